What follows belongs to an exercise in optimizing a design on an open flow for small area and a short achievable clock period; a production flow would make more cautious choices. RTL that was checked went through simulation tests only; none was proved equivalent to the original. The runs stand in the order in which they began. Some may have run side by side, so a run need not build on the results above it, and the first need not be the original design. The series may have gaps, and a smaller design here may also do less where the tests do not look. The RTL of runs 3 to 8, 13, 14 and 20 was laid out without a check of its function. The clock port is modelled as an ideal driver; clocking choices that lean on that would not hold on a real chip. Power and IR drop assume default switching activity.

File: config.mk
export PLATFORM = sky130hd
export DESIGN_NAME = c6288
export DESIGN_NICKNAME = c6288
export VERILOG_FILES = /design/flow/design.v
export SDC_FILE = /design/flow/constraint.sdc
export NUM_CORES = 4
export LEC_CHECK = 0
export CAP_MARGIN = 20
export CORE_MARGIN = 2
export CORE_UTILIZATION = 40
export SLEW_MARGIN = 20
File: constraint.sdc
create_clock -name core_clock -period 14.0 [get_ports {clk}]
set_input_delay 2.8000 -clock core_clock [delete_from_list [all_inputs] [get_ports {clk}]]
set_output_delay 2.8000 -clock core_clock [all_outputs]
set_load 0.01 [all_outputs]
File: design.v
module c6288 (clk, reset, N1_wire,N18_wire,N35_wire,N52_wire,N69_wire,N86_wire,N103_wire,N120_wire,N137_wire,N154_wire,
      N171_wire,N188_wire,N205_wire,N222_wire,N239_wire,N256_wire,N273_wire,N290_wire,N307_wire,N324_wire,
      N341_wire,N358_wire,N375_wire,N392_wire,N409_wire,N426_wire,N443_wire,N460_wire,N477_wire,N494_wire,
      N511_wire,N528_wire,N545,N1581,N1901,N2223,N2548,N2877,N3211,N3552,N3895,N4241,
       N4591,N4946,N5308,N5672,N5971,N6123,N6150,N6160,N6170,N6180, N6190,N6200,N6210,N6220,N6230,N6240,N6250,N6260,N6270,N6280, N6287,N6288);
reg N1,N18,N35,N52,N69,N86,N103,N120,N137,N154,
      N171,N188,N205,N222,N239,N256,N273,N290,N307,N324,
      N341,N358,N375,N392,N409,N426,N443,N460,N477,N494,
      N511,N528;
output reg N545,N1581,N1901,N2223,N2548,N2877,N3211,N3552,N3895,N4241,
       N4591,N4946,N5308,N5672,N5971,N6123,N6150,N6160,N6170,N6180,
       N6190,N6200,N6210,N6220,N6230,N6240,N6250,N6260,N6270,N6280,
       N6287,N6288;
wire N545_wire,N1581_wire,N1901_wire,N2223_wire,N2548_wire,N2877_wire,N3211_wire,N3552_wire,N3895_wire,N4241_wire,
       N4591_wire,N4946_wire,N5308_wire,N5672_wire,N5971_wire,N6123_wire,N6150_wire,N6160_wire,N6170_wire,N6180_wire,
       N6190_wire,N6200_wire,N6210_wire,N6220_wire,N6230_wire,N6240_wire,N6250_wire,N6260_wire,N6270_wire,N6280_wire,
       N6287_wire,N6288_wire;	
input wire clk, reset, N1_wire,N18_wire,N35_wire,N52_wire,N69_wire,N86_wire,N103_wire,N120_wire,N137_wire,N154_wire,
      N171_wire,N188_wire,N205_wire,N222_wire,N239_wire,N256_wire,N273_wire,N290_wire,N307_wire,N324_wire,
      N341_wire,N358_wire,N375_wire,N392_wire,N409_wire,N426_wire,N443_wire,N460_wire,N477_wire,N494_wire,
      N511_wire,N528_wire;
wire N546,N549,N552,N555,N558,N561,N564,N567,N570,N573,
     N576,N579,N582,N585,N588,N591,N594,N597,N600,N603,
     N606,N609,N612,N615,N618,N621,N624,N627,N630,N633,
     N636,N639,N642,N645,N648,N651,N654,N657,N660,N663,
     N666,N669,N672,N675,N678,N681,N684,N687,N690,N693,
     N696,N699,N702,N705,N708,N711,N714,N717,N720,N723,
     N726,N729,N732,N735,N738,N741,N744,N747,N750,N753,
     N756,N759,N762,N765,N768,N771,N774,N777,N780,N783,
     N786,N789,N792,N795,N798,N801,N804,N807,N810,N813,
     N816,N819,N822,N825,N828,N831,N834,N837,N840,N843,
     N846,N849,N852,N855,N858,N861,N864,N867,N870,N873,
     N876,N879,N882,N885,N888,N891,N894,N897,N900,N903,
     N906,N909,N912,N915,N918,N921,N924,N927,N930,N933,
     N936,N939,N942,N945,N948,N951,N954,N957,N960,N963,
     N966,N969,N972,N975,N978,N981,N984,N987,N990,N993,
     N996,N999,N1002,N1005,N1008,N1011,N1014,N1017,N1020,N1023,
     N1026,N1029,N1032,N1035,N1038,N1041,N1044,N1047,N1050,N1053,
     N1056,N1059,N1062,N1065,N1068,N1071,N1074,N1077,N1080,N1083,
     N1086,N1089,N1092,N1095,N1098,N1101,N1104,N1107,N1110,N1113,
     N1116,N1119,N1122,N1125,N1128,N1131,N1134,N1137,N1140,N1143,
     N1146,N1149,N1152,N1155,N1158,N1161,N1164,N1167,N1170,N1173,
     N1176,N1179,N1182,N1185,N1188,N1191,N1194,N1197,N1200,N1203,
     N1206,N1209,N1212,N1215,N1218,N1221,N1224,N1227,N1230,N1233,
     N1236,N1239,N1242,N1245,N1248,N1251,N1254,N1257,N1260,N1263,
     N1266,N1269,N1272,N1275,N1278,N1281,N1284,N1287,N1290,N1293,
     N1296,N1299,N1302,N1305,N1308,N1311,N1315,N1319,N1323,N1327,
     N1331,N1335,N1339,N1343,N1347,N1351,N1355,N1359,N1363,N1367,
     N1371,N1372,N1373,N1374,N1375,N1376,N1377,N1378,N1379,N1380,
     N1381,N1382,N1383,N1384,N1385,N1386,N1387,N1388,N1389,N1390,
     N1391,N1392,N1393,N1394,N1395,N1396,N1397,N1398,N1399,N1400,
     N1401,N1404,N1407,N1410,N1413,N1416,N1419,N1422,N1425,N1428,
     N1431,N1434,N1437,N1440,N1443,N1446,N1450,N1454,N1458,N1462,
     N1466,N1470,N1474,N1478,N1482,N1486,N1490,N1494,N1498,N1502,
     N1506,N1507,N1508,N1511,N1512,N1513,N1516,N1517,N1518,N1521,
     N1522,N1523,N1526,N1527,N1528,N1531,N1532,N1533,N1536,N1537,
     N1538,N1541,N1542,N1543,N1546,N1547,N1548,N1551,N1552,N1553,
     N1556,N1557,N1558,N1561,N1562,N1563,N1566,N1567,N1568,N1571,
     N1572,N1573,N1576,N1577,N1578,N1582,N1585,N1588,N1591,N1594,
     N1597,N1600,N1603,N1606,N1609,N1612,N1615,N1618,N1621,N1624,
     N1628,N1632,N1636,N1640,N1644,N1648,N1652,N1656,N1660,N1664,
     N1668,N1672,N1676,N1680,N1684,N1685,N1686,N1687,N1688,N1689,
     N1690,N1691,N1692,N1693,N1694,N1695,N1696,N1697,N1698,N1699,
     N1700,N1701,N1702,N1703,N1704,N1705,N1706,N1707,N1708,N1709,
     N1710,N1711,N1712,N1713,N1714,N1717,N1720,N1723,N1726,N1729,
     N1732,N1735,N1738,N1741,N1744,N1747,N1750,N1753,N1756,N1759,
     N1763,N1767,N1771,N1775,N1779,N1783,N1787,N1791,N1795,N1799,
     N1803,N1807,N1811,N1815,N1819,N1820,N1821,N1824,N1825,N1826,
     N1829,N1830,N1831,N1834,N1835,N1836,N1839,N1840,N1841,N1844,
     N1845,N1846,N1849,N1850,N1851,N1854,N1855,N1856,N1859,N1860,
     N1861,N1864,N1865,N1866,N1869,N1870,N1871,N1874,N1875,N1876,
     N1879,N1880,N1881,N1884,N1885,N1886,N1889,N1890,N1891,N1894,
     N1897,N1902,N1905,N1908,N1911,N1914,N1917,N1920,N1923,N1926,
     N1929,N1932,N1935,N1938,N1941,N1945,N1946,N1947,N1951,N1955,
     N1959,N1963,N1967,N1971,N1975,N1979,N1983,N1987,N1991,N1995,
     N1999,N2000,N2001,N2004,N2005,N2006,N2007,N2008,N2009,N2010,
     N2011,N2012,N2013,N2014,N2015,N2016,N2017,N2018,N2019,N2020,
     N2021,N2022,N2023,N2024,N2025,N2026,N2027,N2028,N2029,N2030,
     N2033,N2037,N2040,N2043,N2046,N2049,N2052,N2055,N2058,N2061,
     N2064,N2067,N2070,N2073,N2076,N2080,N2081,N2082,N2085,N2089,
     N2093,N2097,N2101,N2105,N2109,N2113,N2117,N2121,N2125,N2129,
     N2133,N2137,N2138,N2139,N2142,N2145,N2149,N2150,N2151,N2154,
     N2155,N2156,N2159,N2160,N2161,N2164,N2165,N2166,N2169,N2170,
     N2171,N2174,N2175,N2176,N2179,N2180,N2181,N2184,N2185,N2186,
     N2189,N2190,N2191,N2194,N2195,N2196,N2199,N2200,N2201,N2204,
     N2205,N2206,N2209,N2210,N2211,N2214,N2217,N2221,N2222,N2224,
     N2227,N2230,N2233,N2236,N2239,N2242,N2245,N2248,N2251,N2254,
     N2257,N2260,N2264,N2265,N2266,N2269,N2273,N2277,N2281,N2285,
     N2289,N2293,N2297,N2301,N2305,N2309,N2313,N2317,N2318,N2319,
     N2322,N2326,N2327,N2328,N2329,N2330,N2331,N2332,N2333,N2334,
     N2335,N2336,N2337,N2338,N2339,N2340,N2341,N2342,N2343,N2344,
     N2345,N2346,N2347,N2348,N2349,N2350,N2353,N2357,N2358,N2359,
     N2362,N2365,N2368,N2371,N2374,N2377,N2380,N2383,N2386,N2389,
     N2392,N2395,N2398,N2402,N2403,N2404,N2407,N2410,N2414,N2418,
     N2422,N2426,N2430,N2434,N2438,N2442,N2446,N2450,N2454,N2458,
     N2462,N2463,N2464,N2467,N2470,N2474,N2475,N2476,N2477,N2478,
     N2481,N2482,N2483,N2486,N2487,N2488,N2491,N2492,N2493,N2496,
     N2497,N2498,N2501,N2502,N2503,N2506,N2507,N2508,N2511,N2512,
     N2513,N2516,N2517,N2518,N2521,N2522,N2523,N2526,N2527,N2528,
     N2531,N2532,N2533,N2536,N2539,N2543,N2544,N2545,N2549,N2552,
     N2555,N2558,N2561,N2564,N2567,N2570,N2573,N2576,N2579,N2582,
     N2586,N2587,N2588,N2591,N2595,N2599,N2603,N2607,N2611,N2615,
     N2619,N2623,N2627,N2631,N2635,N2639,N2640,N2641,N2644,N2648,
     N2649,N2650,N2653,N2654,N2655,N2656,N2657,N2658,N2659,N2660,
     N2661,N2662,N2663,N2664,N2665,N2666,N2667,N2668,N2669,N2670,
     N2671,N2672,N2673,N2674,N2675,N2678,N2682,N2683,N2684,N2687,
     N2690,N2694,N2697,N2700,N2703,N2706,N2709,N2712,N2715,N2718,
     N2721,N2724,N2727,N2731,N2732,N2733,N2736,N2739,N2743,N2744,
     N2745,N2749,N2753,N2757,N2761,N2765,N2769,N2773,N2777,N2781,
     N2785,N2789,N2790,N2791,N2794,N2797,N2801,N2802,N2803,N2806,
     N2807,N2808,N2811,N2812,N2813,N2816,N2817,N2818,N2821,N2822,
     N2823,N2826,N2827,N2828,N2831,N2832,N2833,N2836,N2837,N2838,
     N2841,N2842,N2843,N2846,N2847,N2848,N2851,N2852,N2853,N2856,
     N2857,N2858,N2861,N2864,N2868,N2869,N2870,N2873,N2878,N2881,
     N2884,N2887,N2890,N2893,N2896,N2899,N2902,N2905,N2908,N2912,
     N2913,N2914,N2917,N2921,N2922,N2923,N2926,N2930,N2934,N2938,
     N2942,N2946,N2950,N2954,N2958,N2962,N2966,N2967,N2968,N2971,
     N2975,N2976,N2977,N2980,N2983,N2987,N2988,N2989,N2990,N2991,
     N2992,N2993,N2994,N2995,N2996,N2997,N2998,N2999,N3000,N3001,
     N3002,N3003,N3004,N3005,N3006,N3007,N3010,N3014,N3015,N3016,
     N3019,N3022,N3026,N3027,N3028,N3031,N3034,N3037,N3040,N3043,
     N3046,N3049,N3052,N3055,N3058,N3062,N3063,N3064,N3067,N3070,
     N3074,N3075,N3076,N3079,N3083,N3087,N3091,N3095,N3099,N3103,
     N3107,N3111,N3115,N3119,N3120,N3121,N3124,N3127,N3131,N3132,
     N3133,N3136,N3140,N3141,N3142,N3145,N3146,N3147,N3150,N3151,
     N3152,N3155,N3156,N3157,N3160,N3161,N3162,N3165,N3166,N3167,
     N3170,N3171,N3172,N3175,N3176,N3177,N3180,N3181,N3182,N3185,
     N3186,N3187,N3190,N3193,N3197,N3198,N3199,N3202,N3206,N3207,
     N3208,N3212,N3215,N3218,N3221,N3224,N3227,N3230,N3233,N3236,
     N3239,N3243,N3244,N3245,N3248,N3252,N3253,N3254,N3257,N3260,
     N3264,N3268,N3272,N3276,N3280,N3284,N3288,N3292,N3296,N3300,
     N3301,N3302,N3305,N3309,N3310,N3311,N3314,N3317,N3321,N3322,
     N3323,N3324,N3325,N3326,N3327,N3328,N3329,N3330,N3331,N3332,
     N3333,N3334,N3335,N3336,N3337,N3338,N3339,N3340,N3341,N3344,
     N3348,N3349,N3350,N3353,N3356,N3360,N3361,N3362,N3365,N3368,
     N3371,N3374,N3377,N3380,N3383,N3386,N3389,N3392,N3396,N3397,
     N3398,N3401,N3404,N3408,N3409,N3410,N3413,N3417,N3421,N3425,
     N3429,N3433,N3437,N3441,N3445,N3449,N3453,N3454,N3455,N3458,
     N3461,N3465,N3466,N3467,N3470,N3474,N3475,N3476,N3479,N3480,
     N3481,N3484,N3485,N3486,N3489,N3490,N3491,N3494,N3495,N3496,
     N3499,N3500,N3501,N3504,N3505,N3506,N3509,N3510,N3511,N3514,
     N3515,N3516,N3519,N3520,N3521,N3524,N3527,N3531,N3532,N3533,
     N3536,N3540,N3541,N3542,N3545,N3548,N3553,N3556,N3559,N3562,
     N3565,N3568,N3571,N3574,N3577,N3581,N3582,N3583,N3586,N3590,
     N3591,N3592,N3595,N3598,N3602,N3603,N3604,N3608,N3612,N3616,
     N3620,N3624,N3628,N3632,N3636,N3637,N3638,N3641,N3645,N3646,
     N3647,N3650,N3653,N3657,N3658,N3659,N3662,N3663,N3664,N3665,
     N3666,N3667,N3668,N3669,N3670,N3671,N3672,N3673,N3674,N3675,
     N3676,N3677,N3678,N3681,N3685,N3686,N3687,N3690,N3693,N3697,
     N3698,N3699,N3702,N3706,N3709,N3712,N3715,N3718,N3721,N3724,
     N3727,N3730,N3734,N3735,N3736,N3739,N3742,N3746,N3747,N3748,
     N3751,N3755,N3756,N3757,N3760,N3764,N3768,N3772,N3776,N3780,
     N3784,N3788,N3792,N3793,N3794,N3797,N3800,N3804,N3805,N3806,
     N3809,N3813,N3814,N3815,N3818,N3821,N3825,N3826,N3827,N3830,
     N3831,N3832,N3835,N3836,N3837,N3840,N3841,N3842,N3845,N3846,
     N3847,N3850,N3851,N3852,N3855,N3856,N3857,N3860,N3861,N3862,
     N3865,N3868,N3872,N3873,N3874,N3877,N3881,N3882,N3883,N3886,
     N3889,N3893,N3894,N3896,N3899,N3902,N3905,N3908,N3911,N3914,
     N3917,N3921,N3922,N3923,N3926,N3930,N3931,N3932,N3935,N3938,
     N3942,N3943,N3944,N3947,N3951,N3955,N3959,N3963,N3967,N3971,
     N3975,N3976,N3977,N3980,N3984,N3985,N3986,N3989,N3992,N3996,
     N3997,N3998,N4001,N4005,N4006,N4007,N4008,N4009,N4010,N4011,
     N4012,N4013,N4014,N4015,N4016,N4017,N4018,N4019,N4022,N4026,
     N4027,N4028,N4031,N4034,N4038,N4039,N4040,N4043,N4047,N4048,
     N4049,N4052,N4055,N4058,N4061,N4064,N4067,N4070,N4073,N4077,
     N4078,N4079,N4082,N4085,N4089,N4090,N4091,N4094,N4098,N4099,
     N4100,N4103,N4106,N4110,N4114,N4118,N4122,N4126,N4130,N4134,
     N4138,N4139,N4140,N4143,N4146,N4150,N4151,N4152,N4155,N4159,
     N4160,N4161,N4164,N4167,N4171,N4172,N4173,N4174,N4175,N4178,
     N4179,N4180,N4183,N4184,N4185,N4188,N4189,N4190,N4193,N4194,
     N4195,N4198,N4199,N4200,N4203,N4204,N4205,N4208,N4211,N4215,
     N4216,N4217,N4220,N4224,N4225,N4226,N4229,N4232,N4236,N4237,
     N4238,N4242,N4245,N4248,N4251,N4254,N4257,N4260,N4264,N4265,
     N4266,N4269,N4273,N4274,N4275,N4278,N4281,N4285,N4286,N4287,
     N4290,N4294,N4298,N4302,N4306,N4310,N4314,N4318,N4319,N4320,
     N4323,N4327,N4328,N4329,N4332,N4335,N4339,N4340,N4341,N4344,
     N4348,N4349,N4350,N4353,N4354,N4355,N4356,N4357,N4358,N4359,
     N4360,N4361,N4362,N4363,N4364,N4365,N4368,N4372,N4373,N4374,
     N4377,N4380,N4384,N4385,N4386,N4389,N4393,N4394,N4395,N4398,
     N4401,N4405,N4408,N4411,N4414,N4417,N4420,N4423,N4427,N4428,
     N4429,N4432,N4435,N4439,N4440,N4441,N4444,N4448,N4449,N4450,
     N4453,N4456,N4460,N4461,N4462,N4466,N4470,N4474,N4478,N4482,
     N4486,N4487,N4488,N4491,N4494,N4498,N4499,N4500,N4503,N4507,
     N4508,N4509,N4512,N4515,N4519,N4520,N4521,N4524,N4525,N4526,
     N4529,N4530,N4531,N4534,N4535,N4536,N4539,N4540,N4541,N4544,
     N4545,N4546,N4549,N4550,N4551,N4554,N4557,N4561,N4562,N4563,
     N4566,N4570,N4571,N4572,N4575,N4578,N4582,N4583,N4584,N4587,
     N4592,N4595,N4598,N4601,N4604,N4607,N4611,N4612,N4613,N4616,
     N4620,N4621,N4622,N4625,N4628,N4632,N4633,N4634,N4637,N4641,
     N4642,N4643,N4646,N4650,N4654,N4658,N4662,N4666,N4667,N4668,
     N4671,N4675,N4676,N4677,N4680,N4683,N4687,N4688,N4689,N4692,
     N4696,N4697,N4698,N4701,N4704,N4708,N4709,N4710,N4711,N4712,
     N4713,N4714,N4715,N4716,N4717,N4718,N4721,N4725,N4726,N4727,
     N4730,N4733,N4737,N4738,N4739,N4742,N4746,N4747,N4748,N4751,
     N4754,N4758,N4759,N4760,N4763,N4766,N4769,N4772,N4775,N4779,
     N4780,N4781,N4784,N4787,N4791,N4792,N4793,N4796,N4800,N4801,
     N4802,N4805,N4808,N4812,N4813,N4814,N4817,N4821,N4825,N4829,
     N4833,N4837,N4838,N4839,N4842,N4845,N4849,N4850,N4851,N4854,
     N4858,N4859,N4860,N4863,N4866,N4870,N4871,N4872,N4875,N4879,
     N4880,N4881,N4884,N4885,N4886,N4889,N4890,N4891,N4894,N4895,
     N4896,N4899,N4900,N4901,N4904,N4907,N4911,N4912,N4913,N4916,
     N4920,N4921,N4922,N4925,N4928,N4932,N4933,N4934,N4937,N4941,
     N4942,N4943,N4947,N4950,N4953,N4956,N4959,N4963,N4964,N4965,
     N4968,N4972,N4973,N4974,N4977,N4980,N4984,N4985,N4986,N4989,
     N4993,N4994,N4995,N4998,N5001,N5005,N5009,N5013,N5017,N5021,
     N5022,N5023,N5026,N5030,N5031,N5032,N5035,N5038,N5042,N5043,
     N5044,N5047,N5051,N5052,N5053,N5056,N5059,N5063,N5064,N5065,
     N5066,N5067,N5068,N5069,N5070,N5071,N5072,N5073,N5076,N5080,
     N5081,N5082,N5085,N5088,N5092,N5093,N5094,N5097,N5101,N5102,
     N5103,N5106,N5109,N5113,N5114,N5115,N5118,N5121,N5124,N5127,
     N5130,N5134,N5135,N5136,N5139,N5142,N5146,N5147,N5148,N5151,
     N5155,N5156,N5157,N5160,N5163,N5167,N5168,N5169,N5172,N5176,
     N5180,N5184,N5188,N5192,N5193,N5194,N5197,N5200,N5204,N5205,
     N5206,N5209,N5213,N5214,N5215,N5218,N5221,N5225,N5226,N5227,
     N5230,N5234,N5235,N5236,N5239,N5240,N5241,N5244,N5245,N5246,
     N5249,N5250,N5251,N5254,N5255,N5256,N5259,N5262,N5266,N5267,
     N5268,N5271,N5275,N5276,N5277,N5280,N5283,N5287,N5288,N5289,
     N5292,N5296,N5297,N5298,N5301,N5304,N5309,N5312,N5315,N5318,
     N5322,N5323,N5324,N5327,N5331,N5332,N5333,N5336,N5339,N5343,
     N5344,N5345,N5348,N5352,N5353,N5354,N5357,N5360,N5364,N5365,
     N5366,N5370,N5374,N5378,N5379,N5380,N5383,N5387,N5388,N5389,
     N5392,N5395,N5399,N5400,N5401,N5404,N5408,N5409,N5410,N5413,
     N5416,N5420,N5421,N5422,N5425,N5426,N5427,N5428,N5429,N5430,
     N5431,N5434,N5438,N5439,N5440,N5443,N5446,N5450,N5451,N5452,
     N5455,N5459,N5460,N5461,N5464,N5467,N5471,N5472,N5473,N5476,
     N5480,N5483,N5486,N5489,N5493,N5494,N5495,N5498,N5501,N5505,
     N5506,N5507,N5510,N5514,N5515,N5516,N5519,N5522,N5526,N5527,
     N5528,N5531,N5535,N5536,N5537,N5540,N5544,N5548,N5552,N5553,
     N5554,N5557,N5560,N5564,N5565,N5566,N5569,N5573,N5574,N5575,
     N5578,N5581,N5585,N5586,N5587,N5590,N5594,N5595,N5596,N5599,
     N5602,N5606,N5607,N5608,N5611,N5612,N5613,N5616,N5617,N5618,
     N5621,N5624,N5628,N5629,N5630,N5633,N5637,N5638,N5639,N5642,
     N5645,N5649,N5650,N5651,N5654,N5658,N5659,N5660,N5663,N5666,
     N5670,N5671,N5673,N5676,N5679,N5683,N5684,N5685,N5688,N5692,
     N5693,N5694,N5697,N5700,N5704,N5705,N5706,N5709,N5713,N5714,
     N5715,N5718,N5721,N5725,N5726,N5727,N5730,N5734,N5738,N5739,
     N5740,N5743,N5747,N5748,N5749,N5752,N5755,N5759,N5760,N5761,
     N5764,N5768,N5769,N5770,N5773,N5776,N5780,N5781,N5782,N5785,
     N5786,N5787,N5788,N5789,N5792,N5796,N5797,N5798,N5801,N5804,
     N5808,N5809,N5810,N5813,N5817,N5818,N5819,N5822,N5825,N5829,
     N5830,N5831,N5834,N5837,N5840,N5844,N5845,N5846,N5849,N5852,
     N5856,N5857,N5858,N5861,N5865,N5866,N5867,N5870,N5873,N5877,
     N5878,N5879,N5882,N5886,N5890,N5891,N5892,N5895,N5898,N5902,
     N5903,N5904,N5907,N5911,N5912,N5913,N5916,N5919,N5923,N5924,
     N5925,N5928,N5929,N5930,N5933,N5934,N5935,N5938,N5941,N5945,
     N5946,N5947,N5950,N5954,N5955,N5956,N5959,N5962,N5966,N5967,
     N5968,N5972,N5975,N5979,N5980,N5981,N5984,N5988,N5989,N5990,
     N5993,N5996,N6000,N6001,N6002,N6005,N6009,N6010,N6011,N6014,
     N6018,N6019,N6020,N6023,N6026,N6030,N6031,N6032,N6035,N6036,
     N6037,N6040,N6044,N6045,N6046,N6049,N6052,N6056,N6057,N6058,
     N6061,N6064,N6068,N6069,N6070,N6073,N6076,N6080,N6081,N6082,
     N6085,N6089,N6090,N6091,N6094,N6097,N6101,N6102,N6103,N6106,
     N6107,N6108,N6111,N6114,N6118,N6119,N6120,N6124,N6128,N6129,
     N6130,N6133,N6134,N6135,N6138,N6141,N6145,N6146,N6147,N6151,
     N6155,N6156,N6157,N6161,N6165,N6166,N6167,N6171,N6175,N6176,
     N6177,N6181,N6185,N6186,N6187,N6191,N6195,N6196,N6197,N6201,
     N6205,N6206,N6207,N6211,N6215,N6216,N6217,N6221,N6225,N6226,
     N6227,N6231,N6235,N6236,N6237,N6241,N6245,N6246,N6247,N6251,
     N6255,N6256,N6257,N6261,N6265,N6266,N6267,N6271,N6275,N6276,
     N6277,N6281,N6285,N6286;
	always @ (posedge clk or posedge reset) begin
		if (reset) begin
			N1<= 1'b0;
N18<= 1'b0;
N35<= 1'b0;
N52<= 1'b0;
N69<= 1'b0;
N86<= 1'b0;
N103<= 1'b0;
N120<= 1'b0;
N137<= 1'b0;
N154<= 1'b0;
N171<= 1'b0;
N188<= 1'b0;
N205<= 1'b0;
N222<= 1'b0;
N239<= 1'b0;
N256<= 1'b0;
N273<= 1'b0;
N290<= 1'b0;
N307<= 1'b0;
N324<= 1'b0;
N341<= 1'b0;
N358<= 1'b0;
N375<= 1'b0;
N392<= 1'b0;
N409<= 1'b0;
N426<= 1'b0;
N443<= 1'b0;
N460<= 1'b0;
N477<= 1'b0;
N494<= 1'b0;
N511<= 1'b0;
N528<= 1'b0;
N545<= 1'b0;
N1581<= 1'b0;
N1901<= 1'b0;
N2223<= 1'b0;
N2548<= 1'b0;
N2877<= 1'b0;
N3211<= 1'b0;
N3552<= 1'b0;
N3895<= 1'b0;
N4241<= 1'b0;
N4591<= 1'b0;
N4946<= 1'b0;
N5308<= 1'b0;
N5672<= 1'b0;
N5971<= 1'b0;
N6123<= 1'b0;
N6150<= 1'b0;
N6160<= 1'b0;
N6170<= 1'b0;
N6180<= 1'b0;
N6190<= 1'b0;
N6200<= 1'b0;
N6210<= 1'b0;
N6220<= 1'b0;
N6230<= 1'b0;
N6240<= 1'b0;
N6250<= 1'b0;
N6260<= 1'b0;
N6270<= 1'b0;
N6280<= 1'b0;
N6287<= 1'b0;
N6288<= 1'b0;
		end else begin 
		N1<= N1_wire;
N18<= N18_wire;
N35<= N35_wire;
N52<= N52_wire;
N69<= N69_wire;
N86<= N86_wire;
N103<= N103_wire;
N120<= N120_wire;
N137<= N137_wire;
N154<= N154_wire;
N171<= N171_wire;
N188<= N188_wire;
N205<= N205_wire;
N222<= N222_wire;
N239<= N239_wire;
N256<= N256_wire;
N273<= N273_wire;
N290<= N290_wire;
N307<= N307_wire;
N324<= N324_wire;
N341<= N341_wire;
N358<= N358_wire;
N375<= N375_wire;
N392<= N392_wire;
N409<= N409_wire;
N426<= N426_wire;
N443<= N443_wire;
N460<= N460_wire;
N477<= N477_wire;
N494<= N494_wire;
N511<= N511_wire;
N528<= N528_wire;
N545<= N545_wire;
N1581<= N1581_wire;
N1901<= N1901_wire;
N2223<= N2223_wire;
N2548<= N2548_wire;
N2877<= N2877_wire;
N3211<= N3211_wire;
N3552<= N3552_wire;
N3895<= N3895_wire;
N4241<= N4241_wire;
N4591<= N4591_wire;
N4946<= N4946_wire;
N5308<= N5308_wire;
N5672<= N5672_wire;
N5971<= N5971_wire;
N6123<= N6123_wire;
N6150<= N6150_wire;
N6160<= N6160_wire;
N6170<= N6170_wire;
N6180<= N6180_wire;
N6190<= N6190_wire;
N6200<= N6200_wire;
N6210<= N6210_wire;
N6220<= N6220_wire;
N6230<= N6230_wire;
N6240<= N6240_wire;
N6250<= N6250_wire;
N6260<= N6260_wire;
N6270<= N6270_wire;
N6280<= N6280_wire;
N6287<= N6287_wire;
N6288<= N6288_wire;
		end
	end
	and AND2_1 (N545_wire, N1, N273);
and AND2_2 (N546, N1, N290);
and AND2_3 (N549, N1, N307);
and AND2_4 (N552, N1, N324);
and AND2_5 (N555, N1, N341);
and AND2_6 (N558, N1, N358);
and AND2_7 (N561, N1, N375);
and AND2_8 (N564, N1, N392);
and AND2_9 (N567, N1, N409);
and AND2_10 (N570, N1, N426);
and AND2_11 (N573, N1, N443);
and AND2_12 (N576, N1, N460);
and AND2_13 (N579, N1, N477);
and AND2_14 (N582, N1, N494);
and AND2_15 (N585, N1, N511);
and AND2_16 (N588, N1, N528);
and AND2_17 (N591, N18, N273);
and AND2_18 (N594, N18, N290);
and AND2_19 (N597, N18, N307);
and AND2_20 (N600, N18, N324);
and AND2_21 (N603, N18, N341);
and AND2_22 (N606, N18, N358);
and AND2_23 (N609, N18, N375);
and AND2_24 (N612, N18, N392);
and AND2_25 (N615, N18, N409);
and AND2_26 (N618, N18, N426);
and AND2_27 (N621, N18, N443);
and AND2_28 (N624, N18, N460);
and AND2_29 (N627, N18, N477);
and AND2_30 (N630, N18, N494);
and AND2_31 (N633, N18, N511);
and AND2_32 (N636, N18, N528);
and AND2_33 (N639, N35, N273);
and AND2_34 (N642, N35, N290);
and AND2_35 (N645, N35, N307);
and AND2_36 (N648, N35, N324);
and AND2_37 (N651, N35, N341);
and AND2_38 (N654, N35, N358);
and AND2_39 (N657, N35, N375);
and AND2_40 (N660, N35, N392);
and AND2_41 (N663, N35, N409);
and AND2_42 (N666, N35, N426);
and AND2_43 (N669, N35, N443);
and AND2_44 (N672, N35, N460);
and AND2_45 (N675, N35, N477);
and AND2_46 (N678, N35, N494);
and AND2_47 (N681, N35, N511);
and AND2_48 (N684, N35, N528);
and AND2_49 (N687, N52, N273);
and AND2_50 (N690, N52, N290);
and AND2_51 (N693, N52, N307);
and AND2_52 (N696, N52, N324);
and AND2_53 (N699, N52, N341);
and AND2_54 (N702, N52, N358);
and AND2_55 (N705, N52, N375);
and AND2_56 (N708, N52, N392);
and AND2_57 (N711, N52, N409);
and AND2_58 (N714, N52, N426);
and AND2_59 (N717, N52, N443);
and AND2_60 (N720, N52, N460);
and AND2_61 (N723, N52, N477);
and AND2_62 (N726, N52, N494);
and AND2_63 (N729, N52, N511);
and AND2_64 (N732, N52, N528);
and AND2_65 (N735, N69, N273);
and AND2_66 (N738, N69, N290);
and AND2_67 (N741, N69, N307);
and AND2_68 (N744, N69, N324);
and AND2_69 (N747, N69, N341);
and AND2_70 (N750, N69, N358);
and AND2_71 (N753, N69, N375);
and AND2_72 (N756, N69, N392);
and AND2_73 (N759, N69, N409);
and AND2_74 (N762, N69, N426);
and AND2_75 (N765, N69, N443);
and AND2_76 (N768, N69, N460);
and AND2_77 (N771, N69, N477);
and AND2_78 (N774, N69, N494);
and AND2_79 (N777, N69, N511);
and AND2_80 (N780, N69, N528);
and AND2_81 (N783, N86, N273);
and AND2_82 (N786, N86, N290);
and AND2_83 (N789, N86, N307);
and AND2_84 (N792, N86, N324);
and AND2_85 (N795, N86, N341);
and AND2_86 (N798, N86, N358);
and AND2_87 (N801, N86, N375);
and AND2_88 (N804, N86, N392);
and AND2_89 (N807, N86, N409);
and AND2_90 (N810, N86, N426);
and AND2_91 (N813, N86, N443);
and AND2_92 (N816, N86, N460);
and AND2_93 (N819, N86, N477);
and AND2_94 (N822, N86, N494);
and AND2_95 (N825, N86, N511);
and AND2_96 (N828, N86, N528);
and AND2_97 (N831, N103, N273);
and AND2_98 (N834, N103, N290);
and AND2_99 (N837, N103, N307);
and AND2_100 (N840, N103, N324);
and AND2_101 (N843, N103, N341);
and AND2_102 (N846, N103, N358);
and AND2_103 (N849, N103, N375);
and AND2_104 (N852, N103, N392);
and AND2_105 (N855, N103, N409);
and AND2_106 (N858, N103, N426);
and AND2_107 (N861, N103, N443);
and AND2_108 (N864, N103, N460);
and AND2_109 (N867, N103, N477);
and AND2_110 (N870, N103, N494);
and AND2_111 (N873, N103, N511);
and AND2_112 (N876, N103, N528);
and AND2_113 (N879, N120, N273);
and AND2_114 (N882, N120, N290);
and AND2_115 (N885, N120, N307);
and AND2_116 (N888, N120, N324);
and AND2_117 (N891, N120, N341);
and AND2_118 (N894, N120, N358);
and AND2_119 (N897, N120, N375);
and AND2_120 (N900, N120, N392);
and AND2_121 (N903, N120, N409);
and AND2_122 (N906, N120, N426);
and AND2_123 (N909, N120, N443);
and AND2_124 (N912, N120, N460);
and AND2_125 (N915, N120, N477);
and AND2_126 (N918, N120, N494);
and AND2_127 (N921, N120, N511);
and AND2_128 (N924, N120, N528);
and AND2_129 (N927, N137, N273);
and AND2_130 (N930, N137, N290);
and AND2_131 (N933, N137, N307);
and AND2_132 (N936, N137, N324);
and AND2_133 (N939, N137, N341);
and AND2_134 (N942, N137, N358);
and AND2_135 (N945, N137, N375);
and AND2_136 (N948, N137, N392);
and AND2_137 (N951, N137, N409);
and AND2_138 (N954, N137, N426);
and AND2_139 (N957, N137, N443);
and AND2_140 (N960, N137, N460);
and AND2_141 (N963, N137, N477);
and AND2_142 (N966, N137, N494);
and AND2_143 (N969, N137, N511);
and AND2_144 (N972, N137, N528);
and AND2_145 (N975, N154, N273);
and AND2_146 (N978, N154, N290);
and AND2_147 (N981, N154, N307);
and AND2_148 (N984, N154, N324);
and AND2_149 (N987, N154, N341);
and AND2_150 (N990, N154, N358);
and AND2_151 (N993, N154, N375);
and AND2_152 (N996, N154, N392);
and AND2_153 (N999, N154, N409);
and AND2_154 (N1002, N154, N426);
and AND2_155 (N1005, N154, N443);
and AND2_156 (N1008, N154, N460);
and AND2_157 (N1011, N154, N477);
and AND2_158 (N1014, N154, N494);
and AND2_159 (N1017, N154, N511);
and AND2_160 (N1020, N154, N528);
and AND2_161 (N1023, N171, N273);
and AND2_162 (N1026, N171, N290);
and AND2_163 (N1029, N171, N307);
and AND2_164 (N1032, N171, N324);
and AND2_165 (N1035, N171, N341);
and AND2_166 (N1038, N171, N358);
and AND2_167 (N1041, N171, N375);
and AND2_168 (N1044, N171, N392);
and AND2_169 (N1047, N171, N409);
and AND2_170 (N1050, N171, N426);
and AND2_171 (N1053, N171, N443);
and AND2_172 (N1056, N171, N460);
and AND2_173 (N1059, N171, N477);
and AND2_174 (N1062, N171, N494);
and AND2_175 (N1065, N171, N511);
and AND2_176 (N1068, N171, N528);
and AND2_177 (N1071, N188, N273);
and AND2_178 (N1074, N188, N290);
and AND2_179 (N1077, N188, N307);
and AND2_180 (N1080, N188, N324);
and AND2_181 (N1083, N188, N341);
and AND2_182 (N1086, N188, N358);
and AND2_183 (N1089, N188, N375);
and AND2_184 (N1092, N188, N392);
and AND2_185 (N1095, N188, N409);
and AND2_186 (N1098, N188, N426);
and AND2_187 (N1101, N188, N443);
and AND2_188 (N1104, N188, N460);
and AND2_189 (N1107, N188, N477);
and AND2_190 (N1110, N188, N494);
and AND2_191 (N1113, N188, N511);
and AND2_192 (N1116, N188, N528);
and AND2_193 (N1119, N205, N273);
and AND2_194 (N1122, N205, N290);
and AND2_195 (N1125, N205, N307);
and AND2_196 (N1128, N205, N324);
and AND2_197 (N1131, N205, N341);
and AND2_198 (N1134, N205, N358);
and AND2_199 (N1137, N205, N375);
and AND2_200 (N1140, N205, N392);
and AND2_201 (N1143, N205, N409);
and AND2_202 (N1146, N205, N426);
and AND2_203 (N1149, N205, N443);
and AND2_204 (N1152, N205, N460);
and AND2_205 (N1155, N205, N477);
and AND2_206 (N1158, N205, N494);
and AND2_207 (N1161, N205, N511);
and AND2_208 (N1164, N205, N528);
and AND2_209 (N1167, N222, N273);
and AND2_210 (N1170, N222, N290);
and AND2_211 (N1173, N222, N307);
and AND2_212 (N1176, N222, N324);
and AND2_213 (N1179, N222, N341);
and AND2_214 (N1182, N222, N358);
and AND2_215 (N1185, N222, N375);
and AND2_216 (N1188, N222, N392);
and AND2_217 (N1191, N222, N409);
and AND2_218 (N1194, N222, N426);
and AND2_219 (N1197, N222, N443);
and AND2_220 (N1200, N222, N460);
and AND2_221 (N1203, N222, N477);
and AND2_222 (N1206, N222, N494);
and AND2_223 (N1209, N222, N511);
and AND2_224 (N1212, N222, N528);
and AND2_225 (N1215, N239, N273);
and AND2_226 (N1218, N239, N290);
and AND2_227 (N1221, N239, N307);
and AND2_228 (N1224, N239, N324);
and AND2_229 (N1227, N239, N341);
and AND2_230 (N1230, N239, N358);
and AND2_231 (N1233, N239, N375);
and AND2_232 (N1236, N239, N392);
and AND2_233 (N1239, N239, N409);
and AND2_234 (N1242, N239, N426);
and AND2_235 (N1245, N239, N443);
and AND2_236 (N1248, N239, N460);
and AND2_237 (N1251, N239, N477);
and AND2_238 (N1254, N239, N494);
and AND2_239 (N1257, N239, N511);
and AND2_240 (N1260, N239, N528);
and AND2_241 (N1263, N256, N273);
and AND2_242 (N1266, N256, N290);
and AND2_243 (N1269, N256, N307);
and AND2_244 (N1272, N256, N324);
and AND2_245 (N1275, N256, N341);
and AND2_246 (N1278, N256, N358);
and AND2_247 (N1281, N256, N375);
and AND2_248 (N1284, N256, N392);
and AND2_249 (N1287, N256, N409);
and AND2_250 (N1290, N256, N426);
and AND2_251 (N1293, N256, N443);
and AND2_252 (N1296, N256, N460);
and AND2_253 (N1299, N256, N477);
and AND2_254 (N1302, N256, N494);
and AND2_255 (N1305, N256, N511);
and AND2_256 (N1308, N256, N528);
not NOT1_257 (N1311, N591);
not NOT1_258 (N1315, N639);
not NOT1_259 (N1319, N687);
not NOT1_260 (N1323, N735);
not NOT1_261 (N1327, N783);
not NOT1_262 (N1331, N831);
not NOT1_263 (N1335, N879);
not NOT1_264 (N1339, N927);
not NOT1_265 (N1343, N975);
not NOT1_266 (N1347, N1023);
not NOT1_267 (N1351, N1071);
not NOT1_268 (N1355, N1119);
not NOT1_269 (N1359, N1167);
not NOT1_270 (N1363, N1215);
not NOT1_271 (N1367, N1263);
nor NOR2_272 (N1371, N591, N1311);
not NOT1_273 (N1372, N1311);
nor NOR2_274 (N1373, N639, N1315);
not NOT1_275 (N1374, N1315);
nor NOR2_276 (N1375, N687, N1319);
not NOT1_277 (N1376, N1319);
nor NOR2_278 (N1377, N735, N1323);
not NOT1_279 (N1378, N1323);
nor NOR2_280 (N1379, N783, N1327);
not NOT1_281 (N1380, N1327);
nor NOR2_282 (N1381, N831, N1331);
not NOT1_283 (N1382, N1331);
nor NOR2_284 (N1383, N879, N1335);
not NOT1_285 (N1384, N1335);
nor NOR2_286 (N1385, N927, N1339);
not NOT1_287 (N1386, N1339);
nor NOR2_288 (N1387, N975, N1343);
not NOT1_289 (N1388, N1343);
nor NOR2_290 (N1389, N1023, N1347);
not NOT1_291 (N1390, N1347);
nor NOR2_292 (N1391, N1071, N1351);
not NOT1_293 (N1392, N1351);
nor NOR2_294 (N1393, N1119, N1355);
not NOT1_295 (N1394, N1355);
nor NOR2_296 (N1395, N1167, N1359);
not NOT1_297 (N1396, N1359);
nor NOR2_298 (N1397, N1215, N1363);
not NOT1_299 (N1398, N1363);
nor NOR2_300 (N1399, N1263, N1367);
not NOT1_301 (N1400, N1367);
nor NOR2_302 (N1401, N1371, N1372);
nor NOR2_303 (N1404, N1373, N1374);
nor NOR2_304 (N1407, N1375, N1376);
nor NOR2_305 (N1410, N1377, N1378);
nor NOR2_306 (N1413, N1379, N1380);
nor NOR2_307 (N1416, N1381, N1382);
nor NOR2_308 (N1419, N1383, N1384);
nor NOR2_309 (N1422, N1385, N1386);
nor NOR2_310 (N1425, N1387, N1388);
nor NOR2_311 (N1428, N1389, N1390);
nor NOR2_312 (N1431, N1391, N1392);
nor NOR2_313 (N1434, N1393, N1394);
nor NOR2_314 (N1437, N1395, N1396);
nor NOR2_315 (N1440, N1397, N1398);
nor NOR2_316 (N1443, N1399, N1400);
nor NOR2_317 (N1446, N1401, N546);
nor NOR2_318 (N1450, N1404, N594);
nor NOR2_319 (N1454, N1407, N642);
nor NOR2_320 (N1458, N1410, N690);
nor NOR2_321 (N1462, N1413, N738);
nor NOR2_322 (N1466, N1416, N786);
nor NOR2_323 (N1470, N1419, N834);
nor NOR2_324 (N1474, N1422, N882);
nor NOR2_325 (N1478, N1425, N930);
nor NOR2_326 (N1482, N1428, N978);
nor NOR2_327 (N1486, N1431, N1026);
nor NOR2_328 (N1490, N1434, N1074);
nor NOR2_329 (N1494, N1437, N1122);
nor NOR2_330 (N1498, N1440, N1170);
nor NOR2_331 (N1502, N1443, N1218);
nor NOR2_332 (N1506, N1401, N1446);
nor NOR2_333 (N1507, N1446, N546);
nor NOR2_334 (N1508, N1311, N1446);
nor NOR2_335 (N1511, N1404, N1450);
nor NOR2_336 (N1512, N1450, N594);
nor NOR2_337 (N1513, N1315, N1450);
nor NOR2_338 (N1516, N1407, N1454);
nor NOR2_339 (N1517, N1454, N642);
nor NOR2_340 (N1518, N1319, N1454);
nor NOR2_341 (N1521, N1410, N1458);
nor NOR2_342 (N1522, N1458, N690);
nor NOR2_343 (N1523, N1323, N1458);
nor NOR2_344 (N1526, N1413, N1462);
nor NOR2_345 (N1527, N1462, N738);
nor NOR2_346 (N1528, N1327, N1462);
nor NOR2_347 (N1531, N1416, N1466);
nor NOR2_348 (N1532, N1466, N786);
nor NOR2_349 (N1533, N1331, N1466);
nor NOR2_350 (N1536, N1419, N1470);
nor NOR2_351 (N1537, N1470, N834);
nor NOR2_352 (N1538, N1335, N1470);
nor NOR2_353 (N1541, N1422, N1474);
nor NOR2_354 (N1542, N1474, N882);
nor NOR2_355 (N1543, N1339, N1474);
nor NOR2_356 (N1546, N1425, N1478);
nor NOR2_357 (N1547, N1478, N930);
nor NOR2_358 (N1548, N1343, N1478);
nor NOR2_359 (N1551, N1428, N1482);
nor NOR2_360 (N1552, N1482, N978);
nor NOR2_361 (N1553, N1347, N1482);
nor NOR2_362 (N1556, N1431, N1486);
nor NOR2_363 (N1557, N1486, N1026);
nor NOR2_364 (N1558, N1351, N1486);
nor NOR2_365 (N1561, N1434, N1490);
nor NOR2_366 (N1562, N1490, N1074);
nor NOR2_367 (N1563, N1355, N1490);
nor NOR2_368 (N1566, N1437, N1494);
nor NOR2_369 (N1567, N1494, N1122);
nor NOR2_370 (N1568, N1359, N1494);
nor NOR2_371 (N1571, N1440, N1498);
nor NOR2_372 (N1572, N1498, N1170);
nor NOR2_373 (N1573, N1363, N1498);
nor NOR2_374 (N1576, N1443, N1502);
nor NOR2_375 (N1577, N1502, N1218);
nor NOR2_376 (N1578, N1367, N1502);
nor NOR2_377 (N1581_wire, N1506, N1507);
nor NOR2_378 (N1582, N1511, N1512);
nor NOR2_379 (N1585, N1516, N1517);
nor NOR2_380 (N1588, N1521, N1522);
nor NOR2_381 (N1591, N1526, N1527);
nor NOR2_382 (N1594, N1531, N1532);
nor NOR2_383 (N1597, N1536, N1537);
nor NOR2_384 (N1600, N1541, N1542);
nor NOR2_385 (N1603, N1546, N1547);
nor NOR2_386 (N1606, N1551, N1552);
nor NOR2_387 (N1609, N1556, N1557);
nor NOR2_388 (N1612, N1561, N1562);
nor NOR2_389 (N1615, N1566, N1567);
nor NOR2_390 (N1618, N1571, N1572);
nor NOR2_391 (N1621, N1576, N1577);
nor NOR2_392 (N1624, N1266, N1578);
nor NOR2_393 (N1628, N1582, N1508);
nor NOR2_394 (N1632, N1585, N1513);
nor NOR2_395 (N1636, N1588, N1518);
nor NOR2_396 (N1640, N1591, N1523);
nor NOR2_397 (N1644, N1594, N1528);
nor NOR2_398 (N1648, N1597, N1533);
nor NOR2_399 (N1652, N1600, N1538);
nor NOR2_400 (N1656, N1603, N1543);
nor NOR2_401 (N1660, N1606, N1548);
nor NOR2_402 (N1664, N1609, N1553);
nor NOR2_403 (N1668, N1612, N1558);
nor NOR2_404 (N1672, N1615, N1563);
nor NOR2_405 (N1676, N1618, N1568);
nor NOR2_406 (N1680, N1621, N1573);
nor NOR2_407 (N1684, N1266, N1624);
nor NOR2_408 (N1685, N1624, N1578);
nor NOR2_409 (N1686, N1582, N1628);
nor NOR2_410 (N1687, N1628, N1508);
nor NOR2_411 (N1688, N1585, N1632);
nor NOR2_412 (N1689, N1632, N1513);
nor NOR2_413 (N1690, N1588, N1636);
nor NOR2_414 (N1691, N1636, N1518);
nor NOR2_415 (N1692, N1591, N1640);
nor NOR2_416 (N1693, N1640, N1523);
nor NOR2_417 (N1694, N1594, N1644);
nor NOR2_418 (N1695, N1644, N1528);
nor NOR2_419 (N1696, N1597, N1648);
nor NOR2_420 (N1697, N1648, N1533);
nor NOR2_421 (N1698, N1600, N1652);
nor NOR2_422 (N1699, N1652, N1538);
nor NOR2_423 (N1700, N1603, N1656);
nor NOR2_424 (N1701, N1656, N1543);
nor NOR2_425 (N1702, N1606, N1660);
nor NOR2_426 (N1703, N1660, N1548);
nor NOR2_427 (N1704, N1609, N1664);
nor NOR2_428 (N1705, N1664, N1553);
nor NOR2_429 (N1706, N1612, N1668);
nor NOR2_430 (N1707, N1668, N1558);
nor NOR2_431 (N1708, N1615, N1672);
nor NOR2_432 (N1709, N1672, N1563);
nor NOR2_433 (N1710, N1618, N1676);
nor NOR2_434 (N1711, N1676, N1568);
nor NOR2_435 (N1712, N1621, N1680);
nor NOR2_436 (N1713, N1680, N1573);
nor NOR2_437 (N1714, N1684, N1685);
nor NOR2_438 (N1717, N1686, N1687);
nor NOR2_439 (N1720, N1688, N1689);
nor NOR2_440 (N1723, N1690, N1691);
nor NOR2_441 (N1726, N1692, N1693);
nor NOR2_442 (N1729, N1694, N1695);
nor NOR2_443 (N1732, N1696, N1697);
nor NOR2_444 (N1735, N1698, N1699);
nor NOR2_445 (N1738, N1700, N1701);
nor NOR2_446 (N1741, N1702, N1703);
nor NOR2_447 (N1744, N1704, N1705);
nor NOR2_448 (N1747, N1706, N1707);
nor NOR2_449 (N1750, N1708, N1709);
nor NOR2_450 (N1753, N1710, N1711);
nor NOR2_451 (N1756, N1712, N1713);
nor NOR2_452 (N1759, N1714, N1221);
nor NOR2_453 (N1763, N1717, N549);
nor NOR2_454 (N1767, N1720, N597);
nor NOR2_455 (N1771, N1723, N645);
nor NOR2_456 (N1775, N1726, N693);
nor NOR2_457 (N1779, N1729, N741);
nor NOR2_458 (N1783, N1732, N789);
nor NOR2_459 (N1787, N1735, N837);
nor NOR2_460 (N1791, N1738, N885);
nor NOR2_461 (N1795, N1741, N933);
nor NOR2_462 (N1799, N1744, N981);
nor NOR2_463 (N1803, N1747, N1029);
nor NOR2_464 (N1807, N1750, N1077);
nor NOR2_465 (N1811, N1753, N1125);
nor NOR2_466 (N1815, N1756, N1173);
nor NOR2_467 (N1819, N1714, N1759);
nor NOR2_468 (N1820, N1759, N1221);
nor NOR2_469 (N1821, N1624, N1759);
nor NOR2_470 (N1824, N1717, N1763);
nor NOR2_471 (N1825, N1763, N549);
nor NOR2_472 (N1826, N1628, N1763);
nor NOR2_473 (N1829, N1720, N1767);
nor NOR2_474 (N1830, N1767, N597);
nor NOR2_475 (N1831, N1632, N1767);
nor NOR2_476 (N1834, N1723, N1771);
nor NOR2_477 (N1835, N1771, N645);
nor NOR2_478 (N1836, N1636, N1771);
nor NOR2_479 (N1839, N1726, N1775);
nor NOR2_480 (N1840, N1775, N693);
nor NOR2_481 (N1841, N1640, N1775);
nor NOR2_482 (N1844, N1729, N1779);
nor NOR2_483 (N1845, N1779, N741);
nor NOR2_484 (N1846, N1644, N1779);
nor NOR2_485 (N1849, N1732, N1783);
nor NOR2_486 (N1850, N1783, N789);
nor NOR2_487 (N1851, N1648, N1783);
nor NOR2_488 (N1854, N1735, N1787);
nor NOR2_489 (N1855, N1787, N837);
nor NOR2_490 (N1856, N1652, N1787);
nor NOR2_491 (N1859, N1738, N1791);
nor NOR2_492 (N1860, N1791, N885);
nor NOR2_493 (N1861, N1656, N1791);
nor NOR2_494 (N1864, N1741, N1795);
nor NOR2_495 (N1865, N1795, N933);
nor NOR2_496 (N1866, N1660, N1795);
nor NOR2_497 (N1869, N1744, N1799);
nor NOR2_498 (N1870, N1799, N981);
nor NOR2_499 (N1871, N1664, N1799);
nor NOR2_500 (N1874, N1747, N1803);
nor NOR2_501 (N1875, N1803, N1029);
nor NOR2_502 (N1876, N1668, N1803);
nor NOR2_503 (N1879, N1750, N1807);
nor NOR2_504 (N1880, N1807, N1077);
nor NOR2_505 (N1881, N1672, N1807);
nor NOR2_506 (N1884, N1753, N1811);
nor NOR2_507 (N1885, N1811, N1125);
nor NOR2_508 (N1886, N1676, N1811);
nor NOR2_509 (N1889, N1756, N1815);
nor NOR2_510 (N1890, N1815, N1173);
nor NOR2_511 (N1891, N1680, N1815);
nor NOR2_512 (N1894, N1819, N1820);
nor NOR2_513 (N1897, N1269, N1821);
nor NOR2_514 (N1901_wire, N1824, N1825);
nor NOR2_515 (N1902, N1829, N1830);
nor NOR2_516 (N1905, N1834, N1835);
nor NOR2_517 (N1908, N1839, N1840);
nor NOR2_518 (N1911, N1844, N1845);
nor NOR2_519 (N1914, N1849, N1850);
nor NOR2_520 (N1917, N1854, N1855);
nor NOR2_521 (N1920, N1859, N1860);
nor NOR2_522 (N1923, N1864, N1865);
nor NOR2_523 (N1926, N1869, N1870);
nor NOR2_524 (N1929, N1874, N1875);
nor NOR2_525 (N1932, N1879, N1880);
nor NOR2_526 (N1935, N1884, N1885);
nor NOR2_527 (N1938, N1889, N1890);
nor NOR2_528 (N1941, N1894, N1891);
nor NOR2_529 (N1945, N1269, N1897);
nor NOR2_530 (N1946, N1897, N1821);
nor NOR2_531 (N1947, N1902, N1826);
nor NOR2_532 (N1951, N1905, N1831);
nor NOR2_533 (N1955, N1908, N1836);
nor NOR2_534 (N1959, N1911, N1841);
nor NOR2_535 (N1963, N1914, N1846);
nor NOR2_536 (N1967, N1917, N1851);
nor NOR2_537 (N1971, N1920, N1856);
nor NOR2_538 (N1975, N1923, N1861);
nor NOR2_539 (N1979, N1926, N1866);
nor NOR2_540 (N1983, N1929, N1871);
nor NOR2_541 (N1987, N1932, N1876);
nor NOR2_542 (N1991, N1935, N1881);
nor NOR2_543 (N1995, N1938, N1886);
nor NOR2_544 (N1999, N1894, N1941);
nor NOR2_545 (N2000, N1941, N1891);
nor NOR2_546 (N2001, N1945, N1946);
nor NOR2_547 (N2004, N1902, N1947);
nor NOR2_548 (N2005, N1947, N1826);
nor NOR2_549 (N2006, N1905, N1951);
nor NOR2_550 (N2007, N1951, N1831);
nor NOR2_551 (N2008, N1908, N1955);
nor NOR2_552 (N2009, N1955, N1836);
nor NOR2_553 (N2010, N1911, N1959);
nor NOR2_554 (N2011, N1959, N1841);
nor NOR2_555 (N2012, N1914, N1963);
nor NOR2_556 (N2013, N1963, N1846);
nor NOR2_557 (N2014, N1917, N1967);
nor NOR2_558 (N2015, N1967, N1851);
nor NOR2_559 (N2016, N1920, N1971);
nor NOR2_560 (N2017, N1971, N1856);
nor NOR2_561 (N2018, N1923, N1975);
nor NOR2_562 (N2019, N1975, N1861);
nor NOR2_563 (N2020, N1926, N1979);
nor NOR2_564 (N2021, N1979, N1866);
nor NOR2_565 (N2022, N1929, N1983);
nor NOR2_566 (N2023, N1983, N1871);
nor NOR2_567 (N2024, N1932, N1987);
nor NOR2_568 (N2025, N1987, N1876);
nor NOR2_569 (N2026, N1935, N1991);
nor NOR2_570 (N2027, N1991, N1881);
nor NOR2_571 (N2028, N1938, N1995);
nor NOR2_572 (N2029, N1995, N1886);
nor NOR2_573 (N2030, N1999, N2000);
nor NOR2_574 (N2033, N2001, N1224);
nor NOR2_575 (N2037, N2004, N2005);
nor NOR2_576 (N2040, N2006, N2007);
nor NOR2_577 (N2043, N2008, N2009);
nor NOR2_578 (N2046, N2010, N2011);
nor NOR2_579 (N2049, N2012, N2013);
nor NOR2_580 (N2052, N2014, N2015);
nor NOR2_581 (N2055, N2016, N2017);
nor NOR2_582 (N2058, N2018, N2019);
nor NOR2_583 (N2061, N2020, N2021);
nor NOR2_584 (N2064, N2022, N2023);
nor NOR2_585 (N2067, N2024, N2025);
nor NOR2_586 (N2070, N2026, N2027);
nor NOR2_587 (N2073, N2028, N2029);
nor NOR2_588 (N2076, N2030, N1176);
nor NOR2_589 (N2080, N2001, N2033);
nor NOR2_590 (N2081, N2033, N1224);
nor NOR2_591 (N2082, N1897, N2033);
nor NOR2_592 (N2085, N2037, N552);
nor NOR2_593 (N2089, N2040, N600);
nor NOR2_594 (N2093, N2043, N648);
nor NOR2_595 (N2097, N2046, N696);
nor NOR2_596 (N2101, N2049, N744);
nor NOR2_597 (N2105, N2052, N792);
nor NOR2_598 (N2109, N2055, N840);
nor NOR2_599 (N2113, N2058, N888);
nor NOR2_600 (N2117, N2061, N936);
nor NOR2_601 (N2121, N2064, N984);
nor NOR2_602 (N2125, N2067, N1032);
nor NOR2_603 (N2129, N2070, N1080);
nor NOR2_604 (N2133, N2073, N1128);
nor NOR2_605 (N2137, N2030, N2076);
nor NOR2_606 (N2138, N2076, N1176);
nor NOR2_607 (N2139, N1941, N2076);
nor NOR2_608 (N2142, N2080, N2081);
nor NOR2_609 (N2145, N1272, N2082);
nor NOR2_610 (N2149, N2037, N2085);
nor NOR2_611 (N2150, N2085, N552);
nor NOR2_612 (N2151, N1947, N2085);
nor NOR2_613 (N2154, N2040, N2089);
nor NOR2_614 (N2155, N2089, N600);
nor NOR2_615 (N2156, N1951, N2089);
nor NOR2_616 (N2159, N2043, N2093);
nor NOR2_617 (N2160, N2093, N648);
nor NOR2_618 (N2161, N1955, N2093);
nor NOR2_619 (N2164, N2046, N2097);
nor NOR2_620 (N2165, N2097, N696);
nor NOR2_621 (N2166, N1959, N2097);
nor NOR2_622 (N2169, N2049, N2101);
nor NOR2_623 (N2170, N2101, N744);
nor NOR2_624 (N2171, N1963, N2101);
nor NOR2_625 (N2174, N2052, N2105);
nor NOR2_626 (N2175, N2105, N792);
nor NOR2_627 (N2176, N1967, N2105);
nor NOR2_628 (N2179, N2055, N2109);
nor NOR2_629 (N2180, N2109, N840);
nor NOR2_630 (N2181, N1971, N2109);
nor NOR2_631 (N2184, N2058, N2113);
nor NOR2_632 (N2185, N2113, N888);
nor NOR2_633 (N2186, N1975, N2113);
nor NOR2_634 (N2189, N2061, N2117);
nor NOR2_635 (N2190, N2117, N936);
nor NOR2_636 (N2191, N1979, N2117);
nor NOR2_637 (N2194, N2064, N2121);
nor NOR2_638 (N2195, N2121, N984);
nor NOR2_639 (N2196, N1983, N2121);
nor NOR2_640 (N2199, N2067, N2125);
nor NOR2_641 (N2200, N2125, N1032);
nor NOR2_642 (N2201, N1987, N2125);
nor NOR2_643 (N2204, N2070, N2129);
nor NOR2_644 (N2205, N2129, N1080);
nor NOR2_645 (N2206, N1991, N2129);
nor NOR2_646 (N2209, N2073, N2133);
nor NOR2_647 (N2210, N2133, N1128);
nor NOR2_648 (N2211, N1995, N2133);
nor NOR2_649 (N2214, N2137, N2138);
nor NOR2_650 (N2217, N2142, N2139);
nor NOR2_651 (N2221, N1272, N2145);
nor NOR2_652 (N2222, N2145, N2082);
nor NOR2_653 (N2223_wire, N2149, N2150);
nor NOR2_654 (N2224, N2154, N2155);
nor NOR2_655 (N2227, N2159, N2160);
nor NOR2_656 (N2230, N2164, N2165);
nor NOR2_657 (N2233, N2169, N2170);
nor NOR2_658 (N2236, N2174, N2175);
nor NOR2_659 (N2239, N2179, N2180);
nor NOR2_660 (N2242, N2184, N2185);
nor NOR2_661 (N2245, N2189, N2190);
nor NOR2_662 (N2248, N2194, N2195);
nor NOR2_663 (N2251, N2199, N2200);
nor NOR2_664 (N2254, N2204, N2205);
nor NOR2_665 (N2257, N2209, N2210);
nor NOR2_666 (N2260, N2214, N2211);
nor NOR2_667 (N2264, N2142, N2217);
nor NOR2_668 (N2265, N2217, N2139);
nor NOR2_669 (N2266, N2221, N2222);
nor NOR2_670 (N2269, N2224, N2151);
nor NOR2_671 (N2273, N2227, N2156);
nor NOR2_672 (N2277, N2230, N2161);
nor NOR2_673 (N2281, N2233, N2166);
nor NOR2_674 (N2285, N2236, N2171);
nor NOR2_675 (N2289, N2239, N2176);
nor NOR2_676 (N2293, N2242, N2181);
nor NOR2_677 (N2297, N2245, N2186);
nor NOR2_678 (N2301, N2248, N2191);
nor NOR2_679 (N2305, N2251, N2196);
nor NOR2_680 (N2309, N2254, N2201);
nor NOR2_681 (N2313, N2257, N2206);
nor NOR2_682 (N2317, N2214, N2260);
nor NOR2_683 (N2318, N2260, N2211);
nor NOR2_684 (N2319, N2264, N2265);
nor NOR2_685 (N2322, N2266, N1227);
nor NOR2_686 (N2326, N2224, N2269);
nor NOR2_687 (N2327, N2269, N2151);
nor NOR2_688 (N2328, N2227, N2273);
nor NOR2_689 (N2329, N2273, N2156);
nor NOR2_690 (N2330, N2230, N2277);
nor NOR2_691 (N2331, N2277, N2161);
nor NOR2_692 (N2332, N2233, N2281);
nor NOR2_693 (N2333, N2281, N2166);
nor NOR2_694 (N2334, N2236, N2285);
nor NOR2_695 (N2335, N2285, N2171);
nor NOR2_696 (N2336, N2239, N2289);
nor NOR2_697 (N2337, N2289, N2176);
nor NOR2_698 (N2338, N2242, N2293);
nor NOR2_699 (N2339, N2293, N2181);
nor NOR2_700 (N2340, N2245, N2297);
nor NOR2_701 (N2341, N2297, N2186);
nor NOR2_702 (N2342, N2248, N2301);
nor NOR2_703 (N2343, N2301, N2191);
nor NOR2_704 (N2344, N2251, N2305);
nor NOR2_705 (N2345, N2305, N2196);
nor NOR2_706 (N2346, N2254, N2309);
nor NOR2_707 (N2347, N2309, N2201);
nor NOR2_708 (N2348, N2257, N2313);
nor NOR2_709 (N2349, N2313, N2206);
nor NOR2_710 (N2350, N2317, N2318);
nor NOR2_711 (N2353, N2319, N1179);
nor NOR2_712 (N2357, N2266, N2322);
nor NOR2_713 (N2358, N2322, N1227);
nor NOR2_714 (N2359, N2145, N2322);
nor NOR2_715 (N2362, N2326, N2327);
nor NOR2_716 (N2365, N2328, N2329);
nor NOR2_717 (N2368, N2330, N2331);
nor NOR2_718 (N2371, N2332, N2333);
nor NOR2_719 (N2374, N2334, N2335);
nor NOR2_720 (N2377, N2336, N2337);
nor NOR2_721 (N2380, N2338, N2339);
nor NOR2_722 (N2383, N2340, N2341);
nor NOR2_723 (N2386, N2342, N2343);
nor NOR2_724 (N2389, N2344, N2345);
nor NOR2_725 (N2392, N2346, N2347);
nor NOR2_726 (N2395, N2348, N2349);
nor NOR2_727 (N2398, N2350, N1131);
nor NOR2_728 (N2402, N2319, N2353);
nor NOR2_729 (N2403, N2353, N1179);
nor NOR2_730 (N2404, N2217, N2353);
nor NOR2_731 (N2407, N2357, N2358);
nor NOR2_732 (N2410, N1275, N2359);
nor NOR2_733 (N2414, N2362, N555);
nor NOR2_734 (N2418, N2365, N603);
nor NOR2_735 (N2422, N2368, N651);
nor NOR2_736 (N2426, N2371, N699);
nor NOR2_737 (N2430, N2374, N747);
nor NOR2_738 (N2434, N2377, N795);
nor NOR2_739 (N2438, N2380, N843);
nor NOR2_740 (N2442, N2383, N891);
nor NOR2_741 (N2446, N2386, N939);
nor NOR2_742 (N2450, N2389, N987);
nor NOR2_743 (N2454, N2392, N1035);
nor NOR2_744 (N2458, N2395, N1083);
nor NOR2_745 (N2462, N2350, N2398);
nor NOR2_746 (N2463, N2398, N1131);
nor NOR2_747 (N2464, N2260, N2398);
nor NOR2_748 (N2467, N2402, N2403);
nor NOR2_749 (N2470, N2407, N2404);
nor NOR2_750 (N2474, N1275, N2410);
nor NOR2_751 (N2475, N2410, N2359);
nor NOR2_752 (N2476, N2362, N2414);
nor NOR2_753 (N2477, N2414, N555);
nor NOR2_754 (N2478, N2269, N2414);
nor NOR2_755 (N2481, N2365, N2418);
nor NOR2_756 (N2482, N2418, N603);
nor NOR2_757 (N2483, N2273, N2418);
nor NOR2_758 (N2486, N2368, N2422);
nor NOR2_759 (N2487, N2422, N651);
nor NOR2_760 (N2488, N2277, N2422);
nor NOR2_761 (N2491, N2371, N2426);
nor NOR2_762 (N2492, N2426, N699);
nor NOR2_763 (N2493, N2281, N2426);
nor NOR2_764 (N2496, N2374, N2430);
nor NOR2_765 (N2497, N2430, N747);
nor NOR2_766 (N2498, N2285, N2430);
nor NOR2_767 (N2501, N2377, N2434);
nor NOR2_768 (N2502, N2434, N795);
nor NOR2_769 (N2503, N2289, N2434);
nor NOR2_770 (N2506, N2380, N2438);
nor NOR2_771 (N2507, N2438, N843);
nor NOR2_772 (N2508, N2293, N2438);
nor NOR2_773 (N2511, N2383, N2442);
nor NOR2_774 (N2512, N2442, N891);
nor NOR2_775 (N2513, N2297, N2442);
nor NOR2_776 (N2516, N2386, N2446);
nor NOR2_777 (N2517, N2446, N939);
nor NOR2_778 (N2518, N2301, N2446);
nor NOR2_779 (N2521, N2389, N2450);
nor NOR2_780 (N2522, N2450, N987);
nor NOR2_781 (N2523, N2305, N2450);
nor NOR2_782 (N2526, N2392, N2454);
nor NOR2_783 (N2527, N2454, N1035);
nor NOR2_784 (N2528, N2309, N2454);
nor NOR2_785 (N2531, N2395, N2458);
nor NOR2_786 (N2532, N2458, N1083);
nor NOR2_787 (N2533, N2313, N2458);
nor NOR2_788 (N2536, N2462, N2463);
nor NOR2_789 (N2539, N2467, N2464);
nor NOR2_790 (N2543, N2407, N2470);
nor NOR2_791 (N2544, N2470, N2404);
nor NOR2_792 (N2545, N2474, N2475);
nor NOR2_793 (N2548_wire, N2476, N2477);
nor NOR2_794 (N2549, N2481, N2482);
nor NOR2_795 (N2552, N2486, N2487);
nor NOR2_796 (N2555, N2491, N2492);
nor NOR2_797 (N2558, N2496, N2497);
nor NOR2_798 (N2561, N2501, N2502);
nor NOR2_799 (N2564, N2506, N2507);
nor NOR2_800 (N2567, N2511, N2512);
nor NOR2_801 (N2570, N2516, N2517);
nor NOR2_802 (N2573, N2521, N2522);
nor NOR2_803 (N2576, N2526, N2527);
nor NOR2_804 (N2579, N2531, N2532);
nor NOR2_805 (N2582, N2536, N2533);
nor NOR2_806 (N2586, N2467, N2539);
nor NOR2_807 (N2587, N2539, N2464);
nor NOR2_808 (N2588, N2543, N2544);
nor NOR2_809 (N2591, N2545, N1230);
nor NOR2_810 (N2595, N2549, N2478);
nor NOR2_811 (N2599, N2552, N2483);
nor NOR2_812 (N2603, N2555, N2488);
nor NOR2_813 (N2607, N2558, N2493);
nor NOR2_814 (N2611, N2561, N2498);
nor NOR2_815 (N2615, N2564, N2503);
nor NOR2_816 (N2619, N2567, N2508);
nor NOR2_817 (N2623, N2570, N2513);
nor NOR2_818 (N2627, N2573, N2518);
nor NOR2_819 (N2631, N2576, N2523);
nor NOR2_820 (N2635, N2579, N2528);
nor NOR2_821 (N2639, N2536, N2582);
nor NOR2_822 (N2640, N2582, N2533);
nor NOR2_823 (N2641, N2586, N2587);
nor NOR2_824 (N2644, N2588, N1182);
nor NOR2_825 (N2648, N2545, N2591);
nor NOR2_826 (N2649, N2591, N1230);
nor NOR2_827 (N2650, N2410, N2591);
nor NOR2_828 (N2653, N2549, N2595);
nor NOR2_829 (N2654, N2595, N2478);
nor NOR2_830 (N2655, N2552, N2599);
nor NOR2_831 (N2656, N2599, N2483);
nor NOR2_832 (N2657, N2555, N2603);
nor NOR2_833 (N2658, N2603, N2488);
nor NOR2_834 (N2659, N2558, N2607);
nor NOR2_835 (N2660, N2607, N2493);
nor NOR2_836 (N2661, N2561, N2611);
nor NOR2_837 (N2662, N2611, N2498);
nor NOR2_838 (N2663, N2564, N2615);
nor NOR2_839 (N2664, N2615, N2503);
nor NOR2_840 (N2665, N2567, N2619);
nor NOR2_841 (N2666, N2619, N2508);
nor NOR2_842 (N2667, N2570, N2623);
nor NOR2_843 (N2668, N2623, N2513);
nor NOR2_844 (N2669, N2573, N2627);
nor NOR2_845 (N2670, N2627, N2518);
nor NOR2_846 (N2671, N2576, N2631);
nor NOR2_847 (N2672, N2631, N2523);
nor NOR2_848 (N2673, N2579, N2635);
nor NOR2_849 (N2674, N2635, N2528);
nor NOR2_850 (N2675, N2639, N2640);
nor NOR2_851 (N2678, N2641, N1134);
nor NOR2_852 (N2682, N2588, N2644);
nor NOR2_853 (N2683, N2644, N1182);
nor NOR2_854 (N2684, N2470, N2644);
nor NOR2_855 (N2687, N2648, N2649);
nor NOR2_856 (N2690, N1278, N2650);
nor NOR2_857 (N2694, N2653, N2654);
nor NOR2_858 (N2697, N2655, N2656);
nor NOR2_859 (N2700, N2657, N2658);
nor NOR2_860 (N2703, N2659, N2660);
nor NOR2_861 (N2706, N2661, N2662);
nor NOR2_862 (N2709, N2663, N2664);
nor NOR2_863 (N2712, N2665, N2666);
nor NOR2_864 (N2715, N2667, N2668);
nor NOR2_865 (N2718, N2669, N2670);
nor NOR2_866 (N2721, N2671, N2672);
nor NOR2_867 (N2724, N2673, N2674);
nor NOR2_868 (N2727, N2675, N1086);
nor NOR2_869 (N2731, N2641, N2678);
nor NOR2_870 (N2732, N2678, N1134);
nor NOR2_871 (N2733, N2539, N2678);
nor NOR2_872 (N2736, N2682, N2683);
nor NOR2_873 (N2739, N2687, N2684);
nor NOR2_874 (N2743, N1278, N2690);
nor NOR2_875 (N2744, N2690, N2650);
nor NOR2_876 (N2745, N2694, N558);
nor NOR2_877 (N2749, N2697, N606);
nor NOR2_878 (N2753, N2700, N654);
nor NOR2_879 (N2757, N2703, N702);
nor NOR2_880 (N2761, N2706, N750);
nor NOR2_881 (N2765, N2709, N798);
nor NOR2_882 (N2769, N2712, N846);
nor NOR2_883 (N2773, N2715, N894);
nor NOR2_884 (N2777, N2718, N942);
nor NOR2_885 (N2781, N2721, N990);
nor NOR2_886 (N2785, N2724, N1038);
nor NOR2_887 (N2789, N2675, N2727);
nor NOR2_888 (N2790, N2727, N1086);
nor NOR2_889 (N2791, N2582, N2727);
nor NOR2_890 (N2794, N2731, N2732);
nor NOR2_891 (N2797, N2736, N2733);
nor NOR2_892 (N2801, N2687, N2739);
nor NOR2_893 (N2802, N2739, N2684);
nor NOR2_894 (N2803, N2743, N2744);
nor NOR2_895 (N2806, N2694, N2745);
nor NOR2_896 (N2807, N2745, N558);
nor NOR2_897 (N2808, N2595, N2745);
nor NOR2_898 (N2811, N2697, N2749);
nor NOR2_899 (N2812, N2749, N606);
nor NOR2_900 (N2813, N2599, N2749);
nor NOR2_901 (N2816, N2700, N2753);
nor NOR2_902 (N2817, N2753, N654);
nor NOR2_903 (N2818, N2603, N2753);
nor NOR2_904 (N2821, N2703, N2757);
nor NOR2_905 (N2822, N2757, N702);
nor NOR2_906 (N2823, N2607, N2757);
nor NOR2_907 (N2826, N2706, N2761);
nor NOR2_908 (N2827, N2761, N750);
nor NOR2_909 (N2828, N2611, N2761);
nor NOR2_910 (N2831, N2709, N2765);
nor NOR2_911 (N2832, N2765, N798);
nor NOR2_912 (N2833, N2615, N2765);
nor NOR2_913 (N2836, N2712, N2769);
nor NOR2_914 (N2837, N2769, N846);
nor NOR2_915 (N2838, N2619, N2769);
nor NOR2_916 (N2841, N2715, N2773);
nor NOR2_917 (N2842, N2773, N894);
nor NOR2_918 (N2843, N2623, N2773);
nor NOR2_919 (N2846, N2718, N2777);
nor NOR2_920 (N2847, N2777, N942);
nor NOR2_921 (N2848, N2627, N2777);
nor NOR2_922 (N2851, N2721, N2781);
nor NOR2_923 (N2852, N2781, N990);
nor NOR2_924 (N2853, N2631, N2781);
nor NOR2_925 (N2856, N2724, N2785);
nor NOR2_926 (N2857, N2785, N1038);
nor NOR2_927 (N2858, N2635, N2785);
nor NOR2_928 (N2861, N2789, N2790);
nor NOR2_929 (N2864, N2794, N2791);
nor NOR2_930 (N2868, N2736, N2797);
nor NOR2_931 (N2869, N2797, N2733);
nor NOR2_932 (N2870, N2801, N2802);
nor NOR2_933 (N2873, N2803, N1233);
nor NOR2_934 (N2877_wire, N2806, N2807);
nor NOR2_935 (N2878, N2811, N2812);
nor NOR2_936 (N2881, N2816, N2817);
nor NOR2_937 (N2884, N2821, N2822);
nor NOR2_938 (N2887, N2826, N2827);
nor NOR2_939 (N2890, N2831, N2832);
nor NOR2_940 (N2893, N2836, N2837);
nor NOR2_941 (N2896, N2841, N2842);
nor NOR2_942 (N2899, N2846, N2847);
nor NOR2_943 (N2902, N2851, N2852);
nor NOR2_944 (N2905, N2856, N2857);
nor NOR2_945 (N2908, N2861, N2858);
nor NOR2_946 (N2912, N2794, N2864);
nor NOR2_947 (N2913, N2864, N2791);
nor NOR2_948 (N2914, N2868, N2869);
nor NOR2_949 (N2917, N2870, N1185);
nor NOR2_950 (N2921, N2803, N2873);
nor NOR2_951 (N2922, N2873, N1233);
nor NOR2_952 (N2923, N2690, N2873);
nor NOR2_953 (N2926, N2878, N2808);
nor NOR2_954 (N2930, N2881, N2813);
nor NOR2_955 (N2934, N2884, N2818);
nor NOR2_956 (N2938, N2887, N2823);
nor NOR2_957 (N2942, N2890, N2828);
nor NOR2_958 (N2946, N2893, N2833);
nor NOR2_959 (N2950, N2896, N2838);
nor NOR2_960 (N2954, N2899, N2843);
nor NOR2_961 (N2958, N2902, N2848);
nor NOR2_962 (N2962, N2905, N2853);
nor NOR2_963 (N2966, N2861, N2908);
nor NOR2_964 (N2967, N2908, N2858);
nor NOR2_965 (N2968, N2912, N2913);
nor NOR2_966 (N2971, N2914, N1137);
nor NOR2_967 (N2975, N2870, N2917);
nor NOR2_968 (N2976, N2917, N1185);
nor NOR2_969 (N2977, N2739, N2917);
nor NOR2_970 (N2980, N2921, N2922);
nor NOR2_971 (N2983, N1281, N2923);
nor NOR2_972 (N2987, N2878, N2926);
nor NOR2_973 (N2988, N2926, N2808);
nor NOR2_974 (N2989, N2881, N2930);
nor NOR2_975 (N2990, N2930, N2813);
nor NOR2_976 (N2991, N2884, N2934);
nor NOR2_977 (N2992, N2934, N2818);
nor NOR2_978 (N2993, N2887, N2938);
nor NOR2_979 (N2994, N2938, N2823);
nor NOR2_980 (N2995, N2890, N2942);
nor NOR2_981 (N2996, N2942, N2828);
nor NOR2_982 (N2997, N2893, N2946);
nor NOR2_983 (N2998, N2946, N2833);
nor NOR2_984 (N2999, N2896, N2950);
nor NOR2_985 (N3000, N2950, N2838);
nor NOR2_986 (N3001, N2899, N2954);
nor NOR2_987 (N3002, N2954, N2843);
nor NOR2_988 (N3003, N2902, N2958);
nor NOR2_989 (N3004, N2958, N2848);
nor NOR2_990 (N3005, N2905, N2962);
nor NOR2_991 (N3006, N2962, N2853);
nor NOR2_992 (N3007, N2966, N2967);
nor NOR2_993 (N3010, N2968, N1089);
nor NOR2_994 (N3014, N2914, N2971);
nor NOR2_995 (N3015, N2971, N1137);
nor NOR2_996 (N3016, N2797, N2971);
nor NOR2_997 (N3019, N2975, N2976);
nor NOR2_998 (N3022, N2980, N2977);
nor NOR2_999 (N3026, N1281, N2983);
nor NOR2_1000 (N3027, N2983, N2923);
nor NOR2_1001 (N3028, N2987, N2988);
nor NOR2_1002 (N3031, N2989, N2990);
nor NOR2_1003 (N3034, N2991, N2992);
nor NOR2_1004 (N3037, N2993, N2994);
nor NOR2_1005 (N3040, N2995, N2996);
nor NOR2_1006 (N3043, N2997, N2998);
nor NOR2_1007 (N3046, N2999, N3000);
nor NOR2_1008 (N3049, N3001, N3002);
nor NOR2_1009 (N3052, N3003, N3004);
nor NOR2_1010 (N3055, N3005, N3006);
nor NOR2_1011 (N3058, N3007, N1041);
nor NOR2_1012 (N3062, N2968, N3010);
nor NOR2_1013 (N3063, N3010, N1089);
nor NOR2_1014 (N3064, N2864, N3010);
nor NOR2_1015 (N3067, N3014, N3015);
nor NOR2_1016 (N3070, N3019, N3016);
nor NOR2_1017 (N3074, N2980, N3022);
nor NOR2_1018 (N3075, N3022, N2977);
nor NOR2_1019 (N3076, N3026, N3027);
nor NOR2_1020 (N3079, N3028, N561);
nor NOR2_1021 (N3083, N3031, N609);
nor NOR2_1022 (N3087, N3034, N657);
nor NOR2_1023 (N3091, N3037, N705);
nor NOR2_1024 (N3095, N3040, N753);
nor NOR2_1025 (N3099, N3043, N801);
nor NOR2_1026 (N3103, N3046, N849);
nor NOR2_1027 (N3107, N3049, N897);
nor NOR2_1028 (N3111, N3052, N945);
nor NOR2_1029 (N3115, N3055, N993);
nor NOR2_1030 (N3119, N3007, N3058);
nor NOR2_1031 (N3120, N3058, N1041);
nor NOR2_1032 (N3121, N2908, N3058);
nor NOR2_1033 (N3124, N3062, N3063);
nor NOR2_1034 (N3127, N3067, N3064);
nor NOR2_1035 (N3131, N3019, N3070);
nor NOR2_1036 (N3132, N3070, N3016);
nor NOR2_1037 (N3133, N3074, N3075);
nor NOR2_1038 (N3136, N3076, N1236);
nor NOR2_1039 (N3140, N3028, N3079);
nor NOR2_1040 (N3141, N3079, N561);
nor NOR2_1041 (N3142, N2926, N3079);
nor NOR2_1042 (N3145, N3031, N3083);
nor NOR2_1043 (N3146, N3083, N609);
nor NOR2_1044 (N3147, N2930, N3083);
nor NOR2_1045 (N3150, N3034, N3087);
nor NOR2_1046 (N3151, N3087, N657);
nor NOR2_1047 (N3152, N2934, N3087);
nor NOR2_1048 (N3155, N3037, N3091);
nor NOR2_1049 (N3156, N3091, N705);
nor NOR2_1050 (N3157, N2938, N3091);
nor NOR2_1051 (N3160, N3040, N3095);
nor NOR2_1052 (N3161, N3095, N753);
nor NOR2_1053 (N3162, N2942, N3095);
nor NOR2_1054 (N3165, N3043, N3099);
nor NOR2_1055 (N3166, N3099, N801);
nor NOR2_1056 (N3167, N2946, N3099);
nor NOR2_1057 (N3170, N3046, N3103);
nor NOR2_1058 (N3171, N3103, N849);
nor NOR2_1059 (N3172, N2950, N3103);
nor NOR2_1060 (N3175, N3049, N3107);
nor NOR2_1061 (N3176, N3107, N897);
nor NOR2_1062 (N3177, N2954, N3107);
nor NOR2_1063 (N3180, N3052, N3111);
nor NOR2_1064 (N3181, N3111, N945);
nor NOR2_1065 (N3182, N2958, N3111);
nor NOR2_1066 (N3185, N3055, N3115);
nor NOR2_1067 (N3186, N3115, N993);
nor NOR2_1068 (N3187, N2962, N3115);
nor NOR2_1069 (N3190, N3119, N3120);
nor NOR2_1070 (N3193, N3124, N3121);
nor NOR2_1071 (N3197, N3067, N3127);
nor NOR2_1072 (N3198, N3127, N3064);
nor NOR2_1073 (N3199, N3131, N3132);
nor NOR2_1074 (N3202, N3133, N1188);
nor NOR2_1075 (N3206, N3076, N3136);
nor NOR2_1076 (N3207, N3136, N1236);
nor NOR2_1077 (N3208, N2983, N3136);
nor NOR2_1078 (N3211_wire, N3140, N3141);
nor NOR2_1079 (N3212, N3145, N3146);
nor NOR2_1080 (N3215, N3150, N3151);
nor NOR2_1081 (N3218, N3155, N3156);
nor NOR2_1082 (N3221, N3160, N3161);
nor NOR2_1083 (N3224, N3165, N3166);
nor NOR2_1084 (N3227, N3170, N3171);
nor NOR2_1085 (N3230, N3175, N3176);
nor NOR2_1086 (N3233, N3180, N3181);
nor NOR2_1087 (N3236, N3185, N3186);
nor NOR2_1088 (N3239, N3190, N3187);
nor NOR2_1089 (N3243, N3124, N3193);
nor NOR2_1090 (N3244, N3193, N3121);
nor NOR2_1091 (N3245, N3197, N3198);
nor NOR2_1092 (N3248, N3199, N1140);
nor NOR2_1093 (N3252, N3133, N3202);
nor NOR2_1094 (N3253, N3202, N1188);
nor NOR2_1095 (N3254, N3022, N3202);
nor NOR2_1096 (N3257, N3206, N3207);
nor NOR2_1097 (N3260, N1284, N3208);
nor NOR2_1098 (N3264, N3212, N3142);
nor NOR2_1099 (N3268, N3215, N3147);
nor NOR2_1100 (N3272, N3218, N3152);
nor NOR2_1101 (N3276, N3221, N3157);
nor NOR2_1102 (N3280, N3224, N3162);
nor NOR2_1103 (N3284, N3227, N3167);
nor NOR2_1104 (N3288, N3230, N3172);
nor NOR2_1105 (N3292, N3233, N3177);
nor NOR2_1106 (N3296, N3236, N3182);
nor NOR2_1107 (N3300, N3190, N3239);
nor NOR2_1108 (N3301, N3239, N3187);
nor NOR2_1109 (N3302, N3243, N3244);
nor NOR2_1110 (N3305, N3245, N1092);
nor NOR2_1111 (N3309, N3199, N3248);
nor NOR2_1112 (N3310, N3248, N1140);
nor NOR2_1113 (N3311, N3070, N3248);
nor NOR2_1114 (N3314, N3252, N3253);
nor NOR2_1115 (N3317, N3257, N3254);
nor NOR2_1116 (N3321, N1284, N3260);
nor NOR2_1117 (N3322, N3260, N3208);
nor NOR2_1118 (N3323, N3212, N3264);
nor NOR2_1119 (N3324, N3264, N3142);
nor NOR2_1120 (N3325, N3215, N3268);
nor NOR2_1121 (N3326, N3268, N3147);
nor NOR2_1122 (N3327, N3218, N3272);
nor NOR2_1123 (N3328, N3272, N3152);
nor NOR2_1124 (N3329, N3221, N3276);
nor NOR2_1125 (N3330, N3276, N3157);
nor NOR2_1126 (N3331, N3224, N3280);
nor NOR2_1127 (N3332, N3280, N3162);
nor NOR2_1128 (N3333, N3227, N3284);
nor NOR2_1129 (N3334, N3284, N3167);
nor NOR2_1130 (N3335, N3230, N3288);
nor NOR2_1131 (N3336, N3288, N3172);
nor NOR2_1132 (N3337, N3233, N3292);
nor NOR2_1133 (N3338, N3292, N3177);
nor NOR2_1134 (N3339, N3236, N3296);
nor NOR2_1135 (N3340, N3296, N3182);
nor NOR2_1136 (N3341, N3300, N3301);
nor NOR2_1137 (N3344, N3302, N1044);
nor NOR2_1138 (N3348, N3245, N3305);
nor NOR2_1139 (N3349, N3305, N1092);
nor NOR2_1140 (N3350, N3127, N3305);
nor NOR2_1141 (N3353, N3309, N3310);
nor NOR2_1142 (N3356, N3314, N3311);
nor NOR2_1143 (N3360, N3257, N3317);
nor NOR2_1144 (N3361, N3317, N3254);
nor NOR2_1145 (N3362, N3321, N3322);
nor NOR2_1146 (N3365, N3323, N3324);
nor NOR2_1147 (N3368, N3325, N3326);
nor NOR2_1148 (N3371, N3327, N3328);
nor NOR2_1149 (N3374, N3329, N3330);
nor NOR2_1150 (N3377, N3331, N3332);
nor NOR2_1151 (N3380, N3333, N3334);
nor NOR2_1152 (N3383, N3335, N3336);
nor NOR2_1153 (N3386, N3337, N3338);
nor NOR2_1154 (N3389, N3339, N3340);
nor NOR2_1155 (N3392, N3341, N996);
nor NOR2_1156 (N3396, N3302, N3344);
nor NOR2_1157 (N3397, N3344, N1044);
nor NOR2_1158 (N3398, N3193, N3344);
nor NOR2_1159 (N3401, N3348, N3349);
nor NOR2_1160 (N3404, N3353, N3350);
nor NOR2_1161 (N3408, N3314, N3356);
nor NOR2_1162 (N3409, N3356, N3311);
nor NOR2_1163 (N3410, N3360, N3361);
nor NOR2_1164 (N3413, N3362, N1239);
nor NOR2_1165 (N3417, N3365, N564);
nor NOR2_1166 (N3421, N3368, N612);
nor NOR2_1167 (N3425, N3371, N660);
nor NOR2_1168 (N3429, N3374, N708);
nor NOR2_1169 (N3433, N3377, N756);
nor NOR2_1170 (N3437, N3380, N804);
nor NOR2_1171 (N3441, N3383, N852);
nor NOR2_1172 (N3445, N3386, N900);
nor NOR2_1173 (N3449, N3389, N948);
nor NOR2_1174 (N3453, N3341, N3392);
nor NOR2_1175 (N3454, N3392, N996);
nor NOR2_1176 (N3455, N3239, N3392);
nor NOR2_1177 (N3458, N3396, N3397);
nor NOR2_1178 (N3461, N3401, N3398);
nor NOR2_1179 (N3465, N3353, N3404);
nor NOR2_1180 (N3466, N3404, N3350);
nor NOR2_1181 (N3467, N3408, N3409);
nor NOR2_1182 (N3470, N3410, N1191);
nor NOR2_1183 (N3474, N3362, N3413);
nor NOR2_1184 (N3475, N3413, N1239);
nor NOR2_1185 (N3476, N3260, N3413);
nor NOR2_1186 (N3479, N3365, N3417);
nor NOR2_1187 (N3480, N3417, N564);
nor NOR2_1188 (N3481, N3264, N3417);
nor NOR2_1189 (N3484, N3368, N3421);
nor NOR2_1190 (N3485, N3421, N612);
nor NOR2_1191 (N3486, N3268, N3421);
nor NOR2_1192 (N3489, N3371, N3425);
nor NOR2_1193 (N3490, N3425, N660);
nor NOR2_1194 (N3491, N3272, N3425);
nor NOR2_1195 (N3494, N3374, N3429);
nor NOR2_1196 (N3495, N3429, N708);
nor NOR2_1197 (N3496, N3276, N3429);
nor NOR2_1198 (N3499, N3377, N3433);
nor NOR2_1199 (N3500, N3433, N756);
nor NOR2_1200 (N3501, N3280, N3433);
nor NOR2_1201 (N3504, N3380, N3437);
nor NOR2_1202 (N3505, N3437, N804);
nor NOR2_1203 (N3506, N3284, N3437);
nor NOR2_1204 (N3509, N3383, N3441);
nor NOR2_1205 (N3510, N3441, N852);
nor NOR2_1206 (N3511, N3288, N3441);
nor NOR2_1207 (N3514, N3386, N3445);
nor NOR2_1208 (N3515, N3445, N900);
nor NOR2_1209 (N3516, N3292, N3445);
nor NOR2_1210 (N3519, N3389, N3449);
nor NOR2_1211 (N3520, N3449, N948);
nor NOR2_1212 (N3521, N3296, N3449);
nor NOR2_1213 (N3524, N3453, N3454);
nor NOR2_1214 (N3527, N3458, N3455);
nor NOR2_1215 (N3531, N3401, N3461);
nor NOR2_1216 (N3532, N3461, N3398);
nor NOR2_1217 (N3533, N3465, N3466);
nor NOR2_1218 (N3536, N3467, N1143);
nor NOR2_1219 (N3540, N3410, N3470);
nor NOR2_1220 (N3541, N3470, N1191);
nor NOR2_1221 (N3542, N3317, N3470);
nor NOR2_1222 (N3545, N3474, N3475);
nor NOR2_1223 (N3548, N1287, N3476);
nor NOR2_1224 (N3552_wire, N3479, N3480);
nor NOR2_1225 (N3553, N3484, N3485);
nor NOR2_1226 (N3556, N3489, N3490);
nor NOR2_1227 (N3559, N3494, N3495);
nor NOR2_1228 (N3562, N3499, N3500);
nor NOR2_1229 (N3565, N3504, N3505);
nor NOR2_1230 (N3568, N3509, N3510);
nor NOR2_1231 (N3571, N3514, N3515);
nor NOR2_1232 (N3574, N3519, N3520);
nor NOR2_1233 (N3577, N3524, N3521);
nor NOR2_1234 (N3581, N3458, N3527);
nor NOR2_1235 (N3582, N3527, N3455);
nor NOR2_1236 (N3583, N3531, N3532);
nor NOR2_1237 (N3586, N3533, N1095);
nor NOR2_1238 (N3590, N3467, N3536);
nor NOR2_1239 (N3591, N3536, N1143);
nor NOR2_1240 (N3592, N3356, N3536);
nor NOR2_1241 (N3595, N3540, N3541);
nor NOR2_1242 (N3598, N3545, N3542);
nor NOR2_1243 (N3602, N1287, N3548);
nor NOR2_1244 (N3603, N3548, N3476);
nor NOR2_1245 (N3604, N3553, N3481);
nor NOR2_1246 (N3608, N3556, N3486);
nor NOR2_1247 (N3612, N3559, N3491);
nor NOR2_1248 (N3616, N3562, N3496);
nor NOR2_1249 (N3620, N3565, N3501);
nor NOR2_1250 (N3624, N3568, N3506);
nor NOR2_1251 (N3628, N3571, N3511);
nor NOR2_1252 (N3632, N3574, N3516);
nor NOR2_1253 (N3636, N3524, N3577);
nor NOR2_1254 (N3637, N3577, N3521);
nor NOR2_1255 (N3638, N3581, N3582);
nor NOR2_1256 (N3641, N3583, N1047);
nor NOR2_1257 (N3645, N3533, N3586);
nor NOR2_1258 (N3646, N3586, N1095);
nor NOR2_1259 (N3647, N3404, N3586);
nor NOR2_1260 (N3650, N3590, N3591);
nor NOR2_1261 (N3653, N3595, N3592);
nor NOR2_1262 (N3657, N3545, N3598);
nor NOR2_1263 (N3658, N3598, N3542);
nor NOR2_1264 (N3659, N3602, N3603);
nor NOR2_1265 (N3662, N3553, N3604);
nor NOR2_1266 (N3663, N3604, N3481);
nor NOR2_1267 (N3664, N3556, N3608);
nor NOR2_1268 (N3665, N3608, N3486);
nor NOR2_1269 (N3666, N3559, N3612);
nor NOR2_1270 (N3667, N3612, N3491);
nor NOR2_1271 (N3668, N3562, N3616);
nor NOR2_1272 (N3669, N3616, N3496);
nor NOR2_1273 (N3670, N3565, N3620);
nor NOR2_1274 (N3671, N3620, N3501);
nor NOR2_1275 (N3672, N3568, N3624);
nor NOR2_1276 (N3673, N3624, N3506);
nor NOR2_1277 (N3674, N3571, N3628);
nor NOR2_1278 (N3675, N3628, N3511);
nor NOR2_1279 (N3676, N3574, N3632);
nor NOR2_1280 (N3677, N3632, N3516);
nor NOR2_1281 (N3678, N3636, N3637);
nor NOR2_1282 (N3681, N3638, N999);
nor NOR2_1283 (N3685, N3583, N3641);
nor NOR2_1284 (N3686, N3641, N1047);
nor NOR2_1285 (N3687, N3461, N3641);
nor NOR2_1286 (N3690, N3645, N3646);
nor NOR2_1287 (N3693, N3650, N3647);
nor NOR2_1288 (N3697, N3595, N3653);
nor NOR2_1289 (N3698, N3653, N3592);
nor NOR2_1290 (N3699, N3657, N3658);
nor NOR2_1291 (N3702, N3659, N1242);
nor NOR2_1292 (N3706, N3662, N3663);
nor NOR2_1293 (N3709, N3664, N3665);
nor NOR2_1294 (N3712, N3666, N3667);
nor NOR2_1295 (N3715, N3668, N3669);
nor NOR2_1296 (N3718, N3670, N3671);
nor NOR2_1297 (N3721, N3672, N3673);
nor NOR2_1298 (N3724, N3674, N3675);
nor NOR2_1299 (N3727, N3676, N3677);
nor NOR2_1300 (N3730, N3678, N951);
nor NOR2_1301 (N3734, N3638, N3681);
nor NOR2_1302 (N3735, N3681, N999);
nor NOR2_1303 (N3736, N3527, N3681);
nor NOR2_1304 (N3739, N3685, N3686);
nor NOR2_1305 (N3742, N3690, N3687);
nor NOR2_1306 (N3746, N3650, N3693);
nor NOR2_1307 (N3747, N3693, N3647);
nor NOR2_1308 (N3748, N3697, N3698);
nor NOR2_1309 (N3751, N3699, N1194);
nor NOR2_1310 (N3755, N3659, N3702);
nor NOR2_1311 (N3756, N3702, N1242);
nor NOR2_1312 (N3757, N3548, N3702);
nor NOR2_1313 (N3760, N3706, N567);
nor NOR2_1314 (N3764, N3709, N615);
nor NOR2_1315 (N3768, N3712, N663);
nor NOR2_1316 (N3772, N3715, N711);
nor NOR2_1317 (N3776, N3718, N759);
nor NOR2_1318 (N3780, N3721, N807);
nor NOR2_1319 (N3784, N3724, N855);
nor NOR2_1320 (N3788, N3727, N903);
nor NOR2_1321 (N3792, N3678, N3730);
nor NOR2_1322 (N3793, N3730, N951);
nor NOR2_1323 (N3794, N3577, N3730);
nor NOR2_1324 (N3797, N3734, N3735);
nor NOR2_1325 (N3800, N3739, N3736);
nor NOR2_1326 (N3804, N3690, N3742);
nor NOR2_1327 (N3805, N3742, N3687);
nor NOR2_1328 (N3806, N3746, N3747);
nor NOR2_1329 (N3809, N3748, N1146);
nor NOR2_1330 (N3813, N3699, N3751);
nor NOR2_1331 (N3814, N3751, N1194);
nor NOR2_1332 (N3815, N3598, N3751);
nor NOR2_1333 (N3818, N3755, N3756);
nor NOR2_1334 (N3821, N1290, N3757);
nor NOR2_1335 (N3825, N3706, N3760);
nor NOR2_1336 (N3826, N3760, N567);
nor NOR2_1337 (N3827, N3604, N3760);
nor NOR2_1338 (N3830, N3709, N3764);
nor NOR2_1339 (N3831, N3764, N615);
nor NOR2_1340 (N3832, N3608, N3764);
nor NOR2_1341 (N3835, N3712, N3768);
nor NOR2_1342 (N3836, N3768, N663);
nor NOR2_1343 (N3837, N3612, N3768);
nor NOR2_1344 (N3840, N3715, N3772);
nor NOR2_1345 (N3841, N3772, N711);
nor NOR2_1346 (N3842, N3616, N3772);
nor NOR2_1347 (N3845, N3718, N3776);
nor NOR2_1348 (N3846, N3776, N759);
nor NOR2_1349 (N3847, N3620, N3776);
nor NOR2_1350 (N3850, N3721, N3780);
nor NOR2_1351 (N3851, N3780, N807);
nor NOR2_1352 (N3852, N3624, N3780);
nor NOR2_1353 (N3855, N3724, N3784);
nor NOR2_1354 (N3856, N3784, N855);
nor NOR2_1355 (N3857, N3628, N3784);
nor NOR2_1356 (N3860, N3727, N3788);
nor NOR2_1357 (N3861, N3788, N903);
nor NOR2_1358 (N3862, N3632, N3788);
nor NOR2_1359 (N3865, N3792, N3793);
nor NOR2_1360 (N3868, N3797, N3794);
nor NOR2_1361 (N3872, N3739, N3800);
nor NOR2_1362 (N3873, N3800, N3736);
nor NOR2_1363 (N3874, N3804, N3805);
nor NOR2_1364 (N3877, N3806, N1098);
nor NOR2_1365 (N3881, N3748, N3809);
nor NOR2_1366 (N3882, N3809, N1146);
nor NOR2_1367 (N3883, N3653, N3809);
nor NOR2_1368 (N3886, N3813, N3814);
nor NOR2_1369 (N3889, N3818, N3815);
nor NOR2_1370 (N3893, N1290, N3821);
nor NOR2_1371 (N3894, N3821, N3757);
nor NOR2_1372 (N3895_wire, N3825, N3826);
nor NOR2_1373 (N3896, N3830, N3831);
nor NOR2_1374 (N3899, N3835, N3836);
nor NOR2_1375 (N3902, N3840, N3841);
nor NOR2_1376 (N3905, N3845, N3846);
nor NOR2_1377 (N3908, N3850, N3851);
nor NOR2_1378 (N3911, N3855, N3856);
nor NOR2_1379 (N3914, N3860, N3861);
nor NOR2_1380 (N3917, N3865, N3862);
nor NOR2_1381 (N3921, N3797, N3868);
nor NOR2_1382 (N3922, N3868, N3794);
nor NOR2_1383 (N3923, N3872, N3873);
nor NOR2_1384 (N3926, N3874, N1050);
nor NOR2_1385 (N3930, N3806, N3877);
nor NOR2_1386 (N3931, N3877, N1098);
nor NOR2_1387 (N3932, N3693, N3877);
nor NOR2_1388 (N3935, N3881, N3882);
nor NOR2_1389 (N3938, N3886, N3883);
nor NOR2_1390 (N3942, N3818, N3889);
nor NOR2_1391 (N3943, N3889, N3815);
nor NOR2_1392 (N3944, N3893, N3894);
nor NOR2_1393 (N3947, N3896, N3827);
nor NOR2_1394 (N3951, N3899, N3832);
nor NOR2_1395 (N3955, N3902, N3837);
nor NOR2_1396 (N3959, N3905, N3842);
nor NOR2_1397 (N3963, N3908, N3847);
nor NOR2_1398 (N3967, N3911, N3852);
nor NOR2_1399 (N3971, N3914, N3857);
nor NOR2_1400 (N3975, N3865, N3917);
nor NOR2_1401 (N3976, N3917, N3862);
nor NOR2_1402 (N3977, N3921, N3922);
nor NOR2_1403 (N3980, N3923, N1002);
nor NOR2_1404 (N3984, N3874, N3926);
nor NOR2_1405 (N3985, N3926, N1050);
nor NOR2_1406 (N3986, N3742, N3926);
nor NOR2_1407 (N3989, N3930, N3931);
nor NOR2_1408 (N3992, N3935, N3932);
nor NOR2_1409 (N3996, N3886, N3938);
nor NOR2_1410 (N3997, N3938, N3883);
nor NOR2_1411 (N3998, N3942, N3943);
nor NOR2_1412 (N4001, N3944, N1245);
nor NOR2_1413 (N4005, N3896, N3947);
nor NOR2_1414 (N4006, N3947, N3827);
nor NOR2_1415 (N4007, N3899, N3951);
nor NOR2_1416 (N4008, N3951, N3832);
nor NOR2_1417 (N4009, N3902, N3955);
nor NOR2_1418 (N4010, N3955, N3837);
nor NOR2_1419 (N4011, N3905, N3959);
nor NOR2_1420 (N4012, N3959, N3842);
nor NOR2_1421 (N4013, N3908, N3963);
nor NOR2_1422 (N4014, N3963, N3847);
nor NOR2_1423 (N4015, N3911, N3967);
nor NOR2_1424 (N4016, N3967, N3852);
nor NOR2_1425 (N4017, N3914, N3971);
nor NOR2_1426 (N4018, N3971, N3857);
nor NOR2_1427 (N4019, N3975, N3976);
nor NOR2_1428 (N4022, N3977, N954);
nor NOR2_1429 (N4026, N3923, N3980);
nor NOR2_1430 (N4027, N3980, N1002);
nor NOR2_1431 (N4028, N3800, N3980);
nor NOR2_1432 (N4031, N3984, N3985);
nor NOR2_1433 (N4034, N3989, N3986);
nor NOR2_1434 (N4038, N3935, N3992);
nor NOR2_1435 (N4039, N3992, N3932);
nor NOR2_1436 (N4040, N3996, N3997);
nor NOR2_1437 (N4043, N3998, N1197);
nor NOR2_1438 (N4047, N3944, N4001);
nor NOR2_1439 (N4048, N4001, N1245);
nor NOR2_1440 (N4049, N3821, N4001);
nor NOR2_1441 (N4052, N4005, N4006);
nor NOR2_1442 (N4055, N4007, N4008);
nor NOR2_1443 (N4058, N4009, N4010);
nor NOR2_1444 (N4061, N4011, N4012);
nor NOR2_1445 (N4064, N4013, N4014);
nor NOR2_1446 (N4067, N4015, N4016);
nor NOR2_1447 (N4070, N4017, N4018);
nor NOR2_1448 (N4073, N4019, N906);
nor NOR2_1449 (N4077, N3977, N4022);
nor NOR2_1450 (N4078, N4022, N954);
nor NOR2_1451 (N4079, N3868, N4022);
nor NOR2_1452 (N4082, N4026, N4027);
nor NOR2_1453 (N4085, N4031, N4028);
nor NOR2_1454 (N4089, N3989, N4034);
nor NOR2_1455 (N4090, N4034, N3986);
nor NOR2_1456 (N4091, N4038, N4039);
nor NOR2_1457 (N4094, N4040, N1149);
nor NOR2_1458 (N4098, N3998, N4043);
nor NOR2_1459 (N4099, N4043, N1197);
nor NOR2_1460 (N4100, N3889, N4043);
nor NOR2_1461 (N4103, N4047, N4048);
nor NOR2_1462 (N4106, N1293, N4049);
nor NOR2_1463 (N4110, N4052, N570);
nor NOR2_1464 (N4114, N4055, N618);
nor NOR2_1465 (N4118, N4058, N666);
nor NOR2_1466 (N4122, N4061, N714);
nor NOR2_1467 (N4126, N4064, N762);
nor NOR2_1468 (N4130, N4067, N810);
nor NOR2_1469 (N4134, N4070, N858);
nor NOR2_1470 (N4138, N4019, N4073);
nor NOR2_1471 (N4139, N4073, N906);
nor NOR2_1472 (N4140, N3917, N4073);
nor NOR2_1473 (N4143, N4077, N4078);
nor NOR2_1474 (N4146, N4082, N4079);
nor NOR2_1475 (N4150, N4031, N4085);
nor NOR2_1476 (N4151, N4085, N4028);
nor NOR2_1477 (N4152, N4089, N4090);
nor NOR2_1478 (N4155, N4091, N1101);
nor NOR2_1479 (N4159, N4040, N4094);
nor NOR2_1480 (N4160, N4094, N1149);
nor NOR2_1481 (N4161, N3938, N4094);
nor NOR2_1482 (N4164, N4098, N4099);
nor NOR2_1483 (N4167, N4103, N4100);
nor NOR2_1484 (N4171, N1293, N4106);
nor NOR2_1485 (N4172, N4106, N4049);
nor NOR2_1486 (N4173, N4052, N4110);
nor NOR2_1487 (N4174, N4110, N570);
nor NOR2_1488 (N4175, N3947, N4110);
nor NOR2_1489 (N4178, N4055, N4114);
nor NOR2_1490 (N4179, N4114, N618);
nor NOR2_1491 (N4180, N3951, N4114);
nor NOR2_1492 (N4183, N4058, N4118);
nor NOR2_1493 (N4184, N4118, N666);
nor NOR2_1494 (N4185, N3955, N4118);
nor NOR2_1495 (N4188, N4061, N4122);
nor NOR2_1496 (N4189, N4122, N714);
nor NOR2_1497 (N4190, N3959, N4122);
nor NOR2_1498 (N4193, N4064, N4126);
nor NOR2_1499 (N4194, N4126, N762);
nor NOR2_1500 (N4195, N3963, N4126);
nor NOR2_1501 (N4198, N4067, N4130);
nor NOR2_1502 (N4199, N4130, N810);
nor NOR2_1503 (N4200, N3967, N4130);
nor NOR2_1504 (N4203, N4070, N4134);
nor NOR2_1505 (N4204, N4134, N858);
nor NOR2_1506 (N4205, N3971, N4134);
nor NOR2_1507 (N4208, N4138, N4139);
nor NOR2_1508 (N4211, N4143, N4140);
nor NOR2_1509 (N4215, N4082, N4146);
nor NOR2_1510 (N4216, N4146, N4079);
nor NOR2_1511 (N4217, N4150, N4151);
nor NOR2_1512 (N4220, N4152, N1053);
nor NOR2_1513 (N4224, N4091, N4155);
nor NOR2_1514 (N4225, N4155, N1101);
nor NOR2_1515 (N4226, N3992, N4155);
nor NOR2_1516 (N4229, N4159, N4160);
nor NOR2_1517 (N4232, N4164, N4161);
nor NOR2_1518 (N4236, N4103, N4167);
nor NOR2_1519 (N4237, N4167, N4100);
nor NOR2_1520 (N4238, N4171, N4172);
nor NOR2_1521 (N4241_wire, N4173, N4174);
nor NOR2_1522 (N4242, N4178, N4179);
nor NOR2_1523 (N4245, N4183, N4184);
nor NOR2_1524 (N4248, N4188, N4189);
nor NOR2_1525 (N4251, N4193, N4194);
nor NOR2_1526 (N4254, N4198, N4199);
nor NOR2_1527 (N4257, N4203, N4204);
nor NOR2_1528 (N4260, N4208, N4205);
nor NOR2_1529 (N4264, N4143, N4211);
nor NOR2_1530 (N4265, N4211, N4140);
nor NOR2_1531 (N4266, N4215, N4216);
nor NOR2_1532 (N4269, N4217, N1005);
nor NOR2_1533 (N4273, N4152, N4220);
nor NOR2_1534 (N4274, N4220, N1053);
nor NOR2_1535 (N4275, N4034, N4220);
nor NOR2_1536 (N4278, N4224, N4225);
nor NOR2_1537 (N4281, N4229, N4226);
nor NOR2_1538 (N4285, N4164, N4232);
nor NOR2_1539 (N4286, N4232, N4161);
nor NOR2_1540 (N4287, N4236, N4237);
nor NOR2_1541 (N4290, N4238, N1248);
nor NOR2_1542 (N4294, N4242, N4175);
nor NOR2_1543 (N4298, N4245, N4180);
nor NOR2_1544 (N4302, N4248, N4185);
nor NOR2_1545 (N4306, N4251, N4190);
nor NOR2_1546 (N4310, N4254, N4195);
nor NOR2_1547 (N4314, N4257, N4200);
nor NOR2_1548 (N4318, N4208, N4260);
nor NOR2_1549 (N4319, N4260, N4205);
nor NOR2_1550 (N4320, N4264, N4265);
nor NOR2_1551 (N4323, N4266, N957);
nor NOR2_1552 (N4327, N4217, N4269);
nor NOR2_1553 (N4328, N4269, N1005);
nor NOR2_1554 (N4329, N4085, N4269);
nor NOR2_1555 (N4332, N4273, N4274);
nor NOR2_1556 (N4335, N4278, N4275);
nor NOR2_1557 (N4339, N4229, N4281);
nor NOR2_1558 (N4340, N4281, N4226);
nor NOR2_1559 (N4341, N4285, N4286);
nor NOR2_1560 (N4344, N4287, N1200);
nor NOR2_1561 (N4348, N4238, N4290);
nor NOR2_1562 (N4349, N4290, N1248);
nor NOR2_1563 (N4350, N4106, N4290);
nor NOR2_1564 (N4353, N4242, N4294);
nor NOR2_1565 (N4354, N4294, N4175);
nor NOR2_1566 (N4355, N4245, N4298);
nor NOR2_1567 (N4356, N4298, N4180);
nor NOR2_1568 (N4357, N4248, N4302);
nor NOR2_1569 (N4358, N4302, N4185);
nor NOR2_1570 (N4359, N4251, N4306);
nor NOR2_1571 (N4360, N4306, N4190);
nor NOR2_1572 (N4361, N4254, N4310);
nor NOR2_1573 (N4362, N4310, N4195);
nor NOR2_1574 (N4363, N4257, N4314);
nor NOR2_1575 (N4364, N4314, N4200);
nor NOR2_1576 (N4365, N4318, N4319);
nor NOR2_1577 (N4368, N4320, N909);
nor NOR2_1578 (N4372, N4266, N4323);
nor NOR2_1579 (N4373, N4323, N957);
nor NOR2_1580 (N4374, N4146, N4323);
nor NOR2_1581 (N4377, N4327, N4328);
nor NOR2_1582 (N4380, N4332, N4329);
nor NOR2_1583 (N4384, N4278, N4335);
nor NOR2_1584 (N4385, N4335, N4275);
nor NOR2_1585 (N4386, N4339, N4340);
nor NOR2_1586 (N4389, N4341, N1152);
nor NOR2_1587 (N4393, N4287, N4344);
nor NOR2_1588 (N4394, N4344, N1200);
nor NOR2_1589 (N4395, N4167, N4344);
nor NOR2_1590 (N4398, N4348, N4349);
nor NOR2_1591 (N4401, N1296, N4350);
nor NOR2_1592 (N4405, N4353, N4354);
nor NOR2_1593 (N4408, N4355, N4356);
nor NOR2_1594 (N4411, N4357, N4358);
nor NOR2_1595 (N4414, N4359, N4360);
nor NOR2_1596 (N4417, N4361, N4362);
nor NOR2_1597 (N4420, N4363, N4364);
nor NOR2_1598 (N4423, N4365, N861);
nor NOR2_1599 (N4427, N4320, N4368);
nor NOR2_1600 (N4428, N4368, N909);
nor NOR2_1601 (N4429, N4211, N4368);
nor NOR2_1602 (N4432, N4372, N4373);
nor NOR2_1603 (N4435, N4377, N4374);
nor NOR2_1604 (N4439, N4332, N4380);
nor NOR2_1605 (N4440, N4380, N4329);
nor NOR2_1606 (N4441, N4384, N4385);
nor NOR2_1607 (N4444, N4386, N1104);
nor NOR2_1608 (N4448, N4341, N4389);
nor NOR2_1609 (N4449, N4389, N1152);
nor NOR2_1610 (N4450, N4232, N4389);
nor NOR2_1611 (N4453, N4393, N4394);
nor NOR2_1612 (N4456, N4398, N4395);
nor NOR2_1613 (N4460, N1296, N4401);
nor NOR2_1614 (N4461, N4401, N4350);
nor NOR2_1615 (N4462, N4405, N573);
nor NOR2_1616 (N4466, N4408, N621);
nor NOR2_1617 (N4470, N4411, N669);
nor NOR2_1618 (N4474, N4414, N717);
nor NOR2_1619 (N4478, N4417, N765);
nor NOR2_1620 (N4482, N4420, N813);
nor NOR2_1621 (N4486, N4365, N4423);
nor NOR2_1622 (N4487, N4423, N861);
nor NOR2_1623 (N4488, N4260, N4423);
nor NOR2_1624 (N4491, N4427, N4428);
nor NOR2_1625 (N4494, N4432, N4429);
nor NOR2_1626 (N4498, N4377, N4435);
nor NOR2_1627 (N4499, N4435, N4374);
nor NOR2_1628 (N4500, N4439, N4440);
nor NOR2_1629 (N4503, N4441, N1056);
nor NOR2_1630 (N4507, N4386, N4444);
nor NOR2_1631 (N4508, N4444, N1104);
nor NOR2_1632 (N4509, N4281, N4444);
nor NOR2_1633 (N4512, N4448, N4449);
nor NOR2_1634 (N4515, N4453, N4450);
nor NOR2_1635 (N4519, N4398, N4456);
nor NOR2_1636 (N4520, N4456, N4395);
nor NOR2_1637 (N4521, N4460, N4461);
nor NOR2_1638 (N4524, N4405, N4462);
nor NOR2_1639 (N4525, N4462, N573);
nor NOR2_1640 (N4526, N4294, N4462);
nor NOR2_1641 (N4529, N4408, N4466);
nor NOR2_1642 (N4530, N4466, N621);
nor NOR2_1643 (N4531, N4298, N4466);
nor NOR2_1644 (N4534, N4411, N4470);
nor NOR2_1645 (N4535, N4470, N669);
nor NOR2_1646 (N4536, N4302, N4470);
nor NOR2_1647 (N4539, N4414, N4474);
nor NOR2_1648 (N4540, N4474, N717);
nor NOR2_1649 (N4541, N4306, N4474);
nor NOR2_1650 (N4544, N4417, N4478);
nor NOR2_1651 (N4545, N4478, N765);
nor NOR2_1652 (N4546, N4310, N4478);
nor NOR2_1653 (N4549, N4420, N4482);
nor NOR2_1654 (N4550, N4482, N813);
nor NOR2_1655 (N4551, N4314, N4482);
nor NOR2_1656 (N4554, N4486, N4487);
nor NOR2_1657 (N4557, N4491, N4488);
nor NOR2_1658 (N4561, N4432, N4494);
nor NOR2_1659 (N4562, N4494, N4429);
nor NOR2_1660 (N4563, N4498, N4499);
nor NOR2_1661 (N4566, N4500, N1008);
nor NOR2_1662 (N4570, N4441, N4503);
nor NOR2_1663 (N4571, N4503, N1056);
nor NOR2_1664 (N4572, N4335, N4503);
nor NOR2_1665 (N4575, N4507, N4508);
nor NOR2_1666 (N4578, N4512, N4509);
nor NOR2_1667 (N4582, N4453, N4515);
nor NOR2_1668 (N4583, N4515, N4450);
nor NOR2_1669 (N4584, N4519, N4520);
nor NOR2_1670 (N4587, N4521, N1251);
nor NOR2_1671 (N4591_wire, N4524, N4525);
nor NOR2_1672 (N4592, N4529, N4530);
nor NOR2_1673 (N4595, N4534, N4535);
nor NOR2_1674 (N4598, N4539, N4540);
nor NOR2_1675 (N4601, N4544, N4545);
nor NOR2_1676 (N4604, N4549, N4550);
nor NOR2_1677 (N4607, N4554, N4551);
nor NOR2_1678 (N4611, N4491, N4557);
nor NOR2_1679 (N4612, N4557, N4488);
nor NOR2_1680 (N4613, N4561, N4562);
nor NOR2_1681 (N4616, N4563, N960);
nor NOR2_1682 (N4620, N4500, N4566);
nor NOR2_1683 (N4621, N4566, N1008);
nor NOR2_1684 (N4622, N4380, N4566);
nor NOR2_1685 (N4625, N4570, N4571);
nor NOR2_1686 (N4628, N4575, N4572);
nor NOR2_1687 (N4632, N4512, N4578);
nor NOR2_1688 (N4633, N4578, N4509);
nor NOR2_1689 (N4634, N4582, N4583);
nor NOR2_1690 (N4637, N4584, N1203);
nor NOR2_1691 (N4641, N4521, N4587);
nor NOR2_1692 (N4642, N4587, N1251);
nor NOR2_1693 (N4643, N4401, N4587);
nor NOR2_1694 (N4646, N4592, N4526);
nor NOR2_1695 (N4650, N4595, N4531);
nor NOR2_1696 (N4654, N4598, N4536);
nor NOR2_1697 (N4658, N4601, N4541);
nor NOR2_1698 (N4662, N4604, N4546);
nor NOR2_1699 (N4666, N4554, N4607);
nor NOR2_1700 (N4667, N4607, N4551);
nor NOR2_1701 (N4668, N4611, N4612);
nor NOR2_1702 (N4671, N4613, N912);
nor NOR2_1703 (N4675, N4563, N4616);
nor NOR2_1704 (N4676, N4616, N960);
nor NOR2_1705 (N4677, N4435, N4616);
nor NOR2_1706 (N4680, N4620, N4621);
nor NOR2_1707 (N4683, N4625, N4622);
nor NOR2_1708 (N4687, N4575, N4628);
nor NOR2_1709 (N4688, N4628, N4572);
nor NOR2_1710 (N4689, N4632, N4633);
nor NOR2_1711 (N4692, N4634, N1155);
nor NOR2_1712 (N4696, N4584, N4637);
nor NOR2_1713 (N4697, N4637, N1203);
nor NOR2_1714 (N4698, N4456, N4637);
nor NOR2_1715 (N4701, N4641, N4642);
nor NOR2_1716 (N4704, N1299, N4643);
nor NOR2_1717 (N4708, N4592, N4646);
nor NOR2_1718 (N4709, N4646, N4526);
nor NOR2_1719 (N4710, N4595, N4650);
nor NOR2_1720 (N4711, N4650, N4531);
nor NOR2_1721 (N4712, N4598, N4654);
nor NOR2_1722 (N4713, N4654, N4536);
nor NOR2_1723 (N4714, N4601, N4658);
nor NOR2_1724 (N4715, N4658, N4541);
nor NOR2_1725 (N4716, N4604, N4662);
nor NOR2_1726 (N4717, N4662, N4546);
nor NOR2_1727 (N4718, N4666, N4667);
nor NOR2_1728 (N4721, N4668, N864);
nor NOR2_1729 (N4725, N4613, N4671);
nor NOR2_1730 (N4726, N4671, N912);
nor NOR2_1731 (N4727, N4494, N4671);
nor NOR2_1732 (N4730, N4675, N4676);
nor NOR2_1733 (N4733, N4680, N4677);
nor NOR2_1734 (N4737, N4625, N4683);
nor NOR2_1735 (N4738, N4683, N4622);
nor NOR2_1736 (N4739, N4687, N4688);
nor NOR2_1737 (N4742, N4689, N1107);
nor NOR2_1738 (N4746, N4634, N4692);
nor NOR2_1739 (N4747, N4692, N1155);
nor NOR2_1740 (N4748, N4515, N4692);
nor NOR2_1741 (N4751, N4696, N4697);
nor NOR2_1742 (N4754, N4701, N4698);
nor NOR2_1743 (N4758, N1299, N4704);
nor NOR2_1744 (N4759, N4704, N4643);
nor NOR2_1745 (N4760, N4708, N4709);
nor NOR2_1746 (N4763, N4710, N4711);
nor NOR2_1747 (N4766, N4712, N4713);
nor NOR2_1748 (N4769, N4714, N4715);
nor NOR2_1749 (N4772, N4716, N4717);
nor NOR2_1750 (N4775, N4718, N816);
nor NOR2_1751 (N4779, N4668, N4721);
nor NOR2_1752 (N4780, N4721, N864);
nor NOR2_1753 (N4781, N4557, N4721);
nor NOR2_1754 (N4784, N4725, N4726);
nor NOR2_1755 (N4787, N4730, N4727);
nor NOR2_1756 (N4791, N4680, N4733);
nor NOR2_1757 (N4792, N4733, N4677);
nor NOR2_1758 (N4793, N4737, N4738);
nor NOR2_1759 (N4796, N4739, N1059);
nor NOR2_1760 (N4800, N4689, N4742);
nor NOR2_1761 (N4801, N4742, N1107);
nor NOR2_1762 (N4802, N4578, N4742);
nor NOR2_1763 (N4805, N4746, N4747);
nor NOR2_1764 (N4808, N4751, N4748);
nor NOR2_1765 (N4812, N4701, N4754);
nor NOR2_1766 (N4813, N4754, N4698);
nor NOR2_1767 (N4814, N4758, N4759);
nor NOR2_1768 (N4817, N4760, N576);
nor NOR2_1769 (N4821, N4763, N624);
nor NOR2_1770 (N4825, N4766, N672);
nor NOR2_1771 (N4829, N4769, N720);
nor NOR2_1772 (N4833, N4772, N768);
nor NOR2_1773 (N4837, N4718, N4775);
nor NOR2_1774 (N4838, N4775, N816);
nor NOR2_1775 (N4839, N4607, N4775);
nor NOR2_1776 (N4842, N4779, N4780);
nor NOR2_1777 (N4845, N4784, N4781);
nor NOR2_1778 (N4849, N4730, N4787);
nor NOR2_1779 (N4850, N4787, N4727);
nor NOR2_1780 (N4851, N4791, N4792);
nor NOR2_1781 (N4854, N4793, N1011);
nor NOR2_1782 (N4858, N4739, N4796);
nor NOR2_1783 (N4859, N4796, N1059);
nor NOR2_1784 (N4860, N4628, N4796);
nor NOR2_1785 (N4863, N4800, N4801);
nor NOR2_1786 (N4866, N4805, N4802);
nor NOR2_1787 (N4870, N4751, N4808);
nor NOR2_1788 (N4871, N4808, N4748);
nor NOR2_1789 (N4872, N4812, N4813);
nor NOR2_1790 (N4875, N4814, N1254);
nor NOR2_1791 (N4879, N4760, N4817);
nor NOR2_1792 (N4880, N4817, N576);
nor NOR2_1793 (N4881, N4646, N4817);
nor NOR2_1794 (N4884, N4763, N4821);
nor NOR2_1795 (N4885, N4821, N624);
nor NOR2_1796 (N4886, N4650, N4821);
nor NOR2_1797 (N4889, N4766, N4825);
nor NOR2_1798 (N4890, N4825, N672);
nor NOR2_1799 (N4891, N4654, N4825);
nor NOR2_1800 (N4894, N4769, N4829);
nor NOR2_1801 (N4895, N4829, N720);
nor NOR2_1802 (N4896, N4658, N4829);
nor NOR2_1803 (N4899, N4772, N4833);
nor NOR2_1804 (N4900, N4833, N768);
nor NOR2_1805 (N4901, N4662, N4833);
nor NOR2_1806 (N4904, N4837, N4838);
nor NOR2_1807 (N4907, N4842, N4839);
nor NOR2_1808 (N4911, N4784, N4845);
nor NOR2_1809 (N4912, N4845, N4781);
nor NOR2_1810 (N4913, N4849, N4850);
nor NOR2_1811 (N4916, N4851, N963);
nor NOR2_1812 (N4920, N4793, N4854);
nor NOR2_1813 (N4921, N4854, N1011);
nor NOR2_1814 (N4922, N4683, N4854);
nor NOR2_1815 (N4925, N4858, N4859);
nor NOR2_1816 (N4928, N4863, N4860);
nor NOR2_1817 (N4932, N4805, N4866);
nor NOR2_1818 (N4933, N4866, N4802);
nor NOR2_1819 (N4934, N4870, N4871);
nor NOR2_1820 (N4937, N4872, N1206);
nor NOR2_1821 (N4941, N4814, N4875);
nor NOR2_1822 (N4942, N4875, N1254);
nor NOR2_1823 (N4943, N4704, N4875);
nor NOR2_1824 (N4946_wire, N4879, N4880);
nor NOR2_1825 (N4947, N4884, N4885);
nor NOR2_1826 (N4950, N4889, N4890);
nor NOR2_1827 (N4953, N4894, N4895);
nor NOR2_1828 (N4956, N4899, N4900);
nor NOR2_1829 (N4959, N4904, N4901);
nor NOR2_1830 (N4963, N4842, N4907);
nor NOR2_1831 (N4964, N4907, N4839);
nor NOR2_1832 (N4965, N4911, N4912);
nor NOR2_1833 (N4968, N4913, N915);
nor NOR2_1834 (N4972, N4851, N4916);
nor NOR2_1835 (N4973, N4916, N963);
nor NOR2_1836 (N4974, N4733, N4916);
nor NOR2_1837 (N4977, N4920, N4921);
nor NOR2_1838 (N4980, N4925, N4922);
nor NOR2_1839 (N4984, N4863, N4928);
nor NOR2_1840 (N4985, N4928, N4860);
nor NOR2_1841 (N4986, N4932, N4933);
nor NOR2_1842 (N4989, N4934, N1158);
nor NOR2_1843 (N4993, N4872, N4937);
nor NOR2_1844 (N4994, N4937, N1206);
nor NOR2_1845 (N4995, N4754, N4937);
nor NOR2_1846 (N4998, N4941, N4942);
nor NOR2_1847 (N5001, N1302, N4943);
nor NOR2_1848 (N5005, N4947, N4881);
nor NOR2_1849 (N5009, N4950, N4886);
nor NOR2_1850 (N5013, N4953, N4891);
nor NOR2_1851 (N5017, N4956, N4896);
nor NOR2_1852 (N5021, N4904, N4959);
nor NOR2_1853 (N5022, N4959, N4901);
nor NOR2_1854 (N5023, N4963, N4964);
nor NOR2_1855 (N5026, N4965, N867);
nor NOR2_1856 (N5030, N4913, N4968);
nor NOR2_1857 (N5031, N4968, N915);
nor NOR2_1858 (N5032, N4787, N4968);
nor NOR2_1859 (N5035, N4972, N4973);
nor NOR2_1860 (N5038, N4977, N4974);
nor NOR2_1861 (N5042, N4925, N4980);
nor NOR2_1862 (N5043, N4980, N4922);
nor NOR2_1863 (N5044, N4984, N4985);
nor NOR2_1864 (N5047, N4986, N1110);
nor NOR2_1865 (N5051, N4934, N4989);
nor NOR2_1866 (N5052, N4989, N1158);
nor NOR2_1867 (N5053, N4808, N4989);
nor NOR2_1868 (N5056, N4993, N4994);
nor NOR2_1869 (N5059, N4998, N4995);
nor NOR2_1870 (N5063, N1302, N5001);
nor NOR2_1871 (N5064, N5001, N4943);
nor NOR2_1872 (N5065, N4947, N5005);
nor NOR2_1873 (N5066, N5005, N4881);
nor NOR2_1874 (N5067, N4950, N5009);
nor NOR2_1875 (N5068, N5009, N4886);
nor NOR2_1876 (N5069, N4953, N5013);
nor NOR2_1877 (N5070, N5013, N4891);
nor NOR2_1878 (N5071, N4956, N5017);
nor NOR2_1879 (N5072, N5017, N4896);
nor NOR2_1880 (N5073, N5021, N5022);
nor NOR2_1881 (N5076, N5023, N819);
nor NOR2_1882 (N5080, N4965, N5026);
nor NOR2_1883 (N5081, N5026, N867);
nor NOR2_1884 (N5082, N4845, N5026);
nor NOR2_1885 (N5085, N5030, N5031);
nor NOR2_1886 (N5088, N5035, N5032);
nor NOR2_1887 (N5092, N4977, N5038);
nor NOR2_1888 (N5093, N5038, N4974);
nor NOR2_1889 (N5094, N5042, N5043);
nor NOR2_1890 (N5097, N5044, N1062);
nor NOR2_1891 (N5101, N4986, N5047);
nor NOR2_1892 (N5102, N5047, N1110);
nor NOR2_1893 (N5103, N4866, N5047);
nor NOR2_1894 (N5106, N5051, N5052);
nor NOR2_1895 (N5109, N5056, N5053);
nor NOR2_1896 (N5113, N4998, N5059);
nor NOR2_1897 (N5114, N5059, N4995);
nor NOR2_1898 (N5115, N5063, N5064);
nor NOR2_1899 (N5118, N5065, N5066);
nor NOR2_1900 (N5121, N5067, N5068);
nor NOR2_1901 (N5124, N5069, N5070);
nor NOR2_1902 (N5127, N5071, N5072);
nor NOR2_1903 (N5130, N5073, N771);
nor NOR2_1904 (N5134, N5023, N5076);
nor NOR2_1905 (N5135, N5076, N819);
nor NOR2_1906 (N5136, N4907, N5076);
nor NOR2_1907 (N5139, N5080, N5081);
nor NOR2_1908 (N5142, N5085, N5082);
nor NOR2_1909 (N5146, N5035, N5088);
nor NOR2_1910 (N5147, N5088, N5032);
nor NOR2_1911 (N5148, N5092, N5093);
nor NOR2_1912 (N5151, N5094, N1014);
nor NOR2_1913 (N5155, N5044, N5097);
nor NOR2_1914 (N5156, N5097, N1062);
nor NOR2_1915 (N5157, N4928, N5097);
nor NOR2_1916 (N5160, N5101, N5102);
nor NOR2_1917 (N5163, N5106, N5103);
nor NOR2_1918 (N5167, N5056, N5109);
nor NOR2_1919 (N5168, N5109, N5053);
nor NOR2_1920 (N5169, N5113, N5114);
nor NOR2_1921 (N5172, N5115, N1257);
nor NOR2_1922 (N5176, N5118, N579);
nor NOR2_1923 (N5180, N5121, N627);
nor NOR2_1924 (N5184, N5124, N675);
nor NOR2_1925 (N5188, N5127, N723);
nor NOR2_1926 (N5192, N5073, N5130);
nor NOR2_1927 (N5193, N5130, N771);
nor NOR2_1928 (N5194, N4959, N5130);
nor NOR2_1929 (N5197, N5134, N5135);
nor NOR2_1930 (N5200, N5139, N5136);
nor NOR2_1931 (N5204, N5085, N5142);
nor NOR2_1932 (N5205, N5142, N5082);
nor NOR2_1933 (N5206, N5146, N5147);
nor NOR2_1934 (N5209, N5148, N966);
nor NOR2_1935 (N5213, N5094, N5151);
nor NOR2_1936 (N5214, N5151, N1014);
nor NOR2_1937 (N5215, N4980, N5151);
nor NOR2_1938 (N5218, N5155, N5156);
nor NOR2_1939 (N5221, N5160, N5157);
nor NOR2_1940 (N5225, N5106, N5163);
nor NOR2_1941 (N5226, N5163, N5103);
nor NOR2_1942 (N5227, N5167, N5168);
nor NOR2_1943 (N5230, N5169, N1209);
nor NOR2_1944 (N5234, N5115, N5172);
nor NOR2_1945 (N5235, N5172, N1257);
nor NOR2_1946 (N5236, N5001, N5172);
nor NOR2_1947 (N5239, N5118, N5176);
nor NOR2_1948 (N5240, N5176, N579);
nor NOR2_1949 (N5241, N5005, N5176);
nor NOR2_1950 (N5244, N5121, N5180);
nor NOR2_1951 (N5245, N5180, N627);
nor NOR2_1952 (N5246, N5009, N5180);
nor NOR2_1953 (N5249, N5124, N5184);
nor NOR2_1954 (N5250, N5184, N675);
nor NOR2_1955 (N5251, N5013, N5184);
nor NOR2_1956 (N5254, N5127, N5188);
nor NOR2_1957 (N5255, N5188, N723);
nor NOR2_1958 (N5256, N5017, N5188);
nor NOR2_1959 (N5259, N5192, N5193);
nor NOR2_1960 (N5262, N5197, N5194);
nor NOR2_1961 (N5266, N5139, N5200);
nor NOR2_1962 (N5267, N5200, N5136);
nor NOR2_1963 (N5268, N5204, N5205);
nor NOR2_1964 (N5271, N5206, N918);
nor NOR2_1965 (N5275, N5148, N5209);
nor NOR2_1966 (N5276, N5209, N966);
nor NOR2_1967 (N5277, N5038, N5209);
nor NOR2_1968 (N5280, N5213, N5214);
nor NOR2_1969 (N5283, N5218, N5215);
nor NOR2_1970 (N5287, N5160, N5221);
nor NOR2_1971 (N5288, N5221, N5157);
nor NOR2_1972 (N5289, N5225, N5226);
nor NOR2_1973 (N5292, N5227, N1161);
nor NOR2_1974 (N5296, N5169, N5230);
nor NOR2_1975 (N5297, N5230, N1209);
nor NOR2_1976 (N5298, N5059, N5230);
nor NOR2_1977 (N5301, N5234, N5235);
nor NOR2_1978 (N5304, N1305, N5236);
nor NOR2_1979 (N5308_wire, N5239, N5240);
nor NOR2_1980 (N5309, N5244, N5245);
nor NOR2_1981 (N5312, N5249, N5250);
nor NOR2_1982 (N5315, N5254, N5255);
nor NOR2_1983 (N5318, N5259, N5256);
nor NOR2_1984 (N5322, N5197, N5262);
nor NOR2_1985 (N5323, N5262, N5194);
nor NOR2_1986 (N5324, N5266, N5267);
nor NOR2_1987 (N5327, N5268, N870);
nor NOR2_1988 (N5331, N5206, N5271);
nor NOR2_1989 (N5332, N5271, N918);
nor NOR2_1990 (N5333, N5088, N5271);
nor NOR2_1991 (N5336, N5275, N5276);
nor NOR2_1992 (N5339, N5280, N5277);
nor NOR2_1993 (N5343, N5218, N5283);
nor NOR2_1994 (N5344, N5283, N5215);
nor NOR2_1995 (N5345, N5287, N5288);
nor NOR2_1996 (N5348, N5289, N1113);
nor NOR2_1997 (N5352, N5227, N5292);
nor NOR2_1998 (N5353, N5292, N1161);
nor NOR2_1999 (N5354, N5109, N5292);
nor NOR2_2000 (N5357, N5296, N5297);
nor NOR2_2001 (N5360, N5301, N5298);
nor NOR2_2002 (N5364, N1305, N5304);
nor NOR2_2003 (N5365, N5304, N5236);
nor NOR2_2004 (N5366, N5309, N5241);
nor NOR2_2005 (N5370, N5312, N5246);
nor NOR2_2006 (N5374, N5315, N5251);
nor NOR2_2007 (N5378, N5259, N5318);
nor NOR2_2008 (N5379, N5318, N5256);
nor NOR2_2009 (N5380, N5322, N5323);
nor NOR2_2010 (N5383, N5324, N822);
nor NOR2_2011 (N5387, N5268, N5327);
nor NOR2_2012 (N5388, N5327, N870);
nor NOR2_2013 (N5389, N5142, N5327);
nor NOR2_2014 (N5392, N5331, N5332);
nor NOR2_2015 (N5395, N5336, N5333);
nor NOR2_2016 (N5399, N5280, N5339);
nor NOR2_2017 (N5400, N5339, N5277);
nor NOR2_2018 (N5401, N5343, N5344);
nor NOR2_2019 (N5404, N5345, N1065);
nor NOR2_2020 (N5408, N5289, N5348);
nor NOR2_2021 (N5409, N5348, N1113);
nor NOR2_2022 (N5410, N5163, N5348);
nor NOR2_2023 (N5413, N5352, N5353);
nor NOR2_2024 (N5416, N5357, N5354);
nor NOR2_2025 (N5420, N5301, N5360);
nor NOR2_2026 (N5421, N5360, N5298);
nor NOR2_2027 (N5422, N5364, N5365);
nor NOR2_2028 (N5425, N5309, N5366);
nor NOR2_2029 (N5426, N5366, N5241);
nor NOR2_2030 (N5427, N5312, N5370);
nor NOR2_2031 (N5428, N5370, N5246);
nor NOR2_2032 (N5429, N5315, N5374);
nor NOR2_2033 (N5430, N5374, N5251);
nor NOR2_2034 (N5431, N5378, N5379);
nor NOR2_2035 (N5434, N5380, N774);
nor NOR2_2036 (N5438, N5324, N5383);
nor NOR2_2037 (N5439, N5383, N822);
nor NOR2_2038 (N5440, N5200, N5383);
nor NOR2_2039 (N5443, N5387, N5388);
nor NOR2_2040 (N5446, N5392, N5389);
nor NOR2_2041 (N5450, N5336, N5395);
nor NOR2_2042 (N5451, N5395, N5333);
nor NOR2_2043 (N5452, N5399, N5400);
nor NOR2_2044 (N5455, N5401, N1017);
nor NOR2_2045 (N5459, N5345, N5404);
nor NOR2_2046 (N5460, N5404, N1065);
nor NOR2_2047 (N5461, N5221, N5404);
nor NOR2_2048 (N5464, N5408, N5409);
nor NOR2_2049 (N5467, N5413, N5410);
nor NOR2_2050 (N5471, N5357, N5416);
nor NOR2_2051 (N5472, N5416, N5354);
nor NOR2_2052 (N5473, N5420, N5421);
nor NOR2_2053 (N5476, N5422, N1260);
nor NOR2_2054 (N5480, N5425, N5426);
nor NOR2_2055 (N5483, N5427, N5428);
nor NOR2_2056 (N5486, N5429, N5430);
nor NOR2_2057 (N5489, N5431, N726);
nor NOR2_2058 (N5493, N5380, N5434);
nor NOR2_2059 (N5494, N5434, N774);
nor NOR2_2060 (N5495, N5262, N5434);
nor NOR2_2061 (N5498, N5438, N5439);
nor NOR2_2062 (N5501, N5443, N5440);
nor NOR2_2063 (N5505, N5392, N5446);
nor NOR2_2064 (N5506, N5446, N5389);
nor NOR2_2065 (N5507, N5450, N5451);
nor NOR2_2066 (N5510, N5452, N969);
nor NOR2_2067 (N5514, N5401, N5455);
nor NOR2_2068 (N5515, N5455, N1017);
nor NOR2_2069 (N5516, N5283, N5455);
nor NOR2_2070 (N5519, N5459, N5460);
nor NOR2_2071 (N5522, N5464, N5461);
nor NOR2_2072 (N5526, N5413, N5467);
nor NOR2_2073 (N5527, N5467, N5410);
nor NOR2_2074 (N5528, N5471, N5472);
nor NOR2_2075 (N5531, N5473, N1212);
nor NOR2_2076 (N5535, N5422, N5476);
nor NOR2_2077 (N5536, N5476, N1260);
nor NOR2_2078 (N5537, N5304, N5476);
nor NOR2_2079 (N5540, N5480, N582);
nor NOR2_2080 (N5544, N5483, N630);
nor NOR2_2081 (N5548, N5486, N678);
nor NOR2_2082 (N5552, N5431, N5489);
nor NOR2_2083 (N5553, N5489, N726);
nor NOR2_2084 (N5554, N5318, N5489);
nor NOR2_2085 (N5557, N5493, N5494);
nor NOR2_2086 (N5560, N5498, N5495);
nor NOR2_2087 (N5564, N5443, N5501);
nor NOR2_2088 (N5565, N5501, N5440);
nor NOR2_2089 (N5566, N5505, N5506);
nor NOR2_2090 (N5569, N5507, N921);
nor NOR2_2091 (N5573, N5452, N5510);
nor NOR2_2092 (N5574, N5510, N969);
nor NOR2_2093 (N5575, N5339, N5510);
nor NOR2_2094 (N5578, N5514, N5515);
nor NOR2_2095 (N5581, N5519, N5516);
nor NOR2_2096 (N5585, N5464, N5522);
nor NOR2_2097 (N5586, N5522, N5461);
nor NOR2_2098 (N5587, N5526, N5527);
nor NOR2_2099 (N5590, N5528, N1164);
nor NOR2_2100 (N5594, N5473, N5531);
nor NOR2_2101 (N5595, N5531, N1212);
nor NOR2_2102 (N5596, N5360, N5531);
nor NOR2_2103 (N5599, N5535, N5536);
nor NOR2_2104 (N5602, N1308, N5537);
nor NOR2_2105 (N5606, N5480, N5540);
nor NOR2_2106 (N5607, N5540, N582);
nor NOR2_2107 (N5608, N5366, N5540);
nor NOR2_2108 (N5611, N5483, N5544);
nor NOR2_2109 (N5612, N5544, N630);
nor NOR2_2110 (N5613, N5370, N5544);
nor NOR2_2111 (N5616, N5486, N5548);
nor NOR2_2112 (N5617, N5548, N678);
nor NOR2_2113 (N5618, N5374, N5548);
nor NOR2_2114 (N5621, N5552, N5553);
nor NOR2_2115 (N5624, N5557, N5554);
nor NOR2_2116 (N5628, N5498, N5560);
nor NOR2_2117 (N5629, N5560, N5495);
nor NOR2_2118 (N5630, N5564, N5565);
nor NOR2_2119 (N5633, N5566, N873);
nor NOR2_2120 (N5637, N5507, N5569);
nor NOR2_2121 (N5638, N5569, N921);
nor NOR2_2122 (N5639, N5395, N5569);
nor NOR2_2123 (N5642, N5573, N5574);
nor NOR2_2124 (N5645, N5578, N5575);
nor NOR2_2125 (N5649, N5519, N5581);
nor NOR2_2126 (N5650, N5581, N5516);
nor NOR2_2127 (N5651, N5585, N5586);
nor NOR2_2128 (N5654, N5587, N1116);
nor NOR2_2129 (N5658, N5528, N5590);
nor NOR2_2130 (N5659, N5590, N1164);
nor NOR2_2131 (N5660, N5416, N5590);
nor NOR2_2132 (N5663, N5594, N5595);
nor NOR2_2133 (N5666, N5599, N5596);
nor NOR2_2134 (N5670, N1308, N5602);
nor NOR2_2135 (N5671, N5602, N5537);
nor NOR2_2136 (N5672_wire, N5606, N5607);
nor NOR2_2137 (N5673, N5611, N5612);
nor NOR2_2138 (N5676, N5616, N5617);
nor NOR2_2139 (N5679, N5621, N5618);
nor NOR2_2140 (N5683, N5557, N5624);
nor NOR2_2141 (N5684, N5624, N5554);
nor NOR2_2142 (N5685, N5628, N5629);
nor NOR2_2143 (N5688, N5630, N825);
nor NOR2_2144 (N5692, N5566, N5633);
nor NOR2_2145 (N5693, N5633, N873);
nor NOR2_2146 (N5694, N5446, N5633);
nor NOR2_2147 (N5697, N5637, N5638);
nor NOR2_2148 (N5700, N5642, N5639);
nor NOR2_2149 (N5704, N5578, N5645);
nor NOR2_2150 (N5705, N5645, N5575);
nor NOR2_2151 (N5706, N5649, N5650);
nor NOR2_2152 (N5709, N5651, N1068);
nor NOR2_2153 (N5713, N5587, N5654);
nor NOR2_2154 (N5714, N5654, N1116);
nor NOR2_2155 (N5715, N5467, N5654);
nor NOR2_2156 (N5718, N5658, N5659);
nor NOR2_2157 (N5721, N5663, N5660);
nor NOR2_2158 (N5725, N5599, N5666);
nor NOR2_2159 (N5726, N5666, N5596);
nor NOR2_2160 (N5727, N5670, N5671);
nor NOR2_2161 (N5730, N5673, N5608);
nor NOR2_2162 (N5734, N5676, N5613);
nor NOR2_2163 (N5738, N5621, N5679);
nor NOR2_2164 (N5739, N5679, N5618);
nor NOR2_2165 (N5740, N5683, N5684);
nor NOR2_2166 (N5743, N5685, N777);
nor NOR2_2167 (N5747, N5630, N5688);
nor NOR2_2168 (N5748, N5688, N825);
nor NOR2_2169 (N5749, N5501, N5688);
nor NOR2_2170 (N5752, N5692, N5693);
nor NOR2_2171 (N5755, N5697, N5694);
nor NOR2_2172 (N5759, N5642, N5700);
nor NOR2_2173 (N5760, N5700, N5639);
nor NOR2_2174 (N5761, N5704, N5705);
nor NOR2_2175 (N5764, N5706, N1020);
nor NOR2_2176 (N5768, N5651, N5709);
nor NOR2_2177 (N5769, N5709, N1068);
nor NOR2_2178 (N5770, N5522, N5709);
nor NOR2_2179 (N5773, N5713, N5714);
nor NOR2_2180 (N5776, N5718, N5715);
nor NOR2_2181 (N5780, N5663, N5721);
nor NOR2_2182 (N5781, N5721, N5660);
nor NOR2_2183 (N5782, N5725, N5726);
nor NOR2_2184 (N5785, N5673, N5730);
nor NOR2_2185 (N5786, N5730, N5608);
nor NOR2_2186 (N5787, N5676, N5734);
nor NOR2_2187 (N5788, N5734, N5613);
nor NOR2_2188 (N5789, N5738, N5739);
nor NOR2_2189 (N5792, N5740, N729);
nor NOR2_2190 (N5796, N5685, N5743);
nor NOR2_2191 (N5797, N5743, N777);
nor NOR2_2192 (N5798, N5560, N5743);
nor NOR2_2193 (N5801, N5747, N5748);
nor NOR2_2194 (N5804, N5752, N5749);
nor NOR2_2195 (N5808, N5697, N5755);
nor NOR2_2196 (N5809, N5755, N5694);
nor NOR2_2197 (N5810, N5759, N5760);
nor NOR2_2198 (N5813, N5761, N972);
nor NOR2_2199 (N5817, N5706, N5764);
nor NOR2_2200 (N5818, N5764, N1020);
nor NOR2_2201 (N5819, N5581, N5764);
nor NOR2_2202 (N5822, N5768, N5769);
nor NOR2_2203 (N5825, N5773, N5770);
nor NOR2_2204 (N5829, N5718, N5776);
nor NOR2_2205 (N5830, N5776, N5715);
nor NOR2_2206 (N5831, N5780, N5781);
nor NOR2_2207 (N5834, N5785, N5786);
nor NOR2_2208 (N5837, N5787, N5788);
nor NOR2_2209 (N5840, N5789, N681);
nor NOR2_2210 (N5844, N5740, N5792);
nor NOR2_2211 (N5845, N5792, N729);
nor NOR2_2212 (N5846, N5624, N5792);
nor NOR2_2213 (N5849, N5796, N5797);
nor NOR2_2214 (N5852, N5801, N5798);
nor NOR2_2215 (N5856, N5752, N5804);
nor NOR2_2216 (N5857, N5804, N5749);
nor NOR2_2217 (N5858, N5808, N5809);
nor NOR2_2218 (N5861, N5810, N924);
nor NOR2_2219 (N5865, N5761, N5813);
nor NOR2_2220 (N5866, N5813, N972);
nor NOR2_2221 (N5867, N5645, N5813);
nor NOR2_2222 (N5870, N5817, N5818);
nor NOR2_2223 (N5873, N5822, N5819);
nor NOR2_2224 (N5877, N5773, N5825);
nor NOR2_2225 (N5878, N5825, N5770);
nor NOR2_2226 (N5879, N5829, N5830);
nor NOR2_2227 (N5882, N5834, N585);
nor NOR2_2228 (N5886, N5837, N633);
nor NOR2_2229 (N5890, N5789, N5840);
nor NOR2_2230 (N5891, N5840, N681);
nor NOR2_2231 (N5892, N5679, N5840);
nor NOR2_2232 (N5895, N5844, N5845);
nor NOR2_2233 (N5898, N5849, N5846);
nor NOR2_2234 (N5902, N5801, N5852);
nor NOR2_2235 (N5903, N5852, N5798);
nor NOR2_2236 (N5904, N5856, N5857);
nor NOR2_2237 (N5907, N5858, N876);
nor NOR2_2238 (N5911, N5810, N5861);
nor NOR2_2239 (N5912, N5861, N924);
nor NOR2_2240 (N5913, N5700, N5861);
nor NOR2_2241 (N5916, N5865, N5866);
nor NOR2_2242 (N5919, N5870, N5867);
nor NOR2_2243 (N5923, N5822, N5873);
nor NOR2_2244 (N5924, N5873, N5819);
nor NOR2_2245 (N5925, N5877, N5878);
nor NOR2_2246 (N5928, N5834, N5882);
nor NOR2_2247 (N5929, N5882, N585);
nor NOR2_2248 (N5930, N5730, N5882);
nor NOR2_2249 (N5933, N5837, N5886);
nor NOR2_2250 (N5934, N5886, N633);
nor NOR2_2251 (N5935, N5734, N5886);
nor NOR2_2252 (N5938, N5890, N5891);
nor NOR2_2253 (N5941, N5895, N5892);
nor NOR2_2254 (N5945, N5849, N5898);
nor NOR2_2255 (N5946, N5898, N5846);
nor NOR2_2256 (N5947, N5902, N5903);
nor NOR2_2257 (N5950, N5904, N828);
nor NOR2_2258 (N5954, N5858, N5907);
nor NOR2_2259 (N5955, N5907, N876);
nor NOR2_2260 (N5956, N5755, N5907);
nor NOR2_2261 (N5959, N5911, N5912);
nor NOR2_2262 (N5962, N5916, N5913);
nor NOR2_2263 (N5966, N5870, N5919);
nor NOR2_2264 (N5967, N5919, N5867);
nor NOR2_2265 (N5968, N5923, N5924);
nor NOR2_2266 (N5971_wire, N5928, N5929);
nor NOR2_2267 (N5972, N5933, N5934);
nor NOR2_2268 (N5975, N5938, N5935);
nor NOR2_2269 (N5979, N5895, N5941);
nor NOR2_2270 (N5980, N5941, N5892);
nor NOR2_2271 (N5981, N5945, N5946);
nor NOR2_2272 (N5984, N5947, N780);
nor NOR2_2273 (N5988, N5904, N5950);
nor NOR2_2274 (N5989, N5950, N828);
nor NOR2_2275 (N5990, N5804, N5950);
nor NOR2_2276 (N5993, N5954, N5955);
nor NOR2_2277 (N5996, N5959, N5956);
nor NOR2_2278 (N6000, N5916, N5962);
nor NOR2_2279 (N6001, N5962, N5913);
nor NOR2_2280 (N6002, N5966, N5967);
nor NOR2_2281 (N6005, N5972, N5930);
nor NOR2_2282 (N6009, N5938, N5975);
nor NOR2_2283 (N6010, N5975, N5935);
nor NOR2_2284 (N6011, N5979, N5980);
nor NOR2_2285 (N6014, N5981, N732);
nor NOR2_2286 (N6018, N5947, N5984);
nor NOR2_2287 (N6019, N5984, N780);
nor NOR2_2288 (N6020, N5852, N5984);
nor NOR2_2289 (N6023, N5988, N5989);
nor NOR2_2290 (N6026, N5993, N5990);
nor NOR2_2291 (N6030, N5959, N5996);
nor NOR2_2292 (N6031, N5996, N5956);
nor NOR2_2293 (N6032, N6000, N6001);
nor NOR2_2294 (N6035, N5972, N6005);
nor NOR2_2295 (N6036, N6005, N5930);
nor NOR2_2296 (N6037, N6009, N6010);
nor NOR2_2297 (N6040, N6011, N684);
nor NOR2_2298 (N6044, N5981, N6014);
nor NOR2_2299 (N6045, N6014, N732);
nor NOR2_2300 (N6046, N5898, N6014);
nor NOR2_2301 (N6049, N6018, N6019);
nor NOR2_2302 (N6052, N6023, N6020);
nor NOR2_2303 (N6056, N5993, N6026);
nor NOR2_2304 (N6057, N6026, N5990);
nor NOR2_2305 (N6058, N6030, N6031);
nor NOR2_2306 (N6061, N6035, N6036);
nor NOR2_2307 (N6064, N6037, N636);
nor NOR2_2308 (N6068, N6011, N6040);
nor NOR2_2309 (N6069, N6040, N684);
nor NOR2_2310 (N6070, N5941, N6040);
nor NOR2_2311 (N6073, N6044, N6045);
nor NOR2_2312 (N6076, N6049, N6046);
nor NOR2_2313 (N6080, N6023, N6052);
nor NOR2_2314 (N6081, N6052, N6020);
nor NOR2_2315 (N6082, N6056, N6057);
nor NOR2_2316 (N6085, N6061, N588);
nor NOR2_2317 (N6089, N6037, N6064);
nor NOR2_2318 (N6090, N6064, N636);
nor NOR2_2319 (N6091, N5975, N6064);
nor NOR2_2320 (N6094, N6068, N6069);
nor NOR2_2321 (N6097, N6073, N6070);
nor NOR2_2322 (N6101, N6049, N6076);
nor NOR2_2323 (N6102, N6076, N6046);
nor NOR2_2324 (N6103, N6080, N6081);
nor NOR2_2325 (N6106, N6061, N6085);
nor NOR2_2326 (N6107, N6085, N588);
nor NOR2_2327 (N6108, N6005, N6085);
nor NOR2_2328 (N6111, N6089, N6090);
nor NOR2_2329 (N6114, N6094, N6091);
nor NOR2_2330 (N6118, N6073, N6097);
nor NOR2_2331 (N6119, N6097, N6070);
nor NOR2_2332 (N6120, N6101, N6102);
nor NOR2_2333 (N6123_wire, N6106, N6107);
nor NOR2_2334 (N6124, N6111, N6108);
nor NOR2_2335 (N6128, N6094, N6114);
nor NOR2_2336 (N6129, N6114, N6091);
nor NOR2_2337 (N6130, N6118, N6119);
nor NOR2_2338 (N6133, N6111, N6124);
nor NOR2_2339 (N6134, N6124, N6108);
nor NOR2_2340 (N6135, N6128, N6129);
nor NOR2_2341 (N6138, N6133, N6134);
not NOT1_2342 (N6141, N6138);
nor NOR2_2343 (N6145, N6138, N6141);
not NOT1_2344 (N6146, N6141);
nor NOR2_2345 (N6147, N6124, N6141);
nor NOR2_2346 (N6150_wire, N6145, N6146);
nor NOR2_2347 (N6151, N6135, N6147);
nor NOR2_2348 (N6155, N6135, N6151);
nor NOR2_2349 (N6156, N6151, N6147);
nor NOR2_2350 (N6157, N6114, N6151);
nor NOR2_2351 (N6160_wire, N6155, N6156);
nor NOR2_2352 (N6161, N6130, N6157);
nor NOR2_2353 (N6165, N6130, N6161);
nor NOR2_2354 (N6166, N6161, N6157);
nor NOR2_2355 (N6167, N6097, N6161);
nor NOR2_2356 (N6170_wire, N6165, N6166);
nor NOR2_2357 (N6171, N6120, N6167);
nor NOR2_2358 (N6175, N6120, N6171);
nor NOR2_2359 (N6176, N6171, N6167);
nor NOR2_2360 (N6177, N6076, N6171);
nor NOR2_2361 (N6180_wire, N6175, N6176);
nor NOR2_2362 (N6181, N6103, N6177);
nor NOR2_2363 (N6185, N6103, N6181);
nor NOR2_2364 (N6186, N6181, N6177);
nor NOR2_2365 (N6187, N6052, N6181);
nor NOR2_2366 (N6190_wire, N6185, N6186);
nor NOR2_2367 (N6191, N6082, N6187);
nor NOR2_2368 (N6195, N6082, N6191);
nor NOR2_2369 (N6196, N6191, N6187);
nor NOR2_2370 (N6197, N6026, N6191);
nor NOR2_2371 (N6200_wire, N6195, N6196);
nor NOR2_2372 (N6201, N6058, N6197);
nor NOR2_2373 (N6205, N6058, N6201);
nor NOR2_2374 (N6206, N6201, N6197);
nor NOR2_2375 (N6207, N5996, N6201);
nor NOR2_2376 (N6210_wire, N6205, N6206);
nor NOR2_2377 (N6211, N6032, N6207);
nor NOR2_2378 (N6215, N6032, N6211);
nor NOR2_2379 (N6216, N6211, N6207);
nor NOR2_2380 (N6217, N5962, N6211);
nor NOR2_2381 (N6220_wire, N6215, N6216);
nor NOR2_2382 (N6221, N6002, N6217);
nor NOR2_2383 (N6225, N6002, N6221);
nor NOR2_2384 (N6226, N6221, N6217);
nor NOR2_2385 (N6227, N5919, N6221);
nor NOR2_2386 (N6230_wire, N6225, N6226);
nor NOR2_2387 (N6231, N5968, N6227);
nor NOR2_2388 (N6235, N5968, N6231);
nor NOR2_2389 (N6236, N6231, N6227);
nor NOR2_2390 (N6237, N5873, N6231);
nor NOR2_2391 (N6240_wire, N6235, N6236);
nor NOR2_2392 (N6241, N5925, N6237);
nor NOR2_2393 (N6245, N5925, N6241);
nor NOR2_2394 (N6246, N6241, N6237);
nor NOR2_2395 (N6247, N5825, N6241);
nor NOR2_2396 (N6250_wire, N6245, N6246);
nor NOR2_2397 (N6251, N5879, N6247);
nor NOR2_2398 (N6255, N5879, N6251);
nor NOR2_2399 (N6256, N6251, N6247);
nor NOR2_2400 (N6257, N5776, N6251);
nor NOR2_2401 (N6260_wire, N6255, N6256);
nor NOR2_2402 (N6261, N5831, N6257);
nor NOR2_2403 (N6265, N5831, N6261);
nor NOR2_2404 (N6266, N6261, N6257);
nor NOR2_2405 (N6267, N5721, N6261);
nor NOR2_2406 (N6270_wire, N6265, N6266);
nor NOR2_2407 (N6271, N5782, N6267);
nor NOR2_2408 (N6275, N5782, N6271);
nor NOR2_2409 (N6276, N6271, N6267);
nor NOR2_2410 (N6277, N5666, N6271);
nor NOR2_2411 (N6280_wire, N6275, N6276);
nor NOR2_2412 (N6281, N5727, N6277);
nor NOR2_2413 (N6285, N5727, N6281);
nor NOR2_2414 (N6286, N6281, N6277);
nor NOR2_2415 (N6287_wire, N5602, N6281);
nor NOR2_2416 (N6288_wire, N6285, N6286);
endmodule
File: run.sh
#!/bin/bash
# synth_recipe.tcl (not shown) runs the flow's synth.tcl, then flattens the netlist and writes it again
# the make line also repeats each setting of config.mk as NAME=value (left out here)
make -C /OpenROAD-flow-scripts/flow DESIGN_CONFIG=/design/flow/config.mk WORK_HOME=/design/flow/orfs CLKGATE_MAP_FILE= SYNTH_SCRIPT=/design/flow/synth_recipe.tcl finish
==> run summary, run 1 <==
* Result of the run: timing/DRC/antenna clean
- The via count of the first global-routing pass is 5,018.
- The number of different library cells used by synthesis comes to 8.
* Pin count of the biggest net entering global routing: 65
- Of the cells placed in the final design, the portion with a size suffix greater than 1 is 6.08%.
* Detail-routed via count per cell: 4.64
- For this run the aggregate overflow at the end of global routing stands at 0.
* TNS Setup: 0 ns
* Number of port buffers: 65
* Final cycle utilization of the critical path: 97.2%
* Clk sinks: 64
* Worst Max-Slew Pin Slew: 0.797 ns
* Final slew viol count: 0
- The routed layout has 4,309 vias.
- Average size of a mapped cell: 13.7 sq um
- The floorplan step set the die height to 147 um.
- Largest fanout of any net on the critical path: 6
* Worst max-slew margin expressed relative to the limit: 46.9%
- Netlist area before placement: 8200 sq um
- The first routing iteration left 100 violations.
- Crit-path slowest cell: sky130_fd_sc_hd__fa_1
* DIE WIDTH: 147 um
- TritonCTS created 9 clock buffers.
- Maximum root-to-sink buffer count: 2
- Remaining number of nets flagged by the antenna check after routing: 0
- Count of state elements after synthesis: 64
* Number of maximum-capacitance violations: 0
- The floorplan step defined a die boundary enclosing 21,700 sq um.
- Largest stage delay on the critical path: 0.57 ns
- Detailed placement finished with a half-perimeter wire length of 10.7 mm.
- The startpoint identified for the worst register-to-register timing path is N273.
* Fraction of post-synthesis cell area in the top cell type by area: 54.7%
* Tightest Hold Check Type: flip-flop to flip-flop
- The H-tree was split into 3 levels.
* Category of the worst setup path launch point: flip-flop
* Worst Hold End: N545
- Antenna violations before repair: 0
- Clk slew on worst S/H paths: 0.06 ns
- Worst-case clock skew: 0.0129 ns
- DRC violations left: 0
* Number of endpoints with negative hold slack in the final report: 0
* Setup slack, reg-to-reg: 0.39 ns
- Fmax: 73.5 MHz
* TritonCTS clock tree: built
- Mean routed wirelength per cell: 13.1 um
- Synthesis produced 597 cells.
* TritonRoute pass-1 iters: 4
- For this run, the post-layout net count is 927.
- Overall Global Routing Usage: 12.3%
- Time the final worst path needs with I/O delays and setup: 13.61 ns
- Clock latency on the worst-skew pair, taken at its later pin, is 0.35 ns.
- Critical path data required time: 14.22 ns
* Unrepaired setup endpoints after global routing: no
- Along the worst hold path, the cell count comes to 1.
- Area of the placeable core: 20,200 sq um
* Master cell of the clock root buffer: sky130_fd_sc_hd__clkbuf_16
- After synthesis, the cell types taking the most area are sky130_fd_sc_hd__fa_1, sky130_fd_sc_hd__dfrtp_1, sky130_fd_sc_hd__and2_1.
- The worst setup path is captured at a flip-flop.
* Synthesis-to-finish area growth: 13.6%
- By startpoint and endpoint, the worst setup path is classified as flip-flop to flip-flop.
- Final RePlAce weighted congestion: 0.724
* Reg-to-reg endpoint: N6288
- 66 I/O pins were placed.
- For this run, the number of Yosys warnings is 1.
- 0 antenna diodes ended up in the layout.
- After detailed routing, the total wire length is 12.2 mm.
- The first global-routing pass estimated 21.5 mm of wire.
- The startpoint identified for the worst hold timing path is N1.
- The biggest area contributor in the post-synthesis netlist is sky130_fd_sc_hd__fa_1.
- Setup violators final: 0
- Summing all flip-flop and latch instances after layout gives 1600 sq um.
- Effective utilization at floorplan: 40.7%
- Cell type with the highest occurrence count on the critical path: sky130_fd_sc_hd__fa_1
- Critical Path AT: 13.84 ns
- Cell depth of the worst flop-to-flop path: 31
* Proportion of synthesized chip area in sequential cells: 19.5%
- Multi-input logic area: 6310 sq um
- The floorplan has 52 rows.
- Layout filler cell count: 1,833
==> critical path: cells and delay by family (launching register included) <==
family,cells,cell delay [ns]
flip-flops,1,0.43
adder cells (fa/ha/maj),30,12.88
AND/OR/NAND/NOR,1,0.17
==> layout by cell type (no fill, tap or decap), drive strengths merged <==
master,synthesis,routed
and2,255,255
fa,224,224
clkdlybuf4s50,0,65
dfrtp,64,64
ha,16,16
clkbuf,0,13
buf,32,12
inv,5,5
clkinv,0,2
nand2,1,1
bufinv,0,1
==> stage by stage <==
stage	worst slack (ns)	hold WS (ns)	util, %	cells	area, sq um
6_report	0.388	0.758	46.2	928	9310
5_1_grt	0.00155	0.825	46.2	928	9310
4_1_cts	0.00664	0.756	46.0	926	9270
3_5_place_dp	-0.0516	0.758	44.5	910	8970
3_3_place_gp	0.118	0.762	44.5	910	8970
2_1_floorplan	0.301	0.646	-	597	8200
==> layer usage <==
layer	GRT usage [%]	up-vias	share of wire [%]
met1	14.4	2343	41
met4	4.38	0	1.6
met5	0	-	0
met2	22.2	59	54
met3	2.89	11	3.2
li1	-	1896	-
==> synthesized netlist by cell type <==
library cell,n
sky130_fd_sc_hd__and2_1,255
sky130_fd_sc_hd__fa_1,224
sky130_fd_sc_hd__dfrtp_1,64
sky130_fd_sc_hd__buf_4,17
sky130_fd_sc_hd__ha_1,16
sky130_fd_sc_hd__buf_6,15
sky130_fd_sc_hd__inv_1,5
sky130_fd_sc_hd__nand2_1,1
==> cell type report <==
type	instances	share of cell area [%]
clock buffers	13	2.79
repair buffers	77	7.95
multi-input cells	496	67.8
clock inverters	3	0.430
flip-flops and latches	64	17.2
well taps	270	3.63
inverters	5	0.202
==> how the worst max path moves through the flow <==
stage               startpoint  slack [ns]  endpoint  cells after the start
finish                    N273        0.39     N6288                     31
global route              N273       0.002     N6288                     30
CTS                       N273       0.007     N6288                     31
detailed placement        N273       -0.05     N6288                     31
global placement          N273        0.12     N6288                     31
floorplan                 N273        0.30     N6288                     32
==> what timing repair did <==
action                                  4_1_cts  5_1_grt
setup buffers                                 0        2
pin swaps                                     1       25
hold buffers                                  0        0
resized for setup                             1       12
endpoints found under the setup margin        1        2
==> kinds of logic after synthesis <==
family                   count (synthesis)  share of synthesized area (%)
adder cells (fa/ha/maj)                240                           57.1
buffers and inverters                   37                           3.84
AND/OR/NAND/NOR                        256                           19.5
flip-flops                              64                           19.5
Power of run 1 is not shown: default switching activity piles up to over one toggle a cycle in this logic, so the estimate is an artifact.
--- run 2: outline of the changes from run 1 ---
design.v: 2810 -> 702 lines; modules unchanged: 0
  c6288: edited, 2810 -> 698 lines, shown in part
  mfa: new, 4 lines
==> module c6288 as of run 2, first 4 of 698 lines <==
module c6288 (clk, reset, N1_wire, N18_wire, N35_wire, N52_wire, N69_wire, N86_wire, N103_wire, N120_wire, N137_wire, N154_wire, N171_wire, N188_wire, N205_wire, N222_wire, N239_wire, N256_wire, N273_wire, N290_wire, N307_wire, N324_wire, N341_wire, N358_wire, N375_wire, N392_wire, N409_wire, N426_wire, N443_wire, N460_wire, N477_wire, N494_wire, N511_wire, N528_wire,
  N545, N1581, N1901, N2223, N2548, N2877, N3211, N3552, N3895, N4241, N4591, N4946, N5308, N5672, N5971, N6123, N6150, N6160, N6170, N6180, N6190, N6200, N6210, N6220, N6230, N6240, N6250, N6260, N6270, N6280, N6288, N6287);
  input wire clk, reset;
  input wire N1_wire, N18_wire, N35_wire, N52_wire, N69_wire, N86_wire, N103_wire, N120_wire, N137_wire, N154_wire, N171_wire, N188_wire, N205_wire, N222_wire, N239_wire, N256_wire, N273_wire, N290_wire, N307_wire, N324_wire, N341_wire, N358_wire, N375_wire, N392_wire, N409_wire, N426_wire, N443_wire, N460_wire, N477_wire, N494_wire, N511_wire, N528_wire;
==> module mfa as of run 2 <==
module mfa (input wire a, input wire b, input wire c, output wire s, output wire co);
  assign s = a ^ b ^ c;
  assign co = (a & b) | (a & c) | (b & c);
endmodule
--- a/config.mk
+++ b/config.mk
@@ -9,3 +9,4 @@
 export CORE_MARGIN = 2
 export CORE_UTILIZATION = 40
 export SLEW_MARGIN = 20
+export SYNTH_HIERARCHICAL = 1
==> run 2 against run 1 <==
Net effect: still clean on timing, DRC and antenna; global-route usage is 8.2 points higher; clock skew down 0.0068 ns; cell count grew 22%; critical endpoint is now rp[29].
==> run summary, run 2 <==
- For this run, the leading register cell type out of synthesis is sky130_fd_sc_hd__dfrtp_1.
- Proportion of layout cells with a drive suffix above 1: 3.06% (-3.0 points)
- DIE WIDTH: 155 um (+5.6%)
- The final setup skew is 0.00614 ns (-0.00679 ns).
- The count of antenna-violating nets left after detailed routing was 0 (unchanged).
* Number of port buffers: 65 (unchanged)
- The sequential element share of the synthesized area is 17.4% (-2.1 points).
- The transition at the pin with the smallest max-transition slack is 0.802 ns (+0.00453 ns).
- Vertical extent of the die: 155 um (+5.6%)
- Most common library cell in the layout ignoring fill and taps: sky130_fd_sc_hd__and2_1
* Netlist area before placement: 9180 sq um (+12%)
- In the layout the commonest cells are sky130_fd_sc_hd__and2_1, sky130_fd_sc_hd__fa_1, sky130_fd_sc_hd__clkdlybuf4s50_1.
- The detailed-route DRC error count came to 0 (unchanged).
- The critical path is of the flip-flop to flip-flop type.
* Post-detailed-placement half-perimeter wirelength: 17.4 mm (+63%)
* Unique cell type count in the Yosys netlist: 50 (+42)
* Count of state elements after synthesis: 64 (unchanged)
- Tightest Hold Check Type: flip-flop to flip-flop
- The clock-pin transition on the worst setup and hold timing paths is 0.05 ns (about the same).
- Clock insertion delay at the later pin of the skew report: 0.34 ns (about the same)
- The share of flip-flops with an asynchronous set or reset came to 100% (unchanged).
* Fmax: 178 MHz (+140%)
* Antenna violations before repair: 0 (unchanged)
- The maximum fanout encountered on the critical timing path was 16 (+10).
- The clock period minus final worst setup slack was 5.63 ns (-7.99 ns).
- The run finished with no timing, DRC or antenna violations.
* EDFF count, synth: 0 (unchanged)
- Worst max-slew margin expressed relative to the limit: 46.6% (-0.30 points)
- TNS Setup: 0 ns (unchanged)
- Net count, final: 1,119 (+21%)
- Clock buffer count from CTS: 9 (unchanged)
- Number of DRC markers in iteration 0: 306 (+210%)
- Synth area leader: sky130_fd_sc_hd__fa_1
- Master cell of the clock root buffer: sky130_fd_sc_hd__clkbuf_16
- Critical path data required time: 14.27 ns (+0.05 ns)
* Registers with the most flip-flops: rp x32, ra x16, rb x16
- The number of setup violations in the final report came to 0 (unchanged).
- The register-to-register setup slack was 8.37 ns (+7.99 ns).
- The max-slew violation count was 0 (unchanged).
* TritonCTS clock tree: built
* Total of hold buffers inserted after clock tree synthesis: 0 (unchanged)
* Cells taking the most area after synthesis: sky130_fd_sc_hd__fa_1, sky130_fd_sc_hd__and2_1, sky130_fd_sc_hd__dfrtp_1
* Final cycle utilization of the critical path: 40.2% (-57 points)
- The core outline area is 22,600 sq um (+12%).
- The level count of the clock H-tree was 3 (unchanged).
- The number of clock sinks seen by CTS was 64 (unchanged).
- The number of vias after detailed routing is 6,119 (+42%).
- Maximum root-to-sink buffer count: 2 (unchanged)
* Crit end category: flip-flop
- Critical Path AT: 5.90 ns (-7.94 ns)
* Number of flip-flops under the largest register name: 32
* Wire length reported by the detailed router: 23.2 mm (+90%)
- Number of maximum-capacitance violations: 0 (unchanged)
* Most repeated cell in the gate-level netlist after synthesis: sky130_fd_sc_hd__and2_1
* First-pass GRT wire length: 37.5 mm (+74%)
* Unrepaired setup endpoints after global routing: no
- Overall Global Routing Usage: 20.6% (+8.2 points)
* Detail-routed via count per cell: 5.40 (+16%)
- The weighted congestion reported at the end of routability-driven placement came to 0.881 (+22%).
- In the synthesized netlist, the cells that appear most often are sky130_fd_sc_hd__and2_1, sky130_fd_sc_hd__fa_1, sky130_fd_sc_hd__dfrtp_1.
- The wire length per cell after detailed routing is 20.4 um (+56%).
- The number of gates resized after CTS came to 0 (-1).
- Category of the worst setup path launch point: flip-flop
- The number of antenna cells inserted is 0 (unchanged).
- The number of placement rows is 55 (+5.8%).
* Effective utilization at floorplan: 40.7% (about the same)
- Number of global-route vias before repair: 6,767 (+35%)
- The final hold violation count was 0 (unchanged).
- The number of standard cells after synthesis came to 809 (+36%).
* Overflow left after global routing: 0 (unchanged)
* Reg with most FFs: rp
- The length of the first detailed-routing pass in iterations is 4 (unchanged).
- Fraction of post-synthesis cell area in the top cell type by area: 42.7% (-12 points)
- The area enclosed by the die boundary is 24,200 sq um (+12%).
* Total number of yosys warnings: 7 (+6)
- The synthesized area divided by synthesized cell count came to 11.3 sq um (-17%).
- Post-CTS Setup Repair Bufs: 0 (unchanged)
- Synthesis-to-finish area growth: 12.5%
- Boundary pin count: 66 (unchanged)
- Pin count of the biggest net entering global routing: 65 (unchanged)
==> run 2: kinds of logic after synthesis <==
logic type / synth area share (%)
simple gates: 20.7
flops: 17.4
compound gates: 8.26
fa+ha+maj: 48.9
mux: 0.109
xor+xnor: 2.29
buf+inv: 2.33
==> run 2: through the flow <==
stage                     std cells  hold slack, ns  setup slack [ns]  utilization (%)  area (sq um)
final                          1134           0.822              8.37             45.8         10300
after global routing           1134           0.860              8.11             45.8         10300
after CTS                      1134           0.832              8.43             45.8         10300
after detailed placement       1118           0.819              8.46             44.4         10000
after global placement         1118           0.815              8.54             44.4         10000
after floorplan                 809           0.524              8.96                -          9180
==> run 2: per-module statistics from Yosys, one instance, submodules excluded <==
module  cells inside  flops+latches  times used
mfa                1              0         195
c6288            614             64           1
==> run 2: worst max-delay path, cell delays in order, from the launching register on <==
cell and delay, ns:
sky130_fd_sc_hd__dfrtp_1 0.72, sky130_fd_sc_hd__and2_1 0.24, sky130_fd_sc_hd__fa_1 0.43, sky130_fd_sc_hd__fa_1 0.51, sky130_fd_sc_hd__fa_1 0.45, sky130_fd_sc_hd__fa_1 0.40, sky130_fd_sc_hd__fa_1 0.51, sky130_fd_sc_hd__fa_1 0.42
sky130_fd_sc_hd__ha_1 0.39, sky130_fd_sc_hd__nand2_1 0.11, sky130_fd_sc_hd__o21ai_0 0.29, sky130_fd_sc_hd__a211oi_1 0.09, sky130_fd_sc_hd__a31oi_1 0.34, sky130_fd_sc_hd__a31oi_1 0.20, sky130_fd_sc_hd__o31ai_1 0.28, sky130_fd_sc_hd__xor2_1 0.16
==> run 2: layout make-up <==
type	count	area, sq um
Fill cell	2126	12200
Multi-Input combinational cell	690	7360
Sequential cell	64	1600
Timing Repair Buffer	66	658
Tap cell	285	357
Clock buffer	13	260
Inverter	13	48.8
Clock inverter	3	40.0
==> run 2: path summary, 6_finish.rpt <==
| kind | from | cells past startpoint | endpoint |
|---|---|---|---|
| setup / recovery | rb[4] | 15 | rp[29] |
| hold / removal | ra[0] | 1 | rp[0] |
| setup reg to reg | rb[4] | 15 | rp[29] |
| hold reg to reg | ra[0] | 1 | rp[0] |
| max in group asynchronous | reset | 3 | ra[0] |
| min in group asynchronous | reset | 3 | rp[20] |
==> run 2: routing by layer <==
layer,vias to the layer above,global-route usage [%],part of all wire (%)
li1,2702,-,-
met1,3249,27.2,43
met2,139,35.3,51
met3,29,3.09,3.5
met4,0,5.77,2.0
met5,-,0,0
Power of run 2 is not shown: the default activity estimate is doubtful for this run.
--- run 3: outline of the changes from run 2 ---
design.v: 702 -> 1168 lines; modules unchanged: 1
  c6288: edited, 698 -> 698 lines, not shown
  mhan: new, 4 lines, not shown
  fadd: new, 438 lines, not shown
  g_aoi21: new, 3 lines, not shown
  g_inv: new, 3 lines
  g_nand2: new, 3 lines
  g_nor2: new, 3 lines
  g_oai21: new, 3 lines, not shown
  g_or2: new, 3 lines
  g_xnor2: new, 3 lines
  g_xor2: new, 3 lines
==> module g_inv as of run 3 <==
module g_inv (input wire a, output wire y);
  assign y = ~a;
endmodule
==> module g_nand2 as of run 3 <==
module g_nand2 (input wire a, input wire b, output wire y);
  assign y = ~(a & b);
endmodule
==> module g_nor2 as of run 3 <==
module g_nor2 (input wire a, input wire b, output wire y);
  assign y = ~(a | b);
endmodule
==> module g_or2 as of run 3 <==
module g_or2 (input wire a, input wire b, output wire y);
  assign y = a | b;
endmodule
==> module g_xnor2 as of run 3 <==
module g_xnor2 (input wire a, input wire b, output wire y);
  assign y = ~(a ^ b);
endmodule
==> module g_xor2 as of run 3 <==
module g_xor2 (input wire a, input wire b, output wire y);
  assign y = a ^ b;
endmodule
==> run 3 against run 2 <==
Net effect: largest cell class unchanged; clock-buffer cell count down 4; sequential share of layout area is 1.7 points higher; register-to-register slack worse by 0.24 ns; die area is 2.9% lower; global-route usage down 2.6 points; cell count fell by 2.0%; flip-flop and latch count did not move; worst hold slack better by 0.052 ns; area after synthesis is 3.0% lower; synthesized cell count grew 4.2%.
==> run summary, run 3 <==
- The total setup buffers inserted after CTS is 0 (unchanged).
- Total power divided by cell area: 246 nW/um^2
- Number of cells produced by synthesis: 843 (+4.2%)
- Total number of yosys warnings: 7 (unchanged)
- Number of endpoints with negative hold slack in the final report: 0 (unchanged)
- Overall Global Routing Usage: 17.9% (-2.6 points)
* Result of the run: timing/DRC/antenna clean
- DIE WIDTH: 153 um (-1.5%)
* Number of buffers and inverters on the critical path: 2 (+2)
* Setup slack, reg-to-reg: 8.13 ns (-0.24 ns)
* Critical Path AT: 6.10 ns (+0.20 ns)
- Clk slew on worst S/H paths: 0.07 ns (+0.02 ns)
* Total of hold buffers inserted after clock tree synthesis: 0 (unchanged)
* TritonRoute pass-1 iters: 5 (+1)
- In the layout the commonest cells are sky130_fd_sc_hd__nand2_1, sky130_fd_sc_hd__fa_1, sky130_fd_sc_hd__clkdlybuf4s50_1.
* Worst Max-Slew Pin Slew: 0.809 ns (+0.00758 ns)
* Pre-CTS setup slack: 8.16 ns (-0.305 ns)
- Number of maximum-capacitance violations: 0 (unchanged)
- Largest fanout of any net on the critical path: 16 (unchanged)
- Time the final worst path needs with I/O delays and setup: 5.87 ns (+0.242 ns)
- The flip-flop count of the largest register after layout came to 32 (unchanged).
- The cell area after synthesis is 8900 sq um (-3.0%).
* Overflow left after global routing: 0 (unchanged)
- Int Pwr: 1.20 mW
* Mean routed wirelength per cell: 17.7 um (-13%)
- Remaining number of nets flagged by the antenna check after routing: 0 (unchanged)
- Clock buffer count from CTS: 9 (unchanged)
* Proportion of layout cells with a drive suffix above 1: 6.86% (+3.8 points)
- Antenna Cells: 0 (unchanged)
* Net switching fraction of the power: 47.8%
- Effective utilization at floorplan: 40.8% (+0.13 points)
* Antenna violations before repair: 0 (unchanged)
* Layout filler cell count: 2,111 (-0.71%)
* Cells traversed along the worst timing path: nand2_1 -> or2_1 -> fa_1 -> fa_1 -> fa_1 -> fa_1 -> fa_1 -> nand2_1 -> nand2_1 -> nor2_1 -> nand2_1 -> o21ai_1 -> inv_1 -> o21ai_1 -> inv_1 -> o21ai_1 -> a21oi_2 -> xnor2_1
* Clock insertion delay at the later pin of the skew report: 0.35 ns (about the same)
- The tree is rooted in a sky130_fd_sc_hd__clkbuf_16.
- The chip height is 153 um (-1.5%).
* DRC violations left: 0 (unchanged)
* Site Rows: 54 (-1.8%)
- Unrepaired setup endpoints after global routing: no
- The level count of the clock H-tree was 3 (unchanged).
- The estimated wirelength of the detail-placed design is 14.5 mm (-17%).
- Smallest setup slack after layout: 8.13 ns (-0.242 ns)
- Average size of a mapped cell: 10.6 sq um (-6.9%)
* Maximum root-to-sink buffer count: 2 (unchanged)
- The weighted congestion reported at the end of routability-driven placement was 0.851 (-3.5%).
- The final setup skew was 0.0116 ns (+0.00550 ns).
- Pin count of the biggest net entering global routing: 65 (unchanged)
- The critical path is of the flip-flop to flip-flop type.
- The I/O pin count came to 66 (unchanged).
* Synthesis-to-finish area growth: 4.38%
- The number of DRC markers after the initial detailed-route iteration is 341 (+11%).
- Number of global-route vias before repair: 6,135 (-9.3%)
- Detail-routed via count per cell: 5.04 (-6.7%)
* TritonCTS clock tree: built
* Worst max-slew margin expressed relative to the limit: 46.0% (-0.50 points)
- The aggregate routed wire length was 19.7 mm (-15%).
* IR drop worst, VDD: 0.138 mV
* Fraction of power consumed by combinational cells: 75.4%
- Family with the most delay on the worst path: adder cells
- Net count, final: 1,055 (-5.7%)
* Resized Gates After CTS: 0 (unchanged)
- The analysis attributes to net switching a power of 1.09 mW.
- First-pass GRT wire length: 32.6 mm (-13%)
- The highest cell delay on the worst timing path was 0.80 ns (+0.08 ns).
- Area of the placeable core: 21,800 sq um (-3.3%)
- The number of port buffers was 65 (unchanged).
- Crit end category: flip-flop
* Vias after detailed routing: 5,594 (-8.6%)
- Proportion of power drawn by the clock network: 11.2%
- Final cycle utilization of the critical path: 41.9% (+1.7 points)
* Tightest Hold Check Type: flip-flop to flip-flop
- Critical path data required time: 14.23 ns (-0.04 ns)
- The largest registers in the layout are rp x32, ra x16, rb x16.
- Leaving out fill and tap cells, the most frequent cell in the layout is sky130_fd_sc_hd__nand2_1.
- The sum of negative setup slack was 0 ns (unchanged).
- The area enclosed by the die boundary came to 23,500 sq um (-2.9%).
- Category of the worst setup path launch point: flip-flop
* Setup violators final: 0 (unchanged)
* Sequential cell fraction of total power: 13.5%
* Leakage power: 3.40 nW
- Fmax: 170 MHz (-4.1%)
- Among the stages of the critical path, the cell type that occurs most often is sky130_fd_sc_hd__fa_1.
- Final slew viol count: 0 (unchanged)
- The number of clock sinks seen by CTS came to 64 (unchanged).
- The slowest stage of the critical path belongs to the cell sky130_fd_sc_hd__dfrtp_1.
- rp holds more flip-flops than any other register.
==> run 3: final timing paths <==
path / end / start / cells past startpoint
worst max-delay path: rp[27] / rb[3] / 18
worst min register to register: rp[0] / ra[0] / 2
min in group asynchronous: ra[0] / reset / 3
worst max register to register: rp[27] / rb[3] / 18
worst min-delay path: rp[0] / ra[0] / 2
max in group asynchronous: rp[16] / reset / 3
==> run 3: stage by stage <==
stage	area, sq um	std cells	total power, mW	hold slack, ns	util [%]
after floorplan	8900	843	2.14	0.661	-
after global placement	8970	1095	2.04	0.843	41.1
after detailed placement	8970	1095	2.06	0.842	41.1
after CTS	9290	1111	2.33	0.862	42.6
after global routing	9290	1111	2.55	0.944	42.6
final	9290	1111	2.29	0.874	42.6
==> run 3: area by class of cell <==
class	count	area, sq um	share of cell area [%]
Timing Repair Buffer	66	658	7.08
Tap cell	280	350	3.77
Clock inverter	7	103	1.10
Sequential cell	64	1600	17.2
Multi-Input combinational cell	672	6310	67.9
Inverter	13	48.8	0.525
Clock buffer	9	225	2.42
==> run 3: power groups by stage <==
stage | Clock [mW] | Sequential (mW) | Combinational (mW)
after CTS | 0.266 | 0.309 | 1.75
after floorplan | 0 | 0.310 | 1.83
after global placement | 0 | 0.313 | 1.72
final | 0.256 | 0.309 | 1.73
after detailed placement | 0 | 0.313 | 1.75
after global routing | 0.272 | 0.316 | 1.96
==> run 3: metal layers <==
layer / share of wire [%] / GRT usage (%) / routed length, um
met5: 0 / 0 / 0
met4: 2.5 / 7.19 / 484
met1: 43 / 23.9 / 8390
met3: 5.9 / 2.69 / 1170
met2: 49 / 29.5 / 9630
==> run 3: worst reg2reg max path: stages (launching register included) <==
cell and delay [ns]:
sky130_fd_sc_hd__dfrtp_1 0.80, sky130_fd_sc_hd__nand2_1 0.18, sky130_fd_sc_hd__or2_1 0.31, sky130_fd_sc_hd__fa_1 0.53
sky130_fd_sc_hd__fa_1 0.43, sky130_fd_sc_hd__fa_1 0.39, sky130_fd_sc_hd__fa_1 0.51, sky130_fd_sc_hd__fa_1 0.47
sky130_fd_sc_hd__nand2_1 0.13, sky130_fd_sc_hd__nand2_1 0.08, sky130_fd_sc_hd__nor2_1 0.17, sky130_fd_sc_hd__nand2_1 0.08
sky130_fd_sc_hd__o21ai_1 0.61, sky130_fd_sc_hd__inv_1 0.11, sky130_fd_sc_hd__o21ai_1 0.42, sky130_fd_sc_hd__inv_1 0.08
sky130_fd_sc_hd__o21ai_1 0.23, sky130_fd_sc_hd__a21oi_2 0.09, sky130_fd_sc_hd__xnor2_1 0.13
==> run 4: too many edits to list; what changed since run 3 <==
design.v: 1168 -> 1097 lines; modules unchanged: 10
  c6288: edited, 698 -> 606 lines, shown in part
  fadd: edited, 438 -> 452 lines, not shown
  benc: new, 4 lines
  bsel: new, 3 lines
==> module c6288 as of run 4, first 4 of 606 lines <==
module c6288 (clk, reset, N1_wire, N18_wire, N35_wire, N52_wire, N69_wire, N86_wire, N103_wire, N120_wire, N137_wire, N154_wire, N171_wire, N188_wire, N205_wire, N222_wire, N239_wire, N256_wire, N273_wire, N290_wire, N307_wire, N324_wire, N341_wire, N358_wire, N375_wire, N392_wire, N409_wire, N426_wire, N443_wire, N460_wire, N477_wire, N494_wire, N511_wire, N528_wire,
  N545, N1581, N1901, N2223, N2548, N2877, N3211, N3552, N3895, N4241, N4591, N4946, N5308, N5672, N5971, N6123, N6150, N6160, N6170, N6180, N6190, N6200, N6210, N6220, N6230, N6240, N6250, N6260, N6270, N6280, N6288, N6287);
  input wire clk, reset;
  input wire N1_wire, N18_wire, N35_wire, N52_wire, N69_wire, N86_wire, N103_wire, N120_wire, N137_wire, N154_wire, N171_wire, N188_wire, N205_wire, N222_wire, N239_wire, N256_wire, N273_wire, N290_wire, N307_wire, N324_wire, N341_wire, N358_wire, N375_wire, N392_wire, N409_wire, N426_wire, N443_wire, N460_wire, N477_wire, N494_wire, N511_wire, N528_wire;
==> module benc as of run 4 <==
module benc (input wire b2, input wire b1, input wire b0, output wire one, output wire two);
  assign one = b1 ^ b0;
  assign two = (b2 & ~b1 & ~b0) | (~b2 & b1 & b0);
endmodule
==> module bsel as of run 4 <==
module bsel (input wire one, input wire two, input wire a1, input wire a0, input wire neg, output wire pp);
  assign pp = ~(((one & a1) | (two & a0)) ^ neg);
endmodule
==> run 4 against run 3 <==
Net effect: highest routed layer unchanged; clock skew is 0.00075 ns lower; setup slack worse by 0.18 ns; worst hold slack improved by 0.13 ns; maximum frequency down 3.0%; final area is 12% higher; area after synthesis is 0.46% lower; critical path depth grew 2; largest cell class unchanged; sequential share of layout area down 1.8 points; core utilization grew 5.0 points.
==> run summary, run 4 <==
- The flow ran to the end and the layout has no timing, DRC or antenna violations.
* Worst Max-Slew Pin Slew: 1.10 ns (+0.289 ns)
- Maximum root-to-sink buffer count: 2 (unchanged)
- The multi-input logic area came to 7040 sq um (+12%).
- The number of placement rows came to 54 (unchanged).
* Boundary pin count: 66 (unchanged)
- Area of the placeable core: 21,800 sq um (-0.31%)
- Clock buffer count from CTS: 9 (unchanged)
* TritonCTS clock tree: built
- Clk slew on worst S/H paths: 0.06 ns (about the same)
- Proportion of layout cells with a drive suffix above 1: 27.3% (+20 points)
- Number of port buffers: 65 (unchanged)
* Fmax: 165 MHz (-3.0%)
- Detail-routed via count per cell: 5.17 (+2.8%)
- Remaining number of nets flagged by the antenna check after routing: 0 (unchanged)
- The cell sitting at the root of the clock tree is a sky130_fd_sc_hd__clkbuf_16.
- Ranked by flip-flop count, first place goes to rp.
- The total of hold buffers inserted after clock tree synthesis came to 0 (unchanged).
* Most common library cell in the layout ignoring fill and taps: sky130_fd_sc_hd__xor2_1
- The final setup skew is 0.0109 ns (-0.000747 ns).
* Max H-tree Level: 3 (unchanged)
- Vertical extent of the die: 153 um (-0.23%)
- The aggregate global-route resource usage was 19.5% (+1.6 points).
- Total number of yosys warnings: 7 (unchanged)
- The cell area after synthesis is 8860 sq um (-0.46%).
- Time the final worst path needs with I/O delays and setup: 6.05 ns (+0.181 ns)
- The count of nets after finishing came to 1,023 (-3.0%).
- Number of flip-flops under the largest register name: 32 (unchanged)
* Number of maximum-capacitance violations: 0 (unchanged)
- Registers with the most flip-flops: rp x32, ra x16, rb x16
- Crit end category: flip-flop
- Ranked by total area, the top cell class in this layout is multi-input combinational cells.
- The synthesized area divided by synthesized cell count came to 11.4 sq um (+7.6%).
* First-pass GRT wire length: 36.0 mm (+11%)
* Non-clock buffer contribution to total cell area: 8.96% (+1.9 points)
* Final cycle utilization of the critical path: 43.2% (+1.3 points)
- The number of filler cells placed in the layout came to 2,076 (-1.7%).
* Multi-input logic portion of the cell area: 67.9% (about the same)
* Worst max-slew margin expressed relative to the limit: 26.8% (-19 points)
* Storage cell area: 1600 sq um (unchanged)
- The data required time of the critical path was 14.23 ns (about the same).
* TNS Setup: 0 ns (unchanged)
- Synthesis-to-finish area growth: 16.9%
- Antenna Cells: 0 (unchanged)
* Tap Cells: 280 (unchanged)
- Multi-input combinational cell count: 674 (+0.30%)
- The number of clock sinks seen by CTS was 64 (unchanged).
* Number of global-route vias before repair: 6,512 (+6.1%)
* Critical Path AT: 6.28 ns (+0.18 ns)
- The source-to-sink clock delay at the later pin of the worst-skew pair came to 0.35 ns (about the same).
* TritonRoute pass-1 iters: 4 (-1)
- Fraction of standard cell area that is sequential: 15.5% (-1.8 points)
- The max-slew violation count was 0 (unchanged).
* Mean routed wirelength per cell: 18.2 um (+2.9%)
* Largest fanout of any net on the critical path: 24 (+8)
* Number of cells produced by synthesis: 780 (-7.5%)
- The starting density of the core came to 40.7% (-0.063 points).
- Category of the worst setup path launch point: flip-flop
- Non-clock inverter total of the final layout: 26 (+13)
* Flip-flop and latch count: 64 (unchanged)
* Final RePlAce weighted congestion: 0.786 (-7.6%)
- The aggregate global routing overflow came to 0 (unchanged).
* Post-CTS Setup Repair Bufs: 0 (unchanged)
- Commonest cells after routing, fill and taps aside: sky130_fd_sc_hd__xor2_1, sky130_fd_sc_hd__a22oi_2, sky130_fd_sc_hd__fa_1
- The path class of the tightest hold or removal check is flip-flop to flip-flop.
- The number of clock buffer instances in the layout came to 9 (unchanged).
- The pin count of the biggest net entering global routing is 65 (unchanged).
- Number of DRC markers in iteration 0: 275 (-19%)
- Area enclosed by the die boundary: 23,400 sq um (-0.46%)
* Non-clk bufs: 102 (+55%)
- DRC violations left: 0 (unchanged)
- The estimated wirelength of the detail-placed design is 15.2 mm (+4.4%).
* Resized Gates After CTS: 0 (unchanged)
- Setup violators final: 0 (unchanged)
* Vias after detailed routing: 6,012 (+7.5%)
* Clock-cell share: 3.38% (-0.15 points)
- By startpoint and endpoint, the worst setup path is classified as flip-flop to flip-flop.
- Antenna violations before repair: 0 (unchanged)
- Wire length reported by the detailed router: 21.2 mm (+7.7%)
- DIE WIDTH: 153 um (-0.23%)
- Unrepaired setup endpoints after global routing: no
* Number of endpoints with negative hold slack in the final report: 0 (unchanged)
==> run 4: cell types whose count changed in the layout (fill, tap and decap cells not counted), moves of 7 or more <==
cell                       before  now
sky130_fd_sc_hd__a22oi_2        0  136
sky130_fd_sc_hd__xor2_2         0    7
sky130_fd_sc_hd__nand2_1      297   69
sky130_fd_sc_hd__buf_4          1   37
sky130_fd_sc_hd__inv_1         12   25
sky130_fd_sc_hd__xor2_1        41  178
sky130_fd_sc_hd__nand2b_1       0    8
sky130_fd_sc_hd__conb_1         0   19
sky130_fd_sc_hd__o22ai_2        0    8
sky130_fd_sc_hd__fa_1         195  112
==> run 4: worst paths after layout <==
path | startpoint | end | cells past startpoint | slack [ns]
max reg2reg | rb[5] | rp[31] | 20 | 7.95
max | rb[5] | rp[31] | 20 | 7.95
min | rb[1] | rp[1] | 3 | 1.01
min reg2reg | rb[1] | rp[1] | 3 | 1.01
min in group asynchronous | reset | rb[1] | 3 | 3.02
max in group asynchronous | reset | rp[16] | 3 | 10.42
==> run 4: worst max-delay path, cell delays in order (launching register included) <==
cell and delay (ns):
sky130_fd_sc_hd__dfrtp_1 0.33, sky130_fd_sc_hd__buf_4 0.35, sky130_fd_sc_hd__nand2b_1 0.12, sky130_fd_sc_hd__o22ai_2 0.87, sky130_fd_sc_hd__a22oi_2 0.11, sky130_fd_sc_hd__xor2_1 0.21
sky130_fd_sc_hd__fa_1 0.50, sky130_fd_sc_hd__fa_1 0.40, sky130_fd_sc_hd__fa_1 0.53, sky130_fd_sc_hd__fa_1 0.46, sky130_fd_sc_hd__nand2_1 0.13, sky130_fd_sc_hd__nand2_1 0.08
sky130_fd_sc_hd__nor2_1 0.15, sky130_fd_sc_hd__nand2_1 0.08, sky130_fd_sc_hd__o21ai_1 0.47, sky130_fd_sc_hd__inv_1 0.09, sky130_fd_sc_hd__o21ai_1 0.43, sky130_fd_sc_hd__a21oi_2 0.15
sky130_fd_sc_hd__o21ai_1 0.26, sky130_fd_sc_hd__a21oi_2 0.09, sky130_fd_sc_hd__xnor2_1 0.13
==> run 4: layer usage <==
metal	track usage [%]	vias to the layer above	share of wire (%)
li1	-	2799	-
met1	26.5	3094	45
met2	33.2	95	51
met3	2.44	24	2.2
met4	5.29	0	2.1
met5	0	-	0
==> run 4: stage by stage <==
stage               std cells  area, sq um  hold slack [ns]  setup WS, ns  util, %
global route             1162        10400             1.08          7.47     47.6
CTS                      1162        10400             1.02          7.89     47.6
global placement         1146        10000             1.01          7.97     46.0
finish                   1162        10400             1.01          7.95     47.6
detailed placement       1146        10000             1.01          7.91     46.0
floorplan                 798         8930             1.17          7.73        -
Power of run 4 is not shown: the default activity estimate is doubtful for this run.
==> inputs of run 5 (changes only) <==
==> design.v: back to that of run 3 <==
==> flow/run.sh (new file) <==
#!/bin/bash
# Own layout flow: the standard flow (standard.sh), with repair_timing
# asked to keep a setup margin, so that the resizer sizes and buffers the
# multiplier for a short period instead of only for the 14 ns clock.
# Each step's full output goes to a log file in the work folder.
set -euo pipefail
MARGIN=$(cat flow/margin.txt)
bash standard.sh synth > synth.log 2>&1
bash standard.sh finish SETUP_SLACK_MARGIN=$MARGIN > layout.log 2>&1
==> flow/margin.txt (new file) <==
9.0
==> standard.sh (new file) <==
#!/bin/bash
# synth_recipe.tcl (not shown) runs the flow's synth.tcl, then flattens the netlist and writes it again
# the make line also repeats each setting of config.mk as NAME=value (left out here)
make -C /OpenROAD-flow-scripts/flow DESIGN_CONFIG=/design/flow/config.mk WORK_HOME=/design/flow/orfs CLKGATE_MAP_FILE= SYNTH_SCRIPT=/design/flow/synth_recipe.tcl "${@:-finish}"
removed: run.sh
==> run 5 against run 4 <==
Net effect: still clean on timing, DRC and antenna; final area is 5.2% lower; core utilization is 2.6 points lower; flip-flop and latch count stayed put; maximum frequency is 25% higher; clock skew is 0.00099 ns higher; cell count hardly changed; setup slack better by 1.2 ns; die area is 0.46% higher; area after synthesis is 0.47% higher; register-to-register slack better by 1.2 ns; worst hold slack worse by 0.26 ns; sequential share of layout area is 1.8 points higher; critical path type unchanged; critical endpoint is now rp[27].
==> run summary, run 5 <==
* Post-detailed-placement half-perimeter wirelength: 14.5 mm (-4.2%)
- Worst-case clock skew: 0.0119 ns (+0.000995 ns)
- The synthesized area divided by synthesized cell count came to 10.6 sq um (-7.0%).
* Capture point of the worst path: rp[27]
- STA classifies the critical path startpoint as a flip-flop.
* TNS Setup: 0 ns (unchanged)
- The number of placement rows came to 54 (unchanged).
- Fmax: 207 MHz (+25%)
* Detail-routed via count per cell: 5.05 (-2.3%)
- TritonCTS clock tree: built
* Vias after detailed routing: 5,867 (-2.4%)
- First-pass GRT wire length: 33.3 mm (-7.6%)
* Number of global-route vias before repair: 6,240 (-4.2%)
* Most common library cell in the layout ignoring fill and taps: sky130_fd_sc_hd__nand2_1
- Master cell of the clock root buffer: sky130_fd_sc_hd__clkbuf_16
* Reg-to-reg endpoint: rp[27]
- Worst max-slew margin expressed relative to the limit: 45.7% (+19 points)
- The top cell types in the final layout, fill and taps aside, are sky130_fd_sc_hd__nand2_1, sky130_fd_sc_hd__fa_1, sky130_fd_sc_hd__clkdlybuf4s50_1.
* Effective utilization at floorplan: 40.8% (+0.063 points)
* Area enclosed by the die boundary: 23,500 sq um (+0.46%)
- Path type of the worst setup path: flip-flop to flip-flop
* Overflow left after global routing: 0 (unchanged)
* Overall Global Routing Usage: 18.4% (-1.2 points)
- The length in cells of the worst reg-to-reg path came to 18 (-10%).
* Clk sinks: 64 (unchanged)
* Startpoint of the worst-slack reg-to-reg timing path: ra[4]
- Critical path data required time: 14.23 ns (about the same)
- Synthesis-to-finish area growth: 10.3%
- The multi-input logic area is 6350 sq um (-9.8%).
* Number of endpoints with negative hold slack in the final report: 0 (unchanged)
* Area of the placeable core: 21,800 sq um (+0.31%)
* Final cycle utilization of the critical path: 34.5% (-8.7 points)
- Max H-tree Level: 3 (unchanged)
- Antenna Cells: 0 (unchanged)
- The length of the first detailed-routing pass in iterations was 5 (+1).
* Number of cells produced by synthesis: 843 (+8.1%)
* DRC violations left: 0 (unchanged)
- Number of DRC markers in iteration 0: 379 (+38%)
- The weighted congestion reported at the end of routability-driven placement came to 0.851 (+8.2%).
* Wire length reported by the detailed router: 20.7 mm (-2.1%)
- The cell area after synthesis came to 8900 sq um (+0.47%).
- The I/O pin count is 66 (unchanged).
- Mean routed wirelength per cell: 17.9 um (-2.1%)
* Pin count of the biggest net entering global routing: 65 (unchanged)
- Setup violators final: 0 (unchanged)
- Remaining number of nets flagged by the antenna check after routing: 0 (unchanged)
- The flip-flop count of the largest register after layout came to 32 (unchanged).
- The total number of yosys warnings was 7 (unchanged).
* Clk slew on worst S/H paths: 0.06 ns (about the same)
- The flow ran to the end and the layout has no timing, DRC or antenna violations.
* Clock insertion delay at the later pin of the skew report: 0.35 ns (about the same)
- Crit path launch: ra[4]
* Largest fanout of any net on the critical path: 7 (-71%)
- Setup repair after global routing could not meet its margin everywhere.
- Counting flops per register, the top entry is rp.
- Storage cell area: 1700 sq um (+6.0%)
* DIE WIDTH: 153 um (+0.23%)
- The arrival time reported for the critical path endpoint came to 5.06 ns (-1.22 ns).
- The number of antenna violations at the first check in global routing is 0 (unchanged).
- Time the final worst path needs with I/O delays and setup: 4.83 ns (-1.22 ns)
- Setup slack, reg-to-reg: 9.17 ns (+1.22 ns)
- The chip height was 153 um (+0.23%).
- The count of nets after finishing was 1,105 (+8.0%).
- The share of cells above drive strength 1 was 16.5% (-11 points).
- Clock buffer count from CTS: 9 (unchanged)
* Registers with the most flip-flops: rp x32, ra x16, rb x16
* Maximum root-to-sink buffer count: 2 (unchanged)
* Final slew viol count: 0 (unchanged)
- Number of port buffers: 65 (unchanged)
* Number of maximum-capacitance violations: 0 (unchanged)
- Tightest Hold Check Type: flip-flop to flip-flop
- Worst Max-Slew Pin Slew: 0.814 ns (-0.284 ns)
- STA classifies the critical path endpoint as a flip-flop.
- Layout filler cell count: 2,067 (-0.43%)
-- run 5: repair_timing --
| item | 4_1_cts | 5_1_grt |
|---|---|---|
| gates resized for setup | 45 | 19 |
| buffers inserted | 15 | 35 |
| hold buffers | 0 | 0 |
| setup endpoints to repair | 15 | 7 |
| pin swaps | 1 | 2 |
-- run 5: critical path, cell delays in order (launching register included) --
cell                      delay (ns)
sky130_fd_sc_hd__dfrtp_4        0.54
sky130_fd_sc_hd__buf_4          0.20
sky130_fd_sc_hd__nand2_1        0.09
sky130_fd_sc_hd__fa_1           0.44
sky130_fd_sc_hd__fa_1           0.46
sky130_fd_sc_hd__fa_1           0.46
sky130_fd_sc_hd__fa_1           0.54
sky130_fd_sc_hd__fa_1           0.46
sky130_fd_sc_hd__nand2_1        0.12
sky130_fd_sc_hd__nand2_1        0.09
sky130_fd_sc_hd__nor2_2         0.18
sky130_fd_sc_hd__nand2_1        0.12
sky130_fd_sc_hd__o21ai_4        0.24
sky130_fd_sc_hd__inv_1          0.10
sky130_fd_sc_hd__o21ai_4        0.19
sky130_fd_sc_hd__inv_1          0.07
sky130_fd_sc_hd__o21ai_2        0.18
sky130_fd_sc_hd__a21oi_2        0.08
sky130_fd_sc_hd__xnor2_1        0.13
-- run 5: layout make-up --
cell class              count  area share (%)
inverters                  13           0.497
flip-flops and latches     64            17.3
clock inverters             7            1.04
well taps                 280            3.57
repair buffers            116            10.7
multi-input cells         672            64.6
clock buffers               9            2.29
-- run 5: through the flow --
stage	cell area, sq um	setup slack (ns)	hold slack [ns]	instances	utilization (%)
floorplan	8900	9.09	0.661	843	-
global placement	8970	8.22	0.843	1095	41.1
detailed placement	8970	8.16	0.842	1095	41.1
CTS	9510	9.01	0.695	1126	43.6
global route	9820	8.98	0.815	1161	45.0
finish	9820	9.17	0.748	1161	45.0
-- run 5: per-layer routing --
metal	vias up	share of wire [%]	track usage, %
met5	-	0	0
met4	0	3.8	8.38
met3	47	6.5	2.75
met2	253	48	30.0
met1	3010	41	24.4
li1	2557	-	-
-- run 5: worst min path at each step --
stage | to | slack (ns) | startpoint | depth (start not counted)
after floorplan | rp[0] | 0.66 | ra[0] | 4
after global placement | rp[0] | 0.84 | ra[0] | 2
after detailed placement | rp[0] | 0.84 | ra[0] | 2
after CTS | rp[0] | 0.69 | ra[0] | 2
after global routing | rp[0] | 0.81 | rb[0] | 2
final | rp[0] | 0.75 | rb[0] | 2
Power of run 5 is not shown: the default activity estimate is doubtful for this run.
==> inputs of run 6 (changes only) <==
==> design.v: back to that of run 4 <==
==> run 6 against run 5 <==
Net effect: still clean; final area up 14%; die area fell by 0.46%; synthesized cell count fell by 7.5%; non-clock buffer count is 36 higher.
==> run summary, run 6 <==
- Worst Max-Slew Pin Slew: 0.997 ns (+0.184 ns)
* Max H-tree Level: 3 (unchanged)
- Traced cell by cell, the critical path runs through buf_12 -> xor2_4 -> buf_12 -> a22oi_2 -> xor2_1 -> fa_1 -> fa_1 -> fa_1 -> fa_1 -> nand2_1 -> nand2_1 -> nor2_2 -> nand2_1 -> o21ai_4 -> inv_2 -> o21ai_4 -> a21oi_4 -> o21ai_2 -> a21oi_2 -> xnor2_1.
- The aggregate global routing overflow came to 0 (unchanged).
- Commonest cells after routing, fill and taps aside: sky130_fd_sc_hd__xor2_1, sky130_fd_sc_hd__a22oi_2, sky130_fd_sc_hd__fa_1
- Category of the worst setup path launch point: flip-flop
- The largest registers in the layout are rp x32, ra x16, rb x16.
* Clk sinks: 64 (unchanged)
- The floorplan die width came to 153 um (-0.23%).
- Proportion of layout cells with a drive suffix above 1: 35.5% (+19 points)
* Antenna violations before repair: 0 (unchanged)
- Number of flip-flops under the largest register name: 32 (unchanged)
- Overall Global Routing Usage: 20.5% (+2.1 points)
- The cell area after synthesis came to 8860 sq um (-0.46%).
* Wire length reported by the detailed router: 22.9 mm (+10%)
- Final slew viol count: 0 (unchanged)
- The data required time of the critical path was 14.23 ns (about the same).
- Crit end category: flip-flop
* Detail-routed via count per cell: 5.20 (+3.0%)
- Final RePlAce weighted congestion: 0.805 (-5.4%)
- Total number of yosys warnings: 7 (unchanged)
- Crit path launch: rb[1]
- TritonRoute pass-1 iters: 5 (unchanged)
* Worst max-slew margin expressed relative to the limit: 33.5% (-12 points)
* Clk slew on worst S/H paths: 0.06 ns (about the same)
- Maximum root-to-sink buffer count: 2 (unchanged)
- Antenna Cells: 0 (unchanged)
- Boundary pin count: 66 (unchanged)
- Vertical extent of the die: 153 um (-0.23%)
* Worst-case clock skew: 0.0123 ns (+0.000379 ns)
- Synthesis-to-finish area growth: 25.9%
* Number of port buffers: 65 (unchanged)
- The wire length per cell after detailed routing came to 18.9 um (+5.7%).
* Crit-path slowest cell: sky130_fd_sc_hd__fa_1
- The global-route wire length before repair was 37.6 mm (+13%).
- The CTS buffer count is 9 (unchanged).
- Area of the placeable core: 21,800 sq um (-0.31%)
- Setup violators final: 0 (unchanged)
* Worst slack on hold paths: 0.825 ns (+0.0771 ns)
- The pin count of the biggest net entering global routing came to 65 (unchanged).
- Clock insertion delay at the later pin of the skew report: 0.35 ns (about the same)
- The detailed-route DRC error count came to 0 (unchanged).
- Largest stage delay on the critical path: 0.51 ns (-0.03 ns)
* Number of endpoints with negative hold slack in the final report: 0 (unchanged)
- Number of DRC markers in iteration 0: 239 (-37%)
- In this run the clock root is driven by a sky130_fd_sc_hd__clkbuf_16.
- Number of global-route vias before repair: 6,716 (+7.6%)
* Unrepaired setup endpoints after global routing: no
- Most common library cell in the layout ignoring fill and taps: sky130_fd_sc_hd__xor2_1
* Layout filler cell count: 2,010 (-2.8%)
* TritonCTS clock tree: built
- The startpoint identified for the worst hold timing path is rb[1].
- The count of antenna-violating nets left after detailed routing was 0 (unchanged).
- The worst setup path is of the flip-flop to flip-flop kind.
- The total of hold buffers inserted after clock tree synthesis came to 0 (unchanged).
- The max-cap check violation count came to 0 (unchanged).
- The number of placement rows is 54 (unchanged).
* Number of cells produced by synthesis: 780 (-7.5%)
- Tightest Hold Check Type: flip-flop to flip-flop
* Result of the run: timing/DRC/antenna clean
- Reg with most FFs: rp
- Startpoint of the worst-slack reg-to-reg timing path: rb[1]
- The starting density of the core came to 40.7% (-0.063 points).
- Fmax: 209 MHz (+1.0%)
- The sum of negative setup slack is 0 ns (unchanged).
- Largest fanout of any net on the critical path: 6 (-1)
- The synthesized area divided by synthesized cell count is 11.4 sq um (+7.6%).
- The fraction of the cycle the final worst path needs came to 34.2% (-0.35 points).
- The number of vias after detailed routing is 6,307 (+7.5%).
* Critical Path AT: 5.01 ns (-0.05 ns)
* Area enclosed by the die boundary: 23,400 sq um (-0.46%)
- Cell type with the highest occurrence count on the critical path: sky130_fd_sc_hd__fa_1
- Post-detailed-placement half-perimeter wirelength: 15.3 mm (+5.6%)
- Time the final worst path needs with I/O delays and setup: 4.78 ns (-0.0491 ns)
- The count of nets after finishing is 1,073 (-2.9%).
run 6: metal layers:
layer  global-route usage (%)  wire [um]  up-vias
li1                         -          -     2910
met1                     27.4      10200     3237
met2                     35.3      11500      136
met3                     2.64        737       24
met4                     5.42        468        0
met5                        0          0        -
run 6: worst paths after layout:
| check | endpoint | slack (ns) | cells after the start |
|---|---|---|---|
| max | rp[31] | 9.22 | 20 |
| min | rp[0] | 0.83 | 2 |
| max reg2reg | rp[31] | 9.22 | 20 |
| min reg2reg | rp[0] | 0.83 | 2 |
| max in group asynchronous | rb[9] | 10.35 | 3 |
| min in group asynchronous | rp[2] | 3.01 | 3 |
run 6: area by class of cell:
cell class | count | area (sq um) | share of cell area [%]
clock inverter | 7 | 125 | 1.12
clock buffer | 9 | 225 | 2.02
inverter | 26 | 97.6 | 0.875
multi-input combinational | 674 | 7280 | 65.2
sequential | 64 | 1640 | 14.7
timing repair buffer | 152 | 1450 | 13.0
tap | 280 | 350 | 3.14
run 6: what timing repair did:
action,4_1_cts,5_1_grt
pin swaps,15,24
endpoints found under the setup margin,15,8
setup buffers,59,17
gates resized for setup,10,24
run 6: critical path: cells and delay by family, from the launching register on:
family,cells,cell delay [ns]
adders and majority gates,4,1.83
AOI/OAI and AO/OA,6,1.01
xor gates and xnor gates,3,0.51
DFF,1,0.50
and+or+nand+nor,4,0.43
buffers and inverters,3,0.37
run 6: through the flow:
| step | utilization, % | setup slack [ns] | cell area, sq um | instances |
|---|---|---|---|---|
| 2_1_floorplan | - | 8.87 | 9180 | 798 |
| 3_3_place_gp | 45.9 | 8.38 | 9990 | 1120 |
| 3_5_place_dp | 45.9 | 8.28 | 9990 | 1120 |
| 4_1_cts | 50.1 | 9.01 | 10900 | 1195 |
| 5_1_grt | 51.3 | 8.98 | 11200 | 1212 |
| 6_report | 51.3 | 9.22 | 11200 | 1212 |
Power of run 6 is not shown: the default activity estimate is doubtful for this run.
==> inputs of run 7 (changes only) <==
==> design.v: back to that of run 3 <==
==> flow/run.sh (replaced) <==
#!/bin/bash
# Own layout flow: the standard flow (standard.sh) with extra ORFS make
# variables from flow/extra.txt (one VAR=value per line), e.g. a setup margin
# so that repair_timing sizes and buffers the multiplier for a short period
# rather than only for the 14 ns clock. Each step's full output goes to a log
# file in the work folder.
set -euo pipefail
mapfile -t EXTRA < <(grep -v '^#' flow/extra.txt | grep .)
bash standard.sh synth > synth.log 2>&1
bash standard.sh finish "${EXTRA[@]}" > layout.log 2>&1
==> flow/extra.txt (new file) <==
SETUP_SLACK_MARGIN=10
removed: flow/margin.txt
==> run 7 against run 6 <==
Net effect: still clean on timing, DRC and antenna; clock-buffer cell count increased by 1; critical path depth is 2 lower; sequential share of layout area increased by 1.5 points; first-iteration DRC count is 45% higher; non-clock buffer count is 18 higher; critical endpoint is now rp[25]; largest cell class unchanged.
==> run summary, run 7 <==
- The largest registers in the layout are rp x32, ra x16, rb x16.
- The final setup skew came to 0.0144 ns (+0.00217 ns).
- Tracing the worst setup path back leads to its startpoint at ra[3].
- The CTS buffer count is 9 (unchanged).
- Antenna Cells: 0 (unchanged)
- The estimated wirelength of the detail-placed design is 14.6 mm (-5.0%).
- Number of global-route vias before repair: 6,748 (+0.48%)
* Net count, final: 1,159 (+8.0%)
- For this design, the slowest cell found on the critical path is sky130_fd_sc_hd__fa_1.
* TNS Setup: 0 ns (unchanged)
- Among cell families on the critical path, the largest total delay comes from adder cells.
- Number of DRC markers in iteration 0: 346 (+45%)
- Crit end category: flip-flop
- Most common library cell in the layout ignoring fill and taps: sky130_fd_sc_hd__nand2_1
- Antenna violations before repair: 0 (unchanged)
* Area of the placeable core: 21,800 sq um (+0.31%)
- The highest cell delay on the worst timing path was 0.64 ns (+0.13 ns).
* Netlist area before placement: 8900 sq um (+0.47%)
- The I/O pin count came to 66 (unchanged).
* Smallest setup slack after layout: 9.23 ns (+0.0134 ns)
- The fmax was 210 MHz (+0.28%).
* DRC violations left: 0 (unchanged)
- The number of port buffers was 65 (unchanged).
- TritonCTS built the clock tree.
- The tightest hold margin is 0.817 ns (-0.00839 ns).
- Final core area utilization: 48.1% (-3.2 points)
* DIE WIDTH: 153 um (+0.23%)
- The average vias per placed instance is 5.02 (-3.4%).
- The tightest min-delay check is of the flip-flop to flip-flop type.
* Total number of yosys warnings: 7 (unchanged)
- The wire length per cell after detailed routing is 18.1 um (-4.3%).
- The clock tree buffer depth was 2 (unchanged).
- The max-cap check violation count was 0 (unchanged).
- The area growth from synthesis to layout is 17.8%.
* Final RePlAce weighted congestion: 0.851 (+5.7%)
- The data required time of the critical path came to 14.27 ns (+0.04 ns).
- The number of filler cells placed in the layout was 1,997 (-0.65%).
- The area enclosed by the die boundary came to 23,500 sq um (+0.46%).
- Effective utilization at floorplan: 40.8% (+0.063 points)
- The synthesized area divided by synthesized cell count is 10.6 sq um (-7.0%).
* Category of the worst setup path launch point: flip-flop
- The flip-flop count of the largest register after layout is 32 (unchanged).
- Reg with most FFs: rp
- Final slew viol count: 0 (unchanged)
- The chip height is 153 um (+0.23%).
* Startpoint of the worst-slack reg-to-reg timing path: ra[3]
- The aggregate global routing overflow was 0 (unchanged).
- The pin count of the biggest net entering global routing was 65 (unchanged).
- The transition at the pin with the smallest max-transition slack is 0.807 ns (-0.191 ns).
* Worst max-slew margin expressed relative to the limit: 46.2% (+13 points)
* Number of buffers and inverters on the critical path: 4 (+1)
- Time the final worst path needs with I/O delays and setup: 4.77 ns (-0.0134 ns)
- The arrival time reported for the critical path endpoint came to 5.03 ns (+0.02 ns).
* Result of the run: timing/DRC/antenna clean
- The number of vias after detailed routing came to 6,100 (-3.3%).
* TritonRoute pass-1 iters: 7 (+2)
* Overall Global Routing Usage: 19.7% (-0.84 points)
- Clk sinks: 64 (unchanged)
- Final cycle utilization of the critical path: 34.1% (-0.096 points)
- The clock-pin transition on the worst setup and hold timing paths came to 0.07 ns (about the same).
* Remaining number of nets flagged by the antenna check after routing: 0 (unchanged)
- The aggregate routed wire length was 21.9 mm (-4.1%).
- First-pass GRT wire length: 35.4 mm (-5.8%)
- The level count of the clock H-tree is 3 (unchanged).
- Commonest cells after routing, fill and taps aside: sky130_fd_sc_hd__nand2_1, sky130_fd_sc_hd__fa_1, sky130_fd_sc_hd__buf_4
- In this run the clock root is driven by a sky130_fd_sc_hd__clkbuf_16.
* Pre-CTS setup slack: 8.67 ns (+0.386 ns)
* Path type of the worst setup path: flip-flop to flip-flop
- Proportion of layout cells with a drive suffix above 1: 26.1% (-9.4 points)
* Clock insertion delay at the later pin of the skew report: 0.35 ns (about the same)
- The maximum fanout encountered on the critical timing path came to 4 (-2).
- Setup violators final: 0 (unchanged)
- Site Rows: 54 (unchanged)
- Among the stages of the critical path, the cell type that occurs most often is sky130_fd_sc_hd__fa_1.
* Cells traversed along the worst timing path: buf_12 -> buf_6 -> nand2_4 -> fa_1 -> fa_1 -> fa_2 -> fa_2 -> fa_1 -> fa_1 -> nor2_2 -> a21oi_2 -> o21ai_2 -> a21oi_2 -> o21ai_4 -> buf_4 -> buf_6 -> a21oi_2 -> xnor2_1
* Unrepaired setup endpoints after global routing: yes
* Number of cells produced by synthesis: 843 (+8.1%)
- Startpoint of the worst hold path: ra[0]
- Number of endpoints with negative hold slack in the final report: 0 (unchanged)
## run 7: worst paths after layout
kind,depth (start not counted),slack (ns),end
max,18,9.23,rp[25]
min,3,0.82,rp[0]
max reg2reg,18,9.23,rp[25]
min reg2reg,3,0.82,rp[0]
max in group asynchronous,3,10.31,ra[12]
min in group asynchronous,3,3.06,ra[0]
## run 7: routing by layer
metal	up-vias	routed length [um]	track usage, %
met5	-	0	0
met4	0	695	7.72
met3	48	1890	5.08
met2	254	10500	32.2
met1	3132	8830	25.1
li1	2666	-	-
## run 7: stage by stage
stage               cells  cell area (sq um)
CTS                  1197              10200
global route         1214              10500
finish               1214              10500
global placement     1095               9030
floorplan             843               8970
detailed placement   1095               9030
## run 7: area by class of cell
cell class	instances	area (sq um)	area share [%]
repair buffers	170	1550	14.7
clock inverters	5	81.3	0.776
flip-flops and latches	64	1690	16.1
inverters	13	52.6	0.501
multi-input cells	672	6530	62.2
clock buffers	10	239	2.28
well taps	280	350	3.34
## run 7: tightest hold or removal path, delay by kind of cell (launching register included)
| family | cells | cell delay, ns |
|---|---|---|
| flops | 1 | 0.50 |
| simple gates | 1 | 0.05 |
| buf+inv | 2 | 0.22 |
## run 7: what timing repair did
item | CTS | global route
resized for setup | 109 | 35
setup buffers | 87 | 17
cloned | 0 | 0
hold buffers | 0 | 0
pin swaps | 20 | 19
setup endpoints to repair | 51 | 21
Power of run 7 is not shown: the default activity estimate is doubtful for this run.
==> inputs of run 8 (changes only) <==
==> flow/extra.txt (replaced) <==
SETUP_SLACK_MARGIN=9.5
==> run 8 against run 7 <==
Net effect: register-to-register slack gained 0.07 ns; area after synthesis is the same; non-clock buffer count grew 7; flip-flop and latch count is the same; global-route usage grew 0.46 points; worst hold slack gained 0.057 ns; core utilization grew 0.72 points; largest cell class unchanged; highest routed layer unchanged.
==> run summary, run 8 <==
* Global routing met2 resource utilization: 33.7% (+1.5 points)
- The final setup skew came to 0.0125 ns (-0.00191 ns).
* Worst Max-Slew Pin Slew: 0.815 ns (+0.00850 ns)
* Number of cells produced by synthesis: 843 (unchanged)
- Number of flip-flops under the largest register name: 32 (unchanged)
- Effective utilization at floorplan: 40.8% (unchanged)
* Met3 Use GR: 4.82% (-0.26 points)
* Average size of a mapped cell: 10.6 sq um (unchanged)
* Commonest cells after routing, fill and taps aside: sky130_fd_sc_hd__nand2_1, sky130_fd_sc_hd__fa_1, sky130_fd_sc_hd__buf_4
- Clk slew on worst S/H paths: 0.06 ns (about the same)
- Mean routed wirelength per cell: 18.6 um (+2.9%)
- The arrival time reported for the critical path endpoint came to 4.92 ns (-0.11 ns).
* Setup violators final: 0 (unchanged)
- Setup repair after global routing could not meet its margin everywhere.
- The area enclosed by the die boundary is 23,500 sq um (unchanged).
* Clock insertion delay at the later pin of the skew report: 0.35 ns (about the same)
* Boundary pin count: 66 (unchanged)
* DRC violations left: 0 (unchanged)
- Pin count of the biggest net entering global routing: 65 (unchanged)
- Category of the worst setup path launch point: flip-flop
- The chip height came to 153 um (unchanged).
* Final cycle utilization of the critical path: 33.6% (-0.48 points)
* Time the final worst path needs with I/O delays and setup: 4.70 ns (-0.0675 ns)
* Vias after detailed routing: 6,235 (+2.2%)
- The met1 routing resource usage after global routing came to 25.2% (about the same).
* Master cell of the clock root buffer: sky130_fd_sc_hd__clkbuf_16
- Number of DRC markers in iteration 0: 445 (+29%)
- Counting flops per register, the top entry is rp.
- The global-route wire length before repair came to 36.3 mm (+2.4%).
- TritonRoute pass-1 iters: 5 (-2)
- The via count of the first global-routing pass was 6,981 (+3.5%).
- Post-detailed-placement half-perimeter wirelength: 14.6 mm (+0.10%)
* DIE WIDTH: 153 um (unchanged)
- Largest fanout of any net on the critical path: 5 (+1)
- The core outline area is 21,800 sq um (unchanged).
* Netlist area before placement: 8900 sq um (unchanged)
* TNS Setup: 0 ns (unchanged)
- The final hold violation count came to 0 (unchanged).
- Critical path data required time: 14.22 ns (-0.05 ns)
* Most common library cell in the layout ignoring fill and taps: sky130_fd_sc_hd__nand2_1
- Clock buffer count from CTS: 9 (unchanged)
- Path type of the worst setup path: flip-flop to flip-flop
- The number of placement rows is 54 (unchanged).
- Number of port buffers: 65 (unchanged)
* Remaining number of nets flagged by the antenna check after routing: 0 (unchanged)
- Proportion of layout cells with a drive suffix above 1: 28.7% (+2.5 points)
- The fmax is 213 MHz (+1.4%).
* Overflow left after global routing: 0 (unchanged)
- The average vias per placed instance was 5.10 (+1.5%).
- Final slew viol count: 0 (unchanged)
* Registers with the most flip-flops: rp x32, ra x16, rb x16
- Total number of yosys warnings: 7 (unchanged)
* Worst max-slew margin expressed relative to the limit: 45.6% (-0.57 points)
* Result of the run: timing/DRC/antenna clean
- The level count of the clock H-tree was 3 (unchanged).
- Final RePlAce weighted congestion: 0.845 (-0.69%)
- The aggregate global-route resource usage is 20.1% (+0.46 points).
- The worst setup path is captured at a flip-flop.
- In this run the worst hold path is classified as flip-flop to flip-flop.
- The max-cap check violation count came to 0 (unchanged).
- Top Usage Layer GRT: met2
* Net count, final: 1,166 (+0.60%)
* Maximum root-to-sink buffer count: 2 (unchanged)
* Synthesis-to-finish area growth: 19.5%
- The number of clock sinks seen by CTS is 64 (unchanged).
* Wire length reported by the detailed router: 22.7 mm (+3.6%)
- TritonCTS clock tree: built
- Antenna Cells: 0 (unchanged)
- Antenna violations before repair: 0 (unchanged)
## run 8: cell type report
class / count / area, sq um
clock inverter: 6 / 66.3
timing repair buffer: 177 / 1660
tap: 280 / 350
inverter: 13 / 48.8
multi-input combinational: 672 / 6590
fill: 1942 / 11200
sequential: 64 / 1690
clock buffer: 10 / 239
## run 8: what timing repair did
action,in CTS,in global routing
hold buffers,0,0
resized for setup,92,52
pin swaps,28,28
endpoints found under the setup margin,16,16
setup buffers,101,10
## run 8: metrics by stage
step	instances	hold slack [ns]	setup slack [ns]	utilization (%)	area, sq um
6_report	1222	0.874	9.30	48.8	10600
5_1_grt	1222	0.897	9.13	48.8	10600
4_1_cts	1212	0.855	9.30	47.5	10400
3_5_place_dp	1095	0.892	8.69	41.3	9010
3_3_place_gp	1095	0.875	8.75	41.3	9010
2_1_floorplan	843	0.661	9.35	-	8950
## run 8: final timing paths
check,cells past startpoint,slack [ns],start,endpoint
max,16,9.30,ra[1],rp[30]
min,4,0.87,ra[0],rp[0]
min reg2reg,4,0.87,ra[0],rp[0]
max reg2reg,16,9.30,ra[1],rp[30]
min in group asynchronous,3,3.01,reset,rb[3]
max in group asynchronous,3,10.36,reset,ra[12]
## run 8: routing by layer
metal | share of wire, % | routed length (um)
met5 | 0 | 0
met4 | 3.4 | 772
met3 | 8.0 | 1830
met2 | 49 | 11100
met1 | 40 | 9000
## run 8: critical path, stage by stage (launching register included)
cell and delay, ns:
sky130_fd_sc_hd__dfrtp_2 0.43, sky130_fd_sc_hd__buf_12 0.14, sky130_fd_sc_hd__nand2_4 0.05, sky130_fd_sc_hd__fa_1 0.49, sky130_fd_sc_hd__fa_1 0.52, sky130_fd_sc_hd__fa_2 0.44, sky130_fd_sc_hd__fa_2 0.34, sky130_fd_sc_hd__fa_1 0.47
sky130_fd_sc_hd__fa_2 0.59, sky130_fd_sc_hd__nand2_4 0.07, sky130_fd_sc_hd__a21oi_4 0.19, sky130_fd_sc_hd__o21ai_4 0.10, sky130_fd_sc_hd__a21oi_2 0.18, sky130_fd_sc_hd__o21ai_4 0.11, sky130_fd_sc_hd__a21oi_4 0.17, sky130_fd_sc_hd__o21ai_2 0.10
sky130_fd_sc_hd__xor2_1 0.16
Power of run 8 is not shown: the default activity estimate is doubtful for this run.
==> inputs of run 9 (changes only) <==
--- a/design.v
+++ b/design.v
@@ -9,9 +9,8 @@
   always @(posedge clk or posedge reset)
     if (reset) ra <= 16'd0;
     else ra <= {N256_wire, N239_wire, N222_wire, N205_wire, N188_wire, N171_wire, N154_wire, N137_wire, N120_wire, N103_wire, N86_wire, N69_wire, N52_wire, N35_wire, N18_wire, N1_wire};
-  always @(posedge clk or posedge reset)
-    if (reset) rb <= 16'd0;
-    else rb <= {N528_wire, N511_wire, N494_wire, N477_wire, N460_wire, N443_wire, N426_wire, N409_wire, N392_wire, N375_wire, N358_wire, N341_wire, N324_wire, N307_wire, N290_wire, N273_wire};
+  always @(posedge clk)
+    rb <= {N528_wire, N511_wire, N494_wire, N477_wire, N460_wire, N443_wire, N426_wire, N409_wire, N392_wire, N375_wire, N358_wire, N341_wire, N324_wire, N307_wire, N290_wire, N273_wire};
   always @(posedge clk or posedge reset)
     if (reset) rp <= 32'd0;
     else rp <= p;
@@ -942,205 +941,329 @@
   wire n117;
   g_nand2 u117 (n85, n82, n117);
   wire n118;
-  g_inv u118 (n0, n118);
+  g_aoi21 u118 (n4, n0, n3, n118);
   wire n119;
-  g_oai21 u119 (n91, n118, n90, n119);
+  g_inv u119 (n0, n119);
   wire n120;
-  g_oai21 u120 (n95, n92, n94, n120);
+  g_oai21 u120 (n91, n119, n90, n120);
   wire n121;
-  g_nor2 u121 (n95, n93, n121);
+  g_inv u121 (n92, n121);
   wire n122;
-  g_oai21 u122 (n99, n96, n98, n122);
+  g_inv u122 (n93, n122);
   wire n123;
-  g_nor2 u123 (n99, n97, n123);
+  g_aoi21 u123 (n16, n121, n15, n123);
   wire n124;
-  g_oai21 u124 (n103, n100, n102, n124);
+  g_nand2 u124 (n16, n122, n124);
   wire n125;
-  g_nor2 u125 (n103, n101, n125);
+  g_oai21 u125 (n95, n92, n94, n125);
   wire n126;
-  g_oai21 u126 (n107, n104, n106, n126);
+  g_nor2 u126 (n95, n93, n126);
   wire n127;
-  g_nor2 u127 (n107, n105, n127);
+  g_inv u127 (n96, n127);
   wire n128;
-  g_oai21 u128 (n111, n108, n110, n128);
+  g_inv u128 (n97, n128);
   wire n129;
-  g_nor2 u129 (n111, n109, n129);
+  g_aoi21 u129 (n28, n127, n27, n129);
   wire n130;
-  g_oai21 u130 (n115, n112, n114, n130);
+  g_nand2 u130 (n28, n128, n130);
   wire n131;
-  g_nor2 u131 (n115, n113, n131);
+  g_oai21 u131 (n99, n96, n98, n131);
   wire n132;
-  g_aoi21 u132 (n121, n119, n120, n132);
+  g_nor2 u132 (n99, n97, n132);
   wire n133;
-  g_aoi21 u133 (n125, n122, n124, n133);
+  g_inv u133 (n100, n133);
   wire n134;
-  g_nand2 u134 (n125, n123, n134);
+  g_inv u134 (n101, n134);
   wire n135;
-  g_aoi21 u135 (n129, n126, n128, n135);
+  g_aoi21 u135 (n40, n133, n39, n135);
   wire n136;
-  g_nand2 u136 (n129, n127, n136);
+  g_nand2 u136 (n40, n134, n136);
   wire n137;
-  g_oai21 u137 (n134, n132, n133, n137);
+  g_oai21 u137 (n103, n100, n102, n137);
   wire n138;
-  g_inv u138 (n137, n138);
+  g_nor2 u138 (n103, n101, n138);
   wire n139;
-  g_oai21 u139 (n136, n138, n135, n139);
+  g_inv u139 (n104, n139);
   wire n140;
-  g_inv u140 (n132, n140);
+  g_inv u140 (n105, n140);
   wire n141;
-  g_aoi21 u141 (n123, n140, n122, n141);
+  g_aoi21 u141 (n52, n139, n51, n141);
   wire n142;
-  g_aoi21 u142 (n127, n137, n126, n142);
+  g_nand2 u142 (n52, n140, n142);
   wire n143;
-  g_aoi21 u143 (n131, n139, n130, n143);
+  g_oai21 u143 (n107, n104, n106, n143);
   wire n144;
-  g_inv u144 (n119, n144);
+  g_nor2 u144 (n107, n105, n144);
   wire n145;
-  g_oai21 u145 (n93, n144, n92, n145);
+  g_inv u145 (n108, n145);
   wire n146;
-  g_oai21 u146 (n97, n132, n96, n146);
+  g_inv u146 (n109, n146);
   wire n147;
-  g_oai21 u147 (n101, n141, n100, n147);
+  g_aoi21 u147 (n64, n145, n63, n147);
   wire n148;
-  g_inv u148 (n137, n148);
+  g_nand2 u148 (n64, n146, n148);
   wire n149;
-  g_oai21 u149 (n105, n148, n104, n149);
+  g_oai21 u149 (n111, n108, n110, n149);
   wire n150;
-  g_oai21 u150 (n109, n142, n108, n150);
+  g_nor2 u150 (n111, n109, n150);
   wire n151;
-  g_inv u151 (n139, n151);
+  g_inv u151 (n112, n151);
   wire n152;
-  g_oai21 u152 (n113, n151, n112, n152);
+  g_inv u152 (n113, n152);
   wire n153;
-  g_oai21 u153 (n117, n143, n116, n153);
+  g_aoi21 u153 (n76, n151, n75, n153);
   wire n154;
-  g_aoi21 u154 (n4, n0, n3, n154);
+  g_nand2 u154 (n76, n152, n154);
   wire n155;
-  g_aoi21 u155 (n10, n119, n9, n155);
+  g_oai21 u155 (n115, n112, n114, n155);
   wire n156;
-  g_aoi21 u156 (n16, n145, n15, n156);
+  g_nor2 u156 (n115, n113, n156);
   wire n157;
-  g_inv u157 (n132, n157);
+  g_inv u157 (n116, n157);
   wire n158;
-  g_aoi21 u158 (n22, n157, n21, n158);
+  g_inv u158 (n117, n158);
   wire n159;
-  g_aoi21 u159 (n28, n146, n27, n159);
+  g_aoi21 u159 (n88, n157, n87, n159);
   wire n160;
-  g_inv u160 (n141, n160);
+  g_nand2 u160 (n88, n158, n160);
   wire n161;
-  g_aoi21 u161 (n34, n160, n33, n161);
+  g_aoi21 u161 (n10, n120, n9, n161);
   wire n162;
-  g_aoi21 u162 (n40, n147, n39, n162);
+  g_inv u162 (n120, n162);
   wire n163;
-  g_aoi21 u163 (n46, n137, n45, n163);
+  g_oai21 u163 (n93, n162, n92, n163);
   wire n164;
-  g_aoi21 u164 (n52, n149, n51, n164);
+  g_oai21 u164 (n124, n162, n123, n164);
   wire n165;
-  g_inv u165 (n142, n165);
+  g_aoi21 u165 (n126, n120, n125, n165);
   wire n166;
-  g_aoi21 u166 (n58, n165, n57, n166);
+  g_aoi21 u166 (n34, n131, n33, n166);
   wire n167;
-  g_aoi21 u167 (n64, n150, n63, n167);
+  g_nand2 u167 (n34, n132, n167);
   wire n168;
-  g_aoi21 u168 (n70, n139, n69, n168);
+  g_inv u168 (n131, n168);
   wire n169;
-  g_aoi21 u169 (n76, n152, n75, n169);
+  g_inv u169 (n132, n169);
   wire n170;
-  g_inv u170 (n143, n170);
+  g_oai21 u170 (n101, n168, n100, n170);
   wire n171;
-  g_aoi21 u171 (n82, n170, n81, n171);
+  g_nor2 u171 (n101, n169, n171);
   wire n172;
-  g_aoi21 u172 (n88, n153, n87, n172);
-  assign p[0] = ~x[0];
-  assign p[1] = n2;
+  g_oai21 u172 (n136, n168, n135, n172);
   wire n173;
-  g_xor2 u173 (n5, n0, n173);
-  assign p[2] = n173;
+  g_nor2 u173 (n136, n169, n173);
   wire n174;
-  g_xnor2 u174 (n8, n154, n174);
-  assign p[3] = n174;
+  g_aoi21 u174 (n138, n131, n137, n174);
   wire n175;
-  g_xor2 u175 (n11, n119, n175);
-  assign p[4] = n175;
+  g_nand2 u175 (n138, n132, n175);
   wire n176;
-  g_xnor2 u176 (n14, n155, n176);
-  assign p[5] = n176;
+  g_aoi21 u176 (n58, n143, n57, n176);
   wire n177;
-  g_xor2 u177 (n17, n145, n177);
-  assign p[6] = n177;
+  g_nand2 u177 (n58, n144, n177);
   wire n178;
-  g_xnor2 u178 (n20, n156, n178);
-  assign p[7] = n178;
+  g_inv u178 (n143, n178);
   wire n179;
-  g_xnor2 u179 (n23, n132, n179);
-  assign p[8] = n179;
+  g_inv u179 (n144, n179);
   wire n180;
-  g_xnor2 u180 (n26, n158, n180);
-  assign p[9] = n180;
+  g_oai21 u180 (n109, n178, n108, n180);
   wire n181;
-  g_xor2 u181 (n29, n146, n181);
-  assign p[10] = n181;
+  g_nor2 u181 (n109, n179, n181);
   wire n182;
-  g_xnor2 u182 (n32, n159, n182);
-  assign p[11] = n182;
+  g_oai21 u182 (n148, n178, n147, n182);
   wire n183;
-  g_xnor2 u183 (n35, n141, n183);
-  assign p[12] = n183;
+  g_nor2 u183 (n148, n179, n183);
   wire n184;
-  g_xnor2 u184 (n38, n161, n184);
-  assign p[13] = n184;
+  g_aoi21 u184 (n150, n143, n149, n184);
   wire n185;
-  g_xor2 u185 (n41, n147, n185);
-  assign p[14] = n185;
+  g_nand2 u185 (n150, n144, n185);
   wire n186;
-  g_xnor2 u186 (n44, n162, n186);
-  assign p[15] = n186;
+  g_aoi21 u186 (n82, n155, n81, n186);
   wire n187;
-  g_xor2 u187 (n47, n137, n187);
-  assign p[16] = n187;
+  g_nand2 u187 (n82, n156, n187);
   wire n188;
-  g_xnor2 u188 (n50, n163, n188);
-  assign p[17] = n188;
+  g_inv u188 (n155, n188);
   wire n189;
-  g_xor2 u189 (n53, n149, n189);
-  assign p[18] = n189;
+  g_inv u189 (n156, n189);
   wire n190;
-  g_xnor2 u190 (n56, n164, n190);
-  assign p[19] = n190;
+  g_oai21 u190 (n117, n188, n116, n190);
   wire n191;
-  g_xnor2 u191 (n59, n142, n191);
-  assign p[20] = n191;
+  g_nor2 u191 (n117, n189, n191);
   wire n192;
-  g_xnor2 u192 (n62, n166, n192);
-  assign p[21] = n192;
+  g_oai21 u192 (n160, n188, n159, n192);
   wire n193;
-  g_xor2 u193 (n65, n150, n193);
-  assign p[22] = n193;
+  g_nor2 u193 (n160, n189, n193);
   wire n194;
-  g_xnor2 u194 (n68, n167, n194);
-  assign p[23] = n194;
+  g_inv u194 (n165, n194);
   wire n195;
-  g_xor2 u195 (n71, n139, n195);
-  assign p[24] = n195;
+  g_aoi21 u195 (n22, n194, n21, n195);
   wire n196;
-  g_xnor2 u196 (n74, n168, n196);
-  assign p[25] = n196;
+  g_oai21 u196 (n97, n165, n96, n196);
   wire n197;
-  g_xor2 u197 (n77, n152, n197);
-  assign p[26] = n197;
+  g_oai21 u197 (n130, n165, n129, n197);
   wire n198;
-  g_xnor2 u198 (n80, n169, n198);
-  assign p[27] = n198;
+  g_aoi21 u198 (n132, n194, n131, n198);
   wire n199;
-  g_xnor2 u199 (n83, n143, n199);
-  assign p[28] = n199;
+  g_oai21 u199 (n167, n165, n166, n199);
   wire n200;
-  g_xnor2 u200 (n86, n171, n200);
-  assign p[29] = n200;
+  g_aoi21 u200 (n171, n194, n170, n200);
   wire n201;
-  g_xor2 u201 (n89, n153, n201);
-  assign p[30] = n201;
-  assign p[31] = ~n172;
+  g_aoi21 u201 (n173, n194, n172, n201);
+  wire n202;
+  g_oai21 u202 (n175, n165, n174, n202);
+  wire n203;
+  g_inv u203 (n184, n203);
+  wire n204;
+  g_inv u204 (n185, n204);
+  wire n205;
+  g_aoi21 u205 (n70, n203, n69, n205);
+  wire n206;
+  g_nand2 u206 (n70, n204, n206);
+  wire n207;
+  g_oai21 u207 (n113, n184, n112, n207);
+  wire n208;
+  g_nor2 u208 (n113, n185, n208);
+  wire n209;
+  g_oai21 u209 (n154, n184, n153, n209);
+  wire n210;
+  g_nor2 u210 (n154, n185, n210);
+  wire n211;
+  g_aoi21 u211 (n156, n203, n155, n211);
+  wire n212;
+  g_nand2 u212 (n156, n204, n212);
+  wire n213;
+  g_oai21 u213 (n187, n184, n186, n213);
+  wire n214;
+  g_nor2 u214 (n187, n185, n214);
+  wire n215;
+  g_aoi21 u215 (n191, n203, n190, n215);
+  wire n216;
+  g_nand2 u216 (n191, n204, n216);
+  wire n217;
+  g_aoi21 u217 (n193, n203, n192, n217);
+  wire n218;
+  g_nand2 u218 (n193, n204, n218);
+  wire n219;
+  g_aoi21 u219 (n46, n202, n45, n219);
+  wire n220;
+  g_inv u220 (n202, n220);
+  wire n221;
+  g_oai21 u221 (n105, n220, n104, n221);
+  wire n222;
+  g_oai21 u222 (n142, n220, n141, n222);
+  wire n223;
+  g_aoi21 u223 (n144, n202, n143, n223);
+  wire n224;
+  g_oai21 u224 (n177, n220, n176, n224);
+  wire n225;
+  g_aoi21 u225 (n181, n202, n180, n225);
+  wire n226;
+  g_aoi21 u226 (n183, n202, n182, n226);
+  wire n227;
+  g_oai21 u227 (n185, n220, n184, n227);
+  wire n228;
+  g_oai21 u228 (n206, n220, n205, n228);
+  wire n229;
+  g_aoi21 u229 (n208, n202, n207, n229);
+  wire n230;
+  g_aoi21 u230 (n210, n202, n209, n230);
+  wire n231;
+  g_oai21 u231 (n212, n220, n211, n231);
+  wire n232;
+  g_aoi21 u232 (n214, n202, n213, n232);
+  wire n233;
+  g_oai21 u233 (n216, n220, n215, n233);
+  wire n234;
+  g_oai21 u234 (n218, n220, n217, n234);
+  assign p[0] = ~x[0];
+  assign p[1] = n2;
+  wire n235;
+  g_xor2 u235 (n5, n0, n235);
+  assign p[2] = n235;
+  wire n236;
+  g_xnor2 u236 (n8, n118, n236);
+  assign p[3] = n236;
+  wire n237;
+  g_xor2 u237 (n11, n120, n237);
+  assign p[4] = n237;
+  wire n238;
+  g_xnor2 u238 (n14, n161, n238);
+  assign p[5] = n238;
+  wire n239;
+  g_xor2 u239 (n17, n163, n239);
+  assign p[6] = n239;
+  wire n240;
+  g_xor2 u240 (n20, n164, n240);
+  assign p[7] = n240;
+  wire n241;
+  g_xnor2 u241 (n23, n165, n241);
+  assign p[8] = n241;
+  wire n242;
+  g_xnor2 u242 (n26, n195, n242);
+  assign p[9] = n242;
+  wire n243;
+  g_xor2 u243 (n29, n196, n243);
+  assign p[10] = n243;
+  wire n244;
+  g_xor2 u244 (n32, n197, n244);
+  assign p[11] = n244;
+  wire n245;
+  g_xnor2 u245 (n35, n198, n245);
+  assign p[12] = n245;
+  wire n246;
+  g_xor2 u246 (n38, n199, n246);
+  assign p[13] = n246;
+  wire n247;
+  g_xnor2 u247 (n41, n200, n247);
+  assign p[14] = n247;
+  wire n248;
+  g_xnor2 u248 (n44, n201, n248);
+  assign p[15] = n248;
+  wire n249;
+  g_xor2 u249 (n47, n202, n249);
+  assign p[16] = n249;
+  wire n250;
+  g_xnor2 u250 (n50, n219, n250);
+  assign p[17] = n250;
+  wire n251;
+  g_xor2 u251 (n53, n221, n251);
+  assign p[18] = n251;
+  wire n252;
+  g_xor2 u252 (n56, n222, n252);
+  assign p[19] = n252;
+  wire n253;
+  g_xnor2 u253 (n59, n223, n253);
+  assign p[20] = n253;
+  wire n254;
+  g_xor2 u254 (n62, n224, n254);
+  assign p[21] = n254;
+  wire n255;
+  g_xnor2 u255 (n65, n225, n255);
+  assign p[22] = n255;
+  wire n256;
+  g_xnor2 u256 (n68, n226, n256);
+  assign p[23] = n256;
+  wire n257;
+  g_xor2 u257 (n71, n227, n257);
+  assign p[24] = n257;
+  wire n258;
+  g_xor2 u258 (n74, n228, n258);
+  assign p[25] = n258;
+  wire n259;
+  g_xnor2 u259 (n77, n229, n259);
+  assign p[26] = n259;
+  wire n260;
+  g_xnor2 u260 (n80, n230, n260);
+  assign p[27] = n260;
+  wire n261;
+  g_xor2 u261 (n83, n231, n261);
+  assign p[28] = n261;
+  wire n262;
+  g_xnor2 u262 (n86, n232, n262);
+  assign p[29] = n262;
+  wire n263;
+  g_xor2 u263 (n89, n233, n263);
+  assign p[30] = n263;
+  assign p[31] = n234;
 endmodule
 module g_aoi21 (input wire a, input wire b, input wire c, output wire y);
   assign y = ~((a & b) | c);
==> flow/extra.txt (replaced) <==
SETUP_SLACK_MARGIN=9
BUFFER_PORTS_ARGS=-buffer_cell sky130_fd_sc_hd__buf_1
--- a/config.mk
+++ b/config.mk
@@ -8,5 +8,6 @@
 export CAP_MARGIN = 20
 export CORE_MARGIN = 2
 export CORE_UTILIZATION = 40
+export CTS_BUF_LIST = sky130_fd_sc_hd__clkbuf_4
 export SLEW_MARGIN = 20
 export SYNTH_HIERARCHICAL = 1
==> run 9 against run 8 <==
Net effect: still clean on timing, DRC and antenna; flip-flop and latch count is the same; maximum frequency down 1.9%; synthesized cell count increased by 7.4%; critical path type unchanged.
==> run summary, run 9 <==
* Result of the run: timing/DRC/antenna clean
- Wire length reported by the detailed router: 20.3 mm (-11%)
- In the layout the commonest cells are sky130_fd_sc_hd__nand2_1, sky130_fd_sc_hd__fa_1, sky130_fd_sc_hd__buf_1.
- TritonCTS clock tree: built
- Final slew viol count: 0 (unchanged)
- STA classifies the critical path startpoint as a flip-flop.
* Reg with most FFs: rp
- The number of port buffers came to 65 (unchanged).
- First-pass GRT wire length: 33.8 mm (-6.9%)
- Clock insertion delay at the later pin of the skew report: 0.45 ns (+0.10 ns)
* Net count, final: 1,136 (-2.6%)
- Cells traversed along the worst timing path: nand2_1 -> fa_1 -> fa_1 -> fa_1 -> fa_1 -> fa_1 -> fa_1 -> nor2_1 -> a21oi_4 -> o21ai_4 -> a21oi_4 -> inv_1 -> a21oi_2 -> o21ai_1 -> xor2_1
- The detailed-route DRC error count was 0 (unchanged).
* Remaining number of nets flagged by the antenna check after routing: 0 (unchanged)
- Detail-routed via count per cell: 4.97 (-2.6%)
- Synthesis-to-finish area growth: 0.464%
- Leaving out fill and tap cells, the most frequent cell in the layout is sky130_fd_sc_hd__nand2_1.
- The via count of the first global-routing pass is 6,463 (-7.4%).
- Netlist area before placement: 9170 sq um (+3.0%)
* Cell depth of the worst flop-to-flop path: 15 (-1)
- The number of buffer and inverter instances along the worst setup path was 1 (unchanged).
* Master cell of the clock root buffer: sky130_fd_sc_hd__clkbuf_4
- Clk sinks: 64 (unchanged)
* Number of flip-flops under the largest register name: 32 (unchanged)
- The I/O pin count came to 66 (unchanged).
- Worst-case clock skew: 0.0157 ns (+0.00314 ns)
- Maximum root-to-sink buffer count: 2 (unchanged)
* Overflow left after global routing: 0 (unchanged)
- The number of standard cells after synthesis is 905 (+7.4%).
- The estimated wirelength of the detail-placed design was 15.4 mm (+5.5%).
- Number of maximum-capacitance violations: 0 (unchanged)
* DIE WIDTH: 155 um (+1.4%)
- Final core area utilization: 40.8% (-8.0 points)
- Clock buffer count from CTS: 9 (unchanged)
* Area enclosed by the die boundary: 24,200 sq um (+2.9%)
- The transition at the pin with the smallest max-transition slack is 0.651 ns (-0.164 ns).
- The starting density of the core was 40.6% (-0.17 points).
- Capture point of the worst path: rp[30]
- The number of antenna violations at the first check in global routing was 1 (+1).
* DP Area: 8790 sq um (-2.5%)
* TritonRoute pass-1 iters: 7 (+2)
- Worst max-slew margin expressed relative to the limit: 56.6% (+11 points)
- Critical path data required time: 14.38 ns (+0.16 ns)
- The number of DRC markers after the initial detailed-route iteration was 306 (-31%).
- Startpoint of the worst-slack reg-to-reg timing path: ra[1]
- In this design, the critical path's most frequently occurring cell is sky130_fd_sc_hd__fa_1.
- The synthesized area divided by synthesized cell count is 10.1 sq um (-4.1%).
* Mean routed wirelength per cell: 16.9 um (-9.0%)
- The fmax was 209 MHz (-1.9%).
- The number of placement rows was 55 (+1.9%).
* Pin count of the biggest net entering global routing: 49 (-25%)
- The level count of the clock H-tree is 3 (unchanged).
* Overall Global Routing Usage: 18.3% (-1.9 points)
- Area of all placed cells without fillers: 9210 sq um (-13%)
* Final cycle utilization of the critical path: 34.2% (+0.64 points)
- Number of instances on the worst hold path: 2 (-2)
- The tightest min-delay check is of the flip-flop to flip-flop type.
- The chip height was 155 um (+1.4%).
- The worst setup path is captured at a flip-flop.
- Proportion of layout cells with a drive suffix above 1: 13.5% (-15 points)
- In this design, the largest share of critical-path delay is due to adder cells.
- The arrival time reported for the critical path endpoint was 5.17 ns (+0.25 ns).
- The largest individual stage delay along the critical path comes from the cell sky130_fd_sc_hd__dfrtp_4.
- The final hold violation count was 0 (unchanged).
- The weighted congestion reported at the end of routability-driven placement was 0.822 (-2.7%).
- The total number of yosys warnings came to 7 (unchanged).
* Crit path launch: ra[1]
- Setup repair after global routing could not meet its margin everywhere.
- Setup slack, reg-to-reg: 9.21 ns (-0.09 ns)
* Logic depth of the worst setup path including buffers: 15 (-1)
- Setup violators final: 0 (unchanged)
- The number of vias after detailed routing came to 5,951 (-4.6%).
- In this run the critical register-to-register path is captured at rp[30].
- TNS Setup: 0 ns (unchanged)
- Registers with the most flip-flops: rp x32, ra x16, rb x16
- The maximum fanout encountered on the critical timing path came to 11 (+6).
- The worst setup path is of the flip-flop to flip-flop kind.
- Clk slew on worst S/H paths: 0.12 ns (+0.06 ns)
- The core outline area came to 22,600 sq um (+3.4%).
- Time the final worst path needs with I/O delays and setup: 4.79 ns (+0.0895 ns)
* Largest stage delay on the critical path: 0.57 ns (-0.02 ns)
- The tightest hold margin came to 0.700 ns (-0.173 ns).
## run 9: changes by cell type in the layout (fill, tap and decap cells not counted), moves of 18 or more
cell / before / now
sky130_fd_sc_hd__o21ai_1: 9 / 28
sky130_fd_sc_hd__nand2_1: 274 / 310
sky130_fd_sc_hd__fa_1: 166 / 195
sky130_fd_sc_hd__inv_1: 8 / 26
sky130_fd_sc_hd__buf_4: 86 / 18
sky130_fd_sc_hd__fa_2: 29 / 0
sky130_fd_sc_hd__clkdlybuf4s50_1: 65 / 0
sky130_fd_sc_hd__buf_1: 0 / 65
## run 9: how the worst min path moves through the flow
stage | end | from | slack, ns
3_3_place_gp | rp[1] | rb[0] | 0.88
2_1_floorplan | rp[0] | rb[0] | 0.64
5_1_grt | rp[1] | rb[0] | 0.75
4_1_cts | rp[1] | ra[1] | 0.81
3_5_place_dp | rp[1] | rb[0] | 0.87
6_report | rp[1] | rb[0] | 0.70
## run 9: tightest hold or removal path: cells and delay by family (launching register included)
kind	cells	cell delay, ns
DFF	1	0.46
and+or+nand+nor	1	0.12
xor gates and xnor gates	1	0.08
## run 9: area by class of cell
cell class / instances / area [sq um]
Multi-Input combinational cell: 718 / 6590
Antenna cell: 1 / 2.50
Fill cell: 2232 / 13400
Sequential cell: 64 / 1600
Inverter: 28 / 109
Tap cell: 285 / 357
Clock inverter: 6 / 61.3
Timing Repair Buffer: 86 / 415
Clock buffer: 10 / 75.1
## run 9: what timing repair did
| action | in CTS | in global routing |
|---|---|---|
| hold buffers | 0 | 0 |
| endpoints found under the hold margin | 0 | 0 |
| setup endpoints to repair | 13 | 13 |
| resized for setup | 22 | 38 |
| buffers inserted | 0 | 19 |
## run 9: metal layers
metal / GRT usage, % / vias to the layer above / wire [um]
met5: 0 / - / 0
met4: 7.12 / 0 / 569
met3: 3.62 / 35 / 1320
met2: 29.8 / 187 / 9840
met1: 24.2 / 3042 / 8540
li1: - / 2687 / -
## run 9: per-stage QoR
| step | setup slack, ns | cells |
|---|---|---|
| after CTS | 9.01 | 1178 |
| after global routing | 8.99 | 1198 |
| after floorplan | 9.16 | 905 |
| after detailed placement | 8.71 | 1162 |
| final | 9.21 | 1198 |
| after global placement | 8.83 | 1162 |
Power of run 9 is not shown: the default activity estimate is doubtful for this run.
==> inputs of run 10 (changes only) <==
==> flow/extra.txt (replaced) <==
SETUP_SLACK_MARGIN=9
BUFFER_PORTS_ARGS=-buffer_cell sky130_fd_sc_hd__buf_1
RECOVER_POWER=100
--- a/config.mk
+++ b/config.mk
@@ -8,6 +8,6 @@
 export CAP_MARGIN = 20
 export CORE_MARGIN = 2
 export CORE_UTILIZATION = 40
-export CTS_BUF_LIST = sky130_fd_sc_hd__clkbuf_4
+export CTS_BUF_LIST = sky130_fd_sc_hd__clkbuf_4 sky130_fd_sc_hd__clkbuf_8
 export SLEW_MARGIN = 20
 export SYNTH_HIERARCHICAL = 1
==> run 10 against run 9 <==
Net effect: the layout now fails its checks (capacitance limit, slew limit); flip-flop and latch count did not move; worst hold slack improved by 0.0014 ns; non-clock buffer count is 1 lower; via count shrank 0.30%; critical path depth did not move.
==> run summary, run 10 <==
- Final RePlAce weighted congestion: 0.822 (unchanged)
- Clk sinks: 64 (unchanged)
* Number of flip-flops under the largest register name: 32 (unchanged)
- Average size of a mapped cell: 10.1 sq um (unchanged)
- The number of setup violations in the final report came to 0 (unchanged).
* Largest fanout of any net on the critical path: 12 (+1)
- TNS Setup: 0 ns (unchanged)
- Mean routed wirelength per cell: 17.0 um (+0.28%)
* Reg with most FFs: rp
- Number of cells produced by synthesis: 905 (unchanged)
- Site Rows: 55 (unchanged)
* Overflow left after global routing: 0 (unchanged)
* Maximum root-to-sink buffer count: 2 (unchanged)
- The worst register-to-register path ends at rp[18].
* Final slew viol count: 49 (+49)
- The flow ran to the end, but the layout failed its checks.
* Critical Path AT: 5.69 ns (+0.52 ns)
* Max H-tree Level: 3 (unchanged)
- The number of port buffers was 65 (unchanged).
- Antenna Cells: 0 (-1)
* Worst Max-Slew Pin Slew: 2.73 ns (+2.07 ns)
* Layout check failures: capacitance limit, slew limit
* Cell type with the highest occurrence count on the critical path: sky130_fd_sc_hd__fa_1
- In the layout the commonest cells are sky130_fd_sc_hd__nand2_1, sky130_fd_sc_hd__fa_1, sky130_fd_sc_hd__buf_1.
- Clock insertion delay at the later pin of the skew report: 0.36 ns (-0.09 ns)
- TritonRoute pass-1 iters: 5 (-2)
- The clock period minus final worst setup slack was 5.41 ns (+0.614 ns).
- The average vias per placed instance came to 4.96 (-0.14%).
- Worst-case clock skew: 0.0107 ns (-0.00498 ns)
- Worst slack on hold paths: 0.702 ns (+0.00142 ns)
* Crit end category: flip-flop
* Number of buffers and inverters on the critical path: 2 (+1)
- Startpoint of the worst hold path: rb[0]
- Most common library cell in the layout ignoring fill and taps: sky130_fd_sc_hd__nand2_1
* Effective utilization at floorplan: 40.6% (unchanged)
- The highest cell delay on the worst timing path was 0.61 ns (+0.04 ns).
* Antenna violations before repair: 0 (-1)
* Crit-path slowest cell: sky130_fd_sc_hd__dfrtp_1
- DRC violations left: 0 (unchanged)
* DIE WIDTH: 155 um (unchanged)
- Boundary pin count: 66 (unchanged)
* Tightest Hold Check Type: flip-flop to flip-flop
* Cell depth of the worst flop-to-flop path: 15 (unchanged)
- Worst Hold End: rp[1]
- CTS placed an instance of sky130_fd_sc_hd__clkbuf_8 at the clock tree root.
- Number of instances on the worst hold path: 2 (unchanged)
- The total of hold buffers inserted after clock tree synthesis came to 0 (unchanged).
- The cell area after synthesis was 9170 sq um (unchanged).
* Path type of the worst setup path: flip-flop to flip-flop
- The chip height is 155 um (unchanged).
- The total number of yosys warnings is 7 (unchanged).
- Layout filler cell count: 2,231 (-0.045%)
- The area added between synthesis and finish is 0.532% (about the same).
- Pin count of the biggest net entering global routing: 49 (unchanged)
- Clk slew on worst S/H paths: 0.08 ns (-0.04 ns)
- The critical path goes through nand2_1 -> fa_1 -> fa_1 -> fa_1 -> fa_1 -> fa_1 -> nand2_1 -> nand2_1 -> nor2_1 -> nand2_1 -> o21ai_0 -> clkbuf_1 -> clkinvlp_2 -> o21ai_0 -> xor2_1.
* Fmax: 185 MHz (-11%)
* Area of the placeable core: 22,600 sq um (unchanged)
- STA classifies the critical path startpoint as a flip-flop.
- Startpoint of the worst-slack reg-to-reg timing path: ra[0]
- The CTS buffer count came to 9 (unchanged).
* Remaining number of nets flagged by the antenna check after routing: 0 (unchanged)
- Final cycle utilization of the critical path: 38.6% (+4.4 points)
- The aggregate global-route resource usage was 18.2% (-0.072 points).
* Wire length reported by the detailed router: 20.3 mm (+0.11%)
- Critical path data required time: 14.28 ns (-0.10 ns)
- TritonCTS built the clock tree.
- The share of cells above drive strength 1 was 11.9% (-1.6 points).
- Number of endpoints with negative hold slack in the final report: 0 (unchanged)
- The global-route wire length before repair was 33.8 mm (about the same).
- The number of DRC markers after the initial detailed-route iteration was 320 (+4.6%).
- In this design, the largest share of critical-path delay is due to adder cells.
- The register-to-register setup slack is 8.59 ns (-0.61 ns).
* Registers with the most flip-flops: rp x32, ra x16, rb x16
- The worst-case headroom to the max-slew limit came to -81.7% (-140 points).
- The via count of the first global-routing pass is 6,509 (+0.71%).
- Unrepaired setup endpoints after global routing: yes
- The area enclosed by the die boundary is 24,200 sq um (unchanged).
- Vias after detailed routing: 5,933 (-0.30%)
- The max-cap check violation count came to 1 (+1).
* Post-detailed-placement half-perimeter wirelength: 15.4 mm (unchanged)
- The count of nets after finishing is 1,135 (-0.088%).
## run 10: final cells by class
class                      instances  area [sq um]  share of cell area (%)
sequential                        64          1600                    17.3
clock inverter                     4          53.8                   0.584
timing repair buffer              85           392                    4.25
clock buffer                      12           159                    1.72
multi-input combinational        718          6550                    71.1
inverter                          28           106                    1.15
tap                              285           357                    3.87
## run 10: metrics by stage
stage | util [%] | setup slack [ns] | cells | cell area (sq um)
floorplan | - | 9.16 | 905 | 9170
global placement | 38.9 | 8.83 | 1162 | 8790
detailed placement | 38.9 | 8.71 | 1162 | 8790
CTS | 40.0 | 9.02 | 1178 | 9030
global route | 40.8 | 7.78 | 1196 | 9220
finish | 40.8 | 8.59 | 1196 | 9220
## run 10: layer usage
metal / global-route usage, % / vias to the layer above / part of all wire, %
met3: 3.54 / 34 / 6.3
met4: 6.73 / 0 / 2.7
met5: 0 / - / 0
met2: 29.9 / 195 / 48
li1: - / 2684 / -
met1: 24.1 / 3020 / 43
## run 10: tightest hold or removal path: cells and delay by family (launching register included)
family	cells	cell delay, ns
simple gates	1	0.12
flops	1	0.45
xor+xnor	1	0.08
## run 10: what timing repair did
item | in CTS | in global routing
setup buffers | 0 | 18
cloned | 0 | 0
resized for setup | 22 | 38
endpoints found under the setup margin | 13 | 13
## run 10: how the worst max path moves through the flow
stage	from	end	slack [ns]	depth (start not counted)
6_report	ra[0]	rp[18]	8.59	15
5_1_grt	reset	ra[5]	7.78	3
4_1_cts	rb[7]	rp[24]	9.02	15
3_5_place_dp	ra[0]	rp[28]	8.71	15
3_3_place_gp	ra[0]	rp[28]	8.83	15
2_1_floorplan	rb[3]	rp[18]	9.16	18
Power of run 10 is not shown: the default activity estimate is doubtful for this run.
==> inputs of run 11 (changes only) <==
==> flow/extra.txt (replaced) <==
SETUP_SLACK_MARGIN=9
BUFFER_PORTS_ARGS=-buffer_cell sky130_fd_sc_hd__buf_1
==> run 11 against run 10 <==
Net effect: the run now finishes clean; register-to-register slack improved by 0.65 ns; global-route usage stayed put; first-iteration DRC count shrank 10%.
==> run summary, run 11 <==
- The run finished with no timing, DRC or antenna violations.
- Average size of a mapped cell: 10.1 sq um (unchanged)
- Proportion of layout cells with a drive suffix above 1: 13.6% (+1.8 points)
- In the layout the commonest cells are sky130_fd_sc_hd__nand2_1, sky130_fd_sc_hd__fa_1, sky130_fd_sc_hd__buf_1.
* Clock buffer count from CTS: 9 (unchanged)
* Remaining number of nets flagged by the antenna check after routing: 0 (unchanged)
* Net count, final: 1,135 (unchanged)
- The number of antenna violations at the first check in global routing came to 0 (unchanged).
- Number of flip-flops under the largest register name: 32 (unchanged)
- Cells traversed along the worst timing path: nand2_1 -> fa_1 -> fa_1 -> fa_1 -> fa_1 -> fa_1 -> fa_1 -> nand2_1 -> a21oi_4 -> o21ai_4 -> a21oi_4 -> inv_1 -> a21oi_2 -> o21ai_1 -> xor2_1
- Cell type with the highest occurrence count on the critical path: sky130_fd_sc_hd__fa_1
- Number of cells produced by synthesis: 905 (unchanged)
- TritonRoute pass-1 iters: 5 (unchanged)
* Crit end category: flip-flop
* Area enclosed by the die boundary: 24,200 sq um (unchanged)
* Pre-CTS setup slack: 8.71 ns (unchanged)
* Path type of the worst setup path: flip-flop to flip-flop
- Clk sinks: 64 (unchanged)
* TritonCTS clock tree: built
- In this run the critical register-to-register path is captured at rp[30].
- Master cell of the clock root buffer: sky130_fd_sc_hd__clkbuf_8
- The total of hold buffers inserted after clock tree synthesis came to 0 (unchanged).
* Unrepaired setup endpoints after global routing: yes
- Startpoint of the worst hold path: rb[0]
* Worst Hold End: rp[1]
* Netlist area before placement: 9170 sq um (unchanged)
- Number of instances on the worst hold path: 2 (unchanged)
- The starting density of the core is 40.6% (unchanged).
* Post-detailed-placement half-perimeter wirelength: 15.4 mm (unchanged)
- Number of DRC markers in iteration 0: 288 (-10%)
* Maximum root-to-sink buffer count: 2 (unchanged)
- Number of maximum-capacitance violations: 0 (-1)
* Registers with the most flip-flops: rp x32, ra x16, rb x16
* Pin count of the biggest net entering global routing: 49 (unchanged)
- The data required time of the critical path is 14.25 ns (-0.03 ns).
- The level count of the clock H-tree is 3 (unchanged).
- The total number of yosys warnings was 7 (unchanged).
* Fmax: 210 MHz (+14%)
- Synthesis-to-finish area growth: 1.21%
* Mean routed wirelength per cell: 16.9 um (-0.31%)
* Final core area utilization: 41.1% (+0.28 points)
- The source-to-sink clock delay at the later pin of the worst-skew pair is 0.36 ns (about the same).
- STA classifies the critical path startpoint as a flip-flop.
- Worst Max-Slew Pin Slew: 0.651 ns (-2.07 ns)
- Tightest Hold Check Type: flip-flop to flip-flop
- Number of global-route vias before repair: 6,509 (unchanged)
- The number of port buffers is 65 (unchanged).
- Crit-path slowest cell: sky130_fd_sc_hd__fa_1
- The highest cell delay on the worst timing path is 0.57 ns (-0.04 ns).
- Final RePlAce weighted congestion: 0.822 (unchanged)
- The global-route wire length before repair is 33.8 mm (unchanged).
- The number of placement rows is 55 (unchanged).
* Boundary pin count: 66 (unchanged)
- The met3 demand-to-capacity share in global routing was 3.54% (unchanged).
- The number of filler cells placed in the layout was 2,212 (-0.85%).
- Multi-input logic area: 6590 sq um (+0.57%)
- Detail-routed via count per cell: 4.97 (+0.20%)
- The core outline area came to 22,600 sq um (unchanged).
* Setup violators final: 0 (unchanged)
- Wire length reported by the detailed router: 20.2 mm (-0.31%)
- Family with the most delay on the worst path: adder cells
- The clock-pin transition on the worst setup and hold timing paths is 0.08 ns (about the same).
- Setup slack, reg-to-reg: 9.24 ns (+0.65 ns)
- DRC violations left: 0 (unchanged)
- Cell depth of the worst flop-to-flop path: 15 (unchanged)
- The met1 routing resource usage after global routing came to 24.1% (unchanged).
- Time the final worst path needs with I/O delays and setup: 4.76 ns (-0.646 ns)
* Critical Path AT: 5.01 ns (-0.68 ns)
- The final hold violation count was 0 (unchanged).
- Leaving out fill and tap cells, the most frequent cell in the layout is sky130_fd_sc_hd__nand2_1.
* Vias after detailed routing: 5,945 (+0.20%)
- The number of antenna cells inserted is 0 (unchanged).
* Smallest setup slack after layout: 9.24 ns (+0.646 ns)
* Global routing met2 resource utilization: 29.9% (unchanged)
* Worst-case clock skew: 0.0105 ns (-0.000165 ns)
- Overall Global Routing Usage: 18.2% (unchanged)
* Number of buffers and inverters on the critical path: 1 (-1)
* Logic depth of the worst setup path including buffers: 15 (unchanged)
* Overflow left after global routing: 0 (unchanged)
* DIE WIDTH: 155 um (unchanged)
- Top Usage Layer GRT: met2
* Reg with most FFs: rp
- The maximum fanout encountered on the critical timing path was 12 (unchanged).
* Final slew viol count: 0 (-100%)
- The sum of negative setup slack is 0 ns (unchanged).
* Startpoint of the worst-slack reg-to-reg timing path: ra[0]
- The fraction of the cycle the final worst path needs came to 34.0% (-4.6 points).
- The chip height is 155 um (unchanged).
* Worst max-slew margin expressed relative to the limit: 56.6% (+140 points)
- The sequential cell area came to 1600 sq um (+0.24%).
[run 11: final cells by class]
cell class	instances	share of cell area, %
Clock inverter	4	0.580
Multi-Input combinational cell	718	71.0
Sequential cell	64	17.3
Inverter	28	1.17
Timing Repair Buffer	85	4.42
Clock buffer	12	1.71
Tap cell	285	3.84
[run 11: per-stage QoR]
| stage | hold slack (ns) | cells | cell area [sq um] |
|---|---|---|---|
| CTS | 0.812 | 1178 | 9030 |
| global route | 0.743 | 1196 | 9280 |
| detailed placement | 0.873 | 1162 | 8790 |
| finish | 0.698 | 1196 | 9280 |
| floorplan | 0.642 | 905 | 9170 |
| global placement | 0.875 | 1162 | 8790 |
[run 11: what timing repair did]
action / 4_1_cts / 5_1_grt
setup endpoints to repair: 13 / 13
resized for setup: 22 / 38
pin swaps: 0 / 0
setup buffers: 0 / 18
[run 11: worst max-delay path by stage]
stage,from,slack [ns],to
2_1_floorplan,rb[3],9.16,rp[18]
3_3_place_gp,ra[0],8.83,rp[28]
3_5_place_dp,ra[0],8.71,rp[28]
4_1_cts,rb[7],9.02,rp[24]
5_1_grt,ra[0],8.98,rp[25]
6_report,ra[0],9.24,rp[30]
[run 11: metal layers]
metal | up-vias | wire (um)
met1 | 3034 | 8540
met4 | 0 | 589
met5 | - | 0
met3 | 38 | 1260
met2 | 188 | 9850
li1 | 2685 | -
[run 11: worst register-to-register path: cells and delay by family, from the launching register on]
family | cells | cell delay, ns
AOI/OAI and AO/OA | 5 | 0.74
xor gates and xnor gates | 1 | 0.16
buffers and inverters | 1 | 0.15
adders and majority gates | 6 | 2.86
and+or+nand+nor | 2 | 0.23
DFF | 1 | 0.51
Power of run 11 is not shown: the default activity estimate is doubtful for this run.
==> inputs of run 12 (changes only) <==
--- a/config.mk
+++ b/config.mk
@@ -7,7 +7,7 @@
 export LEC_CHECK = 0
 export CAP_MARGIN = 20
 export CORE_MARGIN = 2
-export CORE_UTILIZATION = 40
+export CORE_UTILIZATION = 65
 export CTS_BUF_LIST = sky130_fd_sc_hd__clkbuf_4 sky130_fd_sc_hd__clkbuf_8
 export SLEW_MARGIN = 20
 export SYNTH_HIERARCHICAL = 1
==> run 12 against run 11 <==
Net effect: still clean; clock-buffer cell count down 2; register-to-register slack worse by 0.09 ns; worst hold slack worse by 0.10 ns; critical path depth unchanged; via count up 6.5%; area after synthesis unchanged; die area down 38%; critical path type unchanged; largest cell class unchanged.
==> run summary, run 12 <==
- The run finished with no timing, DRC or antenna violations.
* Layout filler cell count: 1,115 (-50%)
* Post-route non-filler standard cell count: 1,120 (-6.4%)
- Startpoint of the worst-slack reg-to-reg timing path: ra[6]
* Unrepaired setup endpoints after global routing: no
* Net count, final: 1,164 (+2.6%)
- Number of cells produced by synthesis: 905 (unchanged)
- Reg with most FFs: rp
- The worst-case headroom to the max-slew limit was 38.9% (-18 points).
- The flip-flop count of the largest register after layout came to 32 (unchanged).
- The pin count of the biggest net entering global routing is 49 (unchanged).
- Master cell of the clock root buffer: sky130_fd_sc_hd__clkbuf_8
- First-pass GRT wire length: 34.4 mm (+1.8%)
- The number of buffer and inverter instances along the worst setup path was 1 (unchanged).
- The number of antenna violations at the first check in global routing is 0 (unchanged).
- Area enclosed by the die boundary: 15,100 sq um (-38%)
- Critical path data required time: 14.25 ns (about the same)
- The average vias per placed instance is 5.66 (+14%).
- Worst Max-Slew Pin Slew: 0.917 ns (+0.266 ns)
- Clk sinks: 64 (unchanged)
* Time the final worst path needs with I/O delays and setup: 4.85 ns (+0.0866 ns)
* Post-detailed-placement half-perimeter wirelength: 15.6 mm (+1.4%)
- The path class of the tightest hold or removal check is flip-flop to flip-flop.
* Final cycle utilization of the critical path: 34.6% (+0.62 points)
- The max-slew violation count came to 0 (unchanged).
- The hold-critical path depth is 2 (unchanged).
* Worst-case clock skew: 0.0221 ns (+0.0116 ns)
- Remaining number of nets flagged by the antenna check after routing: 0 (unchanged)
- The length in cells of the worst reg-to-reg path came to 15 (unchanged).
- Worst Hold End: rp[0]
- Wire length reported by the detailed router: 21.3 mm (+5.2%)
- The detailed-route DRC error count came to 0 (unchanged).
- Reg-to-reg endpoint: rp[25]
- The cell family contributing the most delay on the critical path is adder cells.
- Commonest cells after routing, fill and taps aside: sky130_fd_sc_hd__nand2_1, sky130_fd_sc_hd__fa_1, sky130_fd_sc_hd__buf_1
* Effective utilization at floorplan: 66.3% (+26 points)
- Leaving out fill and tap cells, the most frequent cell in the layout is sky130_fd_sc_hd__nand2_1.
- Logic depth of the worst setup path including buffers: 15 (unchanged)
- Fmax: 206 MHz (-1.8%)
- In this run the most critical hold path is launched from rb[0].
* Cell type with the highest occurrence count on the critical path: sky130_fd_sc_hd__fa_1
- The core outline area came to 13,800 sq um (-39%).
- The number of cells in the design after placement is 1,056 (-9.1%).
* Clock buffer count from CTS: 9 (unchanged)
- The register-to-register setup slack is 9.15 ns (-0.09 ns).
- Site Rows: 43 (-22%)
- Crit-path slowest cell: sky130_fd_sc_hd__dfrtp_4
- Compared with the post-synthesis result, the final layout area differs by 1.75%.
- Storage cell area: 1620 sq um (+0.78%)
* Registers with the most flip-flops: rp x32, ra x16, rb x16
* DIE WIDTH: 123 um (-21%)
- Cells traversed along the worst timing path: nand2_1 -> fa_1 -> fa_1 -> fa_1 -> fa_1 -> fa_1 -> fa_1 -> nand2_1 -> nand2_1 -> o21ai_4 -> a21oi_4 -> inv_1 -> a21oi_2 -> o21ai_1 -> xor2_1
- Clk slew on worst S/H paths: 0.09 ns (about the same)
- The number of antenna cells inserted is 0 (unchanged).
* Vias after detailed routing: 6,334 (+6.5%)
- The total of hold buffers inserted after clock tree synthesis is 0 (unchanged).
- Critical Path AT: 5.10 ns (+0.09 ns)
* Number of endpoints with negative hold slack in the final report: 0 (unchanged)
- The multi-input logic area was 6590 sq um (about the same).
* Number of port buffers: 65 (unchanged)
- The source-to-sink clock delay at the later pin of the worst-skew pair came to 0.38 ns (+0.02 ns).
* Overflow left after global routing: 0 (unchanged)
- Crit end category: flip-flop
* Mean routed wirelength per cell: 19.0 um (+12%)
- TritonCTS built the clock tree.
- The weighted congestion reported at the end of routability-driven placement came to 0.938 (+14%).
* Netlist area before placement: 9170 sq um (unchanged)
* TritonRoute pass-1 iters: 5 (unchanged)
- Number of maximum-capacitance violations: 0 (unchanged)
- The level count of the clock H-tree is 3 (unchanged).
- The chip height was 123 um (-21%).
- The number of DRC markers after the initial detailed-route iteration came to 499 (+73%).
- Average size of a mapped cell: 10.1 sq um (unchanged)
- The highest cell delay on the worst timing path was 0.58 ns (about the same).
- Number of global-route vias before repair: 6,555 (+0.71%)
* Proportion of layout cells with a drive suffix above 1: 16.2% (+2.6 points)
- The number of setup violations in the final report came to 0 (unchanged).
- Total number of yosys warnings: 7 (unchanged)
- The maximum fanout encountered on the critical timing path is 16 (+4).
- The sum of negative setup slack was 0 ns (unchanged).
* Overall Global Routing Usage: 31.0% (+13 points)
* Boundary pin count: 66 (unchanged)
- Maximum root-to-sink buffer count: 2 (unchanged)
* Path type of the worst setup path: flip-flop to flip-flop
* Category of the worst setup path launch point: flip-flop
run 12: area by class of cell:
class / instances / share of cell area (%)
clock inverters: 6 / 0.456
inverters: 28 / 1.18
flip-flops and latches: 64 / 17.3
clock buffers: 10 / 1.48
multi-input cells: 718 / 70.6
well taps: 180 / 2.41
repair buffers: 114 / 6.57
run 12: metal layers:
metal / vias up / track usage [%] / wire length, um
met1: 3268 / 45.1 / 8940
met2: 296 / 46.2 / 9890
met4: 0 / 9.84 / 470
li1: 2739 / - / -
met5: - / 0 / 0
met3: 31 / 7.95 / 1990
run 12: repair_timing:
action | CTS | global route
setup buffers | 20 | 28
setup endpoints to repair | 15 | 12
cloned | 0 | 0
resized for setup | 38 | 26
run 12: worst max path at each step:
stage	end	startpoint
finish	rp[25]	ra[6]
global route	rp[30]	ra[6]
CTS	rp[25]	ra[2]
detailed placement	rp[18]	rb[3]
global placement	rp[28]	rb[12]
floorplan	rp[18]	rb[3]
run 12: worst register-to-register path: cells and delay by family (launching register included):
kind / cells / cell delay, ns
adders and majority gates: 6 / 2.82
DFF: 1 / 0.58
AOI/OAI and AO/OA: 4 / 0.56
buffers and inverters: 1 / 0.17
xor gates and xnor gates: 1 / 0.17
and+or+nand+nor: 3 / 0.44
run 12: per-stage QoR:
step                      setup slack [ns]  hold WS [ns]  util, %  cell area [sq um]
after CTS                             9.01         0.581     65.4               9040
after global routing                  8.99         0.656     67.5               9330
after floorplan                       9.16         0.642        -               9170
final                                 9.15         0.594     67.5               9330
after global placement                8.79         0.740     62.5               8650
after detailed placement              8.64         0.748     62.5               8650
Power of run 12 is not shown: the default activity estimate is doubtful for this run.
==> run 13: too many edits to list; what changed since run 12 <==
design.v: 1291 -> 1257 lines; modules unchanged: 11
  fadd: edited, 562 -> 528 lines, not shown
--- a/config.mk
+++ b/config.mk
@@ -7,7 +7,7 @@
 export LEC_CHECK = 0
 export CAP_MARGIN = 20
 export CORE_MARGIN = 2
-export CORE_UTILIZATION = 65
+export CORE_UTILIZATION = 40
 export CTS_BUF_LIST = sky130_fd_sc_hd__clkbuf_4 sky130_fd_sc_hd__clkbuf_8
 export SLEW_MARGIN = 20
 export SYNTH_HIERARCHICAL = 1
==> run 13 against run 12 <==
Net effect: still clean on timing, DRC and antenna; synthesized cell count shrank 1.9%; clock skew shrank 0.0054 ns; first-iteration DRC count shrank 33%.
==> run summary, run 13 <==
- Tightest Hold Check Type: flip-flop to flip-flop
- The source-to-sink clock delay at the later pin of the worst-skew pair was 0.39 ns (about the same).
- The path with the worst hold slack has its endpoint at rp[1].
- The clock tree buffer depth is 2 (unchanged).
* Number of instances on the worst hold path: 3 (+1)
- The number of setup violations in the final report was 0 (unchanged).
- The number of vias after detailed routing is 6,074 (-4.1%).
* Proportion of layout cells with a drive suffix above 1: 19.6% (+3.4 points)
- Multi-input logic area: 6550 sq um (-0.53%)
* Clock buffer count from CTS: 9 (unchanged)
- By instance count, the cell type seen most on the critical path is sky130_fd_sc_hd__fa_1.
* Number of cells produced by synthesis: 888 (-1.9%)
* Detail-routed via count per cell: 4.95 (-13%)
* Number of DRC markers in iteration 0: 332 (-33%)
- The register-to-register setup slack came to 8.72 ns (-0.44 ns).
* Crit-path slowest cell: sky130_fd_sc_hd__fa_1
- The arrival time reported for the critical path endpoint came to 5.55 ns (+0.45 ns).
* Antenna Cells: 0 (unchanged)
- The global-route wire length before repair is 35.3 mm (+2.8%).
- The estimated wirelength of the detail-placed design was 15.2 mm (-2.3%).
* Total number of yosys warnings: 7 (unchanged)
* Number of maximum-capacitance violations: 0 (unchanged)
- Worst max-slew margin expressed relative to the limit: 53.4% (+15 points)
- Mean routed wirelength per cell: 17.4 um (-8.6%)
- In this run the clock root is driven by a sky130_fd_sc_hd__clkbuf_8.
- Vertical extent of the die: 155 um (+26%)
- The final setup skew is 0.0167 ns (-0.00543 ns).
* Area enclosed by the die boundary: 23,900 sq um (+59%)
- The length in cells of the worst reg-to-reg path is 18 (+3).
- Worst Max-Slew Pin Slew: 0.698 ns (-0.219 ns)
* Storage cell area: 1590 sq um (-1.5%)
* Remaining number of nets flagged by the antenna check after routing: 0 (unchanged)
* Registers with the most flip-flops: rp x32, ra x16, rb x16
* Antenna violations before repair: 0 (unchanged)
- Fmax: 189 MHz (-8.3%)
- The starting density of the core came to 40.5% (-26 points).
- The worst setup path is of the flip-flop to flip-flop kind.
- Overflow left after global routing: 0 (unchanged)
* Netlist area before placement: 9080 sq um (-0.98%)
- Largest fanout of any net on the critical path: 8 (-8)
* DIE WIDTH: 155 um (+26%)
* Cells traversed along the worst timing path: buf_6 -> buf_8 -> buf_4 -> nand2_1 -> fa_1 -> fa_1 -> fa_1 -> fa_1 -> fa_1 -> fa_1 -> nand2_1 -> a21oi_2 -> inv_1 -> a21oi_2 -> inv_1 -> a21oi_2 -> o21ai_4 -> xor2_1
* Crit end category: flip-flop
- The flip-flop count of the largest register after layout was 32 (unchanged).
* TritonRoute pass-1 iters: 5 (unchanged)
- Final cycle utilization of the critical path: 37.7% (+3.1 points)
* Wire length reported by the detailed router: 21.3 mm (+0.18%)
- The number of placement rows was 55 (+28%).
- Final slew viol count: 0 (unchanged)
- The number of port buffers is 65 (unchanged).
- Pin count of the biggest net entering global routing: 49 (unchanged)
- Most common library cell in the layout ignoring fill and taps: sky130_fd_sc_hd__nand2_1
* Result of the run: timing/DRC/antenna clean
- Max H-tree Level: 3 (unchanged)
* Synthesis-to-finish area growth: 6.57%
- In the layout the commonest cells are sky130_fd_sc_hd__nand2_1, sky130_fd_sc_hd__fa_1, sky130_fd_sc_hd__buf_1.
* Reg-to-reg endpoint: rp[28]
* Layout filler cell count: 2,190 (+96%)
- Overall Global Routing Usage: 19.5% (-12 points)
- The final hold violation count came to 0 (unchanged).
* Area of the placeable core: 22,400 sq um (+62%)
- Ranked by flip-flop count, first place goes to rp.
* Net count, final: 1,167 (+0.26%)
- The sum of negative setup slack was 0 ns (unchanged).
* Category of the worst setup path launch point: flip-flop
- Unrepaired setup endpoints after global routing: yes
- Final RePlAce weighted congestion: 0.847 (-9.7%)
- The via count of the first global-routing pass is 6,602 (+0.72%).
* Clk slew on worst S/H paths: 0.08 ns (about the same)
- The data required time of the critical path is 14.27 ns (+0.02 ns).
- The startpoint identified for the worst hold timing path is rb[1].
* Time the final worst path needs with I/O delays and setup: 5.28 ns (+0.439 ns)
* Startpoint of the worst-slack reg-to-reg timing path: ra[2]
- Average size of a mapped cell: 10.2 sq um (+0.91%)
- The highest cell delay on the worst timing path came to 0.57 ns (about the same).
- Clk sinks: 64 (unchanged)
- TritonCTS clock tree: built
* DRC violations left: 0 (unchanged)
- The I/O pin count came to 66 (unchanged).
## run 13: critical path: cells and delay by family (launching register included)
kind / cells / cell delay [ns]
buf+inv: 5 / 0.67
fa+ha+maj: 6 / 2.88
compound gates: 4 / 0.78
simple gates: 2 / 0.18
xor+xnor: 1 / 0.16
flops: 1 / 0.47
## run 13: area by class of cell
| type | count | share of cell area, % |
|---|---|---|
| sequential | 64 | 16.4 |
| inverter | 36 | 1.42 |
| multi-input combinational | 694 | 67.7 |
| timing repair buffer | 133 | 8.46 |
| clock inverter | 3 | 0.698 |
| clock buffer | 13 | 1.59 |
| tap | 285 | 3.69 |
## run 13: worst max path at each step
| stage | depth (start not counted) | to | startpoint |
|---|---|---|---|
| final | 18 | rp[28] | ra[2] |
| after global routing | 30 | rp[26] | ra[2] |
| after CTS | 27 | rp[28] | ra[1] |
| after detailed placement | 29 | rp[29] | ra[2] |
| after global placement | 29 | rp[30] | ra[2] |
| after floorplan | 29 | rp[18] | ra[0] |
## run 13: per-stage QoR
stage / std cells / setup WS [ns] / area [sq um] / hold slack [ns] / utilization (%)
3_3_place_gp: 1146 / 8.26 / 8710 / 0.837 / 38.8
3_5_place_dp: 1146 / 8.15 / 8710 / 0.873 / 38.8
2_1_floorplan: 888 / 9.01 / 9090 / 0.642 / -
4_1_cts: 1216 / 8.69 / 9480 / 0.705 / 42.2
6_report: 1228 / 8.72 / 9680 / 0.715 / 43.1
5_1_grt: 1228 / 8.42 / 9680 / 0.742 / 43.1
## run 13: what timing repair did
item | 4_1_cts | 5_1_grt
setup endpoints to repair | 16 | 17
buffers inserted | 54 | 12
pin swaps | 22 | 29
gates resized for setup | 58 | 31
hold buffers | 0 | 0
## run 13: routing by layer
metal	vias to the layer above	GRT usage (%)	wire, um
met5	-	0	0
met4	0	6.97	595
met3	39	3.45	1410
met2	224	33.0	10600
met1	3099	25.3	8700
li1	2712	-	-
Power of run 13 is not shown: the default activity estimate is doubtful for this run.
==> inputs of run 14 (changes only) <==
--- a/design.v
+++ b/design.v
@@ -947,289 +947,255 @@
   wire n120;
   g_aoi21 u120 (n49, n119, n48, n120);
   wire n121;
-  g_aoi21 u121 (n52, n48, n51, n121);
+  g_inv u121 (n120, n121);
   wire n122;
-  g_nand2 u122 (n52, n49, n122);
+  g_aoi21 u122 (n52, n121, n51, n122);
   wire n123;
-  g_oai21 u123 (n122, n118, n121, n123);
+  g_aoi21 u123 (n55, n51, n54, n123);
   wire n124;
-  g_inv u124 (n121, n124);
+  g_nand2 u124 (n55, n52, n124);
   wire n125;
-  g_inv u125 (n122, n125);
+  g_oai21 u125 (n124, n120, n123, n125);
   wire n126;
-  g_aoi21 u126 (n55, n124, n54, n126);
+  g_inv u126 (n123, n126);
   wire n127;
-  g_nand2 u127 (n55, n125, n127);
+  g_inv u127 (n124, n127);
   wire n128;
-  g_oai21 u128 (n127, n118, n126, n128);
+  g_aoi21 u128 (n58, n126, n57, n128);
   wire n129;
-  g_inv u129 (n126, n129);
+  g_nand2 u129 (n58, n127, n129);
   wire n130;
-  g_inv u130 (n127, n130);
+  g_oai21 u130 (n129, n120, n128, n130);
   wire n131;
-  g_aoi21 u131 (n58, n129, n57, n131);
+  g_inv u131 (n128, n131);
   wire n132;
-  g_nand2 u132 (n58, n130, n132);
+  g_inv u132 (n129, n132);
   wire n133;
-  g_oai21 u133 (n132, n118, n131, n133);
+  g_aoi21 u133 (n61, n131, n60, n133);
   wire n134;
-  g_aoi21 u134 (n61, n57, n60, n134);
+  g_nand2 u134 (n61, n132, n134);
   wire n135;
-  g_nand2 u135 (n61, n58, n135);
+  g_oai21 u135 (n134, n120, n133, n135);
   wire n136;
-  g_oai21 u136 (n135, n126, n134, n136);
+  g_inv u136 (n133, n136);
   wire n137;
-  g_nor2 u137 (n135, n127, n137);
+  g_inv u137 (n134, n137);
   wire n138;
-  g_aoi21 u138 (n137, n119, n136, n138);
+  g_aoi21 u138 (n64, n136, n63, n138);
   wire n139;
-  g_inv u139 (n134, n139);
+  g_nand2 u139 (n64, n137, n139);
   wire n140;
-  g_inv u140 (n135, n140);
+  g_oai21 u140 (n139, n120, n138, n140);
   wire n141;
-  g_aoi21 u141 (n64, n139, n63, n141);
+  g_aoi21 u141 (n67, n63, n66, n141);
   wire n142;
-  g_nand2 u142 (n64, n140, n142);
+  g_nand2 u142 (n67, n64, n142);
   wire n143;
-  g_oai21 u143 (n142, n126, n141, n143);
+  g_oai21 u143 (n142, n133, n141, n143);
   wire n144;
-  g_nor2 u144 (n142, n127, n144);
+  g_nor2 u144 (n142, n134, n144);
   wire n145;
-  g_aoi21 u145 (n144, n119, n143, n145);
+  g_aoi21 u145 (n144, n121, n143, n145);
   wire n146;
   g_inv u146 (n141, n146);
   wire n147;
   g_inv u147 (n142, n147);
   wire n148;
-  g_aoi21 u148 (n67, n146, n66, n148);
+  g_aoi21 u148 (n70, n146, n69, n148);
   wire n149;
-  g_nand2 u149 (n67, n147, n149);
+  g_nand2 u149 (n70, n147, n149);
   wire n150;
-  g_oai21 u150 (n149, n126, n148, n150);
+  g_oai21 u150 (n149, n133, n148, n150);
   wire n151;
-  g_nor2 u151 (n149, n127, n151);
+  g_nor2 u151 (n149, n134, n151);
   wire n152;
-  g_aoi21 u152 (n151, n119, n150, n152);
+  g_aoi21 u152 (n151, n121, n150, n152);
   wire n153;
-  g_aoi21 u153 (n70, n66, n69, n153);
+  g_inv u153 (n148, n153);
   wire n154;
-  g_nand2 u154 (n70, n67, n154);
+  g_inv u154 (n149, n154);
   wire n155;
-  g_oai21 u155 (n154, n141, n153, n155);
+  g_aoi21 u155 (n73, n153, n72, n155);
   wire n156;
-  g_nor2 u156 (n154, n142, n156);
+  g_nand2 u156 (n73, n154, n156);
   wire n157;
-  g_aoi21 u157 (n156, n129, n155, n157);
+  g_oai21 u157 (n156, n133, n155, n157);
   wire n158;
-  g_nand2 u158 (n156, n130, n158);
+  g_nor2 u158 (n156, n134, n158);
   wire n159;
-  g_oai21 u159 (n158, n118, n157, n159);
+  g_aoi21 u159 (n158, n121, n157, n159);
   wire n160;
-  g_inv u160 (n153, n160);
+  g_inv u160 (n155, n160);
   wire n161;
-  g_inv u161 (n154, n161);
+  g_inv u161 (n156, n161);
   wire n162;
-  g_aoi21 u162 (n73, n160, n72, n162);
+  g_aoi21 u162 (n76, n160, n75, n162);
   wire n163;
-  g_nand2 u163 (n73, n161, n163);
+  g_nand2 u163 (n76, n161, n163);
   wire n164;
-  g_oai21 u164 (n163, n141, n162, n164);
+  g_oai21 u164 (n163, n133, n162, n164);
   wire n165;
-  g_nor2 u165 (n163, n142, n165);
+  g_nor2 u165 (n163, n134, n165);
   wire n166;
-  g_aoi21 u166 (n165, n129, n164, n166);
+  g_aoi21 u166 (n165, n121, n164, n166);
   wire n167;
-  g_nand2 u167 (n165, n130, n167);
+  g_aoi21 u167 (n79, n75, n78, n167);
   wire n168;
-  g_oai21 u168 (n167, n118, n166, n168);
+  g_nand2 u168 (n79, n76, n168);
   wire n169;
-  g_inv u169 (n162, n169);
+  g_oai21 u169 (n168, n155, n167, n169);
   wire n170;
-  g_inv u170 (n163, n170);
+  g_nor2 u170 (n168, n156, n170);
   wire n171;
-  g_aoi21 u171 (n76, n169, n75, n171);
+  g_aoi21 u171 (n170, n136, n169, n171);
   wire n172;
-  g_nand2 u172 (n76, n170, n172);
+  g_nand2 u172 (n170, n137, n172);
   wire n173;
-  g_oai21 u173 (n172, n141, n171, n173);
+  g_oai21 u173 (n172, n120, n171, n173);
   wire n174;
-  g_nor2 u174 (n172, n142, n174);
+  g_inv u174 (n167, n174);
   wire n175;
-  g_aoi21 u175 (n174, n129, n173, n175);
+  g_inv u175 (n168, n175);
   wire n176;
-  g_nand2 u176 (n174, n130, n176);
+  g_aoi21 u176 (n82, n174, n81, n176);
   wire n177;
-  g_oai21 u177 (n176, n118, n175, n177);
+  g_nand2 u177 (n82, n175, n177);
   wire n178;
-  g_inv u178 (n171, n178);
+  g_oai21 u178 (n177, n155, n176, n178);
   wire n179;
-  g_inv u179 (n172, n179);
+  g_nor2 u179 (n177, n156, n179);
   wire n180;
-  g_aoi21 u180 (n79, n178, n78, n180);
+  g_aoi21 u180 (n179, n136, n178, n180);
   wire n181;
-  g_nand2 u181 (n79, n179, n181);
+  g_nand2 u181 (n179, n137, n181);
   wire n182;
-  g_oai21 u182 (n181, n141, n180, n182);
+  g_oai21 u182 (n181, n120, n180, n182);
   wire n183;
-  g_nor2 u183 (n181, n142, n183);
+  g_inv u183 (n176, n183);
   wire n184;
-  g_aoi21 u184 (n183, n129, n182, n184);
+  g_inv u184 (n177, n184);
   wire n185;
-  g_nand2 u185 (n183, n130, n185);
+  g_aoi21 u185 (n85, n183, n84, n185);
   wire n186;
-  g_oai21 u186 (n185, n118, n184, n186);
+  g_nand2 u186 (n85, n184, n186);
   wire n187;
-  g_aoi21 u187 (n82, n78, n81, n187);
+  g_oai21 u187 (n186, n155, n185, n187);
   wire n188;
-  g_nand2 u188 (n82, n79, n188);
+  g_nor2 u188 (n186, n156, n188);
   wire n189;
-  g_oai21 u189 (n188, n171, n187, n189);
+  g_aoi21 u189 (n188, n136, n187, n189);
   wire n190;
-  g_nor2 u190 (n188, n172, n190);
+  g_nand2 u190 (n188, n137, n190);
   wire n191;
-  g_aoi21 u191 (n190, n146, n189, n191);
+  g_oai21 u191 (n190, n120, n189, n191);
   wire n192;
-  g_nand2 u192 (n190, n147, n192);
+  g_inv u192 (n185, n192);
   wire n193;
-  g_oai21 u193 (n192, n126, n191, n193);
+  g_inv u193 (n186, n193);
   wire n194;
-  g_nor2 u194 (n192, n127, n194);
+  g_aoi21 u194 (n88, n192, n87, n194);
   wire n195;
-  g_aoi21 u195 (n194, n119, n193, n195);
+  g_nand2 u195 (n88, n193, n195);
   wire n196;
-  g_inv u196 (n187, n196);
+  g_oai21 u196 (n195, n155, n194, n196);
   wire n197;
-  g_inv u197 (n188, n197);
+  g_nor2 u197 (n195, n156, n197);
   wire n198;
-  g_aoi21 u198 (n85, n196, n84, n198);
+  g_aoi21 u198 (n197, n136, n196, n198);
   wire n199;
-  g_nand2 u199 (n85, n197, n199);
+  g_nand2 u199 (n197, n137, n199);
   wire n200;
-  g_oai21 u200 (n199, n171, n198, n200);
+  g_oai21 u200 (n199, n120, n198, n200);
+  assign p[0] = ~x[0];
+  assign p[1] = n2;
   wire n201;
-  g_nor2 u201 (n199, n172, n201);
+  g_xor2 u201 (n5, n0, n201);
+  assign p[2] = n201;
   wire n202;
-  g_aoi21 u202 (n201, n146, n200, n202);
+  g_xnor2 u202 (n8, n90, n202);
+  assign p[3] = n202;
   wire n203;
-  g_nand2 u203 (n201, n147, n203);
+  g_xnor2 u203 (n11, n92, n203);
+  assign p[4] = n203;
   wire n204;
-  g_oai21 u204 (n203, n126, n202, n204);
+  g_xnor2 u204 (n14, n94, n204);
+  assign p[5] = n204;
   wire n205;
-  g_nor2 u205 (n203, n127, n205);
+  g_xnor2 u205 (n17, n96, n205);
+  assign p[6] = n205;
   wire n206;
-  g_aoi21 u206 (n205, n119, n204, n206);
+  g_xnor2 u206 (n20, n98, n206);
+  assign p[7] = n206;
   wire n207;
-  g_inv u207 (n198, n207);
+  g_xnor2 u207 (n23, n100, n207);
+  assign p[8] = n207;
   wire n208;
-  g_inv u208 (n199, n208);
+  g_xnor2 u208 (n26, n102, n208);
+  assign p[9] = n208;
   wire n209;
-  g_aoi21 u209 (n88, n207, n87, n209);
+  g_xnor2 u209 (n29, n104, n209);
+  assign p[10] = n209;
   wire n210;
-  g_nand2 u210 (n88, n208, n210);
+  g_xnor2 u210 (n32, n106, n210);
+  assign p[11] = n210;
   wire n211;
-  g_oai21 u211 (n210, n171, n209, n211);
+  g_xnor2 u211 (n35, n108, n211);
+  assign p[12] = n211;
   wire n212;
-  g_nor2 u212 (n210, n172, n212);
+  g_xnor2 u212 (n38, n110, n212);
+  assign p[13] = n212;
   wire n213;
-  g_aoi21 u213 (n212, n146, n211, n213);
+  g_xnor2 u213 (n41, n112, n213);
+  assign p[14] = n213;
   wire n214;
-  g_nand2 u214 (n212, n147, n214);
+  g_xnor2 u214 (n44, n114, n214);
+  assign p[15] = n214;
   wire n215;
-  g_oai21 u215 (n214, n126, n213, n215);
+  g_xnor2 u215 (n47, n116, n215);
+  assign p[16] = n215;
   wire n216;
-  g_nor2 u216 (n214, n127, n216);
+  g_xnor2 u216 (n50, n118, n216);
+  assign p[17] = n216;
   wire n217;
-  g_aoi21 u217 (n216, n119, n215, n217);
-  assign p[0] = ~x[0];
-  assign p[1] = n2;
+  g_xnor2 u217 (n53, n120, n217);
+  assign p[18] = n217;
   wire n218;
-  g_xor2 u218 (n5, n0, n218);
-  assign p[2] = n218;
+  g_xnor2 u218 (n56, n122, n218);
+  assign p[19] = n218;
   wire n219;
-  g_xnor2 u219 (n8, n90, n219);
-  assign p[3] = n219;
+  g_xor2 u219 (n59, n125, n219);
+  assign p[20] = n219;
   wire n220;
-  g_xnor2 u220 (n11, n92, n220);
-  assign p[4] = n220;
+  g_xor2 u220 (n62, n130, n220);
+  assign p[21] = n220;
   wire n221;
-  g_xnor2 u221 (n14, n94, n221);
-  assign p[5] = n221;
+  g_xor2 u221 (n65, n135, n221);
+  assign p[22] = n221;
   wire n222;
-  g_xnor2 u222 (n17, n96, n222);
-  assign p[6] = n222;
+  g_xor2 u222 (n68, n140, n222);
+  assign p[23] = n222;
   wire n223;
-  g_xnor2 u223 (n20, n98, n223);
-  assign p[7] = n223;
+  g_xnor2 u223 (n71, n145, n223);
+  assign p[24] = n223;
   wire n224;
-  g_xnor2 u224 (n23, n100, n224);
-  assign p[8] = n224;
+  g_xnor2 u224 (n74, n152, n224);
+  assign p[25] = n224;
   wire n225;
-  g_xnor2 u225 (n26, n102, n225);
-  assign p[9] = n225;
+  g_xnor2 u225 (n77, n159, n225);
+  assign p[26] = n225;
   wire n226;
-  g_xnor2 u226 (n29, n104, n226);
-  assign p[10] = n226;
+  g_xnor2 u226 (n80, n166, n226);
+  assign p[27] = n226;
   wire n227;
-  g_xnor2 u227 (n32, n106, n227);
-  assign p[11] = n227;
+  g_xor2 u227 (n83, n173, n227);
+  assign p[28] = n227;
   wire n228;
-  g_xnor2 u228 (n35, n108, n228);
-  assign p[12] = n228;
+  g_xor2 u228 (n86, n182, n228);
+  assign p[29] = n228;
   wire n229;
-  g_xnor2 u229 (n38, n110, n229);
-  assign p[13] = n229;
-  wire n230;
-  g_xnor2 u230 (n41, n112, n230);
-  assign p[14] = n230;
-  wire n231;
-  g_xnor2 u231 (n44, n114, n231);
-  assign p[15] = n231;
-  wire n232;
-  g_xnor2 u232 (n47, n116, n232);
-  assign p[16] = n232;
-  wire n233;
-  g_xnor2 u233 (n50, n118, n233);
-  assign p[17] = n233;
-  wire n234;
-  g_xnor2 u234 (n53, n120, n234);
-  assign p[18] = n234;
-  wire n235;
-  g_xor2 u235 (n56, n123, n235);
-  assign p[19] = n235;
-  wire n236;
-  g_xor2 u236 (n59, n128, n236);
-  assign p[20] = n236;
-  wire n237;
-  g_xor2 u237 (n62, n133, n237);
-  assign p[21] = n237;
-  wire n238;
-  g_xnor2 u238 (n65, n138, n238);
-  assign p[22] = n238;
-  wire n239;
-  g_xnor2 u239 (n68, n145, n239);
-  assign p[23] = n239;
-  wire n240;
-  g_xnor2 u240 (n71, n152, n240);
-  assign p[24] = n240;
-  wire n241;
-  g_xor2 u241 (n74, n159, n241);
-  assign p[25] = n241;
-  wire n242;
-  g_xor2 u242 (n77, n168, n242);
-  assign p[26] = n242;
-  wire n243;
-  g_xor2 u243 (n80, n177, n243);
-  assign p[27] = n243;
-  wire n244;
-  g_xor2 u244 (n83, n186, n244);
-  assign p[28] = n244;
-  wire n245;
-  g_xnor2 u245 (n86, n195, n245);
-  assign p[29] = n245;
-  wire n246;
-  g_xnor2 u246 (n89, n206, n246);
-  assign p[30] = n246;
-  assign p[31] = ~n217;
+  g_xor2 u229 (n89, n191, n229);
+  assign p[30] = n229;
+  assign p[31] = n200;
 endmodule
 module g_aoi21 (input wire a, input wire b, input wire c, output wire y);
   assign y = ~((a & b) | c);
==> run 14 against run 13 <==
Net effect: still clean; worst hold slack got worse by 0.0055 ns; synthesized cell count fell by 1.9%; clock-buffer cell count is 1 lower; critical endpoint is now rp[19].
==> run summary, run 14 <==
* Result of the run: timing/DRC/antenna clean
* Worst Max-Slew Pin Slew: 0.804 ns (+0.106 ns)
* Commonest cells after routing, fill and taps aside: sky130_fd_sc_hd__nand2_1, sky130_fd_sc_hd__fa_1, sky130_fd_sc_hd__buf_1
- Site Rows: 54 (-1.8%)
- Family with the most delay on the worst path: adder cells
* Boundary pin count: 66 (unchanged)
- Clock buffer count from CTS: 9 (unchanged)
- Overall Global Routing Usage: 18.3% (-1.2 points)
- The register-to-register setup slack is 8.61 ns (-0.11 ns).
* Master cell of the clock root buffer: sky130_fd_sc_hd__clkbuf_8
- The starting density of the core came to 40.9% (+0.47 points).
- The length of the first detailed-routing pass in iterations was 5 (unchanged).
- The number of antenna cells inserted was 0 (unchanged).
- The aggregate global routing overflow was 0 (unchanged).
- Fmax: 185 MHz (-2.0%)
- Largest fanout of any net on the critical path: 10 (+2)
* Number of flip-flops under the largest register name: 32 (unchanged)
* Reg-to-reg endpoint: rp[19]
- Reg with most FFs: rp
- Critical Path AT: 5.67 ns (+0.12 ns)
- The level count of the clock H-tree came to 3 (unchanged).
- The clock tree buffer depth came to 2 (unchanged).
- The detailed-route DRC error count was 0 (unchanged).
- The largest registers in the layout are rp x32, ra x16, rb x16.
* Number of cells produced by synthesis: 871 (-1.9%)
- The fraction of the cycle the final worst path needs is 38.5% (+0.78 points).
* Cell type with the highest occurrence count on the critical path: sky130_fd_sc_hd__a21oi_2
- First-pass GRT wire length: 33.5 mm (-5.3%)
- Proportion of layout cells with a drive suffix above 1: 15.6% (-4.0 points)
- Wire length reported by the detailed router: 20.1 mm (-5.9%)
- Mean routed wirelength per cell: 16.8 um (-3.0%)
- The pin count of the biggest net entering global routing is 49 (unchanged).
* Clk slew on worst S/H paths: 0.09 ns (about the same)
* Most common library cell in the layout ignoring fill and taps: sky130_fd_sc_hd__nand2_1
- The max-slew violation count came to 0 (unchanged).
- Net count, final: 1,135 (-2.7%)
- Critical path data required time: 14.28 ns (about the same)
- Area enclosed by the die boundary: 23,700 sq um (-0.97%)
* Crit end category: flip-flop
- The number of filler cells placed in the layout is 2,107 (-3.8%).
- The final setup skew was 0.0174 ns (+0.000734 ns).
* Largest stage delay on the critical path: 0.56 ns (about the same)
- Multi-input logic area: 6360 sq um (-2.8%)
- Area of the placeable core: 22,000 sq um (-2.1%)
* Synthesis-to-finish area growth: 4.22%
- The number of antenna violations at the first check in global routing came to 0 (unchanged).
* Storage cell area: 1580 sq um (-0.71%)
* Clock insertion delay at the later pin of the skew report: 0.37 ns (-0.02 ns)
* Average size of a mapped cell: 10.3 sq um (+0.94%)
- Clk sinks: 64 (unchanged)
* Tightest Hold Check Type: flip-flop to flip-flop
* Number of global-route vias before repair: 6,394 (-3.2%)
* Number of DRC markers in iteration 0: 262 (-21%)
- Total number of yosys warnings: 7 (unchanged)
- The worst setup path is of the flip-flop to flip-flop kind.
* Setup violators final: 0 (unchanged)
* TritonCTS clock tree: built
* Startpoint of the worst hold path: rb[0]
- The cell area after synthesis was 8990 sq um (-0.99%).
- Vias after detailed routing: 5,897 (-2.9%)
* Crit-path slowest cell: sky130_fd_sc_hd__fa_1
- Worst Hold End: rp[0]
* Number of endpoints with negative hold slack in the final report: 0 (unchanged)
- The number of port buffers came to 65 (unchanged).
- The weighted congestion reported at the end of routability-driven placement was 0.825 (-2.7%).
* Number of buffers and inverters on the critical path: 10 (+5)
- TNS Setup: 0 ns (unchanged)
* Time the final worst path needs with I/O delays and setup: 5.39 ns (+0.109 ns)
- The critical path depth was 26 (+8).
- In this run the critical register-to-register path is launched from ra[1].
- Post-detailed-placement half-perimeter wirelength: 14.7 mm (-3.5%)
- The chip height came to 154 um (-0.48%).
* Category of the worst setup path launch point: flip-flop
* Remaining number of nets flagged by the antenna check after routing: 0 (unchanged)
- The hold-critical path depth came to 3 (unchanged).
- DIE WIDTH: 154 um (-0.48%)
- Cell depth of the worst flop-to-flop path: 26 (+8)
- Detail-routed via count per cell: 4.95 (+0.10%)
- Number of maximum-capacitance violations: 0 (unchanged)
* Unrepaired setup endpoints after global routing: yes
* Worst max-slew margin expressed relative to the limit: 46.4% (-7.1 points)
[run 14: worst reg2reg max path: cells and delay by family, from the launching register on]
family	cells	cell delay, ns
fa+ha+maj	5	2.36
compound gates	8	1.25
buf+inv	10	0.94
flops	1	0.44
simple gates	2	0.16
xor+xnor	1	0.13
[run 14: worst max-delay path by stage]
stage / start / end / slack [ns]
final: ra[1] / rp[19] / 8.61
after global routing: ra[4] / rp[24] / 8.23
after CTS: ra[4] / rp[19] / 8.57
after detailed placement: rb[4] / rp[19] / 7.89
after global placement: rb[4] / rp[24] / 8.01
after floorplan: rb[3] / rp[24] / 8.85
[run 14: layout make-up]
type                    count  area share [%]
clock inverters             4            1.06
multi-input cells         676            67.9
inverters                  36            1.44
clock buffers              12            1.76
flip-flops and latches     64            16.9
repair buffers            119            7.20
well taps                 280            3.74
[run 14: metrics by stage]
step | setup slack, ns | hold WS [ns] | cells | util [%] | cell area, sq um
floorplan | 8.85 | 0.646 | 871 | - | 9010
global placement | 8.01 | 0.849 | 1125 | 39.3 | 8640
detailed placement | 7.89 | 0.850 | 1125 | 39.3 | 8640
CTS | 8.57 | 0.616 | 1176 | 42.1 | 9240
global route | 8.23 | 0.738 | 1191 | 42.7 | 9370
finish | 8.61 | 0.709 | 1191 | 42.7 | 9370
[run 14: routing by layer]
layer | up-vias | share of wire [%] | global-route usage (%)
li1 | 2629 | - | -
met5 | - | 0 | 0
met2 | 167 | 50 | 31.1
met3 | 32 | 5.2 | 3.13
met4 | 0 | 2.3 | 5.07
met1 | 3069 | 43 | 24.3
[run 14: repair_timing]
item	in CTS	in global routing
setup buffers	35	15
gates resized for setup	29	5
endpoints found under the setup margin	16	16
pin swaps	3	5
hold buffers	0	0
Power of run 14 is not shown: the default activity estimate is doubtful for this run.
==> inputs of run 15 (changes only) <==
==> design.v: back to that of run 9 <==
==> flow/run.sh (replaced) <==
#!/bin/bash
# Own layout flow: the standard flow (standard.sh) with extra ORFS make
# variables from flow/extra.txt (one VAR=value per line), e.g. a setup margin
# so that repair_timing sizes and buffers the multiplier for a short period
# rather than only for the 14 ns clock. After the standard synthesis every
# combinational cell is set to the smallest size of its footprint
# (flow/downsize.py); the resizer upsizes where timing needs it.
# Each step's full output goes to a log file in the work folder.
set -euo pipefail
mapfile -t EXTRA < <(grep -v '^#' flow/extra.txt | grep .)
bash standard.sh synth > synth.log 2>&1
RES=orfs/results/$FLOW_PLATFORM/c6288/base
python3 flow/downsize.py $FLOW_HOME/platforms/$FLOW_PLATFORM/lib/sky130_fd_sc_hd__tt_025C_1v80.lib $RES/1_2_yosys.v > downsize.log 2>&1
rm -f $RES/1_synth.odb $RES/1_synth.sdc
bash standard.sh finish "${EXTRA[@]}" > layout.log 2>&1
==> flow/downsize.py (new file) <==
#!/usr/bin/env python3
"""Give every combinational cell of the synthesized netlist the smallest size
of its footprint (e.g. a22oi_2 -> a22oi_1); the resizer later upsizes only
where timing needs it. Flip-flops, tie cells and dont-use cells are left as
they are. usage: downsize.py LIB NETLIST"""
import re, sys
lib, net = sys.argv[1], sys.argv[2]
txt = open(lib).read()
cells = {}
for m in re.finditer(r'cell \("(\w+)"\)\s*\{', txt):
    body = txt[m.end():m.end() + 4000]
    fp = re.search(r'cell_footprint : "(\w+)"', body)
    ar = re.search(r'area : ([\d.]+)', body)
    if fp and ar:
        cells[m.group(1)] = (fp.group(1), float(ar.group(1)))
skip = re.compile(r'sky130_fd_sc_hd__(df|dl|sdf|edf|conb|tap|fill|decap|diode|clk|probe|lpflow|buf|inv|bufinv)')
best = {}
for c, (fp, ar) in cells.items():
    if skip.match(c):
        continue
    if fp not in best or ar < cells[best[fp]][1]:
        best[fp] = c
src = open(net).read()
n = [0]
def rep(m):
    c = m.group(1)
    if c in cells and not skip.match(c):
        b = best.get(cells[c][0], c)
        if b != c and cells[b][1] < cells[c][1] - 1e-6:
            n[0] += 1
            return b + m.group(2)
    return m.group(0)
out = re.sub(r'\b(sky130_fd_sc_hd__\w+)(\s+\S+\s*\()', rep, src)
open(net, 'w').write(out)
print(f"downsized {n[0]} cells")
==> run 15 against run 14 <==
Net effect: worst hold slack got worse by 0.057 ns; cell count stayed put; highest routed layer unchanged; flip-flop and latch count unchanged; synthesized cell count increased by 3.9%.
==> run summary, run 15 <==
- The flow ran to the end and the layout has no timing, DRC or antenna violations.
- The global-route wire length before repair was 33.8 mm (+1.0%).
- The aggregate global routing overflow came to 0 (unchanged).
* Number of flip-flops under the largest register name: 32 (unchanged)
- The count of nets after finishing came to 1,135 (unchanged).
- Clock insertion delay at the later pin of the skew report: 0.38 ns (about the same)
* Largest stage delay on the critical path: 0.57 ns (about the same)
- Worst Max-Slew Pin Slew: 0.869 ns (+0.0642 ns)
- Vertical extent of the die: 154 um (about the same)
- The max-slew violation count came to 0 (unchanged).
- Startpoint of the worst hold path: rb[0]
- The synthesized area divided by synthesized cell count is 9.94 sq um (-3.7%).
- Storage cell area: 1610 sq um (+1.6%)
* Clk slew on worst S/H paths: 0.09 ns (about the same)
- Number of DRC markers in iteration 0: 418 (+60%)
* Maximum root-to-sink buffer count: 2 (unchanged)
- Startpoint of the worst-slack reg-to-reg timing path: ra[4]
- Fmax: 209 MHz (+13%)
- Vias after detailed routing: 5,976 (+1.3%)
* Boundary pin count: 66 (unchanged)
* Crit end category: flip-flop
- Unrepaired setup endpoints after global routing: no
- The library cell used most frequently in the layout, excluding fill and tap cells, is sky130_fd_sc_hd__nand2_1.
- Antenna violations before repair: 0 (unchanged)
- The aggregate routed wire length was 20.6 mm (+2.6%).
- The worst register-to-register path ends at rp[29].
* Overall Global Routing Usage: 18.5% (+0.27 points)
* Clk sinks: 64 (unchanged)
- The hold-critical path depth was 2 (-1).
- Reg with most FFs: rp
- Cell depth of the worst flop-to-flop path: 16 (-38%)
- The maximum fanout encountered on the critical timing path was 6 (-4).
* Registers with the most flip-flops: rp x32, ra x16, rb x16
- Clock buffer count from CTS: 9 (unchanged)
* Area of the placeable core: 22,000 sq um (unchanged)
* Effective utilization at floorplan: 41.0% (about the same)
- The most numerous cell type found on the critical path is sky130_fd_sc_hd__fa_1.
- The fraction of the cycle the final worst path needs came to 34.1% (-4.4 points).
- Tightest Hold Check Type: flip-flop to flip-flop
- The via count of the first global-routing pass was 6,318 (-1.2%).
- Number of port buffers: 65 (unchanged)
- Cells traversed along the worst timing path: buf_4 -> nand2_1 -> fa_1 -> fa_1 -> fa_1 -> fa_1 -> fa_1 -> fa_1 -> nand2_1 -> a21oi_2 -> o21ai_4 -> a21oi_2 -> buf_4 -> o21ai_1 -> a21oi_1 -> xnor2_1
- The count of antenna-violating nets left after detailed routing is 0 (unchanged).
- The final setup skew is 0.0162 ns (-0.00128 ns).
* Netlist area before placement: 8990 sq um (about the same)
- TNS Setup: 0 ns (unchanged)
- Setup violators final: 0 (unchanged)
- Final RePlAce weighted congestion: 0.851 (+3.2%)
- Worst Hold End: rp[0]
* Number of cells produced by synthesis: 905 (+3.9%)
- Antenna Cells: 0 (unchanged)
- TritonCTS clock tree: built
- The pin count of the biggest net entering global routing is 49 (unchanged).
- Setup slack, reg-to-reg: 9.23 ns (+0.62 ns)
* Crit-path slowest cell: sky130_fd_sc_hd__fa_1
- Worst max-slew margin expressed relative to the limit: 42.1% (-4.3 points)
* Time the final worst path needs with I/O delays and setup: 4.77 ns (-0.619 ns)
- Post-detailed-placement half-perimeter wirelength: 15.0 mm (+2.1%)
- Category of the worst setup path launch point: flip-flop
* Multi-input logic area: 6410 sq um (+0.79%)
- Site Rows: 54 (unchanged)
- Number of endpoints with negative hold slack in the final report: 0 (unchanged)
* Total number of yosys warnings: 7 (unchanged)
* Master cell of the clock root buffer: sky130_fd_sc_hd__clkbuf_8
* Mean routed wirelength per cell: 17.3 um (+2.6%)
- Area enclosed by the die boundary: 23,700 sq um (about the same)
- Path type of the worst setup path: flip-flop to flip-flop
* Layout filler cell count: 2,145 (+1.8%)
- The share of cells above drive strength 1 was 8.67% (-6.9 points).
- The max-cap check violation count came to 0 (unchanged).
- The length of the first detailed-routing pass in iterations is 5 (unchanged).
- The floorplan die width came to 154 um (about the same).
* Max H-tree Level: 3 (unchanged)
- DRC violations left: 0 (unchanged)
* Synthesis-to-finish area growth: 1.02%
- The top cell types in the final layout, fill and taps aside, are sky130_fd_sc_hd__nand2_1, sky130_fd_sc_hd__fa_1, sky130_fd_sc_hd__buf_1.
* Critical Path AT: 5.06 ns (-0.61 ns)
- Critical path data required time: 14.28 ns (about the same)
* Detail-routed via count per cell: 5.02 (+1.3%)
run 15: routing by layer:
layer	GRT usage (%)	share of wire, %
met1	24.3	42
met2	31.2	49
met3	3.61	6.2
met4	5.92	2.2
met5	0	0
run 15: what timing repair did:
item,4_1_cts,5_1_grt
endpoints found under the setup margin,16,11
pin swaps,0,4
gates resized for setup,41,23
hold buffers,0,0
hold endpoints to repair,0,0
buffers inserted,3,16
run 15: area by class of cell:
class | count | area share [%]
multi-input combinational | 718 | 70.6
sequential | 64 | 17.7
timing repair buffer | 85 | 4.39
clock inverter | 6 | 0.744
tap | 280 | 3.86
clock buffer | 10 | 1.52
inverter | 28 | 1.20
run 15: worst max-delay path, delay by kind of cell, from the launching register on:
kind / cells / cell delay, ns
adders and majority gates: 6 / 2.73
AOI/OAI and AO/OA: 5 / 0.76
DFF: 1 / 0.53
buffers and inverters: 2 / 0.33
and+or+nand+nor: 2 / 0.18
xor gates and xnor gates: 1 / 0.15
run 15: per-stage QoR:
stage	worst slack (ns)	hold slack, ns	std cells	util [%]	area, sq um
after floorplan	9.22	0.636	905	-	8990
after CTS	9.00	0.661	1175	40.5	8900
after global placement	8.48	0.842	1156	39.1	8600
after detailed placement	8.32	0.862	1156	39.1	8600
after global routing	8.98	0.700	1191	41.4	9080
final	9.23	0.652	1191	41.4	9080
run 15: worst max path at each step:
| stage | startpoint | end | slack (ns) | cells past startpoint |
|---|---|---|---|---|
| 6_report | ra[4] | rp[29] | 9.23 | 16 |
| 5_1_grt | ra[4] | rp[30] | 8.98 | 16 |
| 4_1_cts | ra[5] | rp[28] | 9.00 | 15 |
| 3_5_place_dp | rb[4] | rp[21] | 8.32 | 15 |
| 3_3_place_gp | rb[4] | rp[28] | 8.48 | 15 |
| 2_1_floorplan | ra[0] | rp[28] | 9.22 | 18 |
Power of run 15 is not shown: the default activity estimate is doubtful for this run.
## Run 16: large edit since run 15, in outline
design.v: 1291 -> 1221 lines; modules unchanged: 10
  c6288: edited, 697 -> 603 lines, shown in part
  fadd: edited, 562 -> 576 lines, not shown
  benc: new, 4 lines
  bsel: new, 3 lines
  bsel0: new, 3 lines
==> module c6288, changes in run 16, first 10 of 1170 lines <==
@@ -3,695 +3,601 @@
   input wire clk, reset;
   input wire N1_wire, N18_wire, N35_wire, N52_wire, N69_wire, N86_wire, N103_wire, N120_wire, N137_wire, N154_wire, N171_wire, N188_wire, N205_wire, N222_wire, N239_wire, N256_wire, N273_wire, N290_wire, N307_wire, N324_wire, N341_wire, N358_wire, N375_wire, N392_wire, N409_wire, N426_wire, N443_wire, N460_wire, N477_wire, N494_wire, N511_wire, N528_wire;
   output wire N545, N1581, N1901, N2223, N2548, N2877, N3211, N3552, N3895, N4241, N4591, N4946, N5308, N5672, N5971, N6123, N6150, N6160, N6170, N6180, N6190, N6200, N6210, N6220, N6230, N6240, N6250, N6260, N6270, N6280, N6288, N6287;
-  reg [15:0] ra, rb;
+  reg [15:0] ra;
   reg [31:0] rp;
   wire [31:0] p;
   always @(posedge clk or posedge reset)
     if (reset) ra <= 16'd0;
==> module benc as of run 16 <==
module benc (input wire b2, input wire b1, input wire b0, output wire one, output wire two);
  assign one = b1 ^ b0;
  assign two = (b2 & ~b1 & ~b0) | (~b2 & b1 & b0);
endmodule
==> module bsel as of run 16 <==
module bsel (input wire one, input wire two, input wire a1, input wire a0, input wire neg, output wire pp);
  assign pp = ~(((one & a1) | (two & a0)) ^ neg);
endmodule
==> module bsel0 as of run 16 <==
module bsel0 (input wire one, input wire a1, input wire neg, output wire pp);
  assign pp = ~((one & a1) ^ neg);
endmodule
==> run 16 against run 15 <==
Net effect: setup slack improved by 0.057 ns; wire length decreased by 4.7%; largest cell class unchanged; worst hold slack improved by 0.28 ns; maximum frequency is 1.2% higher; still clean on timing, DRC and antenna; clock skew up 0.0012 ns; clock-buffer cell count down 1; global-route usage up 0.43 points; first-iteration DRC count down 6.9%.
==> run summary, run 16 <==
- DP Area: 8650 sq um (+0.63%)
- Area of the placeable core: 20,300 sq um (-7.6%)
* Time the final worst path needs with I/O delays and setup: 4.72 ns (-0.0568 ns)
- The detailed-route DRC error count came to 0 (unchanged).
- The number of clock sinks seen by CTS came to 72 (+13%).
* Clk slew on worst S/H paths: 0.09 ns (about the same)
* Master cell of the clock root buffer: sky130_fd_sc_hd__clkbuf_8
* Crit path launch: ra[9]
* TritonRoute pass-1 iters: 6 (+1)
- Final RePlAce weighted congestion: 0.826 (-2.9%)
- The I/O pin count was 66 (unchanged).
* Overall Global Routing Usage: 19.0% (+0.43 points)
* Max H-tree Level: 3 (unchanged)
- Antenna Cells: 0 (unchanged)
- The top cell types in the final layout, fill and taps aside, are sky130_fd_sc_hd__xor2_1, sky130_fd_sc_hd__a22oi_1, sky130_fd_sc_hd__fa_1.
- The arrival time reported for the critical path endpoint came to 4.98 ns (-0.08 ns).
* Mean routed wirelength per cell: 16.7 um (-3.4%)
* Category of the worst setup path launch point: flip-flop
- Largest fanout of any net on the critical path: 17 (+11)
- Clock buffer count from CTS: 9 (unchanged)
- The number of antenna violations at the first check in global routing came to 0 (unchanged).
- Overflow left after global routing: 0 (unchanged)
- The fmax was 212 MHz (+1.2%).
- The final setup skew is 0.0174 ns (+0.00121 ns).
* Number of global-route vias before repair: 6,291 (-0.43%)
* Number of port buffers: 65 (unchanged)
- Critical path data required time: 14.27 ns (about the same)
* Average size of a mapped cell: 9.74 sq um (-1.9%)
* Clock insertion delay at the later pin of the skew report: 0.39 ns (about the same)
- Path type of the worst setup path: flip-flop to flip-flop
* Setup slack, reg-to-reg: 9.28 ns (+0.06 ns)
- The slowest stage of the critical path is the sky130_fd_sc_hd__dfrtp_1 cell.
- Proportion of layout cells with a drive suffix above 1: 4.97% (-3.7 points)
* Result of the run: timing/DRC/antenna clean
- The starting density of the core is 40.8% (-0.15 points).
* Number of cells produced by synthesis: 850 (-6.1%)
* Registers with the most flip-flops: rp x32, ra x16
- Wire length reported by the detailed router: 19.6 mm (-4.7%)
- The area enclosed by the die boundary was 21,900 sq um (-7.7%).
* Detail-routed via count per cell: 5.20 (+3.6%)
* First-pass GRT wire length: 32.7 mm (-3.4%)
* Synthesis-to-finish area growth: 7.33%
* Vias after detailed routing: 6,110 (+2.2%)
* Pin count of the biggest net entering global routing: 49 (unchanged)
- Number of DRC markers in iteration 0: 389 (-6.9%)
- The number of setup violations in the final report came to 0 (unchanged).
- TritonCTS clock tree: built
- The library cell used most frequently in the layout, excluding fill and tap cells, is sky130_fd_sc_hd__xor2_1.
- Netlist area before placement: 8280 sq um (-7.9%)
- Startpoint of the worst-slack reg-to-reg timing path: ra[9]
- The transition at the pin with the smallest max-transition slack came to 0.746 ns (-0.123 ns).
- The count of antenna-violating nets left after detailed routing came to 0 (unchanged).
- The cell area after layout came to 8890 sq um (-2.1%).
- The sum of negative setup slack was 0 ns (unchanged).
- The count of nets after finishing came to 1,046 (-7.8%).
- The tightest min-delay check is of the flip-flop to flip-flop type.
* Vertical extent of the die: 148 um (-3.9%)
- Final core area utilization: 43.8% (+2.4 points)
- The cell that appears most often on the critical path is sky130_fd_sc_hd__fa_1.
- rp holds more flip-flops than any other register.
- Largest stage delay on the critical path: 0.73 ns (+0.16 ns)
- Post-detailed-placement half-perimeter wirelength: 14.3 mm (-4.7%)
- The worst hold path begins at neg[0].
- The flip-flop count of the largest register after layout was 32 (unchanged).
* DIE WIDTH: 148 um (-3.9%)
- Total number of yosys warnings: 7 (unchanged)
- Unrepaired setup endpoints after global routing: no
- Number of endpoints with negative hold slack in the final report: 0 (unchanged)
- Final cycle utilization of the critical path: 33.7% (-0.41 points)
- Worst max-slew margin expressed relative to the limit: 50.2% (+8.1 points)
- Crit end category: flip-flop
* Final slew viol count: 0 (unchanged)
* Site Rows: 52 (-3.7%)
- Number of maximum-capacitance violations: 0 (unchanged)
* Maximum root-to-sink buffer count: 2 (unchanged)
- Walking the worst path, the cells encountered are a22oi_1 -> xor2_1 -> fa_1 -> fa_1 -> fa_1 -> fa_1 -> nor2_1 -> a21oi_1 -> o21ai_1 -> a21oi_1 -> inv_1 -> a21oi_1 -> o21ai_1 -> xor2_1.
-- run 16: path summary, 6_finish.rpt --
path,depth (start not counted),end
worst max-delay path,14,rp[30]
worst min-delay path,3,rp[1]
worst max register to register,14,rp[30]
worst min register to register,3,rp[1]
max in group asynchronous,3,ra[12]
min in group asynchronous,3,rp[12]
-- run 16: area by class of cell --
class | instances | area, sq um
repair buffers | 71 | 289
clock buffers | 9 | 124
inverters | 42 | 158
flip-flops and latches | 72 | 1710
fillers | 2018 | 11400
well taps | 270 | 338
multi-input cells | 704 | 6190
clock inverters | 7 | 85.1
-- run 16: worst max-delay path, delay by kind of cell, from the launching register on --
kind            cells  cell delay, ns
xor+xnor            2            0.47
flops               1            0.73
simple gates        1            0.08
buf+inv             1            0.16
compound gates      6            1.24
fa+ha+maj           4            1.91
-- run 16: metrics by stage --
step	std cells	setup slack, ns	hold slack, ns
2_1_floorplan	852	9.40	0.885
3_3_place_gp	1159	9.03	0.904
3_5_place_dp	1159	8.92	0.908
4_1_cts	1175	9.18	0.930
5_1_grt	1175	9.01	0.956
6_report	1175	9.28	0.927
-- run 16: what timing repair did --
item | CTS | global route
gates resized for setup | 3 | 19
buffers inserted | 0 | 0
setup endpoints to repair | 8 | 8
hold buffers | 0 | 0
-- run 16: routing by layer --
| layer | GRT usage (%) | part of all wire, % |
|---|---|---|
| met5 | 0 | 0 |
| met4 | 6.76 | 2.5 |
| met3 | 2.10 | 4.3 |
| met2 | 32.3 | 50 |
| met1 | 25.2 | 43 |
Power of run 16 is not shown: the default activity estimate is doubtful for this run.
==> inputs of run 17 (changes only) <==
==> design.v: back to that of run 9 <==
==> flow/extra.txt (replaced) <==
SETUP_SLACK_MARGIN=9.3
BUFFER_PORTS_ARGS=-buffer_cell sky130_fd_sc_hd__buf_1
==> run 17 against run 16 <==
Net effect: still clean on timing, DRC and antenna; critical endpoint is now rp[26]; die area increased by 8.3%; non-clock buffer count rose by 38; maximum frequency up 0.26%; flip-flop and latch count shrank 8; wire length is 8.4% higher; critical path depth up 1; cell count up 3.4%; setup slack better by 0.012 ns; register-to-register slack about the same; synthesized cell count is 6.5% higher; core utilization is 1.1 points lower.
==> run summary, run 17 <==
- Result of the run: timing/DRC/antenna clean
* Clk sinks: 64 (-11%)
- The sum of negative setup slack is 0 ns (unchanged).
* Max H-tree Level: 3 (unchanged)
- The fraction of the cycle the final worst path needs is 33.6% (-0.089 points).
- Effective utilization at floorplan: 41.0% (+0.15 points)
* Largest stage delay on the critical path: 0.58 ns (-0.15 ns)
- The worst-case headroom to the max-slew limit is 45.9% (-4.3 points).
- Antenna violations before repair: 0 (unchanged)
- The met2 demand-to-capacity share in global routing is 31.6% (-0.68 points).
- Site Rows: 54 (+3.8%)
- Crit end category: flip-flop
- Top Usage Layer GRT: met2
- The CTS buffer count came to 9 (unchanged).
- The clock-pin transition on the worst setup and hold timing paths is 0.10 ns (about the same).
* Time the final worst path needs with I/O delays and setup: 4.70 ns (-0.0124 ns)
- Proportion of layout cells with a drive suffix above 1: 13.0% (+8.1 points)
- Among all stages on the critical path, the largest delay is contributed by sky130_fd_sc_hd__fa_1.
- The fmax came to 213 MHz (+0.26%).
- Largest fanout of any net on the critical path: 6 (-11)
- Most common library cell in the layout ignoring fill and taps: sky130_fd_sc_hd__nand2_1
- Number of global-route vias before repair: 6,610 (+5.1%)
- Remaining number of nets flagged by the antenna check after routing: 0 (unchanged)
* Worst-case clock skew: 0.0188 ns (+0.00145 ns)
* TritonCTS clock tree: built
* Met3 Use GR: 4.06% (+2.0 points)
- Tightest Hold Check Type: flip-flop to flip-flop
- Setup repair after global routing could not meet its margin everywhere.
- The core outline area was 22,000 sq um (+8.2%).
- Number of flip-flops under the largest register name: 32 (unchanged)
- Vertical extent of the die: 154 um (+4.1%)
- First-pass GRT wire length: 35.0 mm (+7.3%)
- Master cell of the clock root buffer: sky130_fd_sc_hd__clkbuf_8
- Layout filler cell count: 2,114 (+4.8%)
- The floorplan die width was 154 um (+4.1%).
- The critical path in this run is classified as flip-flop to flip-flop.
- Setup violators final: 0 (unchanged)
- Maximum root-to-sink buffer count: 2 (unchanged)
* Vias after detailed routing: 6,023 (-1.4%)
- Synthesis-to-finish area growth: 4.12%
- The library cells used most frequently in the layout, excluding fill and tap cells, are sky130_fd_sc_hd__nand2_1, sky130_fd_sc_hd__fa_1, sky130_fd_sc_hd__buf_1.
- The number of standard cells after synthesis came to 905 (+6.5%).
- The aggregate global routing overflow came to 0 (unchanged).
- The average vias per placed instance is 4.96 (-4.7%).
- The transition at the pin with the smallest max-transition slack is 0.812 ns (+0.0659 ns).
* Number of endpoints with negative hold slack in the final report: 0 (unchanged)
- The weighted congestion reported at the end of routability-driven placement was 0.840 (+1.6%).
* TritonRoute pass-1 iters: 5 (-1)
- The number of port buffers came to 65 (unchanged).
- The met1 routing resource usage after global routing is 26.0% (+0.77 points).
- The largest registers in the layout are rp x32, ra x16, rb x16.
* Number of maximum-capacitance violations: 0 (unchanged)
- The estimated wirelength of the detail-placed design is 15.2 mm (+5.9%).
- The arrival time reported for the critical path endpoint was 4.99 ns (about the same).
* Critical path data required time: 14.29 ns (+0.02 ns)
* Reg with most FFs: rp
* Mean routed wirelength per cell: 17.5 um (+4.8%)
- Wire length reported by the detailed router: 21.3 mm (+8.4%)
- Average size of a mapped cell: 9.94 sq um (+2.0%)
* Clock insertion delay at the later pin of the skew report: 0.38 ns (about the same)
- The number of antenna cells inserted is 0 (unchanged).
- The pin count of the biggest net entering global routing is 49 (unchanged).
- Category of the worst setup path launch point: flip-flop
* Cells traversed along the worst timing path: nand2_1 -> fa_1 -> fa_1 -> fa_1 -> fa_1 -> fa_1 -> fa_1 -> nor2_1 -> a21oi_2 -> o21ai_4 -> a21oi_2 -> buf_4 -> o21ai_1 -> a21oi_2 -> xnor2_1
* Overall Global Routing Usage: 19.2% (+0.23 points)
- The total number of yosys warnings came to 7 (unchanged).
* Cell type with the highest occurrence count on the critical path: sky130_fd_sc_hd__fa_1
- The number of DRC markers after the initial detailed-route iteration came to 384 (-1.3%).
- DRC violations left: 0 (unchanged)
- Area enclosed by the die boundary: 23,700 sq um (+8.3%)
- Boundary pin count: 66 (unchanged)
- Netlist area before placement: 8990 sq um (+8.6%)
- The max-slew violation count came to 0 (unchanged).
- Net count, final: 1,159 (+11%)
-- run 17: what timing repair did --
| action | 4_1_cts | 5_1_grt |
|---|---|---|
| pin swaps | 2 | 12 |
| gates cloned | 0 | 0 |
| hold buffers | 0 | 0 |
| setup buffers | 26 | 17 |
| endpoints found under the setup margin | 16 | 15 |
| gates resized for setup | 48 | 35 |
-- run 17: worst paths after layout --
kind	startpoint	to	slack, ns	depth (start not counted)
max	ra[2]	rp[26]	9.30	15
min	rb[0]	rp[0]	0.61	2
max reg2reg	ra[2]	rp[26]	9.30	15
min reg2reg	rb[0]	rp[0]	0.61	2
max in group asynchronous	reset	ra[3]	10.92	3
min in group asynchronous	reset	rp[16]	2.56	3
-- run 17: layer usage --
metal  wire length, um  share of wire (%)
met1              9190                 43
met2             10400                 49
met3              1390                6.5
met4               272                1.3
met5                 0                  0
-- run 17: cell type report --
| type | instances | area, sq um | area share, % |
|---|---|---|---|
| clock buffer | 9 | 124 | 1.32 |
| multi-input combinational | 718 | 6480 | 69.2 |
| sequential | 64 | 1610 | 17.2 |
| timing repair buffer | 109 | 591 | 6.31 |
| clock inverter | 7 | 103 | 1.10 |
| tap | 280 | 350 | 3.74 |
| inverter | 28 | 108 | 1.15 |
-- run 17: critical path: cells and delay by family, from the launching register on --
kind | cells | cell delay (ns)
fa+ha+maj | 6 | 2.80
compound gates | 5 | 0.77
flops | 1 | 0.53
simple gates | 2 | 0.19
buf+inv | 1 | 0.16
xor+xnor | 1 | 0.14
-- run 17: stage by stage --
| stage | setup WS (ns) | cell area [sq um] | utilization [%] | hold slack, ns | std cells |
|---|---|---|---|---|---|
| after detailed placement | 8.28 | 8610 | 39.2 | 0.769 | 1156 |
| after floorplan | 9.35 | 9000 | - | 0.636 | 905 |
| after global routing | 9.15 | 9360 | 42.6 | 0.645 | 1215 |
| after CTS | 9.31 | 9130 | 41.6 | 0.600 | 1198 |
| final | 9.30 | 9360 | 42.6 | 0.607 | 1215 |
| after global placement | 8.40 | 8610 | 39.2 | 0.785 | 1156 |
Power of run 17 is not shown: the default activity estimate is doubtful for this run.
==> inputs of run 18 (changes only) <==
==> design.v: back to that of run 16 <==
==> flow/extra.txt (replaced) <==
SETUP_SLACK_MARGIN=9.7
BUFFER_PORTS_ARGS=-buffer_cell sky130_fd_sc_hd__buf_1
==> run 18 against run 17 <==
Net effect: area after synthesis shrank 7.9%; non-clock buffer count increased by 11; setup slack gained 0.42 ns; sequential share of layout area rose by 1.1 points; first-iteration DRC count is 14% higher; critical path depth unchanged; worst hold slack gained 0.18 ns; final area grew 3.4%; core utilization is 5.1 points higher; synthesized cell count is 6.1% lower.
==> run summary, run 18 <==
- Worst max-slew margin expressed relative to the limit: 55.4% (+9.5 points)
* TritonRoute pass-1 iters: 6 (+1)
- The area enclosed by the die boundary came to 21,900 sq um (-7.7%).
- Setup repair after global routing could not meet its margin everywhere.
* Post-detailed-placement half-perimeter wirelength: 14.9 mm (-2.1%)
- The clock tree buffer depth came to 2 (unchanged).
* Worst Max-Slew Pin Slew: 0.670 ns (-0.142 ns)
- Crit path launch: ra[10]
- The number of standard cells after synthesis was 850 (-6.1%).
* TritonCTS clock tree: built
* Net count, final: 1,095 (-5.5%)
* Worst-case clock skew: 0.0194 ns (+0.000612 ns)
- Netlist area before placement: 8280 sq um (-7.9%)
* Uppermost signal routing layer after detailed routing: met4
- The aggregate global-route resource usage came to 19.7% (+0.51 points).
- TNS Setup: 0 ns (unchanged)
- Number of global-route vias before repair: 6,552 (-0.88%)
* Category of the worst setup path launch point: flip-flop
* Remaining number of nets flagged by the antenna check after routing: 0 (unchanged)
- Antenna Cells: 0 (unchanged)
- The number of port buffers was 65 (unchanged).
- The I/O pin count is 66 (unchanged).
- Fmax: 233 MHz (+9.7%)
- Reg with most FFs: rp
- Total number of yosys warnings: 7 (unchanged)
- The data required time of the critical path is 14.29 ns (about the same).
* Time the final worst path needs with I/O delays and setup: 4.29 ns (-0.417 ns)
* Wire length reported by the detailed router: 21.6 mm (+1.5%)
- Area of the placeable core: 20,300 sq um (-7.6%)
- Effective utilization at floorplan: 40.8% (-0.15 points)
* Crit-path slowest cell: sky130_fd_sc_hd__dfrtp_4
- The max-cap check violation count is 0 (unchanged).
* Mean routed wirelength per cell: 17.6 um (+0.80%)
- The clock-pin transition on the worst setup and hold timing paths was 0.10 ns (about the same).
- The total of hold buffers inserted after clock tree synthesis was 0 (unchanged).
* Startpoint of the worst hold path: one[0]
- The CTS buffer count is 9 (unchanged).
* Overflow left after global routing: 0 (unchanged)
* Layout filler cell count: 1,943 (-8.1%)
* DIE WIDTH: 148 um (-3.9%)
* Master cell of the clock root buffer: sky130_fd_sc_hd__clkbuf_8
- Total met3 wirelength after detailed routing: 1.28 mm (-8.1%)
- The level count of the clock H-tree was 3 (unchanged).
* Startpoint of the worst-slack reg-to-reg timing path: ra[10]
* Pin count of the biggest net entering global routing: 49 (unchanged)
- The highest cell delay on the worst timing path was 0.55 ns (-0.03 ns).
- Leaving out fill and tap cells, the most frequent cell in the layout is sky130_fd_sc_hd__xor2_1.
- The synthesized area divided by synthesized cell count came to 9.74 sq um (-1.9%).
- First-pass GRT wire length: 33.9 mm (-3.3%)
- The worst hold path belongs to the class flip-flop to flip-flop.
* Number of flip-flops under the largest register name: 32 (unchanged)
- Final RePlAce weighted congestion: 0.887 (+5.7%)
- Synthesis-to-finish area growth: 16.9%
* Commonest cells after routing, fill and taps aside: sky130_fd_sc_hd__xor2_1, sky130_fd_sc_hd__fa_1, sky130_fd_sc_hd__a22oi_1
- The signal on the critical path passes through buf_4 -> a22oi_2 -> xor2_1 -> fa_2 -> fa_2 -> fa_1 -> fa_1 -> nand2_1 -> a21oi_2 -> o21ai_4 -> a21oi_2 -> buf_4 -> o21ai_1 -> a21oi_1 -> xnor2_1.
- The amount of wire on met2 after detailed routing came to 10.6 mm (+1.9%).
* Number of endpoints with negative hold slack in the final report: 0 (unchanged)
- The maximum fanout encountered on the critical timing path is 7 (+1).
- Detail-routed via count per cell: 5.31 (+7.1%)
* Registers with the most flip-flops: rp x32, ra x16
* Crit end category: flip-flop
- The sum of routed wire segments on met1 came to 9.03 mm (-1.8%).
- The number of vias after detailed routing came to 6,500 (+7.9%).
- Site Rows: 52 (-3.7%)
- The max-slew violation count is 0 (unchanged).
- The arrival time reported for the critical path endpoint came to 4.58 ns (-0.41 ns).
* Vertical extent of the die: 148 um (-3.9%)
* Path type of the worst setup path: flip-flop to flip-flop
- Number of DRC markers in iteration 0: 436 (+14%)
- Clock insertion delay at the later pin of the skew report: 0.39 ns (about the same)
* Final cycle utilization of the critical path: 30.6% (-3.0 points)
* Setup violators final: 0 (unchanged)
- Proportion of layout cells with a drive suffix above 1: 20.4% (+7.4 points)
- Antenna violations before repair: 0 (unchanged)
- Clk sinks: 72 (+13%)
- DRC violations left: 0 (unchanged)
* Result of the run: timing/DRC/antenna clean
[run 18: final timing paths]
path / cells past startpoint / slack, ns / end
setup / recovery: 15 / 9.71 / rp[26]
setup reg to reg: 15 / 9.71 / rp[26]
hold / removal: 3 / 0.79 / rp[0]
max in group asynchronous: 3 / 10.91 / ra[10]
min in group asynchronous: 3 / 2.55 / rp[18]
hold reg to reg: 3 / 0.79 / rp[0]
[run 18: final cells by class]
cell class | instances | area, sq um | area share (%)
flip-flops and latches | 72 | 1770 | 18.3
inverters | 42 | 161 | 1.67
repair buffers | 120 | 669 | 6.91
clock buffers | 9 | 124 | 1.28
well taps | 270 | 338 | 3.49
clock inverters | 7 | 86.3 | 0.891
multi-input cells | 704 | 6540 | 67.5
[run 18: worst max-delay path, delay by kind of cell (launching register included)]
family	cells	cell delay, ns
compound gates	6	0.89
xor+xnor	2	0.37
fa+ha+maj	4	1.92
buf+inv	2	0.36
flops	1	0.55
simple gates	1	0.10
[run 18: what timing repair did]
action,in CTS,in global routing
pin swaps,1,38
resized for setup,35,107
endpoints found under the hold margin,0,0
setup endpoints to repair,15,16
setup buffers,16,34
[run 18: stage by stage]
stage | cell area, sq um | worst slack [ns] | hold slack (ns) | instances | utilization [%]
3_5_place_dp | 8650 | 9.27 | 0.922 | 1158 | 42.6
4_1_cts | 9050 | 9.70 | 0.817 | 1190 | 44.6
5_1_grt | 9680 | 9.57 | 0.825 | 1224 | 47.7
6_report | 9680 | 9.71 | 0.790 | 1224 | 47.7
3_3_place_gp | 8650 | 9.28 | 0.930 | 1158 | 42.6
2_1_floorplan | 8300 | 9.78 | 0.877 | 852 | -
[run 18: routing by layer]
metal  up-vias  global-route usage (%)
met2       234                    33.1
met1      3213                    25.2
li1       3012                       -
met3        41                    3.58
met4         0                    8.14
met5         -                       0
Power of run 18 is left out: the tool's default activity adds up to more than one toggle a clock period on the data nets, which glitch-free logic cannot reach.
==> inputs of run 19 (changes only) <==
==> flow/extra.txt (replaced) <==
SETUP_SLACK_MARGIN=9.4
BUFFER_PORTS_ARGS=-buffer_cell sky130_fd_sc_hd__buf_1
==> run 19 against run 18 <==
Net effect: still clean; clock skew down 0.0020 ns; wire length decreased by 9.5%; flip-flop and latch count unchanged; clock-buffer cell count unchanged; first-iteration DRC count down 3.4%; maximum frequency is 1.1% lower; worst hold slack improved by 0.042 ns; via count is 6.0% lower; non-clock buffer count shrank 47; final area fell by 7.6%; sequential share of layout area rose by 1.0 points; area after synthesis stayed put; largest cell class unchanged.
==> run summary, run 19 <==
* DP Area: 8650 sq um (about the same)
* Post-placement cell count: 1,159 (+0.086%)
- Area of the placeable core: 20,300 sq um (unchanged)
* Vertical extent of the die: 148 um (unchanged)
- The clock period minus final worst setup slack is 4.34 ns (+0.0486 ns).
- The flip-flop count of the largest register after layout is 32 (unchanged).
- Net count, final: 1,048 (-4.3%)
- Multi-input logic area: 6210 sq um (-5.1%)
* Overall Global Routing Usage: 19.0% (-0.73 points)
* Wire length reported by the detailed router: 19.5 mm (-9.5%)
- The number of DRC markers after the initial detailed-route iteration came to 421 (-3.4%).
- DRC violations left: 0 (unchanged)
- The aggregate global routing overflow was 0 (unchanged).
- Final RePlAce weighted congestion: 0.826 (-6.9%)
- Final cycle utilization of the critical path: 31.0% (+0.35 points)
- Clk sinks: 72 (unchanged)
* Boundary pin count: 66 (unchanged)
* Remaining number of nets flagged by the antenna check after routing: 0 (unchanged)
- The sequential cell area came to 1730 sq um (-2.4%).
* Registers with the most flip-flops: rp x32, ra x16
- The number of filler cells placed in the layout came to 2,014 (+3.7%).
- Number of cells produced by synthesis: 850 (unchanged)
- Clock insertion delay at the later pin of the skew report: 0.39 ns (about the same)
- The global-route wire length before repair is 32.7 mm (-3.6%).
- The length of the first detailed-routing pass in iterations was 7 (+1).
- Post-detailed-placement half-perimeter wirelength: 14.3 mm (-3.5%)
- Crit-path slowest cell: sky130_fd_sc_hd__dfrtp_4
* Worst-case clock skew: 0.0174 ns (-0.00200 ns)
- The critical path depth came to 14 (-1).
- Synthesis-to-finish area growth: 7.99%
- Worst slack on hold paths: 0.832 ns (+0.0422 ns)
- The number of vias after detailed routing is 6,107 (-6.0%).
- The level count of the clock H-tree is 3 (unchanged).
- The transition at the pin with the smallest max-transition slack was 0.808 ns (+0.139 ns).
* Number of global-route vias before repair: 6,287 (-4.0%)
- Unrepaired setup endpoints after global routing: no
* Number of port buffers: 65 (unchanged)
- More flip-flops sit in one register than any other, and that register is rp.
- The highest cell delay on the worst timing path is 0.59 ns (+0.04 ns).
- Master cell of the clock root buffer: sky130_fd_sc_hd__clkbuf_8
- The hold-critical path depth is 3 (unchanged).
- Commonest cells after routing, fill and taps aside: sky130_fd_sc_hd__xor2_1, sky130_fd_sc_hd__a22oi_1, sky130_fd_sc_hd__fa_1
- The library cell used most frequently in the layout, excluding fill and tap cells, is sky130_fd_sc_hd__xor2_1.
- The worst setup path is of the flip-flop to flip-flop kind.
- Cell type with the highest occurrence count on the critical path: sky130_fd_sc_hd__fa_1
- The share of cells above drive strength 1 came to 7.06% (-13 points).
- Cells traversed along the worst timing path: a22oi_1 -> xor2_1 -> fa_1 -> fa_1 -> fa_1 -> fa_1 -> nand2_1 -> a21oi_1 -> o21ai_1 -> a21oi_1 -> o21ai_4 -> inv_4 -> o21ai_1 -> xor2_1
- The cell area after synthesis was 8280 sq um (unchanged).
* Area enclosed by the die boundary: 21,900 sq um (unchanged)
- The number of antenna cells inserted is 0 (unchanged).
* Maximum root-to-sink buffer count: 2 (unchanged)
* Critical path data required time: 14.26 ns (-0.03 ns)
- The run finished with no timing, DRC or antenna violations.
* Clk slew on worst S/H paths: 0.09 ns (about the same)
- The max-slew violation count came to 0 (unchanged).
* Site Rows: 52 (unchanged)
* Largest fanout of any net on the critical path: 17 (+10)
- Total number of yosys warnings: 7 (unchanged)
- TritonCTS clock tree: built
- The sum of negative setup slack is 0 ns (unchanged).
- The final hold violation count is 0 (unchanged).
* Family with the most delay on the worst path: adder cells
- Cell depth of the worst flop-to-flop path: 14 (-1)
* Effective utilization at floorplan: 40.8% (unchanged)
* Detail-routed via count per cell: 5.19 (-2.3%)
- The max-cap check violation count is 0 (unchanged).
- Mean routed wirelength per cell: 16.6 um (-5.9%)
- Critical Path AT: 4.59 ns (about the same)
* Average size of a mapped cell: 9.74 sq um (unchanged)
- Antenna violations before repair: 0 (unchanged)
* DIE WIDTH: 148 um (unchanged)
- The pin count of the biggest net entering global routing was 49 (unchanged).
- The worst setup path is launched from a flip-flop.
* Clock buffer count from CTS: 9 (unchanged)
- Setup violators final: 0 (unchanged)
* Tightest Hold Check Type: flip-flop to flip-flop
- Number of buffers and inverters on the critical path: 1 (-1)
- The worst setup path is captured at a flip-flop.
* Area of all placed cells without fillers: 8940 sq um (-7.6%)
- The fmax came to 231 MHz (-1.1%).
- Post-route non-filler standard cell count: 1,177 (-3.8%)
* Worst max-slew margin expressed relative to the limit: 46.1% (-9.2 points)
* Total of hold buffers inserted after clock tree synthesis: 0 (unchanged)
## run 19: path summary, 6_finish.rpt
check | startpoint | to | slack (ns)
worst max-delay path | ra[12] | rp[19] | 9.66
worst min-delay path | one[0] | rp[0] | 0.83
worst max register to register | ra[12] | rp[19] | 9.66
worst min register to register | one[0] | rp[0] | 0.83
max in group asynchronous | reset | ra[12] | 10.94
min in group asynchronous | reset | rp[12] | 2.55
## run 19: metrics by stage
step                      util (%)  worst slack, ns
after global placement        42.6             9.03
final                         44.1             9.66
after global routing          44.1             9.43
after CTS                     43.9             9.41
after floorplan                  -             9.40
after detailed placement      42.6             8.92
## run 19: worst register-to-register path, cell delays in order (launching register included)
cell	delay [ns]
sky130_fd_sc_hd__dfrtp_4	0.59
sky130_fd_sc_hd__a22oi_1	0.24
sky130_fd_sc_hd__xor2_1	0.23
sky130_fd_sc_hd__fa_1	0.46
sky130_fd_sc_hd__fa_1	0.40
sky130_fd_sc_hd__fa_1	0.46
sky130_fd_sc_hd__fa_1	0.54
sky130_fd_sc_hd__nand2_1	0.08
sky130_fd_sc_hd__a21oi_1	0.25
sky130_fd_sc_hd__o21ai_1	0.11
sky130_fd_sc_hd__a21oi_1	0.22
sky130_fd_sc_hd__o21ai_4	0.18
sky130_fd_sc_hd__inv_4	0.17
sky130_fd_sc_hd__o21ai_1	0.10
sky130_fd_sc_hd__xor2_1	0.16
## run 19: layer usage
| metal | track usage, % | up-vias | share of wire, % |
|---|---|---|---|
| li1 | - | 2918 | - |
| met1 | 25.2 | 2996 | 43 |
| met2 | 32.4 | 167 | 50 |
| met3 | 2.10 | 26 | 4.0 |
| met4 | 6.52 | 0 | 2.3 |
| met5 | 0 | - | 0 |
## run 19: final cells by class
type / instances / share of cell area [%]
clock inverter: 7 / 0.951
timing repair buffer: 73 / 3.40
inverter: 42 / 1.79
multi-input combinational: 704 / 69.4
clock buffer: 9 / 1.39
sequential: 72 / 19.3
tap: 270 / 3.78
## run 19: timing repair
item / CTS / global route
pin swaps: 0 / 1
buffers inserted: 0 / 2
gates cloned: 0 / 0
setup endpoints to repair: 16 / 11
resized for setup: 33 / 9
Power of run 19 is not shown: the default activity estimate is doubtful for this run.
==> run 20: too many edits to list; what changed since run 19 <==
design.v: 1221 -> 1383 lines; modules unchanged: 14
  fadd: edited, 576 -> 738 lines, shown in part
==> module fadd, changes in run 20, first 53 of 758 lines <==
@@ -190,387 +190,549 @@
   wire n94;
   g_nor2 u94 (x[1], n93, n94);
   wire n95;
-  g_aoi21 u95 (n7, n3, n6, n95);
+  g_inv u95 (x[1], n95);
   wire n96;
-  g_nand2 u96 (n7, n4, n96);
+  g_nand2 u96 (n4, n95, n96);
   wire n97;
-  g_aoi21 u97 (n13, n9, n12, n97);
+  g_aoi21 u97 (n7, n3, n6, n97);
   wire n98;
-  g_nand2 u98 (n13, n10, n98);
+  g_nand2 u98 (n7, n4, n98);
   wire n99;
-  g_aoi21 u99 (n19, n15, n18, n99);
+  g_aoi21 u99 (n10, n6, n9, n99);
   wire n100;
-  g_nand2 u100 (n19, n16, n100);
+  g_nand2 u100 (n10, n7, n100);
   wire n101;
-  g_aoi21 u101 (n25, n21, n24, n101);
+  g_aoi21 u101 (n13, n9, n12, n101);
   wire n102;
-  g_nand2 u102 (n25, n22, n102);
+  g_nand2 u102 (n13, n10, n102);
   wire n103;
-  g_aoi21 u103 (n31, n27, n30, n103);
+  g_aoi21 u103 (n16, n12, n15, n103);
   wire n104;
-  g_nand2 u104 (n31, n28, n104);
+  g_nand2 u104 (n16, n13, n104);
   wire n105;
-  g_aoi21 u105 (n37, n33, n36, n105);
+  g_aoi21 u105 (n19, n15, n18, n105);
   wire n106;
-  g_nand2 u106 (n37, n34, n106);
+  g_nand2 u106 (n19, n16, n106);
   wire n107;
-  g_aoi21 u107 (n43, n39, n42, n107);
+  g_aoi21 u107 (n22, n18, n21, n107);
   wire n108;
-  g_nand2 u108 (n43, n40, n108);
+  g_nand2 u108 (n22, n19, n108);
   wire n109;
-  g_aoi21 u109 (n49, n45, n48, n109);
+  g_aoi21 u109 (n25, n21, n24, n109);
   wire n110;
-  g_nand2 u110 (n49, n46, n110);
+  g_nand2 u110 (n25, n22, n110);
   wire n111;
-  g_aoi21 u111 (n55, n51, n54, n111);
==> run 20 against run 19 <==
Net effect: wire length up 26%; clock skew shrank 0.010 ns; core utilization grew 0.068 points; clock-buffer cell count did not move; setup slack got worse by 0.039 ns; first-iteration DRC count increased by 16%; maximum frequency fell by 0.90%; synthesized cell count is 9.5% higher; cell count is 7.1% higher; via count is 12% higher; flip-flop and latch count did not move; global-route usage grew 3.9 points.
==> run summary, run 20 <==
- The run finished with no timing, DRC or antenna violations.
* Final RePlAce weighted congestion: 0.930 (+13%)
- In this run the critical register-to-register path is captured at rp[22].
- DRC violations left: 0 (unchanged)
* Effective utilization at floorplan: 41.0% (+0.20 points)
- The via count of the first global-routing pass is 6,874 (+9.3%).
- The aggregate global-route resource usage came to 22.9% (+3.9 points).
- Category of the worst setup path launch point: flip-flop
- The average vias per placed instance was 5.42 (+4.4%).
- Counting flops per register, the top entry is rp.
- Relative to the synthesized area, the layout overhead comes to 7.63%.
- The core outline area was 21,100 sq um (+3.9%).
* Cell type with the highest occurrence count on the critical path: sky130_fd_sc_hd__fa_1
- The number of filler cells placed in the layout came to 2,147 (+6.6%).
- Wire length reported by the detailed router: 24.7 mm (+26%)
- DIE WIDTH: 151 um (+2.1%)
- Number of flip-flops under the largest register name: 32 (unchanged)
* Path type of the worst setup path: flip-flop to flip-flop
- Setup slack, reg-to-reg: 9.62 ns (-0.04 ns)
- Vertical extent of the die: 151 um (+2.1%)
- Clock buffer count from CTS: 9 (unchanged)
- Worst-case clock skew: 0.00698 ns (-0.0104 ns)
- Setup violators final: 0 (unchanged)
* Crit end category: flip-flop
- Startpoint of the worst-slack reg-to-reg timing path: ra[15]
- The sequential cell area was 1730 sq um (unchanged).
- The share of cells above drive strength 1 was 5.98% (-1.1 points).
- Clk sinks: 72 (unchanged)
- The total number of yosys warnings is 7 (unchanged).
- The max-cap check violation count is 0 (unchanged).
* Tightest Hold Check Type: flip-flop to flip-flop
- The number of antenna violations at the first check in global routing was 0 (unchanged).
* Fmax: 229 MHz (-0.90%)
* Post-detailed-placement half-perimeter wirelength: 19.0 mm (+33%)
- Clock insertion delay at the later pin of the skew report: 0.37 ns (-0.02 ns)
* Commonest cells after routing, fill and taps aside: sky130_fd_sc_hd__xor2_1, sky130_fd_sc_hd__nand2_1, sky130_fd_sc_hd__a22oi_1
* Area enclosed by the die boundary: 22,800 sq um (+4.3%)
- Largest fanout of any net on the critical path: 17 (unchanged)
- Number of cells produced by synthesis: 931 (+9.5%)
- The critical path goes through a22oi_1 -> xor2_1 -> fa_1 -> fa_1 -> fa_1 -> fa_1 -> nand2_1 -> a21oi_1 -> o21ai_1 -> a21oi_2 -> o21ai_1 -> a21oi_1 -> xnor2_1.
* Clk slew on worst S/H paths: 0.08 ns (about the same)
* Critical Path AT: 4.62 ns (+0.03 ns)
* Number of instances on the worst hold path: 3 (unchanged)
- The max-slew violation count is 0 (unchanged).
* Cell depth of the worst flop-to-flop path: 13 (-1)
- Final cycle utilization of the critical path: 31.3% (+0.28 points)
- The final hold violation count is 0 (unchanged).
- Startpoint of the worst hold path: one[0]
* Worst max-slew margin expressed relative to the limit: 58.7% (+13 points)
- The synthesized area divided by synthesized cell count is 9.29 sq um (-4.7%).
- Netlist area before placement: 8650 sq um (+4.4%)
- The pin count of the biggest net entering global routing was 36 (-27%).
* Worst Max-Slew Pin Slew: 0.620 ns (-0.188 ns)
* Mean routed wirelength per cell: 19.6 um (+18%)
- Site Rows: 53 (+1.9%)
- Antenna Cells: 0 (unchanged)
* Worst Hold End: rp[0]
* Net count, final: 1,127 (+7.5%)
* Total of hold buffers inserted after clock tree synthesis: 0 (unchanged)
- The number of port buffers came to 65 (unchanged).
* Time the final worst path needs with I/O delays and setup: 4.38 ns (+0.0394 ns)
- Most common library cell in the layout ignoring fill and taps: sky130_fd_sc_hd__xor2_1
- Master cell of the clock root buffer: sky130_fd_sc_hd__clkbuf_8
- TritonRoute pass-1 iters: 8 (+1)
- The aggregate global routing overflow is 0 (unchanged).
* Crit-path slowest cell: sky130_fd_sc_hd__fa_1
- Maximum root-to-sink buffer count: 2 (unchanged)
- The largest registers in the layout are rp x32, ra x16.
* First-pass GRT wire length: 39.4 mm (+21%)
- TritonCTS built the clock tree.
- Post-CTS Setup Repair Bufs: 0 (unchanged)
- Boundary pin count: 66 (unchanged)
- The number of vias after detailed routing is 6,834 (+12%).
- Critical path data required time: 14.25 ns (about the same)
- The highest cell delay on the worst timing path is 0.60 ns (about the same).
- Number of DRC markers in iteration 0: 488 (+16%)
- Multi-input logic area: 6620 sq um (+6.6%)
- TNS Setup: 0 ns (unchanged)
* Max H-tree Level: 3 (unchanged)
- Unrepaired setup endpoints after global routing: yes
* Remaining number of nets flagged by the antenna check after routing: 0 (unchanged)
[run 20: critical path: cells and delay by family, from the launching register on]
family          cells  cell delay [ns]
flops               1             0.59
simple gates        1             0.12
xor+xnor            2             0.38
fa+ha+maj           4             1.96
compound gates      6             1.19
[run 20: timing repair]
item                       4_1_cts  5_1_grt
setup endpoints to repair        9       13
gates resized for setup         14       23
pin swaps                        0        0
[run 20: worst max-delay path by stage]
stage | cells after the start | endpoint | startpoint | slack [ns]
floorplan | 15 | rp[30] | neg[7] | 9.71
global placement | 12 | rp[22] | neg[0] | 9.14
detailed placement | 12 | rp[22] | neg[0] | 9.11
CTS | 13 | rp[22] | ra[8] | 9.40
global route | 13 | rp[22] | ra[7] | 9.40
finish | 13 | rp[22] | ra[15] | 9.62
[run 20: stage by stage]
step | worst slack [ns] | area (sq um) | instances | utilization, % | hold slack, ns
finish | 9.62 | 9310 | 1261 | 44.1 | 0.852
global route | 9.40 | 9310 | 1261 | 44.1 | 0.898
CTS | 9.40 | 9270 | 1261 | 44.0 | 0.954
detailed placement | 9.11 | 9030 | 1245 | 42.8 | 0.965
global placement | 9.14 | 9010 | 1244 | 42.7 | 0.969
floorplan | 9.71 | 8650 | 933 | - | 0.885
[run 20: per-layer routing]
metal | vias to the layer above | wire, um | GRT usage (%)
met5 | - | 0 | 0
met4 | 0 | 420 | 5.09
met3 | 30 | 1440 | 3.37
met2 | 253 | 11200 | 36.3
met1 | 3321 | 11600 | 33.2
li1 | 3230 | - | -
[run 20: area by class of cell]
cell class / instances / share of cell area (%)
inverters: 26 / 1.05
clock buffers: 9 / 1.33
well taps: 275 / 3.70
repair buffers: 71 / 3.24
clock inverters: 7 / 1.04
flip-flops and latches: 72 / 18.6
multi-input cells: 801 / 71.1
Power of run 20 is left out: the tool's default activity adds up to more than one toggle a clock period on the data nets, which glitch-free logic cannot reach.
==> inputs of run 21 (changes only) <==
==> design.v: back to that of run 16 <==
==> flow/extra.txt (replaced) <==
SETUP_SLACK_MARGIN=9.5
BUFFER_PORTS_ARGS=-buffer_cell sky130_fd_sc_hd__buf_1
==> run 21 against run 20 <==
Net effect: clock-buffer cell count unchanged; core utilization up 1.4 points; first-iteration DRC count down 18%; still clean; worst hold slack worse by 0.016 ns; setup slack better by 0.00058 ns; largest cell class unchanged.
==> run summary, run 21 <==
* Vertical extent of the die: 148 um (-2.1%)
- The aggregate global routing overflow is 0 (unchanged).
- Overall Global Routing Usage: 19.7% (-3.2 points)
- Family with the most delay on the worst path: adder cells
- Master cell of the clock root buffer: sky130_fd_sc_hd__clkbuf_8
- The number of clock sinks seen by CTS was 72 (unchanged).
- Number of buffers and inverters on the critical path: 2 (+2)
* Worst max-slew margin expressed relative to the limit: 48.4% (-10 points)
- The starting density of the core is 40.8% (-0.20 points).
* Proportion of layout cells with a drive suffix above 1: 12.9% (+6.9 points)
- The clock-pin transition on the worst setup and hold timing paths is 0.10 ns (+0.02 ns).
- In the final layout, the registers with the most flip-flops are rp x32, ra x16.
- Number of port buffers: 65 (unchanged)
- The amount of wire on met2 after detailed routing is 10.4 mm (-7.7%).
- Mean routed wirelength per cell: 17.2 um (-12%)
- The detailed-route DRC error count came to 0 (unchanged).
- The max-slew violation count is 0 (unchanged).
* Crit-path slowest cell: sky130_fd_sc_hd__fa_1
* Average size of a mapped cell: 9.74 sq um (+4.9%)
* Number of flip-flops under the largest register name: 32 (unchanged)
- Clock insertion delay at the later pin of the skew report: 0.38 ns (about the same)
* Cell type with the highest occurrence count on the critical path: sky130_fd_sc_hd__fa_1
* Smallest setup slack after layout: 9.62 ns (+0.000580 ns)
* Area of the placeable core: 20,300 sq um (-3.7%)
- The final setup skew is 0.0168 ns (+0.00980 ns).
- rp holds more flip-flops than any other register.
- Antenna Cells: 0 (unchanged)
- Path type of the worst setup path: flip-flop to flip-flop
- The highest metal layer carrying signal wires in the routed design is met4.
- Synthesis-to-finish area growth: 11.6%
- Unrepaired setup endpoints after global routing: yes
- Category of the worst setup path launch point: flip-flop
* Maximum root-to-sink buffer count: 2 (unchanged)
- Largest stage delay on the critical path: 0.58 ns (-0.02 ns)
- Setup violators final: 0 (unchanged)
- In this run the critical register-to-register path is launched from ra[10].
* Detail-routed via count per cell: 5.24 (-3.3%)
- Time the final worst path needs with I/O delays and setup: 4.38 ns (-0.000580 ns)
- Boundary pin count: 66 (unchanged)
* TNS Setup: 0 ns (unchanged)
* Number of maximum-capacitance violations: 0 (unchanged)
* Final RePlAce weighted congestion: 0.831 (-11%)
- The cell area after synthesis was 8280 sq um (-4.2%).
- The hold-critical path depth came to 3 (unchanged).
- Setup slack, reg-to-reg: 9.62 ns (about the same)
- Net count, final: 1,065 (-5.5%)
* Cell depth of the worst flop-to-flop path: 15 (+2)
- Wire length reported by the detailed router: 20.5 mm (-17%)
- Fmax: 229 MHz (about the same)
* Clock buffer count from CTS: 9 (unchanged)
- The total of hold buffers inserted after clock tree synthesis came to 0 (unchanged).
- Following the worst setup path forward leads to its endpoint at rp[31].
- Layout filler cell count: 1,979 (-7.8%)
* Critical path data required time: 14.26 ns (about the same)
- Total number of yosys warnings: 7 (unchanged)
- Number of endpoints with negative hold slack in the final report: 0 (unchanged)
- The worst register-to-register path ends at rp[31].
- Max H-tree Level: 3 (unchanged)
- The wire length on met3 was 1.11 mm (-23%).
- Tightest Hold Check Type: flip-flop to flip-flop
* Antenna violations before repair: 0 (unchanged)
- The estimated wirelength of the detail-placed design was 14.5 mm (-24%).
- Final cycle utilization of the critical path: 31.3% (about the same)
- TritonCTS built the clock tree.
* Vias after detailed routing: 6,259 (-8.4%)
- Met1 wire length: 8.58 mm (-26%)
- The count of antenna-violating nets left after detailed routing was 0 (unchanged).
* Post-route non-filler standard cell count: 1,194 (-5.3%)
- The cell area after placement is 8650 sq um (-4.2%).
- The arrival time reported for the critical path endpoint is 4.64 ns (+0.02 ns).
- The cell area after layout is 9240 sq um (-0.67%).
- Post-placement cell count: 1,159 (-6.9%)
- DIE WIDTH: 148 um (-2.1%)
* Site Rows: 52 (-1.9%)
- Worst Max-Slew Pin Slew: 0.774 ns (+0.154 ns)
- The length of the first detailed-routing pass in iterations is 6 (-2).
- The run finished with no timing, DRC or antenna violations.
- The worst setup slack after placement is 8.95 ns (-0.166 ns).
- Number of cells produced by synthesis: 850 (-8.7%)
* Largest fanout of any net on the critical path: 6 (-11)
* Crit end category: flip-flop
* First-pass GRT wire length: 34.0 mm (-14%)
* Commonest cells after routing, fill and taps aside: sky130_fd_sc_hd__xor2_1, sky130_fd_sc_hd__a22oi_1, sky130_fd_sc_hd__fa_1
* Pin count of the biggest net entering global routing: 49 (+36%)
- Crit path launch: ra[10]
* Logic depth of the worst setup path including buffers: 15 (+2)
* Number of global-route vias before repair: 6,457 (-6.1%)
* Number of DRC markers in iteration 0: 400 (-18%)
- Cells traversed along the worst timing path: clkbuf_4 -> a22oi_2 -> xor2_1 -> fa_1 -> fa_1 -> fa_1 -> fa_1 -> nor2_1 -> a21oi_2 -> o21ai_4 -> a21oi_4 -> inv_2 -> a21oi_1 -> o21ai_2 -> xor2_1
- Most common library cell in the layout ignoring fill and taps: sky130_fd_sc_hd__xor2_1
- The area enclosed by the die boundary was 21,900 sq um (-4.1%).
## run 21: what timing repair did
action,4_1_cts,5_1_grt
gates resized for setup,36,53
setup buffers,0,19
setup endpoints to repair,16,15
pin swaps,0,10
## run 21: worst register-to-register path: cells and delay by family (launching register included)
| family | cells | cell delay, ns |
|---|---|---|
| compound gates | 6 | 0.89 |
| xor+xnor | 2 | 0.37 |
| fa+ha+maj | 4 | 2.07 |
| buf+inv | 2 | 0.29 |
| flops | 1 | 0.54 |
| simple gates | 1 | 0.10 |
## run 21: layer usage
layer,global-route usage [%],vias to the layer above
met4,5.90,0
met3,3.02,26
met2,34.1,218
met1,25.6,3056
met5,0,-
li1,-,2959
## run 21: cell type report
class                      count  area (sq um)  area share (%)
sequential                    72          1740            18.9
inverter                      42           161            1.75
clock inverter                 7          85.1           0.921
tap                          270           338            3.66
timing repair buffer          90           429            4.64
clock buffer                   9           124            1.34
multi-input combinational    704          6360            68.8
## run 21: how the worst min path moves through the flow
stage	start	slack, ns	end
final	one[0]	0.84	rp[0]
after global routing	one[0]	0.89	rp[0]
after CTS	one[0]	0.83	rp[0]
after detailed placement	neg[0]	0.90	rp[1]
after global placement	neg[0]	0.90	rp[1]
after floorplan	one[0]	0.88	rp[0]
## run 21: stage by stage
step | util [%] | hold WS (ns)
finish | 45.5 | 0.836
global route | 45.5 | 0.890
CTS | 43.9 | 0.825
detailed placement | 42.6 | 0.895
global placement | 42.6 | 0.901
floorplan | - | 0.885
Power of run 21 is left out for the same reason.
==> inputs of run 22 (changes only) <==
==> flow/extra.txt (replaced) <==
SETUP_SLACK_MARGIN=9.4
BUFFER_PORTS_ARGS=-buffer_cell sky130_fd_sc_hd__buf_1
--- a/config.mk
+++ b/config.mk
@@ -7,7 +7,7 @@
 export LEC_CHECK = 0
 export CAP_MARGIN = 20
 export CORE_MARGIN = 2
-export CORE_UTILIZATION = 40
+export CORE_UTILIZATION = 55
 export CTS_BUF_LIST = sky130_fd_sc_hd__clkbuf_4 sky130_fd_sc_hd__clkbuf_8
 export SLEW_MARGIN = 20
 export SYNTH_HIERARCHICAL = 1
==> run 22 against run 21 <==
Net effect: global-route usage increased by 7.4 points; critical path depth stayed put; critical endpoint is now rp[28]; clock-buffer cell count rose by 1; still clean; final area rose by 0.43%; critical path type unchanged.
==> run summary, run 22 <==
- Leaving out fill and tap cells, the most frequent cells in the layout are sky130_fd_sc_hd__xor2_1, sky130_fd_sc_hd__a22oi_1, sky130_fd_sc_hd__fa_1.
- Number of global-route vias before repair: 6,587 (+2.0%)
- Antenna violations before repair: 0 (unchanged)
- The maximum fanout encountered on the critical timing path is 8 (+2).
* TritonRoute pass-1 iters: 7 (+1)
* Effective utilization at floorplan: 56.6% (+16 points)
- Detail-routed via count per cell: 5.82 (+11%)
- The min-delay analysis places its worst path in the category flip-flop to flip-flop.
- The share of cells above drive strength 1 was 13.0% (+0.11 points).
- From synthesis to final layout, the design area changed by 12.1%.
* Vertical extent of the die: 127 um (-14%)
- Clk sinks: 72 (unchanged)
- Final slew viol count: 0 (unchanged)
- The worst hold path terminates at rp[0].
- TritonCTS clock tree: built
- Worst max-slew margin expressed relative to the limit: 40.5% (-7.9 points)
- The number of vias after detailed routing came to 6,585 (+5.2%).
- The number of filler cells placed in the layout is 1,283 (-35%).
- The core outline area was 14,600 sq um (-28%).
- Result of the run: timing/DRC/antenna clean
* Clock buffer count from CTS: 9 (unchanged)
- The wire length per cell after detailed routing is 19.0 um (+10%).
- Pre-CTS setup slack: 8.86 ns (-0.0932 ns)
* Clk slew on worst S/H paths: 0.09 ns (about the same)
* Reg-to-reg endpoint: rp[28]
* Registers with the most flip-flops: rp x32, ra x16
- Number of port buffers: 65 (unchanged)
* Path type of the worst setup path: flip-flop to flip-flop
- The arrival time reported for the critical path endpoint was 4.67 ns (+0.03 ns).
- Number of maximum-capacitance violations: 0 (unchanged)
- The area enclosed by the die boundary is 16,100 sq um (-27%).
- Worst Max-Slew Pin Slew: 0.893 ns (+0.119 ns)
- Overflow left after global routing: 0 (unchanged)
- Most common library cell in the layout ignoring fill and taps: sky130_fd_sc_hd__xor2_1
* Boundary pin count: 66 (unchanged)
- Smallest setup slack after layout: 9.58 ns (-0.0441 ns)
- The clock tree buffer depth came to 2 (unchanged).
- The register-to-register setup slack came to 9.58 ns (-0.04 ns).
- Total of hold buffers inserted after clock tree synthesis: 0 (unchanged)
* Remaining number of nets flagged by the antenna check after routing: 0 (unchanged)
- First-pass GRT wire length: 34.0 mm (+0.18%)
* Net count, final: 1,088 (+2.2%)
- The final hold violation count is 0 (unchanged).
- Clock insertion delay at the later pin of the skew report: 0.37 ns (about the same)
* TNS Setup: 0 ns (unchanged)
- The clock period minus final worst setup slack came to 4.42 ns (+0.0441 ns).
- The pin count of the biggest net entering global routing is 49 (unchanged).
- Total number of yosys warnings: 7 (unchanged)
* Max H-tree Level: 3 (unchanged)
- The cell area after synthesis was 8280 sq um (unchanged).
- The worst setup path is launched from a flip-flop.
- Reg with most FFs: rp
- The number of placement rows is 44 (-15%).
* Post-detailed-placement half-perimeter wirelength: 15.3 mm (+5.5%)
- Average size of a mapped cell: 9.74 sq um (unchanged)
* Fmax: 226 MHz (-1.0%)
* Wire length reported by the detailed router: 21.4 mm (+4.5%)
- Setup repair after global routing left no endpoint under its margin.
* Startpoint of the worst-slack reg-to-reg timing path: ra[12]
* Cell depth of the worst flop-to-flop path: 15 (unchanged)
- The fraction of the cycle the final worst path needs came to 31.6% (+0.32 points).
* Antenna Cells: 0 (unchanged)
* Number of DRC markers in iteration 0: 455 (+14%)
* Number of cells produced by synthesis: 850 (unchanged)
* Final RePlAce weighted congestion: 0.884 (+6.3%)
- Setup violators final: 0 (unchanged)
* Crit end category: flip-flop
- CTS placed an instance of sky130_fd_sc_hd__clkbuf_8 at the clock tree root.
* DIE WIDTH: 127 um (-14%)
- The final setup skew was 0.0100 ns (-0.00674 ns).
* Number of flip-flops under the largest register name: 32 (unchanged)
- The aggregate global-route resource usage came to 27.2% (+7.4 points).
- Critical path data required time: 14.25 ns (about the same)
* Number of instances on the worst hold path: 3 (unchanged)
- The detailed-route DRC error count came to 0 (unchanged).
* Startpoint of the worst hold path: one[0]
[run 22: critical path, cell delays in order (launching register included)]
cell and delay, ns:
sky130_fd_sc_hd__dfrtp_4 0.54, sky130_fd_sc_hd__a22oi_2 0.18, sky130_fd_sc_hd__xor2_1 0.32, sky130_fd_sc_hd__fa_1 0.49
sky130_fd_sc_hd__fa_2 0.39, sky130_fd_sc_hd__fa_1 0.47, sky130_fd_sc_hd__fa_2 0.58, sky130_fd_sc_hd__nand2_1 0.07
sky130_fd_sc_hd__a21oi_1 0.24, sky130_fd_sc_hd__o21ai_1 0.12, sky130_fd_sc_hd__a21oi_1 0.16, sky130_fd_sc_hd__o21ai_2 0.11
sky130_fd_sc_hd__buf_6 0.15, sky130_fd_sc_hd__clkinvlp_4 0.19, sky130_fd_sc_hd__o21ai_1 0.12, sky130_fd_sc_hd__xor2_1 0.16
[run 22: worst max path at each step]
stage | from | end
detailed placement | ra[4] | rp[31]
global route | ra[15] | rp[30]
global placement | ra[4] | rp[30]
floorplan | neg[7] | rp[28]
finish | ra[12] | rp[28]
CTS | ra[4] | rp[31]
[run 22: stage by stage]
step | hold slack [ns] | cells | utilization (%) | cell area [sq um]
6_report | 0.818 | 1131 | 63.4 | 9280
5_1_grt | 0.866 | 1131 | 63.4 | 9280
4_1_cts | 0.818 | 1094 | 60.4 | 8840
3_5_place_dp | 0.897 | 1075 | 58.4 | 8560
3_3_place_gp | 0.918 | 1075 | 58.4 | 8560
2_1_floorplan | 0.885 | 852 | - | 8290
[run 22: repair_timing]
| item | CTS | global route |
|---|---|---|
| setup buffers | 3 | 37 |
| endpoints found under the setup margin | 11 | 11 |
| resized for setup | 35 | 38 |
| pin swaps | 1 | 6 |
| endpoints found under the hold margin | 0 | 0 |
[run 22: area by class of cell]
cell class                 count  area (sq um)  area share, %
inverter                      42           163           1.75
sequential                    72          1750           18.9
tap                          184           230           2.48
multi-input combinational    704          6280           67.7
clock inverter                 6          75.1          0.809
clock buffer                  10           138           1.48
timing repair buffer         113           643           6.93
[run 22: routing by layer]
metal  vias to the layer above  part of all wire [%]  track usage, %
li1                       3005                     -               -
met1                      3293                    44            37.9
met2                       244                    46            42.2
met3                        43                   7.1            5.86
met4                         0                   2.4            9.89
met5                         -                     0               0
Power of run 22 is left out for the same reason.
==> inputs of run 23 (changes only) <==
==> flow/run.sh (replaced) <==
#!/bin/bash
# Own layout flow, built on the standard flow (standard.sh):
#  1. the standard synthesis;
#  2. every combinational cell set to the smallest size of its footprint
#     (flow/downsize.py); the resizer upsizes where timing needs it;
#  3. the standard flow up to CTS, with extra ORFS make variables from
#     flow/extra.txt (a setup margin, so that repair_timing works towards a
#     short period rather than only the 14 ns clock; port buffers of buf_1);
#  5. the rest of the standard flow (global route, repair, detailed route).
# Each step's full output goes to a log file of its own in the work folder.
set -euo pipefail
mapfile -t EXTRA < <(grep -v '^#' flow/extra.txt | grep .)
RES=orfs/results/$FLOW_PLATFORM/c6288/base
PLAT=$FLOW_HOME/platforms/$FLOW_PLATFORM
bash standard.sh synth > synth.log 2>&1
python3 flow/downsize.py $PLAT/lib/sky130_fd_sc_hd__tt_025C_1v80.lib $RES/1_2_yosys.v > downsize.log 2>&1
rm -f $RES/1_synth.odb $RES/1_synth.sdc
bash standard.sh cts "${EXTRA[@]}" > place_cts.log 2>&1
RES=$RES SKEW_CELLS="$(cat flow/skew_cells.txt)" LIB=$PLAT/lib/sky130_fd_sc_hd__tt_025C_1v80.lib PLATFORM_DIR=$PLAT \
  openroad -no_init -exit flow/skew.tcl > skew.log 2>&1
bash standard.sh finish "${EXTRA[@]}" > route.log 2>&1
==> flow/extra.txt (replaced) <==
SETUP_SLACK_MARGIN=9.6
BUFFER_PORTS_ARGS=-buffer_cell sky130_fd_sc_hd__buf_1
==> flow/skew.tcl (new file) <==
set res $::env(RES)
set cells $::env(SKEW_CELLS)
read_db $res/4_cts.odb
read_liberty $::env(LIB)
read_sdc $res/4_cts.sdc
source $::env(PLATFORM_DIR)/setRC.tcl
set_propagated_clock [all_clocks]
estimate_parasitics -placement
report_clock_skew
# group rp CLK pins by their clock net
set groups [dict create]
foreach inst [get_cells rp*] {
  set pin [get_pins [get_full_name $inst]/CLK]
  set net [get_full_name [get_nets -of_objects $pin]]
  dict lappend groups $net $pin
}
set block [ord::get_db_block]
set gi 0
foreach net [dict keys $groups] {
  incr gi
  set pins [dict get $groups $net]
  # centroid of the loads
  set sx 0; set sy 0; set n 0
  foreach p $pins {
    set i [sta::sta_to_db_inst [get_cells -of_objects $p]]
    set loc [$i getLocation]
    incr sx [lindex $loc 0]; incr sy [lindex $loc 1]; incr n
  }
  set x [expr {$sx / $n / 1000.0}]; set y [expr {$sy / $n / 1000.0}]
  set curnet $net
  set d 0
  foreach cell $cells {
    incr d
    set bn "rpdly_${gi}_$d"
    insert_buffer -buffer_cell $cell -net $curnet -load_pins $pins -location [list $x $y] -buffer_name $bn -net_name "${bn}_net"
    set curnet [get_full_name [get_nets -of_objects [lindex $pins 0]]]
  }
  puts "net $net: [llength $pins] rp clock pins behind $cells"
}
set_placement_padding -global -left 0 -right 0
detailed_placement
check_placement
estimate_parasitics -placement
report_clock_skew
report_checks -path_delay max -digits 3 -format full_clock_expanded -to [all_outputs]
report_checks -path_delay max -digits 3 -format full_clock_expanded -to [get_pins rp*/D]
report_check_types -max_slew -violators
write_db $res/4_cts.odb
==> flow/skew_cells.txt (new file) <==
sky130_fd_sc_hd__clkbuf_1 sky130_fd_sc_hd__clkbuf_4
--- a/config.mk
+++ b/config.mk
@@ -7,7 +7,7 @@
 export LEC_CHECK = 0
 export CAP_MARGIN = 20
 export CORE_MARGIN = 2
-export CORE_UTILIZATION = 55
+export CORE_UTILIZATION = 40
 export CTS_BUF_LIST = sky130_fd_sc_hd__clkbuf_4 sky130_fd_sc_hd__clkbuf_8
 export SLEW_MARGIN = 20
 export SYNTH_HIERARCHICAL = 1
==> run 23 against run 22 <==
Net effect: clock-buffer cell count rose by 9; critical path type unchanged; highest routed layer unchanged; cell count grew 5.6%; wire length is 6.1% lower; setup slack better by 0.24 ns; clock skew grew 0.23 ns; flip-flop and latch count is the same; synthesized cell count unchanged; global-route usage shrank 7.2 points; register-to-register slack improved by 0.24 ns; worst hold slack lost 0.20 ns.
==> run summary, run 23 <==
* Max H-tree Level: 3 (unchanged)
* Netlist area before placement: 8280 sq um (unchanged)
- Number of global-route vias before repair: 6,640 (+0.80%)
* Mean routed wirelength per cell: 16.9 um (-11%)
- Number of maximum-capacitance violations: 0 (unchanged)
- The maximum fanout encountered on the critical timing path is 17 (+9).
* Area enclosed by the die boundary: 21,900 sq um (+36%)
- The I/O pin count was 66 (unchanged).
- The count of nets after finishing is 1,065 (-2.1%).
- STA classifies the critical path startpoint as a flip-flop.
- The flow ran to the end and the layout has no timing, DRC or antenna violations.
- The number of standard cells in the final layout excluding fillers is 1,194 (+5.6%).
* Tightest Hold Check Type: flip-flop to flip-flop
- Final slew viol count: 0 (unchanged)
- Total number of yosys warnings: 7 (unchanged)
* Post-placement cell count: 1,159 (+7.8%)
- The number of setup violations in the final report was 0 (unchanged).
- The data required time of the critical path came to 14.47 ns (+0.22 ns).
- TNS Setup: 0 ns (unchanged)
- The library cell used most frequently in the layout, excluding fill and tap cells, is sky130_fd_sc_hd__xor2_1.
* Worst Max-Slew Pin Slew: 0.790 ns (-0.103 ns)
- The number of DRC markers after the initial detailed-route iteration came to 391 (-14%).
- The pin count of the biggest net entering global routing is 49 (unchanged).
- Number of flip-flops under the largest register name: 32 (unchanged)
- Detail-routed via count per cell: 5.22 (-10%)
- TritonCTS clock tree: built
- Counting flops per register, the top entry is rp.
- The estimated wirelength of the detail-placed design came to 14.5 mm (-5.2%).
* Antenna Cells: 0 (unchanged)
* Vertical extent of the die: 148 um (+17%)
* Final cycle utilization of the critical path: 29.9% (-1.7 points)
* Proportion of layout cells with a drive suffix above 1: 8.23% (-4.8 points)
* Remaining number of nets flagged by the antenna check after routing: 0 (unchanged)
- The top cell types in the final layout, fill and taps aside, are sky130_fd_sc_hd__xor2_1, sky130_fd_sc_hd__a22oi_1, sky130_fd_sc_hd__fa_1.
- The area growth from synthesis to layout is 9.31%.
* Critical Path AT: 4.65 ns (-0.02 ns)
- The global-route wire length before repair is 34.4 mm (+1.1%).
* DP Area: 8650 sq um (+1.1%)
* Total of hold buffers inserted after clock tree synthesis: 0 (unchanged)
- The critical path in this run is classified as flip-flop to flip-flop.
- Registers with the most flip-flops: rp x32, ra x16
- Smallest setup slack after layout: 9.82 ns (+0.238 ns)
- Number of port buffers: 65 (unchanged)
- Site Rows: 52 (+18%)
- TritonRoute pass-1 iters: 5 (-2)
* Clock insertion delay at the later pin of the skew report: 0.60 ns (+0.23 ns)
- Worst-case clock skew: 0.244 ns (+0.234 ns)
* Startpoint of the worst hold path: one[0]
* Wire length reported by the detailed router: 20.1 mm (-6.1%)
- The worst setup slack after placement is 8.95 ns (+0.0932 ns).
- The number of antenna violations at the first check in global routing came to 0 (unchanged).
- Maximum root-to-sink buffer count: 2 (unchanged)
- The aggregate global-route resource usage came to 20.0% (-7.2 points).
- The cell area after layout came to 9050 sq um (-2.5%).
- DRC violations left: 0 (unchanged)
- Tracing the worst setup path back leads to its startpoint at ra[12].
- The number of clock sinks seen by CTS was 72 (unchanged).
* Crit end category: flip-flop
- The tree is rooted in a sky130_fd_sc_hd__clkbuf_8.
- Clk slew on worst S/H paths: 0.09 ns (about the same)
- The final hold violation count came to 0 (unchanged).
* Unrepaired setup endpoints after global routing: no
- Final RePlAce weighted congestion: 0.831 (-5.9%)
* Clock buffer count from CTS: 9 (unchanged)
- Startpoint of the worst-slack reg-to-reg timing path: ra[12]
- Overflow left after global routing: 0 (unchanged)
- Number of cells produced by synthesis: 850 (unchanged)
- The worst-case headroom to the max-slew limit was 47.3% (+6.8 points).
- Area of the placeable core: 20,300 sq um (+39%)
- Effective utilization at floorplan: 40.8% (-16 points)
- The fmax is 239 MHz (+5.7%).
- Average size of a mapped cell: 9.74 sq um (unchanged)
* Vias after detailed routing: 6,236 (-5.3%)
- DIE WIDTH: 148 um (+17%)
* Time the final worst path needs with I/O delays and setup: 4.18 ns (-0.238 ns)
-- run 23: area by class of cell --
type,instances,area [sq um]
Fill cell,2003,11200
Multi-Input combinational cell,704,6210
Sequential cell,72,1730
Timing Repair Buffer,80,357
Tap cell,270,338
Clock buffer,19,180
Inverter,42,158
Clock inverter,7,85.1
-- run 23: repair_timing --
| item | CTS | global route |
|---|---|---|
| endpoints found under the setup margin | 16 | 7 |
| pin swaps | 1 | 0 |
| resized for setup | 39 | 2 |
| buffers inserted | 9 | 0 |
-- run 23: final timing paths --
check | to | slack, ns | cells after the start
worst min register to register | rp[0] | 0.62 | 3
max in group asynchronous | ra[12] | 10.94 | 3
min in group asynchronous | rp[12] | 2.33 | 3
worst max register to register | rp[19] | 9.82 | 14
worst max-delay path | rp[19] | 9.82 | 14
worst min-delay path | rp[0] | 0.62 | 3
-- run 23: stage by stage --
stage / util [%] / hold slack [ns]
after floorplan: - / 0.885
after global placement: 42.6 / 0.901
after detailed placement: 42.6 / 0.895
after CTS: 44.3 / 0.825
after global routing: 44.6 / 0.651
final: 44.6 / 0.617
-- run 23: metal layers --
metal	part of all wire (%)	vias to the layer above	routed length, um	global-route usage, %
met5	0	-	0	0
met4	2.8	0	569	7.05
met3	6.2	39	1250	3.73
met2	49	231	9960	33.8
met1	41	3013	8350	25.7
li1	-	2953	-	-
-- run 23: worst max-delay path, cell delays in order (launching register included) --
cell and delay [ns]:
sky130_fd_sc_hd__dfrtp_4 0.60, sky130_fd_sc_hd__a22oi_1 0.26, sky130_fd_sc_hd__xor2_1 0.21, sky130_fd_sc_hd__fa_1 0.46, sky130_fd_sc_hd__fa_1 0.40, sky130_fd_sc_hd__fa_1 0.46
sky130_fd_sc_hd__fa_1 0.55, sky130_fd_sc_hd__nand2_1 0.08, sky130_fd_sc_hd__a21oi_1 0.27, sky130_fd_sc_hd__o21ai_1 0.11, sky130_fd_sc_hd__a21oi_1 0.23, sky130_fd_sc_hd__o21ai_4 0.17
sky130_fd_sc_hd__inv_2 0.20, sky130_fd_sc_hd__o21ai_1 0.10, sky130_fd_sc_hd__xor2_1 0.16
Power of run 23 is not shown: the default activity estimate is doubtful for this run.
==> inputs of run 24 (changes only) <==
==> flow/extra.txt (replaced) <==
SETUP_SLACK_MARGIN=9.4
BUFFER_PORTS_ARGS=-buffer_cell sky130_fd_sc_hd__buf_1
==> run 24 against run 23 <==
Net effect: setup slack lost 0.11 ns; clock-buffer cell count did not move; worst hold slack got worse by 0.0032 ns; flip-flop and latch count stayed put; synthesized cell count unchanged; critical path depth did not move; critical endpoint unchanged.
==> run summary, run 24 <==
- Result of the run: timing/DRC/antenna clean
- The floorplan die width was 148 um (unchanged).
- Number of cells produced by synthesis: 850 (unchanged)
- Remaining number of nets flagged by the antenna check after routing: 0 (unchanged)
- The number of port buffers is 65 (unchanged).
- The number of vias after detailed routing came to 6,133 (-1.7%).
- Area of the placeable core: 20,300 sq um (unchanged)
- Overall Global Routing Usage: 19.1% (-0.89 points)
* Post-route non-filler standard cell count: 1,185 (-0.75%)
- Boundary pin count: 66 (unchanged)
- TNS Setup: 0 ns (unchanged)
- Met3 Use GR: 2.56% (-1.2 points)
* Post-detailed-placement half-perimeter wirelength: 14.3 mm (-0.97%)
* Effective utilization at floorplan: 40.8% (unchanged)
- Path type of the worst setup path: flip-flop to flip-flop
- Post-CTS Setup Repair Bufs: 0 (-9)
- The length of the first detailed-routing pass in iterations came to 5 (unchanged).
* Worst Max-Slew Pin Slew: 0.707 ns (-0.0829 ns)
- The synthesized area divided by synthesized cell count was 9.74 sq um (unchanged).
- Clock tree synthesis selected as its root buffer the cell sky130_fd_sc_hd__clkbuf_8.
- Site Rows: 52 (unchanged)
- Clk slew on worst S/H paths: 0.09 ns (about the same)
- Vertical extent of the die: 148 um (unchanged)
- Unrepaired setup endpoints after global routing: no
- Ranked by flip-flop count, first place goes to rp.
- The library cell used most frequently in the layout, excluding fill and tap cells, is sky130_fd_sc_hd__xor2_1.
- Maximum root-to-sink buffer count: 2 (unchanged)
- The flip-flop count of the largest register after layout is 32 (unchanged).
- The CTS buffer count is 9 (unchanged).
- Crit end category: flip-flop
- Pin count of the biggest net entering global routing: 49 (unchanged)
* Largest fanout of any net on the critical path: 17 (unchanged)
* Area enclosed by the die boundary: 21,900 sq um (unchanged)
- Final core area utilization: 44.2% (-0.43 points)
- Clock insertion delay at the later pin of the skew report: 0.62 ns (+0.02 ns)
* Final slew viol count: 0 (unchanged)
- The data required time of the critical path is 14.52 ns (+0.05 ns).
- The number of setup violations in the final report came to 0 (unchanged).
- Post-placement cell count: 1,159 (unchanged)
* Critical Path AT: 4.81 ns (+0.16 ns)
* Antenna violations before repair: 0 (unchanged)
- The total number of yosys warnings was 7 (unchanged).
- Wire length reported by the detailed router: 19.6 mm (-2.6%)
* DRC violations left: 0 (unchanged)
- STA classifies the critical path startpoint as a flip-flop.
* Worst max-slew margin expressed relative to the limit: 52.8% (+5.5 points)
- Compared with the post-synthesis result, the final layout area differs by 8.25%.
- The share of cells above drive strength 1 is 6.99% (-1.2 points).
- Total of hold buffers inserted after clock tree synthesis: 0 (unchanged)
- Net count, final: 1,056 (-0.85%)
- Number of endpoints with negative hold slack in the final report: 0 (unchanged)
- The fmax came to 233 MHz (-2.6%).
- Detail-routed via count per cell: 5.18 (-0.90%)
- The met2 demand-to-capacity share in global routing is 32.1% (-1.7 points).
- Number of maximum-capacitance violations: 0 (unchanged)
* Smallest setup slack after layout: 9.71 ns (-0.110 ns)
* Final RePlAce weighted congestion: 0.826 (-0.64%)
- Netlist area before placement: 8280 sq um (unchanged)
- Worst-case clock skew: 0.255 ns (+0.0105 ns)
* Max H-tree Level: 3 (unchanged)
- Clk sinks: 72 (unchanged)
- TritonCTS clock tree: built
- Number of DRC markers in iteration 0: 414 (+5.9%)
* Overflow left after global routing: 0 (unchanged)
* Pre-CTS setup slack: 8.92 ns (-0.0243 ns)
- The largest registers in the layout are rp x32, ra x16.
* Antenna Cells: 0 (unchanged)
- The global-route wire length before repair is 32.8 mm (-4.5%).
- Final cycle utilization of the critical path: 30.7% (+0.79 points)
- Met1 usage: 25.2% (-0.54 points)
* Layout filler cell count: 2,019 (+0.80%)
- In the layout the commonest cells are sky130_fd_sc_hd__xor2_1, sky130_fd_sc_hd__a22oi_1, sky130_fd_sc_hd__fa_1.
* Top Usage Layer GRT: met2
* Time the final worst path needs with I/O delays and setup: 4.29 ns (+0.110 ns)
- Tightest Hold Check Type: flip-flop to flip-flop
- Mean routed wirelength per cell: 16.6 um (-1.8%)
* Number of global-route vias before repair: 6,356 (-4.3%)
run 24: cell count changes in the layout (fill, tap and decap cells not counted), sizes merged:
cell / change
buf: -9
run 24: repair_timing:
action	4_1_cts	5_1_grt
endpoints found under the hold margin	0	0
pin swaps	0	0
gates resized for setup	33	3
setup endpoints to repair	16	4
run 24: worst paths after layout:
kind / from / slack (ns) / cells past startpoint / to
max in group asynchronous: reset / 10.95 / 3 / ra[2]
hold reg to reg: one[0] / 0.61 / 3 / rp[0]
setup reg to reg: ra[12] / 9.71 / 14 / rp[19]
hold / removal: one[0] / 0.61 / 3 / rp[0]
setup / recovery: ra[12] / 9.71 / 14 / rp[19]
min in group asynchronous: reset / 2.32 / 3 / rp[12]
run 24: stage by stage:
step / cell area [sq um] / hold slack [ns]
after floorplan: 8290 / 0.885
after global placement: 8650 / 0.904
after detailed placement: 8650 / 0.908
after CTS: 8900 / 0.823
after global routing: 8960 / 0.634
final: 8960 / 0.613
run 24: layer usage:
metal | wire length (um) | share of wire (%)
met3 | 1030 | 5.3
met1 | 8400 | 43
met5 | 0 | 0
met2 | 9700 | 49
met4 | 489 | 2.5
run 24: area by class of cell:
type                       count  area, sq um  share of cell area (%)
clock buffer                  19          180                    2.01
clock inverter                 7         85.1                   0.949
inverter                      42          158                    1.76
multi-input combinational    704         6190                    69.1
sequential                    72         1720                    19.2
tap                          270          338                    3.77
timing repair buffer          71          289                    3.22
run 24: worst max-delay path: stages (launching register included):
cell,delay (ns)
sky130_fd_sc_hd__dfrtp_2,0.56
sky130_fd_sc_hd__a22oi_1,0.26
sky130_fd_sc_hd__xor2_1,0.23
sky130_fd_sc_hd__fa_1,0.46
sky130_fd_sc_hd__fa_1,0.40
sky130_fd_sc_hd__fa_1,0.51
sky130_fd_sc_hd__fa_1,0.45
sky130_fd_sc_hd__nand2_1,0.10
sky130_fd_sc_hd__nand2_1,0.10
sky130_fd_sc_hd__nor2_1,0.16
sky130_fd_sc_hd__nand2_1,0.08
sky130_fd_sc_hd__o21ai_2,0.43
sky130_fd_sc_hd__inv_1,0.28
sky130_fd_sc_hd__o21ai_1,0.24
sky130_fd_sc_hd__xor2_1,0.15
Power of run 24 is not shown: the default activity estimate is doubtful for this run.
==> inputs of run 25 (changes only) <==
==> flow/extra.txt (replaced) <==
SETUP_SLACK_MARGIN=9.6
BUFFER_PORTS_ARGS=-buffer_cell sky130_fd_sc_hd__buf_1
==> flow/skew_cells.txt (replaced) <==
sky130_fd_sc_hd__clkbuf_1 sky130_fd_sc_hd__clkbuf_1 sky130_fd_sc_hd__clkbuf_4
==> run 25 against run 24 <==
Net effect: core utilization rose by 0.51 points; wire length grew 2.8%; critical path depth stayed put; flip-flop and latch count did not move; non-clock buffer count grew 9; global-route usage up 0.94 points; still clean on timing, DRC and antenna.
==> run summary, run 25 <==
- The worst-case headroom to the max-slew limit is 47.3% (-5.5 points).
- Total of hold buffers inserted after clock tree synthesis: 0 (unchanged)
* Clock insertion delay at the later pin of the skew report: 0.68 ns (+0.06 ns)
* Wire length reported by the detailed router: 20.2 mm (+2.8%)
* Area enclosed by the die boundary: 21,900 sq um (unchanged)
- Registers with the most flip-flops: rp x32, ra x16
* Final RePlAce weighted congestion: 0.831 (+0.64%)
- TritonCTS built the clock tree.
- The arrival time reported for the critical path endpoint came to 4.66 ns (-0.15 ns).
* Largest fanout of any net on the critical path: 17 (unchanged)
- The min-delay analysis places its worst path in the category flip-flop to flip-flop.
- Result of the run: timing/DRC/antenna clean
* Number of global-route vias before repair: 6,702 (+5.4%)
* Proportion of layout cells with a drive suffix above 1: 8.07% (+1.1 points)
- The number of antenna cells inserted came to 0 (unchanged).
- TNS Setup: 0 ns (unchanged)
* Unrepaired setup endpoints after global routing: no
- First-pass GRT wire length: 34.5 mm (+5.1%)
* TritonRoute pass-1 iters: 5 (unchanged)
- In this run the clock root is driven by a sky130_fd_sc_hd__clkbuf_8.
* Number of maximum-capacitance violations: 0 (unchanged)
* Vias after detailed routing: 6,245 (+1.8%)
* Final cycle utilization of the critical path: 29.3% (-1.4 points)
- DIE WIDTH: 148 um (unchanged)
- Site Rows: 52 (unchanged)
* Number of port buffers: 65 (unchanged)
- The aggregate global routing overflow is 0 (unchanged).
* Largest stage delay on the critical path: 0.60 ns (+0.04 ns)
- Time the final worst path needs with I/O delays and setup: 4.10 ns (-0.195 ns)
- The level count of the clock H-tree was 3 (unchanged).
- The wire length per cell after detailed routing came to 16.8 um (+1.6%).
- The total number of yosys warnings was 7 (unchanged).
* Synthesis-to-finish area growth: 9.49%
- Number of endpoints with negative hold slack in the final report: 0 (unchanged)
- Number of DRC markers in iteration 0: 405 (-2.2%)
* Final slew viol count: 0 (unchanged)
- Overall Global Routing Usage: 20.0% (+0.94 points)
* Detail-routed via count per cell: 5.21 (+0.64%)
- The synthesized area divided by synthesized cell count is 9.74 sq um (unchanged).
- Most common library cell in the layout ignoring fill and taps: sky130_fd_sc_hd__xor2_1
- Fmax: 244 MHz (+4.8%)
* Antenna violations before repair: 0 (unchanged)
- Number of flip-flops under the largest register name: 32 (unchanged)
* Reg with most FFs: rp
* Net count, final: 1,070 (+1.3%)
- Pin count of the biggest net entering global routing: 49 (unchanged)
- Walking the worst path, the cells encountered are a22oi_1 -> xor2_1 -> fa_1 -> fa_1 -> fa_1 -> fa_1 -> nand2_1 -> a21oi_1 -> o21ai_1 -> a21oi_1 -> o21ai_4 -> inv_2 -> o21ai_1 -> xor2_1.
- Path type of the worst setup path: flip-flop to flip-flop
- The starting density of the core is 40.8% (unchanged).
- The estimated wirelength of the detail-placed design was 14.5 mm (+0.98%).
* Area of the placeable core: 20,300 sq um (unchanged)
- Cell type with the highest occurrence count on the critical path: sky130_fd_sc_hd__fa_1
- Worst-case clock skew: 0.321 ns (+0.0661 ns)
- Clk slew on worst S/H paths: 0.09 ns (about the same)
- The worst setup path is launched from a flip-flop.
- The I/O pin count was 66 (unchanged).
- The detailed-route DRC error count was 0 (unchanged).
- Maximum root-to-sink buffer count: 2 (unchanged)
* Worst Max-Slew Pin Slew: 0.790 ns (+0.0829 ns)
- The chip height was 148 um (unchanged).
- Crit-path slowest cell: sky130_fd_sc_hd__dfrtp_4
- The number of standard cells after synthesis was 850 (unchanged).
- Crit end category: flip-flop
- The CTS buffer count was 9 (unchanged).
- Setup violators final: 0 (unchanged)
- Critical path data required time: 14.56 ns (+0.04 ns)
- Remaining number of nets flagged by the antenna check after routing: 0 (unchanged)
- Netlist area before placement: 8280 sq um (unchanged)
- The number of clock sinks seen by CTS came to 72 (unchanged).
* Commonest cells after routing, fill and taps aside: sky130_fd_sc_hd__xor2_1, sky130_fd_sc_hd__a22oi_1, sky130_fd_sc_hd__fa_1
## run 25: changes by cell type in the layout (fill, tap and decap cells not counted), sizes merged
cell / delta
clkbuf: +5
buf: +9
## run 25: critical path, delay by kind of cell, from the launching register on
kind	cells	cell delay (ns)
compound gates	6	1.15
xor+xnor	2	0.37
simple gates	1	0.08
flops	1	0.60
buf+inv	1	0.20
fa+ha+maj	4	1.87
## run 25: layer usage
layer | vias to the layer above | routed length, um | track usage (%) | part of all wire [%]
met4 | 0 | 546 | 7.33 | 2.7
met1 | 3012 | 8480 | 25.7 | 42
met5 | - | 0 | 0 | 0
li1 | 2962 | - | - | -
met3 | 45 | 1230 | 3.77 | 6.1
met2 | 226 | 9910 | 33.9 | 49
## run 25: path summary, 6_finish.rpt
| check | startpoint | slack (ns) | cells after the start | to |
|---|---|---|---|---|
| worst max-delay path | ra[12] | 9.90 | 14 | rp[30] |
| worst min-delay path | one[0] | 0.53 | 3 | rp[0] |
| worst max register to register | ra[12] | 9.90 | 14 | rp[30] |
| worst min register to register | one[0] | 0.53 | 3 | rp[0] |
| max in group asynchronous | reset | 10.94 | 3 | ra[12] |
| min in group asynchronous | reset | 2.25 | 3 | rp[12] |
## run 25: cell type report
cell class,instances,area [sq um]
timing repair buffer,80,357
multi-input combinational,704,6200
clock buffer,24,199
clock inverter,7,85.1
tap,270,338
fill,2008,11200
inverter,42,158
sequential,72,1730
## run 25: what timing repair did
action                                  in CTS  in global routing
pin swaps                                    1                  0
endpoints found under the setup margin      16                  3
gates resized for setup                     39                  1
buffers inserted                             9                  0
## run 25: through the flow
| step | setup WS, ns | hold slack (ns) | cell area [sq um] | util [%] | instances |
|---|---|---|---|---|---|
| 6_report | 9.90 | 0.528 | 9070 | 44.7 | 1199 |
| 5_1_grt | 9.62 | 0.534 | 9070 | 44.7 | 1199 |
| 4_1_cts | 9.63 | 0.825 | 8990 | 44.3 | 1184 |
| 3_5_place_dp | 8.95 | 0.895 | 8650 | 42.6 | 1159 |
| 3_3_place_gp | 9.05 | 0.901 | 8650 | 42.6 | 1159 |
| 2_1_floorplan | 9.63 | 0.885 | 8290 | - | 852 |
Power of run 25 is not shown: the default activity estimate is doubtful for this run.
==> inputs of run 26 (changes only) <==
==> flow/extra.txt (replaced) <==
SETUP_SLACK_MARGIN=9.8
BUFFER_PORTS_ARGS=-buffer_cell sky130_fd_sc_hd__buf_1
==> run 26 against run 25 <==
Net effect: sequential share of layout area increased by 0.059 points; area after synthesis unchanged; still clean on timing, DRC and antenna; synthesized cell count unchanged; critical path depth decreased by 13.
==> run summary, run 26 <==
- The area enclosed by the die boundary is 21,900 sq um (unchanged).
- The total of hold buffers inserted after clock tree synthesis was 0 (unchanged).
* Crit end category: output pin
- The register with the most flip-flops in the final layout is rp.
- The length of the first detailed-routing pass in iterations is 5 (unchanged).
- Clock insertion delay at the later pin of the skew report: 0.69 ns (about the same)
- Final cycle utilization of the critical path: 28.5% (-0.76 points)
* Critical path data required time: 11.20 ns (-3.36 ns)
- The average vias per placed instance came to 5.20 (-0.21%).
- Proportion of layout cells with a drive suffix above 1: 10.1% (+2.0 points)
- Remaining number of nets flagged by the antenna check after routing: 0 (unchanged)
- Post-placement cell count: 1,155 (-0.35%)
- The flow ran to the end and the layout has no timing, DRC or antenna violations.
- Netlist area before placement: 8280 sq um (unchanged)
- Post-route non-filler standard cell count: 1,205 (+0.50%)
* Commonest cells after routing, fill and taps aside: sky130_fd_sc_hd__xor2_1, sky130_fd_sc_hd__a22oi_1, sky130_fd_sc_hd__fa_1
- The highest cell delay on the worst timing path is 0.37 ns (-0.23 ns).
- DIE WIDTH: 148 um (unchanged)
* Overflow left after global routing: 0 (unchanged)
* Antenna Cells: 0 (unchanged)
- The fmax came to 251 MHz (+2.7%).
* Number of flip-flops under the largest register name: 32 (unchanged)
- The chip height was 148 um (unchanged).
- Antenna violations before repair: 0 (unchanged)
* Boundary pin count: 66 (unchanged)
* Overall Global Routing Usage: 19.9% (-0.086 points)
- Number of global-route vias before repair: 6,719 (+0.25%)
- Registers with the most flip-flops: rp x32, ra x16
* Unrepaired setup endpoints after global routing: no
* Pre-CTS setup slack: 9.29 ns (+0.343 ns)
* Clk sinks: 72 (unchanged)
- TritonCTS clock tree: built
* Synthesis-to-finish area growth: 10.7%
- TNS Setup: 0 ns (unchanged)
- Worst max-slew margin expressed relative to the limit: 56.8% (+9.5 points)
* Mean routed wirelength per cell: 16.9 um (+0.38%)
- Crit-path slowest cell: sky130_fd_sc_hd__dfrtp_1
- The final setup skew is 0.325 ns (+0.00408 ns).
- The critical path goes through buf_1.
- Number of buffers and inverters on the critical path: 1 (unchanged)
- Area of the placeable core: 20,300 sq um (unchanged)
- Number of port buffers: 65 (unchanged)
* Final RePlAce weighted congestion: 0.882 (+6.1%)
* Layout filler cell count: 2,032 (+1.2%)
- The total number of yosys warnings is 7 (unchanged).
* Number of maximum-capacitance violations: 0 (unchanged)
- The CTS buffer count is 9 (unchanged).
- Site Rows: 52 (unchanged)
* Category of the worst setup path launch point: flip-flop
- The number of DRC markers after the initial detailed-route iteration is 474 (+17%).
* Setup violators final: 0 (unchanged)
- Worst Max-Slew Pin Slew: 0.648 ns (-0.143 ns)
- The maximum fanout encountered on the critical timing path was 1 (-16).
- The setup slack of the critical path after layout is 10.01 ns (+0.106 ns).
- The final hold violation count was 0 (unchanged).
* Effective utilization at floorplan: 40.8% (unchanged)
- Pin count of the biggest net entering global routing: 49 (unchanged)
- Post-detailed-placement half-perimeter wirelength: 14.4 mm (-0.49%)
* Wire length reported by the detailed router: 20.3 mm (+0.88%)
- Final slew viol count: 0 (unchanged)
* Master cell of the clock root buffer: sky130_fd_sc_hd__clkbuf_8
- Net count, final: 1,076 (+0.56%)
- The number of standard cells after synthesis is 850 (unchanged).
* Average size of a mapped cell: 9.74 sq um (unchanged)
- Max H-tree Level: 3 (unchanged)
- Clk slew on worst S/H paths: 0.08 ns (about the same)
- The clock period minus final worst setup slack came to 3.99 ns (-0.106 ns).
* First-pass GRT wire length: 34.4 mm (-0.38%)
- DRC violations left: 0 (unchanged)
- The cell family contributing the most delay on the critical path is flip-flops.
- The arrival time reported for the critical path endpoint was 1.19 ns (-3.47 ns).
* Maximum root-to-sink buffer count: 2 (unchanged)
- The critical path in this run is classified as flip-flop to output pin.
* Most common library cell in the layout ignoring fill and taps: sky130_fd_sc_hd__xor2_1
- Tightest Hold Check Type: flip-flop to flip-flop
* Vias after detailed routing: 6,263 (+0.29%)
[run 26: timing repair]
item / CTS / global route
buffers inserted: 19 / 0
setup endpoints to repair: 16 / 0
resized for setup: 50 / 0
[run 26: layout make-up]
| type | instances | area [sq um] | area share (%) |
|---|---|---|---|
| Tap cell | 270 | 338 | 3.69 |
| Clock inverter | 7 | 86.3 | 0.942 |
| Multi-Input combinational cell | 704 | 6230 | 68.0 |
| Clock buffer | 24 | 199 | 2.17 |
| Sequential cell | 72 | 1750 | 19.1 |
| Inverter | 42 | 158 | 1.72 |
| Timing Repair Buffer | 86 | 403 | 4.40 |
[run 26: metal layers]
layer | global-route usage (%) | part of all wire [%]
met5 | 0 | 0
met4 | 8.43 | 2.9
met3 | 3.58 | 5.8
met2 | 32.7 | 49
met1 | 26.1 | 43
[run 26: path summary, 6_finish.rpt]
| kind | to | slack, ns | cells past startpoint | from |
|---|---|---|---|---|
| max | N6150 | 10.01 | 1 | rp[16] |
| min | rp[0] | 0.52 | 3 | one[0] |
| max reg2reg | rp[26] | 10.06 | 15 | ra[14] |
| min reg2reg | rp[0] | 0.52 | 3 | one[0] |
| max in group asynchronous | ra[10] | 10.95 | 3 | reset |
| min in group asynchronous | rp[16] | 2.25 | 3 | reset |
[run 26: stage by stage]
stage / utilization (%) / hold WS, ns / area [sq um]
finish: 45.1 / 0.522 / 9160
global route: 45.1 / 0.506 / 9160
CTS: 44.8 / 0.824 / 9090
detailed placement: 42.6 / 0.919 / 8640
global placement: 42.6 / 0.918 / 8640
floorplan: - / 0.877 / 8310
[run 26: worst reg2reg max path, delay by kind of cell, from the launching register on]
kind / cells / cell delay, ns
simple gates: 1 / 0.10
compound gates: 6 / 0.93
buf+inv: 2 / 0.32
flops: 1 / 0.47
fa+ha+maj: 4 / 1.95
xor+xnor: 2 / 0.38
Power of run 26 is not shown: the default activity estimate is doubtful for this run.
==> inputs of run 27 (changes only) <==
==> flow/extra.txt (replaced) <==
SETUP_SLACK_MARGIN=10.1
BUFFER_PORTS_ARGS=-buffer_cell sky130_fd_sc_hd__buf_1
==> run 27 against run 26 <==
Net effect: still clean on timing, DRC and antenna; worst hold slack improved by 0.0098 ns; highest routed layer unchanged; wire length rose by 11%; via count rose by 5.3%.
==> run summary, run 27 <==
- Setup violators final: 0 (unchanged)
* Net count, final: 1,119 (+4.0%)
- The largest registers in the layout are rp x32, ra x16.
- The number of filler cells placed in the layout is 1,899 (-6.5%).
* Netlist area before placement: 8280 sq um (unchanged)
- Antenna Cells: 0 (unchanged)
- From synthesis to final layout, the design area changed by 22.1%.
* Unrepaired setup endpoints after global routing: yes
- The cell family contributing the most delay on the critical path is flip-flops.
- DRC violations left: 0 (unchanged)
* Number of buffers and inverters on the critical path: 1 (unchanged)
- TritonRoute pass-1 iters: 5 (unchanged)
- Reg with most FFs: rp
- The wire length per cell after detailed routing was 18.1 um (+7.1%).
- The maximum fanout encountered on the critical timing path is 1 (unchanged).
- The number of antenna violations at the first check in global routing came to 0 (unchanged).
- Result of the run: timing/DRC/antenna clean
- Cells traversed along the worst timing path: clkbuf_2
- The library cell used most frequently in the layout, excluding fill and tap cells, is sky130_fd_sc_hd__xor2_1.
- The arrival time reported for the critical path endpoint was 1.20 ns (about the same).
- STA classifies the critical path endpoint as an output pin.
- The I/O pin count came to 66 (unchanged).
- Number of flip-flops under the largest register name: 32 (unchanged)
- Area enclosed by the die boundary: 21,900 sq um (unchanged)
* Number of DRC markers in iteration 0: 452 (-4.6%)
- The weighted congestion reported at the end of routability-driven placement was 0.856 (-2.9%).
- Clk sinks: 72 (unchanged)
* Number of global-route vias before repair: 6,879 (+2.4%)
- Vias after detailed routing: 6,596 (+5.3%)
* Clock buffer count from CTS: 9 (unchanged)
- The data required time of the critical path came to 11.20 ns (about the same).
- The aggregate global-route resource usage was 21.2% (+1.2 points).
- Number of endpoints with negative hold slack in the final report: 0 (unchanged)
* Clock insertion delay at the later pin of the skew report: 0.71 ns (+0.02 ns)
- Max H-tree Level: 3 (unchanged)
- The worst setup path is launched from a flip-flop.
- On the critical path, the stage with the largest delay is an instance of sky130_fd_sc_hd__dfrtp_1.
- In this run the worst hold path is classified as flip-flop to flip-flop.
- Worst Max-Slew Pin Slew: 0.757 ns (+0.109 ns)
* Worst slack on hold paths: 0.532 ns (+0.00975 ns)
- The clock tree buffer depth is 2 (unchanged).
* Effective utilization at floorplan: 40.8% (unchanged)
- The number of placement rows came to 52 (unchanged).
- Storage cell area: 1780 sq um (+1.4%)
* Largest stage delay on the critical path: 0.37 ns (about the same)
- Detail-routed via count per cell: 5.29 (+1.7%)
- Multi-input logic area: 6720 sq um (+7.8%)
- The core outline area is 20,300 sq um (unchanged).
* Wire length reported by the detailed router: 22.6 mm (+11%)
- Number of maximum-capacitance violations: 0 (unchanged)
* Worst max-slew margin expressed relative to the limit: 49.5% (-7.3 points)
- First-pass GRT wire length: 36.2 mm (+5.2%)
* DIE WIDTH: 148 um (unchanged)
* Master cell of the clock root buffer: sky130_fd_sc_hd__clkbuf_8
- The chip height is 148 um (unchanged).
* Average size of a mapped cell: 9.74 sq um (unchanged)
- Remaining number of nets flagged by the antenna check after routing: 0 (unchanged)
* Commonest cells after routing, fill and taps aside: sky130_fd_sc_hd__xor2_1, sky130_fd_sc_hd__a22oi_1, sky130_fd_sc_hd__fa_1
* Fmax: 250 MHz (-0.18%)
- The clock-pin transition on the worst setup and hold timing paths is 0.09 ns (about the same).
* Path type of the worst setup path: flip-flop to output pin
- The sum of negative setup slack came to 0 ns (unchanged).
- The fraction of the cycle the final worst path needs is 28.6% (+0.052 points).
- Pin count of the biggest net entering global routing: 49 (unchanged)
- TritonCTS built the clock tree.
- The total number of yosys warnings is 7 (unchanged).
- The clock period minus final worst setup slack came to 4.00 ns (+0.00730 ns).
* Post-detailed-placement half-perimeter wirelength: 14.6 mm (+1.2%)
- Worst-case clock skew: 0.347 ns (+0.0220 ns)
- The number of standard cells after synthesis was 850 (unchanged).
- Final slew viol count: 0 (unchanged)
* Number of port buffers: 65 (unchanged)
- Proportion of layout cells with a drive suffix above 1: 28.1% (+18 points)
- The aggregate global routing overflow was 0 (unchanged).
==> run 27: timing repair <==
action / CTS / global route
resized for setup: 72 / 113
hold buffers: 0 / 0
buffers inserted: 37 / 26
endpoints found under the setup margin: 16 / 47
pin swaps: 48 / 51
==> run 27: metrics by stage <==
stage	cells	utilization (%)	area [sq um]	worst slack, ns
6_report	1248	49.8	10100	10.00
5_1_grt	1248	49.8	10100	9.88
4_1_cts	1207	46.5	9440	9.79
3_5_place_dp	1154	43.0	8730	9.56
3_3_place_gp	1154	43.0	8730	9.61
2_1_floorplan	852	-	8410	10.01
==> run 27: worst paths after layout <==
kind / startpoint / endpoint / slack, ns / cells after the start
max in group asynchronous: reset / ra[11] / 10.89 / 3
min in group asynchronous: reset / rp[18] / 2.27 / 3
worst min register to register: one[0] / rp[0] / 0.53 / 3
worst max-delay path: rp[18] / N6170 / 10.00 / 1
worst min-delay path: one[0] / rp[0] / 0.53 / 3
worst max register to register: ra[12] / rp[31] / 10.04 / 15
==> run 27: cell type report <==
type	count	share of cell area (%)
Multi-Input combinational cell	704	66.4
Inverter	42	1.65
Clock inverter	6	0.730
Timing Repair Buffer	129	8.23
Clock buffer	25	2.10
Sequential cell	72	17.6
Tap cell	270	3.34
==> run 27: metal layers <==
metal,track usage (%),vias up,part of all wire [%]
met1,27.6,3243,41
met4,9.33,0,3.4
met5,0,-,0
li1,-,3061,-
met3,3.21,56,6.4
met2,35.2,236,49
Power of run 27 is not shown: default switching activity piles up to over one toggle a cycle in this logic, so the estimate is an artifact.
==> inputs of run 28 (changes only) <==
--- a/flow/run.sh
+++ b/flow/run.sh
@@ -16,6 +16,6 @@
 python3 flow/downsize.py $PLAT/lib/sky130_fd_sc_hd__tt_025C_1v80.lib $RES/1_2_yosys.v > downsize.log 2>&1
 rm -f $RES/1_synth.odb $RES/1_synth.sdc
 bash standard.sh cts "${EXTRA[@]}" > place_cts.log 2>&1
-RES=$RES SKEW_CELLS="$(cat flow/skew_cells.txt)" LIB=$PLAT/lib/sky130_fd_sc_hd__tt_025C_1v80.lib PLATFORM_DIR=$PLAT \
+RES=$RES SKEW_CELLS="$(cat flow/skew_cells.txt)" LAUNCH_GROUPS=$(cat flow/launch_groups.txt) LAUNCH_CELL=sky130_fd_sc_hd__clkbuf_16 LIB=$PLAT/lib/sky130_fd_sc_hd__tt_025C_1v80.lib PLATFORM_DIR=$PLAT \
   openroad -no_init -exit flow/skew.tcl > skew.log 2>&1
 bash standard.sh finish "${EXTRA[@]}" > route.log 2>&1
==> flow/launch_groups.txt (new file) <==
2
--- a/flow/skew.tcl
+++ b/flow/skew.tcl
@@ -7,6 +7,28 @@
 set_propagated_clock [all_clocks]
 estimate_parasitics -placement
 report_clock_skew
+set block [ord::get_db_block]
+set ng $::env(LAUNCH_GROUPS)
+if {$ng > 0} {
+  set lst {}
+  foreach inst [get_cells {ra* one* two* neg*}] {
+    set p [get_pins [get_full_name $inst]/CLK]
+    set loc [[sta::sta_to_db_inst $inst] getLocation]
+    lappend lst [list [lindex $loc 0] [lindex $loc 1] $p]
+  }
+  set lst [lsort -integer -index 0 $lst]
+  set per [expr {([llength $lst] + $ng - 1) / $ng}]
+  for {set g 0} {$g < $ng} {incr g} {
+    set sub [lrange $lst [expr {$g*$per}] [expr {$g*$per + $per - 1}]]
+    set sx 0; set sy 0; set gp {}
+    foreach e $sub { incr sx [lindex $e 0]; incr sy [lindex $e 1]; lappend gp [lindex $e 2] }
+    set n [llength $sub]
+    insert_buffer -buffer_cell $::env(LAUNCH_CELL) -net clk -load_pins $gp \
+      -location [list [expr {$sx/$n/1000.0}] [expr {$sy/$n/1000.0}]] \
+      -buffer_name launch_clkbuf_$g -net_name launch_clk_$g -load_pins_on_diff_nets
+    puts "launch group $g: $n clock pins"
+  }
+}
 # group rp CLK pins by their clock net
 set groups [dict create]
 foreach inst [get_cells rp*] {
@@ -37,6 +59,24 @@
   }
   puts "net $net: [llength $pins] rp clock pins behind $cells"
 }
+# remove clock buffers left without loads
+set changed 1
+while {$changed} {
+  set changed 0
+  foreach inst [$block getInsts] {
+    if {![string match "*clkbuf*" [[$inst getMaster] getName]]} continue
+    set out [$inst findITerm X]
+    if {$out eq "NULL"} continue
+    set net [$out getNet]
+    if {$net eq "NULL" || [llength [$net getITerms]] <= 1} {
+      puts "remove [$inst getName]"
+      odb::dbInst_destroy $inst
+      if {$net ne "NULL"} { odb::dbNet_destroy $net }
+      set changed 1
+      break
+    }
+  }
+}
 set_placement_padding -global -left 0 -right 0
 detailed_placement
 check_placement
@@ -45,4 +85,6 @@
 report_checks -path_delay max -digits 3 -format full_clock_expanded -to [all_outputs]
 report_checks -path_delay max -digits 3 -format full_clock_expanded -to [get_pins rp*/D]
 report_check_types -max_slew -violators
+report_clock_latency
+foreach p [get_pins -hierarchical */CLK] { if {[get_property $p slew_max] > 0.11} { puts "slow clock pin [get_full_name $p] [get_property $p slew_max]" } }
 write_db $res/4_cts.odb
==> flow/skew_cells.txt (replaced) <==
sky130_fd_sc_hd__clkbuf_1 sky130_fd_sc_hd__clkbuf_4
==> run 28 against run 27 <==
Net effect: clock skew grew 0.095 ns; register-to-register slack improved by 0.21 ns; critical path type unchanged; critical path depth did not move; wire length down 3.4%; global-route usage up 0.26 points; flip-flop and latch count unchanged.
==> run summary, run 28 <==
* Largest stage delay on the critical path: 0.38 ns (about the same)
- In this run the worst setup path begins at rp[28].
- Area of the placeable core: 20,300 sq um (unchanged)
- The total of hold buffers inserted after clock tree synthesis is 0 (unchanged).
- Worst Max-Slew Pin Slew: 0.756 ns (-0.000512 ns)
* Remaining number of nets flagged by the antenna check after routing: 0 (unchanged)
* Total number of yosys warnings: 7 (unchanged)
- The clock tree buffer depth came to 2 (unchanged).
- Time the final worst path needs with I/O delays and setup: 3.89 ns (-0.109 ns)
- Startpoint of the worst hold path: one[0]
- Overall Global Routing Usage: 21.5% (+0.26 points)
- TritonCTS built the clock tree.
- Vias after detailed routing: 6,548 (-0.73%)
* Clk sinks: 72 (unchanged)
- Layout filler cell count: 1,944 (+2.4%)
- Path type of the worst setup path: flip-flop to output pin
* Number of global-route vias before repair: 6,873 (-0.087%)
* Number of maximum-capacitance violations: 0 (unchanged)
- The level count of the clock H-tree is 3 (unchanged).
- The area enclosed by the die boundary is 21,900 sq um (unchanged).
- Pin count of the biggest net entering global routing: 49 (unchanged)
- Clock insertion delay at the later pin of the skew report: 0.58 ns (-0.13 ns)
- Master cell of the clock root buffer: sky130_fd_sc_hd__clkbuf_8
- The cell area after synthesis came to 8280 sq um (unchanged).
* Post-detailed-placement half-perimeter wirelength: 14.6 mm (unchanged)
* Number of port buffers: 65 (unchanged)
* Worst-case clock skew: 0.442 ns (+0.0949 ns)
* Reg with most FFs: rp
* TNS Setup: 0 ns (unchanged)
- The aggregate routed wire length was 21.8 mm (-3.4%).
- Antenna violations before repair: 0 (unchanged)
- The length of the first detailed-routing pass in iterations was 6 (+1).
- Result of the run: timing/DRC/antenna clean
- The average vias per placed instance came to 5.35 (+1.1%).
* Final slew viol count: 0 (unchanged)
- The fraction of the cycle the final worst path needs was 27.8% (-0.78 points).
* Mean routed wirelength per cell: 17.8 um (-1.6%)
* Category of the worst setup path launch point: flip-flop
* Clock buffer count from CTS: 9 (unchanged)
- Storage cell area: 1770 sq um (-0.14%)
- The number of placement rows was 52 (unchanged).
* Worst max-slew margin expressed relative to the limit: 49.6% (about the same)
* Fmax: 257 MHz (+2.8%)
- Effective utilization at floorplan: 40.8% (unchanged)
- The data required time of the critical path is 11.20 ns (about the same).
- Largest fanout of any net on the critical path: 1 (unchanged)
* Average size of a mapped cell: 9.74 sq um (unchanged)
- Commonest cells after routing, fill and taps aside: sky130_fd_sc_hd__xor2_1, sky130_fd_sc_hd__a22oi_1, sky130_fd_sc_hd__fa_1
- Most common library cell in the layout ignoring fill and taps: sky130_fd_sc_hd__xor2_1
- DRC violations left: 0 (unchanged)
* Cells traversed along the worst timing path: clkbuf_2
* Registers with the most flip-flops: rp x32, ra x16
- The arrival time reported for the critical path endpoint came to 1.09 ns (-0.11 ns).
- The multi-input logic area is 6480 sq um (-3.5%).
* Crit-path slowest cell: sky130_fd_sc_hd__dfrtp_1
* Setup violators final: 0 (unchanged)
* Boundary pin count: 66 (unchanged)
- The aggregate global routing overflow came to 0 (unchanged).
- Number of endpoints with negative hold slack in the final report: 0 (unchanged)
- The floorplan die width is 148 um (unchanged).
- STA classifies the critical path endpoint as an output pin.
- The worst hold path belongs to the class flip-flop to flip-flop.
* Final RePlAce weighted congestion: 0.856 (unchanged)
* Vertical extent of the die: 148 um (unchanged)
- Number of buffers and inverters on the critical path: 1 (unchanged)
- Number of flip-flops under the largest register name: 32 (unchanged)
- Unrepaired setup endpoints after global routing: yes
- Antenna Cells: 0 (unchanged)
- Family with the most delay on the worst path: flip-flops
- Synthesis-to-finish area growth: 17.2%
- Clk slew on worst S/H paths: 0.10 ns (about the same)
- Number of DRC markers in iteration 0: 481 (+6.4%)
- The global-route wire length before repair is 35.8 mm (-1.1%).
- The share of cells above drive strength 1 is 21.9% (-6.2 points).
- Startpoint of the worst-slack reg-to-reg timing path: ra[8]
- Net count, final: 1,097 (-2.0%)
- The number of standard cells after synthesis was 850 (unchanged).
run 28: path summary, 6_finish.rpt:
path	endpoint	cells after the start	slack [ns]
min in group asynchronous	rp[23]	3	2.39
worst min register to register	rp[0]	3	0.43
worst max-delay path	N6270	1	10.11
max in group asynchronous	ra[11]	3	10.66
worst min-delay path	rp[0]	3	0.43
worst max register to register	rp[18]	15	10.25
run 28: what timing repair did:
| item | CTS | global route |
|---|---|---|
| hold endpoints to repair | 0 | 0 |
| gates resized for setup | 72 | 49 |
| pin swaps | 48 | 17 |
| buffers inserted | 37 | 9 |
| setup endpoints to repair | 16 | 38 |
run 28: through the flow:
step           worst slack (ns)  util (%)  cells  hold WS [ns]  instance area, sq um
2_1_floorplan             10.01         -    852         0.812                  8410
3_3_place_gp               9.61      43.0   1154         0.813                  8730
3_5_place_dp               9.56      43.0   1154         0.823                  8730
4_1_cts                    9.79      46.5   1207         0.849                  9440
5_1_grt                   10.04      47.8   1225         0.443                  9700
6_report                  10.11      47.8   1225         0.430                  9700
run 28: layout make-up:
cell class | instances | area share (%)
multi-input combinational | 704 | 66.8
clock buffer | 19 | 2.09
inverter | 42 | 1.69
timing repair buffer | 112 | 6.94
tap | 270 | 3.48
sequential | 72 | 18.3
clock inverter | 6 | 0.761
run 28: routing by layer:
layer | share of wire [%] | vias up | GRT usage [%] | wire length [um]
li1 | - | 3021 | - | -
met1 | 41 | 3238 | 28.0 | 9000
met2 | 49 | 245 | 36.1 | 10800
met3 | 6.9 | 44 | 3.43 | 1510
met4 | 2.4 | 0 | 8.05 | 532
met5 | 0 | - | 0 | 0
Power of run 28 is left out for the same reason.
==> inputs of run 29 (changes only) <==
==> flow/extra.txt (replaced) <==
SETUP_SLACK_MARGIN=9.9
BUFFER_PORTS_ARGS=-buffer_cell sky130_fd_sc_hd__buf_1
==> run 29 against run 28 <==
Net effect: flip-flop and latch count unchanged; clock-buffer cell count is 1 higher; die area did not move; clock skew rose by 0.021 ns; largest cell class unchanged; first-iteration DRC count down 10%; still clean on timing, DRC and antenna; wire length decreased by 5.6%.
==> run summary, run 29 <==
- Netlist area before placement: 8280 sq um (unchanged)
* Max H-tree Level: 3 (unchanged)
- Storage cell area: 1750 sq um (-1.3%)
- Largest fanout of any net on the critical path: 1 (unchanged)
- The count of nets after finishing came to 1,080 (-1.5%).
- Setup repair after global routing left no endpoint under its margin.
* Worst-case clock skew: 0.463 ns (+0.0210 ns)
- The data required time of the critical path was 11.20 ns (about the same).
- The number of port buffers was 65 (unchanged).
* TNS Setup: 0 ns (unchanged)
- Wire length reported by the detailed router: 20.6 mm (-5.6%)
- Setup violators final: 0 (unchanged)
- The highest cell delay on the worst timing path was 0.38 ns (about the same).
- The clock-pin transition on the worst setup and hold timing paths was 0.11 ns (about the same).
- Crit end category: output pin
* Cells traversed along the worst timing path: buf_1
* Commonest cells after routing, fill and taps aside: sky130_fd_sc_hd__xor2_1, sky130_fd_sc_hd__a22oi_1, sky130_fd_sc_hd__fa_1
* Master cell of the clock root buffer: sky130_fd_sc_hd__clkbuf_8
- Final cycle utilization of the critical path: 27.8% (+0.069 points)
* Area of the placeable core: 20,300 sq um (unchanged)
- The number of filler cells placed in the layout came to 1,992 (+2.5%).
- Multi-input logic area: 6330 sq um (-2.2%)
* Antenna violations before repair: 0 (unchanged)
- By startpoint and endpoint, the worst setup path is classified as flip-flop to output pin.
- The chip height came to 148 um (unchanged).
- Number of global-route vias before repair: 6,823 (-0.73%)
- Final slew viol count: 0 (unchanged)
- On the critical path, the stage with the largest delay is an instance of sky130_fd_sc_hd__dfrtp_1.
- The cell area after placement is 8650 sq um (-0.92%).
- Tightest Hold Check Type: flip-flop to flip-flop
- Worst slack on hold paths: 0.427 ns (-0.00333 ns)
* Proportion of layout cells with a drive suffix above 1: 14.2% (-7.7 points)
- The number of vias after detailed routing is 6,435 (-1.7%).
* Result of the run: timing/DRC/antenna clean
* Most common library cell in the layout ignoring fill and taps: sky130_fd_sc_hd__xor2_1
* Boundary pin count: 66 (unchanged)
* Pin count of the biggest net entering global routing: 49 (unchanged)
* Site Rows: 52 (unchanged)
* Total number of yosys warnings: 7 (unchanged)
- The global-route wire length before repair came to 34.5 mm (-3.6%).
- Worst Max-Slew Pin Slew: 0.651 ns (-0.106 ns)
* Maximum root-to-sink buffer count: 2 (unchanged)
- The CTS buffer count is 9 (unchanged).
- Number of cells produced by synthesis: 850 (unchanged)
- The fmax came to 256 MHz (-0.25%).
- TritonCTS built the clock tree.
* Area enclosed by the die boundary: 21,900 sq um (unchanged)
- DRC violations left: 0 (unchanged)
* Post-detailed-placement half-perimeter wirelength: 14.5 mm (-0.39%)
- Overall Global Routing Usage: 20.6% (-0.87 points)
* Remaining number of nets flagged by the antenna check after routing: 0 (unchanged)
- Number of buffers and inverters on the critical path: 1 (unchanged)
- Final RePlAce weighted congestion: 0.848 (-0.91%)
- Category of the worst setup path launch point: flip-flop
- The total of hold buffers inserted after clock tree synthesis is 0 (unchanged).
* Antenna Cells: 0 (unchanged)
- Registers with the most flip-flops: rp x32, ra x16
- In this design, the largest share of critical-path delay is due to flip-flops.
- The source-to-sink clock delay at the later pin of the worst-skew pair was 0.60 ns (+0.02 ns).
* Effective utilization at floorplan: 40.8% (unchanged)
- The synthesized area divided by synthesized cell count came to 9.74 sq um (unchanged).
- The final hold violation count was 0 (unchanged).
- Detail-routed via count per cell: 5.32 (-0.43%)
- The flip-flop count of the largest register after layout was 32 (unchanged).
* Reg with most FFs: rp
- The length of the first detailed-routing pass in iterations is 6 (unchanged).
* Overflow left after global routing: 0 (unchanged)
* Area of all placed cells without fillers: 9390 sq um (-3.3%)
- From synthesis to final layout, the design area changed by 13.3%.
- The arrival time reported for the critical path endpoint was 1.10 ns (about the same).
- Time the final worst path needs with I/O delays and setup: 3.90 ns (+0.00970 ns)
- The max-cap check violation count was 0 (unchanged).
* Worst max-slew margin expressed relative to the limit: 56.6% (+7.0 points)
- Mean routed wirelength per cell: 17.0 um (-4.4%)
- The number of clock sinks seen by CTS is 72 (unchanged).
- DIE WIDTH: 148 um (unchanged)
* Number of DRC markers in iteration 0: 432 (-10%)
[run 29: layout make-up]
cell class	count	share of cell area, %
Tap cell	270	3.60
Timing Repair Buffer	94	5.33
Clock inverter	7	0.906
Inverter	42	1.71
Clock buffer	20	2.31
Multi-Input combinational cell	704	67.5
Sequential cell	72	18.7
[run 29: stage by stage]
stage	setup slack (ns)	util, %	cells
after floorplan	9.93	-	852
after global placement	9.44	42.6	1155
after detailed placement	9.35	42.6	1155
after CTS	9.83	45.8	1198
after global routing	9.99	46.2	1209
final	10.10	46.2	1209
[run 29: routing by layer]
metal	vias up	global-route usage [%]	routed length, um
met5	-	0	0
met4	0	9.52	761
met3	60	3.46	1250
met2	243	34.5	10200
met1	3139	26.1	8320
li1	2993	-	-
[run 29: repair_timing]
| action | in CTS | in global routing |
|---|---|---|
| endpoints found under the hold margin | 0 | 0 |
| resized for setup | 76 | 0 |
| endpoints found under the setup margin | 16 | 0 |
| buffers inserted | 27 | 0 |
[run 29: worst paths after layout]
path                            endpoint  cells past startpoint   start  slack, ns
worst min register to register     rp[0]                      3  one[0]       0.43
worst max register to register    rp[30]                     15  ra[12]      10.26
worst max-delay path               N2223                      1   rp[3]      10.10
worst min-delay path               rp[0]                      3  one[0]       0.43
min in group asynchronous         rp[12]                      3   reset       2.34
max in group asynchronous         ra[12]                      3   reset      10.69
Power of run 29 is left out for the same reason.
==> inputs of run 30 (changes only) <==
==> flow/extra.txt (replaced) <==
SETUP_SLACK_MARGIN=10.0
BUFFER_PORTS_ARGS=-buffer_cell sky130_fd_sc_hd__buf_1
==> run 30 against run 29 <==
Net effect: clock skew fell by 0.010 ns; register-to-register slack barely moved; first-iteration DRC count rose by 18%; cell count rose by 2.6%; critical endpoint is now N6190.
==> run summary, run 30 <==
- The slowest stage of the critical path belongs to the cell sky130_fd_sc_hd__dfrtp_1.
- From synthesis to final layout, the design area changed by 17.7%.
* Clk slew on worst S/H paths: 0.09 ns (-0.02 ns)
- The worst setup slack after placement is 9.57 ns (+0.217 ns).
- The global-route wire length before repair is 35.6 mm (+3.4%).
* Smallest setup slack after layout: 10.10 ns (+0.00350 ns)
* Most common library cell in the layout ignoring fill and taps: sky130_fd_sc_hd__xor2_1
* Overflow left after global routing: 0 (unchanged)
* Clock insertion delay at the later pin of the skew report: 0.59 ns (about the same)
- Largest stage delay on the critical path: 0.38 ns (about the same)
- Setup violators final: 0 (unchanged)
* Master cell of the clock root buffer: sky130_fd_sc_hd__clkbuf_8
- Setup repair after global routing left no endpoint under its margin.
* Area enclosed by the die boundary: 21,900 sq um (unchanged)
- Startpoint of the worst-slack reg-to-reg timing path: ra[8]
- Final RePlAce weighted congestion: 0.826 (-2.6%)
* Worst-case clock skew: 0.453 ns (-0.0101 ns)
* Commonest cells after routing, fill and taps aside: sky130_fd_sc_hd__xor2_1, sky130_fd_sc_hd__a22oi_1, sky130_fd_sc_hd__nand2_1
- The detailed-route DRC error count was 0 (unchanged).
- The floorplan die width came to 148 um (unchanged).
- By startpoint and endpoint, the worst setup path is classified as flip-flop to output pin.
* Result of the run: timing/DRC/antenna clean
- The clock period minus final worst setup slack is 3.90 ns (-0.00350 ns).
- The wire length per cell after detailed routing is 17.4 um (+2.4%).
* Area of the placeable core: 20,300 sq um (unchanged)
* Post-detailed-placement half-perimeter wirelength: 14.4 mm (-0.69%)
- Vias after detailed routing: 6,507 (+1.1%)
* Crit end category: output pin
- The min-delay analysis places its worst path in the category flip-flop to flip-flop.
* Worst max-slew margin expressed relative to the limit: 44.1% (-13 points)
- Number of port buffers: 65 (unchanged)
- The most critical setup path has its startpoint at rp[20].
- DP Area: 8720 sq um (+0.80%)
- The register-to-register setup slack came to 10.27 ns (about the same).
- The transition at the pin with the smallest max-transition slack is 0.838 ns (+0.188 ns).
* Number of buffers and inverters on the critical path: 1 (unchanged)
- The cell area after layout came to 9750 sq um (+3.9%).
* Number of cells produced by synthesis: 850 (unchanged)
- The aggregate global-route resource usage came to 21.3% (+0.77 points).
- Total number of yosys warnings: 7 (unchanged)
- The aggregate routed wire length was 21.6 mm (+5.0%).
- Registers with the most flip-flops: rp x32, ra x16
- Antenna violations before repair: 0 (unchanged)
- Final slew viol count: 0 (unchanged)
- The synthesized area divided by synthesized cell count is 9.74 sq um (unchanged).
- Number of endpoints with negative hold slack in the final report: 0 (unchanged)
* Startpoint of the worst hold path: one[0]
* Effective utilization at floorplan: 40.8% (unchanged)
- Counting flops per register, the top entry is rp.
- Clk sinks: 72 (unchanged)
- The pin count of the biggest net entering global routing came to 49 (unchanged).
* Final cycle utilization of the critical path: 27.8% (about the same)
- Number of global-route vias before repair: 6,898 (+1.1%)
* Critical path data required time: 11.20 ns (about the same)
- The number of placement rows was 52 (unchanged).
* Maximum root-to-sink buffer count: 2 (unchanged)
- Critical Path AT: 1.10 ns (about the same)
* Antenna Cells: 0 (unchanged)
- The I/O pin count came to 66 (unchanged).
* Number of flip-flops under the largest register name: 32 (unchanged)
- TritonRoute pass-1 iters: 6 (unchanged)
- The level count of the clock H-tree was 3 (unchanged).
- Remaining number of nets flagged by the antenna check after routing: 0 (unchanged)
* Cells traversed along the worst timing path: buf_1
* Category of the worst setup path launch point: flip-flop
- Largest fanout of any net on the critical path: 1 (unchanged)
- The cell area after synthesis came to 8280 sq um (unchanged).
- The share of cells above drive strength 1 was 18.8% (+4.6 points).
- The chip height is 148 um (unchanged).
* Family with the most delay on the worst path: flip-flops
- The count of nets after finishing came to 1,111 (+2.9%).
- The tightest hold margin came to 0.383 ns (-0.0438 ns).
- Number of DRC markers in iteration 0: 508 (+18%)
* TritonCTS clock tree: built
* Clock buffer count from CTS: 9 (unchanged)
- Fmax: 257 MHz (about the same)
- Number of maximum-capacitance violations: 0 (unchanged)
- Detail-routed via count per cell: 5.25 (-1.4%)
- The sum of negative setup slack was 0 ns (unchanged).
-- run 30: metrics by stage --
stage	std cells	util [%]
finish	1240	48.0
floorplan	852	-
CTS	1229	47.6
detailed placement	1154	43.0
global route	1240	48.0
global placement	1154	43.0
-- run 30: path summary, 6_finish.rpt --
kind / cells past startpoint / end
min in group asynchronous: 3 / rp[16]
setup / recovery: 1 / N6190
hold reg to reg: 3 / rp[0]
setup reg to reg: 15 / rp[31]
hold / removal: 3 / rp[0]
max in group asynchronous: 3 / ra[11]
-- run 30: what timing repair did --
action                     CTS  global route
setup endpoints to repair   16             0
hold buffers                 0             0
setup buffers               59             0
gates resized for setup     79             0
-- run 30: layout make-up --
class,count,area (sq um)
inverters,42,164
well taps,270,338
clock inverters,7,111
fillers,1927,10600
flip-flops and latches,72,1790
clock buffers,20,216
repair buffers,125,743
multi-input cells,704,6390
-- run 30: per-layer routing --
metal | global-route usage [%] | vias to the layer above | wire length [um]
met3 | 4.10 | 57 | 1320
li1 | - | 3047 | -
met4 | 10.4 | 0 | 852
met1 | 27.4 | 3186 | 9040
met2 | 34.7 | 217 | 10400
met5 | 0 | - | 0
Power of run 30 is not shown: the default activity estimate is doubtful for this run.
==> inputs of run 31 (changes only) <==
==> flow/extra.txt (replaced) <==
SETUP_SLACK_MARGIN=9.8
BUFFER_PORTS_ARGS=-buffer_cell sky130_fd_sc_hd__buf_1
TNS_END_PERCENT=0
==> flow/skew_cells.txt (replaced) <==
sky130_fd_sc_hd__clkbuf_1 sky130_fd_sc_hd__clkbuf_1 sky130_fd_sc_hd__clkbuf_4
removed: flow/launch_groups.txt
==> run 31 against run 30 <==
Net effect: still clean; cell count fell by 3.1%; wire length fell by 6.9%; synthesized cell count is the same; final area is 6.5% lower; via count down 3.6%; register-to-register slack worse by 0.23 ns; non-clock buffer count fell by 43; maximum frequency decreased by 2.5%; worst hold slack better by 0.14 ns; core utilization is 3.1 points lower; highest routed layer unchanged.
==> run summary, run 31 <==
* Result of the run: timing/DRC/antenna clean
- The via count of the first global-routing pass came to 6,680 (-3.2%).
- The area enclosed by the die boundary was 21,900 sq um (unchanged).
- The count of nets after finishing is 1,072 (-3.5%).
- The level count of the clock H-tree was 3 (unchanged).
- Unrepaired setup endpoints after global routing: no
- Category of the worst setup path launch point: flip-flop
* Proportion of layout cells with a drive suffix above 1: 9.13% (-9.6 points)
- The number of setup violations in the final report was 0 (unchanged).
- Worst Max-Slew Pin Slew: 0.666 ns (-0.172 ns)
- Final slew viol count: 0 (unchanged)
- Number of DRC markers in iteration 0: 426 (-16%)
- The number of antenna violations at the first check in global routing was 0 (unchanged).
* Final RePlAce weighted congestion: 0.882 (+6.8%)
- The floorplan die width is 148 um (unchanged).
- The number of filler cells placed in the layout came to 2,031 (+5.4%).
- Storage cell area: 1750 sq um (-1.9%)
* Boundary pin count: 66 (unchanged)
* TritonRoute pass-1 iters: 7 (+1)
- Tightest Hold Check Type: flip-flop to flip-flop
- The library cells used most frequently in the layout, excluding fill and tap cells, are sky130_fd_sc_hd__xor2_1, sky130_fd_sc_hd__a22oi_1, sky130_fd_sc_hd__fa_1.
- Reg with most FFs: rp
- The CTS buffer count came to 9 (unchanged).
* Critical Path AT: 1.20 ns (+0.10 ns)
* Mean routed wirelength per cell: 16.7 um (-3.9%)
- The count of antenna-violating nets left after detailed routing is 0 (unchanged).
* Clk slew on worst S/H paths: 0.08 ns (about the same)
- The final setup skew was 0.329 ns (-0.124 ns).
* Clock insertion delay at the later pin of the skew report: 0.69 ns (+0.10 ns)
- TritonCTS built the clock tree.
- The clock period minus final worst setup slack came to 4.00 ns (+0.101 ns).
- Pin count of the biggest net entering global routing: 49 (unchanged)
- The number of vias after detailed routing came to 6,274 (-3.6%).
* Overall Global Routing Usage: 19.8% (-1.6 points)
* Number of flip-flops under the largest register name: 32 (unchanged)
- The cell area after synthesis was 8280 sq um (unchanged).
- Worst max-slew margin expressed relative to the limit: 55.6% (+11 points)
- The chip height was 148 um (unchanged).
- The fraction of the cycle the final worst path needs came to 28.5% (+0.72 points).
- The total number of yosys warnings was 7 (unchanged).
* Overflow left after global routing: 0 (unchanged)
- Number of buffers and inverters on the critical path: 1 (unchanged)
- Broken down by cell family, the worst path's largest delay share belongs to flip-flops.
* Cells traversed along the worst timing path: buf_1
- The clock tree buffer depth was 2 (unchanged).
- The data required time of the critical path was 11.20 ns (about the same).
- Clk sinks: 72 (unchanged)
* Path type of the worst setup path: flip-flop to output pin
* Average size of a mapped cell: 9.74 sq um (unchanged)
- Post-detailed-placement half-perimeter wirelength: 14.4 mm (-0.12%)
- Number of endpoints with negative hold slack in the final report: 0 (unchanged)
- The library cell used most frequently in the layout, excluding fill and tap cells, is sky130_fd_sc_hd__xor2_1.
* Crit-path slowest cell: sky130_fd_sc_hd__dfrtp_1
- The maximum fanout encountered on the critical timing path was 1 (unchanged).
- Synthesis-to-finish area growth: 10.1%
- The core outline area came to 20,300 sq um (unchanged).
* Antenna Cells: 0 (unchanged)
- Number of cells produced by synthesis: 850 (unchanged)
* First-pass GRT wire length: 34.1 mm (-4.2%)
- The number of port buffers came to 65 (unchanged).
- Largest stage delay on the critical path: 0.37 ns (about the same)
- Number of maximum-capacitance violations: 0 (unchanged)
- Site Rows: 52 (unchanged)
- Wire length reported by the detailed router: 20.1 mm (-6.9%)
- The average vias per placed instance came to 5.22 (-0.45%).
* Registers with the most flip-flops: rp x32, ra x16
- Total of hold buffers inserted after clock tree synthesis: 0 (unchanged)
* Master cell of the clock root buffer: sky130_fd_sc_hd__clkbuf_8
* TNS Setup: 0 ns (unchanged)
- Effective utilization at floorplan: 40.8% (unchanged)
- The detailed-route DRC error count was 0 (unchanged).
- Multi-input logic area: 6210 sq um (-2.8%)
- Fmax: 250 MHz (-2.5%)
- Crit end category: output pin
[run 31: layout make-up]
type / count / area share, %
multi-input cells: 704 / 68.1
flip-flops and latches: 72 / 19.2
repair buffers: 82 / 4.08
well taps: 270 / 3.71
clock buffers: 24 / 2.18
inverters: 42 / 1.73
clock inverters: 7 / 0.947
[run 31: layer usage]
metal | share of wire, % | global-route usage, %
met3 | 6.7 | 3.73
met1 | 42 | 25.8
met2 | 49 | 32.3
met5 | 0 | 0
met4 | 2.8 | 8.33
[run 31: through the flow]
stage / cells / area, sq um / setup WS (ns) / hold slack, ns / util [%]
floorplan: 852 / 8310 / 9.87 / 0.877 / -
global placement: 1155 / 8640 / 9.37 / 0.918 / 42.6
detailed placement: 1155 / 8640 / 9.29 / 0.919 / 42.6
CTS: 1186 / 9040 / 9.77 / 0.824 / 44.5
global route: 1201 / 9120 / 9.81 / 0.506 / 44.9
finish: 1201 / 9120 / 10.00 / 0.527 / 44.9
[run 31: what timing repair did]
item | 4_1_cts | 5_1_grt
gates resized for setup | 44 | 0
setup buffers | 15 | 0
setup endpoints to repair | 16 | 0
[run 31: path summary, 6_finish.rpt]
kind,startpoint,slack (ns),cells past startpoint,end
worst max register to register,ra[7],10.04,15,rp[26]
worst max-delay path,rp[16],10.00,1,N6150
max in group asynchronous,reset,10.95,3,ra[10]
worst min register to register,one[0],0.53,3,rp[0]
min in group asynchronous,reset,2.24,3,rp[16]
worst min-delay path,one[0],0.53,3,rp[0]
Power of run 31 is not shown: the default activity estimate is doubtful for this run.
==> inputs of run 32 (changes only) <==
==> flow/extra.txt (replaced) <==
SETUP_SLACK_MARGIN=9.7
BUFFER_PORTS_ARGS=-buffer_cell sky130_fd_sc_hd__buf_1
TNS_END_PERCENT=0
==> flow/launch_groups.txt (new file) <==
2
==> flow/skew_cells.txt (replaced) <==
sky130_fd_sc_hd__clkbuf_1 sky130_fd_sc_hd__clkbuf_4
==> run 32 against run 31 <==
Net effect: clock-buffer cell count fell by 4; clock skew rose by 0.12 ns; still clean on timing, DRC and antenna; area after synthesis did not move.
==> run summary, run 32 <==
* Reg with most FFs: rp
* Total number of yosys warnings: 7 (unchanged)
* Number of buffers and inverters on the critical path: 1 (unchanged)
- The fraction of the cycle the final worst path needs is 27.8% (-0.74 points).
- The maximum fanout encountered on the critical timing path came to 1 (unchanged).
* Post-detailed-placement half-perimeter wirelength: 14.9 mm (+3.1%)
* Clock insertion delay at the later pin of the skew report: 0.59 ns (-0.10 ns)
* Crit end category: output pin
- Area of all placed cells without fillers: 9140 sq um (+0.25%)
- The area enclosed by the die boundary is 21,900 sq um (unchanged).
* Family with the most delay on the worst path: flip-flops
* Number of DRC markers in iteration 0: 531 (+25%)
* Fmax: 257 MHz (+2.7%)
* Path type of the worst setup path: flip-flop to output pin
- The cell area after placement is 8650 sq um (+0.16%).
- Clock tree synthesis selected as its root buffer the cell sky130_fd_sc_hd__clkbuf_8.
* Average size of a mapped cell: 9.74 sq um (unchanged)
* Site Rows: 52 (unchanged)
- Remaining number of nets flagged by the antenna check after routing: 0 (unchanged)
- The final hold violation count came to 0 (unchanged).
* Cells traversed along the worst timing path: buf_1
- Max H-tree Level: 3 (unchanged)
- The floorplan die width came to 148 um (unchanged).
* Final RePlAce weighted congestion: 0.887 (+0.58%)
* Number of maximum-capacitance violations: 0 (unchanged)
- The highest cell delay on the worst timing path was 0.38 ns (about the same).
* Unrepaired setup endpoints after global routing: no
- The CTS buffer count came to 9 (unchanged).
* Worst Max-Slew Pin Slew: 0.668 ns (+0.00176 ns)
- Tightest Hold Check Type: flip-flop to flip-flop
- TritonRoute pass-1 iters: 6 (-1)
- The flow ran to the end and the layout has no timing, DRC or antenna violations.
* Most common library cell in the layout ignoring fill and taps: sky130_fd_sc_hd__xor2_1
* Proportion of layout cells with a drive suffix above 1: 9.02% (-0.11 points)
- Multi-input logic area: 6200 sq um (-0.16%)
- The number of antenna violations at the first check in global routing was 0 (unchanged).
- Critical path data required time: 11.20 ns (about the same)
- The max-slew violation count is 0 (unchanged).
- The clock-pin transition on the worst setup and hold timing paths came to 0.11 ns (+0.03 ns).
- Detail-routed via count per cell: 5.27 (+0.96%)
- The wire length per cell after detailed routing is 17.0 um (+1.5%).
- TritonCTS built the clock tree.
- The worst-case headroom to the max-slew limit was 55.5% (-0.12 points).
- The flip-flop count of the largest register after layout came to 32 (unchanged).
* Overall Global Routing Usage: 20.4% (+0.68 points)
* Synthesis-to-finish area growth: 10.4%
- Commonest cells after routing, fill and taps aside: sky130_fd_sc_hd__xor2_1, sky130_fd_sc_hd__a22oi_1, sky130_fd_sc_hd__fa_1
* First-pass GRT wire length: 34.0 mm (-0.28%)
- STA classifies the critical path startpoint as a flip-flop.
* Vertical extent of the die: 148 um (unchanged)
- The core outline area is 20,300 sq um (unchanged).
* Number of port buffers: 65 (unchanged)
- The sum of negative setup slack was 0 ns (unchanged).
- Critical Path AT: 1.09 ns (-0.11 ns)
- Crit-path slowest cell: sky130_fd_sc_hd__dfrtp_1
- Storage cell area: 1730 sq um (-1.1%)
- DRC violations left: 0 (unchanged)
* Clk sinks: 72 (unchanged)
- The aggregate global routing overflow was 0 (unchanged).
* Worst-case clock skew: 0.453 ns (+0.124 ns)
- The pin count of the biggest net entering global routing was 49 (unchanged).
- Registers with the most flip-flops: rp x32, ra x16
- The number of antenna cells inserted came to 0 (unchanged).
* Layout filler cell count: 1,984 (-2.3%)
* Netlist area before placement: 8280 sq um (unchanged)
* Boundary pin count: 66 (unchanged)
* Net count, final: 1,072 (unchanged)
- Setup violators final: 0 (unchanged)
- Wire length reported by the detailed router: 20.4 mm (+1.5%)
* Effective utilization at floorplan: 40.8% (unchanged)
* Time the final worst path needs with I/O delays and setup: 3.89 ns (-0.103 ns)
- Number of global-route vias before repair: 6,613 (-1.0%)
- The number of vias after detailed routing was 6,334 (+0.96%).
* Maximum root-to-sink buffer count: 2 (unchanged)
- Number of cells produced by synthesis: 850 (unchanged)
-- run 32: cell count changes in the layout (fill, tap and decap cells not counted), moves of 2 or more --
cell	before	now
sky130_fd_sc_hd__clkbuf_16	0	2
sky130_fd_sc_hd__dfxtp_1	0	3
sky130_fd_sc_hd__clkbuf_1	10	5
sky130_fd_sc_hd__buf_4	17	21
sky130_fd_sc_hd__dfrtp_4	4	2
sky130_fd_sc_hd__dfrtp_1	33	35
sky130_fd_sc_hd__dfxtp_4	5	2
-- run 32: layer usage --
metal  global-route usage [%]  up-vias  part of all wire (%)
met3                     3.18       47                   6.1
met4                     9.38        0                   3.3
met5                        0        -                     0
li1                         -     2978                     -
met1                     26.8     3061                    42
met2                     33.5      248                    48
-- run 32: per-stage QoR --
step           hold WS, ns  util [%]  setup slack [ns]  instances
2_1_floorplan        0.877         -              9.78        852
3_3_place_gp         0.930      42.6              9.28       1158
3_5_place_dp         0.922      42.6              9.27       1158
4_1_cts              0.817      44.6              9.70       1190
5_1_grt              0.431      45.0              9.75       1201
6_report             0.407      45.0             10.11       1201
-- run 32: what timing repair did --
action | in CTS | in global routing
hold buffers | 0 | 0
buffers inserted | 16 | 0
gates resized for setup | 35 | 0
endpoints found under the setup margin | 15 | 0
-- run 32: cell type report --
type	count	area share, %
tap	270	3.70
timing repair buffer	86	4.39
sequential	72	19.0
multi-input combinational	704	67.9
clock buffer	20	2.37
clock inverter	7	0.945
inverter	42	1.77
-- run 32: path summary, 6_finish.rpt --
check	from	end	slack, ns	depth (start not counted)
setup / recovery	rp[3]	N2223	10.11	1
hold / removal	one[0]	rp[0]	0.41	3
setup reg to reg	two[6]	rp[31]	10.11	14
hold reg to reg	one[0]	rp[0]	0.41	3
max in group asynchronous	reset	ra[10]	10.67	3
min in group asynchronous	reset	rp[17]	2.35	3
Power of run 32 is not shown: the default activity estimate is doubtful for this run.
==> inputs of run 33 (changes only) <==
--- a/design.v
+++ b/design.v
@@ -24,9 +24,11 @@
   always @(posedge clk) begin
     one <= one_d;
     two <= two_d;
-    neg <= {bin[15], bin[13], bin[11], bin[9], bin[7], bin[5], bin[3], bin[1]};
   end
   always @(posedge clk or posedge reset)
+    if (reset) neg <= 8'd0;
+    else neg <= {bin[15], bin[13], bin[11], bin[9], bin[7], bin[5], bin[3], bin[1]};
+  always @(posedge clk or posedge reset)
     if (reset) rp <= 32'd0;
     else rp <= p;
   assign {N6287, N6288, N6280, N6270, N6260, N6250, N6240, N6230, N6220, N6210, N6200, N6190, N6180, N6170, N6160, N6150, N6123, N5971, N5672, N5308, N4946, N4591, N4241, N3895, N3552, N3211, N2877, N2548, N2223, N1901, N1581, N545} = rp;
@@ -321,9 +323,9 @@
   wire pp14_71 = ~(neg7);
   wire pp16_88 = ~((ra[0] & neg[7]));
   wire pp17_96 = ~((ra[1] & neg[7]));
-  wire pp17_97 = ~(~~neg0);
+  wire pp17_97 = ~(~(~neg0));
   wire pp18_105 = ~((ra[2] & neg[7]));
-  wire pp18_106 = ~(~~neg0);
+  wire pp18_106 = ~(~(~neg0));
   wire pp19_107 = ~(~neg1);
   wire pp19_114 = ~((ra[3] & neg[7]));
   wire pp19_115 = ~(~neg0);
@@ -458,7 +460,7 @@
   wire s45, c45;
   mfa u_fa45 (.a(c14), .b(s16), .c(s17), .s(s45), .co(c45));
   wire s46, c46;
-  mfa u_fa46 (.a(~bp6_8), .b(c15), .c(c16), .s(s46), .co(c46));
+  mfa u_fa46 (.a(~(bp6_8)), .b(c15), .c(c16), .s(s46), .co(c46));
   wire s47, c47;
   mfa u_fa47 (.a(c17), .b(s18), .c(s19), .s(s47), .co(c47));
   wire s48, c48;
@@ -466,7 +468,7 @@
   wire s49, c49;
   mfa u_fa49 (.a(c19), .b(s20), .c(s21), .s(s49), .co(c49));
   wire s50, c50;
-  mfa u_fa50 (.a(bp5_12), .b(bp6_10), .c(~bp7_8), .s(s50), .co(c50));
+  mfa u_fa50 (.a(bp5_12), .b(bp6_10), .c(~(bp7_8)), .s(s50), .co(c50));
   wire s51, c51;
   mfa u_fa51 (.a(c20), .b(c21), .c(s22), .s(s51), .co(c51));
   wire s52, c52;
@@ -476,7 +478,7 @@
   wire s54, c54;
   mfa u_fa54 (.a(pp24_147), .b(bp5_14), .c(bp6_12), .s(s54), .co(c54));
   wire s55, c55;
-  mfa u_fa55 (.a(bp7_10), .b(~bp4_16), .c(c23), .s(s55), .co(c55));
+  mfa u_fa55 (.a(bp7_10), .b(~(bp4_16)), .c(c23), .s(s55), .co(c55));
   wire s56, c56;
   mfa u_fa56 (.a(pp25_153), .b(pp25_149), .c(bp4_16), .s(s56), .co(c56));
   wire s57, c57;
@@ -530,11 +532,11 @@
   wire s79, c79;
   mfa u_fa79 (.a(c54), .b(s56), .c(s57), .s(s79), .co(c79));
   wire s80, c80;
-  mfa u_fa80 (.a(~bp5_16), .b(c56), .c(c57), .s(s80), .co(c80));
+  mfa u_fa80 (.a(~(bp5_16)), .b(c56), .c(c57), .s(s80), .co(c80));
   wire s81, c81;
   mfa u_fa81 (.a(bp6_15), .b(bp7_13), .c(c58), .s(s81), .co(c81));
   wire s82, c82;
-  mfa u_fa82 (.a(pp28_165), .b(bp7_14), .c(~bp6_16), .s(s82), .co(c82));
+  mfa u_fa82 (.a(pp28_165), .b(bp7_14), .c(~(bp6_16)), .s(s82), .co(c82));
   wire s83, c83;
   mfa u_fa83 (.a(pp29_169), .b(pp29_167), .c(bp6_16), .s(s83), .co(c83));
   wire hs12, hc12;
@@ -594,7 +596,7 @@
   wire s109, c109;
   mfa u_fa109 (.a(bp7_15), .b(c82), .c(s83), .s(s109), .co(c109));
   wire s110, c110;
-  mfa u_fa110 (.a(pp30_171), .b(~bp7_16), .c(c83), .s(s110), .co(c110));
+  mfa u_fa110 (.a(pp30_171), .b(~(bp7_16)), .c(c83), .s(s110), .co(c110));
   wire s111, c111;
   mfa u_fa111 (.a(pp31_174), .b(pp31_173), .c(bp7_16), .s(s111), .co(c111));
   wire [31:0] opx = {s111, c109, s109, s108, c106, s106, c104, c103, c102, c101, c100, c99, c98, c97, c96, c95, c94, c93, c92, c91, c90, c89, c88, c87, c86, c85, c84, hc13, hc12, bp1_0, bp0_1, pp0_1};
==> flow/extra.txt (replaced) <==
SETUP_SLACK_MARGIN=9.8
BUFFER_PORTS_ARGS=-buffer_cell sky130_fd_sc_hd__buf_1
TNS_END_PERCENT=0
==> flow/skew_cells.txt (replaced) <==
sky130_fd_sc_hd__clkbuf_4
==> run 33 against run 32 <==
Net effect: critical endpoint is now rp[26]; cell count about the same; clock-buffer cell count down 5; area after synthesis up 0.48%; first-iteration DRC count up 15%; via count down 0.38%; setup slack better by 0.0089 ns.
==> run summary, run 33 <==
* Setup violators final: 0 (unchanged)
* Largest stage delay on the critical path: 0.78 ns (+0.40 ns)
* Post-detailed-placement half-perimeter wirelength: 14.4 mm (-2.8%)
- Fmax: 257 MHz (+0.23%)
- The maximum fanout encountered on the critical timing path was 17 (+16).
- Path type of the worst setup path: flip-flop to flip-flop
- The detailed-route DRC error count was 0 (unchanged).
* Final cycle utilization of the critical path: 27.7% (-0.064 points)
* Tightest Hold Check Type: flip-flop to flip-flop
- The most numerous cell type found on the critical path is sky130_fd_sc_hd__fa_1.
- The aggregate routed wire length came to 19.7 mm (-3.5%).
* Startpoint of the worst hold path: one[0]
* Commonest cells after routing, fill and taps aside: sky130_fd_sc_hd__xor2_1, sky130_fd_sc_hd__a22oi_1, sky130_fd_sc_hd__fa_1
- The number of standard cells after synthesis was 850 (unchanged).
* Registers with the most flip-flops: rp x32, ra x16
- The number of filler cells placed in the layout is 1,962 (-1.1%).
- The tree is rooted in a sky130_fd_sc_hd__clkbuf_8.
* Cells traversed along the worst timing path: nand2_1 -> fa_1 -> fa_1 -> fa_1 -> fa_1 -> nand2_1 -> a21oi_2 -> o21ai_2 -> a21oi_2 -> buf_4 -> o21ai_1 -> a21oi_1 -> xnor2_1
- Boundary pin count: 66 (unchanged)
- The share of cells above drive strength 1 is 10.3% (+1.3 points).
- The chip height came to 148 um (+0.23%).
- The worst-case headroom to the max-slew limit came to 47.5% (-8.0 points).
* Clock buffer count from CTS: 9 (unchanged)
- The number of clock sinks seen by CTS is 72 (unchanged).
- The flow ran to the end and the layout has no timing, DRC or antenna violations.
- The total of hold buffers inserted after clock tree synthesis was 0 (unchanged).
- Clk slew on worst S/H paths: 0.08 ns (-0.03 ns)
* Most common library cell in the layout ignoring fill and taps: sky130_fd_sc_hd__xor2_1
* Worst Hold End: rp[0]
* Unrepaired setup endpoints after global routing: no
- The data required time of the critical path is 14.41 ns (+3.21 ns).
* Clock insertion delay at the later pin of the skew report: 0.51 ns (-0.08 ns)
- The core outline area is 20,300 sq um (unchanged).
- Detail-routed via count per cell: 5.26 (-0.30%)
- Storage cell area: 1780 sq um (+2.5%)
* Synthesis-to-finish area growth: 11.3%
* Maximum root-to-sink buffer count: 2 (unchanged)
- Reg with most FFs: rp
- The sum of negative setup slack is 0 ns (unchanged).
* Number of flip-flops under the largest register name: 32 (unchanged)
- Max H-tree Level: 3 (unchanged)
- The final setup skew was 0.373 ns (-0.0803 ns).
- The worst setup slack after placement was 9.01 ns (-0.259 ns).
- Cell depth of the worst flop-to-flop path: 13 (-1)
* Crit-path slowest cell: sky130_fd_sc_hd__dfrtp_1
* Number of instances on the worst hold path: 3 (unchanged)
- Remaining number of nets flagged by the antenna check after routing: 0 (unchanged)
- The number of antenna cells inserted was 0 (unchanged).
- In this run the critical register-to-register path is captured at rp[26].
- The weighted congestion reported at the end of routability-driven placement was 0.882 (-0.61%).
- The number of port buffers came to 65 (unchanged).
- The pin count of the biggest net entering global routing is 57 (+16%).
- The aggregate global routing overflow is 0 (unchanged).
- Site Rows: 52 (unchanged)
- Crit end category: flip-flop
- Total number of yosys warnings: 7 (unchanged)
- The number of antenna violations at the first check in global routing is 0 (unchanged).
- TritonRoute pass-1 iters: 5 (-1)
- Final slew viol count: 0 (unchanged)
- The max-cap check violation count came to 0 (unchanged).
- The global-route wire length before repair came to 33.3 mm (-2.1%).
* Overall Global Routing Usage: 19.8% (-0.68 points)
* Multi-input logic area: 6230 sq um (+0.40%)
- The worst setup path is launched from a flip-flop.
* Critical Path AT: 4.30 ns (+3.21 ns)
* Number of global-route vias before repair: 6,505 (-1.6%)
* Startpoint of the worst-slack reg-to-reg timing path: ra[0]
- The synthesized area divided by synthesized cell count was 9.79 sq um (+0.48%).
- Netlist area before placement: 8320 sq um (+0.48%)
- The number of vias after detailed routing is 6,310 (-0.38%).
* Time the final worst path needs with I/O delays and setup: 3.88 ns (-0.00890 ns)
* Effective utilization at floorplan: 41.0% (+0.20 points)
- Number of DRC markers in iteration 0: 613 (+15%)
- The transition at the pin with the smallest max-transition slack was 0.787 ns (+0.119 ns).
* Area enclosed by the die boundary: 22,000 sq um (+0.47%)
- Mean routed wirelength per cell: 16.4 um (-3.4%)
- The setup slack of the critical path after layout is 10.12 ns (+0.00890 ns).
- TritonCTS clock tree: built
- DIE WIDTH: 148 um (+0.23%)
- Setup slack, reg-to-reg: 10.12 ns (about the same)
- The final hold violation count is 0 (unchanged).
- The tightest hold margin came to 0.515 ns (+0.107 ns).
* Net count, final: 1,071 (-0.093%)
[run 33: metrics by stage]
stage	cells	instance area, sq um	utilization (%)
final	1200	9260	45.6
after floorplan	852	8340	-
after detailed placement	1157	8690	42.8
after CTS	1194	9190	45.3
after global placement	1157	8690	42.8
after global routing	1200	9260	45.6
[run 33: cell type report]
cell class                 instances  share of cell area, %
timing repair buffer              90                   4.93
inverter                          42                   1.77
clock inverter                     7                   1.11
sequential                        72                   19.2
tap                              270                   3.65
clock buffer                      15                   2.13
multi-input combinational        704                   67.2
[run 33: per-layer routing]
| layer | global-route usage [%] | part of all wire [%] | vias to the layer above |
|---|---|---|---|
| li1 | - | - | 2968 |
| met3 | 3.19 | 5.8 | 46 |
| met5 | 0 | 0 | - |
| met1 | 26.1 | 42 | 3073 |
| met4 | 8.76 | 3.6 | 0 |
| met2 | 32.2 | 49 | 223 |
[run 33: worst max-delay path by stage]
stage	start	slack (ns)	cells past startpoint	end
detailed placement	neg[2]	9.01	13	rp[31]
floorplan	neg[2]	9.71	14	rp[18]
global route	ra[13]	9.85	14	rp[28]
finish	ra[0]	10.12	13	rp[26]
global placement	neg[2]	9.08	13	rp[30]
CTS	ra[7]	9.79	14	rp[26]
[run 33: repair_timing]
action	in CTS	in global routing
resized for setup	51	0
buffers inserted	21	0
setup endpoints to repair	16	0
[run 33: critical path: cells and delay by family (launching register included)]
family	cells	cell delay, ns
AO/OA/AOI/OAI	5	0.74
adder cells (fa/ha/maj)	4	2.04
AND/OR/NAND/NOR	2	0.26
XOR/XNOR	1	0.15
buffers and inverters	1	0.15
flip-flops	1	0.78
Power of run 33 is not shown: the default activity estimate is doubtful for this run.
==> inputs of run 34 (changes only) <==
==> flow/extra.txt (replaced) <==
SETUP_SLACK_MARGIN=9.6
BUFFER_PORTS_ARGS=-buffer_cell sky130_fd_sc_hd__buf_1
TNS_END_PERCENT=0
==> flow/skew_cells.txt (replaced) <==
sky130_fd_sc_hd__clkbuf_1 sky130_fd_sc_hd__clkbuf_4
==> run 34 against run 33 <==
Net effect: critical path depth grew 1; worst hold slack worse by 0.12 ns; cell count decreased by 1.2%; flip-flop and latch count did not move; setup slack worse by 0.12 ns; register-to-register slack lost 0.12 ns; synthesized cell count unchanged; maximum frequency decreased by 2.9%; clock-buffer cell count rose by 4; non-clock buffer count decreased by 17; via count is 1.5% lower; critical path type unchanged.
==> run summary, run 34 <==
* Proportion of layout cells with a drive suffix above 1: 7.53% (-2.8 points)
- The tightest hold margin is 0.399 ns (-0.116 ns).
- The worst-case headroom to the max-slew limit was 50.3% (+2.7 points).
- The transition at the pin with the smallest max-transition slack is 0.746 ns (-0.0412 ns).
- Effective utilization at floorplan: 41.0% (unchanged)
* Path type of the worst setup path: flip-flop to flip-flop
- Antenna violations before repair: 0 (unchanged)
- STA classifies the critical path endpoint as a flip-flop.
* Critical Path AT: 4.44 ns (+0.14 ns)
- Area enclosed by the die boundary: 22,000 sq um (unchanged)
- Smallest setup slack after layout: 10.0 ns (-0.116 ns)
- The number of DRC markers after the initial detailed-route iteration came to 439 (-28%).
* Final cycle utilization of the critical path: 28.6% (+0.83 points)
* Net count, final: 1,058 (-1.2%)
- Overall Global Routing Usage: 19.8% (+0.041 points)
- Clock buffer count from CTS: 9 (unchanged)
- Number of endpoints with negative hold slack in the final report: 0 (unchanged)
* Wire length reported by the detailed router: 19.7 mm (about the same)
- Vertical extent of the die: 148 um (unchanged)
* Clock insertion delay at the later pin of the skew report: 0.58 ns (+0.07 ns)
* Largest fanout of any net on the critical path: 16 (-1)
- Mean routed wirelength per cell: 16.6 um (+1.2%)
* DIE WIDTH: 148 um (unchanged)
- The global-route wire length before repair was 33.6 mm (+0.83%).
* Boundary pin count: 66 (unchanged)
* Number of cells produced by synthesis: 850 (unchanged)
- rp holds more flip-flops than any other register.
- The number of port buffers was 65 (unchanged).
- Reg-to-reg endpoint: rp[30]
* Overflow left after global routing: 0 (unchanged)
* Clk slew on worst S/H paths: 0.09 ns (about the same)
* Fmax: 250 MHz (-2.9%)
- The length of the first detailed-routing pass in iterations is 5 (unchanged).
- The pin count of the biggest net entering global routing came to 57 (unchanged).
* TNS Setup: 0 ns (unchanged)
- Post-detailed-placement half-perimeter wirelength: 14.4 mm (-0.11%)
* Critical path data required time: 14.44 ns (+0.03 ns)
- The final setup skew came to 0.440 ns (+0.0672 ns).
* Area of the placeable core: 20,300 sq um (unchanged)
- Time the final worst path needs with I/O delays and setup: 4.00 ns (+0.116 ns)
* Antenna Cells: 0 (unchanged)
* Category of the worst setup path launch point: flip-flop
- Max H-tree Level: 3 (unchanged)
- Final slew viol count: 0 (unchanged)
- The run finished with no timing, DRC or antenna violations.
- Number of flip-flops under the largest register name: 32 (unchanged)
* TritonCTS clock tree: built
- The largest registers in the layout are rp x32, ra x16.
* Post-placement cell count: 1,157 (unchanged)
* Remaining number of nets flagged by the antenna check after routing: 0 (unchanged)
- Capture point of the worst path: rp[30]
- The number of placement rows came to 52 (unchanged).
- The number of vias after detailed routing was 6,215 (-1.5%).
* Pre-CTS setup slack: 8.99 ns (-0.0157 ns)
- The area growth from synthesis to layout is 8.71%.
* Unrepaired setup endpoints after global routing: no
- Final RePlAce weighted congestion: 0.840 (-4.8%)
- The synthesized area divided by synthesized cell count was 9.79 sq um (unchanged).
* Master cell of the clock root buffer: sky130_fd_sc_hd__clkbuf_8
- Clk sinks: 72 (unchanged)
* Commonest cells after routing, fill and taps aside: sky130_fd_sc_hd__xor2_1, sky130_fd_sc_hd__a22oi_1, sky130_fd_sc_hd__fa_1
- Leaving out fill and tap cells, the most frequent cell in the layout is sky130_fd_sc_hd__xor2_1.
- Startpoint of the worst-slack reg-to-reg timing path: two[7]
* Cell depth of the worst flop-to-flop path: 14 (+1)
- The total number of yosys warnings is 7 (unchanged).
- Detail-routed via count per cell: 5.24 (-0.34%)
- Total of hold buffers inserted after clock tree synthesis: 0 (unchanged)
* Setup violators final: 0 (unchanged)
- Number of maximum-capacitance violations: 0 (unchanged)
- The number of standard cells in the final layout excluding fillers came to 1,186 (-1.2%).
* Setup slack, reg-to-reg: 10.0 ns (-0.12 ns)
* Tightest Hold Check Type: flip-flop to flip-flop
- Netlist area before placement: 8320 sq um (unchanged)
* DRC violations left: 0 (unchanged)
- Number of global-route vias before repair: 6,568 (+0.97%)
* Crit path launch: two[7]
- Maximum root-to-sink buffer count: 2 (unchanged)
## run 34: stage by stage
| step | area [sq um] | utilization [%] |
|---|---|---|
| 4_1_cts | 8980 | 44.2 |
| 6_report | 9050 | 44.6 |
| 2_1_floorplan | 8330 | - |
| 3_5_place_dp | 8680 | 42.7 |
| 5_1_grt | 9050 | 44.6 |
| 3_3_place_gp | 8680 | 42.7 |
## run 34: timing repair
action                     4_1_cts  5_1_grt
setup endpoints to repair       16        0
gates resized for setup         41        0
setup buffers                    4        0
## run 34: worst min path at each step
stage	from	cells past startpoint	slack [ns]	endpoint
floorplan	one[0]	4	0.88	rp[0]
global placement	one[0]	3	0.94	rp[0]
detailed placement	one[0]	3	0.94	rp[0]
CTS	one[0]	3	0.80	rp[0]
global route	one[0]	3	0.41	rp[0]
finish	one[0]	3	0.40	rp[0]
## run 34: worst max-delay path, cell delays in order (launching register included)
cell and delay [ns]:
sky130_fd_sc_hd__dfxtp_1 0.76, sky130_fd_sc_hd__a22oi_1 0.17, sky130_fd_sc_hd__xor2_1 0.19, sky130_fd_sc_hd__fa_1 0.47, sky130_fd_sc_hd__fa_1 0.40, sky130_fd_sc_hd__fa_1 0.48, sky130_fd_sc_hd__fa_1 0.55, sky130_fd_sc_hd__nand2_1 0.10
sky130_fd_sc_hd__a21oi_2 0.22, sky130_fd_sc_hd__o21ai_1 0.18, sky130_fd_sc_hd__a21oi_2 0.26, sky130_fd_sc_hd__inv_1 0.13, sky130_fd_sc_hd__a21oi_1 0.14, sky130_fd_sc_hd__o21ai_1 0.09, sky130_fd_sc_hd__xor2_1 0.16
## run 34: per-layer routing
| metal | part of all wire, % | up-vias | global-route usage [%] |
|---|---|---|---|
| met5 | 0 | - | 0 |
| met4 | 3.0 | 0 | 8.05 |
| met3 | 5.3 | 37 | 2.55 |
| met2 | 50 | 220 | 33.3 |
| met1 | 42 | 3015 | 26.0 |
| li1 | - | 2943 | - |
## run 34: area by class of cell
class / count / area [sq um]
multi-input combinational: 704 / 6200
tap: 270 / 338
timing repair buffer: 73 / 304
clock inverter: 6 / 72.6
clock buffer: 19 / 203
sequential: 72 / 1770
inverter: 42 / 158
fill: 2001 / 11300
Power of run 34 is not shown: the default activity estimate is doubtful for this run.
==> inputs of run 35 (changes only) <==
==> flow/extra.txt (replaced) <==
SETUP_SLACK_MARGIN=9.7
BUFFER_PORTS_ARGS=-buffer_cell sky130_fd_sc_hd__buf_1
TNS_END_PERCENT=0
==> run 35 against run 34 <==
Net effect: maximum frequency is 2.8% higher; area after synthesis unchanged; wire length increased by 0.20%; worst hold slack better by 0.047 ns; clock skew fell by 0.0016 ns; critical path type is now flip-flop to output pin; synthesized cell count stayed put; clock-buffer cell count is the same; highest routed layer unchanged; register-to-register slack better by 0.13 ns; critical endpoint is now N6170; still clean on timing, DRC and antenna; setup slack gained 0.11 ns; via count increased by 2.5%.
==> run summary, run 35 <==
- The average vias per placed instance was 5.28 (+0.71%).
* Number of flip-flops under the largest register name: 32 (unchanged)
- Cells traversed along the worst timing path: buf_1
- The number of vias after detailed routing was 6,370 (+2.5%).
* Clk sinks: 72 (unchanged)
- Worst-case clock skew: 0.438 ns (-0.00158 ns)
* Critical Path AT: 1.09 ns (-3.35 ns)
- The final hold violation count is 0 (unchanged).
- Critical path data required time: 11.20 ns (-3.24 ns)
* Largest stage delay on the critical path: 0.34 ns (-0.42 ns)
- The fmax came to 257 MHz (+2.8%).
- Top Usage Layer GRT: met2
- Netlist area before placement: 8320 sq um (unchanged)
- The largest registers in the layout are rp x32, ra x16.
- Total number of yosys warnings: 7 (unchanged)
- The number of antenna violations at the first check in global routing is 0 (unchanged).
- DP Area: 8670 sq um (about the same)
* Commonest cells after routing, fill and taps aside: sky130_fd_sc_hd__xor2_1, sky130_fd_sc_hd__a22oi_1, sky130_fd_sc_hd__fa_1
* Final slew viol count: 0 (unchanged)
- Global routing met2 resource utilization: 32.9% (-0.39 points)
- The number of standard cells after synthesis is 850 (unchanged).
- Average size of a mapped cell: 9.79 sq um (unchanged)
* Reg-to-reg endpoint: rp[25]
- Synthesis-to-finish area growth: 10.7%
- The area enclosed by the die boundary is 22,000 sq um (unchanged).
* Unrepaired setup endpoints after global routing: no
- Number of maximum-capacitance violations: 0 (unchanged)
* Setup slack, reg-to-reg: 10.13 ns (+0.13 ns)
- Net count, final: 1,079 (+2.0%)
- TritonCTS built the clock tree.
* Most common library cell in the layout ignoring fill and taps: sky130_fd_sc_hd__xor2_1
- The number of cells in the design after placement was 1,156 (-0.086%).
- The number of placement rows came to 52 (unchanged).
* Final RePlAce weighted congestion: 0.844 (+0.51%)
* Cell depth of the worst flop-to-flop path: 15 (+1)
- The number of antenna cells inserted was 0 (unchanged).
- TNS Setup: 0 ns (unchanged)
* Overflow left after global routing: 0 (unchanged)
- The number of buffer and inverter instances along the worst setup path came to 1 (unchanged).
- The detailed-route DRC error count came to 0 (unchanged).
* DIE WIDTH: 148 um (unchanged)
- Effective utilization at floorplan: 41.0% (unchanged)
- Max H-tree Level: 3 (unchanged)
- Area of all placed cells without fillers: 9210 sq um (+1.8%)
* Reg with most FFs: rp
* First-pass GRT wire length: 32.8 mm (-2.5%)
- Startpoint of the worst hold path: one[0]
- Wire length reported by the detailed router: 19.7 mm (+0.20%)
* Boundary pin count: 66 (unchanged)
- The met1 routing resource usage after global routing is 24.9% (-1.1 points).
- Clock insertion delay at the later pin of the skew report: 0.58 ns (about the same)
- STA classifies the critical path startpoint as a flip-flop.
* Proportion of layout cells with a drive suffix above 1: 9.82% (+2.3 points)
* Result of the run: timing/DRC/antenna clean
* Time the final worst path needs with I/O delays and setup: 3.89 ns (-0.111 ns)
- Path type of the worst setup path: flip-flop to output pin
- The number of port buffers was 65 (unchanged).
- Post-route non-filler standard cell count: 1,207 (+1.8%)
- The count of antenna-violating nets left after detailed routing was 0 (unchanged).
- The clock-pin transition on the worst setup and hold timing paths came to 0.08 ns (about the same).
- The number of setup violations in the final report is 0 (unchanged).
- Post-detailed-placement half-perimeter wirelength: 14.4 mm (+0.13%)
* Met3 Use GR: 3.04% (+0.49 points)
- The maximum fanout encountered on the critical timing path is 1 (-15).
* Worst max-slew margin expressed relative to the limit: 46.9% (-3.4 points)
- The chip height was 148 um (unchanged).
* Clock buffer count from CTS: 9 (unchanged)
- Mean routed wirelength per cell: 16.4 um (-1.5%)
- Crit end category: output pin
- The number of DRC markers after the initial detailed-route iteration is 576 (+31%).
- The fraction of the cycle the final worst path needs was 27.8% (-0.79 points).
- Total of hold buffers inserted after clock tree synthesis: 0 (unchanged)
* Worst Hold End: rp[0]
- Crit-path slowest cell: sky130_fd_sc_hd__dfrtp_1
- The root buffer cell chosen for the clock tree is sky130_fd_sc_hd__clkbuf_8.
- Startpoint of the worst-slack reg-to-reg timing path: ra[14]
* Pin count of the biggest net entering global routing: 57 (unchanged)
* Worst Max-Slew Pin Slew: 0.796 ns (+0.0506 ns)
- Overall Global Routing Usage: 19.7% (-0.15 points)
- The clock tree buffer depth came to 2 (unchanged).
* Family with the most delay on the worst path: flip-flops
- The via count of the first global-routing pass is 6,496 (-1.1%).
- Area of the placeable core: 20,300 sq um (unchanged)
* Number of instances on the worst hold path: 3 (unchanged)
* Tightest Hold Check Type: flip-flop to flip-flop
- TritonRoute pass-1 iters: 8 (+3)
[run 35: how the worst max path moves through the flow]
stage	start	to	slack, ns	depth (start not counted)
CTS	ra[14]	rp[25]	9.71	15
detailed placement	neg[2]	rp[30]	8.97	13
floorplan	neg[1]	rp[18]	9.70	14
global route	ra[10]	rp[31]	9.84	15
finish	rp[18]	N6170	10.11	1
global placement	neg[3]	rp[31]	9.07	13
[run 35: what timing repair did]
| item | in CTS | in global routing |
|---|---|---|
| resized for setup | 44 | 0 |
| setup buffers | 26 | 0 |
| endpoints found under the setup margin | 16 | 0 |
[run 35: cell type report]
type                       instances  area (sq um)
clock buffer                      19           203
clock inverter                     6          43.8
fill                            1976         11100
inverter                          42           158
multi-input combinational        704          6210
sequential                        72          1780
tap                              270           338
timing repair buffer              94           487
[run 35: metrics by stage]
stage	setup WS, ns	utilization, %	hold WS (ns)
2_1_floorplan	9.70	-	0.885
3_3_place_gp	9.07	42.7	0.942
3_5_place_dp	8.97	42.7	0.936
4_1_cts	9.71	45.0	0.822
5_1_grt	9.84	45.4	0.486
6_report	10.11	45.4	0.446
[run 35: per-layer routing]
| metal | wire length (um) | vias up |
|---|---|---|
| met2 | 9760 | 230 |
| met4 | 733 | 0 |
| met3 | 1070 | 44 |
| li1 | - | 2980 |
| met1 | 8170 | 3116 |
| met5 | 0 | - |
Power of run 35 is not shown: the default activity estimate is doubtful for this run.
==> inputs of run 36 (changes only) <==
--- a/config.mk
+++ b/config.mk
@@ -5,9 +5,9 @@
 export SDC_FILE = /design/flow/constraint.sdc
 export NUM_CORES = 4
 export LEC_CHECK = 0
-export CAP_MARGIN = 20
+export CAP_MARGIN = 5
 export CORE_MARGIN = 2
 export CORE_UTILIZATION = 40
 export CTS_BUF_LIST = sky130_fd_sc_hd__clkbuf_4 sky130_fd_sc_hd__clkbuf_8
-export SLEW_MARGIN = 20
+export SLEW_MARGIN = 5
 export SYNTH_HIERARCHICAL = 1
==> run 36 against run 35 <==
Net effect: die area is the same; non-clock buffer count stayed put; flip-flop and latch count stayed put; sequential share of layout area stayed put; register-to-register slack barely moved; global-route usage is the same; clock-buffer cell count is the same; critical path depth unchanged; cell count did not move; clock skew unchanged; setup slack did not move.
==> run summary, run 36 <==
- The total of hold buffers inserted after clock tree synthesis was 0 (unchanged).
* Clk sinks: 72 (unchanged)
* Total number of yosys warnings: 7 (unchanged)
- Antenna Cells: 0 (unchanged)
* Boundary pin count: 66 (unchanged)
* First-pass GRT wire length: 32.8 mm (unchanged)
- Startpoint of the worst-slack reg-to-reg timing path: ra[14]
- Net count, final: 1,079 (unchanged)
- Overflow left after global routing: 0 (unchanged)
- Overall Global Routing Usage: 19.7% (unchanged)
* Commonest cells after routing, fill and taps aside: sky130_fd_sc_hd__xor2_1, sky130_fd_sc_hd__a22oi_1, sky130_fd_sc_hd__fa_1
- The number of buffer and inverter instances along the worst setup path was 1 (unchanged).
- Synthesis-to-finish area growth: 10.7% (unchanged)
- STA classifies the critical path startpoint as a flip-flop.
- Clock buffer count from CTS: 9 (unchanged)
* Number of cells produced by synthesis: 850 (unchanged)
- Met1 usage: 24.9% (unchanged)
- The core outline area is 20,300 sq um (unchanged).
* Worst Max-Slew Pin Slew: 0.796 ns (unchanged)
* Mean routed wirelength per cell: 16.4 um (unchanged)
* Maximum root-to-sink buffer count: 2 (unchanged)
- The data required time of the critical path was 11.20 ns (about the same).
- Average size of a mapped cell: 9.79 sq um (unchanged)
- The number of setup violations in the final report is 0 (unchanged).
- The share of cells above drive strength 1 is 9.82% (unchanged).
- Registers with the most flip-flops: rp x32, ra x16
- The fmax was 257 MHz (unchanged).
* Unrepaired setup endpoints after global routing: no
* Cells traversed along the worst timing path: buf_1
* Cell depth of the worst flop-to-flop path: 15 (unchanged)
* TritonCTS clock tree: built
- The number of antenna violations at the first check in global routing was 0 (unchanged).
- Time the final worst path needs with I/O delays and setup: 3.89 ns (unchanged)
- The level count of the clock H-tree came to 3 (unchanged).
- Number of port buffers: 65 (unchanged)
- Vias after detailed routing: 6,370 (unchanged)
* TritonRoute pass-1 iters: 8 (unchanged)
* Top Usage Layer GRT: met2
- Vertical extent of the die: 148 um (unchanged)
* Site Rows: 52 (unchanged)
- The met3 demand-to-capacity share in global routing is 3.04% (unchanged).
* DIE WIDTH: 148 um (unchanged)
- Clk slew on worst S/H paths: 0.08 ns (about the same)
* Crit-path slowest cell: sky130_fd_sc_hd__dfrtp_1
- Storage cell area: 1780 sq um (unchanged)
- The most critical setup path has its endpoint at N6170.
- Master cell of the clock root buffer: sky130_fd_sc_hd__clkbuf_8
- The final setup skew came to 0.438 ns (unchanged).
- The met2 demand-to-capacity share in global routing came to 32.9% (unchanged).
- TNS Setup: 0 ns (unchanged)
- The critical path depth was 1 (unchanged).
- The number of DRC markers after the initial detailed-route iteration was 576 (unchanged).
- Most common library cell in the layout ignoring fill and taps: sky130_fd_sc_hd__xor2_1
* Effective utilization at floorplan: 41.0% (unchanged)
- The cell family contributing the most delay on the critical path is flip-flops.
* Worst max-slew margin expressed relative to the limit: 46.9% (unchanged)
- Wire length reported by the detailed router: 19.7 mm (unchanged)
* Setup slack, reg-to-reg: 10.13 ns (about the same)
- Number of flip-flops under the largest register name: 32 (unchanged)
- Number of maximum-capacitance violations: 0 (unchanged)
- The critical path starts at rp[18].
- The maximum fanout encountered on the critical timing path is 1 (unchanged).
- Final slew viol count: 0 (unchanged)
- The estimated wirelength of the detail-placed design was 14.4 mm (unchanged).
- The cell area after synthesis was 8320 sq um (unchanged).
- Reg with most FFs: rp
- Clock insertion delay at the later pin of the skew report: 0.58 ns (about the same)
- The fraction of the cycle the final worst path needs was 27.8% (unchanged).
- The min-delay analysis places its worst path in the category flip-flop to flip-flop.
- The multi-input logic area is 6210 sq um (unchanged).
* DRC violations left: 0 (unchanged)
- The count of antenna-violating nets left after detailed routing was 0 (unchanged).
- The via count of the first global-routing pass is 6,496 (unchanged).
- Crit end category: output pin
- Reg-to-reg endpoint: rp[25]
* Area enclosed by the die boundary: 22,000 sq um (unchanged)
* Number of endpoints with negative hold slack in the final report: 0 (unchanged)
* Detail-routed via count per cell: 5.28 (unchanged)
* Result of the run: timing/DRC/antenna clean
* Final RePlAce weighted congestion: 0.844 (unchanged)
- The number of filler cells placed in the layout is 1,976 (unchanged).
* Critical Path AT: 1.09 ns (about the same)
- Path type of the worst setup path: flip-flop to output pin
* Largest stage delay on the critical path: 0.34 ns (about the same)
* Pin count of the biggest net entering global routing: 57 (unchanged)
[run 36: cell counts in the layout (fill, tap and decap cells not counted)]
Identical to the previous run, type by type.
[run 36: metal layers]
layer  wire length, um  vias up
met3              1070       44
met5                 0        -
met2              9760      230
li1                  -     2980
met1              8170     3116
met4               733        0
[run 36: timing repair]
action	CTS	global route
buffers inserted	26	0
gates resized for setup	44	0
endpoints found under the setup margin	16	0
endpoints found under the hold margin	0	0
[run 36: area by class of cell]
| type | count | area share, % |
|---|---|---|
| multi-input combinational | 704 | 67.4 |
| sequential | 72 | 19.3 |
| timing repair buffer | 94 | 5.28 |
| tap | 270 | 3.67 |
| clock buffer | 19 | 2.20 |
| inverter | 42 | 1.71 |
| clock inverter | 6 | 0.475 |
[run 36: worst min path at each step]
stage	cells past startpoint	to	start	slack, ns
after floorplan	4	rp[0]	one[0]	0.88
after global placement	3	rp[0]	one[0]	0.94
after detailed placement	3	rp[0]	one[0]	0.94
after CTS	3	rp[0]	one[0]	0.82
after global routing	3	rp[0]	one[0]	0.49
final	3	rp[0]	one[0]	0.45
[run 36: per-stage QoR]
step	worst slack (ns)	hold WS (ns)	utilization, %	instances	cell area [sq um]
final	10.11	0.446	45.4	1207	9210
after global routing	9.84	0.486	45.4	1207	9210
after CTS	9.71	0.822	45.0	1198	9140
after detailed placement	8.97	0.936	42.7	1156	8670
after global placement	9.07	0.942	42.7	1156	8670
after floorplan	9.70	0.885	-	852	8340
Power of run 36 is not shown: the default activity estimate is doubtful for this run.

[re-timing with driven ports]
The flow's constraints put no driver on any port. The routed layouts listed below were extracted and timed again, unchanged, in two steps. Step 1: set_driving_cell puts a clkbuf_16 on clk and a buf_2 on each other input, an assumption about the parent block. Step 2, shift: input delay + t, output delay - t, t = (earliest + latest rising clock arrival at the registers) / 2. This alone moves slack from input paths to output paths. a / b / c = no drivers / after step 1 / after step 2; a / b = the first two.
run | t (ns) | setup slack, ns | worst hold slack (ns) | worst setup path at the end | clock arrival spread, ns | worst slew at a driven data input, ns
run 1 | 0.388 | 0.388 / 0.388 / 0.388 | 0.758 / 0.758 / 0.758 | register to register | 0.013 / 0.013 | 0.04
run 2 | 0.389 | 8.374 / 8.374 / 8.374 | 0.822 / 0.822 / 0.822 | register to register | 0.006 / 0.006 | 0.04
run 3 | 0.392 | 8.133 / 8.133 / 8.133 | 0.874 / 0.874 / 0.874 | register to register | 0.012 / 0.012 | 0.03
run 4 | 0.392 | 7.951 / 7.951 / 7.951 | 1.007 / 1.007 / 1.007 | register to register | 0.011 / 0.011 | 0.05
run 5 | 0.393 | 9.168 / 9.168 / 9.168 | 0.748 / 0.748 / 0.748 | register to register | 0.012 / 0.013 | 0.03
run 6 | 0.389 | 9.217 / 9.217 / 9.217 | 0.825 / 0.825 / 0.825 | register to register | 0.013 / 0.012 | 0.05
run 7 | 0.391 | 9.231 / 9.231 / 9.231 | 0.817 / 0.817 / 0.817 | register to register | 0.014 / 0.014 | 0.03
run 8 | 0.390 | 9.298 / 9.298 / 9.298 | 0.874 / 0.874 / 0.874 | register to register | 0.012 / 0.013 | 0.04
run 9 | 0.485 | 9.209 / 9.209 / 9.209 | 0.700 / 0.700 / 0.700 | register to register | 0.016 / 0.016 | 0.04
run 10 | 0.403 | 8.594 / 8.594 / 8.270 | 0.702 / 0.702 / 0.702 | input, reset recovery | 0.011 / 0.011 | 0.04
run 11 | 0.402 | 9.241 / 9.241 / 9.241 | 0.698 / 0.698 / 0.698 | register to register | 0.010 / 0.011 | 0.04
run 12 | 0.411 | 9.154 / 9.154 / 9.154 | 0.594 / 0.594 / 0.594 | register to register | 0.022 / 0.023 | 0.04
run 13 | 0.420 | 8.716 / 8.716 / 8.716 | 0.715 / 0.715 / 0.715 | register to register | 0.017 / 0.017 | 0.04
run 14 | 0.401 | 8.607 / 8.607 / 8.607 | 0.709 / 0.709 / 0.709 | register to register | 0.018 / 0.017 | 0.03
run 15 | 0.406 | 9.226 / 9.226 / 9.226 | 0.652 / 0.652 / 0.652 | register to register | 0.016 / 0.016 | 0.04
run 16 | 0.420 | 9.283 / 9.283 / 9.283 | 0.927 / 0.927 / 0.927 | register to register | 0.017 / 0.017 | 0.04
run 17 | 0.416 | 9.295 / 9.295 / 9.295 | 0.607 / 0.607 / 0.607 | register to register | 0.019 / 0.019 | 0.04
run 18 | 0.418 | 9.712 / 9.712 / 9.712 | 0.790 / 0.790 / 0.790 | register to register | 0.019 / 0.019 | 0.04
run 19 | 0.419 | 9.663 / 9.663 / 9.663 | 0.832 / 0.832 / 0.832 | register to register | 0.018 / 0.017 | 0.04
run 20 | 0.410 | 9.624 / 9.624 / 9.624 | 0.852 / 0.852 / 0.852 | register to register | 0.007 / 0.008 | 0.04
run 21 | 0.413 | 9.624 / 9.624 / 9.624 | 0.836 / 0.836 / 0.836 | register to register | 0.018 / 0.018 | 0.04
run 22 | 0.406 | 9.580 / 9.580 / 9.580 | 0.818 / 0.818 / 0.818 | register to register | 0.010 / 0.010 | 0.04
run 23 | 0.523 | 9.818 / 9.818 / 9.818 | 0.617 / 0.617 / 0.617 | register to register | 0.244 / 0.244 | 0.04
run 24 | 0.531 | 9.707 / 9.707 / 9.707 | 0.613 / 0.613 / 0.613 | register to register | 0.255 / 0.254 | 0.04
run 25 | 0.562 | 9.903 / 9.903 / 9.903 | 0.528 / 0.528 / 0.528 | register to register | 0.321 / 0.321 | 0.04
run 26 | 0.562 | 10.009 / 9.974 / 10.064 | 0.522 / 0.522 / 0.522 | register to register | 0.325 / 0.324 | 0.04
run 27 | 0.579 | 10.001 / 9.957 / 10.040 | 0.532 / 0.532 / 0.532 | register to register | 0.347 / 0.347 | 0.04
run 28 | 0.430 | 10.111 / 10.042 / 10.249 | 0.430 / 0.430 / 0.430 | register to register | 0.441 / 0.442 | 0.04
run 29 | 0.443 | 10.101 / 10.028 / 10.264 | 0.427 / 0.427 / 0.427 | register to register | 0.462 / 0.463 | 0.04
run 30 | 0.438 | 10.105 / 10.034 / 10.266 | 0.383 / 0.383 / 0.383 | register to register | 0.452 / 0.452 | 0.04
run 31 | 0.565 | 10.003 / 9.968 / 10.042 | 0.527 / 0.527 / 0.527 | register to register | 0.328 / 0.328 | 0.04
run 32 | 0.433 | 10.107 / 10.041 / 10.108 | 0.407 / 0.407 / 0.407 | register to register | 0.454 / 0.454 | 0.04
run 33 | 0.392 | 10.116 / 10.112 / 10.116 | 0.515 / 0.515 / 0.515 | register to register | 0.373 / 0.373 | 0.04
run 34 | 0.428 | 10.000 / 10.000 / 10.000 | 0.399 / 0.398 / 0.398 | register to register | 0.440 / 0.440 | 0.04
run 35 | 0.432 | 10.111 / 10.037 / 10.132 | 0.446 / 0.446 / 0.446 | register to register | 0.439 / 0.439 | 0.04
run 36 | 0.432 | 10.111 / 10.037 / 10.132 | 0.446 / 0.446 / 0.446 | register to register | 0.439 / 0.439 | 0.04
In 12 of these runs the clock reaches the registers at very different times; t lies between them, and the last value is a rough guide only. For run 10, which loses most, drivers alone change the setup slack by 0.000 ns; drivers and shift together by -0.324 ns. The worst setup slack also covers recovery checks on asynchronous resets.
